This design comes from an exercise in tuning for small area on the open sky130 flow, not from production work.
Function was checked by simulation only, so behaviour that the tests miss may differ from the original.
The runs stand in the order in which they began. Some may have run side by side, so a run need not build on the results above it, and the first need not be the original design.
Some runs may be left out. An edit can pass the tests and still lose a function that they never use.
Power figures rest on the tool's default switching activity, not on a simulated workload.

## design.v

```verilog
`timescale 1 ns / 1 ps
module process_r_dds_0_cbkb_rom (
addr0, ce0, q0, addr1, ce1, q1, clk);
parameter DWIDTH = 17;
parameter AWIDTH = 10;
parameter MEM_SIZE = 1024;
input[AWIDTH-1:0] addr0;
input ce0;
output reg[DWIDTH-1:0] q0;
input[AWIDTH-1:0] addr1;
input ce1;
output reg[DWIDTH-1:0] q1;
input clk;
reg [DWIDTH-1:0] ram[0:MEM_SIZE-1];
initial begin
    $readmemh("process_r_dds_0_cbkb_rom.dat", ram);
end
always @(posedge clk)  
begin 
    if (ce0) 
    begin
        q0 <= ram[addr0];
    end
end
always @(posedge clk)  
begin 
    if (ce1) 
    begin
        q1 <= ram[addr1];
    end
end
endmodule
`timescale 1 ns / 1 ps
module process_r_dds_0_cbkb(
    reset,
    clk,
    address0,
    ce0,
    q0,
    address1,
    ce1,
    q1);
parameter DataWidth = 32'd17;
parameter AddressRange = 32'd1024;
parameter AddressWidth = 32'd10;
input reset;
input clk;
input[AddressWidth - 1:0] address0;
input ce0;
output[DataWidth - 1:0] q0;
input[AddressWidth - 1:0] address1;
input ce1;
output[DataWidth - 1:0] q1;
process_r_dds_0_cbkb_rom process_r_dds_0_cbkb_rom_U(
    .clk( clk ),
    .addr0( address0 ),
    .ce0( ce0 ),
    .q0( q0 ),
    .addr1( address1 ),
    .ce1( ce1 ),
    .q1( q1 ));
endmodule
`timescale 1 ns / 1 ps
module process_r_dds_0_fcud_rom (
addr0, ce0, q0, clk);
parameter DWIDTH = 16;
parameter AWIDTH = 9;
parameter MEM_SIZE = 512;
input[AWIDTH-1:0] addr0;
input ce0;
output reg[DWIDTH-1:0] q0;
input clk;
reg [DWIDTH-1:0] ram[0:MEM_SIZE-1];
initial begin
    $readmemh("process_r_dds_0_fcud_rom.dat", ram);
end
always @(posedge clk)  
begin 
    if (ce0) 
    begin
        q0 <= ram[addr0];
    end
end
endmodule
`timescale 1 ns / 1 ps
module process_r_dds_0_fcud(
    reset,
    clk,
    address0,
    ce0,
    q0);
parameter DataWidth = 32'd16;
parameter AddressRange = 32'd512;
parameter AddressWidth = 32'd9;
input reset;
input clk;
input[AddressWidth - 1:0] address0;
input ce0;
output[DataWidth - 1:0] q0;
process_r_dds_0_fcud_rom process_r_dds_0_fcud_rom_U(
    .clk( clk ),
    .addr0( address0 ),
    .ce0( ce0 ),
    .q0( q0 ));
endmodule
`timescale 1 ns / 1 ps
module dds_mac_muladd_16eOg_DSP48_1(
    input clk,
    input rst,
    input ce,
    input  [16 - 1:0] in0,
    input  [18 - 1:0] in1,
    input  [43 - 1:0] in2,
    output [44 - 1:0]  dout);
wire signed [27 - 1:0]     a;
wire signed [18 - 1:0]     b;
wire signed [48 - 1:0]     c;
wire signed [45 - 1:0]     m;
wire signed [48 - 1:0]     p;
reg  signed [45 - 1:0]     m_reg;
reg  signed [27 - 1:0]     a_reg;
reg  signed [18 - 1:0]     b_reg;
reg  signed [48 - 1:0]     p_reg;
assign a  = $unsigned(in0);
assign b  = $signed(in1);
assign c  = $signed(in2);
assign m  = a_reg * b_reg;
assign p  = m_reg + c;
always @(posedge clk) begin
    if (rst) begin
        m_reg  <= 0;
        a_reg  <= 0;
        b_reg  <= 0;
        p_reg  <= 0;
    end else if (ce) begin
        m_reg  <= m;
        a_reg  <= a;
        b_reg  <= b;
        p_reg  <= p;
    end
end
assign dout = p_reg;
endmodule
`timescale 1 ns / 1 ps
module dds_mac_muladd_16eOg(
    clk,
    reset,
    ce,
    din0,
    din1,
    din2,
    dout);
parameter ID = 32'd1;
parameter NUM_STAGE = 32'd1;
parameter din0_WIDTH = 32'd1;
parameter din1_WIDTH = 32'd1;
parameter din2_WIDTH = 32'd1;
parameter dout_WIDTH = 32'd1;
input clk;
input reset;
input ce;
input[din0_WIDTH - 1:0] din0;
input[din1_WIDTH - 1:0] din1;
input[din2_WIDTH - 1:0] din2;
output[dout_WIDTH - 1:0] dout;
dds_mac_muladd_16eOg_DSP48_1 dds_mac_muladd_16eOg_DSP48_1_U(
    .clk( clk ),
    .rst( reset ),
    .ce( ce ),
    .in0( din0 ),
    .in1( din1 ),
    .in2( din2 ),
    .dout( dout ));
endmodule
`timescale 1 ns / 1 ps
module dds_mac_mulsub_18dEe_DSP48_0(
    input clk,
    input rst,
    input ce,
    input  [18 - 1:0] in0,
    input  [16 - 1:0] in1,
    input  [43 - 1:0] in2,
    output [44 - 1:0]  dout);
wire signed [27 - 1:0]     a;
wire signed [18 - 1:0]     b;
wire signed [48 - 1:0]     c;
wire signed [45 - 1:0]     m;
wire signed [48 - 1:0]     p;
reg  signed [45 - 1:0]     m_reg;
reg  signed [27 - 1:0]     a_reg;
reg  signed [18 - 1:0]     b_reg;
reg  signed [48 - 1:0]     p_reg;
assign a  = $signed(in0);
assign b  = $unsigned(in1);
assign c  = $signed(in2);
assign m  = a_reg * b_reg;
assign p  = c - m_reg;
always @(posedge clk) begin
    if (rst) begin
        m_reg  <= 0;
        a_reg  <= 0;
        b_reg  <= 0;
        p_reg  <= 0;
    end else if (ce) begin
        m_reg  <= m;
        a_reg  <= a;
        b_reg  <= b;
        p_reg  <= p;
    end
end
assign dout = p_reg;
endmodule
`timescale 1 ns / 1 ps
module dds_mac_mulsub_18dEe(
    clk,
    reset,
    ce,
    din0,
    din1,
    din2,
    dout);
parameter ID = 32'd1;
parameter NUM_STAGE = 32'd1;
parameter din0_WIDTH = 32'd1;
parameter din1_WIDTH = 32'd1;
parameter din2_WIDTH = 32'd1;
parameter dout_WIDTH = 32'd1;
input clk;
input reset;
input ce;
input[din0_WIDTH - 1:0] din0;
input[din1_WIDTH - 1:0] din1;
input[din2_WIDTH - 1:0] din2;
output[dout_WIDTH - 1:0] dout;
dds_mac_mulsub_18dEe_DSP48_0 dds_mac_mulsub_18dEe_DSP48_0_U(
    .clk( clk ),
    .rst( reset ),
    .ce( ce ),
    .in0( din0 ),
    .in1( din1 ),
    .in2( din2 ),
    .dout( dout ));
endmodule
`timescale 1 ns / 1 ps 
module process_r (
        ap_clk,
        ap_rst,
        ap_start,
        ap_done,
        ap_idle,
        ap_ready,
        ap_ce,
        incr_V,
        ap_return_0,
        ap_return_1
);
parameter    ap_ST_fsm_pp0_stage0 = 1'b1;
parameter    ap_const_lv32_0 = 32'b00000000000000000000000000000000;
parameter    ap_const_lv32_1E = 32'b11110;
parameter    ap_const_lv32_1F = 32'b11111;
parameter    ap_const_lv32_14 = 32'b10100;
parameter    ap_const_lv32_1D = 32'b11101;
parameter    ap_const_lv32_B = 32'b1011;
parameter    ap_const_lv32_13 = 32'b10011;
parameter    ap_const_lv10_0 = 10'b0000000000;
parameter    ap_const_lv18_0 = 18'b000000000000000000;
parameter    ap_const_lv32_11 = 32'b10001;
parameter    ap_const_lv2_0 = 2'b00;
parameter    ap_const_lv2_1 = 2'b1;
parameter    ap_const_lv2_3 = 2'b11;
parameter    ap_const_lv17_0 = 17'b00000000000000000;
parameter    ap_const_lv18_1FFFF = 18'b11111111111111111;
parameter    ap_const_lv18_20001 = 18'b100000000000000001;
parameter    ap_const_lv25_0 = 25'b0000000000000000000000000;
parameter    ap_const_lv32_2B = 32'b101011;
parameter    ap_const_lv32_2A = 32'b101010;
parameter    ap_const_lv26_0 = 26'b00000000000000000000000000;
parameter    ap_const_lv32_1B = 32'b11011;
parameter    ap_const_lv32_1A = 32'b11010;
parameter    ap_const_lv32_F = 32'b1111;
parameter    ap_const_lv15_0 = 15'b000000000000000;
parameter    ap_const_lv16_7FFF = 16'b111111111111111;
parameter    ap_const_lv16_8001 = 16'b1000000000000001;
input   ap_clk;
input   ap_rst;
input   ap_start;
output   ap_done;
output   ap_idle;
output   ap_ready;
input   ap_ce;
input  [31:0] incr_V;
output  [15:0] ap_return_0;
output  [15:0] ap_return_1;
reg ap_done;
reg ap_idle;
reg ap_ready;
(* fsm_encoding = "none" *) reg   [0:0] ap_CS_fsm;
wire   [0:0] ap_CS_fsm_pp0_stage0;
wire    ap_enable_reg_pp0_iter0;
reg    ap_enable_reg_pp0_iter1;
reg    ap_enable_reg_pp0_iter2;
reg    ap_enable_reg_pp0_iter3;
reg    ap_enable_reg_pp0_iter4;
reg    ap_enable_reg_pp0_iter5;
reg    ap_enable_reg_pp0_iter6;
reg    ap_enable_reg_pp0_iter7;
reg    ap_enable_reg_pp0_iter8;
reg    ap_enable_reg_pp0_iter9;
reg    ap_enable_reg_pp0_iter10;
reg    ap_enable_reg_pp0_iter11;
reg    ap_enable_reg_pp0_iter12;
reg    ap_enable_reg_pp0_iter13;
reg    ap_enable_reg_pp0_iter14;
reg    ap_enable_reg_pp0_iter15;
reg    ap_enable_reg_pp0_iter16;
reg    ap_enable_reg_pp0_iter17;
reg   [31:0] dds_0_acc_V;
wire   [9:0] dds_0_cos_lut_V_address0;
reg    dds_0_cos_lut_V_ce0;
wire   [16:0] dds_0_cos_lut_V_q0;
wire   [9:0] dds_0_cos_lut_V_address1;
reg    dds_0_cos_lut_V_ce1;
wire   [16:0] dds_0_cos_lut_V_q1;
wire   [8:0] dds_0_fine_lut_V_address0;
reg    dds_0_fine_lut_V_ce0;
wire   [15:0] dds_0_fine_lut_V_q0;
reg   [1:0] msb_V_reg_952;
reg   [1:0] ap_pipeline_reg_pp0_iter1_msb_V_reg_952;
reg   [1:0] ap_pipeline_reg_pp0_iter2_msb_V_reg_952;
reg   [1:0] ap_pipeline_reg_pp0_iter3_msb_V_reg_952;
reg   [1:0] ap_pipeline_reg_pp0_iter4_msb_V_reg_952;
reg   [9:0] lsb_V_reg_959;
reg   [9:0] ap_pipeline_reg_pp0_iter1_lsb_V_reg_959;
reg   [8:0] p_Result_8_reg_966;
reg   [8:0] ap_pipeline_reg_pp0_iter1_p_Result_8_reg_966;
reg   [8:0] ap_pipeline_reg_pp0_iter2_p_Result_8_reg_966;
reg   [8:0] ap_pipeline_reg_pp0_iter3_p_Result_8_reg_966;
reg   [8:0] ap_pipeline_reg_pp0_iter4_p_Result_8_reg_966;
reg   [8:0] ap_pipeline_reg_pp0_iter5_p_Result_8_reg_966;
reg   [8:0] ap_pipeline_reg_pp0_iter6_p_Result_8_reg_966;
wire   [9:0] sin_adr_V_fu_169_p2;
reg   [9:0] sin_adr_V_reg_971;
wire   [0:0] tmp_2_fu_178_p2;
reg   [0:0] tmp_2_reg_981;
reg   [0:0] ap_pipeline_reg_pp0_iter3_tmp_2_reg_981;
reg   [0:0] ap_pipeline_reg_pp0_iter4_tmp_2_reg_981;
reg   [0:0] ap_pipeline_reg_pp0_iter5_tmp_2_reg_981;
reg   [16:0] p_Val2_6_reg_996;
reg   [16:0] p_Val2_4_reg_1001;
reg   [16:0] ap_pipeline_reg_pp0_iter4_p_Val2_4_reg_1001;
reg   [16:0] ap_pipeline_reg_pp0_iter5_p_Val2_4_reg_1001;
wire   [17:0] dds_0_cos_lut_V_load_fu_187_p1;
reg   [17:0] dds_0_cos_lut_V_load_reg_1007;
reg   [17:0] ap_pipeline_reg_pp0_iter5_dds_0_cos_lut_V_load_reg_1007;
reg   [17:0] ap_pipeline_reg_pp0_iter6_dds_0_cos_lut_V_load_reg_1007;
wire   [17:0] dds_0_cos_lut_V_load_2_fu_190_p1;
reg   [17:0] dds_0_cos_lut_V_load_2_reg_1014;
reg   [17:0] ap_pipeline_reg_pp0_iter5_dds_0_cos_lut_V_load_2_reg_1014;
wire   [17:0] p_Val2_5_fu_193_p2;
reg   [17:0] p_Val2_5_reg_1019;
reg   [17:0] ap_pipeline_reg_pp0_iter5_p_Val2_5_reg_1019;
reg   [0:0] isneg_reg_1025;
wire   [17:0] p_Val2_7_fu_207_p2;
reg   [17:0] p_Val2_7_reg_1030;
reg   [17:0] ap_pipeline_reg_pp0_iter5_p_Val2_7_reg_1030;
reg   [17:0] ap_pipeline_reg_pp0_iter6_p_Val2_7_reg_1030;
reg   [0:0] isneg_1_reg_1036;
wire   [16:0] tmp_27_fu_221_p1;
reg   [16:0] tmp_27_reg_1041;
wire   [16:0] tmp_28_fu_225_p1;
reg   [16:0] tmp_28_reg_1046;
wire   [0:0] tmp_s_fu_229_p2;
reg   [0:0] tmp_s_reg_1051;
wire   [0:0] tmp_3_fu_234_p2;
reg   [0:0] tmp_3_reg_1058;
wire   [0:0] tmp_6_fu_239_p2;
reg   [0:0] tmp_6_reg_1063;
wire   [0:0] underflow_fu_249_p2;
reg   [0:0] underflow_reg_1069;
wire   [0:0] underflow_1_fu_259_p2;
reg   [0:0] underflow_1_reg_1076;
reg   [0:0] ap_pipeline_reg_pp0_iter6_underflow_1_reg_1076;
wire   [0:0] sel_tmp1_fu_264_p2;
reg   [0:0] sel_tmp1_reg_1084;
wire   [0:0] sel_tmp18_demorgan_fu_269_p2;
reg   [0:0] sel_tmp18_demorgan_reg_1090;
wire   [17:0] p_Val2_74_mux_fu_280_p3;
reg   [17:0] p_Val2_74_mux_reg_1096;
wire   [16:0] p_Val2_0_i_i_fu_286_p3;
reg   [16:0] p_Val2_0_i_i_reg_1101;
wire   [17:0] p_Val2_1_fu_303_p3;
reg   [17:0] p_Val2_1_reg_1106;
reg   [17:0] ap_pipeline_reg_pp0_iter7_p_Val2_1_reg_1106;
wire   [17:0] p_Val2_0_i_i1_fu_321_p3;
reg   [17:0] p_Val2_0_i_i1_reg_1114;
wire   [0:0] sel_tmp9_fu_329_p2;
reg   [0:0] sel_tmp9_reg_1119;
wire   [0:0] sel_tmp5_fu_338_p2;
reg   [0:0] sel_tmp5_reg_1124;
wire   [0:0] sel_tmp7_fu_343_p2;
reg   [0:0] sel_tmp7_reg_1129;
wire   [0:0] sel_tmp12_fu_357_p2;
reg   [0:0] sel_tmp12_reg_1134;
wire   [0:0] sel_tmp14_fu_362_p2;
reg   [0:0] sel_tmp14_reg_1140;
reg   [0:0] ap_pipeline_reg_pp0_iter7_sel_tmp14_reg_1140;
wire   [0:0] sel_tmp17_fu_378_p2;
reg   [0:0] sel_tmp17_reg_1146;
reg   [0:0] ap_pipeline_reg_pp0_iter7_sel_tmp17_reg_1146;
wire   [0:0] sel_tmp20_fu_394_p2;
reg   [0:0] sel_tmp20_reg_1152;
reg   [0:0] ap_pipeline_reg_pp0_iter7_sel_tmp20_reg_1152;
wire   [17:0] sel_tmp23_fu_414_p3;
reg   [17:0] sel_tmp23_reg_1158;
wire   [17:0] p_Val2_0_i_i_cast_fu_422_p1;
reg   [17:0] p_Val2_0_i_i_cast_reg_1163;
wire   [17:0] sel_tmp13_fu_448_p3;
reg   [17:0] sel_tmp13_reg_1168;
wire   [17:0] p_Val2_1_8_fu_474_p3;
reg   [17:0] p_Val2_1_8_reg_1173;
reg  signed [17:0] ap_pipeline_reg_pp0_iter8_p_Val2_1_8_reg_1173;
reg   [17:0] ap_pipeline_reg_pp0_iter9_p_Val2_1_8_reg_1173;
reg   [17:0] ap_pipeline_reg_pp0_iter10_p_Val2_1_8_reg_1173;
wire   [17:0] p_Val2_8_fu_495_p3;
reg  signed [17:0] p_Val2_8_reg_1184;
reg   [17:0] ap_pipeline_reg_pp0_iter9_p_Val2_8_reg_1184;
reg   [17:0] ap_pipeline_reg_pp0_iter10_p_Val2_8_reg_1184;
reg   [15:0] fine_word_V_reg_1190;
wire   [33:0] OP2_V_cast_fu_504_p1;
wire  signed [43:0] grp_fu_930_p3;
reg  signed [43:0] p_Val2_9_reg_1221;
reg  signed [43:0] ap_pipeline_reg_pp0_iter13_p_Val2_9_reg_1221;
reg   [0:0] signbit_reg_1228;
reg   [0:0] ap_pipeline_reg_pp0_iter13_signbit_reg_1228;
reg   [0:0] ap_pipeline_reg_pp0_iter14_signbit_reg_1228;
reg   [0:0] ap_pipeline_reg_pp0_iter15_signbit_reg_1228;
wire   [25:0] tmp_31_fu_539_p1;
reg   [25:0] tmp_31_reg_1236;
reg   [0:0] tmp_32_reg_1241;
reg   [0:0] ap_pipeline_reg_pp0_iter13_tmp_32_reg_1241;
reg   [0:0] ap_pipeline_reg_pp0_iter14_tmp_32_reg_1241;
reg   [0:0] ap_pipeline_reg_pp0_iter15_tmp_32_reg_1241;
wire  signed [43:0] grp_fu_941_p3;
reg  signed [43:0] p_Val2_13_reg_1247;
reg  signed [43:0] ap_pipeline_reg_pp0_iter13_p_Val2_13_reg_1247;
reg   [0:0] signbit_1_reg_1254;
reg   [0:0] ap_pipeline_reg_pp0_iter13_signbit_1_reg_1254;
reg   [0:0] ap_pipeline_reg_pp0_iter14_signbit_1_reg_1254;
reg   [0:0] ap_pipeline_reg_pp0_iter15_signbit_1_reg_1254;
wire   [25:0] tmp_38_fu_556_p1;
reg   [25:0] tmp_38_reg_1262;
reg   [0:0] tmp_39_reg_1267;
reg   [0:0] ap_pipeline_reg_pp0_iter13_tmp_39_reg_1267;
reg   [0:0] ap_pipeline_reg_pp0_iter14_tmp_39_reg_1267;
reg   [0:0] ap_pipeline_reg_pp0_iter15_tmp_39_reg_1267;
wire   [0:0] r_fu_566_p2;
reg   [0:0] r_reg_1273;
wire   [0:0] r_1_fu_571_p2;
reg   [0:0] r_1_reg_1278;
wire   [15:0] p_Val2_11_fu_614_p2;
reg   [15:0] p_Val2_11_reg_1283;
reg   [15:0] ap_pipeline_reg_pp0_iter15_p_Val2_11_reg_1283;
reg   [15:0] ap_pipeline_reg_pp0_iter16_p_Val2_11_reg_1283;
reg   [0:0] newsignbit_reg_1289;
reg   [0:0] ap_pipeline_reg_pp0_iter15_newsignbit_reg_1289;
wire   [14:0] tmp_35_fu_628_p1;
reg   [14:0] tmp_35_reg_1297;
wire   [15:0] p_Val2_15_fu_670_p2;
reg   [15:0] p_Val2_15_reg_1302;
reg   [15:0] ap_pipeline_reg_pp0_iter15_p_Val2_15_reg_1302;
reg   [15:0] ap_pipeline_reg_pp0_iter16_p_Val2_15_reg_1302;
reg   [0:0] newsignbit_1_reg_1308;
reg   [0:0] ap_pipeline_reg_pp0_iter15_newsignbit_1_reg_1308;
wire   [14:0] tmp_42_fu_684_p1;
reg   [14:0] tmp_42_reg_1316;
wire   [0:0] overflow_fu_720_p2;
reg   [0:0] overflow_reg_1321;
reg   [0:0] ap_pipeline_reg_pp0_iter16_overflow_reg_1321;
wire   [0:0] tmp_16_fu_742_p2;
reg   [0:0] tmp_16_reg_1327;
wire   [0:0] overflow_1_fu_780_p2;
reg   [0:0] overflow_1_reg_1332;
reg   [0:0] ap_pipeline_reg_pp0_iter16_overflow_1_reg_1332;
wire   [0:0] tmp_24_fu_802_p2;
reg   [0:0] tmp_24_reg_1338;
wire   [0:0] underflow_2_fu_823_p2;
reg   [0:0] underflow_2_reg_1343;
wire   [0:0] underflow_3_fu_843_p2;
reg   [0:0] underflow_3_reg_1350;
wire   [31:0] tmp_1_fu_174_p1;
wire   [31:0] tmp_4_fu_183_p1;
wire   [31:0] tmp_8_fu_480_p1;
wire   [31:0] p_Val2_3_fu_127_p2;
wire   [0:0] tmp_5_fu_244_p2;
wire   [0:0] tmp_7_fu_254_p2;
wire   [17:0] p_Val2_s_7_fu_297_p3;
wire   [0:0] underflow_12_not_fu_275_p2;
wire   [0:0] sel_tmp2_fu_316_p2;
wire   [17:0] sel_tmp_fu_309_p3;
wire   [0:0] sel_tmp4_fu_333_p2;
wire   [0:0] sel_tmp10_fu_347_p2;
wire   [0:0] sel_tmp11_fu_352_p2;
wire   [0:0] underflow_14_not_fu_292_p2;
wire   [0:0] sel_tmp33_demorgan_fu_368_p2;
wire   [0:0] sel_tmp16_fu_372_p2;
wire   [0:0] sel_tmp42_demorgan_fu_383_p2;
wire   [0:0] sel_tmp19_fu_388_p2;
wire   [17:0] sel_tmp21_fu_400_p3;
wire   [17:0] sel_tmp22_fu_407_p3;
wire   [17:0] sel_tmp3_fu_431_p3;
wire   [17:0] sel_tmp6_fu_436_p3;
wire   [17:0] sel_tmp8_fu_442_p3;
wire   [17:0] p_Val2_77_mux_fu_425_p3;
wire   [17:0] sel_tmp24_fu_455_p3;
wire   [17:0] sel_tmp25_fu_460_p3;
wire   [17:0] sel_tmp26_fu_467_p3;
wire   [17:0] sel_tmp15_fu_484_p3;
wire   [17:0] sel_tmp18_fu_489_p3;
wire  signed [42:0] tmp_9_fu_510_p3;
wire  signed [42:0] tmp_17_fu_521_p3;
wire   [0:0] tmp_33_fu_592_p3;
wire   [0:0] r_i_i_fu_599_p2;
wire   [0:0] qbit_fu_585_p3;
wire   [0:0] qb_assign_1_fu_604_p2;
wire   [15:0] tmp_11_fu_610_p1;
wire   [15:0] p_Val2_10_fu_576_p4;
wire   [0:0] tmp_40_fu_648_p3;
wire   [0:0] r_i_i1_fu_655_p2;
wire   [0:0] qbit_1_fu_641_p3;
wire   [0:0] qb_assign_3_fu_660_p2;
wire   [15:0] tmp_19_fu_666_p1;
wire   [15:0] p_Val2_14_fu_632_p4;
wire   [0:0] tmp_12_fu_688_p2;
wire   [0:0] carry_fu_693_p2;
wire   [0:0] tmp_13_fu_698_p2;
wire   [0:0] p_not_i_fu_710_p2;
wire   [0:0] brmerge_i4_fu_715_p2;
wire   [0:0] deleted_ones_fu_703_p3;
wire   [0:0] brmerge40_demorgan_i_fu_726_p2;
wire   [0:0] tmp_15_fu_737_p2;
wire   [0:0] brmerge40_i_fu_731_p2;
wire   [0:0] tmp_20_fu_748_p2;
wire   [0:0] carry_1_fu_753_p2;
wire   [0:0] tmp_21_fu_758_p2;
wire   [0:0] p_not_i1_fu_770_p2;
wire   [0:0] brmerge_i5_fu_775_p2;
wire   [0:0] deleted_ones_1_fu_763_p3;
wire   [0:0] brmerge40_demorgan_i_1_fu_786_p2;
wire   [0:0] tmp_23_fu_797_p2;
wire   [0:0] brmerge40_i1_fu_791_p2;
wire   [0:0] p_Result_2_not_fu_808_p2;
wire   [0:0] tmp_14_fu_813_p2;
wire   [0:0] tmp_fu_818_p2;
wire   [0:0] p_Result_11_not_fu_828_p2;
wire   [0:0] tmp_22_fu_833_p2;
wire   [0:0] tmp9_fu_838_p2;
wire   [0:0] underflow_16_not_fu_852_p2;
wire   [0:0] brmerge_i_i4_fu_848_p2;
wire   [0:0] brmerge6_fu_857_p2;
wire   [15:0] p_Val2_87_mux_fu_862_p3;
wire   [15:0] p_Val2_4_9_fu_869_p3;
wire   [0:0] underflow_17_not_fu_887_p2;
wire   [0:0] brmerge_i_i5_fu_883_p2;
wire   [0:0] brmerge7_fu_892_p2;
wire   [15:0] p_Val2_91_mux_fu_897_p3;
wire   [15:0] p_Val2_5_10_fu_904_p3;
wire   [15:0] cos_dds_V_fu_875_p3;
wire   [15:0] sin_dds_V_fu_910_p3;
wire   [15:0] grp_fu_930_p1;
wire   [15:0] grp_fu_941_p0;
reg    grp_fu_930_ce;
reg    grp_fu_941_ce;
reg   [0:0] ap_NS_fsm;
reg    ap_pipeline_idle_pp0;
process_r_dds_0_cbkb #(
    .DataWidth( 17 ),
    .AddressRange( 1024 ),
    .AddressWidth( 10 ))
dds_0_cos_lut_V_U(
    .clk(ap_clk),
    .reset(ap_rst),
    .address0(dds_0_cos_lut_V_address0),
    .ce0(dds_0_cos_lut_V_ce0),
    .q0(dds_0_cos_lut_V_q0),
    .address1(dds_0_cos_lut_V_address1),
    .ce1(dds_0_cos_lut_V_ce1),
    .q1(dds_0_cos_lut_V_q1)
);
process_r_dds_0_fcud #(
    .DataWidth( 16 ),
    .AddressRange( 512 ),
    .AddressWidth( 9 ))
dds_0_fine_lut_V_U(
    .clk(ap_clk),
    .reset(ap_rst),
    .address0(dds_0_fine_lut_V_address0),
    .ce0(dds_0_fine_lut_V_ce0),
    .q0(dds_0_fine_lut_V_q0)
);
dds_mac_mulsub_18dEe #(
    .ID( 1 ),
    .NUM_STAGE( 4 ),
    .din0_WIDTH( 18 ),
    .din1_WIDTH( 16 ),
    .din2_WIDTH( 43 ),
    .dout_WIDTH( 44 ))
dds_mac_mulsub_18dEe_U0(
    .clk(ap_clk),
    .reset(ap_rst),
    .din0(ap_pipeline_reg_pp0_iter8_p_Val2_1_8_reg_1173),
    .din1(grp_fu_930_p1),
    .din2(tmp_9_fu_510_p3),
    .ce(grp_fu_930_ce),
    .dout(grp_fu_930_p3)
);
dds_mac_muladd_16eOg #(
    .ID( 1 ),
    .NUM_STAGE( 4 ),
    .din0_WIDTH( 16 ),
    .din1_WIDTH( 18 ),
    .din2_WIDTH( 43 ),
    .dout_WIDTH( 44 ))
dds_mac_muladd_16eOg_U1(
    .clk(ap_clk),
    .reset(ap_rst),
    .din0(grp_fu_941_p0),
    .din1(p_Val2_8_reg_1184),
    .din2(tmp_17_fu_521_p3),
    .ce(grp_fu_941_ce),
    .dout(grp_fu_941_p3)
);
always @ (posedge ap_clk) begin
    if (ap_rst == 1'b1) begin
        ap_CS_fsm <= ap_ST_fsm_pp0_stage0;
    end else begin
        ap_CS_fsm <= ap_NS_fsm;
    end
end
always @ (posedge ap_clk) begin
    if (ap_rst == 1'b1) begin
        ap_enable_reg_pp0_iter1 <= 1'b0;
    end else begin
        if (((ap_CS_fsm_pp0_stage0 == 1'b1) & ~(((1'b1 == ap_enable_reg_pp0_iter0) & (ap_start == 1'b0)) | ~(1'b1 == ap_ce)))) begin
            ap_enable_reg_pp0_iter1 <= ap_start;
        end
    end
end
always @ (posedge ap_clk) begin
    if (ap_rst == 1'b1) begin
        ap_enable_reg_pp0_iter10 <= 1'b0;
    end else begin
        if (~(((1'b1 == ap_enable_reg_pp0_iter0) & (ap_start == 1'b0)) | ~(1'b1 == ap_ce))) begin
            ap_enable_reg_pp0_iter10 <= ap_enable_reg_pp0_iter9;
        end
    end
end
always @ (posedge ap_clk) begin
    if (ap_rst == 1'b1) begin
        ap_enable_reg_pp0_iter11 <= 1'b0;
    end else begin
        if (~(((1'b1 == ap_enable_reg_pp0_iter0) & (ap_start == 1'b0)) | ~(1'b1 == ap_ce))) begin
            ap_enable_reg_pp0_iter11 <= ap_enable_reg_pp0_iter10;
        end
    end
end
always @ (posedge ap_clk) begin
    if (ap_rst == 1'b1) begin
        ap_enable_reg_pp0_iter12 <= 1'b0;
    end else begin
        if (~(((1'b1 == ap_enable_reg_pp0_iter0) & (ap_start == 1'b0)) | ~(1'b1 == ap_ce))) begin
            ap_enable_reg_pp0_iter12 <= ap_enable_reg_pp0_iter11;
        end
    end
end
always @ (posedge ap_clk) begin
    if (ap_rst == 1'b1) begin
        ap_enable_reg_pp0_iter13 <= 1'b0;
    end else begin
        if (~(((1'b1 == ap_enable_reg_pp0_iter0) & (ap_start == 1'b0)) | ~(1'b1 == ap_ce))) begin
            ap_enable_reg_pp0_iter13 <= ap_enable_reg_pp0_iter12;
        end
    end
end
always @ (posedge ap_clk) begin
    if (ap_rst == 1'b1) begin
        ap_enable_reg_pp0_iter14 <= 1'b0;
    end else begin
        if (~(((1'b1 == ap_enable_reg_pp0_iter0) & (ap_start == 1'b0)) | ~(1'b1 == ap_ce))) begin
            ap_enable_reg_pp0_iter14 <= ap_enable_reg_pp0_iter13;
        end
    end
end
always @ (posedge ap_clk) begin
    if (ap_rst == 1'b1) begin
        ap_enable_reg_pp0_iter15 <= 1'b0;
    end else begin
        if (~(((1'b1 == ap_enable_reg_pp0_iter0) & (ap_start == 1'b0)) | ~(1'b1 == ap_ce))) begin
            ap_enable_reg_pp0_iter15 <= ap_enable_reg_pp0_iter14;
        end
    end
end
always @ (posedge ap_clk) begin
    if (ap_rst == 1'b1) begin
        ap_enable_reg_pp0_iter16 <= 1'b0;
    end else begin
        if (~(((1'b1 == ap_enable_reg_pp0_iter0) & (ap_start == 1'b0)) | ~(1'b1 == ap_ce))) begin
            ap_enable_reg_pp0_iter16 <= ap_enable_reg_pp0_iter15;
        end
    end
end
always @ (posedge ap_clk) begin
    if (ap_rst == 1'b1) begin
        ap_enable_reg_pp0_iter17 <= 1'b0;
    end else begin
        if (~(((1'b1 == ap_enable_reg_pp0_iter0) & (ap_start == 1'b0)) | ~(1'b1 == ap_ce))) begin
            ap_enable_reg_pp0_iter17 <= ap_enable_reg_pp0_iter16;
        end
    end
end
always @ (posedge ap_clk) begin
    if (ap_rst == 1'b1) begin
        ap_enable_reg_pp0_iter2 <= 1'b0;
    end else begin
        if (~(((1'b1 == ap_enable_reg_pp0_iter0) & (ap_start == 1'b0)) | ~(1'b1 == ap_ce))) begin
            ap_enable_reg_pp0_iter2 <= ap_enable_reg_pp0_iter1;
        end
    end
end
always @ (posedge ap_clk) begin
    if (ap_rst == 1'b1) begin
        ap_enable_reg_pp0_iter3 <= 1'b0;
    end else begin
        if (~(((1'b1 == ap_enable_reg_pp0_iter0) & (ap_start == 1'b0)) | ~(1'b1 == ap_ce))) begin
            ap_enable_reg_pp0_iter3 <= ap_enable_reg_pp0_iter2;
        end
    end
end
always @ (posedge ap_clk) begin
    if (ap_rst == 1'b1) begin
        ap_enable_reg_pp0_iter4 <= 1'b0;
    end else begin
        if (~(((1'b1 == ap_enable_reg_pp0_iter0) & (ap_start == 1'b0)) | ~(1'b1 == ap_ce))) begin
            ap_enable_reg_pp0_iter4 <= ap_enable_reg_pp0_iter3;
        end
    end
end
always @ (posedge ap_clk) begin
    if (ap_rst == 1'b1) begin
        ap_enable_reg_pp0_iter5 <= 1'b0;
    end else begin
        if (~(((1'b1 == ap_enable_reg_pp0_iter0) & (ap_start == 1'b0)) | ~(1'b1 == ap_ce))) begin
            ap_enable_reg_pp0_iter5 <= ap_enable_reg_pp0_iter4;
        end
    end
end
always @ (posedge ap_clk) begin
    if (ap_rst == 1'b1) begin
        ap_enable_reg_pp0_iter6 <= 1'b0;
    end else begin
        if (~(((1'b1 == ap_enable_reg_pp0_iter0) & (ap_start == 1'b0)) | ~(1'b1 == ap_ce))) begin
            ap_enable_reg_pp0_iter6 <= ap_enable_reg_pp0_iter5;
        end
    end
end
always @ (posedge ap_clk) begin
    if (ap_rst == 1'b1) begin
        ap_enable_reg_pp0_iter7 <= 1'b0;
    end else begin
        if (~(((1'b1 == ap_enable_reg_pp0_iter0) & (ap_start == 1'b0)) | ~(1'b1 == ap_ce))) begin
            ap_enable_reg_pp0_iter7 <= ap_enable_reg_pp0_iter6;
        end
    end
end
always @ (posedge ap_clk) begin
    if (ap_rst == 1'b1) begin
        ap_enable_reg_pp0_iter8 <= 1'b0;
    end else begin
        if (~(((1'b1 == ap_enable_reg_pp0_iter0) & (ap_start == 1'b0)) | ~(1'b1 == ap_ce))) begin
            ap_enable_reg_pp0_iter8 <= ap_enable_reg_pp0_iter7;
        end
    end
end
always @ (posedge ap_clk) begin
    if (ap_rst == 1'b1) begin
        ap_enable_reg_pp0_iter9 <= 1'b0;
    end else begin
        if (~(((1'b1 == ap_enable_reg_pp0_iter0) & (ap_start == 1'b0)) | ~(1'b1 == ap_ce))) begin
            ap_enable_reg_pp0_iter9 <= ap_enable_reg_pp0_iter8;
        end
    end
end
always @ (posedge ap_clk) begin
    if ((~((1'b1 == ap_enable_reg_pp0_iter0) & (ap_start == 1'b0)) & (1'b1 == ap_ce))) begin
        ap_pipeline_reg_pp0_iter10_p_Val2_1_8_reg_1173 <= ap_pipeline_reg_pp0_iter9_p_Val2_1_8_reg_1173;
        ap_pipeline_reg_pp0_iter10_p_Val2_8_reg_1184 <= ap_pipeline_reg_pp0_iter9_p_Val2_8_reg_1184;
        ap_pipeline_reg_pp0_iter13_p_Val2_13_reg_1247 <= p_Val2_13_reg_1247;
        ap_pipeline_reg_pp0_iter13_p_Val2_9_reg_1221 <= p_Val2_9_reg_1221;
        ap_pipeline_reg_pp0_iter13_signbit_1_reg_1254 <= signbit_1_reg_1254;
        ap_pipeline_reg_pp0_iter13_signbit_reg_1228 <= signbit_reg_1228;
        ap_pipeline_reg_pp0_iter13_tmp_32_reg_1241 <= tmp_32_reg_1241;
        ap_pipeline_reg_pp0_iter13_tmp_39_reg_1267 <= tmp_39_reg_1267;
        ap_pipeline_reg_pp0_iter14_signbit_1_reg_1254 <= ap_pipeline_reg_pp0_iter13_signbit_1_reg_1254;
        ap_pipeline_reg_pp0_iter14_signbit_reg_1228 <= ap_pipeline_reg_pp0_iter13_signbit_reg_1228;
        ap_pipeline_reg_pp0_iter14_tmp_32_reg_1241 <= ap_pipeline_reg_pp0_iter13_tmp_32_reg_1241;
        ap_pipeline_reg_pp0_iter14_tmp_39_reg_1267 <= ap_pipeline_reg_pp0_iter13_tmp_39_reg_1267;
        ap_pipeline_reg_pp0_iter15_newsignbit_1_reg_1308 <= newsignbit_1_reg_1308;
        ap_pipeline_reg_pp0_iter15_newsignbit_reg_1289 <= newsignbit_reg_1289;
        ap_pipeline_reg_pp0_iter15_p_Val2_11_reg_1283 <= p_Val2_11_reg_1283;
        ap_pipeline_reg_pp0_iter15_p_Val2_15_reg_1302 <= p_Val2_15_reg_1302;
        ap_pipeline_reg_pp0_iter15_signbit_1_reg_1254 <= ap_pipeline_reg_pp0_iter14_signbit_1_reg_1254;
        ap_pipeline_reg_pp0_iter15_signbit_reg_1228 <= ap_pipeline_reg_pp0_iter14_signbit_reg_1228;
        ap_pipeline_reg_pp0_iter15_tmp_32_reg_1241 <= ap_pipeline_reg_pp0_iter14_tmp_32_reg_1241;
        ap_pipeline_reg_pp0_iter15_tmp_39_reg_1267 <= ap_pipeline_reg_pp0_iter14_tmp_39_reg_1267;
        ap_pipeline_reg_pp0_iter16_overflow_1_reg_1332 <= overflow_1_reg_1332;
        ap_pipeline_reg_pp0_iter16_overflow_reg_1321 <= overflow_reg_1321;
        ap_pipeline_reg_pp0_iter16_p_Val2_11_reg_1283 <= ap_pipeline_reg_pp0_iter15_p_Val2_11_reg_1283;
        ap_pipeline_reg_pp0_iter16_p_Val2_15_reg_1302 <= ap_pipeline_reg_pp0_iter15_p_Val2_15_reg_1302;
        ap_pipeline_reg_pp0_iter2_msb_V_reg_952 <= ap_pipeline_reg_pp0_iter1_msb_V_reg_952;
        ap_pipeline_reg_pp0_iter2_p_Result_8_reg_966 <= ap_pipeline_reg_pp0_iter1_p_Result_8_reg_966;
        ap_pipeline_reg_pp0_iter3_msb_V_reg_952 <= ap_pipeline_reg_pp0_iter2_msb_V_reg_952;
        ap_pipeline_reg_pp0_iter3_p_Result_8_reg_966 <= ap_pipeline_reg_pp0_iter2_p_Result_8_reg_966;
        ap_pipeline_reg_pp0_iter3_tmp_2_reg_981 <= tmp_2_reg_981;
        ap_pipeline_reg_pp0_iter4_msb_V_reg_952 <= ap_pipeline_reg_pp0_iter3_msb_V_reg_952;
        ap_pipeline_reg_pp0_iter4_p_Result_8_reg_966 <= ap_pipeline_reg_pp0_iter3_p_Result_8_reg_966;
        ap_pipeline_reg_pp0_iter4_p_Val2_4_reg_1001 <= p_Val2_4_reg_1001;
        ap_pipeline_reg_pp0_iter4_tmp_2_reg_981 <= ap_pipeline_reg_pp0_iter3_tmp_2_reg_981;
        ap_pipeline_reg_pp0_iter5_dds_0_cos_lut_V_load_2_reg_1014[16 : 0] <= dds_0_cos_lut_V_load_2_reg_1014[16 : 0];
        ap_pipeline_reg_pp0_iter5_dds_0_cos_lut_V_load_reg_1007[16 : 0] <= dds_0_cos_lut_V_load_reg_1007[16 : 0];
        ap_pipeline_reg_pp0_iter5_p_Result_8_reg_966 <= ap_pipeline_reg_pp0_iter4_p_Result_8_reg_966;
        ap_pipeline_reg_pp0_iter5_p_Val2_4_reg_1001 <= ap_pipeline_reg_pp0_iter4_p_Val2_4_reg_1001;
        ap_pipeline_reg_pp0_iter5_p_Val2_5_reg_1019 <= p_Val2_5_reg_1019;
        ap_pipeline_reg_pp0_iter5_p_Val2_7_reg_1030 <= p_Val2_7_reg_1030;
        ap_pipeline_reg_pp0_iter5_tmp_2_reg_981 <= ap_pipeline_reg_pp0_iter4_tmp_2_reg_981;
        ap_pipeline_reg_pp0_iter6_dds_0_cos_lut_V_load_reg_1007[16 : 0] <= ap_pipeline_reg_pp0_iter5_dds_0_cos_lut_V_load_reg_1007[16 : 0];
        ap_pipeline_reg_pp0_iter6_p_Result_8_reg_966 <= ap_pipeline_reg_pp0_iter5_p_Result_8_reg_966;
        ap_pipeline_reg_pp0_iter6_p_Val2_7_reg_1030 <= ap_pipeline_reg_pp0_iter5_p_Val2_7_reg_1030;
        ap_pipeline_reg_pp0_iter6_underflow_1_reg_1076 <= underflow_1_reg_1076;
        ap_pipeline_reg_pp0_iter7_p_Val2_1_reg_1106 <= p_Val2_1_reg_1106;
        ap_pipeline_reg_pp0_iter7_sel_tmp14_reg_1140 <= sel_tmp14_reg_1140;
        ap_pipeline_reg_pp0_iter7_sel_tmp17_reg_1146 <= sel_tmp17_reg_1146;
        ap_pipeline_reg_pp0_iter7_sel_tmp20_reg_1152 <= sel_tmp20_reg_1152;
        ap_pipeline_reg_pp0_iter8_p_Val2_1_8_reg_1173 <= p_Val2_1_8_reg_1173;
        ap_pipeline_reg_pp0_iter9_p_Val2_1_8_reg_1173 <= ap_pipeline_reg_pp0_iter8_p_Val2_1_8_reg_1173;
        ap_pipeline_reg_pp0_iter9_p_Val2_8_reg_1184 <= p_Val2_8_reg_1184;
        dds_0_cos_lut_V_load_2_reg_1014[16 : 0] <= dds_0_cos_lut_V_load_2_fu_190_p1[16 : 0];
        dds_0_cos_lut_V_load_reg_1007[16 : 0] <= dds_0_cos_lut_V_load_fu_187_p1[16 : 0];
        fine_word_V_reg_1190 <= dds_0_fine_lut_V_q0;
        isneg_1_reg_1036 <= p_Val2_7_fu_207_p2[ap_const_lv32_11];
        isneg_reg_1025 <= p_Val2_5_fu_193_p2[ap_const_lv32_11];
        newsignbit_1_reg_1308 <= p_Val2_15_fu_670_p2[ap_const_lv32_F];
        newsignbit_reg_1289 <= p_Val2_11_fu_614_p2[ap_const_lv32_F];
        overflow_1_reg_1332 <= overflow_1_fu_780_p2;
        overflow_reg_1321 <= overflow_fu_720_p2;
        p_Val2_0_i_i1_reg_1114 <= p_Val2_0_i_i1_fu_321_p3;
        p_Val2_0_i_i_reg_1101 <= p_Val2_0_i_i_fu_286_p3;
        p_Val2_11_reg_1283 <= p_Val2_11_fu_614_p2;
        p_Val2_15_reg_1302 <= p_Val2_15_fu_670_p2;
        p_Val2_1_8_reg_1173 <= p_Val2_1_8_fu_474_p3;
        p_Val2_1_reg_1106 <= p_Val2_1_fu_303_p3;
        p_Val2_5_reg_1019 <= p_Val2_5_fu_193_p2;
        p_Val2_74_mux_reg_1096 <= p_Val2_74_mux_fu_280_p3;
        p_Val2_7_reg_1030 <= p_Val2_7_fu_207_p2;
        p_Val2_8_reg_1184 <= p_Val2_8_fu_495_p3;
        r_1_reg_1278 <= r_1_fu_571_p2;
        r_reg_1273 <= r_fu_566_p2;
        sel_tmp12_reg_1134 <= sel_tmp12_fu_357_p2;
        sel_tmp14_reg_1140 <= sel_tmp14_fu_362_p2;
        sel_tmp17_reg_1146 <= sel_tmp17_fu_378_p2;
        sel_tmp18_demorgan_reg_1090 <= sel_tmp18_demorgan_fu_269_p2;
        sel_tmp1_reg_1084 <= sel_tmp1_fu_264_p2;
        sel_tmp20_reg_1152 <= sel_tmp20_fu_394_p2;
        sel_tmp23_reg_1158 <= sel_tmp23_fu_414_p3;
        sel_tmp5_reg_1124 <= sel_tmp5_fu_338_p2;
        sel_tmp7_reg_1129 <= sel_tmp7_fu_343_p2;
        sel_tmp9_reg_1119 <= sel_tmp9_fu_329_p2;
        signbit_1_reg_1254 <= grp_fu_941_p3[ap_const_lv32_2B];
        signbit_reg_1228 <= grp_fu_930_p3[ap_const_lv32_2B];
        tmp_16_reg_1327 <= tmp_16_fu_742_p2;
        tmp_24_reg_1338 <= tmp_24_fu_802_p2;
        tmp_27_reg_1041 <= tmp_27_fu_221_p1;
        tmp_28_reg_1046 <= tmp_28_fu_225_p1;
        tmp_2_reg_981 <= tmp_2_fu_178_p2;
        tmp_31_reg_1236 <= tmp_31_fu_539_p1;
        tmp_32_reg_1241 <= grp_fu_930_p3[ap_const_lv32_2A];
        tmp_35_reg_1297 <= tmp_35_fu_628_p1;
        tmp_38_reg_1262 <= tmp_38_fu_556_p1;
        tmp_39_reg_1267 <= grp_fu_941_p3[ap_const_lv32_2A];
        tmp_3_reg_1058 <= tmp_3_fu_234_p2;
        tmp_42_reg_1316 <= tmp_42_fu_684_p1;
        tmp_6_reg_1063 <= tmp_6_fu_239_p2;
        tmp_s_reg_1051 <= tmp_s_fu_229_p2;
        underflow_1_reg_1076 <= underflow_1_fu_259_p2;
        underflow_2_reg_1343 <= underflow_2_fu_823_p2;
        underflow_3_reg_1350 <= underflow_3_fu_843_p2;
        underflow_reg_1069 <= underflow_fu_249_p2;
    end
end
always @ (posedge ap_clk) begin
    if (((ap_CS_fsm_pp0_stage0 == 1'b1) & ~((1'b1 == ap_enable_reg_pp0_iter0) & (ap_start == 1'b0)) & (1'b1 == ap_ce))) begin
        ap_pipeline_reg_pp0_iter1_lsb_V_reg_959 <= lsb_V_reg_959;
        ap_pipeline_reg_pp0_iter1_msb_V_reg_952 <= msb_V_reg_952;
        ap_pipeline_reg_pp0_iter1_p_Result_8_reg_966 <= p_Result_8_reg_966;
        lsb_V_reg_959 <= {{p_Val2_3_fu_127_p2[ap_const_lv32_1D : ap_const_lv32_14]}};
        msb_V_reg_952 <= {{p_Val2_3_fu_127_p2[ap_const_lv32_1F : ap_const_lv32_1E]}};
        p_Result_8_reg_966 <= {{p_Val2_3_fu_127_p2[ap_const_lv32_13 : ap_const_lv32_B]}};
        sin_adr_V_reg_971 <= sin_adr_V_fu_169_p2;
    end
end
always @ (posedge ap_clk) begin
    if (ap_rst == 1'b1) begin
        dds_0_acc_V <= 32'b00000000000000000000000000000000;
    end else if (((ap_CS_fsm_pp0_stage0 == 1'b1) & (1'b1 == ap_enable_reg_pp0_iter0) & ~((1'b1 == ap_enable_reg_pp0_iter0) & (ap_start == 1'b0)) & (1'b1 == ap_ce))) begin
        dds_0_acc_V <= p_Val2_3_fu_127_p2;
    end
end
always @ (posedge ap_clk) begin
    if ((~((1'b1 == ap_enable_reg_pp0_iter0) & (ap_start == 1'b0)) & (1'b1 == ap_ce) & (sel_tmp17_reg_1146 == 1'b0) & (sel_tmp20_reg_1152 == 1'b0))) begin
        p_Val2_0_i_i_cast_reg_1163[16 : 0] <= p_Val2_0_i_i_cast_fu_422_p1[16 : 0];
    end
end
always @ (posedge ap_clk) begin
    if ((~((1'b1 == ap_enable_reg_pp0_iter0) & (ap_start == 1'b0)) & (1'b1 == ap_ce) & (1'b1 == ap_enable_reg_pp0_iter12))) begin
        p_Val2_13_reg_1247 <= grp_fu_941_p3;
        p_Val2_9_reg_1221 <= grp_fu_930_p3;
    end
end
always @ (posedge ap_clk) begin
    if ((~((1'b1 == ap_enable_reg_pp0_iter0) & (ap_start == 1'b0)) & (1'b1 == ap_ce) & (1'b1 == ap_enable_reg_pp0_iter3))) begin
        p_Val2_4_reg_1001 <= dds_0_cos_lut_V_q1;
        p_Val2_6_reg_996 <= dds_0_cos_lut_V_q0;
    end
end
always @ (posedge ap_clk) begin
    if ((~((1'b1 == ap_enable_reg_pp0_iter0) & (ap_start == 1'b0)) & (1'b1 == ap_ce) & (sel_tmp17_reg_1146 == 1'b0) & (sel_tmp20_reg_1152 == 1'b0) & (sel_tmp14_reg_1140 == 1'b0))) begin
        sel_tmp13_reg_1168 <= sel_tmp13_fu_448_p3;
    end
end
always @ (*) begin
    if ((((1'b0 == ap_start) & (ap_CS_fsm_pp0_stage0 == 1'b1) & (1'b1 == ap_enable_reg_pp0_iter0)) | (~((1'b1 == ap_enable_reg_pp0_iter0) & (ap_start == 1'b0)) & (1'b1 == ap_ce) & (1'b1 == ap_enable_reg_pp0_iter17)))) begin
        ap_done = 1'b1;
    end else begin
        ap_done = 1'b0;
    end
end
always @ (*) begin
    if (((1'b0 == ap_start) & (ap_CS_fsm_pp0_stage0 == 1'b1) & (1'b0 == ap_enable_reg_pp0_iter0) & (1'b0 == ap_enable_reg_pp0_iter1) & (1'b0 == ap_enable_reg_pp0_iter2) & (1'b0 == ap_enable_reg_pp0_iter3) & (1'b0 == ap_enable_reg_pp0_iter4) & (1'b0 == ap_enable_reg_pp0_iter5) & (1'b0 == ap_enable_reg_pp0_iter6) & (1'b0 == ap_enable_reg_pp0_iter7) & (1'b0 == ap_enable_reg_pp0_iter8) & (1'b0 == ap_enable_reg_pp0_iter9) & (1'b0 == ap_enable_reg_pp0_iter10) & (1'b0 == ap_enable_reg_pp0_iter11) & (1'b0 == ap_enable_reg_pp0_iter12) & (1'b0 == ap_enable_reg_pp0_iter13) & (1'b0 == ap_enable_reg_pp0_iter14) & (1'b0 == ap_enable_reg_pp0_iter15) & (1'b0 == ap_enable_reg_pp0_iter16) & (1'b0 == ap_enable_reg_pp0_iter17))) begin
        ap_idle = 1'b1;
    end else begin
        ap_idle = 1'b0;
    end
end
always @ (*) begin
    if (((1'b0 == ap_start) & (1'b0 == ap_enable_reg_pp0_iter0) & (1'b0 == ap_enable_reg_pp0_iter1) & (1'b0 == ap_enable_reg_pp0_iter2) & (1'b0 == ap_enable_reg_pp0_iter3) & (1'b0 == ap_enable_reg_pp0_iter4) & (1'b0 == ap_enable_reg_pp0_iter5) & (1'b0 == ap_enable_reg_pp0_iter6) & (1'b0 == ap_enable_reg_pp0_iter7) & (1'b0 == ap_enable_reg_pp0_iter8) & (1'b0 == ap_enable_reg_pp0_iter9) & (1'b0 == ap_enable_reg_pp0_iter10) & (1'b0 == ap_enable_reg_pp0_iter11) & (1'b0 == ap_enable_reg_pp0_iter12) & (1'b0 == ap_enable_reg_pp0_iter13) & (1'b0 == ap_enable_reg_pp0_iter14) & (1'b0 == ap_enable_reg_pp0_iter15) & (1'b0 == ap_enable_reg_pp0_iter16))) begin
        ap_pipeline_idle_pp0 = 1'b1;
    end else begin
        ap_pipeline_idle_pp0 = 1'b0;
    end
end
always @ (*) begin
    if (((ap_CS_fsm_pp0_stage0 == 1'b1) & (1'b1 == ap_enable_reg_pp0_iter0) & ~((1'b1 == ap_enable_reg_pp0_iter0) & (ap_start == 1'b0)) & (1'b1 == ap_ce))) begin
        ap_ready = 1'b1;
    end else begin
        ap_ready = 1'b0;
    end
end
always @ (*) begin
    if ((~((1'b1 == ap_enable_reg_pp0_iter0) & (ap_start == 1'b0)) & (1'b1 == ap_ce) & (1'b1 == ap_enable_reg_pp0_iter2))) begin
        dds_0_cos_lut_V_ce0 = 1'b1;
    end else begin
        dds_0_cos_lut_V_ce0 = 1'b0;
    end
end
always @ (*) begin
    if ((~((1'b1 == ap_enable_reg_pp0_iter0) & (ap_start == 1'b0)) & (1'b1 == ap_ce) & (1'b1 == ap_enable_reg_pp0_iter2))) begin
        dds_0_cos_lut_V_ce1 = 1'b1;
    end else begin
        dds_0_cos_lut_V_ce1 = 1'b0;
    end
end
always @ (*) begin
    if ((~((1'b1 == ap_enable_reg_pp0_iter0) & (ap_start == 1'b0)) & (1'b1 == ap_ce) & (1'b1 == ap_enable_reg_pp0_iter7))) begin
        dds_0_fine_lut_V_ce0 = 1'b1;
    end else begin
        dds_0_fine_lut_V_ce0 = 1'b0;
    end
end
always @ (*) begin
    if (((ap_CS_fsm_pp0_stage0 == 1'b1) & ~((1'b1 == ap_enable_reg_pp0_iter0) & (ap_start == 1'b0)) & (1'b1 == ap_ce))) begin
        grp_fu_930_ce = 1'b1;
    end else begin
        grp_fu_930_ce = 1'b0;
    end
end
always @ (*) begin
    if (((ap_CS_fsm_pp0_stage0 == 1'b1) & ~((1'b1 == ap_enable_reg_pp0_iter0) & (ap_start == 1'b0)) & (1'b1 == ap_ce))) begin
        grp_fu_941_ce = 1'b1;
    end else begin
        grp_fu_941_ce = 1'b0;
    end
end
always @ (*) begin
    case (ap_CS_fsm)
        ap_ST_fsm_pp0_stage0 : begin
            ap_NS_fsm = ap_ST_fsm_pp0_stage0;
        end
        default : begin
            ap_NS_fsm = 'bx;
        end
    endcase
end
assign OP2_V_cast_fu_504_p1 = fine_word_V_reg_1190;
assign ap_CS_fsm_pp0_stage0 = ap_CS_fsm[ap_const_lv32_0];
assign ap_enable_reg_pp0_iter0 = ap_start;
assign ap_return_0 = cos_dds_V_fu_875_p3;
assign ap_return_1 = sin_dds_V_fu_910_p3;
assign brmerge40_demorgan_i_1_fu_786_p2 = (newsignbit_1_reg_1308 & deleted_ones_1_fu_763_p3);
assign brmerge40_demorgan_i_fu_726_p2 = (newsignbit_reg_1289 & deleted_ones_fu_703_p3);
assign brmerge40_i1_fu_791_p2 = (brmerge40_demorgan_i_1_fu_786_p2 ^ 1'b1);
assign brmerge40_i_fu_731_p2 = (brmerge40_demorgan_i_fu_726_p2 ^ 1'b1);
assign brmerge6_fu_857_p2 = (ap_pipeline_reg_pp0_iter16_overflow_reg_1321 | underflow_16_not_fu_852_p2);
assign brmerge7_fu_892_p2 = (ap_pipeline_reg_pp0_iter16_overflow_1_reg_1332 | underflow_17_not_fu_887_p2);
assign brmerge_i4_fu_715_p2 = (newsignbit_reg_1289 | p_not_i_fu_710_p2);
assign brmerge_i5_fu_775_p2 = (newsignbit_1_reg_1308 | p_not_i1_fu_770_p2);
assign brmerge_i_i4_fu_848_p2 = (underflow_2_reg_1343 | ap_pipeline_reg_pp0_iter16_overflow_reg_1321);
assign brmerge_i_i5_fu_883_p2 = (underflow_3_reg_1350 | ap_pipeline_reg_pp0_iter16_overflow_1_reg_1332);
assign carry_1_fu_753_p2 = (ap_pipeline_reg_pp0_iter14_tmp_39_reg_1267 & tmp_20_fu_748_p2);
assign carry_fu_693_p2 = (ap_pipeline_reg_pp0_iter14_tmp_32_reg_1241 & tmp_12_fu_688_p2);
assign cos_dds_V_fu_875_p3 = ((brmerge6_fu_857_p2[0:0] === 1'b1) ? p_Val2_87_mux_fu_862_p3 : p_Val2_4_9_fu_869_p3);
assign dds_0_cos_lut_V_address0 = tmp_1_fu_174_p1;
assign dds_0_cos_lut_V_address1 = tmp_4_fu_183_p1;
assign dds_0_cos_lut_V_load_2_fu_190_p1 = p_Val2_4_reg_1001;
assign dds_0_cos_lut_V_load_fu_187_p1 = p_Val2_6_reg_996;
assign dds_0_fine_lut_V_address0 = tmp_8_fu_480_p1;
assign deleted_ones_1_fu_763_p3 = ((carry_1_fu_753_p2[0:0] === 1'b1) ? tmp_21_fu_758_p2 : ap_pipeline_reg_pp0_iter14_signbit_1_reg_1254);
assign deleted_ones_fu_703_p3 = ((carry_fu_693_p2[0:0] === 1'b1) ? tmp_13_fu_698_p2 : ap_pipeline_reg_pp0_iter14_signbit_reg_1228);
assign grp_fu_930_p1 = OP2_V_cast_fu_504_p1;
assign grp_fu_941_p0 = OP2_V_cast_fu_504_p1;
assign overflow_1_fu_780_p2 = (brmerge_i5_fu_775_p2 & tmp_21_fu_758_p2);
assign overflow_fu_720_p2 = (brmerge_i4_fu_715_p2 & tmp_13_fu_698_p2);
assign p_Result_11_not_fu_828_p2 = (ap_pipeline_reg_pp0_iter15_tmp_39_reg_1267 ^ 1'b1);
assign p_Result_2_not_fu_808_p2 = (ap_pipeline_reg_pp0_iter15_tmp_32_reg_1241 ^ 1'b1);
assign p_Val2_0_i_i1_fu_321_p3 = ((sel_tmp2_fu_316_p2[0:0] === 1'b1) ? p_Val2_74_mux_fu_280_p3 : sel_tmp_fu_309_p3);
assign p_Val2_0_i_i_cast_fu_422_p1 = p_Val2_0_i_i_reg_1101;
assign p_Val2_0_i_i_fu_286_p3 = ((ap_pipeline_reg_pp0_iter5_tmp_2_reg_981[0:0] === 1'b1) ? ap_const_lv17_0 : ap_pipeline_reg_pp0_iter5_p_Val2_4_reg_1001);
assign p_Val2_10_fu_576_p4 = {{ap_pipeline_reg_pp0_iter13_p_Val2_9_reg_1221[ap_const_lv32_2A : ap_const_lv32_1B]}};
assign p_Val2_11_fu_614_p2 = (tmp_11_fu_610_p1 + p_Val2_10_fu_576_p4);
assign p_Val2_14_fu_632_p4 = {{ap_pipeline_reg_pp0_iter13_p_Val2_13_reg_1247[ap_const_lv32_2A : ap_const_lv32_1B]}};
assign p_Val2_15_fu_670_p2 = (tmp_19_fu_666_p1 + p_Val2_14_fu_632_p4);
assign p_Val2_1_8_fu_474_p3 = ((sel_tmp20_reg_1152[0:0] === 1'b1) ? p_Val2_74_mux_reg_1096 : sel_tmp26_fu_467_p3);
assign p_Val2_1_fu_303_p3 = ((underflow_1_reg_1076[0:0] === 1'b1) ? ap_const_lv18_20001 : ap_pipeline_reg_pp0_iter5_p_Val2_7_reg_1030);
assign p_Val2_3_fu_127_p2 = (incr_V + dds_0_acc_V);
assign p_Val2_4_9_fu_869_p3 = ((underflow_2_reg_1343[0:0] === 1'b1) ? ap_const_lv16_8001 : ap_pipeline_reg_pp0_iter16_p_Val2_11_reg_1283);
assign p_Val2_5_10_fu_904_p3 = ((underflow_3_reg_1350[0:0] === 1'b1) ? ap_const_lv16_8001 : ap_pipeline_reg_pp0_iter16_p_Val2_15_reg_1302);
assign p_Val2_5_fu_193_p2 = (ap_const_lv18_0 - dds_0_cos_lut_V_load_2_fu_190_p1);
assign p_Val2_74_mux_fu_280_p3 = ((underflow_reg_1069[0:0] === 1'b1) ? ap_const_lv18_1FFFF : ap_pipeline_reg_pp0_iter5_p_Val2_5_reg_1019);
assign p_Val2_77_mux_fu_425_p3 = ((ap_pipeline_reg_pp0_iter6_underflow_1_reg_1076[0:0] === 1'b1) ? ap_const_lv18_1FFFF : ap_pipeline_reg_pp0_iter6_p_Val2_7_reg_1030);
assign p_Val2_7_fu_207_p2 = (ap_const_lv18_0 - dds_0_cos_lut_V_load_fu_187_p1);
assign p_Val2_87_mux_fu_862_p3 = ((brmerge_i_i4_fu_848_p2[0:0] === 1'b1) ? ap_const_lv16_7FFF : ap_pipeline_reg_pp0_iter16_p_Val2_11_reg_1283);
assign p_Val2_8_fu_495_p3 = ((ap_pipeline_reg_pp0_iter7_sel_tmp20_reg_1152[0:0] === 1'b1) ? ap_pipeline_reg_pp0_iter7_p_Val2_1_reg_1106 : sel_tmp18_fu_489_p3);
assign p_Val2_91_mux_fu_897_p3 = ((brmerge_i_i5_fu_883_p2[0:0] === 1'b1) ? ap_const_lv16_7FFF : ap_pipeline_reg_pp0_iter16_p_Val2_15_reg_1302);
assign p_Val2_s_7_fu_297_p3 = ((underflow_reg_1069[0:0] === 1'b1) ? ap_const_lv18_20001 : ap_pipeline_reg_pp0_iter5_p_Val2_5_reg_1019);
assign p_not_i1_fu_770_p2 = (ap_pipeline_reg_pp0_iter14_signbit_1_reg_1254 ^ carry_1_fu_753_p2);
assign p_not_i_fu_710_p2 = (ap_pipeline_reg_pp0_iter14_signbit_reg_1228 ^ carry_fu_693_p2);
assign qb_assign_1_fu_604_p2 = (r_i_i_fu_599_p2 & qbit_fu_585_p3);
assign qb_assign_3_fu_660_p2 = (r_i_i1_fu_655_p2 & qbit_1_fu_641_p3);
assign qbit_1_fu_641_p3 = ap_pipeline_reg_pp0_iter13_p_Val2_13_reg_1247[ap_const_lv32_1A];
assign qbit_fu_585_p3 = ap_pipeline_reg_pp0_iter13_p_Val2_9_reg_1221[ap_const_lv32_1A];
assign r_1_fu_571_p2 = ((tmp_38_reg_1262 != ap_const_lv26_0) ? 1'b1 : 1'b0);
assign r_fu_566_p2 = ((tmp_31_reg_1236 != ap_const_lv26_0) ? 1'b1 : 1'b0);
assign r_i_i1_fu_655_p2 = (tmp_40_fu_648_p3 | r_1_reg_1278);
assign r_i_i_fu_599_p2 = (tmp_33_fu_592_p3 | r_reg_1273);
assign sel_tmp10_fu_347_p2 = (sel_tmp18_demorgan_reg_1090 ^ 1'b1);
assign sel_tmp11_fu_352_p2 = (tmp_6_reg_1063 & sel_tmp10_fu_347_p2);
assign sel_tmp12_fu_357_p2 = (sel_tmp11_fu_352_p2 & underflow_1_reg_1076);
assign sel_tmp13_fu_448_p3 = ((sel_tmp12_reg_1134[0:0] === 1'b1) ? p_Val2_0_i_i_cast_fu_422_p1 : sel_tmp8_fu_442_p3);
assign sel_tmp14_fu_362_p2 = (sel_tmp11_fu_352_p2 & underflow_14_not_fu_292_p2);
assign sel_tmp15_fu_484_p3 = ((ap_pipeline_reg_pp0_iter7_sel_tmp14_reg_1140[0:0] === 1'b1) ? p_Val2_0_i_i_cast_reg_1163 : sel_tmp13_reg_1168);
assign sel_tmp16_fu_372_p2 = (sel_tmp33_demorgan_fu_368_p2 ^ 1'b1);
assign sel_tmp17_fu_378_p2 = (ap_pipeline_reg_pp0_iter5_tmp_2_reg_981 & sel_tmp16_fu_372_p2);
assign sel_tmp18_demorgan_fu_269_p2 = (tmp_s_fu_229_p2 | tmp_3_fu_234_p2);
assign sel_tmp18_fu_489_p3 = ((ap_pipeline_reg_pp0_iter7_sel_tmp17_reg_1146[0:0] === 1'b1) ? ap_pipeline_reg_pp0_iter7_p_Val2_1_reg_1106 : sel_tmp15_fu_484_p3);
assign sel_tmp19_fu_388_p2 = (sel_tmp42_demorgan_fu_383_p2 ^ 1'b1);
assign sel_tmp1_fu_264_p2 = (ap_pipeline_reg_pp0_iter4_tmp_2_reg_981 ^ 1'b1);
assign sel_tmp20_fu_394_p2 = (underflow_12_not_fu_275_p2 & sel_tmp19_fu_388_p2);
assign sel_tmp21_fu_400_p3 = ((sel_tmp9_fu_329_p2[0:0] === 1'b1) ? ap_pipeline_reg_pp0_iter5_dds_0_cos_lut_V_load_2_reg_1014 : p_Val2_s_7_fu_297_p3);
assign sel_tmp22_fu_407_p3 = ((sel_tmp5_fu_338_p2[0:0] === 1'b1) ? ap_pipeline_reg_pp0_iter5_dds_0_cos_lut_V_load_reg_1007 : sel_tmp21_fu_400_p3);
assign sel_tmp23_fu_414_p3 = ((sel_tmp7_fu_343_p2[0:0] === 1'b1) ? ap_const_lv18_0 : sel_tmp22_fu_407_p3);
assign sel_tmp24_fu_455_p3 = ((sel_tmp12_reg_1134[0:0] === 1'b1) ? p_Val2_1_reg_1106 : sel_tmp23_reg_1158);
assign sel_tmp25_fu_460_p3 = ((sel_tmp14_reg_1140[0:0] === 1'b1) ? p_Val2_77_mux_fu_425_p3 : sel_tmp24_fu_455_p3);
assign sel_tmp26_fu_467_p3 = ((sel_tmp17_reg_1146[0:0] === 1'b1) ? ap_const_lv18_0 : sel_tmp25_fu_460_p3);
assign sel_tmp2_fu_316_p2 = (underflow_12_not_fu_275_p2 & sel_tmp1_reg_1084);
assign sel_tmp33_demorgan_fu_368_p2 = (sel_tmp18_demorgan_reg_1090 | tmp_6_reg_1063);
assign sel_tmp3_fu_431_p3 = ((sel_tmp9_reg_1119[0:0] === 1'b1) ? ap_pipeline_reg_pp0_iter6_dds_0_cos_lut_V_load_reg_1007 : p_Val2_1_reg_1106);
assign sel_tmp42_demorgan_fu_383_p2 = (sel_tmp33_demorgan_fu_368_p2 | ap_pipeline_reg_pp0_iter5_tmp_2_reg_981);
assign sel_tmp4_fu_333_p2 = (tmp_s_reg_1051 ^ 1'b1);
assign sel_tmp5_fu_338_p2 = (tmp_3_reg_1058 & sel_tmp4_fu_333_p2);
assign sel_tmp6_fu_436_p3 = ((sel_tmp5_reg_1124[0:0] === 1'b1) ? p_Val2_0_i_i1_reg_1114 : sel_tmp3_fu_431_p3);
assign sel_tmp7_fu_343_p2 = (tmp_s_reg_1051 & ap_pipeline_reg_pp0_iter5_tmp_2_reg_981);
assign sel_tmp8_fu_442_p3 = ((sel_tmp7_reg_1129[0:0] === 1'b1) ? ap_pipeline_reg_pp0_iter6_dds_0_cos_lut_V_load_reg_1007 : sel_tmp6_fu_436_p3);
assign sel_tmp9_fu_329_p2 = (tmp_s_reg_1051 & sel_tmp1_reg_1084);
assign sel_tmp_fu_309_p3 = ((ap_pipeline_reg_pp0_iter5_tmp_2_reg_981[0:0] === 1'b1) ? ap_const_lv18_0 : p_Val2_s_7_fu_297_p3);
assign sin_adr_V_fu_169_p2 = (ap_const_lv10_0 - lsb_V_reg_959);
assign sin_dds_V_fu_910_p3 = ((brmerge7_fu_892_p2[0:0] === 1'b1) ? p_Val2_91_mux_fu_897_p3 : p_Val2_5_10_fu_904_p3);
assign tmp9_fu_838_p2 = (tmp_22_fu_833_p2 & tmp_24_reg_1338);
assign tmp_11_fu_610_p1 = qb_assign_1_fu_604_p2;
assign tmp_12_fu_688_p2 = (newsignbit_reg_1289 ^ 1'b1);
assign tmp_13_fu_698_p2 = (ap_pipeline_reg_pp0_iter14_signbit_reg_1228 ^ 1'b1);
assign tmp_14_fu_813_p2 = (ap_pipeline_reg_pp0_iter15_newsignbit_reg_1289 | p_Result_2_not_fu_808_p2);
assign tmp_15_fu_737_p2 = ((tmp_35_reg_1297 == ap_const_lv15_0) ? 1'b1 : 1'b0);
assign tmp_16_fu_742_p2 = (tmp_15_fu_737_p2 | brmerge40_i_fu_731_p2);
assign tmp_17_fu_521_p3 = {{ap_pipeline_reg_pp0_iter10_p_Val2_1_8_reg_1173}, {ap_const_lv25_0}};
assign tmp_19_fu_666_p1 = qb_assign_3_fu_660_p2;
assign tmp_1_fu_174_p1 = ap_pipeline_reg_pp0_iter1_lsb_V_reg_959;
assign tmp_20_fu_748_p2 = (newsignbit_1_reg_1308 ^ 1'b1);
assign tmp_21_fu_758_p2 = (ap_pipeline_reg_pp0_iter14_signbit_1_reg_1254 ^ 1'b1);
assign tmp_22_fu_833_p2 = (ap_pipeline_reg_pp0_iter15_newsignbit_1_reg_1308 | p_Result_11_not_fu_828_p2);
assign tmp_23_fu_797_p2 = ((tmp_42_reg_1316 == ap_const_lv15_0) ? 1'b1 : 1'b0);
assign tmp_24_fu_802_p2 = (tmp_23_fu_797_p2 | brmerge40_i1_fu_791_p2);
assign tmp_27_fu_221_p1 = p_Val2_5_fu_193_p2[16:0];
assign tmp_28_fu_225_p1 = p_Val2_7_fu_207_p2[16:0];
assign tmp_2_fu_178_p2 = ((ap_pipeline_reg_pp0_iter1_lsb_V_reg_959 == ap_const_lv10_0) ? 1'b1 : 1'b0);
assign tmp_31_fu_539_p1 = grp_fu_930_p3[25:0];
assign tmp_33_fu_592_p3 = ap_pipeline_reg_pp0_iter13_p_Val2_9_reg_1221[ap_const_lv32_1B];
assign tmp_35_fu_628_p1 = p_Val2_11_fu_614_p2[14:0];
assign tmp_38_fu_556_p1 = grp_fu_941_p3[25:0];
assign tmp_3_fu_234_p2 = ((ap_pipeline_reg_pp0_iter4_msb_V_reg_952 == ap_const_lv2_1) ? 1'b1 : 1'b0);
assign tmp_40_fu_648_p3 = ap_pipeline_reg_pp0_iter13_p_Val2_13_reg_1247[ap_const_lv32_1B];
assign tmp_42_fu_684_p1 = p_Val2_15_fu_670_p2[14:0];
assign tmp_4_fu_183_p1 = sin_adr_V_reg_971;
assign tmp_5_fu_244_p2 = ((tmp_27_reg_1041 == ap_const_lv17_0) ? 1'b1 : 1'b0);
assign tmp_6_fu_239_p2 = ((ap_pipeline_reg_pp0_iter4_msb_V_reg_952 == ap_const_lv2_3) ? 1'b1 : 1'b0);
assign tmp_7_fu_254_p2 = ((tmp_28_reg_1046 == ap_const_lv17_0) ? 1'b1 : 1'b0);
assign tmp_8_fu_480_p1 = ap_pipeline_reg_pp0_iter6_p_Result_8_reg_966;
assign tmp_9_fu_510_p3 = {{ap_pipeline_reg_pp0_iter10_p_Val2_8_reg_1184}, {ap_const_lv25_0}};
assign tmp_fu_818_p2 = (tmp_14_fu_813_p2 & tmp_16_reg_1327);
assign tmp_s_fu_229_p2 = ((ap_pipeline_reg_pp0_iter4_msb_V_reg_952 == ap_const_lv2_0) ? 1'b1 : 1'b0);
assign underflow_12_not_fu_275_p2 = (underflow_reg_1069 ^ 1'b1);
assign underflow_14_not_fu_292_p2 = (underflow_1_reg_1076 ^ 1'b1);
assign underflow_16_not_fu_852_p2 = (underflow_2_reg_1343 ^ 1'b1);
assign underflow_17_not_fu_887_p2 = (underflow_3_reg_1350 ^ 1'b1);
assign underflow_1_fu_259_p2 = (isneg_1_reg_1036 & tmp_7_fu_254_p2);
assign underflow_2_fu_823_p2 = (tmp_fu_818_p2 & ap_pipeline_reg_pp0_iter15_signbit_reg_1228);
assign underflow_3_fu_843_p2 = (tmp9_fu_838_p2 & ap_pipeline_reg_pp0_iter15_signbit_1_reg_1254);
assign underflow_fu_249_p2 = (isneg_reg_1025 & tmp_5_fu_244_p2);
always @ (posedge ap_clk) begin
    dds_0_cos_lut_V_load_reg_1007[17] <= 1'b0;
    ap_pipeline_reg_pp0_iter5_dds_0_cos_lut_V_load_reg_1007[17] <= 1'b0;
    ap_pipeline_reg_pp0_iter6_dds_0_cos_lut_V_load_reg_1007[17] <= 1'b0;
    dds_0_cos_lut_V_load_2_reg_1014[17] <= 1'b0;
    ap_pipeline_reg_pp0_iter5_dds_0_cos_lut_V_load_2_reg_1014[17] <= 1'b0;
    p_Val2_0_i_i_cast_reg_1163[17] <= 1'b0;
end
endmodule  
```

## process_r_dds_0_cbkb_rom.dat

```
1FFFF
1FFFF
1FFFF
1FFFF
1FFFE
1FFFC
1FFFA
1FFF8
1FFF6
1FFF4
1FFF1
1FFED
1FFEA
1FFE6
1FFE2
1FFDD
1FFD9
1FFD3
1FFCE
1FFC8
1FFC2
1FFBC
1FFB5
1FFAE
1FFA7
1FFA0
1FF98
1FF90
1FF87
1FF7E
1FF75
1FF6C
1FF62
1FF58
1FF4E
1FF43
1FF38
1FF2D
1FF21
1FF16
1FF09
1FEFD
1FEF0
1FEE3
1FED6
1FEC8
1FEBA
1FEAB
1FE9D
1FE8E
1FE7F
1FE6F
1FE5F
1FE4F
1FE3F
1FE2E
1FE1D
1FE0B
1FDFA
1FDE8
1FDD5
1FDC3
1FDB0
1FD9C
1FD89
1FD75
1FD61
1FD4C
1FD38
1FD22
1FD0D
1FCF7
1FCE1
1FCCB
1FCB4
1FC9E
1FC86
1FC6F
1FC57
1FC3F
1FC26
1FC0E
1FBF4
1FBDB
1FBC1
1FBA7
1FB8D
1FB72
1FB58
1FB3C
1FB21
1FB05
1FAE9
1FACC
1FAB0
1FA93
1FA75
1FA58
1FA3A
1FA1B
1F9FD
1F9DE
1F9BF
1F99F
1F980
1F95F
1F93F
1F91E
1F8FD
1F8DC
1F8BA
1F899
1F876
1F854
1F831
1F80E
1F7EA
1F7C7
1F7A3
1F77E
1F75A
1F735
1F70F
1F6EA
1F6C4
1F69E
1F677
1F651
1F629
1F602
1F5DA
1F5B2
1F58A
1F562
1F539
1F510
1F4E6
1F4BC
1F492
1F468
1F43D
1F412
1F3E7
1F3BB
1F38F
1F363
1F337
1F30A
1F2DD
1F2AF
1F281
1F253
1F225
1F1F7
1F1C8
1F198
1F169
1F139
1F109
1F0D9
1F0A8
1F077
1F046
1F014
1EFE2
1EFB0
1EF7D
1EF4B
1EF18
1EEE4
1EEB0
1EE7C
1EE48
1EE14
1EDDF
1EDAA
1ED74
1ED3E
1ED08
1ECD2
1EC9B
1EC64
1EC2D
1EBF5
1EBBE
1EB85
1EB4D
1EB14
1EADB
1EAA2
1EA68
1EA2E
1E9F4
1E9BA
1E97F
1E944
1E908
1E8CD
1E891
1E854
1E818
1E7DB
1E79E
1E760
1E722
1E6E4
1E6A6
1E667
1E629
1E5E9
1E5AA
1E56A
1E52A
1E4EA
1E4A9
1E468
1E427
1E3E5
1E3A3
1E361
1E31F
1E2DC
1E299
1E256
1E212
1E1CE
1E18A
1E146
1E101
1E0BC
1E076
1E031
1DFEB
1DFA5
1DF5E
1DF17
1DED0
1DE89
1DE41
1DDF9
1DDB1
1DD69
1DD20
1DCD7
1DC8D
1DC44
1DBFA
1DBB0
1DB65
1DB1A
1DACF
1DA84
1DA38
1D9EC
1D9A0
1D954
1D907
1D8BA
1D86C
1D81F
1D7D1
1D782
1D734
1D6E5
1D696
1D647
1D5F7
1D5A7
1D557
1D506
1D4B6
1D465
1D413
1D3C2
1D370
1D31E
1D2CB
1D278
1D225
1D1D2
1D17E
1D12B
1D0D6
1D082
1D02D
1CFD8
1CF83
1CF2E
1CED8
1CE82
1CE2B
1CDD5
1CD7E
1CD26
1CCCF
1CC77
1CC1F
1CBC7
1CB6E
1CB15
1CABC
1CA63
1CA09
1C9AF
1C955
1C8FA
1C89F
1C844
1C7E9
1C78D
1C731
1C6D5
1C679
1C61C
1C5BF
1C562
1C504
1C4A6
1C448
1C3EA
1C38B
1C32C
1C2CD
1C26E
1C20E
1C1AE
1C14E
1C0ED
1C08C
1C02B
1BFCA
1BF68
1BF06
1BEA4
1BE42
1BDDF
1BD7C
1BD19
1BCB5
1BC52
1BBED
1BB89
1BB25
1BAC0
1BA5B
1B9F5
1B990
1B92A
1B8C4
1B85D
1B7F6
1B78F
1B728
1B6C1
1B659
1B5F1
1B589
1B520
1B4B7
1B44E
1B3E5
1B37B
1B311
1B2A7
1B23D
1B1D2
1B167
1B0FC
1B091
1B025
1AFB9
1AF4D
1AEE0
1AE74
1AE07
1AD99
1AD2C
1ACBE
1AC50
1ABE2
1AB73
1AB04
1AA95
1AA26
1A9B6
1A947
1A8D6
1A866
1A7F6
1A785
1A714
1A6A2
1A631
1A5BF
1A54D
1A4DA
1A468
1A3F5
1A382
1A30E
1A29A
1A227
1A1B2
1A13E
1A0C9
1A054
19FDF
19F6A
19EF4
19E7E
19E08
19D92
19D1B
19CA4
19C2D
19BB6
19B3E
19AC6
19A4E
199D6
1995D
198E4
1986B
197F2
19778
196FE
19684
1960A
1958F
19514
19499
1941E
193A2
19326
192AA
1922E
191B1
19135
190B8
1903A
18FBD
18F3F
18EC1
18E43
18DC4
18D46
18CC7
18C47
18BC8
18B48
18AC8
18A48
189C8
18947
188C6
18845
187C4
18742
186C1
1863F
185BC
1853A
184B7
18434
183B1
1832D
182AA
18226
181A2
1811D
18099
18014
17F8F
17F0A
17E84
17DFE
17D78
17CF2
17C6C
17BE5
17B5E
17AD7
17A4F
179C8
17940
178B8
17830
177A7
1771E
17696
1760C
17583
174F9
1746F
173E5
1735B
172D1
17246
171BB
17130
170A4
17019
16F8D
16F01
16E74
16DE8
16D5B
16CCE
16C41
16BB3
16B26
16A98
16A0A
1697C
168ED
1685E
167CF
16740
166B1
16621
16592
16502
16471
163E1
16350
162BF
1622E
1619D
1610B
1607A
15FE8
15F56
15EC3
15E31
15D9E
15D0B
15C78
15BE4
15B51
15ABD
15A29
15995
15900
1586B
157D7
15741
156AC
15617
15581
154EB
15455
153BF
15328
15291
151FB
15163
150CC
15035
14F9D
14F05
14E6D
14DD4
14D3C
14CA3
14C0A
14B71
14AD8
14A3E
149A4
1490A
14870
147D6
1473B
146A1
14606
1456B
144CF
14434
14398
142FC
14260
141C4
14127
1408A
13FEE
13F51
13EB3
13E16
13D78
13CDA
13C3C
13B9E
13B00
13A61
139C2
13923
13884
137E5
13745
136A5
13606
13565
134C5
13425
13384
132E3
13242
131A1
130FF
1305E
12FBC
12F1A
12E78
12DD6
12D33
12C91
12BEE
12B4B
12AA7
12A04
12960
128BD
12819
12775
126D0
1262C
12587
124E2
1243D
12398
122F3
1224D
121A8
12102
1205C
11FB5
11F0F
11E68
11DC2
11D1B
11C74
11BCC
11B25
11A7D
119D6
1192E
11886
117DD
11735
1168C
115E3
1153A
11491
113E8
1133F
11295
111EB
11141
11097
10FED
10F42
10E98
10DED
10D42
10C97
10BEC
10B40
10A95
109E9
1093D
10891
107E5
10738
1068C
105DF
10532
10485
103D8
1032B
1027D
101D0
10122
10074
0FFC6
0FF18
0FE69
0FDBB
0FD0C
0FC5D
0FBAE
0FAFF
0FA50
0F9A0
0F8F1
0F841
0F791
0F6E1
0F631
0F580
0F4D0
0F41F
0F36E
0F2BD
0F20C
0F15B
0F0AA
0EFF8
0EF46
0EE94
0EDE3
0ED30
0EC7E
0EBCC
0EB19
0EA67
0E9B4
0E901
0E84E
0E79A
0E6E7
0E633
0E580
0E4CC
0E418
0E364
0E2B0
0E1FB
0E147
0E092
0DFDE
0DF29
0DE74
0DDBE
0DD09
0DC54
0DB9E
0DAE9
0DA33
0D97D
0D8C7
0D810
0D75A
0D6A4
0D5ED
0D536
0D47F
0D3C8
0D311
0D25A
0D1A3
0D0EB
0D034
0CF7C
0CEC4
0CE0C
0CD54
0CC9C
0CBE3
0CB2B
0CA72
0C9B9
0C900
0C847
0C78E
0C6D5
0C61C
0C562
0C4A9
0C3EF
0C335
0C27B
0C1C1
0C107
0C04D
0BF92
0BED8
0BE1D
0BD63
0BCA8
0BBED
0BB32
0BA76
0B9BB
0B900
0B844
0B789
0B6CD
0B611
0B555
0B499
0B3DD
0B320
0B264
0B1A7
0B0EB
0B02E
0AF71
0AEB4
0ADF7
0AD3A
0AC7D
0ABBF
0AB02
0AA44
0A987
0A8C9
0A80B
0A74D
0A68F
0A5D1
0A513
0A454
0A396
0A2D7
0A219
0A15A
0A09B
09FDC
09F1D
09E5E
09D9E
09CDF
09C20
09B60
09AA1
099E1
09921
09861
097A1
096E1
09621
09561
094A0
093E0
0931F
0925F
0919E
090DD
0901C
08F5B
08E9A
08DD9
08D18
08C56
08B95
08AD4
08A12
08950
0888F
087CD
0870B
08649
08587
084C5
08402
08340
0827E
081BB
080F9
08036
07F73
07EB1
07DEE
07D2B
07C68
07BA5
07AE2
07A1E
0795B
07898
077D4
07711
0764D
0758A
074C6
07402
0733E
0727A
071B6
070F2
0702E
06F6A
06EA6
06DE1
06D1D
06C58
06B94
06ACF
06A0B
06946
06881
067BC
066F7
06632
0656D
064A8
063E3
0631E
06258
06193
060CE
06008
05F43
05E7D
05DB7
05CF2
05C2C
05B66
05AA0
059DA
05914
0584E
05788
056C2
055FC
05536
0546F
053A9
052E3
0521C
05156
0508F
04FC9
04F02
04E3B
04D75
04CAE
04BE7
04B20
04A59
04992
048CB
04804
0473D
04676
045AF
044E8
04421
04359
04292
041CB
04103
0403C
03F74
03EAD
03DE5
03D1D
03C56
03B8E
03AC6
039FF
03937
0386F
037A7
036DF
03617
0354F
03487
033BF
032F7
0322F
03167
0309F
02FD7
02F0F
02E46
02D7E
02CB6
02BEE
02B25
02A5D
02995
028CC
02804
0273B
02673
025AA
024E2
02419
02351
02288
021BF
020F7
0202E
01F65
01E9D
01DD4
01D0B
01C43
01B7A
01AB1
019E8
0191F
01857
0178E
016C5
015FC
01533
0146A
013A1
012D8
0120F
01147
0107E
00FB5
00EEC
00E23
00D5A
00C91
00BC8
00AFF
00A36
0096D
008A4
007DB
00711
00648
0057F
004B6
003ED
00324
0025B
00192
000C9

```

## process_r_dds_0_fcud_rom.dat

```
0000
0064
00C9
012D
0192
01F6
025B
02BF
0324
0388
03ED
0451
04B6
051A
057F
05E3
0648
06AD
0711
0776
07DA
083F
08A3
0908
096C
09D1
0A35
0A9A
0AFE
0B63
0BC7
0C2C
0C90
0CF5
0D5A
0DBE
0E23
0E87
0EEC
0F50
0FB5
1019
107E
10E2
1147
11AB
1210
1274
12D9
133E
13A2
1407
146B
14D0
1534
1599
15FD
1662
16C6
172B
178F
17F4
1858
18BD
1921
1986
19EB
1A4F
1AB4
1B18
1B7D
1BE1
1C46
1CAA
1D0F
1D73
1DD8
1E3C
1EA1
1F05
1F6A
1FCF
2033
2098
20FC
2161
21C5
222A
228E
22F3
2357
23BC
2420
2485
24E9
254E
25B2
2617
267C
26E0
2745
27A9
280E
2872
28D7
293B
29A0
2A04
2A69
2ACD
2B32
2B96
2BFB
2C5F
2CC4
2D29
2D8D
2DF2
2E56
2EBB
2F1F
2F84
2FE8
304D
30B1
3116
317A
31DF
3243
32A8
330D
3371
33D6
343A
349F
3503
3568
35CC
3631
3695
36FA
375E
37C3
3827
388C
38F0
3955
39BA
3A1E
3A83
3AE7
3B4C
3BB0
3C15
3C79
3CDE
3D42
3DA7
3E0B
3E70
3ED4
3F39
3F9E
4002
4067
40CB
4130
4194
41F9
425D
42C2
4326
438B
43EF
4454
44B8
451D
4581
45E6
464B
46AF
4714
4778
47DD
4841
48A6
490A
496F
49D3
4A38
4A9C
4B01
4B65
4BCA
4C2F
4C93
4CF8
4D5C
4DC1
4E25
4E8A
4EEE
4F53
4FB7
501C
5080
50E5
5149
51AE
5212
5277
52DC
5340
53A5
5409
546E
54D2
5537
559B
5600
5664
56C9
572D
5792
57F6
585B
58BF
5924
5989
59ED
5A52
5AB6
5B1B
5B7F
5BE4
5C48
5CAD
5D11
5D76
5DDA
5E3F
5EA3
5F08
5F6D
5FD1
6036
609A
60FF
6163
61C8
622C
6291
62F5
635A
63BE
6423
6487
64EC
6550
65B5
661A
667E
66E3
6747
67AC
6810
6875
68D9
693E
69A2
6A07
6A6B
6AD0
6B34
6B99
6BFE
6C62
6CC7
6D2B
6D90
6DF4
6E59
6EBD
6F22
6F86
6FEB
704F
70B4
7118
717D
71E1
7246
72AB
730F
7374
73D8
743D
74A1
7506
756A
75CF
7633
7698
76FC
7761
77C5
782A
788F
78F3
7958
79BC
7A21
7A85
7AEA
7B4E
7BB3
7C17
7C7C
7CE0
7D45
7DA9
7E0E
7E72
7ED7
7F3C
7FA0
8005
8069
80CE
8132
8197
81FB
8260
82C4
8329
838D
83F2
8456
84BB
851F
8584
85E9
864D
86B2
8716
877B
87DF
8844
88A8
890D
8971
89D6
8A3A
8A9F
8B03
8B68
8BCD
8C31
8C96
8CFA
8D5F
8DC3
8E28
8E8C
8EF1
8F55
8FBA
901E
9083
90E7
914C
91B0
9215
927A
92DE
9343
93A7
940C
9470
94D5
9539
959E
9602
9667
96CB
9730
9794
97F9
985E
98C2
9927
998B
99F0
9A54
9AB9
9B1D
9B82
9BE6
9C4B
9CAF
9D14
9D78
9DDD
9E41
9EA6
9F0B
9F6F
9FD4
A038
A09D
A101
A166
A1CA
A22F
A293
A2F8
A35C
A3C1
A425
A48A
A4EE
A553
A5B8
A61C
A681
A6E5
A74A
A7AE
A813
A877
A8DC
A940
A9A5
AA09
AA6E
AAD2
AB37
AB9C
AC00
AC65
ACC9
AD2E
AD92
ADF7
AE5B
AEC0
AF24
AF89
AFED
B052
B0B6
B11B
B17F
B1E4
B249
B2AD
B312
B376
B3DB
B43F
B4A4
B508
B56D
B5D1
B636
B69A
B6FF
B763
B7C8
B82D
B891
B8F6
B95A
B9BF
BA23
BA88
BAEC
BB51
BBB5
BC1A
BC7E
BCE3
BD47
BDAC
BE10
BE75
BEDA
BF3E
BFA3
C007
C06C
C0D0
C135
C199
C1FE
C262
C2C7
C32B
C390
C3F4
C459
C4BD
C522
C587
C5EB
C650
C6B4
C719
C77D
C7E2
C846
C8AB

```

## run.sh

```bash
#!/bin/bash
# synth_recipe.tcl (not shown) runs the flow's synth.tcl, then flattens the netlist and writes it again
# the make line also repeats each setting of config.mk as NAME=value (left out here)
make -C /OpenROAD-flow-scripts/flow DESIGN_CONFIG=/design/flow/config.mk WORK_HOME=/design/flow/orfs CLKGATE_MAP_FILE= SYNTH_SCRIPT=/design/flow/synth_recipe.tcl finish
```

## config.mk

```make
export PLATFORM = sky130hd
export DESIGN_NAME = process_r
export DESIGN_NICKNAME = process_r
export VERILOG_FILES = /design/flow/design.v
export SDC_FILE = /design/flow/constraint.sdc
export NUM_CORES = 4
export LEC_CHECK = 0
export CAP_MARGIN = 20
export CORE_MARGIN = 5
export CORE_UTILIZATION = 35
export SLEW_MARGIN = 20
export SYNTH_MEMORY_MAX_BITS = 32768
```

## constraint.sdc

```tcl
create_clock -name core_clock -period 9.0 [get_ports {ap_clk}]
set_input_delay 1.8000 -clock core_clock [delete_from_list [all_inputs] [get_ports {ap_clk}]]
set_output_delay 1.8000 -clock core_clock [all_outputs]
set_load 0.01 [all_outputs]
```

==> results of run 1 <==
[layout by cell type (no fill, tap or decap), types with 49 or more instances in the layout]
master	instances
inv_1	853
a211oi_1	196
xnor2_1	135
nor4_1	63
o21ai_0	722
clkbuf_16	112
xor2_1	55
buf_4	277
nor2_1	907
clkdlybuf4s50_1	68
dfxtp_1	257
o22ai_1	84
or2_2	49
o221ai_1	72
a21oi_1	747
nor3_1	253
mux2i_1	205
edfxtp_1	904
a221oi_1	75
and2_1	296
o31ai_1	75
a31oi_1	151
fa_1	588
ha_1	336
mux4_2	76
o311ai_0	93
nand3_1	239
a21o_1	105
nand2_1	1120
nand2b_1	81
nor2b_1	127
o211ai_1	132
a311oi_1	53
and3_1	56
[synth_stat cells (25+ instances only)]
cell | n | area share
mux4_2 | 76 | 0.018
nand3_1 | 239 | 0.012
o31ai_1 | 77 | 0.0060
o21a_1 | 44 | 0.0035
a311oi_1 | 53 | 0.0049
o21ai_0 | 725 | 0.038
a21o_1 | 105 | 0.0082
a2111oi_0 | 25 | 0.0023
a31oi_1 | 152 | 0.0099
ha_1 | 336 | 0.044
nor4_1 | 64 | 0.0042
buf_2 | 190 | 0.0099
a22oi_1 | 42 | 0.0033
nand4_1 | 42 | 0.0027
and2_1 | 300 | 0.020
a21oi_1 | 747 | 0.039
nand2b_1 | 81 | 0.0053
buf_1 | 112 | 0.0044
or2_2 | 49 | 0.0032
a221oi_1 | 75 | 0.0069
fa_1 | 588 | 0.12
xnor2_1 | 135 | 0.012
nand2_1 | 1124 | 0.044
nor2b_1 | 137 | 0.0090
and3_1 | 56 | 0.0037
nor3_1 | 259 | 0.014
mux2i_1 | 205 | 0.021
edfxtp_1 | 904 | 0.28
nor2_1 | 924 | 0.036
o22ai_1 | 84 | 0.0055
xor2_1 | 55 | 0.0050
o311ai_0 | 95 | 0.0087
o211ai_1 | 132 | 0.010
inv_1 | 859 | 0.034
o221ai_1 | 72 | 0.0066
clkbuf_1 | 550 | 0.022
a211oi_1 | 197 | 0.015
dfxtp_1 | 259 | 0.054
a211o_1 | 29 | 0.0027
or3_1 | 41 | 0.0027
[final cells by class]
cell class / instances / area (um^2)
antenna: 19 / 47.55
clock buffer: 147 / 2994
clock inverter: 61 / 699.4
fill: 27350 / 169200
inverter: 872 / 3276
multi-input combinational: 7775 / 56640
sequential: 1163 / 32330
tap: 3589 / 4491
timing repair buffer: 369 / 3222
[worst max-delay path: stages, from the launching register on]
cell	delay [ns]
dfxtp_1	0.62
buf_4	0.43
nand2_1	0.19
fa_1	0.77
fa_1	0.48
inv_1	0.09
fa_1	0.44
fa_1	0.51
fa_1	0.50
inv_1	0.05
fa_1	0.49
inv_1	0.04
ha_1	0.33
a21o_1	0.21
a211o_1	0.31
a211oi_1	0.19
o32a_1	0.21
a21oi_1	0.17
o41ai_2	0.46
a21oi_1	0.14
or3_1	0.31
a32o_1	0.26
[routing by layer]
metal | vias to the layer above | track usage
li1 | 37310 | -
met2 | 5322 | 0.4657
met1 | 43340 | 0.3849
met5 | - | 0
met4 | 16 | 0.1845
met3 | 1375 | 0.07331
[worst max-delay path by stage]
stage	cells past startpoint	endpoint	from
2_1_floorplan	22	register	register
3_3_place_gp	20	register	register
3_5_place_dp	20	register	register
4_1_cts	20	register	register
5_1_grt	18	register	register
6_report	21	register	register
[stage by stage]
| step | worst slack (ns) | total power (W) |
|---|---|---|
| after floorplan | 2.518 | 0.01054 |
| after detailed placement | 1.713 | 0.01352 |
| after global routing | 1.329 | 0.01912 |
| after global placement | 1.602 | 0.01353 |
| final | 1.695 | 0.01850 |
| after CTS | 1.725 | 0.01830 |
[power by group through the flow]
| stage | Combinational [W] | Clock [W] | Sequential [W] |
|---|---|---|---|
| after detailed placement | 0.00694 | 0 | 0.00658 |
| after floorplan | 0.00412 | 0 | 0.00641 |
| after global placement | 0.00696 | 0 | 0.00657 |
| after global routing | 0.00754 | 0.00508 | 0.00650 |
| final | 0.00731 | 0.00473 | 0.00646 |
| after CTS | 0.00697 | 0.00486 | 0.00647 |
[cells by family after synthesis]
logic type | after synthesis | synth area share
flip-flops | 1163 | 0.3378
adder cells (fa/ha/maj) | 924 | 0.1669
AND/OR/NAND/NOR | 3412 | 0.1652
multiplexers | 290 | 0.04039
XOR/XNOR | 190 | 0.01739
AO/OA/AOI/OAI | 2959 | 0.2002
buffers and inverters | 1743 | 0.07199
==> reports/metrics.cfg, run 1 <==
[global_route]
overflow=0
grt_pass1_wl_um=635100
antenna_found_initial=29
grt_pass1_vias=85860
grt_max_degree=189
track_usage=0.3027

[sta]
fin_crit_sh=0.8117
skew_ns=0.05665
tns_ns=0
fin_crit_ns=7.306
final-setup-viol-count=0
drv_slew=0
clock.fmax_mhz=136.9
max_slew_margin=0.03730
worstMarginPinSlew_ns=1.426
hold_viol=0
timing.hold.ws_ns=0.3838
grt_setup_unrepaired=no

[floorplan]
start_util=0.3507
ioPinCount=71
die_x_um=532.9
dieArea_mm2=0.2840
rows=192
fp.dieH_um=532.9
core_mm2=0.2729

[setup_path]
reg2reg_slack_ns=1.69
path_class=register to register
cp-end-kind=register
cp.arrival_ns=7.93
cp-start-kind=register
rr_worst_depth=21
crit_fanout=27
cp.required_ns=9.62

[power_and_ir_drop]
swShare=0.4107
p_switching_w=0.007596
power.static_leakage_nw=40.68
seqPwrFrac=0.349
p_clk_frac=0.256
comb_power_share=0.395
power_density_mw_per_mm2=178.4
irDropWorstVdd_mv=0.1950
p_int_w=0.01090

[cts]
ctsRootBufferMaster=clkbuf_16
ctsResizeCount=0
holdBufCountCts=0
cts_tree=done
cts_buffers=111
clock_latency_ns=0.75
clockBufferDepth=3
clkTransAtPathRegs_ns=0.07
post-cts-setup-buffers=0
cts.sinks=1163
cts.htree.levels=3

[route]
ant_nets=0
drc=0
topRoutingLayerUsed=met5
drtIter0Drc=11870
drt-total-wl_um=445800
wl_met3_um=42870
vias=87370
firstDrtPassIters=8
wl_met2_um=194800
vias_per_cell=6.243
wirelength_met1_um=174700
routedWlPerCell_um=31.86

[yosys]
ys_warn_count=5
syn-cell-area_mm2=0.09570
syn_inst=10680
ys_seq_area_frac=0.3378
synth_ff_type=edfxtp_1
ys_seq_elements=1163
synth_cell_types=104
synth_edf_count=904
synthArstFlopShare=0
syn-num-nets=11640
synth.avg_cell_area_um2=8.960

[place]
place_area_mm2=0.09993
place_inst=13770
place.gp.congestion=1.020
hpwl_um=319600
io_buffers=70

[hold_path]
hold_depth=0
hold_path_end=ap_pipeline_reg_pp0_iter2_msb_V_reg_952[0]
hp-start=ap_pipeline_reg_pp0_iter1_msb_V_reg_952[0]
hp-class=register to register

[finish]
syn_to_final_growth_pct=8.365
postLayoutCoreUtil=0.3800
final_cells=14000
fin_area_mm2=0.1037
layout-drive-gt1-share=0.06970
final_nets=11250

[run]
drv_cap=0

[run_status]
status=timing/DRC/antenna clean

==> inputs of run 2 (changes only) <==
==> design.v (replaced) <==
`timescale 1 ns / 1 ps
module process_r_dds_0_cbkb_cos (
    input  [9:0] a,
    output reg [16:0] q
);
always @(*) begin
    case (a)
    10'd0: q = 17'd131071;
    10'd1: q = 17'd131071;
    10'd2: q = 17'd131071;
    10'd3: q = 17'd131071;
    10'd4: q = 17'd131070;
    10'd5: q = 17'd131068;
    10'd6: q = 17'd131066;
    10'd7: q = 17'd131064;
    10'd8: q = 17'd131062;
    10'd9: q = 17'd131060;
    10'd10: q = 17'd131057;
    10'd11: q = 17'd131053;
    10'd12: q = 17'd131050;
    10'd13: q = 17'd131046;
    10'd14: q = 17'd131042;
    10'd15: q = 17'd131037;
    10'd16: q = 17'd131033;
    10'd17: q = 17'd131027;
    10'd18: q = 17'd131022;
    10'd19: q = 17'd131016;
    10'd20: q = 17'd131010;
    10'd21: q = 17'd131004;
    10'd22: q = 17'd130997;
    10'd23: q = 17'd130990;
    10'd24: q = 17'd130983;
    10'd25: q = 17'd130976;
    10'd26: q = 17'd130968;
    10'd27: q = 17'd130960;
    10'd28: q = 17'd130951;
    10'd29: q = 17'd130942;
    10'd30: q = 17'd130933;
    10'd31: q = 17'd130924;
    10'd32: q = 17'd130914;
    10'd33: q = 17'd130904;
    10'd34: q = 17'd130894;
    10'd35: q = 17'd130883;
    10'd36: q = 17'd130872;
    10'd37: q = 17'd130861;
    10'd38: q = 17'd130849;
    10'd39: q = 17'd130838;
    10'd40: q = 17'd130825;
    10'd41: q = 17'd130813;
    10'd42: q = 17'd130800;
    10'd43: q = 17'd130787;
    10'd44: q = 17'd130774;
    10'd45: q = 17'd130760;
    10'd46: q = 17'd130746;
    10'd47: q = 17'd130731;
    10'd48: q = 17'd130717;
    10'd49: q = 17'd130702;
    10'd50: q = 17'd130687;
    10'd51: q = 17'd130671;
    10'd52: q = 17'd130655;
    10'd53: q = 17'd130639;
    10'd54: q = 17'd130623;
    10'd55: q = 17'd130606;
    10'd56: q = 17'd130589;
    10'd57: q = 17'd130571;
    10'd58: q = 17'd130554;
    10'd59: q = 17'd130536;
    10'd60: q = 17'd130517;
    10'd61: q = 17'd130499;
    10'd62: q = 17'd130480;
    10'd63: q = 17'd130460;
    10'd64: q = 17'd130441;
    10'd65: q = 17'd130421;
    10'd66: q = 17'd130401;
    10'd67: q = 17'd130380;
    10'd68: q = 17'd130360;
    10'd69: q = 17'd130338;
    10'd70: q = 17'd130317;
    10'd71: q = 17'd130295;
    10'd72: q = 17'd130273;
    10'd73: q = 17'd130251;
    10'd74: q = 17'd130228;
    10'd75: q = 17'd130206;
    10'd76: q = 17'd130182;
    10'd77: q = 17'd130159;
    10'd78: q = 17'd130135;
    10'd79: q = 17'd130111;
    10'd80: q = 17'd130086;
    10'd81: q = 17'd130062;
    10'd82: q = 17'd130036;
    10'd83: q = 17'd130011;
    10'd84: q = 17'd129985;
    10'd85: q = 17'd129959;
    10'd86: q = 17'd129933;
    10'd87: q = 17'd129906;
    10'd88: q = 17'd129880;
    10'd89: q = 17'd129852;
    10'd90: q = 17'd129825;
    10'd91: q = 17'd129797;
    10'd92: q = 17'd129769;
    10'd93: q = 17'd129740;
    10'd94: q = 17'd129712;
    10'd95: q = 17'd129683;
    10'd96: q = 17'd129653;
    10'd97: q = 17'd129624;
    10'd98: q = 17'd129594;
    10'd99: q = 17'd129563;
    10'd100: q = 17'd129533;
    10'd101: q = 17'd129502;
    10'd102: q = 17'd129471;
    10'd103: q = 17'd129439;
    10'd104: q = 17'd129408;
    10'd105: q = 17'd129375;
    10'd106: q = 17'd129343;
    10'd107: q = 17'd129310;
    10'd108: q = 17'd129277;
    10'd109: q = 17'd129244;
    10'd110: q = 17'd129210;
    10'd111: q = 17'd129177;
    10'd112: q = 17'd129142;
    10'd113: q = 17'd129108;
    10'd114: q = 17'd129073;
    10'd115: q = 17'd129038;
    10'd116: q = 17'd129002;
    10'd117: q = 17'd128967;
    10'd118: q = 17'd128931;
    10'd119: q = 17'd128894;
    10'd120: q = 17'd128858;
    10'd121: q = 17'd128821;
    10'd122: q = 17'd128783;
    10'd123: q = 17'd128746;
    10'd124: q = 17'd128708;
    10'd125: q = 17'd128670;
    10'd126: q = 17'd128631;
    10'd127: q = 17'd128593;
    10'd128: q = 17'd128553;
    10'd129: q = 17'd128514;
    10'd130: q = 17'd128474;
    10'd131: q = 17'd128434;
    10'd132: q = 17'd128394;
    10'd133: q = 17'd128354;
    10'd134: q = 17'd128313;
    10'd135: q = 17'd128272;
    10'd136: q = 17'd128230;
    10'd137: q = 17'd128188;
    10'd138: q = 17'd128146;
    10'd139: q = 17'd128104;
    10'd140: q = 17'd128061;
    10'd141: q = 17'd128018;
    10'd142: q = 17'd127975;
    10'd143: q = 17'd127931;
    10'd144: q = 17'd127887;
    10'd145: q = 17'd127843;
    10'd146: q = 17'd127799;
    10'd147: q = 17'd127754;
    10'd148: q = 17'd127709;
    10'd149: q = 17'd127663;
    10'd150: q = 17'd127617;
    10'd151: q = 17'd127571;
    10'd152: q = 17'd127525;
    10'd153: q = 17'd127479;
    10'd154: q = 17'd127432;
    10'd155: q = 17'd127384;
    10'd156: q = 17'd127337;
    10'd157: q = 17'd127289;
    10'd158: q = 17'd127241;
    10'd159: q = 17'd127193;
    10'd160: q = 17'd127144;
    10'd161: q = 17'd127095;
    10'd162: q = 17'd127046;
    10'd163: q = 17'd126996;
    10'd164: q = 17'd126946;
    10'd165: q = 17'd126896;
    10'd166: q = 17'd126845;
    10'd167: q = 17'd126795;
    10'd168: q = 17'd126744;
    10'd169: q = 17'd126692;
    10'd170: q = 17'd126640;
    10'd171: q = 17'd126588;
    10'd172: q = 17'd126536;
    10'd173: q = 17'd126484;
    10'd174: q = 17'd126431;
    10'd175: q = 17'd126378;
    10'd176: q = 17'd126324;
    10'd177: q = 17'd126270;
    10'd178: q = 17'd126216;
    10'd179: q = 17'd126162;
    10'd180: q = 17'd126107;
    10'd181: q = 17'd126052;
    10'd182: q = 17'd125997;
    10'd183: q = 17'd125941;
    10'd184: q = 17'd125886;
    10'd185: q = 17'd125829;
    10'd186: q = 17'd125773;
    10'd187: q = 17'd125716;
    10'd188: q = 17'd125659;
    10'd189: q = 17'd125602;
    10'd190: q = 17'd125544;
    10'd191: q = 17'd125486;
    10'd192: q = 17'd125428;
    10'd193: q = 17'd125370;
    10'd194: q = 17'd125311;
    10'd195: q = 17'd125252;
    10'd196: q = 17'd125192;
    10'd197: q = 17'd125133;
    10'd198: q = 17'd125073;
    10'd199: q = 17'd125012;
    10'd200: q = 17'd124952;
    10'd201: q = 17'd124891;
    10'd202: q = 17'd124830;
    10'd203: q = 17'd124768;
    10'd204: q = 17'd124706;
    10'd205: q = 17'd124644;
    10'd206: q = 17'd124582;
    10'd207: q = 17'd124519;
    10'd208: q = 17'd124457;
    10'd209: q = 17'd124393;
    10'd210: q = 17'd124330;
    10'd211: q = 17'd124266;
    10'd212: q = 17'd124202;
    10'd213: q = 17'd124138;
    10'd214: q = 17'd124073;
    10'd215: q = 17'd124008;
    10'd216: q = 17'd123943;
    10'd217: q = 17'd123877;
    10'd218: q = 17'd123811;
    10'd219: q = 17'd123745;
    10'd220: q = 17'd123679;
    10'd221: q = 17'd123612;
    10'd222: q = 17'd123545;
    10'd223: q = 17'd123478;
    10'd224: q = 17'd123410;
    10'd225: q = 17'd123342;
    10'd226: q = 17'd123274;
    10'd227: q = 17'd123206;
    10'd228: q = 17'd123137;
    10'd229: q = 17'd123068;
    10'd230: q = 17'd122998;
    10'd231: q = 17'd122929;
    10'd232: q = 17'd122859;
    10'd233: q = 17'd122789;
    10'd234: q = 17'd122718;
    10'd235: q = 17'd122647;
    10'd236: q = 17'd122576;
    10'd237: q = 17'd122505;
    10'd238: q = 17'd122433;
    10'd239: q = 17'd122361;
    10'd240: q = 17'd122289;
    10'd241: q = 17'd122217;
    10'd242: q = 17'd122144;
    10'd243: q = 17'd122071;
    10'd244: q = 17'd121997;
    10'd245: q = 17'd121924;
    10'd246: q = 17'd121850;
    10'd247: q = 17'd121776;
    10'd248: q = 17'd121701;
    10'd249: q = 17'd121626;
    10'd250: q = 17'd121551;
    10'd251: q = 17'd121476;
    10'd252: q = 17'd121400;
    10'd253: q = 17'd121324;
    10'd254: q = 17'd121248;
    10'd255: q = 17'd121172;
    10'd256: q = 17'd121095;
    10'd257: q = 17'd121018;
    10'd258: q = 17'd120940;
    10'd259: q = 17'd120863;
    10'd260: q = 17'd120785;
    10'd261: q = 17'd120706;
    10'd262: q = 17'd120628;
    10'd263: q = 17'd120549;
    10'd264: q = 17'd120470;
    10'd265: q = 17'd120391;
    10'd266: q = 17'd120311;
    10'd267: q = 17'd120231;
    10'd268: q = 17'd120151;
    10'd269: q = 17'd120070;
    10'd270: q = 17'd119990;
    10'd271: q = 17'd119909;
    10'd272: q = 17'd119827;
    10'd273: q = 17'd119746;
    10'd274: q = 17'd119664;
    10'd275: q = 17'd119582;
    10'd276: q = 17'd119499;
    10'd277: q = 17'd119416;
    10'd278: q = 17'd119333;
    10'd279: q = 17'd119250;
    10'd280: q = 17'd119166;
    10'd281: q = 17'd119083;
    10'd282: q = 17'd118998;
    10'd283: q = 17'd118914;
    10'd284: q = 17'd118829;
    10'd285: q = 17'd118744;
    10'd286: q = 17'd118659;
    10'd287: q = 17'd118574;
    10'd288: q = 17'd118488;
    10'd289: q = 17'd118402;
    10'd290: q = 17'd118315;
    10'd291: q = 17'd118229;
    10'd292: q = 17'd118142;
    10'd293: q = 17'd118054;
    10'd294: q = 17'd117967;
    10'd295: q = 17'd117879;
    10'd296: q = 17'd117791;
    10'd297: q = 17'd117703;
    10'd298: q = 17'd117614;
    10'd299: q = 17'd117525;
    10'd300: q = 17'd117436;
    10'd301: q = 17'd117347;
    10'd302: q = 17'd117257;
    10'd303: q = 17'd117167;
    10'd304: q = 17'd117077;
    10'd305: q = 17'd116986;
    10'd306: q = 17'd116895;
    10'd307: q = 17'd116804;
    10'd308: q = 17'd116713;
    10'd309: q = 17'd116621;
    10'd310: q = 17'd116529;
    10'd311: q = 17'd116437;
    10'd312: q = 17'd116345;
    10'd313: q = 17'd116252;
    10'd314: q = 17'd116159;
    10'd315: q = 17'd116066;
    10'd316: q = 17'd115972;
    10'd317: q = 17'd115878;
    10'd318: q = 17'd115784;
    10'd319: q = 17'd115690;
    10'd320: q = 17'd115595;
    10'd321: q = 17'd115500;
    10'd322: q = 17'd115405;
    10'd323: q = 17'd115310;
    10'd324: q = 17'd115214;
    10'd325: q = 17'd115118;
    10'd326: q = 17'd115022;
    10'd327: q = 17'd114925;
    10'd328: q = 17'd114828;
    10'd329: q = 17'd114731;
    10'd330: q = 17'd114634;
    10'd331: q = 17'd114536;
    10'd332: q = 17'd114438;
    10'd333: q = 17'd114340;
    10'd334: q = 17'd114242;
    10'd335: q = 17'd114143;
    10'd336: q = 17'd114044;
    10'd337: q = 17'd113945;
    10'd338: q = 17'd113845;
    10'd339: q = 17'd113746;
    10'd340: q = 17'd113645;
    10'd341: q = 17'd113545;
    10'd342: q = 17'd113445;
    10'd343: q = 17'd113344;
    10'd344: q = 17'd113243;
    10'd345: q = 17'd113141;
    10'd346: q = 17'd113040;
    10'd347: q = 17'd112938;
    10'd348: q = 17'd112836;
    10'd349: q = 17'd112733;
    10'd350: q = 17'd112630;
    10'd351: q = 17'd112527;
    10'd352: q = 17'd112424;
    10'd353: q = 17'd112321;
    10'd354: q = 17'd112217;
    10'd355: q = 17'd112113;
    10'd356: q = 17'd112009;
    10'd357: q = 17'd111904;
    10'd358: q = 17'd111799;
    10'd359: q = 17'd111694;
    10'd360: q = 17'd111589;
    10'd361: q = 17'd111483;
    10'd362: q = 17'd111377;
    10'd363: q = 17'd111271;
    10'd364: q = 17'd111165;
    10'd365: q = 17'd111058;
    10'd366: q = 17'd110951;
    10'd367: q = 17'd110844;
    10'd368: q = 17'd110737;
    10'd369: q = 17'd110629;
    10'd370: q = 17'd110521;
    10'd371: q = 17'd110413;
    10'd372: q = 17'd110304;
    10'd373: q = 17'd110196;
    10'd374: q = 17'd110087;
    10'd375: q = 17'd109977;
    10'd376: q = 17'd109868;
    10'd377: q = 17'd109758;
    10'd378: q = 17'd109648;
    10'd379: q = 17'd109538;
    10'd380: q = 17'd109427;
    10'd381: q = 17'd109316;
    10'd382: q = 17'd109205;
    10'd383: q = 17'd109094;
    10'd384: q = 17'd108982;
    10'd385: q = 17'd108871;
    10'd386: q = 17'd108758;
    10'd387: q = 17'd108646;
    10'd388: q = 17'd108534;
    10'd389: q = 17'd108421;
    10'd390: q = 17'd108308;
    10'd391: q = 17'd108194;
    10'd392: q = 17'd108081;
    10'd393: q = 17'd107967;
    10'd394: q = 17'd107853;
    10'd395: q = 17'd107738;
    10'd396: q = 17'd107624;
    10'd397: q = 17'd107509;
    10'd398: q = 17'd107394;
    10'd399: q = 17'd107278;
    10'd400: q = 17'd107162;
    10'd401: q = 17'd107047;
    10'd402: q = 17'd106930;
    10'd403: q = 17'd106814;
    10'd404: q = 17'd106697;
    10'd405: q = 17'd106580;
    10'd406: q = 17'd106463;
    10'd407: q = 17'd106346;
    10'd408: q = 17'd106228;
    10'd409: q = 17'd106110;
    10'd410: q = 17'd105992;
    10'd411: q = 17'd105874;
    10'd412: q = 17'd105755;
    10'd413: q = 17'd105636;
    10'd414: q = 17'd105517;
    10'd415: q = 17'd105398;
    10'd416: q = 17'd105278;
    10'd417: q = 17'd105158;
    10'd418: q = 17'd105038;
    10'd419: q = 17'd104918;
    10'd420: q = 17'd104797;
    10'd421: q = 17'd104676;
    10'd422: q = 17'd104555;
    10'd423: q = 17'd104434;
    10'd424: q = 17'd104312;
    10'd425: q = 17'd104190;
    10'd426: q = 17'd104068;
    10'd427: q = 17'd103946;
    10'd428: q = 17'd103823;
    10'd429: q = 17'd103700;
    10'd430: q = 17'd103577;
    10'd431: q = 17'd103454;
    10'd432: q = 17'd103330;
    10'd433: q = 17'd103206;
    10'd434: q = 17'd103082;
    10'd435: q = 17'd102958;
    10'd436: q = 17'd102833;
    10'd437: q = 17'd102709;
    10'd438: q = 17'd102584;
    10'd439: q = 17'd102458;
    10'd440: q = 17'd102333;
    10'd441: q = 17'd102207;
    10'd442: q = 17'd102081;
    10'd443: q = 17'd101955;
    10'd444: q = 17'd101828;
    10'd445: q = 17'd101702;
    10'd446: q = 17'd101575;
    10'd447: q = 17'd101447;
    10'd448: q = 17'd101320;
    10'd449: q = 17'd101192;
    10'd450: q = 17'd101064;
    10'd451: q = 17'd100936;
    10'd452: q = 17'd100808;
    10'd453: q = 17'd100679;
    10'd454: q = 17'd100550;
    10'd455: q = 17'd100421;
    10'd456: q = 17'd100292;
    10'd457: q = 17'd100162;
    10'd458: q = 17'd100033;
    10'd459: q = 17'd99903;
    10'd460: q = 17'd99772;
    10'd461: q = 17'd99642;
    10'd462: q = 17'd99511;
    10'd463: q = 17'd99380;
    10'd464: q = 17'd99249;
    10'd465: q = 17'd99117;
    10'd466: q = 17'd98986;
    10'd467: q = 17'd98854;
    10'd468: q = 17'd98722;
    10'd469: q = 17'd98589;
    10'd470: q = 17'd98457;
    10'd471: q = 17'd98324;
    10'd472: q = 17'd98191;
    10'd473: q = 17'd98058;
    10'd474: q = 17'd97924;
    10'd475: q = 17'd97790;
    10'd476: q = 17'd97656;
    10'd477: q = 17'd97522;
    10'd478: q = 17'd97388;
    10'd479: q = 17'd97253;
    10'd480: q = 17'd97118;
    10'd481: q = 17'd96983;
    10'd482: q = 17'd96847;
    10'd483: q = 17'd96712;
    10'd484: q = 17'd96576;
    10'd485: q = 17'd96440;
    10'd486: q = 17'd96304;
    10'd487: q = 17'd96167;
    10'd488: q = 17'd96030;
    10'd489: q = 17'd95894;
    10'd490: q = 17'd95756;
    10'd491: q = 17'd95619;
    10'd492: q = 17'd95481;
    10'd493: q = 17'd95343;
    10'd494: q = 17'd95205;
    10'd495: q = 17'd95067;
    10'd496: q = 17'd94929;
    10'd497: q = 17'd94790;
    10'd498: q = 17'd94651;
    10'd499: q = 17'd94512;
    10'd500: q = 17'd94372;
    10'd501: q = 17'd94233;
    10'd502: q = 17'd94093;
    10'd503: q = 17'd93953;
    10'd504: q = 17'd93812;
    10'd505: q = 17'd93672;
    10'd506: q = 17'd93531;
    10'd507: q = 17'd93390;
    10'd508: q = 17'd93249;
    10'd509: q = 17'd93107;
    10'd510: q = 17'd92966;
    10'd511: q = 17'd92824;
    default: q = 17'd92682;
    endcase
end
endmodule
module process_r_dds_0_cbkb_sin (
    input  [9:0] a,
    output reg [16:0] q
);
always @(*) begin
    case (a)
    10'd0: q = 17'd0;
    10'd1: q = 17'd201;
    10'd2: q = 17'd402;
    10'd3: q = 17'd603;
    10'd4: q = 17'd804;
    10'd5: q = 17'd1005;
    10'd6: q = 17'd1206;
    10'd7: q = 17'd1407;
    10'd8: q = 17'd1608;
    10'd9: q = 17'd1809;
    10'd10: q = 17'd2011;
    10'd11: q = 17'd2212;
    10'd12: q = 17'd2413;
    10'd13: q = 17'd2614;
    10'd14: q = 17'd2815;
    10'd15: q = 17'd3016;
    10'd16: q = 17'd3217;
    10'd17: q = 17'd3418;
    10'd18: q = 17'd3619;
    10'd19: q = 17'd3820;
    10'd20: q = 17'd4021;
    10'd21: q = 17'd4222;
    10'd22: q = 17'd4423;
    10'd23: q = 17'd4623;
    10'd24: q = 17'd4824;
    10'd25: q = 17'd5025;
    10'd26: q = 17'd5226;
    10'd27: q = 17'd5427;
    10'd28: q = 17'd5628;
    10'd29: q = 17'd5829;
    10'd30: q = 17'd6030;
    10'd31: q = 17'd6231;
    10'd32: q = 17'd6431;
    10'd33: q = 17'd6632;
    10'd34: q = 17'd6833;
    10'd35: q = 17'd7034;
    10'd36: q = 17'd7235;
    10'd37: q = 17'd7435;
    10'd38: q = 17'd7636;
    10'd39: q = 17'd7837;
    10'd40: q = 17'd8037;
    10'd41: q = 17'd8238;
    10'd42: q = 17'd8439;
    10'd43: q = 17'd8639;
    10'd44: q = 17'd8840;
    10'd45: q = 17'd9041;
    10'd46: q = 17'd9241;
    10'd47: q = 17'd9442;
    10'd48: q = 17'd9642;
    10'd49: q = 17'd9843;
    10'd50: q = 17'd10043;
    10'd51: q = 17'd10244;
    10'd52: q = 17'd10444;
    10'd53: q = 17'd10645;
    10'd54: q = 17'd10845;
    10'd55: q = 17'd11045;
    10'd56: q = 17'd11246;
    10'd57: q = 17'd11446;
    10'd58: q = 17'd11646;
    10'd59: q = 17'd11846;
    10'd60: q = 17'd12047;
    10'd61: q = 17'd12247;
    10'd62: q = 17'd12447;
    10'd63: q = 17'd12647;
    10'd64: q = 17'd12847;
    10'd65: q = 17'd13047;
    10'd66: q = 17'd13247;
    10'd67: q = 17'd13447;
    10'd68: q = 17'd13647;
    10'd69: q = 17'd13847;
    10'd70: q = 17'd14047;
    10'd71: q = 17'd14247;
    10'd72: q = 17'd14447;
    10'd73: q = 17'd14647;
    10'd74: q = 17'd14847;
    10'd75: q = 17'd15046;
    10'd76: q = 17'd15246;
    10'd77: q = 17'd15446;
    10'd78: q = 17'd15645;
    10'd79: q = 17'd15845;
    10'd80: q = 17'd16045;
    10'd81: q = 17'd16244;
    10'd82: q = 17'd16444;
    10'd83: q = 17'd16643;
    10'd84: q = 17'd16843;
    10'd85: q = 17'd17042;
    10'd86: q = 17'd17241;
    10'd87: q = 17'd17441;
    10'd88: q = 17'd17640;
    10'd89: q = 17'd17839;
    10'd90: q = 17'd18038;
    10'd91: q = 17'd18237;
    10'd92: q = 17'd18436;
    10'd93: q = 17'd18635;
    10'd94: q = 17'd18834;
    10'd95: q = 17'd19033;
    10'd96: q = 17'd19232;
    10'd97: q = 17'd19431;
    10'd98: q = 17'd19630;
    10'd99: q = 17'd19829;
    10'd100: q = 17'd20027;
    10'd101: q = 17'd20226;
    10'd102: q = 17'd20425;
    10'd103: q = 17'd20623;
    10'd104: q = 17'd20822;
    10'd105: q = 17'd21020;
    10'd106: q = 17'd21219;
    10'd107: q = 17'd21417;
    10'd108: q = 17'd21615;
    10'd109: q = 17'd21814;
    10'd110: q = 17'd22012;
    10'd111: q = 17'd22210;
    10'd112: q = 17'd22408;
    10'd113: q = 17'd22606;
    10'd114: q = 17'd22804;
    10'd115: q = 17'd23002;
    10'd116: q = 17'd23200;
    10'd117: q = 17'd23398;
    10'd118: q = 17'd23596;
    10'd119: q = 17'd23794;
    10'd120: q = 17'd23991;
    10'd121: q = 17'd24189;
    10'd122: q = 17'd24387;
    10'd123: q = 17'd24584;
    10'd124: q = 17'd24782;
    10'd125: q = 17'd24979;
    10'd126: q = 17'd25176;
    10'd127: q = 17'd25374;
    10'd128: q = 17'd25571;
    10'd129: q = 17'd25768;
    10'd130: q = 17'd25965;
    10'd131: q = 17'd26162;
    10'd132: q = 17'd26359;
    10'd133: q = 17'd26556;
    10'd134: q = 17'd26753;
    10'd135: q = 17'd26950;
    10'd136: q = 17'd27147;
    10'd137: q = 17'd27343;
    10'd138: q = 17'd27540;
    10'd139: q = 17'd27736;
    10'd140: q = 17'd27933;
    10'd141: q = 17'd28129;
    10'd142: q = 17'd28326;
    10'd143: q = 17'd28522;
    10'd144: q = 17'd28718;
    10'd145: q = 17'd28914;
    10'd146: q = 17'd29110;
    10'd147: q = 17'd29306;
    10'd148: q = 17'd29502;
    10'd149: q = 17'd29698;
    10'd150: q = 17'd29894;
    10'd151: q = 17'd30090;
    10'd152: q = 17'd30285;
    10'd153: q = 17'd30481;
    10'd154: q = 17'd30676;
    10'd155: q = 17'd30872;
    10'd156: q = 17'd31067;
    10'd157: q = 17'd31262;
    10'd158: q = 17'd31458;
    10'd159: q = 17'd31653;
    10'd160: q = 17'd31848;
    10'd161: q = 17'd32043;
    10'd162: q = 17'd32238;
    10'd163: q = 17'd32433;
    10'd164: q = 17'd32627;
    10'd165: q = 17'd32822;
    10'd166: q = 17'd33017;
    10'd167: q = 17'd33211;
    10'd168: q = 17'd33406;
    10'd169: q = 17'd33600;
    10'd170: q = 17'd33794;
    10'd171: q = 17'd33989;
    10'd172: q = 17'd34183;
    10'd173: q = 17'd34377;
    10'd174: q = 17'd34571;
    10'd175: q = 17'd34765;
    10'd176: q = 17'd34959;
    10'd177: q = 17'd35152;
    10'd178: q = 17'd35346;
    10'd179: q = 17'd35540;
    10'd180: q = 17'd35733;
    10'd181: q = 17'd35926;
    10'd182: q = 17'd36120;
    10'd183: q = 17'd36313;
    10'd184: q = 17'd36506;
    10'd185: q = 17'd36699;
    10'd186: q = 17'd36892;
    10'd187: q = 17'd37085;
    10'd188: q = 17'd37278;
    10'd189: q = 17'd37471;
    10'd190: q = 17'd37663;
    10'd191: q = 17'd37856;
    10'd192: q = 17'd38048;
    10'd193: q = 17'd38241;
    10'd194: q = 17'd38433;
    10'd195: q = 17'd38625;
    10'd196: q = 17'd38817;
    10'd197: q = 17'd39009;
    10'd198: q = 17'd39201;
    10'd199: q = 17'd39393;
    10'd200: q = 17'd39585;
    10'd201: q = 17'd39776;
    10'd202: q = 17'd39968;
    10'd203: q = 17'd40159;
    10'd204: q = 17'd40350;
    10'd205: q = 17'd40542;
    10'd206: q = 17'd40733;
    10'd207: q = 17'd40924;
    10'd208: q = 17'd41115;
    10'd209: q = 17'd41306;
    10'd210: q = 17'd41497;
    10'd211: q = 17'd41687;
    10'd212: q = 17'd41878;
    10'd213: q = 17'd42068;
    10'd214: q = 17'd42259;
    10'd215: q = 17'd42449;
    10'd216: q = 17'd42639;
    10'd217: q = 17'd42829;
    10'd218: q = 17'd43019;
    10'd219: q = 17'd43209;
    10'd220: q = 17'd43399;
    10'd221: q = 17'd43588;
    10'd222: q = 17'd43778;
    10'd223: q = 17'd43967;
    10'd224: q = 17'd44157;
    10'd225: q = 17'd44346;
    10'd226: q = 17'd44535;
    10'd227: q = 17'd44724;
    10'd228: q = 17'd44913;
    10'd229: q = 17'd45102;
    10'd230: q = 17'd45291;
    10'd231: q = 17'd45479;
    10'd232: q = 17'd45668;
    10'd233: q = 17'd45856;
    10'd234: q = 17'd46045;
    10'd235: q = 17'd46233;
    10'd236: q = 17'd46421;
    10'd237: q = 17'd46609;
    10'd238: q = 17'd46797;
    10'd239: q = 17'd46985;
    10'd240: q = 17'd47172;
    10'd241: q = 17'd47360;
    10'd242: q = 17'd47547;
    10'd243: q = 17'd47734;
    10'd244: q = 17'd47922;
    10'd245: q = 17'd48109;
    10'd246: q = 17'd48296;
    10'd247: q = 17'd48483;
    10'd248: q = 17'd48669;
    10'd249: q = 17'd48856;
    10'd250: q = 17'd49042;
    10'd251: q = 17'd49229;
    10'd252: q = 17'd49415;
    10'd253: q = 17'd49601;
    10'd254: q = 17'd49787;
    10'd255: q = 17'd49973;
    10'd256: q = 17'd50159;
    10'd257: q = 17'd50345;
    10'd258: q = 17'd50530;
    10'd259: q = 17'd50716;
    10'd260: q = 17'd50901;
    10'd261: q = 17'd51086;
    10'd262: q = 17'd51271;
    10'd263: q = 17'd51456;
    10'd264: q = 17'd51641;
    10'd265: q = 17'd51826;
    10'd266: q = 17'd52011;
    10'd267: q = 17'd52195;
    10'd268: q = 17'd52380;
    10'd269: q = 17'd52564;
    10'd270: q = 17'd52748;
    10'd271: q = 17'd52932;
    10'd272: q = 17'd53116;
    10'd273: q = 17'd53300;
    10'd274: q = 17'd53483;
    10'd275: q = 17'd53667;
    10'd276: q = 17'd53850;
    10'd277: q = 17'd54033;
    10'd278: q = 17'd54216;
    10'd279: q = 17'd54399;
    10'd280: q = 17'd54582;
    10'd281: q = 17'd54765;
    10'd282: q = 17'd54948;
    10'd283: q = 17'd55130;
    10'd284: q = 17'd55312;
    10'd285: q = 17'd55495;
    10'd286: q = 17'd55677;
    10'd287: q = 17'd55859;
    10'd288: q = 17'd56041;
    10'd289: q = 17'd56222;
    10'd290: q = 17'd56404;
    10'd291: q = 17'd56585;
    10'd292: q = 17'd56766;
    10'd293: q = 17'd56948;
    10'd294: q = 17'd57129;
    10'd295: q = 17'd57310;
    10'd296: q = 17'd57490;
    10'd297: q = 17'd57671;
    10'd298: q = 17'd57851;
    10'd299: q = 17'd58032;
    10'd300: q = 17'd58212;
    10'd301: q = 17'd58392;
    10'd302: q = 17'd58572;
    10'd303: q = 17'd58752;
    10'd304: q = 17'd58931;
    10'd305: q = 17'd59111;
    10'd306: q = 17'd59290;
    10'd307: q = 17'd59470;
    10'd308: q = 17'd59649;
    10'd309: q = 17'd59828;
    10'd310: q = 17'd60007;
    10'd311: q = 17'd60185;
    10'd312: q = 17'd60364;
    10'd313: q = 17'd60542;
    10'd314: q = 17'd60720;
    10'd315: q = 17'd60899;
    10'd316: q = 17'd61076;
    10'd317: q = 17'd61254;
    10'd318: q = 17'd61432;
    10'd319: q = 17'd61610;
    10'd320: q = 17'd61787;
    10'd321: q = 17'd61964;
    10'd322: q = 17'd62141;
    10'd323: q = 17'd62318;
    10'd324: q = 17'd62495;
    10'd325: q = 17'd62672;
    10'd326: q = 17'd62848;
    10'd327: q = 17'd63025;
    10'd328: q = 17'd63201;
    10'd329: q = 17'd63377;
    10'd330: q = 17'd63553;
    10'd331: q = 17'd63729;
    10'd332: q = 17'd63904;
    10'd333: q = 17'd64080;
    10'd334: q = 17'd64255;
    10'd335: q = 17'd64430;
    10'd336: q = 17'd64605;
    10'd337: q = 17'd64780;
    10'd338: q = 17'd64955;
    10'd339: q = 17'd65129;
    10'd340: q = 17'd65304;
    10'd341: q = 17'd65478;
    10'd342: q = 17'd65652;
    10'd343: q = 17'd65826;
    10'd344: q = 17'd66000;
    10'd345: q = 17'd66173;
    10'd346: q = 17'd66347;
    10'd347: q = 17'd66520;
    10'd348: q = 17'd66693;
    10'd349: q = 17'd66866;
    10'd350: q = 17'd67039;
    10'd351: q = 17'd67212;
    10'd352: q = 17'd67384;
    10'd353: q = 17'd67557;
    10'd354: q = 17'd67729;
    10'd355: q = 17'd67901;
    10'd356: q = 17'd68073;
    10'd357: q = 17'd68245;
    10'd358: q = 17'd68416;
    10'd359: q = 17'd68588;
    10'd360: q = 17'd68759;
    10'd361: q = 17'd68930;
    10'd362: q = 17'd69101;
    10'd363: q = 17'd69272;
    10'd364: q = 17'd69442;
    10'd365: q = 17'd69613;
    10'd366: q = 17'd69783;
    10'd367: q = 17'd69953;
    10'd368: q = 17'd70123;
    10'd369: q = 17'd70293;
    10'd370: q = 17'd70463;
    10'd371: q = 17'd70632;
    10'd372: q = 17'd70801;
    10'd373: q = 17'd70970;
    10'd374: q = 17'd71139;
    10'd375: q = 17'd71308;
    10'd376: q = 17'd71477;
    10'd377: q = 17'd71645;
    10'd378: q = 17'd71814;
    10'd379: q = 17'd71982;
    10'd380: q = 17'd72150;
    10'd381: q = 17'd72317;
    10'd382: q = 17'd72485;
    10'd383: q = 17'd72652;
    10'd384: q = 17'd72820;
    10'd385: q = 17'd72987;
    10'd386: q = 17'd73154;
    10'd387: q = 17'd73320;
    10'd388: q = 17'd73487;
    10'd389: q = 17'd73653;
    10'd390: q = 17'd73820;
    10'd391: q = 17'd73986;
    10'd392: q = 17'd74152;
    10'd393: q = 17'd74317;
    10'd394: q = 17'd74483;
    10'd395: q = 17'd74648;
    10'd396: q = 17'd74813;
    10'd397: q = 17'd74978;
    10'd398: q = 17'd75143;
    10'd399: q = 17'd75308;
    10'd400: q = 17'd75472;
    10'd401: q = 17'd75637;
    10'd402: q = 17'd75801;
    10'd403: q = 17'd75965;
    10'd404: q = 17'd76128;
    10'd405: q = 17'd76292;
    10'd406: q = 17'd76455;
    10'd407: q = 17'd76619;
    10'd408: q = 17'd76782;
    10'd409: q = 17'd76945;
    10'd410: q = 17'd77107;
    10'd411: q = 17'd77270;
    10'd412: q = 17'd77432;
    10'd413: q = 17'd77594;
    10'd414: q = 17'd77756;
    10'd415: q = 17'd77918;
    10'd416: q = 17'd78079;
    10'd417: q = 17'd78241;
    10'd418: q = 17'd78402;
    10'd419: q = 17'd78563;
    10'd420: q = 17'd78724;
    10'd421: q = 17'd78885;
    10'd422: q = 17'd79045;
    10'd423: q = 17'd79205;
    10'd424: q = 17'd79366;
    10'd425: q = 17'd79525;
    10'd426: q = 17'd79685;
    10'd427: q = 17'd79845;
    10'd428: q = 17'd80004;
    10'd429: q = 17'd80163;
    10'd430: q = 17'd80322;
    10'd431: q = 17'd80481;
    10'd432: q = 17'd80640;
    10'd433: q = 17'd80798;
    10'd434: q = 17'd80956;
    10'd435: q = 17'd81114;
    10'd436: q = 17'd81272;
    10'd437: q = 17'd81430;
    10'd438: q = 17'd81587;
    10'd439: q = 17'd81745;
    10'd440: q = 17'd81902;
    10'd441: q = 17'd82058;
    10'd442: q = 17'd82215;
    10'd443: q = 17'd82372;
    10'd444: q = 17'd82528;
    10'd445: q = 17'd82684;
    10'd446: q = 17'd82840;
    10'd447: q = 17'd82996;
    10'd448: q = 17'd83151;
    10'd449: q = 17'd83307;
    10'd450: q = 17'd83462;
    10'd451: q = 17'd83617;
    10'd452: q = 17'd83771;
    10'd453: q = 17'd83926;
    10'd454: q = 17'd84080;
    10'd455: q = 17'd84234;
    10'd456: q = 17'd84388;
    10'd457: q = 17'd84542;
    10'd458: q = 17'd84696;
    10'd459: q = 17'd84849;
    10'd460: q = 17'd85002;
    10'd461: q = 17'd85155;
    10'd462: q = 17'd85308;
    10'd463: q = 17'd85460;
    10'd464: q = 17'd85613;
    10'd465: q = 17'd85765;
    10'd466: q = 17'd85917;
    10'd467: q = 17'd86069;
    10'd468: q = 17'd86220;
    10'd469: q = 17'd86371;
    10'd470: q = 17'd86523;
    10'd471: q = 17'd86673;
    10'd472: q = 17'd86824;
    10'd473: q = 17'd86975;
    10'd474: q = 17'd87125;
    10'd475: q = 17'd87275;
    10'd476: q = 17'd87425;
    10'd477: q = 17'd87575;
    10'd478: q = 17'd87724;
    10'd479: q = 17'd87873;
    10'd480: q = 17'd88023;
    10'd481: q = 17'd88171;
    10'd482: q = 17'd88320;
    10'd483: q = 17'd88469;
    10'd484: q = 17'd88617;
    10'd485: q = 17'd88765;
    10'd486: q = 17'd88913;
    10'd487: q = 17'd89060;
    10'd488: q = 17'd89208;
    10'd489: q = 17'd89355;
    10'd490: q = 17'd89502;
    10'd491: q = 17'd89649;
    10'd492: q = 17'd89795;
    10'd493: q = 17'd89942;
    10'd494: q = 17'd90088;
    10'd495: q = 17'd90234;
    10'd496: q = 17'd90379;
    10'd497: q = 17'd90525;
    10'd498: q = 17'd90670;
    10'd499: q = 17'd90815;
    10'd500: q = 17'd90960;
    10'd501: q = 17'd91105;
    10'd502: q = 17'd91249;
    10'd503: q = 17'd91394;
    10'd504: q = 17'd91538;
    10'd505: q = 17'd91681;
    10'd506: q = 17'd91825;
    10'd507: q = 17'd91968;
    10'd508: q = 17'd92111;
    10'd509: q = 17'd92254;
    10'd510: q = 17'd92397;
    10'd511: q = 17'd92540;
    default: q = 17'd92682;
    endcase
end
endmodule
`timescale 1 ns / 1 ps
module process_r_dds_0_fcud (
    input  [8:0]  a,
    output [15:0] q
);
wire [29:0] g = ({a, 21'd0} - {a, 19'd0}) + ({a, 16'd0} + {a, 13'd0})
              + ({a, 9'd0} - {a, 2'd0} - {21'd0, a});
assign q = g[29:14] ^ {14'd0, {2{a == 9'd501}}};
endmodule
`timescale 1 ns / 1 ps
module process_r (
        ap_clk,
        ap_rst,
        ap_start,
        ap_done,
        ap_idle,
        ap_ready,
        ap_ce,
        incr_V,
        ap_return_0,
        ap_return_1
);
input   ap_clk;
input   ap_rst;
input   ap_start;
output  ap_done;
output  ap_idle;
output  ap_ready;
input   ap_ce;
input  [31:0] incr_V;
output  [15:0] ap_return_0;
output  [15:0] ap_return_1;
reg  [17:1] vld;
reg  [31:0] acc;
reg  [20:0] ph [2:15];
integer k;
always @(posedge ap_clk) begin
    if (ap_rst) begin
        vld <= 17'd0;
        acc <= 32'd0;
    end else if (ap_ce) begin
        vld <= {vld[16:1], ap_start};
        if (ap_start)
            acc <= acc + incr_V;
    end
end
always @(posedge ap_clk) begin
    if (ap_ce) begin
        ph[2] <= acc[31:11];
        for (k = 3; k <= 15; k = k + 1)
            ph[k] <= ph[k-1];
    end
end
assign ap_ready = ap_start & ap_ce;
assign ap_done  = ap_ce & vld[17];
assign ap_idle  = ~ap_start & ~(|vld);
wire [1:0] quad = ph[15][20:19];
wire [9:0] lsb  = ph[15][18:9];
wire [8:0] fi   = ph[15][8:0];
wire       swap = lsb[9] & (|lsb[8:0]);
wire [9:0] m    = lsb[9] ? (10'd0 - lsb) : lsb;
wire [16:0] tc, ts;
wire [15:0] fw;
process_r_dds_0_cbkb_cos cos_rom (.a(m), .q(tc));
process_r_dds_0_cbkb_sin sin_rom (.a(m), .q(ts));
process_r_dds_0_fcud     fine_rom (.a(fi), .q(fw));
reg  [16:0] c0_q, c1_q;
reg  [15:0] fw_q;
reg  [1:0]  quad_q;
reg         fnz_q, lnz_q;
always @(posedge ap_clk) begin
    if (ap_ce) begin
        c0_q   <= swap ? ts : tc;
        c1_q   <= swap ? tc : ts;
        fw_q   <= fw;
        quad_q <= quad;
        fnz_q  <= |fi;
        lnz_q  <= |lsb;
    end
end
wire [41:0] x = {c0_q, 25'd0} - c1_q * fw_q;
wire [41:0] y = {c1_q, 25'd0} + c0_q * fw_q;
wire stx = fnz_q & lnz_q;
wire sty = fnz_q;
wire [14:0] kx = x[41:27];
wire [14:0] ky = y[41:27];
wire upx = x[26] & (x[25] | stx | kx[0]) & ~(&kx);
wire upy = y[26] & (y[25] | sty | ky[0]) & ~(&ky);
reg  [14:0] kx_q, ky_q;
reg         upx_q, upy_q;
reg  [1:0]  quad_r;
always @(posedge ap_clk) begin
    if (ap_ce) begin
        kx_q   <= kx;
        ky_q   <= ky;
        upx_q  <= upx;
        upy_q  <= upy;
        quad_r <= quad_q;
    end
end
wire [14:0] kc  = quad_r[0] ? ky_q  : kx_q;
wire        upc = quad_r[0] ? upy_q : upx_q;
wire [14:0] ks  = quad_r[0] ? kx_q  : ky_q;
wire        ups = quad_r[0] ? upx_q : upy_q;
wire negc = quad_r[1] ^ quad_r[0];
wire negs = quad_r[1];
assign ap_return_0 = {negc, kc ^ {15{negc}}} + {15'd0, upc ^ negc};
assign ap_return_1 = {negs, ks ^ {15{negs}}} + {15'd0, ups ^ negs};
endmodule
removed: process_r_dds_0_cbkb_rom.dat
removed: process_r_dds_0_fcud_rom.dat
==> run 2 against run 1 <==
Global-route usage decreased by 3.0 points. Sequential share of layout area decreased by 8.5 points. Worst hold slack improved by 0.020 ns. Critical path depth increased by 1. Area after synthesis decreased by 47%. Setup slack got worse by 0.50 ns. Register-to-register slack got worse by 0.50 ns. Routed wire length decreased by 52%. Core utilization increased by 0.31 points. Maximum frequency decreased by 6.3%. Largest cell class unchanged.
==> reports/metrics.cfg, run 2 <==
[yosys]
syn-cell-area_mm2=0.05043  ; -47%
synth_cell_types=113  ; +8.7%
ys_seq_elements=431  ; -63%
synth_top_area_share=0.2275  ; -0.05620
ys_seq_area_frac=0.2469  ; -0.09093
synth_edf_count=382  ; -58%
yosysMostFrequentCell=inv_1
synth_common_cells=667 x inv_1, 619 x nand2_1, 457 x fa_1, 388 x ha_1, 382 x edfxtp_1
syn_inst=5655  ; -47%
ys_warn_count=4  ; -1
synth.avg_cell_area_um2=8.918  ; -0.47%
synth_ff_type=edfxtp_1
synthTopCellsByArea=edfxtp_1 23%, fa_1 18%, ha_1 9.6%
synthArstFlopShare=0  ; unchanged
synth_top_area_cell=edfxtp_1
syn-num-nets=6536  ; -44%

[sta]
skew_ns=0.03849  ; -0.01815 ns
max_slew_margin=0.1878  ; +0.1505
grt_setup_unrepaired=no
tns_ns=0  ; unchanged
hold_viol=0  ; unchanged
worstMarginPinSlew_ns=1.211  ; -0.2149 ns
fin_crit_sh=0.8668  ; +0.05504
drv_slew=0  ; unchanged
clock.fmax_mhz=128.2  ; -6.3%
final-setup-viol-count=0  ; unchanged
fin_crit_ns=7.801  ; +0.4954 ns

[floorplan]
ioPinCount=71  ; unchanged
dieArea_mm2=0.1518  ; -47%
die_x_um=389.6  ; -27%
start_util=0.3515  ; +0.0008118
core_mm2=0.1435  ; -47%
rows=139  ; -28%
fp.dieH_um=389.6  ; -27%

[global_route]
antenna_found_initial=19  ; -34%
grt_use_met2=0.4174  ; -0.04830
grt.met1_usage=0.3459  ; -0.03893
grt_pass1_wl_um=310500  ; -51%
track_usage=0.2725  ; -0.03020
grt_pass1_vias=45300  ; -47%
overflow=0  ; unchanged
gr-max-usage-layer=met2
use_met3=0.06718  ; -0.006122
grt_max_degree=146  ; -23%

[route]
drtIter0Drc=5879  ; -50%
routedWlPerCell_um=28.26  ; -11%
ant_nets=0  ; unchanged
vias=45610  ; -48%
vias_per_cell=6.077  ; -2.7%
firstDrtPassIters=7  ; -1
drc=0  ; unchanged
drt-total-wl_um=212100  ; -52%

[setup_path]
rr_worst_depth=22  ; +4.8%
slowest_stage=a2111oi_1
reg2reg_slack_ns=1.20  ; -0.50 ns
cp.required_ns=9.35  ; -0.27 ns
cp.depth=22  ; +4.8%
crit_buf_inv=4  ; unchanged
cp-end-kind=register
cp-start-kind=register
cp.arrival_ns=8.15  ; +0.22 ns
crit_chain=buf_4 -> nand2_1 -> fa_1 -> fa_1 -> inv_1 -> fa_1 -> fa_1 -> fa_1 -> inv_1 -> fa_1 -> inv_1 -> ha_1 -> a21oi_1 -> o21ai_0 -> a21oi_1 -> nor3b_1 -> a41o_1 -> a2111oi_1 -> mux2i_1 -> o2111a_1 -> nand4_1 -> o31a_1
crit_start=fw_q[2]
max_stage_delay_ns=0.89  ; +0.12 ns
path_class=register to register
reg2reg_to=upy_q
cpMostUsedCell=fa_1
crit_fanout=20  ; -26%
crit_family=adder cells
regToRegStartpoint=fw_q[2]
crit_end=upy_q

[finish]
syn_to_final_growth_pct=9.011
layout_common_cells=667 x inv_1, 619 x nand2_1, 457 x fa_1
final_common_cell=inv_1
largest_reg_flops=294
layout-drive-gt1-share=0.06240  ; -0.007303
seq_area_mm2=0.01245  ; -61%
top_register=ph
fill_cells=14560  ; -47%
multiInputGateArea_mm2=0.03377  ; -40%
final_nets=6434  ; -43%

[cts]
ctsRootBufferMaster=clkbuf_16
cts.htree.levels=2  ; -1
clkTransAtPathRegs_ns=0.07  ; about the same
holdBufCountCts=0  ; unchanged
cts.sinks=431  ; -63%
ctsResizeCount=0  ; unchanged
clock_latency_ns=0.63  ; -0.12 ns
clockBufferDepth=3  ; unchanged
cts_buffers=48  ; -57%
cts_tree=done
post-cts-setup-buffers=0  ; unchanged

[run_status]
status=timing/DRC/antenna clean

[place]
place.gp.congestion=1.075  ; +5.4%
hpwl_um=154700  ; -52%
io_buffers=70  ; unchanged

[hold_path]
hp-class=register to register

[run]
drv_cap=0  ; unchanged

## run 2: worst min path at each step
stage                   start        end  slack, ns  depth (start not counted)
floorplan            ph[9][0]  ph[10][0]       0.40                          0
global placement     ph[9][2]  ph[10][2]       0.40                          0
detailed placement   ph[9][5]  ph[10][5]       0.40                          0
CTS                 ph[14][0]  ph[15][0]       0.41                          0
global route        ph[13][7]  ph[14][7]       0.41                          0
finish              ph[14][0]  ph[15][0]       0.40                          0
## run 2: cells by family (layout without fill, tap and decap cells)
kind of cell               count (synthesis)  after routing  share of synthesized area
DFF                                      431            431                     0.2469
buffers and inverters                   1070           1008                    0.08728
xor gates and xnor gates                 149            149                    0.02682
muxes                                     87             87                    0.01841
adders and majority gates                845            845                     0.2777
other                                      0              9                          0
and+or+nand+nor                         1688           1688                     0.1603
AOI/OAI and AO/OA                       1385           1385                     0.1826
## run 2: stage by stage
step / hold slack [ns] / worst slack (ns) / std cells / cell area [um^2] / utilization
after CTS: 0.4105 / 1.050 / 7494 / 54900 / 0.3826
after floorplan: 0.4003 / 2.188 / 5655 / 50430 / -
after detailed placement: 0.4045 / 1.126 / 7404 / 53230 / 0.3710
after global placement: 0.4002 / 0.8753 / 7404 / 53220 / 0.3709
final: 0.4042 / 1.199 / 7505 / 54980 / 0.3832
after global routing: 0.4112 / 0.7061 / 7500 / 54960 / 0.3831
## run 2: area by class of cell
type	instances	share of cell area
Multi-Input combinational cell	4154	0.6142
Sequential cell	431	0.2265
Inverter	676	0.04638
Tap cell	1903	0.04331
Timing Repair Buffer	242	0.03878
Clock buffer	52	0.02212
Clock inverter	38	0.008262
Antenna cell	9	0.0004097
## run 2: metal layers
metal  share of wire  vias to the layer above
li1                -                    19530
met1            0.39                    22450
met2            0.43                     2743
met3            0.10                      872
met4           0.080                       12
met5         0.00041                        -
## run 2: worst reg2reg max path: cells and delay by family (launching register included)
family                   cells  cell delay (ns)
adder cells (fa/ha/maj)      7             3.38
AND/OR/NAND/NOR              3             0.34
flip-flops                   1             0.81
multiplexers                 1             0.32
AO/OA/AOI/OAI                7             2.16
buffers and inverters        4             0.51
Power of run 2 is not shown: default switching activity piles up to over one toggle a cycle in this logic, so the estimate is an artifact.
==> inputs of run 3 (changes only) <==
--- a/design.v
+++ b/design.v
@@ -1050,5 +1050,996 @@
 );
-wire [29:0] g = ({a, 21'd0} - {a, 19'd0}) + ({a, 16'd0} + {a, 13'd0})
-              + ({a, 9'd0} - {a, 2'd0} - {21'd0, a});
-assign q = g[29:14] ^ {14'd0, {2{a == 9'd501}}};
+wire f1 = a[7] ^ a[3];
+wire f2 = a[7] & a[3];
+wire f3 = a[8] ^ a[4] ^ a[1];
+wire f4 = (a[8] & a[4]) | (a[8] & a[1]) | (a[4] & a[1]);
+wire f5 = a[5] ^ a[2];
+wire f6 = a[5] & a[2];
+wire f7 = a[6] ^ a[3];
+wire f8 = a[6] & a[3];
+wire f9 = a[7] ^ a[4];
+wire f10 = a[7] & a[4];
+wire f11 = a[8] ^ a[5] ^ ~a[2];
+wire f12 = (a[8] & a[5]) | (a[8] & ~a[2]) | (a[5] & ~a[2]);
+wire f13 = a[6] ^ ~a[3];
+wire f14 = a[6] & ~a[3];
+wire f15 = a[7] ^ ~a[4];
+wire f16 = a[7] & ~a[4];
+wire f17 = a[8] ^ ~a[5];
+wire f18 = a[8] & ~a[5];
+wire f19 = ~a[6] ^ ~a[4];
+wire f20 = ~a[6] & ~a[4];
+wire f21 = ~a[7] ^ ~a[5];
+wire f22 = ~a[7] & ~a[5];
+wire f23 = ~a[8] ^ ~a[6];
+wire f24 = ~a[8] & ~a[6];
+wire f25 = ~a[7] ^ a[0] ^ 1'b1;
+wire f26 = (~a[7] & a[0]) | (~a[7] & 1'b1) | (a[0] & 1'b1);
+wire f27 = ~a[8] ^ a[1] ^ 1'b1;
+wire f28 = (~a[8] & a[1]) | (~a[8] & 1'b1) | (a[1] & 1'b1);
+wire f29 = a[4] ^ a[0];
+wire f30 = a[4] & a[0];
+wire f31 = a[5] ^ a[1] ^ 1'b1;
+wire f32 = (a[5] & a[1]) | (a[5] & 1'b1) | (a[1] & 1'b1);
+wire f33 = a[6] ^ a[2] ^ 1'b1;
+wire f34 = (a[6] & a[2]) | (a[6] & 1'b1) | (a[2] & 1'b1);
+wire f35 = a[0] ^ 1'b1 ^ f1;
+wire f36 = (a[0] & 1'b1) | (a[0] & f1) | (1'b1 & f1);
+wire f37 = 1'b1 ^ f2 ^ f3;
+wire f38 = (1'b1 & f2) | (1'b1 & f3) | (f2 & f3);
+wire f39 = 1'b1 ^ f4 ^ f5;
+wire f40 = (1'b1 & f4) | (1'b1 & f5) | (f4 & f5);
+wire f41 = ~a[0] ^ f6 ^ f7;
+wire f42 = (~a[0] & f6) | (~a[0] & f7) | (f6 & f7);
+wire f43 = ~a[1] ^ f8 ^ f9;
+wire f44 = (~a[1] & f8) | (~a[1] & f9) | (f8 & f9);
+wire f45 = a[0] ^ f10 ^ f11;
+wire f46 = (a[0] & f10) | (a[0] & f11) | (f10 & f11);
+wire f47 = a[1] ^ f12 ^ f13;
+wire f48 = (a[1] & f12) | (a[1] & f13) | (f12 & f13);
+wire f49 = a[2] ^ f14 ^ f15;
+wire f50 = (a[2] & f14) | (a[2] & f15) | (f14 & f15);
+wire f51 = a[3] ^ f16 ^ f17;
+wire f52 = (a[3] & f16) | (a[3] & f17) | (f16 & f17);
+wire f53 = ~a[6] ^ a[4] ^ f18;
+wire f54 = (~a[6] & a[4]) | (~a[6] & f18) | (a[4] & f18);
+wire f55 = ~a[7] ^ a[5];
+wire f56 = ~a[7] & a[5];
+wire f57 = ~a[8] ^ a[6];
+wire f58 = ~a[8] & a[6];
+wire f59 = a[7] ^ 1'b1;
+wire f60 = a[7] & 1'b1;
+wire f61 = a[8] ^ 1'b1;
+wire f62 = a[8] & 1'b1;
+wire [24:0] ra = {f60, f58, f56, f54, f52, f50, f48, f46, f44, f42, f40, f38, f36, f34, f32, f30, 1'b1, a[3], a[2], f26, f24, f22, f20, 1'b1, ~a[5]};
+wire [24:0] rb = {f61, f59, f57, f55, f53, f51, f49, f47, f45, f43, f41, f39, f37, f35, f33, f31, f29, 1'b1, f28, f27, f25, f23, f21, f19, ~a[3]};
+wire [24:0] g = ra + rb;
+assign q = g[24:9] ^ {14'd0, {2{a == 9'd501}}};
+endmodule
+`timescale 1 ns / 1 ps
+module dds_mac_muladd_16eOg (
+    input  [16:0] a,
+    input  [15:0] b,
+    input  [16:0] c,
+    output [16:0] hi
+);
+wire m1 = (a[0] & b[13]) ^ (a[1] & b[12]);
+wire m2 = (a[0] & b[13]) & (a[1] & b[12]);
+wire m3 = (a[0] & b[14]) ^ (a[1] & b[13]) ^ (a[2] & b[12]);
+wire m4 = ((a[0] & b[14]) & (a[1] & b[13])) | ((a[0] & b[14]) & (a[2] & b[12])) | ((a[1] & b[13]) & (a[2] & b[12]));
+wire m5 = (a[3] & b[11]) ^ (a[4] & b[10]);
+wire m6 = (a[3] & b[11]) & (a[4] & b[10]);
+wire m7 = (a[0] & b[15]) ^ (a[1] & b[14]) ^ (a[2] & b[13]);
+wire m8 = ((a[0] & b[15]) & (a[1] & b[14])) | ((a[0] & b[15]) & (a[2] & b[13])) | ((a[1] & b[14]) & (a[2] & b[13]));
+wire m9 = (a[3] & b[12]) ^ (a[4] & b[11]) ^ (a[5] & b[10]);
+wire m10 = ((a[3] & b[12]) & (a[4] & b[11])) | ((a[3] & b[12]) & (a[5] & b[10])) | ((a[4] & b[11]) & (a[5] & b[10]));
+wire m11 = (a[6] & b[9]) ^ (a[7] & b[8]);
+wire m12 = (a[6] & b[9]) & (a[7] & b[8]);
+wire m13 = (a[1] & b[15]) ^ (a[2] & b[14]) ^ (a[3] & b[13]);
+wire m14 = ((a[1] & b[15]) & (a[2] & b[14])) | ((a[1] & b[15]) & (a[3] & b[13])) | ((a[2] & b[14]) & (a[3] & b[13]));
+wire m15 = (a[4] & b[12]) ^ (a[5] & b[11]) ^ (a[6] & b[10]);
+wire m16 = ((a[4] & b[12]) & (a[5] & b[11])) | ((a[4] & b[12]) & (a[6] & b[10])) | ((a[5] & b[11]) & (a[6] & b[10]));
+wire m17 = (a[7] & b[9]) ^ (a[8] & b[8]) ^ (a[9] & b[7]);
+wire m18 = ((a[7] & b[9]) & (a[8] & b[8])) | ((a[7] & b[9]) & (a[9] & b[7])) | ((a[8] & b[8]) & (a[9] & b[7]));
+wire m19 = (a[2] & b[15]) ^ (a[3] & b[14]) ^ (a[4] & b[13]);
+wire m20 = ((a[2] & b[15]) & (a[3] & b[14])) | ((a[2] & b[15]) & (a[4] & b[13])) | ((a[3] & b[14]) & (a[4] & b[13]));
+wire m21 = (a[5] & b[12]) ^ (a[6] & b[11]) ^ (a[7] & b[10]);
+wire m22 = ((a[5] & b[12]) & (a[6] & b[11])) | ((a[5] & b[12]) & (a[7] & b[10])) | ((a[6] & b[11]) & (a[7] & b[10]));
+wire m23 = (a[8] & b[9]) ^ (a[9] & b[8]);
+wire m24 = (a[8] & b[9]) & (a[9] & b[8]);
+wire m25 = (a[3] & b[15]) ^ (a[4] & b[14]) ^ (a[5] & b[13]);
+wire m26 = ((a[3] & b[15]) & (a[4] & b[14])) | ((a[3] & b[15]) & (a[5] & b[13])) | ((a[4] & b[14]) & (a[5] & b[13]));
+wire m27 = (a[6] & b[12]) ^ (a[7] & b[11]) ^ (a[8] & b[10]);
+wire m28 = ((a[6] & b[12]) & (a[7] & b[11])) | ((a[6] & b[12]) & (a[8] & b[10])) | ((a[7] & b[11]) & (a[8] & b[10]));
+wire m29 = (a[4] & b[15]) ^ (a[5] & b[14]) ^ (a[6] & b[13]);
+wire m30 = ((a[4] & b[15]) & (a[5] & b[14])) | ((a[4] & b[15]) & (a[6] & b[13])) | ((a[5] & b[14]) & (a[6] & b[13]));
+wire m31 = (a[0] & b[9]) ^ (a[1] & b[8]);
+wire m32 = (a[0] & b[9]) & (a[1] & b[8]);
+wire m33 = (a[0] & b[10]) ^ (a[1] & b[9]) ^ (a[2] & b[8]);
+wire m34 = ((a[0] & b[10]) & (a[1] & b[9])) | ((a[0] & b[10]) & (a[2] & b[8])) | ((a[1] & b[9]) & (a[2] & b[8]));
+wire m35 = (a[3] & b[7]) ^ (a[4] & b[6]);
+wire m36 = (a[3] & b[7]) & (a[4] & b[6]);
+wire m37 = (a[0] & b[11]) ^ (a[1] & b[10]) ^ (a[2] & b[9]);
+wire m38 = ((a[0] & b[11]) & (a[1] & b[10])) | ((a[0] & b[11]) & (a[2] & b[9])) | ((a[1] & b[10]) & (a[2] & b[9]));
+wire m39 = (a[3] & b[8]) ^ (a[4] & b[7]) ^ (a[5] & b[6]);
+wire m40 = ((a[3] & b[8]) & (a[4] & b[7])) | ((a[3] & b[8]) & (a[5] & b[6])) | ((a[4] & b[7]) & (a[5] & b[6]));
+wire m41 = (a[6] & b[5]) ^ (a[7] & b[4]);
+wire m42 = (a[6] & b[5]) & (a[7] & b[4]);
+wire m43 = (a[0] & b[12]) ^ (a[1] & b[11]) ^ (a[2] & b[10]);
+wire m44 = ((a[0] & b[12]) & (a[1] & b[11])) | ((a[0] & b[12]) & (a[2] & b[10])) | ((a[1] & b[11]) & (a[2] & b[10]));
+wire m45 = (a[3] & b[9]) ^ (a[4] & b[8]) ^ (a[5] & b[7]);
+wire m46 = ((a[3] & b[9]) & (a[4] & b[8])) | ((a[3] & b[9]) & (a[5] & b[7])) | ((a[4] & b[8]) & (a[5] & b[7]));
+wire m47 = (a[6] & b[6]) ^ (a[7] & b[5]) ^ (a[8] & b[4]);
+wire m48 = ((a[6] & b[6]) & (a[7] & b[5])) | ((a[6] & b[6]) & (a[8] & b[4])) | ((a[7] & b[5]) & (a[8] & b[4]));
+wire m49 = (a[9] & b[3]) ^ (a[10] & b[2]);
+wire m50 = (a[9] & b[3]) & (a[10] & b[2]);
+wire m51 = (a[2] & b[11]) ^ (a[3] & b[10]) ^ (a[4] & b[9]);
+wire m52 = ((a[2] & b[11]) & (a[3] & b[10])) | ((a[2] & b[11]) & (a[4] & b[9])) | ((a[3] & b[10]) & (a[4] & b[9]));
+wire m53 = (a[5] & b[8]) ^ (a[6] & b[7]) ^ (a[7] & b[6]);
+wire m54 = ((a[5] & b[8]) & (a[6] & b[7])) | ((a[5] & b[8]) & (a[7] & b[6])) | ((a[6] & b[7]) & (a[7] & b[6]));
+wire m55 = (a[8] & b[5]) ^ (a[9] & b[4]) ^ (a[10] & b[3]);
+wire m56 = ((a[8] & b[5]) & (a[9] & b[4])) | ((a[8] & b[5]) & (a[10] & b[3])) | ((a[9] & b[4]) & (a[10] & b[3]));
+wire m57 = (a[11] & b[2]) ^ (a[12] & b[1]) ^ (a[13] & b[0]);
+wire m58 = ((a[11] & b[2]) & (a[12] & b[1])) | ((a[11] & b[2]) & (a[13] & b[0])) | ((a[12] & b[1]) & (a[13] & b[0]));
+wire m59 = (a[5] & b[9]) ^ (a[6] & b[8]) ^ (a[7] & b[7]);
+wire m60 = ((a[5] & b[9]) & (a[6] & b[8])) | ((a[5] & b[9]) & (a[7] & b[7])) | ((a[6] & b[8]) & (a[7] & b[7]));
+wire m61 = (a[8] & b[6]) ^ (a[9] & b[5]) ^ (a[10] & b[4]);
+wire m62 = ((a[8] & b[6]) & (a[9] & b[5])) | ((a[8] & b[6]) & (a[10] & b[4])) | ((a[9] & b[5]) & (a[10] & b[4]));
+wire m63 = (a[11] & b[3]) ^ (a[12] & b[2]) ^ (a[13] & b[1]);
+wire m64 = ((a[11] & b[3]) & (a[12] & b[2])) | ((a[11] & b[3]) & (a[13] & b[1])) | ((a[12] & b[2]) & (a[13] & b[1]));
+wire m65 = (a[14] & b[0]) ^ m2 ^ m3;
+wire m66 = ((a[14] & b[0]) & m2) | ((a[14] & b[0]) & m3) | (m2 & m3);
+wire m67 = (a[8] & b[7]) ^ (a[9] & b[6]) ^ (a[10] & b[5]);
+wire m68 = ((a[8] & b[7]) & (a[9] & b[6])) | ((a[8] & b[7]) & (a[10] & b[5])) | ((a[9] & b[6]) & (a[10] & b[5]));
+wire m69 = (a[11] & b[4]) ^ (a[12] & b[3]) ^ (a[13] & b[2]);
+wire m70 = ((a[11] & b[4]) & (a[12] & b[3])) | ((a[11] & b[4]) & (a[13] & b[2])) | ((a[12] & b[3]) & (a[13] & b[2]));
+wire m71 = (a[14] & b[1]) ^ (a[15] & b[0]) ^ m4;
+wire m72 = ((a[14] & b[1]) & (a[15] & b[0])) | ((a[14] & b[1]) & m4) | ((a[15] & b[0]) & m4);
+wire m73 = m6 ^ m7 ^ m9;
+wire m74 = (m6 & m7) | (m6 & m9) | (m7 & m9);
+wire m75 = (a[10] & b[6]) ^ (a[11] & b[5]) ^ (a[12] & b[4]);
+wire m76 = ((a[10] & b[6]) & (a[11] & b[5])) | ((a[10] & b[6]) & (a[12] & b[4])) | ((a[11] & b[5]) & (a[12] & b[4]));
+wire m77 = (a[13] & b[3]) ^ (a[14] & b[2]) ^ (a[15] & b[1]);
+wire m78 = ((a[13] & b[3]) & (a[14] & b[2])) | ((a[13] & b[3]) & (a[15] & b[1])) | ((a[14] & b[2]) & (a[15] & b[1]));
+wire m79 = (a[16] & b[0]) ^ m8 ^ m10;
+wire m80 = ((a[16] & b[0]) & m8) | ((a[16] & b[0]) & m10) | (m8 & m10);
+wire m81 = m12 ^ m13 ^ m15;
+wire m82 = (m12 & m13) | (m12 & m15) | (m13 & m15);
+wire m83 = (a[10] & b[7]) ^ (a[11] & b[6]) ^ (a[12] & b[5]);
+wire m84 = ((a[10] & b[7]) & (a[11] & b[6])) | ((a[10] & b[7]) & (a[12] & b[5])) | ((a[11] & b[6]) & (a[12] & b[5]));
+wire m85 = (a[13] & b[4]) ^ (a[14] & b[3]) ^ (a[15] & b[2]);
+wire m86 = ((a[13] & b[4]) & (a[14] & b[3])) | ((a[13] & b[4]) & (a[15] & b[2])) | ((a[14] & b[3]) & (a[15] & b[2]));
+wire m87 = (a[16] & b[1]) ^ m14 ^ m16;
+wire m88 = ((a[16] & b[1]) & m14) | ((a[16] & b[1]) & m16) | (m14 & m16);
+wire m89 = m18 ^ m19 ^ m21;
+wire m90 = (m18 & m19) | (m18 & m21) | (m19 & m21);
+wire m91 = (a[9] & b[9]) ^ (a[10] & b[8]) ^ (a[11] & b[7]);
+wire m92 = ((a[9] & b[9]) & (a[10] & b[8])) | ((a[9] & b[9]) & (a[11] & b[7])) | ((a[10] & b[8]) & (a[11] & b[7]));
+wire m93 = (a[12] & b[6]) ^ (a[13] & b[5]) ^ (a[14] & b[4]);
+wire m94 = ((a[12] & b[6]) & (a[13] & b[5])) | ((a[12] & b[6]) & (a[14] & b[4])) | ((a[13] & b[5]) & (a[14] & b[4]));
+wire m95 = (a[15] & b[3]) ^ (a[16] & b[2]) ^ m20;
+wire m96 = ((a[15] & b[3]) & (a[16] & b[2])) | ((a[15] & b[3]) & m20) | ((a[16] & b[2]) & m20);
+wire m97 = m22 ^ m24 ^ m25;
+wire m98 = (m22 & m24) | (m22 & m25) | (m24 & m25);
+wire m99 = (a[7] & b[12]) ^ (a[8] & b[11]) ^ (a[9] & b[10]);
+wire m100 = ((a[7] & b[12]) & (a[8] & b[11])) | ((a[7] & b[12]) & (a[9] & b[10])) | ((a[8] & b[11]) & (a[9] & b[10]));
+wire m101 = (a[10] & b[9]) ^ (a[11] & b[8]) ^ (a[12] & b[7]);
+wire m102 = ((a[10] & b[9]) & (a[11] & b[8])) | ((a[10] & b[9]) & (a[12] & b[7])) | ((a[11] & b[8]) & (a[12] & b[7]));
+wire m103 = (a[13] & b[6]) ^ (a[14] & b[5]) ^ (a[15] & b[4]);
+wire m104 = ((a[13] & b[6]) & (a[14] & b[5])) | ((a[13] & b[6]) & (a[15] & b[4])) | ((a[14] & b[5]) & (a[15] & b[4]));
+wire m105 = (a[16] & b[3]) ^ m26 ^ m28;
+wire m106 = ((a[16] & b[3]) & m26) | ((a[16] & b[3]) & m28) | (m26 & m28);
+wire m107 = (a[5] & b[15]) ^ (a[6] & b[14]) ^ (a[7] & b[13]);
+wire m108 = ((a[5] & b[15]) & (a[6] & b[14])) | ((a[5] & b[15]) & (a[7] & b[13])) | ((a[6] & b[14]) & (a[7] & b[13]));
+wire m109 = (a[8] & b[12]) ^ (a[9] & b[11]) ^ (a[10] & b[10]);
+wire m110 = ((a[8] & b[12]) & (a[9] & b[11])) | ((a[8] & b[12]) & (a[10] & b[10])) | ((a[9] & b[11]) & (a[10] & b[10]));
+wire m111 = (a[11] & b[9]) ^ (a[12] & b[8]) ^ (a[13] & b[7]);
+wire m112 = ((a[11] & b[9]) & (a[12] & b[8])) | ((a[11] & b[9]) & (a[13] & b[7])) | ((a[12] & b[8]) & (a[13] & b[7]));
+wire m113 = (a[14] & b[6]) ^ (a[15] & b[5]) ^ (a[16] & b[4]);
+wire m114 = ((a[14] & b[6]) & (a[15] & b[5])) | ((a[14] & b[6]) & (a[16] & b[4])) | ((a[15] & b[5]) & (a[16] & b[4]));
+wire m115 = (a[6] & b[15]) ^ (a[7] & b[14]) ^ (a[8] & b[13]);
+wire m116 = ((a[6] & b[15]) & (a[7] & b[14])) | ((a[6] & b[15]) & (a[8] & b[13])) | ((a[7] & b[14]) & (a[8] & b[13]));
+wire m117 = (a[9] & b[12]) ^ (a[10] & b[11]) ^ (a[11] & b[10]);
+wire m118 = ((a[9] & b[12]) & (a[10] & b[11])) | ((a[9] & b[12]) & (a[11] & b[10])) | ((a[10] & b[11]) & (a[11] & b[10]));
+wire m119 = (a[12] & b[9]) ^ (a[13] & b[8]) ^ (a[14] & b[7]);
+wire m120 = ((a[12] & b[9]) & (a[13] & b[8])) | ((a[12] & b[9]) & (a[14] & b[7])) | ((a[13] & b[8]) & (a[14] & b[7]));
+wire m121 = (a[7] & b[15]) ^ (a[8] & b[14]) ^ (a[9] & b[13]);
+wire m122 = ((a[7] & b[15]) & (a[8] & b[14])) | ((a[7] & b[15]) & (a[9] & b[13])) | ((a[8] & b[14]) & (a[9] & b[13]));
+wire m123 = (a[10] & b[12]) ^ (a[11] & b[11]) ^ (a[12] & b[10]);
+wire m124 = ((a[10] & b[12]) & (a[11] & b[11])) | ((a[10] & b[12]) & (a[12] & b[10])) | ((a[11] & b[11]) & (a[12] & b[10]));
+wire m125 = (a[8] & b[15]) ^ (a[9] & b[14]) ^ (a[10] & b[13]);
+wire m126 = ((a[8] & b[15]) & (a[9] & b[14])) | ((a[8] & b[15]) & (a[10] & b[13])) | ((a[9] & b[14]) & (a[10] & b[13]));
+wire m127 = (a[0] & b[6]) ^ (a[1] & b[5]) ^ (a[2] & b[4]);
+wire m128 = ((a[0] & b[6]) & (a[1] & b[5])) | ((a[0] & b[6]) & (a[2] & b[4])) | ((a[1] & b[5]) & (a[2] & b[4]));
+wire m129 = (a[0] & b[7]) ^ (a[1] & b[6]) ^ (a[2] & b[5]);
+wire m130 = ((a[0] & b[7]) & (a[1] & b[6])) | ((a[0] & b[7]) & (a[2] & b[5])) | ((a[1] & b[6]) & (a[2] & b[5]));
+wire m131 = (a[3] & b[4]) ^ (a[4] & b[3]);
+wire m132 = (a[3] & b[4]) & (a[4] & b[3]);
+wire m133 = (a[0] & b[8]) ^ (a[1] & b[7]) ^ (a[2] & b[6]);
+wire m134 = ((a[0] & b[8]) & (a[1] & b[7])) | ((a[0] & b[8]) & (a[2] & b[6])) | ((a[1] & b[7]) & (a[2] & b[6]));
+wire m135 = (a[3] & b[5]) ^ (a[4] & b[4]) ^ (a[5] & b[3]);
+wire m136 = ((a[3] & b[5]) & (a[4] & b[4])) | ((a[3] & b[5]) & (a[5] & b[3])) | ((a[4] & b[4]) & (a[5] & b[3]));
+wire m137 = (a[6] & b[2]) ^ (a[7] & b[1]);
+wire m138 = (a[6] & b[2]) & (a[7] & b[1]);
+wire m139 = (a[2] & b[7]) ^ (a[3] & b[6]) ^ (a[4] & b[5]);
+wire m140 = ((a[2] & b[7]) & (a[3] & b[6])) | ((a[2] & b[7]) & (a[4] & b[5])) | ((a[3] & b[6]) & (a[4] & b[5]));
+wire m141 = (a[5] & b[4]) ^ (a[6] & b[3]) ^ (a[7] & b[2]);
+wire m142 = ((a[5] & b[4]) & (a[6] & b[3])) | ((a[5] & b[4]) & (a[7] & b[2])) | ((a[6] & b[3]) & (a[7] & b[2]));
+wire m143 = (a[8] & b[1]) ^ (a[9] & b[0]) ^ m31;
+wire m144 = ((a[8] & b[1]) & (a[9] & b[0])) | ((a[8] & b[1]) & m31) | ((a[9] & b[0]) & m31);
+wire m145 = (a[5] & b[5]) ^ (a[6] & b[4]) ^ (a[7] & b[3]);
+wire m146 = ((a[5] & b[5]) & (a[6] & b[4])) | ((a[5] & b[5]) & (a[7] & b[3])) | ((a[6] & b[4]) & (a[7] & b[3]));
+wire m147 = (a[8] & b[2]) ^ (a[9] & b[1]) ^ (a[10] & b[0]);
+wire m148 = ((a[8] & b[2]) & (a[9] & b[1])) | ((a[8] & b[2]) & (a[10] & b[0])) | ((a[9] & b[1]) & (a[10] & b[0]));
+wire m149 = m32 ^ m33 ^ m35;
+wire m150 = (m32 & m33) | (m32 & m35) | (m33 & m35);
+wire m151 = (a[8] & b[3]) ^ (a[9] & b[2]) ^ (a[10] & b[1]);
+wire m152 = ((a[8] & b[3]) & (a[9] & b[2])) | ((a[8] & b[3]) & (a[10] & b[1])) | ((a[9] & b[2]) & (a[10] & b[1]));
+wire m153 = (a[11] & b[0]) ^ m34 ^ m36;
+wire m154 = ((a[11] & b[0]) & m34) | ((a[11] & b[0]) & m36) | (m34 & m36);
+wire m155 = m37 ^ m39 ^ m41;
+wire m156 = (m37 & m39) | (m37 & m41) | (m39 & m41);
+wire m157 = (a[11] & b[1]) ^ (a[12] & b[0]) ^ m38;
+wire m158 = ((a[11] & b[1]) & (a[12] & b[0])) | ((a[11] & b[1]) & m38) | ((a[12] & b[0]) & m38);
+wire m159 = m40 ^ m42 ^ m43;
+wire m160 = (m40 & m42) | (m40 & m43) | (m42 & m43);
+wire m161 = m45 ^ m47 ^ m49;
+wire m162 = (m45 & m47) | (m45 & m49) | (m47 & m49);
+wire m163 = m1 ^ m44 ^ m46;
+wire m164 = (m1 & m44) | (m1 & m46) | (m44 & m46);
+wire m165 = m48 ^ m50 ^ m51;
+wire m166 = (m48 & m50) | (m48 & m51) | (m50 & m51);
+wire m167 = m53 ^ m55 ^ m57;
+wire m168 = (m53 & m55) | (m53 & m57) | (m55 & m57);
+wire m169 = m5 ^ m52 ^ m54;
+wire m170 = (m5 & m52) | (m5 & m54) | (m52 & m54);
+wire m171 = m56 ^ m58 ^ m59;
+wire m172 = (m56 & m58) | (m56 & m59) | (m58 & m59);
+wire m173 = m61 ^ m63 ^ m65;
+wire m174 = (m61 & m63) | (m61 & m65) | (m63 & m65);
+wire m175 = m11 ^ m60 ^ m62;
+wire m176 = (m11 & m60) | (m11 & m62) | (m60 & m62);
+wire m177 = m64 ^ m66 ^ m67;
+wire m178 = (m64 & m66) | (m64 & m67) | (m66 & m67);
+wire m179 = m69 ^ m71 ^ m73;
+wire m180 = (m69 & m71) | (m69 & m73) | (m71 & m73);
+wire m181 = m17 ^ m68 ^ m70;
+wire m182 = (m17 & m68) | (m17 & m70) | (m68 & m70);
+wire m183 = m72 ^ m74 ^ m75;
+wire m184 = (m72 & m74) | (m72 & m75) | (m74 & m75);
+wire m185 = m77 ^ m79 ^ m81;
+wire m186 = (m77 & m79) | (m77 & m81) | (m79 & m81);
+wire m187 = m23 ^ m76 ^ m78;
+wire m188 = (m23 & m76) | (m23 & m78) | (m76 & m78);
+wire m189 = m80 ^ m82 ^ m83;
+wire m190 = (m80 & m82) | (m80 & m83) | (m82 & m83);
+wire m191 = m85 ^ m87 ^ m89;
+wire m192 = (m85 & m87) | (m85 & m89) | (m87 & m89);
+wire m193 = m27 ^ m84 ^ m86;
+wire m194 = (m27 & m84) | (m27 & m86) | (m84 & m86);
+wire m195 = m88 ^ m90 ^ m91;
+wire m196 = (m88 & m90) | (m88 & m91) | (m90 & m91);
+wire m197 = m93 ^ m95 ^ m97;
+wire m198 = (m93 & m95) | (m93 & m97) | (m95 & m97);
+wire m199 = m29 ^ m92 ^ m94;
+wire m200 = (m29 & m92) | (m29 & m94) | (m92 & m94);
+wire m201 = m96 ^ m98 ^ m99;
+wire m202 = (m96 & m98) | (m96 & m99) | (m98 & m99);
+wire m203 = m101 ^ m103 ^ m105;
+wire m204 = (m101 & m103) | (m101 & m105) | (m103 & m105);
+wire m205 = m30 ^ m100 ^ m102;
+wire m206 = (m30 & m100) | (m30 & m102) | (m100 & m102);
+wire m207 = m104 ^ m106 ^ m107;
+wire m208 = (m104 & m106) | (m104 & m107) | (m106 & m107);
+wire m209 = m109 ^ m111 ^ m113;
+wire m210 = (m109 & m111) | (m109 & m113) | (m111 & m113);
+wire m211 = (a[15] & b[6]) ^ (a[16] & b[5]) ^ m108;
+wire m212 = ((a[15] & b[6]) & (a[16] & b[5])) | ((a[15] & b[6]) & m108) | ((a[16] & b[5]) & m108);
+wire m213 = m110 ^ m112 ^ m114;
+wire m214 = (m110 & m112) | (m110 & m114) | (m112 & m114);
+wire m215 = m115 ^ m117 ^ m119;
+wire m216 = (m115 & m117) | (m115 & m119) | (m117 & m119);
+wire m217 = (a[13] & b[9]) ^ (a[14] & b[8]) ^ (a[15] & b[7]);
+wire m218 = ((a[13] & b[9]) & (a[14] & b[8])) | ((a[13] & b[9]) & (a[15] & b[7])) | ((a[14] & b[8]) & (a[15] & b[7]));
+wire m219 = (a[16] & b[6]) ^ m116 ^ m118;
+wire m220 = ((a[16] & b[6]) & m116) | ((a[16] & b[6]) & m118) | (m116 & m118);
+wire m221 = m120 ^ m121 ^ m123;
+wire m222 = (m120 & m121) | (m120 & m123) | (m121 & m123);
+wire m223 = (a[11] & b[12]) ^ (a[12] & b[11]) ^ (a[13] & b[10]);
+wire m224 = ((a[11] & b[12]) & (a[12] & b[11])) | ((a[11] & b[12]) & (a[13] & b[10])) | ((a[12] & b[11]) & (a[13] & b[10]));
+wire m225 = (a[14] & b[9]) ^ (a[15] & b[8]) ^ (a[16] & b[7]);
+wire m226 = ((a[14] & b[9]) & (a[15] & b[8])) | ((a[14] & b[9]) & (a[16] & b[7])) | ((a[15] & b[8]) & (a[16] & b[7]));
+wire m227 = m122 ^ m124 ^ m125;
+wire m228 = (m122 & m124) | (m122 & m125) | (m124 & m125);
+wire m229 = (a[9] & b[15]) ^ (a[10] & b[14]) ^ (a[11] & b[13]);
+wire m230 = ((a[9] & b[15]) & (a[10] & b[14])) | ((a[9] & b[15]) & (a[11] & b[13])) | ((a[10] & b[14]) & (a[11] & b[13]));
+wire m231 = (a[12] & b[12]) ^ (a[13] & b[11]) ^ (a[14] & b[10]);
+wire m232 = ((a[12] & b[12]) & (a[13] & b[11])) | ((a[12] & b[12]) & (a[14] & b[10])) | ((a[13] & b[11]) & (a[14] & b[10]));
+wire m233 = (a[15] & b[9]) ^ (a[16] & b[8]) ^ m126;
+wire m234 = ((a[15] & b[9]) & (a[16] & b[8])) | ((a[15] & b[9]) & m126) | ((a[16] & b[8]) & m126);
+wire m235 = (a[10] & b[15]) ^ (a[11] & b[14]) ^ (a[12] & b[13]);
+wire m236 = ((a[10] & b[15]) & (a[11] & b[14])) | ((a[10] & b[15]) & (a[12] & b[13])) | ((a[11] & b[14]) & (a[12] & b[13]));
+wire m237 = (a[13] & b[12]) ^ (a[14] & b[11]) ^ (a[15] & b[10]);
+wire m238 = ((a[13] & b[12]) & (a[14] & b[11])) | ((a[13] & b[12]) & (a[15] & b[10])) | ((a[14] & b[11]) & (a[15] & b[10]));
+wire m239 = (a[16] & b[9]) ^ c[0];
+wire m240 = (a[16] & b[9]) & c[0];
+wire m241 = (a[11] & b[15]) ^ (a[12] & b[14]) ^ (a[13] & b[13]);
+wire m242 = ((a[11] & b[15]) & (a[12] & b[14])) | ((a[11] & b[15]) & (a[13] & b[13])) | ((a[12] & b[14]) & (a[13] & b[13]));
+wire m243 = (a[14] & b[12]) ^ (a[15] & b[11]) ^ (a[16] & b[10]);
+wire m244 = ((a[14] & b[12]) & (a[15] & b[11])) | ((a[14] & b[12]) & (a[16] & b[10])) | ((a[15] & b[11]) & (a[16] & b[10]));
+wire m245 = (a[12] & b[15]) ^ (a[13] & b[14]) ^ (a[14] & b[13]);
+wire m246 = ((a[12] & b[15]) & (a[13] & b[14])) | ((a[12] & b[15]) & (a[14] & b[13])) | ((a[13] & b[14]) & (a[14] & b[13]));
+wire m247 = (a[3] & b[3]) ^ (a[4] & b[2]) ^ (a[5] & b[1]);
+wire m248 = ((a[3] & b[3]) & (a[4] & b[2])) | ((a[3] & b[3]) & (a[5] & b[1])) | ((a[4] & b[2]) & (a[5] & b[1]));
+wire m249 = (a[5] & b[2]) ^ (a[6] & b[1]) ^ (a[7] & b[0]);
+wire m250 = ((a[5] & b[2]) & (a[6] & b[1])) | ((a[5] & b[2]) & (a[7] & b[0])) | ((a[6] & b[1]) & (a[7] & b[0]));
+wire m251 = m128 ^ m129;
+wire m252 = m128 & m129;
+wire m253 = (a[8] & b[0]) ^ m130 ^ m132;
+wire m254 = ((a[8] & b[0]) & m130) | ((a[8] & b[0]) & m132) | (m130 & m132);
+wire m255 = m133 ^ m135 ^ m137;
+wire m256 = (m133 & m135) | (m133 & m137) | (m135 & m137);
+wire m257 = m134 ^ m136 ^ m138;
+wire m258 = (m134 & m136) | (m134 & m138) | (m136 & m138);
+wire m259 = m139 ^ m141 ^ m143;
+wire m260 = (m139 & m141) | (m139 & m143) | (m141 & m143);
+wire m261 = m140 ^ m142 ^ m144;
+wire m262 = (m140 & m142) | (m140 & m144) | (m142 & m144);
+wire m263 = m145 ^ m147 ^ m149;
+wire m264 = (m145 & m147) | (m145 & m149) | (m147 & m149);
+wire m265 = m146 ^ m148 ^ m150;
+wire m266 = (m146 & m148) | (m146 & m150) | (m148 & m150);
+wire m267 = m151 ^ m153 ^ m155;
+wire m268 = (m151 & m153) | (m151 & m155) | (m153 & m155);
+wire m269 = m152 ^ m154 ^ m156;
+wire m270 = (m152 & m154) | (m152 & m156) | (m154 & m156);
+wire m271 = m157 ^ m159 ^ m161;
+wire m272 = (m157 & m159) | (m157 & m161) | (m159 & m161);
+wire m273 = m158 ^ m160 ^ m162;
+wire m274 = (m158 & m160) | (m158 & m162) | (m160 & m162);
+wire m275 = m163 ^ m165 ^ m167;
+wire m276 = (m163 & m165) | (m163 & m167) | (m165 & m167);
+wire m277 = m164 ^ m166 ^ m168;
+wire m278 = (m164 & m166) | (m164 & m168) | (m166 & m168);
+wire m279 = m169 ^ m171 ^ m173;
+wire m280 = (m169 & m171) | (m169 & m173) | (m171 & m173);
+wire m281 = m170 ^ m172 ^ m174;
+wire m282 = (m170 & m172) | (m170 & m174) | (m172 & m174);
+wire m283 = m175 ^ m177 ^ m179;
+wire m284 = (m175 & m177) | (m175 & m179) | (m177 & m179);
+wire m285 = m176 ^ m178 ^ m180;
+wire m286 = (m176 & m178) | (m176 & m180) | (m178 & m180);
+wire m287 = m181 ^ m183 ^ m185;
+wire m288 = (m181 & m183) | (m181 & m185) | (m183 & m185);
+wire m289 = m182 ^ m184 ^ m186;
+wire m290 = (m182 & m184) | (m182 & m186) | (m184 & m186);
+wire m291 = m187 ^ m189 ^ m191;
+wire m292 = (m187 & m189) | (m187 & m191) | (m189 & m191);
+wire m293 = m188 ^ m190 ^ m192;
+wire m294 = (m188 & m190) | (m188 & m192) | (m190 & m192);
+wire m295 = m193 ^ m195 ^ m197;
+wire m296 = (m193 & m195) | (m193 & m197) | (m195 & m197);
+wire m297 = m194 ^ m196 ^ m198;
+wire m298 = (m194 & m196) | (m194 & m198) | (m196 & m198);
+wire m299 = m199 ^ m201 ^ m203;
+wire m300 = (m199 & m201) | (m199 & m203) | (m201 & m203);
+wire m301 = m200 ^ m202 ^ m204;
+wire m302 = (m200 & m202) | (m200 & m204) | (m202 & m204);
+wire m303 = m205 ^ m207 ^ m209;
+wire m304 = (m205 & m207) | (m205 & m209) | (m207 & m209);
+wire m305 = m206 ^ m208 ^ m210;
+wire m306 = (m206 & m208) | (m206 & m210) | (m208 & m210);
+wire m307 = m211 ^ m213 ^ m215;
+wire m308 = (m211 & m213) | (m211 & m215) | (m213 & m215);
+wire m309 = m212 ^ m214 ^ m216;
+wire m310 = (m212 & m214) | (m212 & m216) | (m214 & m216);
+wire m311 = m217 ^ m219 ^ m221;
+wire m312 = (m217 & m219) | (m217 & m221) | (m219 & m221);
+wire m313 = m218 ^ m220 ^ m222;
+wire m314 = (m218 & m220) | (m218 & m222) | (m220 & m222);
+wire m315 = m223 ^ m225 ^ m227;
+wire m316 = (m223 & m225) | (m223 & m227) | (m225 & m227);
+wire m317 = m224 ^ m226 ^ m228;
+wire m318 = (m224 & m226) | (m224 & m228) | (m226 & m228);
+wire m319 = m229 ^ m231 ^ m233;
+wire m320 = (m229 & m231) | (m229 & m233) | (m231 & m233);
+wire m321 = m230 ^ m232 ^ m234;
+wire m322 = (m230 & m232) | (m230 & m234) | (m232 & m234);
+wire m323 = m235 ^ m237 ^ m239;
+wire m324 = (m235 & m237) | (m235 & m239) | (m237 & m239);
+wire m325 = c[1] ^ m236 ^ m238;
+wire m326 = (c[1] & m236) | (c[1] & m238) | (m236 & m238);
+wire m327 = m240 ^ m241 ^ m243;
+wire m328 = (m240 & m241) | (m240 & m243) | (m241 & m243);
+wire m329 = (a[15] & b[12]) ^ (a[16] & b[11]) ^ c[2];
+wire m330 = ((a[15] & b[12]) & (a[16] & b[11])) | ((a[15] & b[12]) & c[2]) | ((a[16] & b[11]) & c[2]);
+wire m331 = m242 ^ m244 ^ m245;
+wire m332 = (m242 & m244) | (m242 & m245) | (m244 & m245);
+wire m333 = (a[13] & b[15]) ^ (a[14] & b[14]) ^ (a[15] & b[13]);
+wire m334 = ((a[13] & b[15]) & (a[14] & b[14])) | ((a[13] & b[15]) & (a[15] & b[13])) | ((a[14] & b[14]) & (a[15] & b[13]));
+wire m335 = (a[16] & b[12]) ^ c[3] ^ m246;
+wire m336 = ((a[16] & b[12]) & c[3]) | ((a[16] & b[12]) & m246) | (c[3] & m246);
+wire m337 = (a[14] & b[15]) ^ (a[15] & b[14]) ^ (a[16] & b[13]);
+wire m338 = ((a[14] & b[15]) & (a[15] & b[14])) | ((a[14] & b[15]) & (a[16] & b[13])) | ((a[15] & b[14]) & (a[16] & b[13]));
+wire m339 = (a[6] & b[0]) ^ 1'b1;
+wire m340 = (a[6] & b[0]) & 1'b1;
+wire m341 = m131 ^ m248 ^ m249;
+wire m342 = (m131 & m248) | (m131 & m249) | (m248 & m249);
+wire m343 = m250 ^ m252 ^ m253;
+wire m344 = (m250 & m252) | (m250 & m253) | (m252 & m253);
+wire m345 = m254 ^ m256 ^ m257;
+wire m346 = (m254 & m256) | (m254 & m257) | (m256 & m257);
+wire m347 = m258 ^ m260 ^ m261;
+wire m348 = (m258 & m260) | (m258 & m261) | (m260 & m261);
+wire m349 = m262 ^ m264 ^ m265;
+wire m350 = (m262 & m264) | (m262 & m265) | (m264 & m265);
+wire m351 = m266 ^ m268 ^ m269;
+wire m352 = (m266 & m268) | (m266 & m269) | (m268 & m269);
+wire m353 = m270 ^ m272 ^ m273;
+wire m354 = (m270 & m272) | (m270 & m273) | (m272 & m273);
+wire m355 = m274 ^ m276 ^ m277;
+wire m356 = (m274 & m276) | (m274 & m277) | (m276 & m277);
+wire m357 = m278 ^ m280 ^ m281;
+wire m358 = (m278 & m280) | (m278 & m281) | (m280 & m281);
+wire m359 = m282 ^ m284 ^ m285;
+wire m360 = (m282 & m284) | (m282 & m285) | (m284 & m285);
+wire m361 = m286 ^ m288 ^ m289;
+wire m362 = (m286 & m288) | (m286 & m289) | (m288 & m289);
+wire m363 = m290 ^ m292 ^ m293;
+wire m364 = (m290 & m292) | (m290 & m293) | (m292 & m293);
+wire m365 = m294 ^ m296 ^ m297;
+wire m366 = (m294 & m296) | (m294 & m297) | (m296 & m297);
+wire m367 = m298 ^ m300 ^ m301;
+wire m368 = (m298 & m300) | (m298 & m301) | (m300 & m301);
+wire m369 = m302 ^ m304 ^ m305;
+wire m370 = (m302 & m304) | (m302 & m305) | (m304 & m305);
+wire m371 = m306 ^ m308 ^ m309;
+wire m372 = (m306 & m308) | (m306 & m309) | (m308 & m309);
+wire m373 = m310 ^ m312 ^ m313;
+wire m374 = (m310 & m312) | (m310 & m313) | (m312 & m313);
+wire m375 = m314 ^ m316 ^ m317;
+wire m376 = (m314 & m316) | (m314 & m317) | (m316 & m317);
+wire m377 = m318 ^ m320 ^ m321;
+wire m378 = (m318 & m320) | (m318 & m321) | (m320 & m321);
+wire m379 = m322 ^ m324 ^ m325;
+wire m380 = (m322 & m324) | (m322 & m325) | (m324 & m325);
+wire m381 = m326 ^ m328 ^ m329;
+wire m382 = (m326 & m328) | (m326 & m329) | (m328 & m329);
+wire m383 = m330 ^ m332 ^ m333;
+wire m384 = (m330 & m332) | (m330 & m333) | (m332 & m333);
+wire m385 = c[4] ^ m334 ^ m336;
+wire m386 = (c[4] & m334) | (c[4] & m336) | (m334 & m336);
+wire m387 = (a[15] & b[15]) ^ (a[16] & b[14]) ^ c[5];
+wire m388 = ((a[15] & b[15]) & (a[16] & b[14])) | ((a[15] & b[15]) & c[5]) | ((a[16] & b[14]) & c[5]);
+wire m389 = m127 ^ m247;
+wire m390 = m127 & m247;
+wire m391 = m251 ^ m340 ^ m341;
+wire m392 = (m251 & m340) | (m251 & m341) | (m340 & m341);
+wire m393 = m255 ^ m342 ^ m343;
+wire m394 = (m255 & m342) | (m255 & m343) | (m342 & m343);
+wire m395 = m259 ^ m344 ^ m345;
+wire m396 = (m259 & m344) | (m259 & m345) | (m344 & m345);
+wire m397 = m263 ^ m346 ^ m347;
+wire m398 = (m263 & m346) | (m263 & m347) | (m346 & m347);
+wire m399 = m267 ^ m348 ^ m349;
+wire m400 = (m267 & m348) | (m267 & m349) | (m348 & m349);
+wire m401 = m271 ^ m350 ^ m351;
+wire m402 = (m271 & m350) | (m271 & m351) | (m350 & m351);
+wire m403 = m275 ^ m352 ^ m353;
+wire m404 = (m275 & m352) | (m275 & m353) | (m352 & m353);
+wire m405 = m279 ^ m354 ^ m355;
+wire m406 = (m279 & m354) | (m279 & m355) | (m354 & m355);
+wire m407 = m283 ^ m356 ^ m357;
+wire m408 = (m283 & m356) | (m283 & m357) | (m356 & m357);
+wire m409 = m287 ^ m358 ^ m359;
+wire m410 = (m287 & m358) | (m287 & m359) | (m358 & m359);
+wire m411 = m291 ^ m360 ^ m361;
+wire m412 = (m291 & m360) | (m291 & m361) | (m360 & m361);
+wire m413 = m295 ^ m362 ^ m363;
+wire m414 = (m295 & m362) | (m295 & m363) | (m362 & m363);
+wire m415 = m299 ^ m364 ^ m365;
+wire m416 = (m299 & m364) | (m299 & m365) | (m364 & m365);
+wire m417 = m303 ^ m366 ^ m367;
+wire m418 = (m303 & m366) | (m303 & m367) | (m366 & m367);
+wire m419 = m307 ^ m368 ^ m369;
+wire m420 = (m307 & m368) | (m307 & m369) | (m368 & m369);
+wire m421 = m311 ^ m370 ^ m371;
+wire m422 = (m311 & m370) | (m311 & m371) | (m370 & m371);
+wire m423 = m315 ^ m372 ^ m373;
+wire m424 = (m315 & m372) | (m315 & m373) | (m372 & m373);
+wire m425 = m319 ^ m374 ^ m375;
+wire m426 = (m319 & m374) | (m319 & m375) | (m374 & m375);
+wire m427 = m323 ^ m376 ^ m377;
+wire m428 = (m323 & m376) | (m323 & m377) | (m376 & m377);
+wire m429 = m327 ^ m378 ^ m379;
+wire m430 = (m327 & m378) | (m327 & m379) | (m378 & m379);
+wire m431 = m331 ^ m380 ^ m381;
+wire m432 = (m331 & m380) | (m331 & m381) | (m380 & m381);
+wire m433 = m335 ^ m382 ^ m383;
+wire m434 = (m335 & m382) | (m335 & m383) | (m382 & m383);
+wire m435 = m337 ^ m384 ^ m385;
+wire m436 = (m337 & m384) | (m337 & m385) | (m384 & m385);
+wire m437 = m338 ^ m386 ^ m387;
+wire m438 = (m338 & m386) | (m338 & m387) | (m386 & m387);
+wire m439 = (a[16] & b[15]) ^ c[6] ^ m388;
+wire m440 = ((a[16] & b[15]) & c[6]) | ((a[16] & b[15]) & m388) | (c[6] & m388);
+wire [35:0] ra = {c[16], c[15], c[14], c[13], c[12], c[11], c[10], c[9], c[8], c[7], m438, m436, m434, m432, m430, m428, m426, m424, m422, m420, m418, m416, m414, m412, m410, m408, m406, m404, m402, m400, m398, m396, m394, m392, m390, m339};
+wire [35:0] rb = {1'b0, 1'b0, 1'b0, 1'b0, 1'b0, 1'b0, 1'b0, 1'b0, 1'b0, m440, m439, m437, m435, m433, m431, m429, m427, m425, m423, m421, m419, m417, m415, m413, m411, m409, m407, m405, m403, m401, m399, m397, m395, m393, m391, m389};
+wire [35:0] s = ra + rb;
+assign hi = s[35:19];
+endmodule
+`timescale 1 ns / 1 ps
+module dds_mac_mulsub_18dEe (
+    input  [16:0] a,
+    input  [15:0] b,
+    input  [16:0] c,
+    output [16:0] hi
+);
+wire m1 = (a[0] & b[12]) ^ (a[1] & b[11]);
+wire m2 = (a[0] & b[12]) & (a[1] & b[11]);
+wire m3 = (a[0] & b[13]) ^ (a[1] & b[12]) ^ (a[2] & b[11]);
+wire m4 = ((a[0] & b[13]) & (a[1] & b[12])) | ((a[0] & b[13]) & (a[2] & b[11])) | ((a[1] & b[12]) & (a[2] & b[11]));
+wire m5 = (a[3] & b[10]) ^ (a[4] & b[9]);
+wire m6 = (a[3] & b[10]) & (a[4] & b[9]);
+wire m7 = (a[0] & b[14]) ^ (a[1] & b[13]) ^ (a[2] & b[12]);
+wire m8 = ((a[0] & b[14]) & (a[1] & b[13])) | ((a[0] & b[14]) & (a[2] & b[12])) | ((a[1] & b[13]) & (a[2] & b[12]));
+wire m9 = (a[3] & b[11]) ^ (a[4] & b[10]) ^ (a[5] & b[9]);
+wire m10 = ((a[3] & b[11]) & (a[4] & b[10])) | ((a[3] & b[11]) & (a[5] & b[9])) | ((a[4] & b[10]) & (a[5] & b[9]));
+wire m11 = (a[6] & b[8]) ^ (a[7] & b[7]);
+wire m12 = (a[6] & b[8]) & (a[7] & b[7]);
+wire m13 = (a[0] & b[15]) ^ (a[1] & b[14]) ^ (a[2] & b[13]);
+wire m14 = ((a[0] & b[15]) & (a[1] & b[14])) | ((a[0] & b[15]) & (a[2] & b[13])) | ((a[1] & b[14]) & (a[2] & b[13]));
+wire m15 = (a[3] & b[12]) ^ (a[4] & b[11]) ^ (a[5] & b[10]);
+wire m16 = ((a[3] & b[12]) & (a[4] & b[11])) | ((a[3] & b[12]) & (a[5] & b[10])) | ((a[4] & b[11]) & (a[5] & b[10]));
+wire m17 = (a[6] & b[9]) ^ (a[7] & b[8]) ^ (a[8] & b[7]);
+wire m18 = ((a[6] & b[9]) & (a[7] & b[8])) | ((a[6] & b[9]) & (a[8] & b[7])) | ((a[7] & b[8]) & (a[8] & b[7]));
+wire m19 = (a[9] & b[6]) ^ (a[10] & b[5]);
+wire m20 = (a[9] & b[6]) & (a[10] & b[5]);
+wire m21 = (a[1] & b[15]) ^ (a[2] & b[14]) ^ (a[3] & b[13]);
+wire m22 = ((a[1] & b[15]) & (a[2] & b[14])) | ((a[1] & b[15]) & (a[3] & b[13])) | ((a[2] & b[14]) & (a[3] & b[13]));
+wire m23 = (a[4] & b[12]) ^ (a[5] & b[11]) ^ (a[6] & b[10]);
+wire m24 = ((a[4] & b[12]) & (a[5] & b[11])) | ((a[4] & b[12]) & (a[6] & b[10])) | ((a[5] & b[11]) & (a[6] & b[10]));
+wire m25 = (a[7] & b[9]) ^ (a[8] & b[8]) ^ (a[9] & b[7]);
+wire m26 = ((a[7] & b[9]) & (a[8] & b[8])) | ((a[7] & b[9]) & (a[9] & b[7])) | ((a[8] & b[8]) & (a[9] & b[7]));
+wire m27 = (a[10] & b[6]) ^ (a[11] & b[5]) ^ (a[12] & b[4]);
+wire m28 = ((a[10] & b[6]) & (a[11] & b[5])) | ((a[10] & b[6]) & (a[12] & b[4])) | ((a[11] & b[5]) & (a[12] & b[4]));
+wire m29 = (a[2] & b[15]) ^ (a[3] & b[14]) ^ (a[4] & b[13]);
+wire m30 = ((a[2] & b[15]) & (a[3] & b[14])) | ((a[2] & b[15]) & (a[4] & b[13])) | ((a[3] & b[14]) & (a[4] & b[13]));
+wire m31 = (a[5] & b[12]) ^ (a[6] & b[11]) ^ (a[7] & b[10]);
+wire m32 = ((a[5] & b[12]) & (a[6] & b[11])) | ((a[5] & b[12]) & (a[7] & b[10])) | ((a[6] & b[11]) & (a[7] & b[10]));
+wire m33 = (a[8] & b[9]) ^ (a[9] & b[8]) ^ (a[10] & b[7]);
+wire m34 = ((a[8] & b[9]) & (a[9] & b[8])) | ((a[8] & b[9]) & (a[10] & b[7])) | ((a[9] & b[8]) & (a[10] & b[7]));
+wire m35 = (a[11] & b[6]) ^ (a[12] & b[5]);
+wire m36 = (a[11] & b[6]) & (a[12] & b[5]);
+wire m37 = (a[3] & b[15]) ^ (a[4] & b[14]) ^ (a[5] & b[13]);
+wire m38 = ((a[3] & b[15]) & (a[4] & b[14])) | ((a[3] & b[15]) & (a[5] & b[13])) | ((a[4] & b[14]) & (a[5] & b[13]));
+wire m39 = (a[6] & b[12]) ^ (a[7] & b[11]) ^ (a[8] & b[10]);
+wire m40 = ((a[6] & b[12]) & (a[7] & b[11])) | ((a[6] & b[12]) & (a[8] & b[10])) | ((a[7] & b[11]) & (a[8] & b[10]));
+wire m41 = (a[9] & b[9]) ^ (a[10] & b[8]) ^ (a[11] & b[7]);
+wire m42 = ((a[9] & b[9]) & (a[10] & b[8])) | ((a[9] & b[9]) & (a[11] & b[7])) | ((a[10] & b[8]) & (a[11] & b[7]));
+wire m43 = (a[4] & b[15]) ^ (a[5] & b[14]) ^ (a[6] & b[13]);
+wire m44 = ((a[4] & b[15]) & (a[5] & b[14])) | ((a[4] & b[15]) & (a[6] & b[13])) | ((a[5] & b[14]) & (a[6] & b[13]));
+wire m45 = (a[7] & b[12]) ^ (a[8] & b[11]) ^ (a[9] & b[10]);
+wire m46 = ((a[7] & b[12]) & (a[8] & b[11])) | ((a[7] & b[12]) & (a[9] & b[10])) | ((a[8] & b[11]) & (a[9] & b[10]));
+wire m47 = (a[5] & b[15]) ^ (a[6] & b[14]) ^ (a[7] & b[13]);
+wire m48 = ((a[5] & b[15]) & (a[6] & b[14])) | ((a[5] & b[15]) & (a[7] & b[13])) | ((a[6] & b[14]) & (a[7] & b[13]));
+wire m49 = (a[0] & b[8]) ^ (a[1] & b[7]);
+wire m50 = (a[0] & b[8]) & (a[1] & b[7]);
+wire m51 = (a[0] & b[9]) ^ (a[1] & b[8]) ^ (a[2] & b[7]);
+wire m52 = ((a[0] & b[9]) & (a[1] & b[8])) | ((a[0] & b[9]) & (a[2] & b[7])) | ((a[1] & b[8]) & (a[2] & b[7]));
+wire m53 = (a[3] & b[6]) ^ (a[4] & b[5]);
+wire m54 = (a[3] & b[6]) & (a[4] & b[5]);
+wire m55 = (a[0] & b[10]) ^ (a[1] & b[9]) ^ (a[2] & b[8]);
+wire m56 = ((a[0] & b[10]) & (a[1] & b[9])) | ((a[0] & b[10]) & (a[2] & b[8])) | ((a[1] & b[9]) & (a[2] & b[8]));
+wire m57 = (a[3] & b[7]) ^ (a[4] & b[6]) ^ (a[5] & b[5]);
+wire m58 = ((a[3] & b[7]) & (a[4] & b[6])) | ((a[3] & b[7]) & (a[5] & b[5])) | ((a[4] & b[6]) & (a[5] & b[5]));
+wire m59 = (a[6] & b[4]) ^ (a[7] & b[3]);
+wire m60 = (a[6] & b[4]) & (a[7] & b[3]);
+wire m61 = (a[0] & b[11]) ^ (a[1] & b[10]) ^ (a[2] & b[9]);
+wire m62 = ((a[0] & b[11]) & (a[1] & b[10])) | ((a[0] & b[11]) & (a[2] & b[9])) | ((a[1] & b[10]) & (a[2] & b[9]));
+wire m63 = (a[3] & b[8]) ^ (a[4] & b[7]) ^ (a[5] & b[6]);
+wire m64 = ((a[3] & b[8]) & (a[4] & b[7])) | ((a[3] & b[8]) & (a[5] & b[6])) | ((a[4] & b[7]) & (a[5] & b[6]));
+wire m65 = (a[6] & b[5]) ^ (a[7] & b[4]) ^ (a[8] & b[3]);
+wire m66 = ((a[6] & b[5]) & (a[7] & b[4])) | ((a[6] & b[5]) & (a[8] & b[3])) | ((a[7] & b[4]) & (a[8] & b[3]));
+wire m67 = (a[9] & b[2]) ^ (a[10] & b[1]);
+wire m68 = (a[9] & b[2]) & (a[10] & b[1]);
+wire m69 = (a[2] & b[10]) ^ (a[3] & b[9]) ^ (a[4] & b[8]);
+wire m70 = ((a[2] & b[10]) & (a[3] & b[9])) | ((a[2] & b[10]) & (a[4] & b[8])) | ((a[3] & b[9]) & (a[4] & b[8]));
+wire m71 = (a[5] & b[7]) ^ (a[6] & b[6]) ^ (a[7] & b[5]);
+wire m72 = ((a[5] & b[7]) & (a[6] & b[6])) | ((a[5] & b[7]) & (a[7] & b[5])) | ((a[6] & b[6]) & (a[7] & b[5]));
+wire m73 = (a[8] & b[4]) ^ (a[9] & b[3]) ^ (a[10] & b[2]);
+wire m74 = ((a[8] & b[4]) & (a[9] & b[3])) | ((a[8] & b[4]) & (a[10] & b[2])) | ((a[9] & b[3]) & (a[10] & b[2]));
+wire m75 = (a[11] & b[1]) ^ (a[12] & b[0]) ^ 1'b1;
+wire m76 = ((a[11] & b[1]) & (a[12] & b[0])) | ((a[11] & b[1]) & 1'b1) | ((a[12] & b[0]) & 1'b1);
+wire m77 = (a[5] & b[8]) ^ (a[6] & b[7]) ^ (a[7] & b[6]);
+wire m78 = ((a[5] & b[8]) & (a[6] & b[7])) | ((a[5] & b[8]) & (a[7] & b[6])) | ((a[6] & b[7]) & (a[7] & b[6]));
+wire m79 = (a[8] & b[5]) ^ (a[9] & b[4]) ^ (a[10] & b[3]);
+wire m80 = ((a[8] & b[5]) & (a[9] & b[4])) | ((a[8] & b[5]) & (a[10] & b[3])) | ((a[9] & b[4]) & (a[10] & b[3]));
+wire m81 = (a[11] & b[2]) ^ (a[12] & b[1]) ^ (a[13] & b[0]);
+wire m82 = ((a[11] & b[2]) & (a[12] & b[1])) | ((a[11] & b[2]) & (a[13] & b[0])) | ((a[12] & b[1]) & (a[13] & b[0]));
+wire m83 = 1'b1 ^ m2 ^ m3;
+wire m84 = (1'b1 & m2) | (1'b1 & m3) | (m2 & m3);
+wire m85 = (a[8] & b[6]) ^ (a[9] & b[5]) ^ (a[10] & b[4]);
+wire m86 = ((a[8] & b[6]) & (a[9] & b[5])) | ((a[8] & b[6]) & (a[10] & b[4])) | ((a[9] & b[5]) & (a[10] & b[4]));
+wire m87 = (a[11] & b[3]) ^ (a[12] & b[2]) ^ (a[13] & b[1]);
+wire m88 = ((a[11] & b[3]) & (a[12] & b[2])) | ((a[11] & b[3]) & (a[13] & b[1])) | ((a[12] & b[2]) & (a[13] & b[1]));
+wire m89 = (a[14] & b[0]) ^ 1'b1 ^ m4;
+wire m90 = ((a[14] & b[0]) & 1'b1) | ((a[14] & b[0]) & m4) | (1'b1 & m4);
+wire m91 = m6 ^ m7 ^ m9;
+wire m92 = (m6 & m7) | (m6 & m9) | (m7 & m9);
+wire m93 = (a[11] & b[4]) ^ (a[12] & b[3]) ^ (a[13] & b[2]);
+wire m94 = ((a[11] & b[4]) & (a[12] & b[3])) | ((a[11] & b[4]) & (a[13] & b[2])) | ((a[12] & b[3]) & (a[13] & b[2]));
+wire m95 = (a[14] & b[1]) ^ (a[15] & b[0]) ^ 1'b1;
+wire m96 = ((a[14] & b[1]) & (a[15] & b[0])) | ((a[14] & b[1]) & 1'b1) | ((a[15] & b[0]) & 1'b1);
+wire m97 = m8 ^ m10 ^ m12;
+wire m98 = (m8 & m10) | (m8 & m12) | (m10 & m12);
+wire m99 = m13 ^ m15 ^ m17;
+wire m100 = (m13 & m15) | (m13 & m17) | (m15 & m17);
+wire m101 = (a[13] & b[3]) ^ (a[14] & b[2]) ^ (a[15] & b[1]);
+wire m102 = ((a[13] & b[3]) & (a[14] & b[2])) | ((a[13] & b[3]) & (a[15] & b[1])) | ((a[14] & b[2]) & (a[15] & b[1]));
+wire m103 = (a[16] & b[0]) ^ 1'b1 ^ m14;
+wire m104 = ((a[16] & b[0]) & 1'b1) | ((a[16] & b[0]) & m14) | (1'b1 & m14);
+wire m105 = m16 ^ m18 ^ m20;
+wire m106 = (m16 & m18) | (m16 & m20) | (m18 & m20);
+wire m107 = m21 ^ m23 ^ m25;
+wire m108 = (m21 & m23) | (m21 & m25) | (m23 & m25);
+wire m109 = (a[13] & b[4]) ^ (a[14] & b[3]) ^ (a[15] & b[2]);
+wire m110 = ((a[13] & b[4]) & (a[14] & b[3])) | ((a[13] & b[4]) & (a[15] & b[2])) | ((a[14] & b[3]) & (a[15] & b[2]));
+wire m111 = (a[16] & b[1]) ^ 1'b1 ^ m22;
+wire m112 = ((a[16] & b[1]) & 1'b1) | ((a[16] & b[1]) & m22) | (1'b1 & m22);
+wire m113 = m24 ^ m26 ^ m28;
+wire m114 = (m24 & m26) | (m24 & m28) | (m26 & m28);
+wire m115 = m29 ^ m31 ^ m33;
+wire m116 = (m29 & m31) | (m29 & m33) | (m31 & m33);
+wire m117 = (a[12] & b[6]) ^ (a[13] & b[5]) ^ (a[14] & b[4]);
+wire m118 = ((a[12] & b[6]) & (a[13] & b[5])) | ((a[12] & b[6]) & (a[14] & b[4])) | ((a[13] & b[5]) & (a[14] & b[4]));
+wire m119 = (a[15] & b[3]) ^ (a[16] & b[2]) ^ 1'b1;
+wire m120 = ((a[15] & b[3]) & (a[16] & b[2])) | ((a[15] & b[3]) & 1'b1) | ((a[16] & b[2]) & 1'b1);
+wire m121 = m30 ^ m32 ^ m34;
+wire m122 = (m30 & m32) | (m30 & m34) | (m32 & m34);
+wire m123 = m36 ^ m37 ^ m39;
+wire m124 = (m36 & m37) | (m36 & m39) | (m37 & m39);
+wire m125 = (a[10] & b[9]) ^ (a[11] & b[8]) ^ (a[12] & b[7]);
+wire m126 = ((a[10] & b[9]) & (a[11] & b[8])) | ((a[10] & b[9]) & (a[12] & b[7])) | ((a[11] & b[8]) & (a[12] & b[7]));
+wire m127 = (a[13] & b[6]) ^ (a[14] & b[5]) ^ (a[15] & b[4]);
+wire m128 = ((a[13] & b[6]) & (a[14] & b[5])) | ((a[13] & b[6]) & (a[15] & b[4])) | ((a[14] & b[5]) & (a[15] & b[4]));
+wire m129 = (a[16] & b[3]) ^ 1'b1 ^ m38;
+wire m130 = ((a[16] & b[3]) & 1'b1) | ((a[16] & b[3]) & m38) | (1'b1 & m38);
+wire m131 = m40 ^ m42 ^ m43;
+wire m132 = (m40 & m42) | (m40 & m43) | (m42 & m43);
+wire m133 = (a[8] & b[12]) ^ (a[9] & b[11]) ^ (a[10] & b[10]);
+wire m134 = ((a[8] & b[12]) & (a[9] & b[11])) | ((a[8] & b[12]) & (a[10] & b[10])) | ((a[9] & b[11]) & (a[10] & b[10]));
+wire m135 = (a[11] & b[9]) ^ (a[12] & b[8]) ^ (a[13] & b[7]);
+wire m136 = ((a[11] & b[9]) & (a[12] & b[8])) | ((a[11] & b[9]) & (a[13] & b[7])) | ((a[12] & b[8]) & (a[13] & b[7]));
+wire m137 = (a[14] & b[6]) ^ (a[15] & b[5]) ^ (a[16] & b[4]);
+wire m138 = ((a[14] & b[6]) & (a[15] & b[5])) | ((a[14] & b[6]) & (a[16] & b[4])) | ((a[15] & b[5]) & (a[16] & b[4]));
+wire m139 = 1'b1 ^ m44 ^ m46;
+wire m140 = (1'b1 & m44) | (1'b1 & m46) | (m44 & m46);
+wire m141 = (a[6] & b[15]) ^ (a[7] & b[14]) ^ (a[8] & b[13]);
+wire m142 = ((a[6] & b[15]) & (a[7] & b[14])) | ((a[6] & b[15]) & (a[8] & b[13])) | ((a[7] & b[14]) & (a[8] & b[13]));
+wire m143 = (a[9] & b[12]) ^ (a[10] & b[11]) ^ (a[11] & b[10]);
+wire m144 = ((a[9] & b[12]) & (a[10] & b[11])) | ((a[9] & b[12]) & (a[11] & b[10])) | ((a[10] & b[11]) & (a[11] & b[10]));
+wire m145 = (a[12] & b[9]) ^ (a[13] & b[8]) ^ (a[14] & b[7]);
+wire m146 = ((a[12] & b[9]) & (a[13] & b[8])) | ((a[12] & b[9]) & (a[14] & b[7])) | ((a[13] & b[8]) & (a[14] & b[7]));
+wire m147 = (a[15] & b[6]) ^ (a[16] & b[5]) ^ 1'b1;
+wire m148 = ((a[15] & b[6]) & (a[16] & b[5])) | ((a[15] & b[6]) & 1'b1) | ((a[16] & b[5]) & 1'b1);
+wire m149 = (a[7] & b[15]) ^ (a[8] & b[14]) ^ (a[9] & b[13]);
+wire m150 = ((a[7] & b[15]) & (a[8] & b[14])) | ((a[7] & b[15]) & (a[9] & b[13])) | ((a[8] & b[14]) & (a[9] & b[13]));
+wire m151 = (a[10] & b[12]) ^ (a[11] & b[11]) ^ (a[12] & b[10]);
+wire m152 = ((a[10] & b[12]) & (a[11] & b[11])) | ((a[10] & b[12]) & (a[12] & b[10])) | ((a[11] & b[11]) & (a[12] & b[10]));
+wire m153 = (a[13] & b[9]) ^ (a[14] & b[8]) ^ (a[15] & b[7]);
+wire m154 = ((a[13] & b[9]) & (a[14] & b[8])) | ((a[13] & b[9]) & (a[15] & b[7])) | ((a[14] & b[8]) & (a[15] & b[7]));
+wire m155 = (a[8] & b[15]) ^ (a[9] & b[14]) ^ (a[10] & b[13]);
+wire m156 = ((a[8] & b[15]) & (a[9] & b[14])) | ((a[8] & b[15]) & (a[10] & b[13])) | ((a[9] & b[14]) & (a[10] & b[13]));
+wire m157 = (a[11] & b[12]) ^ (a[12] & b[11]) ^ (a[13] & b[10]);
+wire m158 = ((a[11] & b[12]) & (a[12] & b[11])) | ((a[11] & b[12]) & (a[13] & b[10])) | ((a[12] & b[11]) & (a[13] & b[10]));
+wire m159 = (a[9] & b[15]) ^ (a[10] & b[14]) ^ (a[11] & b[13]);
+wire m160 = ((a[9] & b[15]) & (a[10] & b[14])) | ((a[9] & b[15]) & (a[11] & b[13])) | ((a[10] & b[14]) & (a[11] & b[13]));
+wire m161 = (a[0] & b[7]) ^ (a[1] & b[6]) ^ (a[2] & b[5]);
+wire m162 = ((a[0] & b[7]) & (a[1] & b[6])) | ((a[0] & b[7]) & (a[2] & b[5])) | ((a[1] & b[6]) & (a[2] & b[5]));
+wire m163 = (a[3] & b[4]) ^ (a[4] & b[3]);
+wire m164 = (a[3] & b[4]) & (a[4] & b[3]);
+wire m165 = (a[2] & b[6]) ^ (a[3] & b[5]) ^ (a[4] & b[4]);
+wire m166 = ((a[2] & b[6]) & (a[3] & b[5])) | ((a[2] & b[6]) & (a[4] & b[4])) | ((a[3] & b[5]) & (a[4] & b[4]));
+wire m167 = (a[5] & b[3]) ^ (a[6] & b[2]) ^ (a[7] & b[1]);
+wire m168 = ((a[5] & b[3]) & (a[6] & b[2])) | ((a[5] & b[3]) & (a[7] & b[1])) | ((a[6] & b[2]) & (a[7] & b[1]));
+wire m169 = (a[8] & b[0]) ^ 1'b1;
+wire m170 = (a[8] & b[0]) & 1'b1;
+wire m171 = (a[5] & b[4]) ^ (a[6] & b[3]) ^ (a[7] & b[2]);
+wire m172 = ((a[5] & b[4]) & (a[6] & b[3])) | ((a[5] & b[4]) & (a[7] & b[2])) | ((a[6] & b[3]) & (a[7] & b[2]));
+wire m173 = (a[8] & b[1]) ^ (a[9] & b[0]) ^ 1'b1;
+wire m174 = ((a[8] & b[1]) & (a[9] & b[0])) | ((a[8] & b[1]) & 1'b1) | ((a[9] & b[0]) & 1'b1);
+wire m175 = m50 ^ m51 ^ m53;
+wire m176 = (m50 & m51) | (m50 & m53) | (m51 & m53);
+wire m177 = (a[8] & b[2]) ^ (a[9] & b[1]) ^ (a[10] & b[0]);
+wire m178 = ((a[8] & b[2]) & (a[9] & b[1])) | ((a[8] & b[2]) & (a[10] & b[0])) | ((a[9] & b[1]) & (a[10] & b[0]));
+wire m179 = 1'b1 ^ m52 ^ m54;
+wire m180 = (1'b1 & m52) | (1'b1 & m54) | (m52 & m54);
+wire m181 = m55 ^ m57 ^ m59;
+wire m182 = (m55 & m57) | (m55 & m59) | (m57 & m59);
+wire m183 = (a[11] & b[0]) ^ 1'b1 ^ m56;
+wire m184 = ((a[11] & b[0]) & 1'b1) | ((a[11] & b[0]) & m56) | (1'b1 & m56);
+wire m185 = m58 ^ m60 ^ m61;
+wire m186 = (m58 & m60) | (m58 & m61) | (m60 & m61);
+wire m187 = m63 ^ m65 ^ m67;
+wire m188 = (m63 & m65) | (m63 & m67) | (m65 & m67);
+wire m189 = m1 ^ m62 ^ m64;
+wire m190 = (m1 & m62) | (m1 & m64) | (m62 & m64);
+wire m191 = m66 ^ m68 ^ m69;
+wire m192 = (m66 & m68) | (m66 & m69) | (m68 & m69);
+wire m193 = m71 ^ m73 ^ m75;
+wire m194 = (m71 & m73) | (m71 & m75) | (m73 & m75);
+wire m195 = m5 ^ m70 ^ m72;
+wire m196 = (m5 & m70) | (m5 & m72) | (m70 & m72);
+wire m197 = m74 ^ m76 ^ m77;
+wire m198 = (m74 & m76) | (m74 & m77) | (m76 & m77);
+wire m199 = m79 ^ m81 ^ m83;
+wire m200 = (m79 & m81) | (m79 & m83) | (m81 & m83);
+wire m201 = m11 ^ m78 ^ m80;
+wire m202 = (m11 & m78) | (m11 & m80) | (m78 & m80);
+wire m203 = m82 ^ m84 ^ m85;
+wire m204 = (m82 & m84) | (m82 & m85) | (m84 & m85);
+wire m205 = m87 ^ m89 ^ m91;
+wire m206 = (m87 & m89) | (m87 & m91) | (m89 & m91);
+wire m207 = m19 ^ m86 ^ m88;
+wire m208 = (m19 & m86) | (m19 & m88) | (m86 & m88);
+wire m209 = m90 ^ m92 ^ m93;
+wire m210 = (m90 & m92) | (m90 & m93) | (m92 & m93);
+wire m211 = m95 ^ m97 ^ m99;
+wire m212 = (m95 & m97) | (m95 & m99) | (m97 & m99);
+wire m213 = m27 ^ m94 ^ m96;
+wire m214 = (m27 & m94) | (m27 & m96) | (m94 & m96);
+wire m215 = m98 ^ m100 ^ m101;
+wire m216 = (m98 & m100) | (m98 & m101) | (m100 & m101);
+wire m217 = m103 ^ m105 ^ m107;
+wire m218 = (m103 & m105) | (m103 & m107) | (m105 & m107);
+wire m219 = m35 ^ m102 ^ m104;
+wire m220 = (m35 & m102) | (m35 & m104) | (m102 & m104);
+wire m221 = m106 ^ m108 ^ m109;
+wire m222 = (m106 & m108) | (m106 & m109) | (m108 & m109);
+wire m223 = m111 ^ m113 ^ m115;
+wire m224 = (m111 & m113) | (m111 & m115) | (m113 & m115);
+wire m225 = m41 ^ m110 ^ m112;
+wire m226 = (m41 & m110) | (m41 & m112) | (m110 & m112);
+wire m227 = m114 ^ m116 ^ m117;
+wire m228 = (m114 & m116) | (m114 & m117) | (m116 & m117);
+wire m229 = m119 ^ m121 ^ m123;
+wire m230 = (m119 & m121) | (m119 & m123) | (m121 & m123);
+wire m231 = m45 ^ m118 ^ m120;
+wire m232 = (m45 & m118) | (m45 & m120) | (m118 & m120);
+wire m233 = m122 ^ m124 ^ m125;
+wire m234 = (m122 & m124) | (m122 & m125) | (m124 & m125);
+wire m235 = m127 ^ m129 ^ m131;
+wire m236 = (m127 & m129) | (m127 & m131) | (m129 & m131);
+wire m237 = m47 ^ m126 ^ m128;
+wire m238 = (m47 & m126) | (m47 & m128) | (m126 & m128);
+wire m239 = m130 ^ m132 ^ m133;
+wire m240 = (m130 & m132) | (m130 & m133) | (m132 & m133);
+wire m241 = m135 ^ m137 ^ m139;
+wire m242 = (m135 & m137) | (m135 & m139) | (m137 & m139);
+wire m243 = m48 ^ m134 ^ m136;
+wire m244 = (m48 & m134) | (m48 & m136) | (m134 & m136);
+wire m245 = m138 ^ m140 ^ m141;
+wire m246 = (m138 & m140) | (m138 & m141) | (m140 & m141);
+wire m247 = m143 ^ m145 ^ m147;
+wire m248 = (m143 & m145) | (m143 & m147) | (m145 & m147);
+wire m249 = (a[16] & b[6]) ^ 1'b1 ^ m142;
+wire m250 = ((a[16] & b[6]) & 1'b1) | ((a[16] & b[6]) & m142) | (1'b1 & m142);
+wire m251 = m144 ^ m146 ^ m148;
+wire m252 = (m144 & m146) | (m144 & m148) | (m146 & m148);
+wire m253 = m149 ^ m151 ^ m153;
+wire m254 = (m149 & m151) | (m149 & m153) | (m151 & m153);
+wire m255 = (a[14] & b[9]) ^ (a[15] & b[8]) ^ (a[16] & b[7]);
+wire m256 = ((a[14] & b[9]) & (a[15] & b[8])) | ((a[14] & b[9]) & (a[16] & b[7])) | ((a[15] & b[8]) & (a[16] & b[7]));
+wire m257 = 1'b1 ^ m150 ^ m152;
+wire m258 = (1'b1 & m150) | (1'b1 & m152) | (m150 & m152);
+wire m259 = m154 ^ m155 ^ m157;
+wire m260 = (m154 & m155) | (m154 & m157) | (m155 & m157);
+wire m261 = (a[12] & b[12]) ^ (a[13] & b[11]) ^ (a[14] & b[10]);
+wire m262 = ((a[12] & b[12]) & (a[13] & b[11])) | ((a[12] & b[12]) & (a[14] & b[10])) | ((a[13] & b[11]) & (a[14] & b[10]));
+wire m263 = (a[15] & b[9]) ^ (a[16] & b[8]) ^ 1'b1;
+wire m264 = ((a[15] & b[9]) & (a[16] & b[8])) | ((a[15] & b[9]) & 1'b1) | ((a[16] & b[8]) & 1'b1);
+wire m265 = m156 ^ m158 ^ m159;
+wire m266 = (m156 & m158) | (m156 & m159) | (m158 & m159);
+wire m267 = (a[10] & b[15]) ^ (a[11] & b[14]) ^ (a[12] & b[13]);
+wire m268 = ((a[10] & b[15]) & (a[11] & b[14])) | ((a[10] & b[15]) & (a[12] & b[13])) | ((a[11] & b[14]) & (a[12] & b[13]));
+wire m269 = (a[13] & b[12]) ^ (a[14] & b[11]) ^ (a[15] & b[10]);
+wire m270 = ((a[13] & b[12]) & (a[14] & b[11])) | ((a[13] & b[12]) & (a[15] & b[10])) | ((a[14] & b[11]) & (a[15] & b[10]));
+wire m271 = (a[16] & b[9]) ^ ~c[0] ^ m160;
+wire m272 = ((a[16] & b[9]) & ~c[0]) | ((a[16] & b[9]) & m160) | (~c[0] & m160);
+wire m273 = (a[11] & b[15]) ^ (a[12] & b[14]) ^ (a[13] & b[13]);
+wire m274 = ((a[11] & b[15]) & (a[12] & b[14])) | ((a[11] & b[15]) & (a[13] & b[13])) | ((a[12] & b[14]) & (a[13] & b[13]));
+wire m275 = (a[14] & b[12]) ^ (a[15] & b[11]) ^ (a[16] & b[10]);
+wire m276 = ((a[14] & b[12]) & (a[15] & b[11])) | ((a[14] & b[12]) & (a[16] & b[10])) | ((a[15] & b[11]) & (a[16] & b[10]));
+wire m277 = (a[12] & b[15]) ^ (a[13] & b[14]) ^ (a[14] & b[13]);
+wire m278 = ((a[12] & b[15]) & (a[13] & b[14])) | ((a[12] & b[15]) & (a[14] & b[13])) | ((a[13] & b[14]) & (a[14] & b[13]));
+wire m279 = (a[5] & b[2]) ^ (a[6] & b[1]) ^ (a[7] & b[0]);
+wire m280 = ((a[5] & b[2]) & (a[6] & b[1])) | ((a[5] & b[2]) & (a[7] & b[0])) | ((a[6] & b[1]) & (a[7] & b[0]));
+wire m281 = m49 ^ m162 ^ m164;
+wire m282 = (m49 & m162) | (m49 & m164) | (m162 & m164);
+wire m283 = m165 ^ m167;
+wire m284 = m165 & m167;
+wire m285 = m166 ^ m168 ^ m170;
+wire m286 = (m166 & m168) | (m166 & m170) | (m168 & m170);
+wire m287 = m171 ^ m173 ^ m175;
+wire m288 = (m171 & m173) | (m171 & m175) | (m173 & m175);
+wire m289 = m172 ^ m174 ^ m176;
+wire m290 = (m172 & m174) | (m172 & m176) | (m174 & m176);
+wire m291 = m177 ^ m179 ^ m181;
+wire m292 = (m177 & m179) | (m177 & m181) | (m179 & m181);
+wire m293 = m178 ^ m180 ^ m182;
+wire m294 = (m178 & m180) | (m178 & m182) | (m180 & m182);
+wire m295 = m183 ^ m185 ^ m187;
+wire m296 = (m183 & m185) | (m183 & m187) | (m185 & m187);
+wire m297 = m184 ^ m186 ^ m188;
+wire m298 = (m184 & m186) | (m184 & m188) | (m186 & m188);
+wire m299 = m189 ^ m191 ^ m193;
+wire m300 = (m189 & m191) | (m189 & m193) | (m191 & m193);
+wire m301 = m190 ^ m192 ^ m194;
+wire m302 = (m190 & m192) | (m190 & m194) | (m192 & m194);
+wire m303 = m195 ^ m197 ^ m199;
+wire m304 = (m195 & m197) | (m195 & m199) | (m197 & m199);
+wire m305 = m196 ^ m198 ^ m200;
+wire m306 = (m196 & m198) | (m196 & m200) | (m198 & m200);
+wire m307 = m201 ^ m203 ^ m205;
+wire m308 = (m201 & m203) | (m201 & m205) | (m203 & m205);
+wire m309 = m202 ^ m204 ^ m206;
+wire m310 = (m202 & m204) | (m202 & m206) | (m204 & m206);
+wire m311 = m207 ^ m209 ^ m211;
+wire m312 = (m207 & m209) | (m207 & m211) | (m209 & m211);
+wire m313 = m208 ^ m210 ^ m212;
+wire m314 = (m208 & m210) | (m208 & m212) | (m210 & m212);
+wire m315 = m213 ^ m215 ^ m217;
+wire m316 = (m213 & m215) | (m213 & m217) | (m215 & m217);
+wire m317 = m214 ^ m216 ^ m218;
+wire m318 = (m214 & m216) | (m214 & m218) | (m216 & m218);
+wire m319 = m219 ^ m221 ^ m223;
+wire m320 = (m219 & m221) | (m219 & m223) | (m221 & m223);
+wire m321 = m220 ^ m222 ^ m224;
+wire m322 = (m220 & m222) | (m220 & m224) | (m222 & m224);
+wire m323 = m225 ^ m227 ^ m229;
+wire m324 = (m225 & m227) | (m225 & m229) | (m227 & m229);
+wire m325 = m226 ^ m228 ^ m230;
+wire m326 = (m226 & m228) | (m226 & m230) | (m228 & m230);
+wire m327 = m231 ^ m233 ^ m235;
+wire m328 = (m231 & m233) | (m231 & m235) | (m233 & m235);
+wire m329 = m232 ^ m234 ^ m236;
+wire m330 = (m232 & m234) | (m232 & m236) | (m234 & m236);
+wire m331 = m237 ^ m239 ^ m241;
+wire m332 = (m237 & m239) | (m237 & m241) | (m239 & m241);
+wire m333 = m238 ^ m240 ^ m242;
+wire m334 = (m238 & m240) | (m238 & m242) | (m240 & m242);
+wire m335 = m243 ^ m245 ^ m247;
+wire m336 = (m243 & m245) | (m243 & m247) | (m245 & m247);
+wire m337 = m244 ^ m246 ^ m248;
+wire m338 = (m244 & m246) | (m244 & m248) | (m246 & m248);
+wire m339 = m249 ^ m251 ^ m253;
+wire m340 = (m249 & m251) | (m249 & m253) | (m251 & m253);
+wire m341 = m250 ^ m252 ^ m254;
+wire m342 = (m250 & m252) | (m250 & m254) | (m252 & m254);
+wire m343 = m255 ^ m257 ^ m259;
+wire m344 = (m255 & m257) | (m255 & m259) | (m257 & m259);
+wire m345 = m256 ^ m258 ^ m260;
+wire m346 = (m256 & m258) | (m256 & m260) | (m258 & m260);
+wire m347 = m261 ^ m263 ^ m265;
+wire m348 = (m261 & m263) | (m261 & m265) | (m263 & m265);
+wire m349 = m262 ^ m264 ^ m266;
+wire m350 = (m262 & m264) | (m262 & m266) | (m264 & m266);
+wire m351 = m267 ^ m269 ^ m271;
+wire m352 = (m267 & m269) | (m267 & m271) | (m269 & m271);
+wire m353 = ~c[1] ^ m268 ^ m270;
+wire m354 = (~c[1] & m268) | (~c[1] & m270) | (m268 & m270);
+wire m355 = m272 ^ m273 ^ m275;
+wire m356 = (m272 & m273) | (m272 & m275) | (m273 & m275);
+wire m357 = (a[15] & b[12]) ^ (a[16] & b[11]) ^ ~c[2];
+wire m358 = ((a[15] & b[12]) & (a[16] & b[11])) | ((a[15] & b[12]) & ~c[2]) | ((a[16] & b[11]) & ~c[2]);
+wire m359 = m274 ^ m276 ^ m277;
+wire m360 = (m274 & m276) | (m274 & m277) | (m276 & m277);
+wire m361 = (a[13] & b[15]) ^ (a[14] & b[14]) ^ (a[15] & b[13]);
+wire m362 = ((a[13] & b[15]) & (a[14] & b[14])) | ((a[13] & b[15]) & (a[15] & b[13])) | ((a[14] & b[14]) & (a[15] & b[13]));
+wire m363 = (a[16] & b[12]) ^ ~c[3] ^ m278;
+wire m364 = ((a[16] & b[12]) & ~c[3]) | ((a[16] & b[12]) & m278) | (~c[3] & m278);
+wire m365 = (a[14] & b[15]) ^ (a[15] & b[14]) ^ (a[16] & b[13]);
+wire m366 = ((a[14] & b[15]) & (a[15] & b[14])) | ((a[14] & b[15]) & (a[16] & b[13])) | ((a[15] & b[14]) & (a[16] & b[13]));
+wire m367 = 1'b1 ^ m161;
+wire m368 = 1'b1 & m161;
+wire m369 = m169 ^ m280 ^ m281;
+wire m370 = (m169 & m280) | (m169 & m281) | (m280 & m281);
+wire m371 = m282 ^ m284 ^ m285;
+wire m372 = (m282 & m284) | (m282 & m285) | (m284 & m285);
+wire m373 = m286 ^ m288 ^ m289;
+wire m374 = (m286 & m288) | (m286 & m289) | (m288 & m289);
+wire m375 = m290 ^ m292 ^ m293;
+wire m376 = (m290 & m292) | (m290 & m293) | (m292 & m293);
+wire m377 = m294 ^ m296 ^ m297;
+wire m378 = (m294 & m296) | (m294 & m297) | (m296 & m297);
+wire m379 = m298 ^ m300 ^ m301;
+wire m380 = (m298 & m300) | (m298 & m301) | (m300 & m301);
+wire m381 = m302 ^ m304 ^ m305;
+wire m382 = (m302 & m304) | (m302 & m305) | (m304 & m305);
+wire m383 = m306 ^ m308 ^ m309;
+wire m384 = (m306 & m308) | (m306 & m309) | (m308 & m309);
+wire m385 = m310 ^ m312 ^ m313;
+wire m386 = (m310 & m312) | (m310 & m313) | (m312 & m313);
+wire m387 = m314 ^ m316 ^ m317;
+wire m388 = (m314 & m316) | (m314 & m317) | (m316 & m317);
+wire m389 = m318 ^ m320 ^ m321;
+wire m390 = (m318 & m320) | (m318 & m321) | (m320 & m321);
+wire m391 = m322 ^ m324 ^ m325;
+wire m392 = (m322 & m324) | (m322 & m325) | (m324 & m325);
+wire m393 = m326 ^ m328 ^ m329;
+wire m394 = (m326 & m328) | (m326 & m329) | (m328 & m329);
+wire m395 = m330 ^ m332 ^ m333;
+wire m396 = (m330 & m332) | (m330 & m333) | (m332 & m333);
+wire m397 = m334 ^ m336 ^ m337;
+wire m398 = (m334 & m336) | (m334 & m337) | (m336 & m337);
+wire m399 = m338 ^ m340 ^ m341;
+wire m400 = (m338 & m340) | (m338 & m341) | (m340 & m341);
+wire m401 = m342 ^ m344 ^ m345;
+wire m402 = (m342 & m344) | (m342 & m345) | (m344 & m345);
+wire m403 = m346 ^ m348 ^ m349;
+wire m404 = (m346 & m348) | (m346 & m349) | (m348 & m349);
+wire m405 = m350 ^ m352 ^ m353;
+wire m406 = (m350 & m352) | (m350 & m353) | (m352 & m353);
+wire m407 = m354 ^ m356 ^ m357;
+wire m408 = (m354 & m356) | (m354 & m357) | (m356 & m357);
+wire m409 = m358 ^ m360 ^ m361;
+wire m410 = (m358 & m360) | (m358 & m361) | (m360 & m361);
+wire m411 = ~c[4] ^ m362 ^ m364;
+wire m412 = (~c[4] & m362) | (~c[4] & m364) | (m362 & m364);
+wire m413 = (a[15] & b[15]) ^ (a[16] & b[14]) ^ ~c[5];
+wire m414 = ((a[15] & b[15]) & (a[16] & b[14])) | ((a[15] & b[15]) & ~c[5]) | ((a[16] & b[14]) & ~c[5]);
+wire m415 = m163 ^ m279;
+wire m416 = m163 & m279;
+wire m417 = m283 ^ m368 ^ m369;
+wire m418 = (m283 & m368) | (m283 & m369) | (m368 & m369);
+wire m419 = m287 ^ m370 ^ m371;
+wire m420 = (m287 & m370) | (m287 & m371) | (m370 & m371);
+wire m421 = m291 ^ m372 ^ m373;
+wire m422 = (m291 & m372) | (m291 & m373) | (m372 & m373);
+wire m423 = m295 ^ m374 ^ m375;
+wire m424 = (m295 & m374) | (m295 & m375) | (m374 & m375);
+wire m425 = m299 ^ m376 ^ m377;
+wire m426 = (m299 & m376) | (m299 & m377) | (m376 & m377);
+wire m427 = m303 ^ m378 ^ m379;
+wire m428 = (m303 & m378) | (m303 & m379) | (m378 & m379);
+wire m429 = m307 ^ m380 ^ m381;
+wire m430 = (m307 & m380) | (m307 & m381) | (m380 & m381);
+wire m431 = m311 ^ m382 ^ m383;
+wire m432 = (m311 & m382) | (m311 & m383) | (m382 & m383);
+wire m433 = m315 ^ m384 ^ m385;
+wire m434 = (m315 & m384) | (m315 & m385) | (m384 & m385);
+wire m435 = m319 ^ m386 ^ m387;
+wire m436 = (m319 & m386) | (m319 & m387) | (m386 & m387);
+wire m437 = m323 ^ m388 ^ m389;
+wire m438 = (m323 & m388) | (m323 & m389) | (m388 & m389);
+wire m439 = m327 ^ m390 ^ m391;
+wire m440 = (m327 & m390) | (m327 & m391) | (m390 & m391);
+wire m441 = m331 ^ m392 ^ m393;
+wire m442 = (m331 & m392) | (m331 & m393) | (m392 & m393);
+wire m443 = m335 ^ m394 ^ m395;
+wire m444 = (m335 & m394) | (m335 & m395) | (m394 & m395);
+wire m445 = m339 ^ m396 ^ m397;
+wire m446 = (m339 & m396) | (m339 & m397) | (m396 & m397);
+wire m447 = m343 ^ m398 ^ m399;
+wire m448 = (m343 & m398) | (m343 & m399) | (m398 & m399);
+wire m449 = m347 ^ m400 ^ m401;
+wire m450 = (m347 & m400) | (m347 & m401) | (m400 & m401);
+wire m451 = m351 ^ m402 ^ m403;
+wire m452 = (m351 & m402) | (m351 & m403) | (m402 & m403);
+wire m453 = m355 ^ m404 ^ m405;
+wire m454 = (m355 & m404) | (m355 & m405) | (m404 & m405);
+wire m455 = m359 ^ m406 ^ m407;
+wire m456 = (m359 & m406) | (m359 & m407) | (m406 & m407);
+wire m457 = m363 ^ m408 ^ m409;
+wire m458 = (m363 & m408) | (m363 & m409) | (m408 & m409);
+wire m459 = m365 ^ m410 ^ m411;
+wire m460 = (m365 & m410) | (m365 & m411) | (m410 & m411);
+wire m461 = m366 ^ m412 ^ m413;
+wire m462 = (m366 & m412) | (m366 & m413) | (m412 & m413);
+wire m463 = (a[16] & b[15]) ^ ~c[6] ^ m414;
+wire m464 = ((a[16] & b[15]) & ~c[6]) | ((a[16] & b[15]) & m414) | (~c[6] & m414);
+wire [34:0] ra = {~c[16], ~c[15], ~c[14], ~c[13], ~c[12], ~c[11], ~c[10], ~c[9], ~c[8], ~c[7], m462, m460, m458, m456, m454, m452, m450, m448, m446, m444, m442, m440, m438, m436, m434, m432, m430, m428, m426, m424, m422, m420, m418, m416, m367};
+wire [34:0] rb = {1'b0, 1'b0, 1'b0, 1'b0, 1'b0, 1'b0, 1'b0, 1'b0, 1'b0, m464, m463, m461, m459, m457, m455, m453, m451, m449, m447, m445, m443, m441, m439, m437, m435, m433, m431, m429, m427, m425, m423, m421, m419, m417, m415};
+wire [34:0] s = ra + rb;
+assign hi = ~s[34:18];
 endmodule
@@ -1125,10 +2116,11 @@
 end
-wire [41:0] x = {c0_q, 25'd0} - c1_q * fw_q;
-wire [41:0] y = {c1_q, 25'd0} + c0_q * fw_q;
+wire [16:0] xh, yh;
+dds_mac_mulsub_18dEe mul_x (.a(c1_q), .b(fw_q), .c(c0_q), .hi(xh));
+dds_mac_muladd_16eOg mul_y (.a(c0_q), .b(fw_q), .c(c1_q), .hi(yh));
 wire stx = fnz_q & lnz_q;
 wire sty = fnz_q;
-wire [14:0] kx = x[41:27];
-wire [14:0] ky = y[41:27];
-wire upx = x[26] & (x[25] | stx | kx[0]) & ~(&kx);
-wire upy = y[26] & (y[25] | sty | ky[0]) & ~(&ky);
+wire [14:0] kx = xh[16:2];
+wire [14:0] ky = yh[16:2];
+wire upx = xh[1] & (xh[0] | stx | kx[0]) & ~(&kx);
+wire upy = yh[1] & (yh[0] | sty | ky[0]) & ~(&ky);
 reg  [14:0] kx_q, ky_q;
==> run 3 against run 2 <==
Sequential share of layout area up 2.0 points. Die area down 8.4%. Cell count down 9.2%. Routed wire length up 2.0%. Global-route usage up 2.8 points. Still clean on timing, DRC and antenna.
==> reports/metrics.cfg, run 3 <==
[yosys]
syn-cell-area_mm2=0.04606  ; -8.7%
syn-num-nets=5751  ; -12%
synth_top_area_cell=edfxtp_1
synth_top_area_share=0.2490  ; +0.02158
synth_fa_ha_area_frac=0.2371  ; -0.04059
ys_seq_elements=431  ; unchanged
ys_warn_count=4  ; unchanged
synth_edf_count=382  ; unchanged
synthArstFlopShare=0  ; unchanged
syn_inst=5093  ; -9.9%
ys_seq_area_frac=0.2703  ; +0.02342
yosysMostFrequentCell=nand2_1
synth-simple-area-share=0.1610  ; +0.0006502
synth_compound_area_frac=0.1976  ; +0.01506
synth_ff_type=edfxtp_1
synth_xor_area_frac=0.02714  ; +0.0003166
synth_common_cells=552 x nand2_1, 522 x inv_1, 418 x fa_1, 382 x edfxtp_1, 281 x o21ai_0
synth_cell_types=115  ; +1.8%
synthMuxAreaShare=0.02127  ; +0.002860
synth_top_family_by_area=adder cells
synthTopCellsByArea=edfxtp_1 25%, fa_1 18%, ha_1 5.5%
synth.avg_cell_area_um2=9.044  ; +1.4%

[setup_path]
slowest_stage=edfxtp_1
max_stage_delay_ns=0.66  ; -0.23 ns
cp.required_ns=9.40  ; +0.05 ns
cp-start-kind=register
cpMostUsedCell=fa_1
crit_fanout=20  ; unchanged
cp-end-kind=register
crit_chain=buf_4 -> and2_1 -> fa_1 -> inv_1 -> fa_1 -> fa_1 -> inv_1 -> fa_1 -> fa_1 -> fa_1 -> ha_1 -> nand2_1 -> nor2_1 -> o21ai_0 -> a311oi_1 -> o21a_1 -> o22ai_1 -> or4_1 -> o41ai_1 -> nand2_1
cp.arrival_ns=7.98  ; -0.17 ns
path_class=register to register

[finish]
final_nets=5662  ; -12%
layout_common_cells=551 x nand2_1, 522 x inv_1, 418 x fa_1
top_register=ph
final_common_cell=nand2_1
layout-drive-gt1-share=0.07852  ; +0.01613
multiInputGateArea_mm2=0.02989  ; -11%
fill_cells=13330  ; -8.4%
seq_area_mm2=0.01245  ; unchanged
syn_to_final_growth_pct=9.809
postLayoutCoreUtil=0.3857  ; +0.002568
largest_reg_flops=294  ; unchanged

[sta]
worstMarginPinSlew_ns=1.311  ; +0.1003 ns
drv_slew=0  ; unchanged
tns_ns=0  ; unchanged
fin_crit_sh=0.8424  ; -0.02440
grt_setup_unrepaired=no
clock.fmax_mhz=131.9  ; +2.9%
max_slew_margin=0.1119  ; -0.07582
hold_viol=0  ; unchanged
fin_crit_ns=7.581  ; -0.2196 ns
skew_ns=0.04456  ; +0.006066 ns
final-setup-viol-count=0  ; unchanged

[route]
drt-total-wl_um=216300  ; +2.0%
ant_nets=0  ; unchanged
vias_per_cell=6.247  ; +2.8%
routedWlPerCell_um=31.76  ; +12%
vias=42550  ; -6.7%
drtIter0Drc=5849  ; -0.51%
drc=0  ; unchanged
firstDrtPassIters=7  ; unchanged

[cts]
cts.sinks=431  ; unchanged
clock_latency_ns=0.67  ; +0.04 ns
ctsRootBufferMaster=clkbuf_16
cts_tree=done
cts_buffers=47  ; -2.1%
cts.htree.levels=2  ; unchanged
ctsResizeCount=0  ; unchanged
holdBufCountCts=0  ; unchanged
clockBufferDepth=3  ; unchanged
clkTransAtPathRegs_ns=0.06  ; about the same
post-cts-setup-buffers=0  ; unchanged

[run_status]
status=timing/DRC/antenna clean

[place]
place.gp.congestion=1.117  ; +3.9%
io_buffers=70  ; unchanged
hpwl_um=156100  ; +0.91%

[global_route]
track_usage=0.3001  ; +0.02764
grt_pass1_vias=41800  ; -7.7%
overflow=0  ; unchanged
grt_pass1_wl_um=307000  ; -1.1%
grt_max_degree=186  ; +27%
antenna_found_initial=16  ; -3

[floorplan]
rows=133  ; -4.3%
ioPinCount=71  ; unchanged
die_x_um=372.8  ; -4.3%
dieArea_mm2=0.1390  ; -8.4%
start_util=0.3513  ; about the same
core_mm2=0.1311  ; -8.6%
fp.dieH_um=372.8  ; -4.3%

[hold_path]
hp-class=register to register

[run]
drv_cap=0  ; unchanged

[run 3: critical path, delay by kind of cell (launching register included)]
| kind | cells | cell delay [ns] |
|---|---|---|
| adder cells (fa/ha/maj) | 7 | 3.21 |
| AO/OA/AOI/OAI | 5 | 1.87 |
| AND/OR/NAND/NOR | 5 | 1.11 |
| flip-flops | 1 | 0.66 |
| buffers and inverters | 3 | 0.44 |
[run 3: layer usage]
metal  share of wire  vias up  wire length [um]  GRT usage
li1                -    17810                 -          -
met1            0.36    20950             78820     0.3604
met2            0.43     2832             92150     0.4529
met3            0.11      951             23770    0.09017
met4            0.10        4             21550     0.2281
met5         0.00019        -                42          0
[run 3: final cells by class]
cell class	count	area share
repair buffers	272	0.04695
multi-input cells	3720	0.5910
inverters	532	0.03963
flip-flops and latches	431	0.2462
diodes	13	0.0006432
clock buffers	57	0.02419
well taps	1755	0.04341
clock inverters	31	0.008015
[run 3: final timing paths]
path             from       end  slack, ns  cells after the start
max           fw_q[9]  kx_q[14]       1.42                     20
min          ph[8][7]  ph[9][7]       0.38                      0
max reg2reg   fw_q[9]  kx_q[14]       1.42                     20
min reg2reg  ph[8][7]  ph[9][7]       0.38                      0
[run 3: metrics by stage]
step,setup slack [ns],hold slack (ns),instances,cell area (um^2)
2_1_floorplan,2.808,0.4003,5093,46060
3_3_place_gp,1.391,0.4004,6706,48880
3_5_place_dp,1.333,0.4045,6707,48890
4_1_cts,1.321,0.3749,6795,50520
5_1_grt,1.165,0.4098,6799,50550
6_report,1.419,0.3771,6811,50580
[run 3: logic make-up after synthesis]
logic type / Yosys count
compound gates: 1335
xor+xnor: 132
fa+ha+maj: 622
buf+inv: 942
flops: 431
mux: 84
simple gates: 1547
Power of run 3 is not shown: the default activity estimate is doubtful for this run.
==> inputs of run 4 (changes only) <==
==> flow/run.sh (new file) <==
#!/bin/bash
# Own flow: the standard layout (standard.sh), with the synthesis
# script replaced by flow/my_synth.tcl (area-oriented ABC mapping).
set -euo pipefail
here=$(pwd)
export FLOW_FLOW_ABC_SCRIPT=$here/flow/abc_area.script
sed "s#SYNTH_SCRIPT=[^ ]*#SYNTH_SCRIPT=$here/flow/my_synth.tcl#" standard.sh > my_standard.sh
grep -q "SYNTH_SCRIPT=$here/flow/my_synth.tcl" my_standard.sh
bash my_standard.sh > flow_make.log 2>&1
==> flow/abc_area.script (new file) <==
strash
ifraig
dc2
strash
&get -n
&dch -f
&nf -R 1000
&put
topo
stime -c
buffer -c
upsize -c
dnsize -c
==> flow/my_synth.tcl (new file) <==
# The standard synthesis (synth_recipe.tcl), except that the final ABC
# mapping uses flow/abc_area.script: area-oriented mapping followed by
# ABC's buffering and sizing. Registers are mapped exactly as in the
# standard synthesis; only the combinational mapping differs.
proc synth {args} { yosys synth -nofsm -noshare {*}$args }
proc abc {args} {
  set i [lsearch -exact $args -script]
  if { $i >= 0 } {
    lset args [expr {$i + 1}] $::env(FLOW_FLOW_ABC_SCRIPT)
  }
  yosys abc {*}$args
}
source $::env(SCRIPTS_DIR)/synth.tcl
# left out here: clear keep_hierarchy, flatten, clean up, hide names made inside functions, write 1_2_yosys.v
==> standard.sh (new file) <==
#!/bin/bash
# synth_recipe.tcl (not shown) runs the flow's synth.tcl, then flattens the netlist and writes it again
# the make line also repeats each setting of config.mk as NAME=value (left out here)
make -C /OpenROAD-flow-scripts/flow DESIGN_CONFIG=/design/flow/config.mk WORK_HOME=/design/flow/orfs CLKGATE_MAP_FILE= SYNTH_SCRIPT=/design/flow/synth_recipe.tcl "${@:-finish}"
removed: run.sh
==> run 4 against run 3 <==
Still clean. Setup slack got worse by 0.82 ns. Sequential share of layout area rose by 0.77 points. Critical path depth rose by 15. Area after synthesis fell by 11%. Cell count fell by 3.8%. Design area fell by 3.0%. Maximum frequency fell by 9.8%. Register-to-register slack got worse by 0.82 ns. Synthesized cell count fell by 10%. First-iteration DRC count fell by 14%. Clock skew fell by 0.013 ns. Core utilization rose by 3.6 points. Largest cell class unchanged.
==> reports/metrics.cfg, run 4 <==
[setup_path]
max_stage_delay_ns=0.59  ; -0.07 ns
cp.required_ns=9.38  ; -0.02 ns
cp.arrival_ns=8.78  ; +0.80 ns
crit_buf_inv=3  ; unchanged
slowest_stage=edfxtp_1
cp-start-kind=register
cpMostUsedCell=fa_1
path_class=register to register
crit_fanout=11  ; -45%
crit_family=adder cells
cp-end-kind=register

[sta]
hold_viol=0  ; unchanged
fin_crit_sh=0.9340  ; +0.09162
final-setup-viol-count=0  ; unchanged
worstMarginPinSlew_ns=1.163  ; -0.1479 ns
tns_ns=0  ; unchanged
max_slew_margin=0.2235  ; +0.1116
fin_crit_ns=8.406  ; +0.8246 ns
drv_slew=0  ; unchanged
setup_ws_ns=0.5942  ; -0.8246 ns
clock.fmax_mhz=119.0  ; -9.8%
grt_setup_unrepaired=no
skew_ns=0.03118  ; -0.01337 ns
timing.hold.ws_ns=0.4052  ; +0.02812 ns

[yosys]
synth_top_area_share=0.2790  ; +0.03001
syn_inst=4579  ; -10%
synth.avg_cell_area_um2=8.978  ; -0.74%
ys_warn_count=4  ; unchanged
synth_ff_type=edfxtp_1
syn-num-nets=5237  ; -8.9%
synthArstFlopShare=0  ; unchanged
synthTopCellsByArea=edfxtp_1 28%, fa_1 20%, ha_1 6.2%
ys_seq_area_frac=0.3029  ; +0.03257
synth_top_area_cell=edfxtp_1
synth_common_cells=543 x nand2_1, 523 x inv_1, 418 x fa_1, 382 x edfxtp_1, 356 x nor2_1
synth_cell_types=71  ; -38%
ys_seq_elements=431  ; unchanged
synth_edf_count=382  ; unchanged
yosysMostFrequentCell=nand2_1
syn-cell-area_mm2=0.04111  ; -11%

[cts]
clock_latency_ns=0.66  ; about the same
clkTransAtPathRegs_ns=0.06  ; about the same
cts_buffers=48  ; +2.1%
holdBufCountCts=0  ; unchanged
cts_tree=done
ctsRootBufferMaster=clkbuf_16
cts.htree.levels=2  ; unchanged
cts.sinks=431  ; unchanged
clockBufferDepth=3  ; unchanged

[floorplan]
core_mm2=0.1164  ; -11%
ioPinCount=71  ; unchanged
die_x_um=352.7  ; -5.4%
dieArea_mm2=0.1244  ; -10%
start_util=0.3533  ; +0.002014
fp.dieH_um=352.7  ; -5.4%
rows=125  ; -6.0%

[route]
vias=38290  ; -10%
drc=0  ; unchanged
ant_nets=0  ; unchanged
firstDrtPassIters=6  ; -1
routedWlPerCell_um=29.44  ; -7.3%
drtIter0Drc=5029  ; -14%
vias_per_cell=5.845  ; -6.4%
drt-total-wl_um=192900  ; -11%

[finish]
fill_cells=11560  ; -13%
final_nets=5638  ; -0.42%
final_common_cell=buf_4
layout_common_cells=548 x buf_4, 541 x nand2_1, 522 x inv_1
multiInputGateArea_mm2=0.02570  ; -14%
top_register=ph
syn_to_final_growth_pct=19.29
largest_reg_flops=294  ; unchanged
seq_area_mm2=0.01245  ; unchanged
layout-drive-gt1-share=0.1398  ; +0.06132

[place]
place.gp.congestion=1.106  ; -1.0%
dpl_worst_slack_ns=0.6084  ; -0.7243 ns
hpwl_um=148000  ; -5.2%
io_buffers=70  ; unchanged

[global_route]
grt_max_degree=157  ; -16%
antenna_found_initial=12  ; -4
grt_pass1_wl_um=276500  ; -9.9%
grt_pass1_vias=38760  ; -7.3%
overflow=0  ; unchanged
track_usage=0.3030  ; +0.002884

[hold_path]
hp-class=register to register

[run_status]
status=timing/DRC/antenna clean

[run]
drv_cap=0  ; unchanged

-- run 4: changes by cell type in the layout (fill, tap and decap cells not counted), moves of 47 or more --
cell / previous run / this run
a211oi_1: 85 / 38
nand3_1: 135 / 70
o211ai_1: 99 / 28
nor2_1: 272 / 349
o21ai_0: 279 / 330
a21oi_1: 262 / 320
buf_4: 187 / 548
-- run 4: per-stage QoR --
step | util | area (um^2) | cells
after global routing | 0.4213 | 49020 | 6544
after detailed placement | 0.4068 | 47340 | 6452
after global placement | 0.4068 | 47340 | 6452
final | 0.4214 | 49040 | 6551
after CTS | 0.4211 | 49000 | 6542
after floorplan | - | 41110 | 4579
-- run 4: area by class of cell --
class,instances,share of cell area
diodes,7,0.0003572
clock buffers,54,0.02495
clock inverters,36,0.008879
inverters,534,0.04093
multi-input cells,3323,0.5240
flip-flops and latches,431,0.2539
well taps,1524,0.03888
repair buffers,642,0.1081
-- run 4: worst register-to-register path: cells and delay by family (launching register included) --
kind            cells  cell delay, ns
simple gates       15            2.56
fa+ha+maj           7            3.27
compound gates      9            1.29
buf+inv             3            0.18
flops               1            0.59
xor+xnor            1            0.21
-- run 4: final timing paths --
kind / start / to / slack, ns / cells after the start
worst max-delay path: fw_q[7] / upx_q / 0.59 / 35
worst min register to register: ph[13][18] / ph[14][18] / 0.41 / 0
worst min-delay path: ph[13][18] / ph[14][18] / 0.41 / 0
worst max register to register: fw_q[7] / upx_q / 0.59 / 35
-- run 4: kinds of logic after synthesis --
family                     synth area share
and+or+nand+nor                      0.1617
AOI/OAI and AO/OA                    0.1591
buffers and inverters               0.07554
adders and majority gates            0.2657
DFF                                  0.3029
xor gates and xnor gates            0.02408
muxes                               0.01102
-- run 4: repair_timing --
item,4_1_cts,5_1_grt
endpoints found under the setup margin,0,1
resized for setup,0,0
setup buffers,0,2
-- run 4: metal layers --
layer / track usage / up-vias / wire, um
li1: - / 16380 / -
met1: 0.3766 / 18790 / 73410
met2: 0.4667 / 2428 / 83790
met3: 0.07788 / 679 / 19330
met4: 0.2001 / 8 / 16280
met5: 0.002308 / - / 81
Power of run 4 is not shown: the default activity estimate is doubtful for this run.
==> run 5: too many edits to list; what changed since run 4 <==
design.v: 2146 -> 1900 lines; modules unchanged: 4
  dds_mac_muladd_16eOg: edited, 451 -> 319 lines, not shown
  dds_mac_mulsub_18dEe: edited, 475 -> 361 lines, shown in part
==> module dds_mac_mulsub_18dEe as of run 5, first 37 of 361 lines <==
module dds_mac_mulsub_18dEe (
    input  [16:0] a,
    input  [15:0] b,
    input  [16:0] c,
    output [16:0] hi
);
wire one0 = b[0] ^ 1'b0;
wire two0 = (b[1] & ~b[0] & ~1'b0) | (~b[1] & b[0] & 1'b0);
wire neg0 = b[1] & ~(b[0] & 1'b0);
wire one1 = b[2] ^ b[1];
wire two1 = (b[3] & ~b[2] & ~b[1]) | (~b[3] & b[2] & b[1]);
wire neg1 = b[3] & ~(b[2] & b[1]);
wire one2 = b[4] ^ b[3];
wire two2 = (b[5] & ~b[4] & ~b[3]) | (~b[5] & b[4] & b[3]);
wire neg2 = b[5] & ~(b[4] & b[3]);
wire one3 = b[6] ^ b[5];
wire two3 = (b[7] & ~b[6] & ~b[5]) | (~b[7] & b[6] & b[5]);
wire neg3 = b[7] & ~(b[6] & b[5]);
wire one4 = b[8] ^ b[7];
wire two4 = (b[9] & ~b[8] & ~b[7]) | (~b[9] & b[8] & b[7]);
wire neg4 = b[9] & ~(b[8] & b[7]);
wire one5 = b[10] ^ b[9];
wire two5 = (b[11] & ~b[10] & ~b[9]) | (~b[11] & b[10] & b[9]);
wire neg5 = b[11] & ~(b[10] & b[9]);
wire one6 = b[12] ^ b[11];
wire two6 = (b[13] & ~b[12] & ~b[11]) | (~b[13] & b[12] & b[11]);
wire neg6 = b[13] & ~(b[12] & b[11]);
wire one7 = b[14] ^ b[13];
wire two7 = (b[15] & ~b[14] & ~b[13]) | (~b[15] & b[14] & b[13]);
wire neg7 = b[15] & ~(b[14] & b[13]);
wire one8 = 1'b0 ^ b[15];
wire two8 = (1'b0 & ~1'b0 & ~b[15]) | (~1'b0 & 1'b0 & b[15]);
wire m1 = (((one0 & a[14]) | (two0 & a[13])) ^ neg0) ^ (((one1 & a[12]) | (two1 & a[11])) ^ neg1);
wire m2 = (((one0 & a[14]) | (two0 & a[13])) ^ neg0) & (((one1 & a[12]) | (two1 & a[11])) ^ neg1);
wire m3 = (((one0 & a[15]) | (two0 & a[14])) ^ neg0) ^ (((one1 & a[13]) | (two1 & a[12])) ^ neg1);
wire m4 = (((one0 & a[15]) | (two0 & a[14])) ^ neg0) & (((one1 & a[13]) | (two1 & a[12])) ^ neg1);
wire m5 = (((one0 & a[16]) | (two0 & a[15])) ^ neg0) ^ (((one1 & a[14]) | (two1 & a[13])) ^ neg1) ^ (((one2 & a[12]) | (two2 & a[11])) ^ neg2);
--- a/flow/run.sh
+++ b/flow/run.sh
@@ -2,3 +2,4 @@
 # Own flow: the standard layout (standard.sh), with the synthesis
-# script replaced by flow/my_synth.tcl (area-oriented ABC mapping).
+# script replaced by flow/my_synth.tcl (no early generic ABC pass, so that
+# full adders are extracted with their polarity; area-oriented ABC mapping).
 set -euo pipefail
==> flow/abc_area.script (replaced) <==
strash
ifraig
dc2
strash
&get -n
&dch -f
&nf
&put
topo
stime -c
buffer -c
upsize -c
dnsize -c
--- a/flow/my_synth.tcl
+++ b/flow/my_synth.tcl
@@ -1,2 +1,3 @@
-# The standard synthesis (synth_recipe.tcl), except that the final ABC
+# The standard synthesis (synth_recipe.tcl), except that yosys synth skips
+# its early generic ABC pass (-noabc), and the final ABC
 # mapping uses flow/abc_area.script: area-oriented mapping followed by
@@ -4,3 +5,3 @@
 # standard synthesis; only the combinational mapping differs.
-proc synth {args} { yosys synth -nofsm -noshare {*}$args }
+proc synth {args} { yosys synth -nofsm -noshare -noabc {*}$args }
 proc abc {args} {
--- a/config.mk
+++ b/config.mk
@@ -7,6 +7,8 @@
 export LEC_CHECK = 0
-export CAP_MARGIN = 20
+export CAP_MARGIN = 40
 export CORE_MARGIN = 5
 export CORE_UTILIZATION = 35
-export SLEW_MARGIN = 20
+export GPL_TIMING_DRIVEN = 0
+export SETUP_SLACK_MARGIN = 0.3
+export SLEW_MARGIN = 40
 export SYNTH_MEMORY_MAX_BITS = 32768
==> run 5 against run 4 <==
First-iteration DRC count grew 9.1%. Critical path depth shrank 17. Routed wire length grew 35%. Maximum frequency shrank 0.90%. Worst hold slack gained 0.0082 ns. Critical path type unchanged.
==> reports/metrics.cfg, run 5 <==
[finish]
top_register=ph
largest_reg_flops=294  ; unchanged
final_nets=4771  ; -15%
final_cells=5771  ; -12%
final_common_cell=edfxtp_1
syn_to_final_growth_pct=15.15
layout_common_cells=382 x edfxtp_1, 334 x nand2_1, 317 x a21oi_1
layout-drive-gt1-share=0.09914  ; -0.04070

[cts]
cts.htree.levels=2  ; unchanged
clock_latency_ns=0.66  ; about the same
cts.sinks=431  ; unchanged
cts_buffers=48  ; unchanged
clockBufferDepth=3  ; unchanged
cts_tree=done
ctsRootBufferMaster=clkbuf_16
clkTransAtPathRegs_ns=0.06  ; about the same

[hold_path]
hp-class=register to register
hold_depth=0  ; unchanged
hp-start=ph[11][5]
hold_path_end=ph[12][5]

[setup_path]
reg2reg_slack_ns=0.52  ; -0.08 ns
crit_family=simple AND/OR/NAND/NOR gates
cp.required_ns=9.45  ; +0.07 ns
cp-end-kind=register
slowest_stage=edfxtp_1
cp-start-kind=register
max_stage_delay_ns=0.84  ; +0.25 ns
cpMostUsedCell=nand2_1
crit_fanout=11  ; unchanged
regToRegStartpoint=ph[15][9]
reg2reg_to=c0_q[2]
crit_buf_inv=5  ; +2
path_class=register to register
cp.arrival_ns=8.93  ; +0.15 ns
rr_worst_depth=18  ; -49%
crit_chain=inv_1 -> clkbuf_1 -> clkbuf_2 -> ha_1 -> nor2b_1 -> xor2_1 -> clkbuf_1 -> nand2_1 -> nand2_1 -> nand2_1 -> clkbuf_2 -> o21ai_0 -> o221ai_1 -> nand4_1 -> nand3_1 -> a311oi_1 -> nor2_1 -> a21oi_1

[route]
vias=39370  ; +2.8%
drt-total-wl_um=260700  ; +35%
vias_per_cell=6.822  ; +17%
drc=0  ; unchanged
ant_nets=0  ; unchanged
firstDrtPassIters=12  ; +6
drtIter0Drc=5488  ; +9.1%
routedWlPerCell_um=45.18  ; +53%

[sta]
max_slew_margin=0.2503  ; +0.02681
drv_slew=0  ; unchanged
clock.fmax_mhz=117.9  ; -0.90%
grt_setup_unrepaired=yes
hold_viol=0  ; unchanged
fin_crit_sh=0.9424  ; +0.008449
fin_crit_ns=8.482  ; +0.07604 ns
final-setup-viol-count=0  ; unchanged
worstMarginPinSlew_ns=1.107  ; -0.05646 ns
skew_ns=0.03829  ; +0.007108 ns

[yosys]
synth_cell_types=77  ; +8.5%
ys_seq_area_frac=0.3256  ; +0.02266
synthArstFlopShare=0  ; unchanged
synth_common_cells=382 x edfxtp_1, 340 x nand2_1, 321 x a21oi_1, 317 x xnor2_1, 315 x nor2_1
syn-cell-area_mm2=0.03825  ; -7.0%
synthTopCellsByArea=edfxtp_1 30%, fa_1 12%, xnor2_1 7.3%
syn-num-nets=4605  ; -12%
synth.avg_cell_area_um2=9.276  ; +3.3%
yosysMostFrequentCell=edfxtp_1
synth_edf_count=382  ; unchanged
synth_top_area_cell=edfxtp_1
synth_ff_type=edfxtp_1
ys_warn_count=4  ; unchanged
ys_seq_elements=431  ; unchanged
synth_top_area_share=0.2999  ; +0.02088
syn_inst=4123  ; -10%

[floorplan]
rows=121  ; -3.2%
ioPinCount=71  ; unchanged
dieArea_mm2=0.1160  ; -6.8%
die_x_um=340.6  ; -3.4%
start_util=0.3518  ; -0.001430
fp.dieH_um=340.6  ; -3.4%
core_mm2=0.1087  ; -6.6%

[place]
hpwl_um=198100  ; +34%
io_buffers=69  ; -1.4%
place.gp.congestion=1.156  ; +4.6%
place_inst=5651  ; -12%

[global_route]
grt_max_degree=81  ; -48%
antenna_found_initial=42  ; +30
grt_pass1_wl_um=345900  ; +25%
grt_pass1_vias=38980  ; +0.58%
overflow=0  ; unchanged
track_usage=0.4388  ; +0.1358

[run]
drv_cap=0  ; unchanged

[run_status]
status=timing/DRC/antenna clean

## run 5: cell types whose count changed after synthesis, sizes merged, moves of 20 or more
cell	before	now
xor2	25	45
and2	261	35
xnor2	88	317
nand2	543	340
nor2	358	316
a22oi	10	212
o21ai	359	316
a31oi	89	109
clkbuf	254	286
fa	418	237
inv	531	215
## run 5: kinds of logic (layout without fill, tap and decap cells)
| logic type | after synthesis | count (layout) | synth area share |
|---|---|---|---|
| other | 0 | 30 | 0 |
| AOI/OAI and AO/OA | 1317 | 1317 | 0.2211 |
| adders and majority gates | 446 | 446 | 0.1924 |
| muxes | 47 | 47 | 0.01243 |
| and+or+nand+nor | 973 | 973 | 0.1118 |
| xor gates and xnor gates | 362 | 362 | 0.08290 |
| DFF | 431 | 431 | 0.3256 |
| buffers and inverters | 547 | 751 | 0.05372 |
## run 5: repair_timing
action | CTS | global route
hold buffers | 0 | 0
buffers inserted | 0 | 1
endpoints found under the setup margin | 0 | 3
gates resized for setup | 0 | 29
## run 5: worst max-delay path by stage
stage | slack [ns] | start | end | depth (start not counted)
2_1_floorplan | 1.87 | fw_q[9] | upy_q | 34
3_3_place_gp | -9.51 | ap_ce | ap_ready | 7
3_5_place_dp | 0.39 | fw_q[7] | upy_q | 33
4_1_cts | 0.32 | fw_q[7] | upy_q | 33
5_1_grt | 0.30 | fw_q[7] | upy_q | 33
6_report | 0.52 | ph[15][9] | c0_q[2] | 18
## run 5: cell type report
type                    instances  area [um^2]
fillers                     10970        64660
diodes                         30        75.07
clock buffers                  55         1227
flip-flops and latches        431        12450
plain buffers                 332         1471
well taps                    1414         1769
inverters                     215        810.8
multi-input cells            3145        24260
repair buffers                116         1615
clock inverters                33        365.4
## run 5: per-stage QoR
step	area, um^2	setup slack, ns	hold slack (ns)	TNS, ns	utilization
floorplan	38250	1.871	0.4003	0	-
global placement	40710	-9.507	0.4002	-2691.26	0.3745
detailed placement	42240	0.3866	0.4045	0	0.3886
CTS	43830	0.3225	0.4139	0	0.4032
global route	43980	0.2965	0.4145	0	0.4046
finish	44040	0.5181	0.4134	0	0.4052
## run 5: per-layer routing
metal | part of all wire | global-route usage | up-vias
li1 | - | - | 15440
met1 | 0.34 | 0.4784 | 19400
met2 | 0.41 | 0.6416 | 3198
met3 | 0.12 | 0.1761 | 1315
met4 | 0.13 | 0.4249 | 16
met5 | 0.00035 | 0.003333 | -
Power of run 5 is left out: the tool's default activity adds up to more than one toggle a clock period on the data nets, which glitch-free logic cannot reach.
==> inputs of run 6 (changes only) <==
--- a/config.mk
+++ b/config.mk
@@ -9,4 +9,3 @@
 export CORE_MARGIN = 5
-export CORE_UTILIZATION = 35
-export GPL_TIMING_DRIVEN = 0
+export CORE_UTILIZATION = 40
 export SETUP_SLACK_MARGIN = 0.3
==> run 6 against run 5 <==
Global-route usage shrank 11 points. Critical endpoint is now upx_q. Cell count fell by 6.4%. Still clean. Largest cell class unchanged. Die area shrank 12%. Synthesized cell count is the same. Maximum frequency increased by 7.2%. Clock skew shrank 0.022 ns.
==> reports/metrics.cfg, run 6 <==
[finish]
largest_reg_flops=294  ; unchanged
syn_to_final_growth_pct=11.53
layout-drive-gt1-share=0.08174  ; -0.01740
final_common_cell=edfxtp_1
fill_cells=9324  ; -15%
top_register=ph
final_nets=4579  ; -4.0%
layout_common_cells=382 x edfxtp_1, 336 x nand2_1, 320 x a21oi_1

[sta]
hold_viol=0  ; unchanged
fin_crit_sh=0.8793  ; -0.06313
fin_crit_ns=7.914  ; -0.5682 ns
skew_ns=0.01638  ; -0.02191 ns
worstMarginPinSlew_ns=0.9967  ; -0.1103 ns
clock.fmax_mhz=126.4  ; +7.2%
tns_ns=0  ; unchanged
final-setup-viol-count=0  ; unchanged
drv_slew=0  ; unchanged
grt_setup_unrepaired=no
max_slew_margin=0.3311  ; +0.08077

[floorplan]
rows=113  ; -6.6%
ioPinCount=71  ; unchanged
fp.dieH_um=319.2  ; -6.3%
dieArea_mm2=0.1019  ; -12%
core_mm2=0.09501  ; -13%
die_x_um=319.2  ; -6.3%
start_util=0.4025  ; +0.05070

[yosys]
synth_ff_type=edfxtp_1
synth-simple-area-share=0.1118  ; unchanged
ys_warn_count=4  ; unchanged
syn-cell-area_mm2=0.03825  ; unchanged
synth_compound_area_frac=0.2211  ; unchanged
synth_top_area_cell=edfxtp_1
syn_inst=4123  ; unchanged
syn-num-nets=4605  ; unchanged
synthArstFlopShare=0  ; unchanged
synth_edf_count=382  ; unchanged
synth.avg_cell_area_um2=9.276  ; unchanged
synth_cell_types=77  ; unchanged
synth_top_area_share=0.2999  ; unchanged
yosysMostFrequentCell=edfxtp_1
synth_common_cells=382 x edfxtp_1, 340 x nand2_1, 321 x a21oi_1, 317 x xnor2_1, 315 x nor2_1
synth_top_family_by_area=compound AO/OA/AOI/OAI gates
ys_seq_elements=431  ; unchanged
ys_seq_area_frac=0.3256  ; unchanged
synth_xor_area_frac=0.08290  ; unchanged
synth_fa_ha_area_frac=0.1924  ; unchanged
synthMuxAreaShare=0.01243  ; unchanged
synthTopCellsByArea=edfxtp_1 30%, fa_1 12%, xnor2_1 7.3%

[route]
drtIter0Drc=4726  ; -14%
vias=35210  ; -11%
routedWlPerCell_um=32.05  ; -29%
firstDrtPassIters=7  ; -5
drc=0  ; unchanged
drt-total-wl_um=173200  ; -34%
ant_nets=0  ; unchanged
vias_per_cell=6.515  ; -4.5%

[global_route]
overflow=0  ; unchanged
grt_max_degree=142  ; +75%
grt_pass1_vias=34570  ; -11%
track_usage=0.3295  ; -0.1093
grt_pass1_wl_um=248600  ; -28%
antenna_found_initial=6  ; -86%

[run]
drv_cap=0  ; unchanged

[cts]
ctsRootBufferMaster=clkbuf_16
holdBufCountCts=0  ; unchanged
cts.htree.levels=2  ; unchanged
cts_buffers=48  ; unchanged
post-cts-setup-buffers=0  ; unchanged
cts_tree=done
clockBufferDepth=3  ; unchanged
ctsResizeCount=0  ; unchanged
clkTransAtPathRegs_ns=0.06  ; about the same
clock_latency_ns=0.63  ; -0.03 ns
cts.sinks=431  ; unchanged

[setup_path]
cp-end-kind=register
rr_worst_depth=29  ; +11
cp.required_ns=9.35  ; -0.10 ns
path_class=register to register
regToRegStartpoint=fw_q[7]
cp-start-kind=register
reg2reg_slack_ns=1.09  ; +0.57 ns
reg2reg_to=upx_q
crit_fanout=18  ; +7
slowest_stage=fa_1
cpMostUsedCell=o21a_1
cp.arrival_ns=8.27  ; -0.66 ns
crit_start=fw_q[7]
crit_end=upx_q
max_stage_delay_ns=0.52  ; -0.32 ns

[hold_path]
hp-class=register to register

[place]
io_buffers=70  ; +1.4%
hpwl_um=125100  ; -37%
place.gp.congestion=1.062  ; -8.2%

[run_status]
status=timing/DRC/antenna clean

==> run 6: cell counts after synthesis <==
Identical to the previous run, type by type.
==> run 6: worst min-delay path by stage <==
stage               cells after the start       start  slack, ns         end
floorplan                               0    ph[9][0]       0.40   ph[10][0]
global route                            0   ph[8][19]       0.41   ph[9][19]
CTS                                     0  ph[14][10]       0.40  ph[15][10]
detailed placement                      0    ph[9][7]       0.40   ph[10][7]
finish                                  0  ph[14][10]       0.41  ph[15][10]
global placement                        0   ph[12][2]       0.40   ph[13][2]
==> run 6: area by class of cell <==
cell class / instances / area, um^2 / area share
inverter: 215 / 807.0 / 0.01892
multi-input combinational: 3145 / 24040 / 0.5635
clock buffer: 60 / 1257 / 0.02948
clock inverter: 28 / 276.5 / 0.006482
tap: 1265 / 1583 / 0.03710
sequential: 431 / 12450 / 0.2919
antenna: 4 / 10.01 / 0.0002346
timing repair buffer: 256 / 2233 / 0.05236
==> run 6: logic make-up (layout without fill, tap and decap cells) <==
group                    count (synthesis)  in the layout
other                                    0              4
flip-flops                             431            431
buffers and inverters                  547            559
adder cells (fa/ha/maj)                446            446
XOR/XNOR                               362            362
AND/OR/NAND/NOR                        973            973
AO/OA/AOI/OAI                         1317           1317
multiplexers                            47             47
==> run 6: worst max-delay path, delay by kind of cell (launching register included) <==
kind	cells	cell delay, ns
AO/OA/AOI/OAI	19	3.49
flip-flops	1	0.47
adder cells (fa/ha/maj)	5	2.07
XOR/XNOR	1	0.16
AND/OR/NAND/NOR	2	0.53
buffers and inverters	2	0.90
==> run 6: metrics by stage <==
step | hold WS (ns) | cell area, um^2 | setup slack (ns) | util | cells
floorplan | 0.4003 | 38250 | 1.871 | - | 4123
global placement | 0.4006 | 40900 | 1.283 | 0.4304 | 5304
detailed placement | 0.4045 | 41020 | 1.089 | 0.4318 | 5309
CTS | 0.3997 | 42560 | 1.002 | 0.4479 | 5397
global route | 0.4114 | 42650 | 0.6418 | 0.4489 | 5400
finish | 0.4123 | 42660 | 1.086 | 0.4490 | 5404
==> run 6: layer usage <==
layer,GRT usage,up-vias,part of all wire
met2,0.4917,2386,0.43
met4,0.2452,8,0.098
met5,0,-,0.00047
met1,0.4086,17030,0.37
li1,-,14980,-
met3,0.09030,802,0.10
Power of run 6 is left out for the same reason.
==> inputs of run 7 (changes only) <==
--- a/config.mk
+++ b/config.mk
@@ -10,2 +10,4 @@
 export CORE_UTILIZATION = 40
+export CTS_CLUSTER_DIAMETER = 100
+export CTS_CLUSTER_SIZE = 30
 export SETUP_SLACK_MARGIN = 0.3
==> run 7 against run 6 <==
Still clean on timing, DRC and antenna. Highest routed layer unchanged. Area after synthesis unchanged. Routed wire length is 0.50% lower. Sequential share of layout area rose by 0.42 points. Cell count is 0.78% lower. Critical endpoint unchanged. Count of clock-buffer cells in the layout is 29 lower.
==> reports/metrics.cfg, run 7 <==
[global_route]
grt.met1_usage=0.4051  ; -0.003467
grt_pass1_vias=34300  ; -0.76%
track_usage=0.3269  ; -0.002621
grt_max_degree=142  ; unchanged
grt_use_met2=0.4899  ; -0.001812
antenna_found_initial=9  ; +3
grt_pass1_wl_um=247700  ; -0.38%
gr-max-usage-layer=met2
overflow=0  ; unchanged
use_met3=0.08777  ; -0.002537

[cts]
clock_latency_ns=0.63  ; about the same
cts_tree=done
clkTransAtPathRegs_ns=0.12  ; +0.06 ns
ctsRootBufferMaster=clkbuf_16
cts.htree.levels=1  ; -1
clockBufferDepth=3  ; unchanged
holdBufCountCts=0  ; unchanged
cts_buffers=25  ; -48%
ctsResizeCount=0  ; unchanged
cts.sinks=431  ; unchanged
post-cts-setup-buffers=0  ; unchanged

[yosys]
synth_ff_type=edfxtp_1
synth_edf_count=382  ; unchanged
syn-cell-area_mm2=0.03825  ; unchanged
synth_top_area_cell=edfxtp_1
synthTopCellsByArea=edfxtp_1 30%, fa_1 12%, xnor2_1 7.3%
ys_seq_elements=431  ; unchanged
yosysMostFrequentCell=edfxtp_1
ys_seq_area_frac=0.3256  ; unchanged
syn_inst=4123  ; unchanged
ys_warn_count=4  ; unchanged
synth_top_area_share=0.2999  ; unchanged
synth.avg_cell_area_um2=9.276  ; unchanged
syn-num-nets=4605  ; unchanged
synthArstFlopShare=0  ; unchanged
synth_cell_types=77  ; unchanged
synth_common_cells=382 x edfxtp_1, 340 x nand2_1, 321 x a21oi_1, 317 x xnor2_1, 315 x nor2_1

[floorplan]
fp.dieH_um=319.2  ; unchanged
rows=113  ; unchanged
start_util=0.4025  ; unchanged
die_x_um=319.2  ; unchanged
ioPinCount=71  ; unchanged
core_mm2=0.09501  ; unchanged
dieArea_mm2=0.1019  ; unchanged

[sta]
hold_viol=0  ; unchanged
fin_crit_sh=0.8753  ; -0.003986
tns_ns=0  ; unchanged
worstMarginPinSlew_ns=1.042  ; +0.04522 ns
max_slew_margin=0.3007  ; -0.03035
grt_setup_unrepaired=no
clock.fmax_mhz=126.9  ; +0.46%
final-setup-viol-count=0  ; unchanged
skew_ns=0.03564  ; +0.01925 ns
drv_slew=0  ; unchanged
fin_crit_ns=7.878  ; -0.03587 ns

[route]
routedWlPerCell_um=32.14  ; +0.28%
drt-total-wl_um=172300  ; -0.50%
vias=35060  ; -0.43%
drtIter0Drc=4686  ; -0.85%
firstDrtPassIters=9  ; +2
ant_nets=0  ; unchanged
drc=0  ; unchanged
vias_per_cell=6.538  ; +0.35%

[finish]
top_register=ph
fill_cells=9361  ; +0.40%
final_common_cell=edfxtp_1
seq_area_mm2=0.01245  ; unchanged
largest_reg_flops=294  ; unchanged
final_nets=4556  ; -0.50%
syn_to_final_growth_pct=9.958
layout_common_cells=382 x edfxtp_1, 336 x nand2_1, 320 x a21oi_1
multiInputGateArea_mm2=0.02404  ; about the same
layout-drive-gt1-share=0.07433  ; -0.007414
final_cells=5362  ; -0.78%
fin_area_mm2=0.04206  ; -1.4%

[run]
drv_cap=0  ; unchanged

[place]
io_buffers=70  ; unchanged
place_inst=5309  ; unchanged
place_area_mm2=0.04102  ; unchanged
place.gp.congestion=1.062  ; unchanged
hpwl_um=125100  ; unchanged

[hold_path]
hold_path_end=ph[3][14]
hold_depth=0  ; unchanged
hp-start=ph[2][14]
hp-class=register to register

[setup_path]
cpMostUsedCell=o21a_1
reg2reg_slack_ns=1.12  ; +0.04 ns
max_stage_delay_ns=0.52  ; about the same
reg2reg_to=upx_q
regToRegStartpoint=fw_q[7]
cp-end-kind=register
cp.arrival_ns=8.23  ; -0.04 ns
crit_fanout=18  ; unchanged
crit_family=compound AO/OA/AOI/OAI gates
path_class=register to register
rr_worst_depth=29  ; unchanged
slowest_stage=fa_1
cp.required_ns=9.35  ; about the same
crit_buf_inv=2  ; unchanged
cp-start-kind=register

[run_status]
status=timing/DRC/antenna clean

-- run 7: cell counts after synthesis --
Identical to the previous run, type by type.
-- run 7: per-layer routing --
layer / share of wire / wire length [um]
met5: 0.00023 / 40
met4: 0.10 / 17150
met3: 0.10 / 18020
met2: 0.42 / 73170
met1: 0.37 / 63940
-- run 7: metrics by stage --
| step | hold WS [ns] | setup slack [ns] | utilization |
|---|---|---|---|
| finish | 0.3940 | 1.122 | 0.4426 |
| global route | 0.3965 | 0.6838 | 0.4425 |
| detailed placement | 0.4045 | 1.089 | 0.4318 |
| floorplan | 0.4003 | 1.871 | - |
| global placement | 0.4006 | 1.283 | 0.4304 |
| CTS | 0.3931 | 1.059 | 0.4415 |
-- run 7: worst max path at each step --
stage	slack (ns)	cells past startpoint	from	to
3_3_place_gp	1.28	29	fw_q[7]	upx_q
3_5_place_dp	1.09	29	fw_q[7]	upx_q
4_1_cts	1.06	29	fw_q[7]	upx_q
6_report	1.12	29	fw_q[7]	upx_q
2_1_floorplan	1.87	34	fw_q[9]	upy_q
5_1_grt	0.68	29	fw_q[7]	upx_q
-- run 7: final cells by class --
type                       count  area share
antenna                        7   0.0004165
multi-input combinational   3145      0.5716
clock inverter                12    0.006605
timing repair buffer         256     0.05311
clock buffer                  31     0.01541
tap                         1265     0.03764
sequential                   431      0.2961
inverter                     215     0.01919
-- run 7: logic make-up after synthesis --
kind of cell             count (synthesis)  synth area share
AO/OA/AOI/OAI                         1317            0.2211
XOR/XNOR                               362           0.08290
adder cells (fa/ha/maj)                446            0.1924
buffers and inverters                  547           0.05372
flip-flops                             431            0.3256
multiplexers                            47           0.01243
AND/OR/NAND/NOR                        973            0.1118
Power of run 7 is left out for the same reason.
==> inputs of run 8 (changes only) <==
==> config.mk (replaced) <==
export PLATFORM = sky130hd
export DESIGN_NAME = process_r
export DESIGN_NICKNAME = process_r
export VERILOG_FILES = /design/flow/design.v
export SDC_FILE = /design/flow/constraint.sdc
export NUM_CORES = 4
export LEC_CHECK = 0
export CAP_MARGIN = 30
export CORE_MARGIN = 5
export CORE_UTILIZATION = 45
export SLEW_MARGIN = 30
export SYNTH_MEMORY_MAX_BITS = 32768
==> run 8 against run 7 <==
Via count up 0.63%. Core utilization up 5.6 points. First-iteration DRC count up 12%. Non-clock buffer count down 37. Count of clock-buffer cells in the layout up 29. Sequential cell count unchanged. Clock skew up 0.031 ns. Synthesized cell count unchanged. Worst hold slack worse by 0.029 ns. Sequential share of layout area down 0.16 points. Global-route usage up 3.4 points. Still clean on timing, DRC and antenna.
==> reports/metrics.cfg, run 8 <==
[finish]
syn_to_final_growth_pct=10.55
largest_reg_flops=294  ; unchanged
final_cells=5253  ; -2.0%
layout-drive-gt1-share=0.07407  ; -0.0002536
fill_cells=7989  ; -15%
fin_area_mm2=0.04228  ; +0.54%
layout_common_cells=382 x edfxtp_1, 336 x nand2_1, 321 x a21oi_1
final_common_cell=edfxtp_1
top_register=ph
final_nets=4544  ; -0.26%

[floorplan]
ioPinCount=71  ; unchanged
die_x_um=301.5  ; -5.5%
start_util=0.4513  ; +0.04877
fp.dieH_um=301.5  ; -5.5%
rows=107  ; -5.3%
core_mm2=0.08475  ; -11%
dieArea_mm2=0.09092  ; -11%

[route]
vias=35280  ; +0.63%
vias_per_cell=6.716  ; +2.7%
routedWlPerCell_um=31.96  ; -0.55%
drc=0  ; unchanged
drt-total-wl_um=167900  ; -2.6%
ant_nets=0  ; unchanged
drtIter0Drc=5231  ; +12%
firstDrtPassIters=8  ; -1

[place]
io_buffers=70  ; unchanged
place.gp.congestion=1.101  ; +3.7%
place_area_mm2=0.04056  ; -1.1%
place_inst=5153  ; -2.9%
hpwl_um=119400  ; -4.6%

[global_route]
antenna_found_initial=12  ; +3
overflow=0  ; unchanged
grt_pass1_vias=34420  ; +0.35%
track_usage=0.3606  ; +0.03366
grt_pass1_wl_um=241500  ; -2.5%
grt_max_degree=143  ; +0.70%

[hold_path]
hold_path_end=quad_q[1]
hold_depth=0  ; unchanged
hp-class=register to register
hp-start=ph[15][20]

[yosys]
synth_common_cells=382 x edfxtp_1, 340 x nand2_1, 321 x a21oi_1, 317 x xnor2_1, 315 x nor2_1
synth_cell_types=77  ; unchanged
syn-num-nets=4605  ; unchanged
ys_seq_elements=431  ; unchanged
synthTopCellsByArea=edfxtp_1 30%, fa_1 12%, xnor2_1 7.3%
ys_seq_area_frac=0.3256  ; unchanged
yosysMostFrequentCell=edfxtp_1
synth_ff_type=edfxtp_1
synthArstFlopShare=0  ; unchanged
synth_top_area_cell=edfxtp_1
synth_edf_count=382  ; unchanged
ys_warn_count=4  ; unchanged
syn-cell-area_mm2=0.03825  ; unchanged
synth.avg_cell_area_um2=9.276  ; unchanged
syn_inst=4123  ; unchanged
synth_top_area_share=0.2999  ; unchanged

[sta]
max_slew_margin=0.2272  ; -0.07352
final-setup-viol-count=0  ; unchanged
skew_ns=0.06659  ; +0.03096 ns
fin_crit_ns=8.015  ; +0.1367 ns
drv_slew=0  ; unchanged
worstMarginPinSlew_ns=1.147  ; +0.1051 ns
grt_setup_unrepaired=no
tns_ns=0  ; unchanged
fin_crit_sh=0.8905  ; +0.01519
hold_viol=0  ; unchanged
clock.fmax_mhz=124.8  ; -1.7%

[setup_path]
cp-end-kind=register
max_stage_delay_ns=0.74  ; +0.22 ns
slowest_stage=inv_2
cpMostUsedCell=o21a_1
crit_fanout=31  ; +13
reg2reg_to=upx_q
cp-start-kind=register
regToRegStartpoint=fw_q[5]
cp.required_ns=9.32  ; -0.03 ns
reg2reg_slack_ns=0.99  ; -0.14 ns
path_class=register to register
rr_worst_depth=31  ; +6.9%
cp.arrival_ns=8.33  ; +0.10 ns

[cts]
clockBufferDepth=3  ; unchanged
cts.sinks=431  ; unchanged
cts_tree=done
cts.htree.levels=2  ; +1
clock_latency_ns=0.65  ; +0.02 ns
ctsResizeCount=0  ; unchanged
post-cts-setup-buffers=0  ; unchanged
holdBufCountCts=0  ; unchanged
clkTransAtPathRegs_ns=0.07  ; -0.05 ns
cts_buffers=50  ; +100%
ctsRootBufferMaster=clkbuf_16

[run]
drv_cap=0  ; unchanged

[run_status]
status=timing/DRC/antenna clean

## run 8: cell counts after synthesis
Identical to the previous run, type by type.
## run 8: worst max-delay path, delay by kind of cell, from the launching register on
family | cells | cell delay, ns
and+or+nand+nor | 2 | 0.44
xor gates and xnor gates | 1 | 0.20
AOI/OAI and AO/OA | 20 | 3.60
adders and majority gates | 5 | 2.13
buffers and inverters | 3 | 0.83
DFF | 1 | 0.47
## run 8: layout make-up
class	instances	area (um^2)	area share
Tap cell	1144	1431	0.03385
Antenna cell	5	12.51	0.0002959
Multi-Input combinational cell	3145	23990	0.5674
Clock inverter	34	357.8	0.008463
Clock buffer	60	1319	0.03119
Inverter	215	807.0	0.01909
Sequential cell	431	12450	0.2945
Timing Repair Buffer	219	1911	0.04519
## run 8: kinds of logic after synthesis
kind of cell             after synthesis  synth area share
AO/OA/AOI/OAI                       1317            0.2211
AND/OR/NAND/NOR                      973            0.1118
buffers and inverters                547           0.05372
adder cells (fa/ha/maj)              446            0.1924
flip-flops                           431            0.3256
XOR/XNOR                             362           0.08290
multiplexers                          47           0.01243
## run 8: through the flow
| stage | setup WS, ns | hold slack (ns) | utilization |
|---|---|---|---|
| 3_3_place_gp | 1.204 | 0.4002 | 0.4785 |
| 6_report | 0.9854 | 0.3651 | 0.4989 |
| 3_5_place_dp | 1.080 | 0.4045 | 0.4786 |
| 2_1_floorplan | 1.871 | 0.4003 | - |
| 4_1_cts | 1.015 | 0.3672 | 0.4984 |
| 5_1_grt | 0.5283 | 0.3903 | 0.4989 |
## run 8: worst max-delay path by stage
| stage | startpoint | endpoint | slack (ns) | depth (start not counted) |
|---|---|---|---|---|
| finish | fw_q[5] | upx_q | 0.99 | 31 |
| global route | fw_q[5] | upx_q | 0.53 | 31 |
| CTS | fw_q[5] | upx_q | 1.01 | 31 |
| detailed placement | fw_q[5] | upx_q | 1.08 | 31 |
| global placement | fw_q[5] | upx_q | 1.20 | 31 |
| floorplan | fw_q[9] | upy_q | 1.87 | 34 |
## run 8: layer usage
layer / vias to the layer above / share of wire / global-route usage
li1: 14910 / - / -
met1: 17070 / 0.38 / 0.4617
met2: 2464 / 0.42 / 0.5304
met3: 823 / 0.11 / 0.1047
met4: 10 / 0.087 / 0.2390
met5: - / 0.00060 / 0.004329
Power of run 8 is left out for the same reason.
==> inputs of run 9 (changes only) <==
==> flow/abc_area.script (replaced) <==
strash
ifraig
dc2
strash
&get -n
&dch -f
&nf
&put
--- a/flow/my_synth.tcl
+++ b/flow/my_synth.tcl
@@ -2,4 +2,4 @@
 # its early generic ABC pass (-noabc), and the final ABC
-# mapping uses flow/abc_area.script: area-oriented mapping followed by
-# ABC's buffering and sizing. Registers are mapped exactly as in the
+# mapping uses flow/abc_area.script: area-oriented mapping only (the
+# layout flow buffers and sizes). Registers are mapped exactly as in the
 # standard synthesis; only the combinational mapping differs.
--- a/config.mk
+++ b/config.mk
@@ -7,6 +7,7 @@
 export LEC_CHECK = 0
-export CAP_MARGIN = 30
+export CAP_MARGIN = 40
 export CORE_MARGIN = 5
-export CORE_UTILIZATION = 45
-export SLEW_MARGIN = 30
+export CORE_UTILIZATION = 40
+export SETUP_SLACK_MARGIN = 0.3
+export SLEW_MARGIN = 40
 export SYNTH_MEMORY_MAX_BITS = 32768
==> run 9 against run 8 <==
Still clean. Cell count rose by 3.8%. Setup slack got worse by 0.12 ns. Global-route usage fell by 1.6 points. Non-clock buffer count rose by 166. Sequential share of layout area fell by 0.82 points. Critical path type unchanged.
==> reports/metrics.cfg, run 9 <==
[run_status]
status=timing/DRC/antenna clean

[yosys]
ys_seq_area_frac=0.3376  ; +0.01205
ys_warn_count=4  ; unchanged
syn_inst=3791  ; -8.1%
synthTopCellsByArea=edfxtp_1 31%, fa_1 13%, xnor2_1 7.5%
syn-cell-area_mm2=0.03688  ; -3.6%
synth_top_area_share=0.3110  ; +0.01110
synth.avg_cell_area_um2=9.729  ; +4.9%
yosysMostFrequentCell=edfxtp_1
ys_seq_elements=431  ; unchanged
synth_ff_type=edfxtp_1
synth_cell_types=60  ; -22%
synth_top_area_cell=edfxtp_1
synth_common_cells=382 x edfxtp_1, 340 x nand2_1, 324 x a21oi_1, 317 x xnor2_1
syn-num-nets=4273  ; -7.2%
synth_edf_count=382  ; unchanged
synthArstFlopShare=0  ; unchanged

[sta]
fin_crit_ns=8.138  ; +0.1234 ns
clock.fmax_mhz=122.9  ; -1.5%
grt_setup_unrepaired=no
tns_ns=0  ; unchanged
max_slew_margin=0.3466  ; +0.1194
drv_slew=0  ; unchanged
final-setup-viol-count=0  ; unchanged
fin_crit_sh=0.9042  ; +0.01372
hold_viol=0  ; unchanged
worstMarginPinSlew_ns=0.9698  ; -0.1772 ns
skew_ns=0.04233  ; -0.02427 ns

[setup_path]
rr_worst_depth=32  ; +3.2%
reg2reg_slack_ns=0.86  ; -0.12 ns
cp.arrival_ns=8.48  ; +0.15 ns
crit_end=upy_q
cp-end-kind=register
crit_family=compound AO/OA/AOI/OAI gates
cp.depth=32  ; +3.2%
cp-start-kind=register
path_class=register to register
cp.required_ns=9.34  ; +0.02 ns
crit_start=fw_q[7]
crit_buf_inv=2  ; -1
regToRegStartpoint=fw_q[7]
cpMostUsedCell=a21o_1
max_stage_delay_ns=0.58  ; -0.16 ns
slowest_stage=fa_1
reg2reg_to=upy_q
crit_fanout=16  ; -48%

[route]
routedWlPerCell_um=31.76  ; -0.63%
vias_per_cell=6.526  ; -2.8%
drtIter0Drc=4523  ; -14%
drc=0  ; unchanged
vias=35590  ; +0.87%
firstDrtPassIters=11  ; +3
drt-total-wl_um=173200  ; +3.2%
ant_nets=0  ; unchanged

[floorplan]
fp.dieH_um=313.7  ; +4.0%
start_util=0.4030  ; -0.04834
core_mm2=0.09152  ; +8.0%
dieArea_mm2=0.09838  ; +8.2%
die_x_um=313.7  ; +4.0%
ioPinCount=71  ; unchanged
rows=111  ; +3.7%

[finish]
layout-drive-gt1-share=0.1021  ; +0.02801
syn_to_final_growth_pct=17.92
top_register=ph
final_common_cell=edfxtp_1
final_nets=4706  ; +3.6%
layout_common_cells=382 x edfxtp_1, 335 x nand2_1, 324 x a21oi_1
largest_reg_flops=294  ; unchanged
fill_cells=8775  ; +9.8%

[cts]
ctsRootBufferMaster=clkbuf_16
clockBufferDepth=3  ; unchanged
clkTransAtPathRegs_ns=0.06  ; about the same
holdBufCountCts=0  ; unchanged
cts.htree.levels=2  ; unchanged
cts.sinks=431  ; unchanged
cts_buffers=46  ; -8.0%
clock_latency_ns=0.64  ; about the same
cts_tree=done

[global_route]
grt_pass1_wl_um=250600  ; +3.8%
overflow=0  ; unchanged
grt_max_degree=110  ; -23%
antenna_found_initial=9  ; -3
track_usage=0.3450  ; -0.01555
grt_pass1_vias=35210  ; +2.3%

[place]
place.gp.congestion=1.096  ; -0.48%
hpwl_um=129000  ; +8.0%
io_buffers=70  ; unchanged

[run]
drv_cap=0  ; unchanged

[hold_path]
hp-class=register to register

-- run 9: changes by cell type after synthesis, moves of 4 or more --
| cell | previous run | this run |
|---|---|---|
| inv_1 | 207 | 0 |
| clkinv_1 | 0 | 215 |
| and2_1 | 35 | 0 |
| and2_0 | 0 | 35 |
| clkbuf_1 | 286 | 0 |
| o21ai_0 | 301 | 316 |
| buf_1 | 45 | 0 |
| mux2_1 | 0 | 4 |
| mux2_2 | 4 | 0 |
| o21ai_1 | 14 | 0 |
| inv_2 | 8 | 0 |
-- run 9: repair_timing --
action,CTS,global route
buffers inserted,0,1
endpoints found under the setup margin,0,3
gates resized for setup,0,7
-- run 9: worst min path at each step --
stage | start | to | slack (ns) | cells past startpoint
final | ph[6][0] | ph[7][0] | 0.40 | 0
after CTS | ph[8][10] | ph[9][10] | 0.42 | 0
after floorplan | ph[9][0] | ph[10][0] | 0.40 | 0
after global placement | ph[9][18] | ph[10][18] | 0.40 | 0
after global routing | ph[14][8] | ph[15][8] | 0.42 | 0
after detailed placement | ph[9][11] | ph[10][11] | 0.40 | 0
-- run 9: per-stage QoR --
stage / area, um^2 / std cells / setup WS [ns] / hold slack (ns) / util
after CTS: 43380 / 5443 / 0.4915 / 0.4162 / 0.4740
after floorplan: 36910 / 3791 / 0.3844 / 0.4003 / -
after global placement: 41670 / 5354 / 0.5676 / 0.4002 / 0.4553
after global routing: 43480 / 5447 / 0.3109 / 0.4168 / 0.4750
final: 43490 / 5453 / 0.8620 / 0.3994 / 0.4752
after detailed placement: 41780 / 5358 / 0.5307 / 0.4045 / 0.4565
-- run 9: per-layer routing --
layer,routed length (um),global-route usage,up-vias
met5,28,0,-
met1,63650,0.4220,17180
li1,-,-,15220
met2,74110,0.5182,2355
met3,17010,0.08616,827
met4,18390,0.2768,4
-- run 9: worst register-to-register path: cells and delay by family, from the launching register on --
kind | cells | cell delay [ns]
compound gates | 19 | 4.08
flops | 1 | 0.45
simple gates | 5 | 0.91
fa+ha+maj | 4 | 1.87
buf+inv | 2 | 0.15
xor+xnor | 2 | 0.43
-- run 9: final cells by class --
cell class                 count  area, um^2  area share
inverter                     215       807.0     0.01856
timing repair buffer         385        3208     0.07376
antenna                        6       15.01   0.0003452
multi-input combinational   3145       23930      0.5502
tap                         1186        1484     0.03412
sequential                   431       12450      0.2863
clock buffer                  51        1170     0.02690
clock inverter                34       425.4    0.009781
-- run 9: cells by family (layout without fill, tap and decap cells) --
kind of cell,count (synthesis),count (layout),share of synthesized area
AO/OA/AOI/OAI,1317,1317,0.2264
AND/OR/NAND/NOR,973,973,0.1157
adder cells (fa/ha/maj),446,446,0.1995
flip-flops,431,431,0.3376
XOR/XNOR,362,362,0.08597
buffers and inverters,215,685,0.02188
multiplexers,47,47,0.01289
other,0,6,0
Power of run 9 is left out for the same reason.
==> inputs of run 10 (changes only) <==
==> flow/abc_area.script (replaced) <==
strash
ifraig
dc2
strash
&get -n
&dch -f
&nf
&put
topo
stime -c
buffer -c
upsize -c
dnsize -c
--- a/flow/my_synth.tcl
+++ b/flow/my_synth.tcl
@@ -2,4 +2,4 @@
 # its early generic ABC pass (-noabc), and the final ABC
-# mapping uses flow/abc_area.script: area-oriented mapping only (the
-# layout flow buffers and sizes). Registers are mapped exactly as in the
+# mapping uses flow/abc_area.script: area-oriented mapping followed by
+# ABC's buffering and sizing. Registers are mapped exactly as in the
 # standard synthesis; only the combinational mapping differs.
--- a/config.mk
+++ b/config.mk
@@ -7,7 +7,8 @@
 export LEC_CHECK = 0
-export CAP_MARGIN = 40
+export CAP_MARGIN = 30
 export CORE_MARGIN = 5
-export CORE_UTILIZATION = 40
-export SETUP_SLACK_MARGIN = 0.3
-export SLEW_MARGIN = 40
+export CORE_UTILIZATION = 45
+export CTS_CLUSTER_DIAMETER = 80
+export CTS_CLUSTER_SIZE = 25
+export SLEW_MARGIN = 30
 export SYNTH_MEMORY_MAX_BITS = 32768
==> run 10 against run 9 <==
Design area down 3.9%. Setup slack better by 0.18 ns. Core utilization rose by 1.8 points. Non-clock buffer count fell by 165. Count of clock-buffer cells in the layout decreased by 13. Sequential share of layout area is 1.2 points higher. Maximum frequency up 2.3%. Register-to-register slack gained 0.18 ns. Routed wire length fell by 3.6%. Critical path depth fell by 1. Area after synthesis increased by 3.7%. Critical path type unchanged. Critical endpoint is now upx_q.
==> reports/metrics.cfg, run 10 <==
[cts]
clkTransAtPathRegs_ns=0.10  ; +0.04 ns
ctsRootBufferMaster=clkbuf_16
post-cts-setup-buffers=0  ; unchanged
holdBufCountCts=0  ; unchanged
ctsResizeCount=0  ; unchanged
cts.htree.levels=1  ; -1
clock_latency_ns=0.67  ; +0.03 ns
cts_buffers=31  ; -33%
cts_tree=done
cts.sinks=431  ; unchanged
clockBufferDepth=3  ; unchanged

[floorplan]
fp.dieH_um=301.5  ; -3.9%
core_mm2=0.08475  ; -7.4%
rows=107  ; -3.6%
dieArea_mm2=0.09092  ; -7.6%
ioPinCount=71  ; unchanged
start_util=0.4513  ; +0.04834
die_x_um=301.5  ; -3.9%

[finish]
postLayoutCoreUtil=0.4930  ; +0.01781
fin_area_mm2=0.04178  ; -3.9%
final_common_cell=edfxtp_1
layout-drive-gt1-share=0.06758  ; -0.03450
layout_common_cells=382 x edfxtp_1, 336 x nand2_1, 321 x a21oi_1
final_cells=5217  ; -4.3%
syn_to_final_growth_pct=9.238
largest_reg_flops=294  ; unchanged
multiInputGateArea_mm2=0.02399  ; +0.25%
top_register=ph
fill_cells=8047  ; -8.3%
seq_area_mm2=0.01245  ; unchanged
final_nets=4526  ; -3.8%

[route]
drc=0  ; unchanged
drtIter0Drc=5132  ; +13%
ant_nets=0  ; unchanged
vias=35130  ; -1.3%
routedWlPerCell_um=31.99  ; +0.73%
firstDrtPassIters=13  ; +2
drt-total-wl_um=166900  ; -3.6%
vias_per_cell=6.734  ; +3.2%

[sta]
hold_viol=0  ; unchanged
final-setup-viol-count=0  ; unchanged
grt_setup_unrepaired=no
drv_slew=0  ; unchanged
max_slew_margin=0.2073  ; -0.1393
fin_crit_sh=0.8843  ; -0.01991
clock.fmax_mhz=125.6  ; +2.3%
skew_ns=0.05407  ; +0.01174 ns
fin_crit_ns=7.959  ; -0.1792 ns
worstMarginPinSlew_ns=1.185  ; +0.2148 ns
tns_ns=0  ; unchanged

[global_route]
grt_max_degree=143  ; +30%
track_usage=0.3578  ; +0.01276
antenna_found_initial=9  ; unchanged
overflow=0  ; unchanged
grt_pass1_wl_um=239800  ; -4.3%
grt_pass1_vias=34020  ; -3.4%

[run]
drv_cap=0  ; unchanged

[yosys]
synth_edf_count=382  ; unchanged
ys_seq_area_frac=0.3256  ; -0.01205
syn-cell-area_mm2=0.03825  ; +3.7%
ys_warn_count=4  ; unchanged
synth_top_area_cell=edfxtp_1
synth_ff_type=edfxtp_1
syn_inst=4123  ; +8.8%
synthArstFlopShare=0  ; unchanged
synth_common_cells=382 x edfxtp_1, 340 x nand2_1, 321 x a21oi_1, 317 x xnor2_1, 315 x nor2_1
yosysMostFrequentCell=edfxtp_1
synthTopCellsByArea=edfxtp_1 30%, fa_1 12%, xnor2_1 7.3%
synth_top_area_share=0.2999  ; -0.01110
ys_seq_elements=431  ; unchanged
syn-num-nets=4605  ; +7.8%
synth_cell_types=77  ; +28%
synth.avg_cell_area_um2=9.276  ; -4.6%

[place]
place.gp.congestion=1.101  ; +0.48%
place_area_mm2=0.04056  ; -2.9%
io_buffers=70  ; unchanged
hpwl_um=119400  ; -7.4%
place_inst=5153  ; -3.8%

[setup_path]
cp-end-kind=register
crit_buf_inv=3  ; +1
regToRegStartpoint=fw_q[5]
cp.required_ns=9.38  ; +0.04 ns
cp-start-kind=register
slowest_stage=inv_2
cpMostUsedCell=o21a_1
max_stage_delay_ns=0.75  ; +0.17 ns
path_class=register to register
cp.depth=31  ; -3.1%
rr_worst_depth=31  ; -3.1%
reg2reg_to=upx_q
crit_start=fw_q[5]
crit_end=upx_q
reg2reg_slack_ns=1.04  ; +0.18 ns
crit_fanout=31  ; +15
cp.arrival_ns=8.34  ; -0.14 ns
crit_family=compound AO/OA/AOI/OAI gates

[hold_path]
hp-class=register to register
hold_depth=0  ; unchanged

[run_status]
status=timing/DRC/antenna clean

## run 10: cell types whose count changed after synthesis, moves of 4 or more
| cell | before | now |
|---|---|---|
| inv_2 | 0 | 8 |
| clkbuf_1 | 0 | 286 |
| clkinv_1 | 215 | 0 |
| o21ai_1 | 0 | 14 |
| inv_1 | 0 | 207 |
| o21ai_0 | 316 | 301 |
| mux2_1 | 4 | 0 |
| and2_1 | 0 | 35 |
| mux2_2 | 0 | 4 |
| buf_1 | 0 | 45 |
| and2_0 | 35 | 0 |
## run 10: cell type report
type	instances	area share
clock buffer	38	0.01920
sequential	431	0.2980
multi-input combinational	3145	0.5742
tap	1144	0.03426
inverter	215	0.01932
clock inverter	20	0.008775
antenna	4	0.0002396
timing repair buffer	220	0.04600
## run 10: how the worst min path moves through the flow
stage	slack [ns]	to	from
floorplan	0.40	ph[10][0]	ph[9][0]
global placement	0.40	ph[7][19]	ph[6][19]
detailed placement	0.40	ph[11][8]	ph[10][8]
CTS	0.40	ph[9][4]	ph[8][4]
global route	0.43	ph[3][18]	ph[2][18]
finish	0.39	ph[9][4]	ph[8][4]
## run 10: worst reg2reg max path: cells and delay by family, from the launching register on
family          cells  cell delay (ns)
buf+inv             3             0.85
fa+ha+maj           5             2.14
flops               1             0.47
compound gates     20             3.56
xor+xnor            1             0.21
simple gates        2             0.44
## run 10: cells by family after synthesis
logic type,count (synthesis),synth area share
AO/OA/AOI/OAI,1317,0.2211
AND/OR/NAND/NOR,973,0.1118
buffers and inverters,547,0.05372
adder cells (fa/ha/maj),446,0.1924
flip-flops,431,0.3256
XOR/XNOR,362,0.08290
multiplexers,47,0.01243
## run 10: stage by stage
step	hold slack [ns]	setup WS, ns
after floorplan	0.4003	1.871
after global placement	0.4002	1.204
after detailed placement	0.4045	1.080
after CTS	0.4022	1.053
after global routing	0.4264	0.5785
final	0.3894	1.041
## run 10: metal layers
| metal | vias to the layer above | share of wire | track usage |
|---|---|---|---|
| met5 | - | 0.00042 | 0 |
| met4 | 10 | 0.085 | 0.2297 |
| met3 | 817 | 0.12 | 0.1097 |
| met2 | 2436 | 0.42 | 0.5268 |
| met1 | 17030 | 0.38 | 0.4575 |
| li1 | 14840 | - | - |
Power of run 10 is left out for the same reason.
==> inputs of run 11 (changes only) <==
--- a/config.mk
+++ b/config.mk
@@ -9,3 +9,3 @@
 export CORE_MARGIN = 5
-export CORE_UTILIZATION = 45
+export CORE_UTILIZATION = 50
 export CTS_CLUSTER_DIAMETER = 80
==> run 11 against run 10 <==
Sequential cell count unchanged. Die area down 9.7%. Clock skew fell by 0.0032 ns. Register-to-register slack better by 0.28 ns. Via count grew 0.75%. Sequential share of layout area rose by 0.10 points. Critical path depth unchanged. Worst hold slack gained 0.026 ns. Largest cell class unchanged.
==> reports/metrics.cfg, run 11 <==
[yosys]
synth_top_area_share=0.2999  ; unchanged
synth_cell_types=77  ; unchanged
synth_top_area_cell=edfxtp_1
synth.avg_cell_area_um2=9.276  ; unchanged
synthArstFlopShare=0  ; unchanged
ys_seq_area_frac=0.3256  ; unchanged
syn-num-nets=4605  ; unchanged
synth_common_cells=382 x edfxtp_1, 340 x nand2_1, 321 x a21oi_1, 317 x xnor2_1, 315 x nor2_1
yosysMostFrequentCell=edfxtp_1
syn_inst=4123  ; unchanged
synth_edf_count=382  ; unchanged
synthTopCellsByArea=edfxtp_1 30%, fa_1 12%, xnor2_1 7.3%
ys_warn_count=4  ; unchanged
syn-cell-area_mm2=0.03825  ; unchanged
ys_seq_elements=431  ; unchanged
synth_ff_type=edfxtp_1

[place]
hpwl_um=113700  ; -4.7%
place.gp.congestion=1.170  ; +6.3%
io_buffers=70  ; unchanged

[sta]
final-setup-viol-count=0  ; unchanged
drv_slew=0  ; unchanged
skew_ns=0.05086  ; -0.003208 ns
grt_setup_unrepaired=no
max_slew_margin=0.2335  ; +0.02619
tns_ns=0  ; unchanged
fin_crit_ns=7.681  ; -0.2778 ns
hold_viol=0  ; unchanged
worstMarginPinSlew_ns=1.142  ; -0.04264 ns
clock.fmax_mhz=130.2  ; +3.6%
timing.hold.ws_ns=0.4155  ; +0.02608 ns
fin_crit_sh=0.8534  ; -0.03086

[cts]
ctsRootBufferMaster=clkbuf_16
cts_buffers=25  ; -19%
cts.sinks=431  ; unchanged
holdBufCountCts=0  ; unchanged
clockBufferDepth=3  ; unchanged
clock_latency_ns=0.61  ; -0.06 ns
cts.htree.levels=1  ; unchanged
cts_tree=done
post-cts-setup-buffers=0  ; unchanged
ctsResizeCount=0  ; unchanged
clkTransAtPathRegs_ns=0.09  ; about the same

[route]
firstDrtPassIters=16  ; +3
ant_nets=0  ; unchanged
drtIter0Drc=6009  ; +17%
wl_met3_um=21600  ; +11%
drc=0  ; unchanged
topRoutingLayerUsed=met5
wirelength_met1_um=57200  ; -9.7%
routedWlPerCell_um=31.33  ; -2.1%
wl_met2_um=64690  ; -7.5%
vias_per_cell=6.900  ; +2.5%
vias=35400  ; +0.75%
drt-total-wl_um=160700  ; -3.7%

[setup_path]
cp.required_ns=9.34  ; -0.04 ns
reg2reg_to=upx_q
cp-start-kind=register
max_stage_delay_ns=0.54  ; -0.21 ns
path_class=register to register
cp.arrival_ns=8.02  ; -0.32 ns
rr_worst_depth=31  ; unchanged
reg2reg_slack_ns=1.32  ; +0.28 ns
cp-end-kind=register
crit_fanout=16  ; -48%
regToRegStartpoint=fw_q[5]
slowest_stage=fa_1
cpMostUsedCell=o21a_1

[hold_path]
hp-class=register to register
hp-start=ph[6][0]
hold_path_end=ph[7][0]
hold_depth=0  ; unchanged

[finish]
layout-drive-gt1-share=0.07117  ; +0.003582
syn_to_final_growth_pct=8.856
final_nets=4555  ; +0.64%
final_common_cell=edfxtp_1
top_register=ph
largest_reg_flops=294  ; unchanged
layout_common_cells=382 x edfxtp_1, 336 x nand2_1, 321 x a21oi_1

[global_route]
grt_pass1_vias=34320  ; +0.87%
antenna_found_initial=15  ; +6
grt_max_degree=174  ; +22%
grt_pass1_wl_um=233700  ; -2.5%
track_usage=0.3811  ; +0.02330
overflow=0  ; unchanged

[floorplan]
start_util=0.5036  ; +0.05227
fp.dieH_um=286.6  ; -5.0%
dieArea_mm2=0.08213  ; -9.7%
ioPinCount=71  ; unchanged
rows=101  ; -5.6%
die_x_um=286.6  ; -5.0%
core_mm2=0.07595  ; -10%

[run]
drv_cap=0  ; unchanged

[run_status]
status=timing/DRC/antenna clean

-- run 11: cell types whose count changed in the layout (fill, tap and decap cells not counted), sizes merged --
cell / previous run / this run
clkinv: 8 / 2
inv: 226 / 223
diode: 4 / 11
clkbuf: 38 / 32
buf: 152 / 187
-- run 11: worst max-delay path by stage --
| stage | slack, ns | startpoint | end | depth (start not counted) |
|---|---|---|---|---|
| 2_1_floorplan | 1.87 | fw_q[9] | upy_q | 34 |
| 3_3_place_gp | 1.44 | fw_q[5] | upx_q | 31 |
| 5_1_grt | 0.85 | fw_q[5] | upx_q | 31 |
| 3_5_place_dp | 1.35 | fw_q[5] | upx_q | 31 |
| 6_report | 1.32 | fw_q[5] | upx_q | 31 |
| 4_1_cts | 1.38 | fw_q[1] | upx_q | 29 |
-- run 11: area by class of cell --
class / count / area (um^2)
Antenna cell: 11 / 27.53
Clock buffer: 32 / 694.4
Clock inverter: 11 / 167.7
Fill cell: 6953 / 34320
Inverter: 215 / 807.0
Multi-Input combinational cell: 3145 / 23970
Sequential cell: 431 / 12450
Tap cell: 1030 / 1289
Timing Repair Buffer: 255 / 2225
-- run 11: worst max-delay path, delay by kind of cell, from the launching register on --
| kind | cells | cell delay [ns] |
|---|---|---|
| xor+xnor | 1 | 0.20 |
| flops | 1 | 0.46 |
| compound gates | 20 | 3.65 |
| fa+ha+maj | 5 | 2.05 |
| buf+inv | 3 | 0.56 |
| simple gates | 2 | 0.54 |
-- run 11: metal layers --
| metal | vias up | global-route usage |
|---|---|---|
| met4 | 28 | 0.2762 |
| li1 | 14920 | - |
| met5 | - | 0.02560 |
| met3 | 1006 | 0.1602 |
| met1 | 16750 | 0.4615 |
| met2 | 2695 | 0.5411 |
-- run 11: cells by family (layout without fill, tap and decap cells) --
family / after synthesis / in the layout / share of synthesized area
DFF: 431 / 431 / 0.3256
other: 0 / 11 / 0
xor gates and xnor gates: 362 / 362 / 0.08290
adders and majority gates: 446 / 446 / 0.1924
and+or+nand+nor: 973 / 973 / 0.1118
buffers and inverters: 547 / 513 / 0.05372
AOI/OAI and AO/OA: 1317 / 1317 / 0.2211
muxes: 47 / 47 / 0.01243
-- run 11: through the flow --
| step | std cells | utilization | setup WS (ns) | area, um^2 |
|---|---|---|---|---|
| 6_report | 5130 | 0.5482 | 1.319 | 41630 |
| 5_1_grt | 5122 | 0.5479 | 0.8521 | 41610 |
| 4_1_cts | 5116 | 0.5465 | 1.379 | 41510 |
| 3_5_place_dp | 5073 | 0.5352 | 1.347 | 40650 |
| 3_3_place_gp | 5073 | 0.5352 | 1.437 | 40650 |
| 2_1_floorplan | 4123 | - | 1.871 | 38250 |
Power of run 11 is left out for the same reason.
==> run 12: too many edits to list; what changed since run 11 <==
design.v: 1900 -> 1872 lines; modules unchanged: 4
  dds_mac_muladd_16eOg: edited, 319 -> 319 lines
  dds_mac_mulsub_18dEe: edited, 361 -> 333 lines, shown in part
==> module dds_mac_muladd_16eOg as of run 12 <==
module dds_mac_muladd_16eOg (
    input  [16:0] a,
    input  [15:0] b,
    input  [16:0] c,
    output [16:0] hi
);
wire one0 = b[0] ^ 1'b0;
wire two0 = (b[1] & ~b[0] & ~1'b0) | (~b[1] & b[0] & 1'b0);
wire neg0 = b[1] & ~(b[0] & 1'b0);
wire one1 = b[2] ^ b[1];
wire two1 = (b[3] & ~b[2] & ~b[1]) | (~b[3] & b[2] & b[1]);
wire neg1 = b[3] & ~(b[2] & b[1]);
wire one2 = b[4] ^ b[3];
wire two2 = (b[5] & ~b[4] & ~b[3]) | (~b[5] & b[4] & b[3]);
wire neg2 = b[5] & ~(b[4] & b[3]);
wire one3 = b[6] ^ b[5];
wire two3 = (b[7] & ~b[6] & ~b[5]) | (~b[7] & b[6] & b[5]);
wire neg3 = b[7] & ~(b[6] & b[5]);
wire one4 = b[8] ^ b[7];
wire two4 = (b[9] & ~b[8] & ~b[7]) | (~b[9] & b[8] & b[7]);
wire neg4 = b[9] & ~(b[8] & b[7]);
wire one5 = b[10] ^ b[9];
wire two5 = (b[11] & ~b[10] & ~b[9]) | (~b[11] & b[10] & b[9]);
wire neg5 = b[11] & ~(b[10] & b[9]);
wire one6 = b[12] ^ b[11];
wire two6 = (b[13] & ~b[12] & ~b[11]) | (~b[13] & b[12] & b[11]);
wire neg6 = b[13] & ~(b[12] & b[11]);
wire one7 = b[14] ^ b[13];
wire two7 = (b[15] & ~b[14] & ~b[13]) | (~b[15] & b[14] & b[13]);
wire neg7 = b[15] & ~(b[14] & b[13]);
wire one8 = 1'b0 ^ b[15];
wire two8 = (1'b0 & ~1'b0 & ~b[15]) | (~1'b0 & 1'b0 & b[15]);
wire m1 = ~neg0 ^ (((one1 & a[16]) | (two1 & a[15])) ^ neg1);
wire m2 = ~neg0 & (((one1 & a[16]) | (two1 & a[15])) ^ neg1);
wire m3 = (((two1 & a[16])) ^ neg1) ^ (((one2 & a[15]) | (two2 & a[14])) ^ neg2);
wire m4 = (((two1 & a[16])) ^ neg1) & (((one2 & a[15]) | (two2 & a[14])) ^ neg2);
wire m5 = (((one0 & a[10]) | (two0 & a[9])) ^ neg0) ^ (((one1 & a[8]) | (two1 & a[7])) ^ neg1) ^ (((one2 & a[6]) | (two2 & a[5])) ^ neg2);
wire m6 = ((((one0 & a[10]) | (two0 & a[9])) ^ neg0) & (((one1 & a[8]) | (two1 & a[7])) ^ neg1)) | ((((one0 & a[10]) | (two0 & a[9])) ^ neg0) & (((one2 & a[6]) | (two2 & a[5])) ^ neg2)) | ((((one1 & a[8]) | (two1 & a[7])) ^ neg1) & (((one2 & a[6]) | (two2 & a[5])) ^ neg2));
wire m7 = (((one0 & a[11]) | (two0 & a[10])) ^ neg0) ^ (((one1 & a[9]) | (two1 & a[8])) ^ neg1);
wire m8 = (((one0 & a[11]) | (two0 & a[10])) ^ neg0) & (((one1 & a[9]) | (two1 & a[8])) ^ neg1);
wire m9 = (((one0 & a[12]) | (two0 & a[11])) ^ neg0) ^ (((one1 & a[10]) | (two1 & a[9])) ^ neg1) ^ (((one2 & a[8]) | (two2 & a[7])) ^ neg2);
wire m10 = ((((one0 & a[12]) | (two0 & a[11])) ^ neg0) & (((one1 & a[10]) | (two1 & a[9])) ^ neg1)) | ((((one0 & a[12]) | (two0 & a[11])) ^ neg0) & (((one2 & a[8]) | (two2 & a[7])) ^ neg2)) | ((((one1 & a[10]) | (two1 & a[9])) ^ neg1) & (((one2 & a[8]) | (two2 & a[7])) ^ neg2));
wire m11 = (((one3 & a[6]) | (two3 & a[5])) ^ neg3) ^ (((one4 & a[4]) | (two4 & a[3])) ^ neg4);
wire m12 = (((one3 & a[6]) | (two3 & a[5])) ^ neg3) & (((one4 & a[4]) | (two4 & a[3])) ^ neg4);
wire m13 = (((one0 & a[13]) | (two0 & a[12])) ^ neg0) ^ (((one1 & a[11]) | (two1 & a[10])) ^ neg1) ^ (((one2 & a[9]) | (two2 & a[8])) ^ neg2);
wire m14 = ((((one0 & a[13]) | (two0 & a[12])) ^ neg0) & (((one1 & a[11]) | (two1 & a[10])) ^ neg1)) | ((((one0 & a[13]) | (two0 & a[12])) ^ neg0) & (((one2 & a[9]) | (two2 & a[8])) ^ neg2)) | ((((one1 & a[11]) | (two1 & a[10])) ^ neg1) & (((one2 & a[9]) | (two2 & a[8])) ^ neg2));
wire m15 = (((one3 & a[7]) | (two3 & a[6])) ^ neg3) ^ (((one4 & a[5]) | (two4 & a[4])) ^ neg4);
wire m16 = (((one3 & a[7]) | (two3 & a[6])) ^ neg3) & (((one4 & a[5]) | (two4 & a[4])) ^ neg4);
wire m17 = (((one0 & a[14]) | (two0 & a[13])) ^ neg0) ^ (((one1 & a[12]) | (two1 & a[11])) ^ neg1) ^ (((one2 & a[10]) | (two2 & a[9])) ^ neg2);
wire m18 = ((((one0 & a[14]) | (two0 & a[13])) ^ neg0) & (((one1 & a[12]) | (two1 & a[11])) ^ neg1)) | ((((one0 & a[14]) | (two0 & a[13])) ^ neg0) & (((one2 & a[10]) | (two2 & a[9])) ^ neg2)) | ((((one1 & a[12]) | (two1 & a[11])) ^ neg1) & (((one2 & a[10]) | (two2 & a[9])) ^ neg2));
wire m19 = (((one3 & a[8]) | (two3 & a[7])) ^ neg3) ^ (((one4 & a[6]) | (two4 & a[5])) ^ neg4) ^ (((one5 & a[4]) | (two5 & a[3])) ^ neg5);
wire m20 = ((((one3 & a[8]) | (two3 & a[7])) ^ neg3) & (((one4 & a[6]) | (two4 & a[5])) ^ neg4)) | ((((one3 & a[8]) | (two3 & a[7])) ^ neg3) & (((one5 & a[4]) | (two5 & a[3])) ^ neg5)) | ((((one4 & a[6]) | (two4 & a[5])) ^ neg4) & (((one5 & a[4]) | (two5 & a[3])) ^ neg5));
wire m21 = (((one6 & a[2]) | (two6 & a[1])) ^ neg6) ^ (((one7 & a[0])) ^ neg7);
wire m22 = (((one6 & a[2]) | (two6 & a[1])) ^ neg6) & (((one7 & a[0])) ^ neg7);
wire m23 = (((one0 & a[15]) | (two0 & a[14])) ^ neg0) ^ (((one1 & a[13]) | (two1 & a[12])) ^ neg1) ^ (((one2 & a[11]) | (two2 & a[10])) ^ neg2);
wire m24 = ((((one0 & a[15]) | (two0 & a[14])) ^ neg0) & (((one1 & a[13]) | (two1 & a[12])) ^ neg1)) | ((((one0 & a[15]) | (two0 & a[14])) ^ neg0) & (((one2 & a[11]) | (two2 & a[10])) ^ neg2)) | ((((one1 & a[13]) | (two1 & a[12])) ^ neg1) & (((one2 & a[11]) | (two2 & a[10])) ^ neg2));
wire m25 = (((one3 & a[9]) | (two3 & a[8])) ^ neg3) ^ (((one4 & a[7]) | (two4 & a[6])) ^ neg4) ^ (((one5 & a[5]) | (two5 & a[4])) ^ neg5);
wire m26 = ((((one3 & a[9]) | (two3 & a[8])) ^ neg3) & (((one4 & a[7]) | (two4 & a[6])) ^ neg4)) | ((((one3 & a[9]) | (two3 & a[8])) ^ neg3) & (((one5 & a[5]) | (two5 & a[4])) ^ neg5)) | ((((one4 & a[7]) | (two4 & a[6])) ^ neg4) & (((one5 & a[5]) | (two5 & a[4])) ^ neg5));
wire m27 = (((one6 & a[3]) | (two6 & a[2])) ^ neg6) ^ (((one7 & a[1]) | (two7 & a[0])) ^ neg7);
wire m28 = (((one6 & a[3]) | (two6 & a[2])) ^ neg6) & (((one7 & a[1]) | (two7 & a[0])) ^ neg7);
wire m29 = (((one0 & a[16]) | (two0 & a[15])) ^ neg0) ^ (((one1 & a[14]) | (two1 & a[13])) ^ neg1) ^ (((one2 & a[12]) | (two2 & a[11])) ^ neg2);
wire m30 = ((((one0 & a[16]) | (two0 & a[15])) ^ neg0) & (((one1 & a[14]) | (two1 & a[13])) ^ neg1)) | ((((one0 & a[16]) | (two0 & a[15])) ^ neg0) & (((one2 & a[12]) | (two2 & a[11])) ^ neg2)) | ((((one1 & a[14]) | (two1 & a[13])) ^ neg1) & (((one2 & a[12]) | (two2 & a[11])) ^ neg2));
wire m31 = (((one3 & a[10]) | (two3 & a[9])) ^ neg3) ^ (((one4 & a[8]) | (two4 & a[7])) ^ neg4) ^ (((one5 & a[6]) | (two5 & a[5])) ^ neg5);
wire m32 = ((((one3 & a[10]) | (two3 & a[9])) ^ neg3) & (((one4 & a[8]) | (two4 & a[7])) ^ neg4)) | ((((one3 & a[10]) | (two3 & a[9])) ^ neg3) & (((one5 & a[6]) | (two5 & a[5])) ^ neg5)) | ((((one4 & a[8]) | (two4 & a[7])) ^ neg4) & (((one5 & a[6]) | (two5 & a[5])) ^ neg5));
wire m33 = (((one6 & a[4]) | (two6 & a[3])) ^ neg6) ^ (((one7 & a[2]) | (two7 & a[1])) ^ neg7) ^ ((one8 & a[0]));
wire m34 = ((((one6 & a[4]) | (two6 & a[3])) ^ neg6) & (((one7 & a[2]) | (two7 & a[1])) ^ neg7)) | ((((one6 & a[4]) | (two6 & a[3])) ^ neg6) & ((one8 & a[0]))) | ((((one7 & a[2]) | (two7 & a[1])) ^ neg7) & ((one8 & a[0])));
wire m35 = (((two0 & a[16])) ^ neg0) ^ (((one1 & a[15]) | (two1 & a[14])) ^ neg1) ^ (((one2 & a[13]) | (two2 & a[12])) ^ neg2);
wire m36 = ((((two0 & a[16])) ^ neg0) & (((one1 & a[15]) | (two1 & a[14])) ^ neg1)) | ((((two0 & a[16])) ^ neg0) & (((one2 & a[13]) | (two2 & a[12])) ^ neg2)) | ((((one1 & a[15]) | (two1 & a[14])) ^ neg1) & (((one2 & a[13]) | (two2 & a[12])) ^ neg2));
wire m37 = (((one3 & a[11]) | (two3 & a[10])) ^ neg3) ^ (((one4 & a[9]) | (two4 & a[8])) ^ neg4) ^ (((one5 & a[7]) | (two5 & a[6])) ^ neg5);
wire m38 = ((((one3 & a[11]) | (two3 & a[10])) ^ neg3) & (((one4 & a[9]) | (two4 & a[8])) ^ neg4)) | ((((one3 & a[11]) | (two3 & a[10])) ^ neg3) & (((one5 & a[7]) | (two5 & a[6])) ^ neg5)) | ((((one4 & a[9]) | (two4 & a[8])) ^ neg4) & (((one5 & a[7]) | (two5 & a[6])) ^ neg5));
wire m39 = (((one6 & a[5]) | (two6 & a[4])) ^ neg6) ^ (((one7 & a[3]) | (two7 & a[2])) ^ neg7) ^ ((one8 & a[1]) | (two8 & a[0]));
wire m40 = ((((one6 & a[5]) | (two6 & a[4])) ^ neg6) & (((one7 & a[3]) | (two7 & a[2])) ^ neg7)) | ((((one6 & a[5]) | (two6 & a[4])) ^ neg6) & ((one8 & a[1]) | (two8 & a[0]))) | ((((one7 & a[3]) | (two7 & a[2])) ^ neg7) & ((one8 & a[1]) | (two8 & a[0])));
wire m41 = (((one2 & a[14]) | (two2 & a[13])) ^ neg2) ^ (((one3 & a[12]) | (two3 & a[11])) ^ neg3) ^ (((one4 & a[10]) | (two4 & a[9])) ^ neg4);
wire m42 = ((((one2 & a[14]) | (two2 & a[13])) ^ neg2) & (((one3 & a[12]) | (two3 & a[11])) ^ neg3)) | ((((one2 & a[14]) | (two2 & a[13])) ^ neg2) & (((one4 & a[10]) | (two4 & a[9])) ^ neg4)) | ((((one3 & a[12]) | (two3 & a[11])) ^ neg3) & (((one4 & a[10]) | (two4 & a[9])) ^ neg4));
wire m43 = (((one5 & a[8]) | (two5 & a[7])) ^ neg5) ^ (((one6 & a[6]) | (two6 & a[5])) ^ neg6) ^ (((one7 & a[4]) | (two7 & a[3])) ^ neg7);
wire m44 = ((((one5 & a[8]) | (two5 & a[7])) ^ neg5) & (((one6 & a[6]) | (two6 & a[5])) ^ neg6)) | ((((one5 & a[8]) | (two5 & a[7])) ^ neg5) & (((one7 & a[4]) | (two7 & a[3])) ^ neg7)) | ((((one6 & a[6]) | (two6 & a[5])) ^ neg6) & (((one7 & a[4]) | (two7 & a[3])) ^ neg7));
wire m45 = ((one8 & a[2]) | (two8 & a[1])) ^ 1'b1 ^ m1;
wire m46 = (((one8 & a[2]) | (two8 & a[1])) & 1'b1) | (((one8 & a[2]) | (two8 & a[1])) & m1) | (1'b1 & m1);
wire m47 = (((one3 & a[13]) | (two3 & a[12])) ^ neg3) ^ (((one4 & a[11]) | (two4 & a[10])) ^ neg4) ^ (((one5 & a[9]) | (two5 & a[8])) ^ neg5);
wire m48 = ((((one3 & a[13]) | (two3 & a[12])) ^ neg3) & (((one4 & a[11]) | (two4 & a[10])) ^ neg4)) | ((((one3 & a[13]) | (two3 & a[12])) ^ neg3) & (((one5 & a[9]) | (two5 & a[8])) ^ neg5)) | ((((one4 & a[11]) | (two4 & a[10])) ^ neg4) & (((one5 & a[9]) | (two5 & a[8])) ^ neg5));
wire m49 = (((one6 & a[7]) | (two6 & a[6])) ^ neg6) ^ (((one7 & a[5]) | (two7 & a[4])) ^ neg7) ^ ((one8 & a[3]) | (two8 & a[2]));
wire m50 = ((((one6 & a[7]) | (two6 & a[6])) ^ neg6) & (((one7 & a[5]) | (two7 & a[4])) ^ neg7)) | ((((one6 & a[7]) | (two6 & a[6])) ^ neg6) & ((one8 & a[3]) | (two8 & a[2]))) | ((((one7 & a[5]) | (two7 & a[4])) ^ neg7) & ((one8 & a[3]) | (two8 & a[2])));
wire m51 = 1'b1 ^ m2 ^ m3;
wire m52 = (1'b1 & m2) | (1'b1 & m3) | (m2 & m3);
wire m53 = ~neg1 ^ (((one2 & a[16]) | (two2 & a[15])) ^ neg2) ^ (((one3 & a[14]) | (two3 & a[13])) ^ neg3);
wire m54 = (~neg1 & (((one2 & a[16]) | (two2 & a[15])) ^ neg2)) | (~neg1 & (((one3 & a[14]) | (two3 & a[13])) ^ neg3)) | ((((one2 & a[16]) | (two2 & a[15])) ^ neg2) & (((one3 & a[14]) | (two3 & a[13])) ^ neg3));
wire m55 = (((one4 & a[12]) | (two4 & a[11])) ^ neg4) ^ (((one5 & a[10]) | (two5 & a[9])) ^ neg5) ^ (((one6 & a[8]) | (two6 & a[7])) ^ neg6);
wire m56 = ((((one4 & a[12]) | (two4 & a[11])) ^ neg4) & (((one5 & a[10]) | (two5 & a[9])) ^ neg5)) | ((((one4 & a[12]) | (two4 & a[11])) ^ neg4) & (((one6 & a[8]) | (two6 & a[7])) ^ neg6)) | ((((one5 & a[10]) | (two5 & a[9])) ^ neg5) & (((one6 & a[8]) | (two6 & a[7])) ^ neg6));
wire m57 = (((one7 & a[6]) | (two7 & a[5])) ^ neg7) ^ ((one8 & a[4]) | (two8 & a[3])) ^ m4;
wire m58 = ((((one7 & a[6]) | (two7 & a[5])) ^ neg7) & ((one8 & a[4]) | (two8 & a[3]))) | ((((one7 & a[6]) | (two7 & a[5])) ^ neg7) & m4) | (((one8 & a[4]) | (two8 & a[3])) & m4);
wire m59 = (((two2 & a[16])) ^ neg2) ^ (((one3 & a[15]) | (two3 & a[14])) ^ neg3) ^ (((one4 & a[13]) | (two4 & a[12])) ^ neg4);
wire m60 = ((((two2 & a[16])) ^ neg2) & (((one3 & a[15]) | (two3 & a[14])) ^ neg3)) | ((((two2 & a[16])) ^ neg2) & (((one4 & a[13]) | (two4 & a[12])) ^ neg4)) | ((((one3 & a[15]) | (two3 & a[14])) ^ neg3) & (((one4 & a[13]) | (two4 & a[12])) ^ neg4));
wire m61 = (((one5 & a[11]) | (two5 & a[10])) ^ neg5) ^ (((one6 & a[9]) | (two6 & a[8])) ^ neg6) ^ (((one7 & a[7]) | (two7 & a[6])) ^ neg7);
wire m62 = ((((one5 & a[11]) | (two5 & a[10])) ^ neg5) & (((one6 & a[9]) | (two6 & a[8])) ^ neg6)) | ((((one5 & a[11]) | (two5 & a[10])) ^ neg5) & (((one7 & a[7]) | (two7 & a[6])) ^ neg7)) | ((((one6 & a[9]) | (two6 & a[8])) ^ neg6) & (((one7 & a[7]) | (two7 & a[6])) ^ neg7));
wire m63 = ((one8 & a[5]) | (two8 & a[4])) ^ 1'b1;
wire m64 = ((one8 & a[5]) | (two8 & a[4])) & 1'b1;
wire m65 = ~neg2 ^ (((one3 & a[16]) | (two3 & a[15])) ^ neg3) ^ (((one4 & a[14]) | (two4 & a[13])) ^ neg4);
wire m66 = (~neg2 & (((one3 & a[16]) | (two3 & a[15])) ^ neg3)) | (~neg2 & (((one4 & a[14]) | (two4 & a[13])) ^ neg4)) | ((((one3 & a[16]) | (two3 & a[15])) ^ neg3) & (((one4 & a[14]) | (two4 & a[13])) ^ neg4));
wire m67 = (((one5 & a[12]) | (two5 & a[11])) ^ neg5) ^ (((one6 & a[10]) | (two6 & a[9])) ^ neg6) ^ (((one7 & a[8]) | (two7 & a[7])) ^ neg7);
wire m68 = ((((one5 & a[12]) | (two5 & a[11])) ^ neg5) & (((one6 & a[10]) | (two6 & a[9])) ^ neg6)) | ((((one5 & a[12]) | (two5 & a[11])) ^ neg5) & (((one7 & a[8]) | (two7 & a[7])) ^ neg7)) | ((((one6 & a[10]) | (two6 & a[9])) ^ neg6) & (((one7 & a[8]) | (two7 & a[7])) ^ neg7));
wire m69 = (((two3 & a[16])) ^ neg3) ^ (((one4 & a[15]) | (two4 & a[14])) ^ neg4) ^ (((one5 & a[13]) | (two5 & a[12])) ^ neg5);
wire m70 = ((((two3 & a[16])) ^ neg3) & (((one4 & a[15]) | (two4 & a[14])) ^ neg4)) | ((((two3 & a[16])) ^ neg3) & (((one5 & a[13]) | (two5 & a[12])) ^ neg5)) | ((((one4 & a[15]) | (two4 & a[14])) ^ neg4) & (((one5 & a[13]) | (two5 & a[12])) ^ neg5));
wire m71 = (((one6 & a[11]) | (two6 & a[10])) ^ neg6) ^ (((one7 & a[9]) | (two7 & a[8])) ^ neg7);
wire m72 = (((one6 & a[11]) | (two6 & a[10])) ^ neg6) & (((one7 & a[9]) | (two7 & a[8])) ^ neg7);
wire m73 = ~neg3 ^ (((one4 & a[16]) | (two4 & a[15])) ^ neg4) ^ (((one5 & a[14]) | (two5 & a[13])) ^ neg5);
wire m74 = (~neg3 & (((one4 & a[16]) | (two4 & a[15])) ^ neg4)) | (~neg3 & (((one5 & a[14]) | (two5 & a[13])) ^ neg5)) | ((((one4 & a[16]) | (two4 & a[15])) ^ neg4) & (((one5 & a[14]) | (two5 & a[13])) ^ neg5));
wire m75 = (((two4 & a[16])) ^ neg4) ^ (((one5 & a[15]) | (two5 & a[14])) ^ neg5) ^ (((one6 & a[13]) | (two6 & a[12])) ^ neg6);
wire m76 = ((((two4 & a[16])) ^ neg4) & (((one5 & a[15]) | (two5 & a[14])) ^ neg5)) | ((((two4 & a[16])) ^ neg4) & (((one6 & a[13]) | (two6 & a[12])) ^ neg6)) | ((((one5 & a[15]) | (two5 & a[14])) ^ neg5) & (((one6 & a[13]) | (two6 & a[12])) ^ neg6));
wire m77 = ~neg4 ^ (((one5 & a[16]) | (two5 & a[15])) ^ neg5);
wire m78 = ~neg4 & (((one5 & a[16]) | (two5 & a[15])) ^ neg5);
wire m79 = (((two5 & a[16])) ^ neg5) ^ (((one6 & a[15]) | (two6 & a[14])) ^ neg6);
wire m80 = (((two5 & a[16])) ^ neg5) & (((one6 & a[15]) | (two6 & a[14])) ^ neg6);
wire m81 = neg0 ^ neg1;
wire m82 = neg0 & neg1;
wire m83 = (((one3 & a[4]) | (two3 & a[3])) ^ neg3) ^ (((one4 & a[2]) | (two4 & a[1])) ^ neg4) ^ (((one5 & a[0])) ^ neg5);
wire m84 = ((((one3 & a[4]) | (two3 & a[3])) ^ neg3) & (((one4 & a[2]) | (two4 & a[1])) ^ neg4)) | ((((one3 & a[4]) | (two3 & a[3])) ^ neg3) & (((one5 & a[0])) ^ neg5)) | ((((one4 & a[2]) | (two4 & a[1])) ^ neg4) & (((one5 & a[0])) ^ neg5));
wire m85 = (((one2 & a[7]) | (two2 & a[6])) ^ neg2) ^ (((one3 & a[5]) | (two3 & a[4])) ^ neg3) ^ (((one4 & a[3]) | (two4 & a[2])) ^ neg4);
wire m86 = ((((one2 & a[7]) | (two2 & a[6])) ^ neg2) & (((one3 & a[5]) | (two3 & a[4])) ^ neg3)) | ((((one2 & a[7]) | (two2 & a[6])) ^ neg2) & (((one4 & a[3]) | (two4 & a[2])) ^ neg4)) | ((((one3 & a[5]) | (two3 & a[4])) ^ neg3) & (((one4 & a[3]) | (two4 & a[2])) ^ neg4));
wire m87 = (((one5 & a[1]) | (two5 & a[0])) ^ neg5) ^ m6;
wire m88 = (((one5 & a[1]) | (two5 & a[0])) ^ neg5) & m6;
wire m89 = (((one5 & a[2]) | (two5 & a[1])) ^ neg5) ^ (((one6 & a[0])) ^ neg6) ^ neg6;
wire m90 = ((((one5 & a[2]) | (two5 & a[1])) ^ neg5) & (((one6 & a[0])) ^ neg6)) | ((((one5 & a[2]) | (two5 & a[1])) ^ neg5) & neg6) | ((((one6 & a[0])) ^ neg6) & neg6);
wire m91 = m8 ^ m9 ^ m11;
wire m92 = (m8 & m9) | (m8 & m11) | (m9 & m11);
wire m93 = (((one5 & a[3]) | (two5 & a[2])) ^ neg5) ^ (((one6 & a[1]) | (two6 & a[0])) ^ neg6) ^ m10;
wire m94 = ((((one5 & a[3]) | (two5 & a[2])) ^ neg5) & (((one6 & a[1]) | (two6 & a[0])) ^ neg6)) | ((((one5 & a[3]) | (two5 & a[2])) ^ neg5) & m10) | ((((one6 & a[1]) | (two6 & a[0])) ^ neg6) & m10);
wire m95 = m12 ^ m13 ^ m15;
wire m96 = (m12 & m13) | (m12 & m15) | (m13 & m15);
wire m97 = neg7 ^ m14 ^ m16;
wire m98 = (neg7 & m14) | (neg7 & m16) | (m14 & m16);
wire m99 = m17 ^ m19 ^ m21;
wire m100 = (m17 & m19) | (m17 & m21) | (m19 & m21);
wire m101 = m18 ^ m20 ^ m22;
wire m102 = (m18 & m20) | (m18 & m22) | (m20 & m22);
wire m103 = m23 ^ m25 ^ m27;
wire m104 = (m23 & m25) | (m23 & m27) | (m25 & m27);
wire m105 = m24 ^ m26 ^ m28;
wire m106 = (m24 & m26) | (m24 & m28) | (m26 & m28);
wire m107 = m29 ^ m31 ^ m33;
wire m108 = (m29 & m31) | (m29 & m33) | (m31 & m33);
wire m109 = m30 ^ m32 ^ m34;
wire m110 = (m30 & m32) | (m30 & m34) | (m32 & m34);
wire m111 = m35 ^ m37 ^ m39;
wire m112 = (m35 & m37) | (m35 & m39) | (m37 & m39);
wire m113 = m36 ^ m38 ^ m40;
wire m114 = (m36 & m38) | (m36 & m40) | (m38 & m40);
wire m115 = m41 ^ m43 ^ m45;
wire m116 = (m41 & m43) | (m41 & m45) | (m43 & m45);
wire m117 = m42 ^ m44 ^ m46;
wire m118 = (m42 & m44) | (m42 & m46) | (m44 & m46);
wire m119 = m47 ^ m49 ^ m51;
wire m120 = (m47 & m49) | (m47 & m51) | (m49 & m51);
wire m121 = m48 ^ m50 ^ m52;
wire m122 = (m48 & m50) | (m48 & m52) | (m50 & m52);
wire m123 = m53 ^ m55 ^ m57;
wire m124 = (m53 & m55) | (m53 & m57) | (m55 & m57);
wire m125 = m54 ^ m56 ^ m58;
wire m126 = (m54 & m56) | (m54 & m58) | (m56 & m58);
wire m127 = m59 ^ m61 ^ m63;
wire m128 = (m59 & m61) | (m59 & m63) | (m61 & m63);
wire m129 = ((one8 & a[6]) | (two8 & a[5])) ^ m60 ^ m62;
wire m130 = (((one8 & a[6]) | (two8 & a[5])) & m60) | (((one8 & a[6]) | (two8 & a[5])) & m62) | (m60 & m62);
wire m131 = m64 ^ m65 ^ m67;
wire m132 = (m64 & m65) | (m64 & m67) | (m65 & m67);
wire m133 = ((one8 & a[7]) | (two8 & a[6])) ^ 1'b1 ^ m66;
wire m134 = (((one8 & a[7]) | (two8 & a[6])) & 1'b1) | (((one8 & a[7]) | (two8 & a[6])) & m66) | (1'b1 & m66);
wire m135 = m68 ^ m69 ^ m71;
wire m136 = (m68 & m69) | (m68 & m71) | (m69 & m71);
wire m137 = (((one6 & a[12]) | (two6 & a[11])) ^ neg6) ^ (((one7 & a[10]) | (two7 & a[9])) ^ neg7) ^ ((one8 & a[8]) | (two8 & a[7]));
wire m138 = ((((one6 & a[12]) | (two6 & a[11])) ^ neg6) & (((one7 & a[10]) | (two7 & a[9])) ^ neg7)) | ((((one6 & a[12]) | (two6 & a[11])) ^ neg6) & ((one8 & a[8]) | (two8 & a[7]))) | ((((one7 & a[10]) | (two7 & a[9])) ^ neg7) & ((one8 & a[8]) | (two8 & a[7])));
wire m139 = m70 ^ m72 ^ m73;
wire m140 = (m70 & m72) | (m70 & m73) | (m72 & m73);
wire m141 = (((one7 & a[11]) | (two7 & a[10])) ^ neg7) ^ ((one8 & a[9]) | (two8 & a[8])) ^ c[0];
wire m142 = ((((one7 & a[11]) | (two7 & a[10])) ^ neg7) & ((one8 & a[9]) | (two8 & a[8]))) | ((((one7 & a[11]) | (two7 & a[10])) ^ neg7) & c[0]) | (((one8 & a[9]) | (two8 & a[8])) & c[0]);
wire m143 = 1'b1 ^ m74 ^ m75;
wire m144 = (1'b1 & m74) | (1'b1 & m75) | (m74 & m75);
wire m145 = (((one6 & a[14]) | (two6 & a[13])) ^ neg6) ^ (((one7 & a[12]) | (two7 & a[11])) ^ neg7) ^ ((one8 & a[10]) | (two8 & a[9]));
wire m146 = ((((one6 & a[14]) | (two6 & a[13])) ^ neg6) & (((one7 & a[12]) | (two7 & a[11])) ^ neg7)) | ((((one6 & a[14]) | (two6 & a[13])) ^ neg6) & ((one8 & a[10]) | (two8 & a[9]))) | ((((one7 & a[12]) | (two7 & a[11])) ^ neg7) & ((one8 & a[10]) | (two8 & a[9])));
wire m147 = c[1] ^ m76 ^ m77;
wire m148 = (c[1] & m76) | (c[1] & m77) | (m76 & m77);
wire m149 = (((one7 & a[13]) | (two7 & a[12])) ^ neg7) ^ ((one8 & a[11]) | (two8 & a[10])) ^ c[2];
wire m150 = ((((one7 & a[13]) | (two7 & a[12])) ^ neg7) & ((one8 & a[11]) | (two8 & a[10]))) | ((((one7 & a[13]) | (two7 & a[12])) ^ neg7) & c[2]) | (((one8 & a[11]) | (two8 & a[10])) & c[2]);
wire m151 = 1'b1 ^ m78 ^ m79;
wire m152 = (1'b1 & m78) | (1'b1 & m79) | (m78 & m79);
wire m153 = ~neg5 ^ (((one6 & a[16]) | (two6 & a[15])) ^ neg6) ^ (((one7 & a[14]) | (two7 & a[13])) ^ neg7);
wire m154 = (~neg5 & (((one6 & a[16]) | (two6 & a[15])) ^ neg6)) | (~neg5 & (((one7 & a[14]) | (two7 & a[13])) ^ neg7)) | ((((one6 & a[16]) | (two6 & a[15])) ^ neg6) & (((one7 & a[14]) | (two7 & a[13])) ^ neg7));
wire m155 = ((one8 & a[12]) | (two8 & a[11])) ^ c[3] ^ m80;
wire m156 = (((one8 & a[12]) | (two8 & a[11])) & c[3]) | (((one8 & a[12]) | (two8 & a[11])) & m80) | (c[3] & m80);
wire m157 = (((two6 & a[16])) ^ neg6) ^ (((one7 & a[15]) | (two7 & a[14])) ^ neg7) ^ ((one8 & a[13]) | (two8 & a[12]));
wire m158 = ((((two6 & a[16])) ^ neg6) & (((one7 & a[15]) | (two7 & a[14])) ^ neg7)) | ((((two6 & a[16])) ^ neg6) & ((one8 & a[13]) | (two8 & a[12]))) | ((((one7 & a[15]) | (two7 & a[14])) ^ neg7) & ((one8 & a[13]) | (two8 & a[12])));
wire m159 = c[4] ^ 1'b1;
wire m160 = c[4] & 1'b1;
wire m161 = ~neg6 ^ (((one7 & a[16]) | (two7 & a[15])) ^ neg7) ^ ((one8 & a[14]) | (two8 & a[13]));
wire m162 = (~neg6 & (((one7 & a[16]) | (two7 & a[15])) ^ neg7)) | (~neg6 & ((one8 & a[14]) | (two8 & a[13]))) | ((((one7 & a[16]) | (two7 & a[15])) ^ neg7) & ((one8 & a[14]) | (two8 & a[13])));
wire m163 = (((two7 & a[16])) ^ neg7) ^ ((one8 & a[15]) | (two8 & a[14]));
wire m164 = (((two7 & a[16])) ^ neg7) & ((one8 & a[15]) | (two8 & a[14]));
wire m165 = neg2 ^ neg3;
wire m166 = neg2 & neg3;
wire m167 = neg5 ^ 1'b1;
wire m168 = neg5 & 1'b1;
wire m169 = m7 ^ m84 ^ m85;
wire m170 = (m7 & m84) | (m7 & m85) | (m84 & m85);
wire m171 = m86 ^ m88 ^ m89;
wire m172 = (m86 & m88) | (m86 & m89) | (m88 & m89);
wire m173 = m90 ^ m92 ^ m93;
wire m174 = (m90 & m92) | (m90 & m93) | (m92 & m93);
wire m175 = m94 ^ m96 ^ m97;
wire m176 = (m94 & m96) | (m94 & m97) | (m96 & m97);
wire m177 = m98 ^ m100 ^ m101;
wire m178 = (m98 & m100) | (m98 & m101) | (m100 & m101);
wire m179 = m102 ^ m104 ^ m105;
wire m180 = (m102 & m104) | (m102 & m105) | (m104 & m105);
wire m181 = m106 ^ m108 ^ m109;
wire m182 = (m106 & m108) | (m106 & m109) | (m108 & m109);
wire m183 = m110 ^ m112 ^ m113;
wire m184 = (m110 & m112) | (m110 & m113) | (m112 & m113);
wire m185 = m114 ^ m116 ^ m117;
wire m186 = (m114 & m116) | (m114 & m117) | (m116 & m117);
wire m187 = m118 ^ m120 ^ m121;
wire m188 = (m118 & m120) | (m118 & m121) | (m120 & m121);
wire m189 = m122 ^ m124 ^ m125;
wire m190 = (m122 & m124) | (m122 & m125) | (m124 & m125);
wire m191 = m126 ^ m128 ^ m129;
wire m192 = (m126 & m128) | (m126 & m129) | (m128 & m129);
wire m193 = m130 ^ m132 ^ m133;
wire m194 = (m130 & m132) | (m130 & m133) | (m132 & m133);
wire m195 = m134 ^ m136 ^ m137;
wire m196 = (m134 & m136) | (m134 & m137) | (m136 & m137);
wire m197 = m138 ^ m140 ^ m141;
wire m198 = (m138 & m140) | (m138 & m141) | (m140 & m141);
wire m199 = m142 ^ m144 ^ m145;
wire m200 = (m142 & m144) | (m142 & m145) | (m144 & m145);
wire m201 = m146 ^ m148 ^ m149;
wire m202 = (m146 & m148) | (m146 & m149) | (m148 & m149);
wire m203 = m150 ^ m152 ^ m153;
wire m204 = (m150 & m152) | (m150 & m153) | (m152 & m153);
wire m205 = m154 ^ m156 ^ m157;
wire m206 = (m154 & m156) | (m154 & m157) | (m156 & m157);
wire m207 = c[5] ^ m158 ^ m160;
wire m208 = (c[5] & m158) | (c[5] & m160) | (m158 & m160);
wire m209 = c[6] ^ 1'b1 ^ m162;
wire m210 = (c[6] & 1'b1) | (c[6] & m162) | (1'b1 & m162);
wire m211 = ~neg7 ^ ((one8 & a[16]) | (two8 & a[15])) ^ c[7];
wire m212 = (~neg7 & ((one8 & a[16]) | (two8 & a[15]))) | (~neg7 & c[7]) | (((one8 & a[16]) | (two8 & a[15])) & c[7]);
wire m213 = ((two8 & a[16])) ^ c[8];
wire m214 = ((two8 & a[16])) & c[8];
wire m215 = neg4 ^ m81;
wire m216 = neg4 & m81;
wire m217 = 1'b1 ^ m82 ^ m166;
wire m218 = (1'b1 & m82) | (1'b1 & m166) | (m82 & m166);
wire m219 = m5 ^ m83;
wire m220 = m5 & m83;
wire m221 = m87 ^ m168 ^ m169;
wire m222 = (m87 & m168) | (m87 & m169) | (m168 & m169);
wire m223 = m91 ^ m170 ^ m171;
wire m224 = (m91 & m170) | (m91 & m171) | (m170 & m171);
wire m225 = m95 ^ m172 ^ m173;
wire m226 = (m95 & m172) | (m95 & m173) | (m172 & m173);
wire m227 = m99 ^ m174 ^ m175;
wire m228 = (m99 & m174) | (m99 & m175) | (m174 & m175);
wire m229 = m103 ^ m176 ^ m177;
wire m230 = (m103 & m176) | (m103 & m177) | (m176 & m177);
wire m231 = m107 ^ m178 ^ m179;
wire m232 = (m107 & m178) | (m107 & m179) | (m178 & m179);
wire m233 = m111 ^ m180 ^ m181;
wire m234 = (m111 & m180) | (m111 & m181) | (m180 & m181);
wire m235 = m115 ^ m182 ^ m183;
wire m236 = (m115 & m182) | (m115 & m183) | (m182 & m183);
wire m237 = m119 ^ m184 ^ m185;
wire m238 = (m119 & m184) | (m119 & m185) | (m184 & m185);
wire m239 = m123 ^ m186 ^ m187;
wire m240 = (m123 & m186) | (m123 & m187) | (m186 & m187);
wire m241 = m127 ^ m188 ^ m189;
wire m242 = (m127 & m188) | (m127 & m189) | (m188 & m189);
wire m243 = m131 ^ m190 ^ m191;
wire m244 = (m131 & m190) | (m131 & m191) | (m190 & m191);
wire m245 = m135 ^ m192 ^ m193;
wire m246 = (m135 & m192) | (m135 & m193) | (m192 & m193);
wire m247 = m139 ^ m194 ^ m195;
wire m248 = (m139 & m194) | (m139 & m195) | (m194 & m195);
wire m249 = m143 ^ m196 ^ m197;
wire m250 = (m143 & m196) | (m143 & m197) | (m196 & m197);
wire m251 = m147 ^ m198 ^ m199;
wire m252 = (m147 & m198) | (m147 & m199) | (m198 & m199);
wire m253 = m151 ^ m200 ^ m201;
wire m254 = (m151 & m200) | (m151 & m201) | (m200 & m201);
wire m255 = m155 ^ m202 ^ m203;
wire m256 = (m155 & m202) | (m155 & m203) | (m202 & m203);
wire m257 = m159 ^ m204 ^ m205;
wire m258 = (m159 & m204) | (m159 & m205) | (m204 & m205);
wire m259 = m161 ^ m206 ^ m207;
wire m260 = (m161 & m206) | (m161 & m207) | (m206 & m207);
wire m261 = m163 ^ m208 ^ m209;
wire m262 = (m163 & m208) | (m163 & m209) | (m208 & m209);
wire m263 = m164 ^ m210 ^ m211;
wire m264 = (m164 & m210) | (m164 & m211) | (m210 & m211);
wire m265 = 1'b1 ^ m212 ^ m213;
wire m266 = (1'b1 & m212) | (1'b1 & m213) | (m212 & m213);
wire m267 = c[9] ^ 1'b1 ^ m214;
wire m268 = (c[9] & 1'b1) | (c[9] & m214) | (1'b1 & m214);
wire m269 = c[10] ^ 1'b1;
wire m270 = c[10] & 1'b1;
wire m271 = c[11] ^ 1'b1;
wire m272 = c[11] & 1'b1;
wire m273 = c[12] ^ 1'b1;
wire m274 = c[12] & 1'b1;
wire m275 = c[13] ^ 1'b1;
wire m276 = c[13] & 1'b1;
wire m277 = c[14] ^ 1'b1;
wire m278 = c[14] & 1'b1;
wire m279 = c[15] ^ 1'b1;
wire m280 = c[15] & 1'b1;
wire m281 = c[16] ^ 1'b1;
wire m282 = c[16] & 1'b1;
wire [37:0] ra = {m280, m278, m276, m274, m272, m270, m268, m266, m264, m262, m260, m258, m256, m254, m252, m250, m248, m246, m244, m242, m240, m238, m236, m234, m232, m230, m228, m226, m224, m222, m220, m167, 1'b1, 1'b1, 1'b1, 1'b1, m216, m165};
wire [37:0] rb = {m281, m279, m277, m275, m273, m271, m269, m267, m265, m263, m261, m259, m257, m255, m253, m251, m249, m247, m245, m243, m241, m239, m237, m235, m233, m231, m229, m227, m225, m223, m221, m219, 1'b0, 1'b0, 1'b0, m218, m217, m215};
wire [37:0] s = ra + rb;
assign hi = s[37:21];
endmodule
==> module dds_mac_mulsub_18dEe as of run 12, first 35 of 333 lines <==
module dds_mac_mulsub_18dEe (
    input  [16:0] a,
    input  [15:0] b,
    input  [16:0] c,
    output [16:0] hi
);
wire one0 = b[0] ^ 1'b0;
wire two0 = (b[1] & ~b[0] & ~1'b0) | (~b[1] & b[0] & 1'b0);
wire neg0 = b[1] & ~(b[0] & 1'b0);
wire one1 = b[2] ^ b[1];
wire two1 = (b[3] & ~b[2] & ~b[1]) | (~b[3] & b[2] & b[1]);
wire neg1 = b[3] & ~(b[2] & b[1]);
wire one2 = b[4] ^ b[3];
wire two2 = (b[5] & ~b[4] & ~b[3]) | (~b[5] & b[4] & b[3]);
wire neg2 = b[5] & ~(b[4] & b[3]);
wire one3 = b[6] ^ b[5];
wire two3 = (b[7] & ~b[6] & ~b[5]) | (~b[7] & b[6] & b[5]);
wire neg3 = b[7] & ~(b[6] & b[5]);
wire one4 = b[8] ^ b[7];
wire two4 = (b[9] & ~b[8] & ~b[7]) | (~b[9] & b[8] & b[7]);
wire neg4 = b[9] & ~(b[8] & b[7]);
wire one5 = b[10] ^ b[9];
wire two5 = (b[11] & ~b[10] & ~b[9]) | (~b[11] & b[10] & b[9]);
wire neg5 = b[11] & ~(b[10] & b[9]);
wire one6 = b[12] ^ b[11];
wire two6 = (b[13] & ~b[12] & ~b[11]) | (~b[13] & b[12] & b[11]);
wire neg6 = b[13] & ~(b[12] & b[11]);
wire one7 = b[14] ^ b[13];
wire two7 = (b[15] & ~b[14] & ~b[13]) | (~b[15] & b[14] & b[13]);
wire neg7 = b[15] & ~(b[14] & b[13]);
wire one8 = 1'b0 ^ b[15];
wire two8 = (1'b0 & ~1'b0 & ~b[15]) | (~1'b0 & 1'b0 & b[15]);
wire m1 = (((one0 & a[10]) | (two0 & a[9])) ^ neg0) ^ (((one1 & a[8]) | (two1 & a[7])) ^ neg1) ^ (((one2 & a[6]) | (two2 & a[5])) ^ neg2);
wire m2 = ((((one0 & a[10]) | (two0 & a[9])) ^ neg0) & (((one1 & a[8]) | (two1 & a[7])) ^ neg1)) | ((((one0 & a[10]) | (two0 & a[9])) ^ neg0) & (((one2 & a[6]) | (two2 & a[5])) ^ neg2)) | ((((one1 & a[8]) | (two1 & a[7])) ^ neg1) & (((one2 & a[6]) | (two2 & a[5])) ^ neg2));
wire m3 = (((one3 & a[4]) | (two3 & a[3])) ^ neg3) ^ (((one4 & a[2]) | (two4 & a[1])) ^ neg4) ^ (((one5 & a[0])) ^ neg5);
--- a/config.mk
+++ b/config.mk
@@ -9,3 +9,3 @@
 export CORE_MARGIN = 5
-export CORE_UTILIZATION = 50
+export CORE_UTILIZATION = 45
 export CTS_CLUSTER_DIAMETER = 80
==> run 12 against run 11 <==
Synthesized cell count fell by 2.9%. Maximum frequency decreased by 1.7%. Design area down 1.7%. Global-route usage fell by 2.9 points. First-iteration DRC count is 22% lower. Sequential share of layout area rose by 0.52 points. Core utilization down 5.1 points. Non-clock buffer count fell by 12. Sequential cell count is the same. Clock skew down 0.030 ns. Setup slack got worse by 0.13 ns. Area after synthesis fell by 2.1%.
==> reports/metrics.cfg, run 12 <==
[sta]
skew_ns=0.02081  ; -0.03005 ns
hold_viol=0  ; unchanged
fin_crit_sh=0.8680  ; +0.01458
tns_ns=0  ; unchanged
final-setup-viol-count=0  ; unchanged
grt_setup_unrepaired=no
drv_slew=0  ; unchanged
max_slew_margin=0.2416  ; +0.008134
worstMarginPinSlew_ns=1.133  ; -0.008649 ns
clock.fmax_mhz=128.0  ; -1.7%
fin_crit_ns=7.812  ; +0.1312 ns

[yosys]
synth_top_area_share=0.3062  ; +0.006281
syn-num-nets=4465  ; -3.0%
synth_edf_count=382  ; unchanged
syn_inst=4002  ; -2.9%
ys_seq_area_frac=0.3324  ; +0.006818
synth_compound_area_frac=0.2251  ; +0.003963
synthArstFlopShare=0  ; unchanged
ys_seq_elements=431  ; unchanged
synth_fa_ha_area_frac=0.1879  ; -0.004521
synth_xor_area_frac=0.08042  ; -0.002472
synthMuxAreaShare=0.01216  ; -0.0002741
synth_cell_types=77  ; unchanged
synth_top_area_cell=edfxtp_1
synth.avg_cell_area_um2=9.361  ; +0.91%
synth-simple-area-share=0.1114  ; -0.0004306
yosysMostFrequentCell=edfxtp_1
ys_warn_count=4  ; unchanged
synth_ff_type=edfxtp_1
synthTopCellsByArea=edfxtp_1 31%, fa_1 12%, xnor2_1 7.0%
syn-cell-area_mm2=0.03746  ; -2.1%
synth_top_family_by_area=compound AO/OA/AOI/OAI gates
synth_common_cells=382 x edfxtp_1, 324 x nand2_1, 323 x a21oi_1, 308 x nor2_1, 300 x xnor2_1

[run]
drv_cap=0  ; unchanged

[run_status]
status=timing/DRC/antenna clean

[cts]
cts.htree.levels=1  ; unchanged
clock_latency_ns=0.59  ; -0.02 ns
cts_buffers=26  ; +4.0%
clkTransAtPathRegs_ns=0.09  ; about the same
cts.sinks=431  ; unchanged
cts_tree=done
ctsRootBufferMaster=clkbuf_16
post-cts-setup-buffers=0  ; unchanged
clockBufferDepth=3  ; unchanged
ctsResizeCount=0  ; unchanged
holdBufCountCts=0  ; unchanged

[setup_path]
crit_family=compound AO/OA/AOI/OAI gates
cp-start-kind=register
reg2reg_to=upx_q
regToRegStartpoint=fw_q[7]
crit_fanout=29  ; +13
path_class=register to register
max_stage_delay_ns=0.55  ; about the same
reg2reg_slack_ns=1.19  ; -0.13 ns
cpMostUsedCell=fa_1
crit_buf_inv=2  ; -1
cp-end-kind=register
cp.required_ns=9.35  ; about the same
slowest_stage=fa_1
rr_worst_depth=28  ; -9.7%
cp.arrival_ns=8.16  ; +0.14 ns

[floorplan]
start_util=0.4548  ; -0.04879
dieArea_mm2=0.08912  ; +8.5%
fp.dieH_um=298.5  ; +4.2%
die_x_um=298.5  ; +4.2%
ioPinCount=71  ; unchanged
rows=105  ; +4.0%
core_mm2=0.08237  ; +8.5%

[global_route]
grt_pass1_wl_um=234200  ; +0.18%
antenna_found_initial=15  ; unchanged
grt_pass1_vias=33320  ; -2.9%
overflow=0  ; unchanged
track_usage=0.3522  ; -0.02885
grt_max_degree=134  ; -23%

[route]
routedWlPerCell_um=32.23  ; +2.9%
drt-total-wl_um=162900  ; +1.4%
vias=34070  ; -3.8%
firstDrtPassIters=9  ; -7
wl_met2_um=68880  ; +6.5%
topRoutingLayerUsed=met5
vias_per_cell=6.740  ; -2.3%
wirelength_met1_um=61740  ; +7.9%
ant_nets=0  ; unchanged
drtIter0Drc=4664  ; -22%
drc=0  ; unchanged
wl_met3_um=18460  ; -15%

[place]
io_buffers=70  ; unchanged
hpwl_um=119200  ; +4.9%
place.gp.congestion=1.081  ; -7.6%

[finish]
final_common_cell=edfxtp_1
final_nets=4421  ; -2.9%
layout_common_cells=382 x edfxtp_1, 322 x a21oi_1, 320 x nand2_1
syn_to_final_growth_pct=9.252
largest_reg_flops=294  ; unchanged
layout-drive-gt1-share=0.07567  ; +0.004500
top_register=ph

[hold_path]
hp-start=ph[6][13]
hold_depth=0  ; unchanged
hp-class=register to register
hold_path_end=ph[7][13]

==> run 12: changes by cell type in the layout (fill, tap and decap cells not counted), sizes merged, moves of 9 or more <==
| cell | before | now |
|---|---|---|
| a21oi | 324 | 334 |
| a221oi | 14 | 25 |
| a22oi | 212 | 203 |
| a31oi | 109 | 99 |
| buf | 187 | 175 |
| fa | 237 | 226 |
| inv | 223 | 196 |
| nand2 | 340 | 325 |
| nand3 | 70 | 81 |
| o21ai | 316 | 303 |
| o31ai | 17 | 29 |
| xnor2 | 317 | 300 |
==> run 12: how the worst max path moves through the flow <==
stage / slack (ns) / depth (start not counted) / from / end
6_report: 1.19 / 28 / fw_q[7] / upx_q
5_1_grt: 0.78 / 28 / fw_q[7] / upx_q
2_1_floorplan: 1.48 / 32 / fw_q[9] / upx_q
4_1_cts: 1.16 / 28 / fw_q[7] / upx_q
3_3_place_gp: 1.31 / 30 / fw_q[7] / upx_q
3_5_place_dp: 1.18 / 28 / fw_q[7] / upx_q
==> run 12: layer usage <==
metal  vias to the layer above  track usage
met3                       736       0.1072
li1                      14560            -
met5                         -            0
met4                        16       0.2222
met2                      2228       0.5287
met1                     16520       0.4447
==> run 12: layout make-up <==
| type | instances | area, um^2 |
|---|---|---|
| sequential | 431 | 12450 |
| tap | 1070 | 1339 |
| timing repair buffer | 243 | 2113 |
| fill | 7832 | 41440 |
| inverter | 190 | 713.2 |
| clock buffer | 35 | 684.4 |
| multi-input combinational | 3066 | 23400 |
| antenna | 6 | 15.01 |
| clock inverter | 13 | 209.0 |
==> run 12: kinds of logic (layout without fill, tap and decap cells) <==
logic type      count (synthesis)  after routing
compound gates               1302           1302
xor+xnor                      344            344
fa+ha+maj                     427            427
buf+inv                       505            481
flops                         431            431
mux                            45             45
other cells                     0              6
simple gates                  948            948
==> run 12: stage by stage <==
stage                     std cells  setup slack, ns  utilization  area, um^2  hold WS [ns]
final                          5054            1.188       0.4969       40930        0.4132
after global routing           5048           0.7786       0.4967       40910        0.4160
after CTS                      5048            1.163       0.4964       40890        0.4185
after detailed placement       5000            1.177       0.4856       40000        0.4045
after global placement         4995            1.312       0.4845       39910        0.4004
after floorplan                4002            1.480            -       37460        0.4003
Power of run 12 is left out for the same reason.
==> inputs of run 13 (changes only) <==
--- a/config.mk
+++ b/config.mk
@@ -10,4 +10,4 @@
 export CORE_UTILIZATION = 45
-export CTS_CLUSTER_DIAMETER = 80
-export CTS_CLUSTER_SIZE = 25
+export CTS_CLUSTER_DIAMETER = 100
+export CTS_CLUSTER_SIZE = 30
 export SLEW_MARGIN = 30
==> run 13 against run 12 <==
Maximum frequency up 0.36%. First-iteration DRC count fell by 3.3%. Design area down 0.64%. Cell count is 0.30% lower. Critical path type unchanged. Non-clock buffer count unchanged.
==> reports/metrics.cfg, run 13 <==
[global_route]
grt_pass1_wl_um=233500  ; -0.28%
grt_pass1_vias=33250  ; -0.21%
overflow=0  ; unchanged
grt_max_degree=134  ; unchanged
track_usage=0.3515  ; -0.0007325
antenna_found_initial=13  ; -2

[sta]
tns_ns=0  ; unchanged
max_slew_margin=0.2085  ; -0.03317
grt_setup_unrepaired=no
fin_crit_sh=0.8649  ; -0.003137
setup_ws_ns=1.216  ; +0.02823 ns
clock.fmax_mhz=128.5  ; +0.36%
drv_slew=0  ; unchanged
fin_crit_ns=7.784  ; -0.02823 ns
worstMarginPinSlew_ns=1.172  ; +0.03906 ns
skew_ns=0.02076  ; -0.00004950 ns
final-setup-viol-count=0  ; unchanged
hold_viol=0  ; unchanged

[finish]
layout_common_cells=382 x edfxtp_1, 322 x a21oi_1, 320 x nand2_1
final_nets=4415  ; -0.14%
top_register=ph
final_common_cell=edfxtp_1
layout-drive-gt1-share=0.07289  ; -0.002778
largest_reg_flops=294  ; unchanged
postLayoutCoreUtil=0.4937  ; -0.003174
syn_to_final_growth_pct=8.553

[place]
place.gp.congestion=1.081  ; unchanged
hpwl_um=119200  ; unchanged
io_buffers=70  ; unchanged
dpl_worst_slack_ns=1.177  ; unchanged

[yosys]
ys_warn_count=4  ; unchanged
syn_inst=4002  ; unchanged
synth_common_cells=382 x edfxtp_1, 324 x nand2_1, 323 x a21oi_1, 308 x nor2_1, 300 x xnor2_1
ys_seq_elements=431  ; unchanged
synth_top_area_cell=edfxtp_1
synth_edf_count=382  ; unchanged
synth_top_area_share=0.3062  ; unchanged
syn-num-nets=4465  ; unchanged
synth.avg_cell_area_um2=9.361  ; unchanged
synthTopCellsByArea=edfxtp_1 31%, fa_1 12%, xnor2_1 7.0%
syn-cell-area_mm2=0.03746  ; unchanged
synthArstFlopShare=0  ; unchanged
synth_ff_type=edfxtp_1
synth_cell_types=77  ; unchanged
ys_seq_area_frac=0.3324  ; unchanged
yosysMostFrequentCell=edfxtp_1

[setup_path]
cp.required_ns=9.32  ; -0.03 ns
path_class=register to register
cpMostUsedCell=fa_1
cp-end-kind=register
slowest_stage=fa_1
cp-start-kind=register
max_stage_delay_ns=0.54  ; about the same
crit_fanout=29  ; unchanged
cp.arrival_ns=8.11  ; -0.05 ns

[cts]
ctsResizeCount=0  ; unchanged
clockBufferDepth=3  ; unchanged
cts.sinks=431  ; unchanged
cts_buffers=20  ; -23%
clkTransAtPathRegs_ns=0.10  ; about the same
holdBufCountCts=0  ; unchanged
clock_latency_ns=0.58  ; about the same
cts.htree.levels=1  ; unchanged
post-cts-setup-buffers=0  ; unchanged
ctsRootBufferMaster=clkbuf_16
cts_tree=done

[floorplan]
core_mm2=0.08237  ; unchanged
fp.dieH_um=298.5  ; unchanged
die_x_um=298.5  ; unchanged
start_util=0.4548  ; unchanged
ioPinCount=71  ; unchanged
rows=105  ; unchanged
dieArea_mm2=0.08912  ; unchanged

[route]
firstDrtPassIters=8  ; -1
drt-total-wl_um=162400  ; -0.33%
drc=0  ; unchanged
routedWlPerCell_um=32.22  ; about the same
vias=33960  ; -0.32%
vias_per_cell=6.739  ; about the same
ant_nets=0  ; unchanged
drtIter0Drc=4512  ; -3.3%

[run_status]
status=timing/DRC/antenna clean

[run]
drv_cap=0  ; unchanged

[hold_path]
hp-class=register to register

[run 13: final timing paths]
| path | startpoint | endpoint | slack [ns] | cells past startpoint |
|---|---|---|---|---|
| setup / recovery | fw_q[7] | upx_q | 1.22 | 28 |
| hold reg to reg | ph[9][20] | ph[10][20] | 0.41 | 0 |
| setup reg to reg | fw_q[7] | upx_q | 1.22 | 28 |
| hold / removal | ph[9][20] | ph[10][20] | 0.41 | 0 |
[run 13: per-layer routing]
layer,share of wire,global-route usage,vias up
met5,0.00086,0,-
met4,0.084,0.2227,20
met3,0.11,0.1079,729
met2,0.42,0.5260,2256
met1,0.38,0.4441,16420
li1,-,-,14540
[run 13: stage by stage]
stage | std cells | cell area [um^2] | hold slack, ns
after global routing | 5035 | 40660 | 0.4222
final | 5039 | 40670 | 0.4124
after floorplan | 4002 | 37460 | 0.4003
after detailed placement | 5000 | 40000 | 0.4045
after global placement | 4995 | 39910 | 0.4004
after CTS | 5035 | 40640 | 0.4100
[run 13: layout make-up]
cell class	count	area, um^2
antenna	4	10.01
clock buffer	27	526.8
clock inverter	8	110.1
fill	7861	41710
inverter	190	713.2
multi-input combinational	3066	23400
sequential	431	12450
tap	1070	1339
timing repair buffer	243	2113
[run 13: cells by family (layout without fill, tap and decap cells)]
kind of cell / after synthesis / in the layout / synth area share
compound gates: 1302 / 1302 / 0.2251
simple gates: 948 / 948 / 0.1114
buf+inv: 505 / 468 / 0.05063
flops: 431 / 431 / 0.3324
fa+ha+maj: 427 / 427 / 0.1879
xor+xnor: 344 / 344 / 0.08042
mux: 45 / 45 / 0.01216
other cells: 0 / 4 / 0
[run 13: critical path: cells and delay by family (launching register included)]
| kind | cells | cell delay, ns |
|---|---|---|
| and+or+nand+nor | 3 | 0.56 |
| xor gates and xnor gates | 2 | 0.39 |
| buffers and inverters | 2 | 0.66 |
| adders and majority gates | 6 | 2.56 |
| AOI/OAI and AO/OA | 15 | 2.86 |
| DFF | 1 | 0.49 |
Power of run 13 is left out for the same reason.
==> inputs of run 14 (changes only) <==
--- a/config.mk
+++ b/config.mk
@@ -7,3 +7,3 @@
 export LEC_CHECK = 0
-export CAP_MARGIN = 30
+export CAP_MARGIN = 25
 export CORE_MARGIN = 5
@@ -12,3 +12,3 @@
 export CTS_CLUSTER_SIZE = 30
-export SLEW_MARGIN = 30
+export SLEW_MARGIN = 25
 export SYNTH_MEMORY_MAX_BITS = 32768
==> run 14 against run 13 <==
Still clean on timing, DRC and antenna. Synthesized cell count unchanged. Area after synthesis unchanged. Core utilization barely moved. Register-to-register slack got worse by 0.12 ns. Largest cell class unchanged. Highest routed layer unchanged.
==> reports/metrics.cfg, run 14 <==
[floorplan]
core_mm2=0.08237  ; unchanged
rows=105  ; unchanged
start_util=0.4548  ; unchanged
die_x_um=298.5  ; unchanged
fp.dieH_um=298.5  ; unchanged
dieArea_mm2=0.08912  ; unchanged
ioPinCount=71  ; unchanged

[route]
routedWlPerCell_um=32.39  ; +0.53%
firstDrtPassIters=8  ; unchanged
ant_nets=0  ; unchanged
drt-total-wl_um=163400  ; +0.61%
vias=34150  ; +0.55%
drtIter0Drc=4548  ; +0.80%
drc=0  ; unchanged
vias_per_cell=6.771  ; +0.47%

[sta]
worstMarginPinSlew_ns=1.346  ; +0.1732 ns
fin_crit_sh=0.8780  ; +0.01314
final-setup-viol-count=0  ; unchanged
drv_slew=0  ; unchanged
grt_setup_unrepaired=no
hold_viol=0  ; unchanged
skew_ns=0.02160  ; +0.0008382 ns
max_slew_margin=0.09344  ; -0.1150
fin_crit_ns=7.902  ; +0.1182 ns
clock.fmax_mhz=126.5  ; -1.5%
tns_ns=0  ; unchanged

[place]
place_area_mm2=0.03993  ; -0.16%
place.gp.congestion=1.081  ; unchanged
io_buffers=70  ; unchanged
hpwl_um=119300  ; about the same

[yosys]
synth_top_area_cell=edfxtp_1
synth_ff_type=edfxtp_1
ys_seq_area_frac=0.3324  ; unchanged
synth.avg_cell_area_um2=9.361  ; unchanged
ys_seq_elements=431  ; unchanged
synthTopCellsByArea=edfxtp_1 31%, fa_1 12%, xnor2_1 7.0%
synthArstFlopShare=0  ; unchanged
synth_cell_types=77  ; unchanged
syn-num-nets=4465  ; unchanged
synth_common_cells=382 x edfxtp_1, 324 x nand2_1, 323 x a21oi_1, 308 x nor2_1, 300 x xnor2_1
syn-cell-area_mm2=0.03746  ; unchanged
synth_edf_count=382  ; unchanged
ys_warn_count=4  ; unchanged
synth_top_area_share=0.3062  ; unchanged
syn_inst=4002  ; unchanged
yosysMostFrequentCell=edfxtp_1

[setup_path]
cp-start-kind=register
crit_start=fw_q[7]
crit_end=upx_q
cp-end-kind=register
crit_fanout=29  ; unchanged
slowest_stage=fa_1
path_class=register to register
reg2reg_slack_ns=1.10  ; -0.12 ns
max_stage_delay_ns=0.54  ; about the same
cp.required_ns=9.33  ; about the same
rr_worst_depth=28  ; unchanged
reg2reg_to=upx_q
cp.arrival_ns=8.23  ; +0.12 ns
cpMostUsedCell=fa_1
regToRegStartpoint=fw_q[7]

[cts]
holdBufCountCts=0  ; unchanged
cts.htree.levels=1  ; unchanged
post-cts-setup-buffers=0  ; unchanged
clock_latency_ns=0.58  ; about the same
clkTransAtPathRegs_ns=0.11  ; about the same
clockBufferDepth=3  ; unchanged
cts_tree=done
cts.sinks=431  ; unchanged
ctsResizeCount=0  ; unchanged
cts_buffers=20  ; unchanged
ctsRootBufferMaster=clkbuf_16

[finish]
final_nets=4412  ; -0.068%
fin_area_mm2=0.04064  ; about the same
largest_reg_flops=294  ; unchanged
layout-drive-gt1-share=0.07118  ; -0.001712
postLayoutCoreUtil=0.4934  ; about the same
syn_to_final_growth_pct=8.490  ; about the same
seq_area_mm2=0.01245  ; unchanged
layout_common_cells=382 x edfxtp_1, 322 x a21oi_1, 320 x nand2_1
fill_cells=7899  ; +0.48%
multiInputGateArea_mm2=0.02337  ; -0.12%
final_common_cell=edfxtp_1
top_register=ph

[global_route]
grt_pass1_wl_um=234100  ; +0.25%
track_usage=0.3528  ; +0.001308
grt_max_degree=134  ; unchanged
overflow=0  ; unchanged
antenna_found_initial=13  ; unchanged
grt_pass1_vias=33000  ; -0.78%

[hold_path]
hp-class=register to register
hold_depth=0  ; unchanged

[run_status]
status=timing/DRC/antenna clean

[run]
drv_cap=0  ; unchanged

[run 14: critical path: cells and delay by family, from the launching register on]
kind                     cells  cell delay [ns]
buffers and inverters        2             0.67
AND/OR/NAND/NOR              3             0.58
XOR/XNOR                     2             0.39
flip-flops                   1             0.49
adder cells (fa/ha/maj)      6             2.56
AO/OA/AOI/OAI               15             2.93
[run 14: logic make-up (layout without fill, tap and decap cells)]
kind of cell,after synthesis,count (layout),synth area share
muxes,45,45,0.01216
adders and majority gates,427,427,0.1879
other,0,11,0
AOI/OAI and AO/OA,1302,1302,0.2251
xor gates and xnor gates,344,344,0.08042
DFF,431,431,0.3324
buffers and inverters,505,465,0.05063
and+or+nand+nor,948,948,0.1114
[run 14: metal layers]
metal	routed length, um	vias to the layer above	global-route usage
li1	-	14530	-
met1	61740	16540	0.4445
met2	69280	2359	0.5284
met3	19480	701	0.1176
met4	12770	12	0.2098
met5	90	-	0.007035
[run 14: worst min path at each step]
| stage | start | endpoint | slack, ns |
|---|---|---|---|
| 6_report | ph[10][1] | ph[11][1] | 0.41 |
| 5_1_grt | ph[7][17] | ph[8][17] | 0.42 |
| 4_1_cts | ph[9][19] | ph[10][19] | 0.42 |
| 3_5_place_dp | ph[9][13] | ph[10][13] | 0.40 |
| 3_3_place_gp | ph[9][0] | ph[10][0] | 0.40 |
| 2_1_floorplan | ph[9][0] | ph[10][0] | 0.40 |
[run 14: per-stage QoR]
stage	hold slack [ns]	worst slack [ns]	cells
floorplan	0.4003	1.480	4002
global placement	0.4004	1.312	4995
detailed placement	0.4045	1.117	4996
CTS	0.4165	1.079	5031
global route	0.4222	0.7499	5033
finish	0.4136	1.098	5043
[run 14: area by class of cell]
class	count	area share
diodes	11	0.0006773
repair buffers	240	0.05157
clock inverters	7	0.002709
inverters	190	0.01755
flip-flops and latches	431	0.3064
clock buffers	28	0.01305
multi-input cells	3066	0.5751
well taps	1070	0.03294
Power of run 14 is left out for the same reason.

-- afterwards: timing with drivers on the ports --
In the flow no input, the clock included, has a driving cell. The finished layouts below were timed again as built, in two steps.
Step 1 (the two cells are an assumption about what drives the block):
set clk [get_ports {ap_clk}]
set_driving_cell -lib_cell sky130_fd_sc_hd__clkbuf_16 $clk
set_driving_cell -lib_cell sky130_fd_sc_hd__buf_2 [delete_from_list [all_inputs] $clk]
Step 2 times the ports against the registers' clock, not the clock port: input delays grow and output delays shrink by t, the midpoint of the rising clock arrivals with the driver on.
a / b / c = ideal / step 1 / step 2; a / b = the first two.
run | shift t [ns] | setup WS [ns] | worst setup path after step 2 | clock arrival spread, ns
run 1 | 0.804 | 1.694 / 1.695 / 1.695 | register to register | 0.063 / 0.064
run 2 | 0.696 | 1.199 / 1.199 / 1.199 | register to register | 0.051 / 0.051
run 3 | 0.726 | 1.419 / 1.419 / 1.419 | register to register | 0.045 / 0.045
run 4 | 0.716 | 0.594 / 0.594 / 0.594 | register to register | 0.033 / 0.032
run 5 | 0.715 | 0.518 / 0.518 / 0.518 | register to register | 0.038 / 0.038
run 6 | 0.698 | 1.086 / 1.086 / 1.086 | register to register | 0.019 / 0.019
run 7 | 0.677 | 1.122 / 1.122 / 1.122 | register to register | 0.041 / 0.041
run 8 | 0.675 | 0.985 / 0.985 / 0.985 | register to register | 0.068 / 0.068
run 9 | 0.695 | 0.862 / 0.862 / 0.862 | register to register | 0.045 / 0.044
run 10 | 0.704 | 1.041 / 1.041 / 1.041 | register to register | 0.058 / 0.059
run 11 | 0.660 | 1.319 / 1.319 / 1.319 | register to register | 0.054 / 0.054
run 12 | 0.641 | 1.188 / 1.188 / 1.188 | register to register | 0.026 / 0.026
run 13 | 0.631 | 1.216 / 1.216 / 1.216 | register to register | 0.034 / 0.035
run 14 | 0.629 | 1.098 / 1.098 / 1.098 | register to register | 0.032 / 0.032
After both steps setup and hold are still met in every run listed.
